Context: an optimization exercise on an open-source flow, tuned for small area and a short achievable clock period. The choices shown serve that exercise and are no tape-out recipe. At most, simulation tests tie the RTL to the original design; equivalence was not proved. Order is by start time. A run may have started before the one above it ended, and the first run may already hold edits. Some runs may be left out. An edit can pass the tests and still lose a function that they never use. Only the layout flow was run in runs 3, 14 and 26; the RTL was not checked for function there. In runs 10 to 28 the design's own scripts or RTL, not TritonCTS, make the clock network. The flow treats the clock pin as an ideal source. Dropping or thinning the clock tree relies on that and would not hold on a real chip. Power is estimated from default activity; no workload was simulated.

==> flow/design.v <==
`timescale 1ns  / 10 ps
module CLA_4 (      
                    input  Cin,
                    input  [3:0] A, B,
                    output [3:0] Sum,Generate ,Propogate);
wire [3:0] Carry,g,p; 
assign Sum          = (A ^ B^ Carry);
assign g  		    = (A & B);                 
assign p  		    = (A ^ B);				   
assign Generate     =  g;				   
assign Propogate    =  p; 
assign Carry[0] =     Cin ;
assign Carry[1] =  (( Cin & p[0])                    |  g[0]);
assign Carry[2] =  (( Cin & p[0]&p[1] )              | (g[0]&p[1])               |  g[1]);
assign Carry[3] =  (( Cin & p[0]&p[1]&p[2])          | (g[0]&p[1]&p[2])          | (g[1]&p[2])           |  g[2] );
endmodule
`timescale 1ns  / 10 ps
module carry_out_4 (input  Cin,   input  [3:0] g, p, output Cout);
assign Cout =(( Cin & p[0]&p[1]&p[2]&p[3])     | (g[0]&p[1]&p[2]&p[3])     | (g[1]&p[2]&p[3])      | (g[2]&p[3])       |  g[3] );
endmodule
`timescale 1ns  / 10 ps
module carry_out_8 ( input  Cin,   input  [7:0] g, p, output Cout);
assign Cout = (( Cin & p[0]&p[1]&p[2]&p[3]&p[4]&p[5]&p[6]&p[7])  | (g[0]&p[1]&p[2]&p[3]&p[4]&p[5]&p[6]&p[7]) | (g[1]&p[2]&p[3]&p[4]&p[5]&p[6]&p[7])  | (g[2]&p[3]&p[4]&p[5]&p[6]&p[7])   | (g[3]&p[4]&p[5]&p[6]&p[7])    | g[4]&p[5]&p[6]&p[7]   | g[5]&p[6]&p[7]    | g[6]&p[7] | g[7]);  
endmodule
`timescale 1ns  / 10 ps
module carry_out_16 ( input  Cin,   input  [15:0] g, p, output Cout);
assign Cout = (( Cin &  p[0] &p[1]  &p[2]  &p[3]  &p[4]  &p[5]  &p[6]  &p[7]  &p[8]  &p[9]  &p[10] &p[11] &p[12] &p[13] &p[14] &p[15])  | 
                       (g[0] &p[1]  &p[2]  &p[3]  &p[4]  &p[5]  &p[6]  &p[7]  &p[8]  &p[9]  &p[10] &p[11] &p[12] &p[13] &p[14] &p[15])  | 
                       (g[1] &p[2]  &p[3]  &p[4]  &p[5]  &p[6]  &p[7]  &p[8]  &p[9]  &p[10] &p[11] &p[12] &p[13] &p[14] &p[15])  | 
                       (g[2] &p[3]  &p[4]  &p[5]  &p[6]  &p[7]  &p[8]  &p[9]  &p[10] &p[11] &p[12] &p[13] &p[14] &p[15])  | 
                       (g[3] &p[4]  &p[5]  &p[6]  &p[7]  &p[8]  &p[9]  &p[10] &p[11] &p[12] &p[13] &p[14] &p[15])  | 
                       (g[4] &p[5]  &p[6]  &p[7]  &p[8]  &p[9]  &p[10] &p[11] &p[12] &p[13] &p[14] &p[15])  | 
                       (g[5] &p[6]  &p[7]  &p[8]  &p[9]  &p[10] &p[11] &p[12] &p[13] &p[14] &p[15])  | 
                       (g[6] &p[7]  &p[8]  &p[9]  &p[10] &p[11] &p[12] &p[13] &p[14] &p[15])  | 
                       (g[7] &p[8]  &p[9]  &p[10] &p[11] &p[12] &p[13] &p[14] &p[15])  | 
                       (g[8] &p[9]  &p[10] &p[11] &p[12] &p[13] &p[14] &p[15])  | 
                       (g[9] &p[10] &p[11] &p[12] &p[13] &p[14] &p[15])  | 
                      (g[10] &p[11] &p[12] &p[13] &p[14] &p[15])  | 
                      (g[11] &p[12] &p[13] &p[14] &p[15])  | 
                      (g[12] &p[13] &p[14] &p[15])  | 
                      (g[13] &p[14] &p[15])  | 
                      (g[14] &p[15])  | 
                      (g[15])
					   );
endmodule
`timescale 1ns  / 10 ps
module carry_out_32 ( input  Cin,   input  [31:0] g, p, output Cout);
assign Cout = (( Cin &  p[0] &p[1]  &p[2]  &p[3]  &p[4]  &p[5]  &p[6]  &p[7]  &p[8]  &p[9]  &p[10] &p[11] &p[12] &p[13] &p[14] &p[15] &p[16] &p[17] &p[18] &p[19] &p[20] &p[21] &p[22] &p[23] &p[24] &p[25] &p[26] &p[27] &p[28] &p[29] &p[30] &p[31])  | 
                       (g[0] &p[1]  &p[2]  &p[3]  &p[4]  &p[5]  &p[6]  &p[7]  &p[8]  &p[9]  &p[10] &p[11] &p[12] &p[13] &p[14] &p[15] &p[16] &p[17] &p[18] &p[19] &p[20] &p[21] &p[22] &p[23] &p[24] &p[25] &p[26] &p[27] &p[28] &p[29] &p[30] &p[31])  | 
                       (g[1] &p[2]  &p[3]  &p[4]  &p[5]  &p[6]  &p[7]  &p[8]  &p[9]  &p[10] &p[11] &p[12] &p[13] &p[14] &p[15] &p[16] &p[17] &p[18] &p[19] &p[20] &p[21] &p[22] &p[23] &p[24] &p[25] &p[26] &p[27] &p[28] &p[29] &p[30] &p[31])  |  
                       (g[2] &p[3]  &p[4]  &p[5]  &p[6]  &p[7]  &p[8]  &p[9]  &p[10] &p[11] &p[12] &p[13] &p[14] &p[15] &p[16] &p[17] &p[18] &p[19] &p[20] &p[21] &p[22] &p[23] &p[24] &p[25] &p[26] &p[27] &p[28] &p[29] &p[30] &p[31])  | 
                       (g[3] &p[4]  &p[5]  &p[6]  &p[7]  &p[8]  &p[9]  &p[10] &p[11] &p[12] &p[13] &p[14] &p[15] &p[16] &p[17] &p[18] &p[19] &p[20] &p[21] &p[22] &p[23] &p[24] &p[25] &p[26] &p[27] &p[28] &p[29] &p[30] &p[31])  | 
                       (g[4] &p[5]  &p[6]  &p[7]  &p[8]  &p[9]  &p[10] &p[11] &p[12] &p[13] &p[14] &p[15] &p[16] &p[17] &p[18] &p[19] &p[20] &p[21] &p[22] &p[23] &p[24] &p[25] &p[26] &p[27] &p[28] &p[29] &p[30] &p[31])  | 
                       (g[5] &p[6]  &p[7]  &p[8]  &p[9]  &p[10] &p[11] &p[12] &p[13] &p[14] &p[15] &p[16] &p[17] &p[18] &p[19] &p[20] &p[21] &p[22] &p[23] &p[24] &p[25] &p[26] &p[27] &p[28] &p[29] &p[30] &p[31])  | 
                       (g[6] &p[7]  &p[8]  &p[9]  &p[10] &p[11] &p[12] &p[13] &p[14] &p[15] &p[16] &p[17] &p[18] &p[19] &p[20] &p[21] &p[22] &p[23] &p[24] &p[25] &p[26] &p[27] &p[28] &p[29] &p[30] &p[31])  | 
                       (g[7] &p[8]  &p[9]  &p[10] &p[11] &p[12] &p[13] &p[14] &p[15] &p[16] &p[17] &p[18] &p[19] &p[20] &p[21] &p[22] &p[23] &p[24] &p[25] &p[26] &p[27] &p[28] &p[29] &p[30] &p[31])  | 
                       (g[8] &p[9]  &p[10] &p[11] &p[12] &p[13] &p[14] &p[15] &p[16] &p[17] &p[18] &p[19] &p[20] &p[21] &p[22] &p[23] &p[24] &p[25] &p[26] &p[27] &p[28] &p[29] &p[30] &p[31])  | 
                       (g[9] &p[10] &p[11] &p[12] &p[13] &p[14] &p[15] &p[16] &p[17] &p[18] &p[19] &p[20] &p[21] &p[22] &p[23] &p[24] &p[25] &p[26] &p[27] &p[28] &p[29] &p[30] &p[31])  | 
                       (g[10]&p[11] &p[12] &p[13] &p[14] &p[15] &p[16] &p[17] &p[18] &p[19] &p[20] &p[21] &p[22] &p[23] &p[24] &p[25] &p[26] &p[27] &p[28] &p[29] &p[30] &p[31])  | 
                       (g[11]&p[12] &p[13] &p[14] &p[15] &p[16] &p[17] &p[18] &p[19] &p[20] &p[21] &p[22] &p[23] &p[24] &p[25] &p[26] &p[27] &p[28] &p[29] &p[30] &p[31])  | 
                       (g[12]&p[13] &p[14] &p[15] &p[16] &p[17] &p[18] &p[19] &p[20] &p[21] &p[22] &p[23] &p[24] &p[25] &p[26] &p[27] &p[28] &p[29] &p[30] &p[31])  | 
                       (g[13]&p[14] &p[15] &p[16] &p[17] &p[18] &p[19] &p[20] &p[21] &p[22] &p[23] &p[24] &p[25] &p[26] &p[27] &p[28] &p[29] &p[30] &p[31])  | 
                       (g[14]&p[15] &p[16] &p[17] &p[18] &p[19] &p[20] &p[21] &p[22] &p[23] &p[24] &p[25] &p[26] &p[27] &p[28] &p[29] &p[30] &p[31])  | 
                       (g[15]&p[16] &p[17] &p[18] &p[19] &p[20] &p[21] &p[22] &p[23] &p[24] &p[25] &p[26] &p[27] &p[28] &p[29] &p[30] &p[31])  | 
                       (g[16]&p[17] &p[18] &p[19] &p[20] &p[21] &p[22] &p[23] &p[24] &p[25] &p[26] &p[27] &p[28] &p[29] &p[30] &p[31])  | 
                       (g[17]&p[18] &p[19] &p[20] &p[21] &p[22] &p[23] &p[24] &p[25] &p[26] &p[27] &p[28] &p[29] &p[30] &p[31])  | 
                       (g[18]&p[19] &p[20] &p[21] &p[22] &p[23] &p[24] &p[25] &p[26] &p[27] &p[28] &p[29] &p[30] &p[31])  | 
                       (g[19]&p[20] &p[21] &p[22] &p[23] &p[24] &p[25] &p[26] &p[27] &p[28] &p[29] &p[30] &p[31])  | 
                       (g[20]&p[21] &p[22] &p[23] &p[24] &p[25] &p[26] &p[27] &p[28] &p[29] &p[30] &p[31])  | 
                       (g[21]&p[22] &p[23] &p[24] &p[25] &p[26] &p[27] &p[28] &p[29] &p[30] &p[31])  | 
                       (g[22]&p[23] &p[24] &p[25] &p[26] &p[27] &p[28] &p[29] &p[30] &p[31])  | 
                       (g[23]&p[24] &p[25] &p[26] &p[27] &p[28] &p[29] &p[30] &p[31])  | 
                       (g[24]&p[25] &p[26] &p[27] &p[28] &p[29] &p[30] &p[31])  | 
                       (g[25]&p[26] &p[27] &p[28] &p[29] &p[30] &p[31])  | 
                       (g[26]&p[27] &p[28] &p[29] &p[30] &p[31])  | 
                       (g[27]&p[28] &p[29] &p[30] &p[31])  | 
                       (g[28]&p[29] &p[30] &p[31])  | 
                       (g[29]&p[30] &p[31])  | 
                       (g[30]&p[31])  | 
                       (g[31])
                       );
endmodule
`timescale 1ns  / 10 ps
module CLA_64_4 (   input  [63:0] a_inp, 
                    input  [63:0] b_inp,
                    output reg [63:0] s_out,
                    output reg        c_out,
                    input         clock,
                    input         reset);
wire       Cin_1        ,Cin_2          ,Cin_3          ,Cin_4          ,Cin_5          ,Cin_6          ,Cin_7          ,Cin_8;
wire       Cin_9        ,Cin_10         ,Cin_11         ,Cin_12         ,Cin_13         ,Cin_14         ,Cin_15         ,Cin_16;
wire       Cout_1       ,Cout_2         ,Cout_3         ,Cout_4         ,Cout_5         ,Cout_6         ,Cout_7         ,Cout_8;
wire       Cout_9       ,Cout_10        ,Cout_11        ,Cout_12        ,Cout_13        ,Cout_14        ,Cout_15        ,Cout_16;
reg  [3:0] A_1          ,A_2            ,A_3            ,A_4            ,A_5            ,A_6            ,A_7            ,A_8;
reg  [3:0] A_9          ,A_10           ,A_11           ,A_12           ,A_13           ,A_14           ,A_15           ,A_16;
reg  [3:0] B_1          ,B_2            ,B_3            ,B_4            ,B_5            ,B_6            ,B_7            ,B_8;
reg  [3:0] B_9          ,B_10           ,B_11           ,B_12           ,B_13           ,B_14           ,B_15           ,B_16;
wire [3:0] Sum_1        ,Sum_2          ,Sum_3          ,Sum_4          ,Sum_5          ,Sum_6          ,Sum_7          ,Sum_8;
wire [3:0] Sum_9        ,Sum_10         ,Sum_11         ,Sum_12         ,Sum_13         ,Sum_14         ,Sum_15         ,Sum_16;
wire [3:0] Generate_1   ,Generate_2     ,Generate_3     ,Generate_4     ,Generate_5     ,Generate_6     ,Generate_7      ;
wire [3:0] Generate_9   ,Generate_10    ,Generate_11    ,Generate_12    ,Generate_13    ,Generate_14    ,Generate_15     ;
wire [3:0] Propogate_1   ,Propogate_2   ,Propogate_3    ,Propogate_4    ,Propogate_5    ,Propogate_6     ,Propogate_7     ;
wire [3:0] Propogate_9   ,Propogate_10  ,Propogate_11   ,Propogate_12   ,Propogate_13   ,Propogate_14    ,Propogate_15    ;
wire [3:0]  Ignore_1 ,Ignore_2 ,Ignore_3 ,Ignore_4;
wire [31:0] Propogate_8,Generate_8,Propogate_16,Generate_16;
assign {Generate_16 ,Generate_8 }   = ({A_16,A_15,A_14,A_13,A_12,A_11,A_10,A_9,A_8,A_7,A_6,A_5,A_4,A_3,A_2,A_1} & {B_16,B_15,B_14,B_13,B_12,B_11,B_10,B_9,B_8,B_7,B_6,B_5,B_4,B_3,B_2,B_1});
assign {Propogate_16,Propogate_8}   = ({A_16,A_15,A_14,A_13,A_12,A_11,A_10,A_9,A_8,A_7,A_6,A_5,A_4,A_3,A_2,A_1} ^ {B_16,B_15,B_14,B_13,B_12,B_11,B_10,B_9,B_8,B_7,B_6,B_5,B_4,B_3,B_2,B_1});
assign Cin_1 = 0;
assign Cin_2 = Cout_1;
assign Cin_3 = Cout_2;
assign Cin_4 = Cout_3;
assign Cin_5 = Cout_4;
assign Cin_6 = Cout_5;
assign Cin_7 = Cout_6;
assign Cin_8 = Cout_7;
assign Cin_9  = Cout_8;
assign Cin_10 = Cout_9;
assign Cin_11 = Cout_10;
assign Cin_12 = Cout_11;
assign Cin_13 = Cout_12;
assign Cin_14 = Cout_13;
assign Cin_15 = Cout_14;
assign Cin_16 = Cout_15;
always@(posedge clock or posedge reset) 
begin
    if (reset) 
        begin
            s_out <= 'b0;
            c_out <= 'b0;
            A_1   <= 'b0;
            A_2   <= 'b0;
            A_3   <= 'b0;
            A_4   <= 'b0;
            A_5   <= 'b0;
            A_6   <= 'b0;
            A_7   <= 'b0;
            A_8   <= 'b0;
            A_9    <= 'b0;
            A_10   <= 'b0;
            A_11   <= 'b0;
            A_12   <= 'b0;
            A_13   <= 'b0;
            A_14   <= 'b0;
            A_15   <= 'b0;
            A_16   <= 'b0;
            B_1   <= 'b0;
            B_2   <= 'b0;
            B_3   <= 'b0;
            B_4   <= 'b0;
            B_5   <= 'b0;
            B_6   <= 'b0;
            B_7   <= 'b0;
            B_8   <= 'b0;
            B_9    <= 'b0;
            B_10   <= 'b0;
            B_11   <= 'b0;
            B_12   <= 'b0;
            B_13   <= 'b0;
            B_14   <= 'b0;
            B_15   <= 'b0;
            B_16   <= 'b0;
        end
    else 
        begin
            {A_16,A_15,A_14,A_13,A_12,A_11,A_10,A_9,A_8,A_7,A_6,A_5,A_4,A_3,A_2,A_1} <= a_inp;
            {B_16,B_15,B_14,B_13,B_12,B_11,B_10,B_9,B_8,B_7,B_6,B_5,B_4,B_3,B_2,B_1} <= b_inp;
            s_out <= {Sum_16,Sum_15,Sum_14,Sum_13,Sum_12,Sum_11,Sum_10,Sum_9,Sum_8,Sum_7,Sum_6,Sum_5,Sum_4,Sum_3,Sum_2,Sum_1};
            c_out <= Cout_16;
        end
end
CLA_4 U1  (Cin_1,  A_1,  B_1,  Sum_1,  Generate_1,  Propogate_1 );
CLA_4 U2  (Cin_2,  A_2,  B_2,  Sum_2,  Generate_2,  Propogate_2 );
CLA_4 U3  (Cin_3,  A_3,  B_3,  Sum_3,  Generate_3,  Propogate_3 );
CLA_4 U4  (Cin_4,  A_4,  B_4,  Sum_4,  Generate_4,  Propogate_4 );
CLA_4 U5  (Cin_5,  A_5,  B_5,  Sum_5,  Generate_5,  Propogate_5 );
CLA_4 U6  (Cin_6,  A_6,  B_6,  Sum_6,  Generate_6,  Propogate_6 );
CLA_4 U7  (Cin_7,  A_7,  B_7,  Sum_7,  Generate_7,  Propogate_7 );
CLA_4 U8  (Cin_8,  A_8,  B_8,  Sum_8,  Ignore_1  ,  Ignore_2    );
CLA_4 U9  (Cin_9 , A_9 , B_9 , Sum_9 , Generate_9 , Propogate_9  );
CLA_4 U10 (Cin_10, A_10, B_10, Sum_10, Generate_10, Propogate_10 );
CLA_4 U11 (Cin_11, A_11, B_11, Sum_11, Generate_11, Propogate_11 );
CLA_4 U12 (Cin_12, A_12, B_12, Sum_12, Generate_12, Propogate_12 );
CLA_4 U13 (Cin_13, A_13, B_13, Sum_13, Generate_13, Propogate_13 );
CLA_4 U14 (Cin_14, A_14, B_14, Sum_14, Generate_14, Propogate_14 );
CLA_4 U15 (Cin_15, A_15, B_15, Sum_15, Generate_15, Propogate_15 );
CLA_4 U16 (Cin_16, A_16, B_16, Sum_16, Ignore_3   , Ignore_4     );
carry_out_4 U17 (Cin_1,  Generate_1  ,Propogate_1,  Cout_1);
carry_out_4 U18 (Cin_2,  Generate_2  ,Propogate_2,  Cout_2);
carry_out_4 U19 (Cin_3,  Generate_3  ,Propogate_3,  Cout_3);
carry_out_4 U20 (Cin_4,  Generate_4  ,Propogate_4,  Cout_4);
carry_out_4 U21 (Cin_5,  Generate_5  ,Propogate_5,  Cout_5);
carry_out_4 U22 (Cin_6,  Generate_6  ,Propogate_6,  Cout_6);
carry_out_4 U23 (Cin_7,  Generate_7  ,Propogate_7,  Cout_7);
carry_out_32 U24 (Cin_1,  Generate_8  ,Propogate_8,  Cout_8); 
carry_out_4 U25 (Cin_9 , Generate_9  ,Propogate_9 , Cout_9 );
carry_out_4 U26 (Cin_10, Generate_10 ,Propogate_10, Cout_10);
carry_out_4 U27 (Cin_11, Generate_11 ,Propogate_11, Cout_11);
carry_out_4 U28 (Cin_12, Generate_12 ,Propogate_12, Cout_12);
carry_out_4 U29 (Cin_13, Generate_13 ,Propogate_13, Cout_13);
carry_out_4 U30 (Cin_14, Generate_14 ,Propogate_14, Cout_14);
carry_out_4 U31 (Cin_15, Generate_15 ,Propogate_15, Cout_15);
carry_out_32 U32 (Cin_9, Generate_16 ,Propogate_16, Cout_16);
endmodule 
==> flow/run.sh <==
#!/bin/bash
# synth_recipe.tcl (not shown) runs the flow's synth.tcl, then flattens the netlist and writes it again
# the make line also repeats each setting of config.mk as NAME=value (left out here)
make -C /OpenROAD-flow-scripts/flow DESIGN_CONFIG=/design/flow/config.mk WORK_HOME=/design/flow/orfs CLKGATE_MAP_FILE= SYNTH_SCRIPT=/design/flow/synth_recipe.tcl finish
==> flow/config.mk <==
export PLATFORM = sky130hd
export DESIGN_NAME = CLA_64_4
export DESIGN_NICKNAME = CLA_64_4
export VERILOG_FILES = /design/flow/design.v
export SDC_FILE = /design/flow/constraint.sdc
export NUM_CORES = 4
export LEC_CHECK = 0
export CAP_MARGIN = 20
export CORE_MARGIN = 2
export CORE_UTILIZATION = 40
export SLEW_MARGIN = 20
==> flow/constraint.sdc <==
create_clock -name core_clock -period 9.0 [get_ports {clock}]
set_input_delay 1.8000 -clock core_clock [delete_from_list [all_inputs] [get_ports {clock}]]
set_output_delay 1.8000 -clock core_clock [all_outputs]
set_load 0.01 [all_outputs]
==> results of run 1 <==
-- metal layers --
layer	wire, um	part of all wire [%]	up-vias
li1	-	-	2270
met1	6660	43	2244
met2	7300	48	146
met3	1180	7.7	14
met4	225	1.5	0
met5	0	0	-
-- worst max-delay path: cells and delay by family (launching register included) --
kind                     cells  cell delay (ps)
AO/OA/AOI/OAI               26             4560
adder cells (fa/ha/maj)     10             2130
AND/OR/NAND/NOR              9              880
flip-flops                   1              410
XOR/XNOR                     1              120
buffers and inverters        1               90
-- repair_timing --
action / in CTS / in global routing
endpoints found under the hold margin: 0 / 0
endpoints found under the setup margin: 0 / 4
buffers inserted: 0 / 7
gates resized for setup: 0 / 10
-- layout by cell type (no fill, tap or decap), types with 3 or more instances in the layout --
| master | netlist | final |
|---|---|---|
| and4_1 | 5 | 5 |
| nand2_1 | 13 | 13 |
| nor3_1 | 15 | 15 |
| o21ai_1 | 0 | 6 |
| o211ai_1 | 3 | 3 |
| o21a_1 | 33 | 33 |
| dfrtp_1 | 193 | 193 |
| bufinv_16 | 0 | 3 |
| xor2_1 | 17 | 17 |
| buf_4 | 0 | 9 |
| nand3_1 | 13 | 13 |
| nand2b_1 | 13 | 13 |
| clkinv_2 | 0 | 3 |
| clkbuf_1 | 0 | 3 |
| clkdlybuf4s50_1 | 0 | 194 |
| nand4_1 | 4 | 4 |
| fa_1 | 16 | 16 |
| clkinv_4 | 0 | 3 |
| o21ai_0 | 19 | 13 |
| nor2_1 | 34 | 33 |
| clkbuf_16 | 0 | 17 |
| ha_1 | 80 | 79 |
| xnor2_1 | 16 | 16 |
| a211oi_1 | 3 | 3 |
| inv_1 | 4 | 3 |
| a21oi_1 | 14 | 13 |
-- layout make-up --
cell class,count,share of cell area (%)
clock buffers,20,4.16
clock inverters,12,1.51
inverters,4,0.215
multi-input cells,323,26.2
flip-flops and latches,193,46.0
well taps,234,2.79
repair buffers,203,19.1
-- worst min path at each step --
stage | start | endpoint | slack, ps | depth (start not counted)
after floorplan | B_1[0]$_DFF_PP0_ | s_out[0]$_DFF_PP0_ | 440 | 1
final | B_1[0]$_DFF_PP0_ | s_out[0]$_DFF_PP0_ | 480 | 1
after detailed placement | B_1[0]$_DFF_PP0_ | s_out[0]$_DFF_PP0_ | 470 | 1
after global placement | B_1[0]$_DFF_PP0_ | s_out[0]$_DFF_PP0_ | 460 | 1
after CTS | B_1[0]$_DFF_PP0_ | s_out[0]$_DFF_PP0_ | 490 | 1
after global routing | B_1[0]$_DFF_PP0_ | s_out[0]$_DFF_PP0_ | 500 | 1
-- report_power, final --
part           internal, mW  switching, mW  leakage [nW]
clock                 0.440          0.315         0.290
combinational         0.230          0.177          2.05
sequential            0.954         0.0315          2.25
total                  1.62          0.524          4.59
-- through the flow --
stage / area (um2) / instances / util (%) / worst slack [ps] / hold slack [ps]
after detailed placement: 9830 / 950 / 52.7 / 124 / 471
after CTS: 10400 / 982 / 55.9 / 54.5 / 487
after floorplan: 7570 / 520 / - / 1040 / 443
after global routing: 10500 / 989 / 56.3 / -2.34 / 495
after global placement: 9830 / 950 / 52.7 / 389 / 458
final: 10500 / 989 / 56.3 / 698 / 478
-- cells by family after synthesis --
logic type,after synthesis,synth area share [%]
flops,193,63.8
fa+ha+maj,96,17.4
simple gates,103,6.67
xor+xnor,33,3.82
compound gates,91,8.11
buf+inv,4,0.198
==> results.py, run 1 <==
metrics = {
    "grt": {
        "use_met3_pct": 5.91,
        "grt_max_degree": 139,
        "gr-total-overflow": 0,
        "grt.busiest_layer": "met2",
        "grt_pass1_vias": 5016,
        "antenna_found_initial": 0,
        "track_usage_pct": 16.3,
        "met2_usage_pct": 26.0,
        "grt_pass1_wl_um": 25000,
        "gr-usage-met1_pct": 20.9,
    },
    "power_and_ir_drop": {
        "ir_drop_uv": 132,
        "leakagePower_nw": 4.59,
        "p_total_mw": 2.15,
        "powerDensity_nw_per_um2": 205,
    },
    "placement": {
        "dp_hpwl_um": 11800,
        "port_buffers": 194,
        "place_congestion": 0.860,
    },
    "synthesis": {
        "postSynthCellCount": 520,
        "yosysTopAreaCell": "dfrtp_1",
        "synth_nets": 746,
        "synth_most_common_cell": "dfrtp_1",
        "ys_types": 38,
        "synth_edf_count": 0,
        "yosysSeqAreaShare_pct": 63.8,
        "synth_flop_cell": "dfrtp_1",
        "synth_common_cells": "193 x dfrtp_1, 80 x ha_1, 34 x nor2_1",
        "synth_top_cell_area_share_pct": 63.8,
        "ys_seq_elements": 193,
        "async_flop_share_pct": 100,
        "synth_warnings": 1,
        "syn_avg_cell_area_um2": 14.6,
        "synthTopCellsByArea": "dfrtp_1 64%, ha_1 13%, fa_1 4.2%",
        "synth_area_um2": 7570,
    },
    "floorplanning": {
        "rows": 50,
        "dieArea_um2": 20100,
        "start_util_pct": 40.6,
        "core_area_um2": 18600,
        "pin_count": 195,
        "die_w_um": 142,
        "fp.dieH_um": 142,
    },
    "clocking": {
        "cts_hold_buf": 0,
        "clk_pin_slew_ps": 70,
        "clk_latency_ps": 420,
        "root_buffer": "clkbuf_16",
        "clock-sinks": 193,
        "tritoncts": "built",
        "cts.path.max_buffers": 2,
        "cts-buffers-inserted": 17,
        "ctsHtreeMaxLevel": 4,
    },
    "detailed_routing": {
        "drt_first_pass_iters": 6,
        "avgViaCountPerCell": 4.73,
        "drt_wl_total_um": 15400,
        "ant_nets": 0,
        "avgRoutedWirePerCell_um": 15.5,
        "drc_errors": 0,
        "drtIter0Drc": 136,
        "vias": 4674,
    },
    "timing": {
        "hold_violations": 0,
        "fmax_ghz": 0.120,
        "fin_crit_sh_pct": 92.2,
        "min_period_ps": 8300,
        "slew_violations": 0,
        "tns_ps": 0,
        "max_slew_margin_pct": 39.1,
        "worst_slew_pin_slew_ps": 913,
        "fin_skew_ps": 11.9,
        "setup_viol": 0,
    },
    "worst_setup_path": {
        "arrival_ps": 8640,
        "crit_fanout": 3,
        "worstPathRequired_ps": 9340,
        "slowest_delay_ps": 410,
        "crit_end": "s_out[63]$_DFF_PP0_",
        "crit_type": "flop to flop",
        "crit_start": "A_1[1]$_DFF_PP0_",
        "r2r-end": "s_out[63]$_DFF_PP0_",
        "r2r_setup_slack_ps": 700,
        "r2r_cells": 47,
        "cp_common_cell": "o21a_1",
        "r2r_start": "A_1[1]$_DFF_PP0_",
        "crit_path_end_kind": "flop",
        "cp-start-kind": "flop",
        "cp_slowest_cell": "dfrtp_1",
    },
    "final_layout": {
        "largest_register_ffs": 64,
        "multi_input_area_um2": 2750,
        "syn_to_final_growth_pct": 38.6,
        "final.fill_count": 1530,
        "diodes": 0,
        "drive_gt1_share_pct": 5.96,
        "seqCellArea_um2": 4830,
        "nets": 968,
        "largest-register": "s_out",
    },
    "status": {
        "outcome": "complete, no violations",
    },
    "hold_path": {
        "hold_class": "flop to flop",
    },
    "run": {
        "drv_cap": 0,
    },
}
==> run 2: changes to the inputs <==
--- a/flow/design.v
+++ b/flow/design.v
@@ -80,124 +80,410 @@
                        (g[31])
                        );
 endmodule
-`timescale 1ns  / 10 ps
-module CLA_64_4 (   input  [63:0] a_inp, 
+`timescale 1ns / 10 ps
+module CLA_64_4 (   input  [63:0] a_inp,
                     input  [63:0] b_inp,
                     output reg [63:0] s_out,
                     output reg        c_out,
                     input         clock,
                     input         reset);
-wire       Cin_1        ,Cin_2          ,Cin_3          ,Cin_4          ,Cin_5          ,Cin_6          ,Cin_7          ,Cin_8;
-wire       Cin_9        ,Cin_10         ,Cin_11         ,Cin_12         ,Cin_13         ,Cin_14         ,Cin_15         ,Cin_16;
-wire       Cout_1       ,Cout_2         ,Cout_3         ,Cout_4         ,Cout_5         ,Cout_6         ,Cout_7         ,Cout_8;
-wire       Cout_9       ,Cout_10        ,Cout_11        ,Cout_12        ,Cout_13        ,Cout_14        ,Cout_15        ,Cout_16;
-reg  [3:0] A_1          ,A_2            ,A_3            ,A_4            ,A_5            ,A_6            ,A_7            ,A_8;
-reg  [3:0] A_9          ,A_10           ,A_11           ,A_12           ,A_13           ,A_14           ,A_15           ,A_16;
-reg  [3:0] B_1          ,B_2            ,B_3            ,B_4            ,B_5            ,B_6            ,B_7            ,B_8;
-reg  [3:0] B_9          ,B_10           ,B_11           ,B_12           ,B_13           ,B_14           ,B_15           ,B_16;
-wire [3:0] Sum_1        ,Sum_2          ,Sum_3          ,Sum_4          ,Sum_5          ,Sum_6          ,Sum_7          ,Sum_8;
-wire [3:0] Sum_9        ,Sum_10         ,Sum_11         ,Sum_12         ,Sum_13         ,Sum_14         ,Sum_15         ,Sum_16;
-wire [3:0] Generate_1   ,Generate_2     ,Generate_3     ,Generate_4     ,Generate_5     ,Generate_6     ,Generate_7      ;
-wire [3:0] Generate_9   ,Generate_10    ,Generate_11    ,Generate_12    ,Generate_13    ,Generate_14    ,Generate_15     ;
-wire [3:0] Propogate_1   ,Propogate_2   ,Propogate_3    ,Propogate_4    ,Propogate_5    ,Propogate_6     ,Propogate_7     ;
-wire [3:0] Propogate_9   ,Propogate_10  ,Propogate_11   ,Propogate_12   ,Propogate_13   ,Propogate_14    ,Propogate_15    ;
-wire [3:0]  Ignore_1 ,Ignore_2 ,Ignore_3 ,Ignore_4;
-wire [31:0] Propogate_8,Generate_8,Propogate_16,Generate_16;
-assign {Generate_16 ,Generate_8 }   = ({A_16,A_15,A_14,A_13,A_12,A_11,A_10,A_9,A_8,A_7,A_6,A_5,A_4,A_3,A_2,A_1} & {B_16,B_15,B_14,B_13,B_12,B_11,B_10,B_9,B_8,B_7,B_6,B_5,B_4,B_3,B_2,B_1});
-assign {Propogate_16,Propogate_8}   = ({A_16,A_15,A_14,A_13,A_12,A_11,A_10,A_9,A_8,A_7,A_6,A_5,A_4,A_3,A_2,A_1} ^ {B_16,B_15,B_14,B_13,B_12,B_11,B_10,B_9,B_8,B_7,B_6,B_5,B_4,B_3,B_2,B_1});
-assign Cin_1 = 0;
-assign Cin_2 = Cout_1;
-assign Cin_3 = Cout_2;
-assign Cin_4 = Cout_3;
-assign Cin_5 = Cout_4;
-assign Cin_6 = Cout_5;
-assign Cin_7 = Cout_6;
-assign Cin_8 = Cout_7;
-assign Cin_9  = Cout_8;
-assign Cin_10 = Cout_9;
-assign Cin_11 = Cout_10;
-assign Cin_12 = Cout_11;
-assign Cin_13 = Cout_12;
-assign Cin_14 = Cout_13;
-assign Cin_15 = Cout_14;
-assign Cin_16 = Cout_15;
-always@(posedge clock or posedge reset) 
+reg  [2:0] u0;
+wire [2:0] n0 = {1'b0, a_inp[1:0]} + {1'b0, b_inp[1:0]};
+reg  [2:0] u1;
+wire [2:0] n1 = {1'b0, a_inp[3:2]} + {1'b0, b_inp[3:2]};
+reg  [2:0] u2;
+wire [2:0] n2 = {1'b0, a_inp[5:4]} + {1'b0, b_inp[5:4]};
+reg  [2:0] u3;
+wire [2:0] n3 = {1'b0, a_inp[7:6]} + {1'b0, b_inp[7:6]};
+reg  [2:0] u4;
+wire [2:0] n4 = {1'b0, a_inp[9:8]} + {1'b0, b_inp[9:8]};
+reg  [2:0] u5;
+wire [2:0] n5 = {1'b0, a_inp[11:10]} + {1'b0, b_inp[11:10]};
+reg  [2:0] u6;
+wire [2:0] n6 = {1'b0, a_inp[13:12]} + {1'b0, b_inp[13:12]};
+reg  [2:0] u7;
+wire [2:0] n7 = {1'b0, a_inp[15:14]} + {1'b0, b_inp[15:14]};
+reg  [2:0] u8;
+wire [2:0] n8 = {1'b0, a_inp[17:16]} + {1'b0, b_inp[17:16]};
+reg  [2:0] u9;
+wire [2:0] n9 = {1'b0, a_inp[19:18]} + {1'b0, b_inp[19:18]};
+reg  [2:0] u10;
+wire [2:0] n10 = {1'b0, a_inp[21:20]} + {1'b0, b_inp[21:20]};
+reg  [2:0] u11;
+wire [2:0] n11 = {1'b0, a_inp[23:22]} + {1'b0, b_inp[23:22]};
+reg  [2:0] u12;
+wire [2:0] n12 = {1'b0, a_inp[25:24]} + {1'b0, b_inp[25:24]};
+reg  [2:0] u13;
+wire [2:0] n13 = {1'b0, a_inp[27:26]} + {1'b0, b_inp[27:26]};
+reg  [2:0] u14;
+wire [2:0] n14 = {1'b0, a_inp[29:28]} + {1'b0, b_inp[29:28]};
+reg  [2:0] u15;
+wire [2:0] n15 = {1'b0, a_inp[31:30]} + {1'b0, b_inp[31:30]};
+reg  [2:0] u16;
+wire [2:0] n16 = {1'b0, a_inp[33:32]} + {1'b0, b_inp[33:32]};
+reg  [2:0] u17;
+wire [2:0] n17 = {1'b0, a_inp[35:34]} + {1'b0, b_inp[35:34]};
+reg  [2:0] u18;
+wire [2:0] n18 = {1'b0, a_inp[37:36]} + {1'b0, b_inp[37:36]};
+reg  [2:0] u19;
+wire [2:0] n19 = {1'b0, a_inp[39:38]} + {1'b0, b_inp[39:38]};
+reg  [2:0] u20;
+wire [2:0] n20 = {1'b0, a_inp[41:40]} + {1'b0, b_inp[41:40]};
+reg  [2:0] u21;
+wire [2:0] n21 = {1'b0, a_inp[43:42]} + {1'b0, b_inp[43:42]};
+reg  [2:0] u22;
+wire [2:0] n22 = {1'b0, a_inp[45:44]} + {1'b0, b_inp[45:44]};
+reg  [2:0] u23;
+wire [2:0] n23 = {1'b0, a_inp[47:46]} + {1'b0, b_inp[47:46]};
+reg  [2:0] u24;
+wire [2:0] n24 = {1'b0, a_inp[49:48]} + {1'b0, b_inp[49:48]};
+reg  [2:0] u25;
+wire [2:0] n25 = {1'b0, a_inp[51:50]} + {1'b0, b_inp[51:50]};
+reg  [2:0] u26;
+wire [2:0] n26 = {1'b0, a_inp[53:52]} + {1'b0, b_inp[53:52]};
+reg  [2:0] u27;
+wire [2:0] n27 = {1'b0, a_inp[55:54]} + {1'b0, b_inp[55:54]};
+reg  [2:0] u28;
+wire [2:0] n28 = {1'b0, a_inp[57:56]} + {1'b0, b_inp[57:56]};
+reg  [2:0] u29;
+wire [2:0] n29 = {1'b0, a_inp[59:58]} + {1'b0, b_inp[59:58]};
+reg  [2:0] u30;
+wire [2:0] n30 = {1'b0, a_inp[61:60]} + {1'b0, b_inp[61:60]};
+reg  [2:0] u31;
+wire [2:0] n31 = {1'b0, a_inp[63:62]} + {1'b0, b_inp[63:62]};
+wire g0_0 = u0[2];
+wire p0_0 = &u0[1:0];
+wire g1_1 = u1[2];
+wire p1_1 = &u1[1:0];
+wire g2_2 = u2[2];
+wire p2_2 = &u2[1:0];
+wire g3_3 = u3[2];
+wire p3_3 = &u3[1:0];
+wire g4_4 = u4[2];
+wire p4_4 = &u4[1:0];
+wire g5_5 = u5[2];
+wire p5_5 = &u5[1:0];
+wire g6_6 = u6[2];
+wire p6_6 = &u6[1:0];
+wire g7_7 = u7[2];
+wire p7_7 = &u7[1:0];
+wire g8_8 = u8[2];
+wire p8_8 = &u8[1:0];
+wire g9_9 = u9[2];
+wire p9_9 = &u9[1:0];
+wire g10_10 = u10[2];
+wire p10_10 = &u10[1:0];
+wire g11_11 = u11[2];
+wire p11_11 = &u11[1:0];
+wire g12_12 = u12[2];
+wire p12_12 = &u12[1:0];
+wire g13_13 = u13[2];
+wire p13_13 = &u13[1:0];
+wire g14_14 = u14[2];
+wire p14_14 = &u14[1:0];
+wire g15_15 = u15[2];
+wire p15_15 = &u15[1:0];
+wire g16_16 = u16[2];
+wire p16_16 = &u16[1:0];
+wire g17_17 = u17[2];
+wire p17_17 = &u17[1:0];
+wire g18_18 = u18[2];
+wire p18_18 = &u18[1:0];
+wire g19_19 = u19[2];
+wire p19_19 = &u19[1:0];
+wire g20_20 = u20[2];
+wire p20_20 = &u20[1:0];
+wire g21_21 = u21[2];
+wire p21_21 = &u21[1:0];
+wire g22_22 = u22[2];
+wire p22_22 = &u22[1:0];
+wire g23_23 = u23[2];
+wire p23_23 = &u23[1:0];
+wire g24_24 = u24[2];
+wire p24_24 = &u24[1:0];
+wire g25_25 = u25[2];
+wire p25_25 = &u25[1:0];
+wire g26_26 = u26[2];
+wire p26_26 = &u26[1:0];
+wire g27_27 = u27[2];
+wire p27_27 = &u27[1:0];
+wire g28_28 = u28[2];
+wire p28_28 = &u28[1:0];
+wire g29_29 = u29[2];
+wire p29_29 = &u29[1:0];
+wire g30_30 = u30[2];
+wire p30_30 = &u30[1:0];
+wire g31_31 = u31[2];
+wire p31_31 = &u31[1:0];
+wire g1_0 = g1_1 | (p1_1 & g0_0);
+wire g3_2 = g3_3 | (p3_3 & g2_2);
+wire p3_2 = p3_3 & p2_2;
+wire g5_4 = g5_5 | (p5_5 & g4_4);
+wire p5_4 = p5_5 & p4_4;
+wire g7_6 = g7_7 | (p7_7 & g6_6);
+wire p7_6 = p7_7 & p6_6;
+wire g9_8 = g9_9 | (p9_9 & g8_8);
+wire p9_8 = p9_9 & p8_8;
+wire g11_10 = g11_11 | (p11_11 & g10_10);
+wire p11_10 = p11_11 & p10_10;
+wire g13_12 = g13_13 | (p13_13 & g12_12);
+wire p13_12 = p13_13 & p12_12;
+wire g15_14 = g15_15 | (p15_15 & g14_14);
+wire p15_14 = p15_15 & p14_14;
+wire g17_16 = g17_17 | (p17_17 & g16_16);
+wire p17_16 = p17_17 & p16_16;
+wire g19_18 = g19_19 | (p19_19 & g18_18);
+wire p19_18 = p19_19 & p18_18;
+wire g21_20 = g21_21 | (p21_21 & g20_20);
+wire p21_20 = p21_21 & p20_20;
+wire g23_22 = g23_23 | (p23_23 & g22_22);
+wire p23_22 = p23_23 & p22_22;
+wire g25_24 = g25_25 | (p25_25 & g24_24);
+wire p25_24 = p25_25 & p24_24;
+wire g27_26 = g27_27 | (p27_27 & g26_26);
+wire p27_26 = p27_27 & p26_26;
+wire g29_28 = g29_29 | (p29_29 & g28_28);
+wire p29_28 = p29_29 & p28_28;
+wire g31_30 = g31_31 | (p31_31 & g30_30);
+wire p31_30 = p31_31 & p30_30;
+wire g2_0 = g2_2 | (p2_2 & g1_0);
+wire g3_0 = g3_2 | (p3_2 & g1_0);
+wire g6_4 = g6_6 | (p6_6 & g5_4);
+wire p6_4 = p6_6 & p5_4;
+wire g7_4 = g7_6 | (p7_6 & g5_4);
+wire p7_4 = p7_6 & p5_4;
+wire g10_8 = g10_10 | (p10_10 & g9_8);
+wire p10_8 = p10_10 & p9_8;
+wire g11_8 = g11_10 | (p11_10 & g9_8);
+wire p11_8 = p11_10 & p9_8;
+wire g14_12 = g14_14 | (p14_14 & g13_12);
+wire p14_12 = p14_14 & p13_12;
+wire g15_12 = g15_14 | (p15_14 & g13_12);
+wire p15_12 = p15_14 & p13_12;
+wire g18_16 = g18_18 | (p18_18 & g17_16);
+wire p18_16 = p18_18 & p17_16;
+wire g19_16 = g19_18 | (p19_18 & g17_16);
+wire p19_16 = p19_18 & p17_16;
+wire g22_20 = g22_22 | (p22_22 & g21_20);
+wire p22_20 = p22_22 & p21_20;
+wire g23_20 = g23_22 | (p23_22 & g21_20);
+wire p23_20 = p23_22 & p21_20;
+wire g26_24 = g26_26 | (p26_26 & g25_24);
+wire p26_24 = p26_26 & p25_24;
+wire g27_24 = g27_26 | (p27_26 & g25_24);
+wire p27_24 = p27_26 & p25_24;
+wire g30_28 = g30_30 | (p30_30 & g29_28);
+wire p30_28 = p30_30 & p29_28;
+wire g31_28 = g31_30 | (p31_30 & g29_28);
+wire p31_28 = p31_30 & p29_28;
+wire g4_0 = g4_4 | (p4_4 & g3_0);
+wire g5_0 = g5_4 | (p5_4 & g3_0);
+wire g6_0 = g6_4 | (p6_4 & g3_0);
+wire g7_0 = g7_4 | (p7_4 & g3_0);
+wire g12_8 = g12_12 | (p12_12 & g11_8);
+wire p12_8 = p12_12 & p11_8;
+wire g13_8 = g13_12 | (p13_12 & g11_8);
+wire p13_8 = p13_12 & p11_8;
+wire g14_8 = g14_12 | (p14_12 & g11_8);
+wire p14_8 = p14_12 & p11_8;
+wire g15_8 = g15_12 | (p15_12 & g11_8);
+wire p15_8 = p15_12 & p11_8;
+wire g20_16 = g20_20 | (p20_20 & g19_16);
+wire p20_16 = p20_20 & p19_16;
+wire g21_16 = g21_20 | (p21_20 & g19_16);
+wire p21_16 = p21_20 & p19_16;
+wire g22_16 = g22_20 | (p22_20 & g19_16);
+wire p22_16 = p22_20 & p19_16;
+wire g23_16 = g23_20 | (p23_20 & g19_16);
+wire p23_16 = p23_20 & p19_16;
+wire g28_24 = g28_28 | (p28_28 & g27_24);
+wire p28_24 = p28_28 & p27_24;
+wire g29_24 = g29_28 | (p29_28 & g27_24);
+wire p29_24 = p29_28 & p27_24;
+wire g30_24 = g30_28 | (p30_28 & g27_24);
+wire p30_24 = p30_28 & p27_24;
+wire g31_24 = g31_28 | (p31_28 & g27_24);
+wire p31_24 = p31_28 & p27_24;
+wire g8_0 = g8_8 | (p8_8 & g7_0);
+wire g9_0 = g9_8 | (p9_8 & g7_0);
+wire g10_0 = g10_8 | (p10_8 & g7_0);
+wire g11_0 = g11_8 | (p11_8 & g7_0);
+wire g12_0 = g12_8 | (p12_8 & g7_0);
+wire g13_0 = g13_8 | (p13_8 & g7_0);
+wire g14_0 = g14_8 | (p14_8 & g7_0);
+wire g15_0 = g15_8 | (p15_8 & g7_0);
+wire g24_16 = g24_24 | (p24_24 & g23_16);
+wire p24_16 = p24_24 & p23_16;
+wire g25_16 = g25_24 | (p25_24 & g23_16);
+wire p25_16 = p25_24 & p23_16;
+wire g26_16 = g26_24 | (p26_24 & g23_16);
+wire p26_16 = p26_24 & p23_16;
+wire g27_16 = g27_24 | (p27_24 & g23_16);
+wire p27_16 = p27_24 & p23_16;
+wire g28_16 = g28_24 | (p28_24 & g23_16);
+wire p28_16 = p28_24 & p23_16;
+wire g29_16 = g29_24 | (p29_24 & g23_16);
+wire p29_16 = p29_24 & p23_16;
+wire g30_16 = g30_24 | (p30_24 & g23_16);
+wire p30_16 = p30_24 & p23_16;
+wire g31_16 = g31_24 | (p31_24 & g23_16);
+wire p31_16 = p31_24 & p23_16;
+wire g16_0 = g16_16 | (p16_16 & g15_0);
+wire g17_0 = g17_16 | (p17_16 & g15_0);
+wire g18_0 = g18_16 | (p18_16 & g15_0);
+wire g19_0 = g19_16 | (p19_16 & g15_0);
+wire g20_0 = g20_16 | (p20_16 & g15_0);
+wire g21_0 = g21_16 | (p21_16 & g15_0);
+wire g22_0 = g22_16 | (p22_16 & g15_0);
+wire g23_0 = g23_16 | (p23_16 & g15_0);
+wire g24_0 = g24_16 | (p24_16 & g15_0);
+wire g25_0 = g25_16 | (p25_16 & g15_0);
+wire g26_0 = g26_16 | (p26_16 & g15_0);
+wire g27_0 = g27_16 | (p27_16 & g15_0);
+wire g28_0 = g28_16 | (p28_16 & g15_0);
+wire g29_0 = g29_16 | (p29_16 & g15_0);
+wire g30_0 = g30_16 | (p30_16 & g15_0);
+wire g31_0 = g31_16 | (p31_16 & g15_0);
+wire c0 = 1'b0;
+wire c1 = g0_0;
+wire c2 = g1_0;
+wire c3 = g2_0;
+wire c4 = g3_0;
+wire c5 = g4_0;
+wire c6 = g5_0;
+wire c7 = g6_0;
+wire c8 = g7_0;
+wire c9 = g8_0;
+wire c10 = g9_0;
+wire c11 = g10_0;
+wire c12 = g11_0;
+wire c13 = g12_0;
+wire c14 = g13_0;
+wire c15 = g14_0;
+wire c16 = g15_0;
+wire c17 = g16_0;
+wire c18 = g17_0;
+wire c19 = g18_0;
+wire c20 = g19_0;
+wire c21 = g20_0;
+wire c22 = g21_0;
+wire c23 = g22_0;
+wire c24 = g23_0;
+wire c25 = g24_0;
+wire c26 = g25_0;
+wire c27 = g26_0;
+wire c28 = g27_0;
+wire c29 = g28_0;
+wire c30 = g29_0;
+wire c31 = g30_0;
+wire c32 = g31_0;
+wire [1:0] t0 = u0[1:0] + {1'd0, c0};
+wire [1:0] t1 = u1[1:0] + {1'd0, c1};
+wire [1:0] t2 = u2[1:0] + {1'd0, c2};
+wire [1:0] t3 = u3[1:0] + {1'd0, c3};
+wire [1:0] t4 = u4[1:0] + {1'd0, c4};
+wire [1:0] t5 = u5[1:0] + {1'd0, c5};
+wire [1:0] t6 = u6[1:0] + {1'd0, c6};
+wire [1:0] t7 = u7[1:0] + {1'd0, c7};
+wire [1:0] t8 = u8[1:0] + {1'd0, c8};
+wire [1:0] t9 = u9[1:0] + {1'd0, c9};
+wire [1:0] t10 = u10[1:0] + {1'd0, c10};
+wire [1:0] t11 = u11[1:0] + {1'd0, c11};
+wire [1:0] t12 = u12[1:0] + {1'd0, c12};
+wire [1:0] t13 = u13[1:0] + {1'd0, c13};
+wire [1:0] t14 = u14[1:0] + {1'd0, c14};
+wire [1:0] t15 = u15[1:0] + {1'd0, c15};
+wire [1:0] t16 = u16[1:0] + {1'd0, c16};
+wire [1:0] t17 = u17[1:0] + {1'd0, c17};
+wire [1:0] t18 = u18[1:0] + {1'd0, c18};
+wire [1:0] t19 = u19[1:0] + {1'd0, c19};
+wire [1:0] t20 = u20[1:0] + {1'd0, c20};
+wire [1:0] t21 = u21[1:0] + {1'd0, c21};
+wire [1:0] t22 = u22[1:0] + {1'd0, c22};
+wire [1:0] t23 = u23[1:0] + {1'd0, c23};
+wire [1:0] t24 = u24[1:0] + {1'd0, c24};
+wire [1:0] t25 = u25[1:0] + {1'd0, c25};
+wire [1:0] t26 = u26[1:0] + {1'd0, c26};
+wire [1:0] t27 = u27[1:0] + {1'd0, c27};
+wire [1:0] t28 = u28[1:0] + {1'd0, c28};
+wire [1:0] t29 = u29[1:0] + {1'd0, c29};
+wire [1:0] t30 = u30[1:0] + {1'd0, c30};
+wire [1:0] t31 = u31[1:0] + {1'd0, c31};
+always @(posedge clock or posedge reset)
 begin
-    if (reset) 
+    if (reset)
         begin
-            s_out <= 'b0;
-            c_out <= 'b0;
-            A_1   <= 'b0;
-            A_2   <= 'b0;
-            A_3   <= 'b0;
-            A_4   <= 'b0;
-            A_5   <= 'b0;
-            A_6   <= 'b0;
-            A_7   <= 'b0;
-            A_8   <= 'b0;
-            A_9    <= 'b0;
-            A_10   <= 'b0;
-            A_11   <= 'b0;
-            A_12   <= 'b0;
-            A_13   <= 'b0;
-            A_14   <= 'b0;
-            A_15   <= 'b0;
-            A_16   <= 'b0;
-            B_1   <= 'b0;
-            B_2   <= 'b0;
-            B_3   <= 'b0;
-            B_4   <= 'b0;
-            B_5   <= 'b0;
-            B_6   <= 'b0;
-            B_7   <= 'b0;
-            B_8   <= 'b0;
-            B_9    <= 'b0;
-            B_10   <= 'b0;
-            B_11   <= 'b0;
-            B_12   <= 'b0;
-            B_13   <= 'b0;
-            B_14   <= 'b0;
-            B_15   <= 'b0;
-            B_16   <= 'b0;
+            s_out <= 64'b0;
+            c_out <= 1'b0;
+            u0 <= 'b0;
+            u1 <= 'b0;
+            u2 <= 'b0;
+            u3 <= 'b0;
+            u4 <= 'b0;
+            u5 <= 'b0;
+            u6 <= 'b0;
+            u7 <= 'b0;
+            u8 <= 'b0;
+            u9 <= 'b0;
+            u10 <= 'b0;
+            u11 <= 'b0;
+            u12 <= 'b0;
+            u13 <= 'b0;
+            u14 <= 'b0;
+            u15 <= 'b0;
+            u16 <= 'b0;
+            u17 <= 'b0;
+            u18 <= 'b0;
+            u19 <= 'b0;
+            u20 <= 'b0;
+            u21 <= 'b0;
+            u22 <= 'b0;
+            u23 <= 'b0;
+            u24 <= 'b0;
+            u25 <= 'b0;
+            u26 <= 'b0;
+            u27 <= 'b0;
+            u28 <= 'b0;
+            u29 <= 'b0;
+            u30 <= 'b0;
+            u31 <= 'b0;
         end
-    else 
+    else
         begin
-            {A_16,A_15,A_14,A_13,A_12,A_11,A_10,A_9,A_8,A_7,A_6,A_5,A_4,A_3,A_2,A_1} <= a_inp;
-            {B_16,B_15,B_14,B_13,B_12,B_11,B_10,B_9,B_8,B_7,B_6,B_5,B_4,B_3,B_2,B_1} <= b_inp;
-            s_out <= {Sum_16,Sum_15,Sum_14,Sum_13,Sum_12,Sum_11,Sum_10,Sum_9,Sum_8,Sum_7,Sum_6,Sum_5,Sum_4,Sum_3,Sum_2,Sum_1};
-            c_out <= Cout_16;
+            u0 <= n0;
+            u1 <= n1;
+            u2 <= n2;
+            u3 <= n3;
+            u4 <= n4;
+            u5 <= n5;
+            u6 <= n6;
+            u7 <= n7;
+            u8 <= n8;
+            u9 <= n9;
+            u10 <= n10;
+            u11 <= n11;
+            u12 <= n12;
+            u13 <= n13;
+            u14 <= n14;
+            u15 <= n15;
+            u16 <= n16;
+            u17 <= n17;
+            u18 <= n18;
+            u19 <= n19;
+            u20 <= n20;
+            u21 <= n21;
+            u22 <= n22;
+            u23 <= n23;
+            u24 <= n24;
+            u25 <= n25;
+            u26 <= n26;
+            u27 <= n27;
+            u28 <= n28;
+            u29 <= n29;
+            u30 <= n30;
+            u31 <= n31;
+            s_out <= {t31, t30, t29, t28, t27, t26, t25, t24, t23, t22, t21, t20, t19, t18, t17, t16, t15, t14, t13, t12, t11, t10, t9, t8, t7, t6, t5, t4, t3, t2, t1, t0};
+            c_out <= c32;
         end
 end
-CLA_4 U1  (Cin_1,  A_1,  B_1,  Sum_1,  Generate_1,  Propogate_1 );
-CLA_4 U2  (Cin_2,  A_2,  B_2,  Sum_2,  Generate_2,  Propogate_2 );
-CLA_4 U3  (Cin_3,  A_3,  B_3,  Sum_3,  Generate_3,  Propogate_3 );
-CLA_4 U4  (Cin_4,  A_4,  B_4,  Sum_4,  Generate_4,  Propogate_4 );
-CLA_4 U5  (Cin_5,  A_5,  B_5,  Sum_5,  Generate_5,  Propogate_5 );
-CLA_4 U6  (Cin_6,  A_6,  B_6,  Sum_6,  Generate_6,  Propogate_6 );
-CLA_4 U7  (Cin_7,  A_7,  B_7,  Sum_7,  Generate_7,  Propogate_7 );
-CLA_4 U8  (Cin_8,  A_8,  B_8,  Sum_8,  Ignore_1  ,  Ignore_2    );
-CLA_4 U9  (Cin_9 , A_9 , B_9 , Sum_9 , Generate_9 , Propogate_9  );
-CLA_4 U10 (Cin_10, A_10, B_10, Sum_10, Generate_10, Propogate_10 );
-CLA_4 U11 (Cin_11, A_11, B_11, Sum_11, Generate_11, Propogate_11 );
-CLA_4 U12 (Cin_12, A_12, B_12, Sum_12, Generate_12, Propogate_12 );
-CLA_4 U13 (Cin_13, A_13, B_13, Sum_13, Generate_13, Propogate_13 );
-CLA_4 U14 (Cin_14, A_14, B_14, Sum_14, Generate_14, Propogate_14 );
-CLA_4 U15 (Cin_15, A_15, B_15, Sum_15, Generate_15, Propogate_15 );
-CLA_4 U16 (Cin_16, A_16, B_16, Sum_16, Ignore_3   , Ignore_4     );
-carry_out_4 U17 (Cin_1,  Generate_1  ,Propogate_1,  Cout_1);
-carry_out_4 U18 (Cin_2,  Generate_2  ,Propogate_2,  Cout_2);
-carry_out_4 U19 (Cin_3,  Generate_3  ,Propogate_3,  Cout_3);
-carry_out_4 U20 (Cin_4,  Generate_4  ,Propogate_4,  Cout_4);
-carry_out_4 U21 (Cin_5,  Generate_5  ,Propogate_5,  Cout_5);
-carry_out_4 U22 (Cin_6,  Generate_6  ,Propogate_6,  Cout_6);
-carry_out_4 U23 (Cin_7,  Generate_7  ,Propogate_7,  Cout_7);
-carry_out_32 U24 (Cin_1,  Generate_8  ,Propogate_8,  Cout_8); 
-carry_out_4 U25 (Cin_9 , Generate_9  ,Propogate_9 , Cout_9 );
-carry_out_4 U26 (Cin_10, Generate_10 ,Propogate_10, Cout_10);
-carry_out_4 U27 (Cin_11, Generate_11 ,Propogate_11, Cout_11);
-carry_out_4 U28 (Cin_12, Generate_12 ,Propogate_12, Cout_12);
-carry_out_4 U29 (Cin_13, Generate_13 ,Propogate_13, Cout_13);
-carry_out_4 U30 (Cin_14, Generate_14 ,Propogate_14, Cout_14);
-carry_out_4 U31 (Cin_15, Generate_15 ,Propogate_15, Cout_15);
-carry_out_32 U32 (Cin_9, Generate_16 ,Propogate_16, Cout_16);
-endmodule 
+endmodule
==> results.py, run 2 <==
metrics = {
    "final_layout": {
        "mostFrequentLayoutCells": "194 x clkdlybuf4s50_1, 161 x dfrtp_1, 63 x ha_1",
        "nets": 830,
        "largest_register_ffs": 64,
        "finalNonFillerCells": 832,
        "final_common_cell": "clkdlybuf4s50_1",
        "drive_gt1_share_pct": 7.47,
        "diodes": 0,
        "syn_to_final_growth_pct": 44.3,
        "largest-register": "s_out",
    },
    "synthesis": {
        "synth_compound_area_share_pct": 6.41,
        "synth_warnings": 1,
        "yosysTopAreaCell": "dfrtp_1",
        "async_flop_share_pct": 100,
        "syn_avg_cell_area_um2": 16.4,
        "synthSimpleGateAreaFrac_pct": 3.73,
        "synth_common_cells": "161 x dfrtp_1, 63 x ha_1, 32 x fa_1",
        "synth_area_um2": 6400,
        "synth_top_family_by_area": "adder cells",
        "synth_xor_area_share_pct": 4.24,
        "synth_nets": 616,
        "synthAdderAreaFrac_pct": 22.3,
        "ys_seq_elements": 161,
        "synth_top_cell_area_share_pct": 62.9,
        "synth_flop_cell": "dfrtp_1",
        "synth_most_common_cell": "dfrtp_1",
        "synth_mux_area_share_pct": 0,
        "synthTopCellsByArea": "dfrtp_1 63%, ha_1 12%, fa_1 10%",
        "synth_edf_count": 0,
        "postSynthCellCount": 391,
        "yosysSeqAreaShare_pct": 62.9,
        "ys_types": 38,
    },
    "worst_setup_path": {
        "cp-start-kind": "flop",
        "r2r_cells": 9,
        "r2r_setup_slack_ps": 6530,
        "cp_slowest_cell": "clkdlybuf4s50_1",
        "r2r-end": "s_out[63]$_DFF_PP0_",
        "crit_buf_inv": 1,
        "crit_type": "flop to output pin",
        "worstPathRequired_ps": 7200,
        "crit_chain": "clkdlybuf4s50_1",
        "crit_fanout": 1,
        "arrival_ps": 1320,
        "critPathTopFamily": "buffers and inverters",
        "slowest_delay_ps": 550,
        "r2r_start": "u2[0]$_DFF_PP0_",
        "crit_path_end_kind": "output pin",
    },
    "hold_path": {
        "hold_path_end": "s_out[0]$_DFF_PP0_",
        "hold_class": "flop to flop",
        "hold_depth": 0,
        "holdCritStartpoint": "u0[0]$_DFF_PP0_",
    },
    "timing": {
        "fmax_ghz": 0.321,
        "layout_setup_ws_ps": 5880,
        "worst_slew_pin_slew_ps": 723,
        "min_period_ps": 3120,
        "max_slew_margin_pct": 51.8,
        "fin_crit_sh_pct": 34.6,
        "fin_skew_ps": 6.55,
        "whs_ps": 351,
        "hold_violations": 0,
        "slew_violations": 0,
        "setup_viol": 0,
        "grt_setup_unrepaired": "no",
        "tns_ps": 0,
    },
    "detailed_routing": {
        "drtIter0Drc": 142,
        "drt_wl_total_um": 12400,
        "avgViaCountPerCell": 4.66,
        "drt_first_pass_iters": 4,
        "drc_errors": 0,
        "vias": 3873,
        "avgRoutedWirePerCell_um": 15.0,
        "ant_nets": 0,
    },
    "status": {
        "outcome": "complete, no violations",
    },
    "placement": {
        "port_buffers": 194,
        "place_congestion": 0.790,
        "dp_hpwl_um": 9760,
        "pre_cts_ws_ps": 5070,
        "place_inst": 802,
    },
    "clocking": {
        "cts_resized": 0,
        "ctsHtreeMaxLevel": 4,
        "root_buffer": "clkbuf_16",
        "tritoncts": "built",
        "cts-buffers-inserted": 17,
        "clk_latency_ps": 410,
        "cts_hold_buf": 0,
        "post_cts_buffers": 0,
        "cts.path.max_buffers": 2,
        "clk_pin_slew_ps": 60,
        "clock-sinks": 161,
    },
    "run": {
        "drv_cap": 0,
    },
    "grt": {
        "grt_max_degree": 83,
        "track_usage_pct": 15.6,
        "antenna_found_initial": 0,
        "grt_pass1_vias": 4174,
        "grt_pass1_wl_um": 19800,
        "gr-total-overflow": 0,
    },
    "floorplanning": {
        "pin_count": 195,
        "rows": 46,
        "core_area_um2": 15800,
        "fp.dieH_um": 131,
        "dieArea_um2": 17000,
        "start_util_pct": 40.6,
        "die_w_um": 131,
    },
    "power_and_ir_drop": {
        "p_total_mw": 2.02,
        "leakagePower_nw": 4.14,
        "ir_drop_uv": 130,
        "powerDensity_nw_per_um2": 218,
    },
}
run 2: cell types whose count changed after synthesis, moves of 17 or more:
| cell | before | now |
|---|---|---|
| ha_1 | 80 | 63 |
| dfrtp_1 | 193 | 161 |
| nor2_1 | 34 | 8 |
| o21a_1 | 33 | 1 |
run 2: cells by family (layout without fill, tap and decap cells):
logic type / Yosys count / after routing
DFF: 161 / 161
adders and majority gates: 95 / 95
AOI/OAI and AO/OA: 52 / 52
and+or+nand+nor: 46 / 46
xor gates and xnor gates: 31 / 31
buffers and inverters: 6 / 231
run 2: cell type report:
type	instances	area, um2
timing repair buffer	195	1950
inverter	6	27.5
clock inverter	4	97.6
tap	216	270
clock buffer	26	509
multi-input combinational	224	2350
sequential	161	4030
fill	1246	6530
run 2: per-stage QoR:
stage,area (um2),util (%)
after floorplan,6400,-
after global placement,8630,54.7
after detailed placement,8630,54.7
after CTS,9230,58.5
after global routing,9240,58.6
final,9240,58.6
run 2: layer usage:
layer  track usage, %  share of wire (%)
met5                0                  0
met4             6.76                2.1
met3             5.58                7.6
met2             25.4                 50
met1             18.9                 40
run 2: power breakdown:
part	total (mW)	internal, mW	switching [mW]
Combinational	0.391	0.231	0.160
Clock	0.726	0.471	0.255
Sequential	0.902	0.841	0.0608
run 2: how the worst max path moves through the flow:
stage	slack, ps	cells after the start	end	start
finish	5880	1	s_out[5]	s_out[5]$_DFF_PP0_
global route	5650	3	u2[0]$_DFF_PP0_	reset
CTS	5520	3	s_out[0]$_DFF_PP0_	reset
detailed placement	5070	3	s_out[0]$_DFF_PP0_	reset
global placement	5170	3	s_out[2]$_DFF_PP0_	reset
floorplan	2850	1	c_out$_DFF_PP0_	reset
==> run 3: changes to the inputs <==
==> flow/design.v (replaced) <==
`timescale 1ns  / 10 ps
module CLA_4 (      
                    input  Cin,
                    input  [3:0] A, B,
                    output [3:0] Sum,Generate ,Propogate);
wire [3:0] Carry,g,p; 
assign Sum          = (A ^ B^ Carry);
assign g  		    = (A & B);                 
assign p  		    = (A ^ B);				   
assign Generate     =  g;				   
assign Propogate    =  p; 
assign Carry[0] =     Cin ;
assign Carry[1] =  (( Cin & p[0])                    |  g[0]);
assign Carry[2] =  (( Cin & p[0]&p[1] )              | (g[0]&p[1])               |  g[1]);
assign Carry[3] =  (( Cin & p[0]&p[1]&p[2])          | (g[0]&p[1]&p[2])          | (g[1]&p[2])           |  g[2] );
endmodule
`timescale 1ns  / 10 ps
module carry_out_4 (input  Cin,   input  [3:0] g, p, output Cout);
assign Cout =(( Cin & p[0]&p[1]&p[2]&p[3])     | (g[0]&p[1]&p[2]&p[3])     | (g[1]&p[2]&p[3])      | (g[2]&p[3])       |  g[3] );
endmodule
`timescale 1ns  / 10 ps
module carry_out_8 ( input  Cin,   input  [7:0] g, p, output Cout);
assign Cout = (( Cin & p[0]&p[1]&p[2]&p[3]&p[4]&p[5]&p[6]&p[7])  | (g[0]&p[1]&p[2]&p[3]&p[4]&p[5]&p[6]&p[7]) | (g[1]&p[2]&p[3]&p[4]&p[5]&p[6]&p[7])  | (g[2]&p[3]&p[4]&p[5]&p[6]&p[7])   | (g[3]&p[4]&p[5]&p[6]&p[7])    | g[4]&p[5]&p[6]&p[7]   | g[5]&p[6]&p[7]    | g[6]&p[7] | g[7]);  
endmodule
`timescale 1ns  / 10 ps
module carry_out_16 ( input  Cin,   input  [15:0] g, p, output Cout);
assign Cout = (( Cin &  p[0] &p[1]  &p[2]  &p[3]  &p[4]  &p[5]  &p[6]  &p[7]  &p[8]  &p[9]  &p[10] &p[11] &p[12] &p[13] &p[14] &p[15])  | 
                       (g[0] &p[1]  &p[2]  &p[3]  &p[4]  &p[5]  &p[6]  &p[7]  &p[8]  &p[9]  &p[10] &p[11] &p[12] &p[13] &p[14] &p[15])  | 
                       (g[1] &p[2]  &p[3]  &p[4]  &p[5]  &p[6]  &p[7]  &p[8]  &p[9]  &p[10] &p[11] &p[12] &p[13] &p[14] &p[15])  | 
                       (g[2] &p[3]  &p[4]  &p[5]  &p[6]  &p[7]  &p[8]  &p[9]  &p[10] &p[11] &p[12] &p[13] &p[14] &p[15])  | 
                       (g[3] &p[4]  &p[5]  &p[6]  &p[7]  &p[8]  &p[9]  &p[10] &p[11] &p[12] &p[13] &p[14] &p[15])  | 
                       (g[4] &p[5]  &p[6]  &p[7]  &p[8]  &p[9]  &p[10] &p[11] &p[12] &p[13] &p[14] &p[15])  | 
                       (g[5] &p[6]  &p[7]  &p[8]  &p[9]  &p[10] &p[11] &p[12] &p[13] &p[14] &p[15])  | 
                       (g[6] &p[7]  &p[8]  &p[9]  &p[10] &p[11] &p[12] &p[13] &p[14] &p[15])  | 
                       (g[7] &p[8]  &p[9]  &p[10] &p[11] &p[12] &p[13] &p[14] &p[15])  | 
                       (g[8] &p[9]  &p[10] &p[11] &p[12] &p[13] &p[14] &p[15])  | 
                       (g[9] &p[10] &p[11] &p[12] &p[13] &p[14] &p[15])  | 
                      (g[10] &p[11] &p[12] &p[13] &p[14] &p[15])  | 
                      (g[11] &p[12] &p[13] &p[14] &p[15])  | 
                      (g[12] &p[13] &p[14] &p[15])  | 
                      (g[13] &p[14] &p[15])  | 
                      (g[14] &p[15])  | 
                      (g[15])
					   );
endmodule
`timescale 1ns  / 10 ps
module carry_out_32 ( input  Cin,   input  [31:0] g, p, output Cout);
assign Cout = (( Cin &  p[0] &p[1]  &p[2]  &p[3]  &p[4]  &p[5]  &p[6]  &p[7]  &p[8]  &p[9]  &p[10] &p[11] &p[12] &p[13] &p[14] &p[15] &p[16] &p[17] &p[18] &p[19] &p[20] &p[21] &p[22] &p[23] &p[24] &p[25] &p[26] &p[27] &p[28] &p[29] &p[30] &p[31])  | 
                       (g[0] &p[1]  &p[2]  &p[3]  &p[4]  &p[5]  &p[6]  &p[7]  &p[8]  &p[9]  &p[10] &p[11] &p[12] &p[13] &p[14] &p[15] &p[16] &p[17] &p[18] &p[19] &p[20] &p[21] &p[22] &p[23] &p[24] &p[25] &p[26] &p[27] &p[28] &p[29] &p[30] &p[31])  | 
                       (g[1] &p[2]  &p[3]  &p[4]  &p[5]  &p[6]  &p[7]  &p[8]  &p[9]  &p[10] &p[11] &p[12] &p[13] &p[14] &p[15] &p[16] &p[17] &p[18] &p[19] &p[20] &p[21] &p[22] &p[23] &p[24] &p[25] &p[26] &p[27] &p[28] &p[29] &p[30] &p[31])  |  
                       (g[2] &p[3]  &p[4]  &p[5]  &p[6]  &p[7]  &p[8]  &p[9]  &p[10] &p[11] &p[12] &p[13] &p[14] &p[15] &p[16] &p[17] &p[18] &p[19] &p[20] &p[21] &p[22] &p[23] &p[24] &p[25] &p[26] &p[27] &p[28] &p[29] &p[30] &p[31])  | 
                       (g[3] &p[4]  &p[5]  &p[6]  &p[7]  &p[8]  &p[9]  &p[10] &p[11] &p[12] &p[13] &p[14] &p[15] &p[16] &p[17] &p[18] &p[19] &p[20] &p[21] &p[22] &p[23] &p[24] &p[25] &p[26] &p[27] &p[28] &p[29] &p[30] &p[31])  | 
                       (g[4] &p[5]  &p[6]  &p[7]  &p[8]  &p[9]  &p[10] &p[11] &p[12] &p[13] &p[14] &p[15] &p[16] &p[17] &p[18] &p[19] &p[20] &p[21] &p[22] &p[23] &p[24] &p[25] &p[26] &p[27] &p[28] &p[29] &p[30] &p[31])  | 
                       (g[5] &p[6]  &p[7]  &p[8]  &p[9]  &p[10] &p[11] &p[12] &p[13] &p[14] &p[15] &p[16] &p[17] &p[18] &p[19] &p[20] &p[21] &p[22] &p[23] &p[24] &p[25] &p[26] &p[27] &p[28] &p[29] &p[30] &p[31])  | 
                       (g[6] &p[7]  &p[8]  &p[9]  &p[10] &p[11] &p[12] &p[13] &p[14] &p[15] &p[16] &p[17] &p[18] &p[19] &p[20] &p[21] &p[22] &p[23] &p[24] &p[25] &p[26] &p[27] &p[28] &p[29] &p[30] &p[31])  | 
                       (g[7] &p[8]  &p[9]  &p[10] &p[11] &p[12] &p[13] &p[14] &p[15] &p[16] &p[17] &p[18] &p[19] &p[20] &p[21] &p[22] &p[23] &p[24] &p[25] &p[26] &p[27] &p[28] &p[29] &p[30] &p[31])  | 
                       (g[8] &p[9]  &p[10] &p[11] &p[12] &p[13] &p[14] &p[15] &p[16] &p[17] &p[18] &p[19] &p[20] &p[21] &p[22] &p[23] &p[24] &p[25] &p[26] &p[27] &p[28] &p[29] &p[30] &p[31])  | 
                       (g[9] &p[10] &p[11] &p[12] &p[13] &p[14] &p[15] &p[16] &p[17] &p[18] &p[19] &p[20] &p[21] &p[22] &p[23] &p[24] &p[25] &p[26] &p[27] &p[28] &p[29] &p[30] &p[31])  | 
                       (g[10]&p[11] &p[12] &p[13] &p[14] &p[15] &p[16] &p[17] &p[18] &p[19] &p[20] &p[21] &p[22] &p[23] &p[24] &p[25] &p[26] &p[27] &p[28] &p[29] &p[30] &p[31])  | 
                       (g[11]&p[12] &p[13] &p[14] &p[15] &p[16] &p[17] &p[18] &p[19] &p[20] &p[21] &p[22] &p[23] &p[24] &p[25] &p[26] &p[27] &p[28] &p[29] &p[30] &p[31])  | 
                       (g[12]&p[13] &p[14] &p[15] &p[16] &p[17] &p[18] &p[19] &p[20] &p[21] &p[22] &p[23] &p[24] &p[25] &p[26] &p[27] &p[28] &p[29] &p[30] &p[31])  | 
                       (g[13]&p[14] &p[15] &p[16] &p[17] &p[18] &p[19] &p[20] &p[21] &p[22] &p[23] &p[24] &p[25] &p[26] &p[27] &p[28] &p[29] &p[30] &p[31])  | 
                       (g[14]&p[15] &p[16] &p[17] &p[18] &p[19] &p[20] &p[21] &p[22] &p[23] &p[24] &p[25] &p[26] &p[27] &p[28] &p[29] &p[30] &p[31])  | 
                       (g[15]&p[16] &p[17] &p[18] &p[19] &p[20] &p[21] &p[22] &p[23] &p[24] &p[25] &p[26] &p[27] &p[28] &p[29] &p[30] &p[31])  | 
                       (g[16]&p[17] &p[18] &p[19] &p[20] &p[21] &p[22] &p[23] &p[24] &p[25] &p[26] &p[27] &p[28] &p[29] &p[30] &p[31])  | 
                       (g[17]&p[18] &p[19] &p[20] &p[21] &p[22] &p[23] &p[24] &p[25] &p[26] &p[27] &p[28] &p[29] &p[30] &p[31])  | 
                       (g[18]&p[19] &p[20] &p[21] &p[22] &p[23] &p[24] &p[25] &p[26] &p[27] &p[28] &p[29] &p[30] &p[31])  | 
                       (g[19]&p[20] &p[21] &p[22] &p[23] &p[24] &p[25] &p[26] &p[27] &p[28] &p[29] &p[30] &p[31])  | 
                       (g[20]&p[21] &p[22] &p[23] &p[24] &p[25] &p[26] &p[27] &p[28] &p[29] &p[30] &p[31])  | 
                       (g[21]&p[22] &p[23] &p[24] &p[25] &p[26] &p[27] &p[28] &p[29] &p[30] &p[31])  | 
                       (g[22]&p[23] &p[24] &p[25] &p[26] &p[27] &p[28] &p[29] &p[30] &p[31])  | 
                       (g[23]&p[24] &p[25] &p[26] &p[27] &p[28] &p[29] &p[30] &p[31])  | 
                       (g[24]&p[25] &p[26] &p[27] &p[28] &p[29] &p[30] &p[31])  | 
                       (g[25]&p[26] &p[27] &p[28] &p[29] &p[30] &p[31])  | 
                       (g[26]&p[27] &p[28] &p[29] &p[30] &p[31])  | 
                       (g[27]&p[28] &p[29] &p[30] &p[31])  | 
                       (g[28]&p[29] &p[30] &p[31])  | 
                       (g[29]&p[30] &p[31])  | 
                       (g[30]&p[31])  | 
                       (g[31])
                       );
endmodule
`timescale 1ns / 10 ps
module CLA_64_4 (   input  [63:0] a_inp,
                    input  [63:0] b_inp,
                    output reg [63:0] s_out,
                    output reg        c_out,
                    input         clock,
                    input         reset);
reg  [4:0] u0;
wire [4:0] n0 = {1'b0, a_inp[3:0]} + {1'b0, b_inp[3:0]};
reg  [4:0] u1;
wire [4:0] n1 = {1'b0, a_inp[7:4]} + {1'b0, b_inp[7:4]};
reg  [4:0] u2;
wire [4:0] n2 = {1'b0, a_inp[11:8]} + {1'b0, b_inp[11:8]};
reg  [4:0] u3;
wire [4:0] n3 = {1'b0, a_inp[15:12]} + {1'b0, b_inp[15:12]};
reg  [4:0] u4;
wire [4:0] n4 = {1'b0, a_inp[19:16]} + {1'b0, b_inp[19:16]};
reg  [4:0] u5;
wire [4:0] n5 = {1'b0, a_inp[23:20]} + {1'b0, b_inp[23:20]};
reg  [4:0] u6;
wire [4:0] n6 = {1'b0, a_inp[27:24]} + {1'b0, b_inp[27:24]};
reg  [4:0] u7;
wire [4:0] n7 = {1'b0, a_inp[31:28]} + {1'b0, b_inp[31:28]};
reg  [4:0] u8;
wire [4:0] n8 = {1'b0, a_inp[35:32]} + {1'b0, b_inp[35:32]};
reg  [4:0] u9;
wire [4:0] n9 = {1'b0, a_inp[39:36]} + {1'b0, b_inp[39:36]};
reg  [4:0] u10;
wire [4:0] n10 = {1'b0, a_inp[43:40]} + {1'b0, b_inp[43:40]};
reg  [4:0] u11;
wire [4:0] n11 = {1'b0, a_inp[47:44]} + {1'b0, b_inp[47:44]};
reg  [4:0] u12;
wire [4:0] n12 = {1'b0, a_inp[51:48]} + {1'b0, b_inp[51:48]};
reg  [4:0] u13;
wire [4:0] n13 = {1'b0, a_inp[55:52]} + {1'b0, b_inp[55:52]};
reg  [4:0] u14;
wire [4:0] n14 = {1'b0, a_inp[59:56]} + {1'b0, b_inp[59:56]};
reg  [4:0] u15;
wire [4:0] n15 = {1'b0, a_inp[63:60]} + {1'b0, b_inp[63:60]};
wire g0_0 = u0[4];
wire p0_0 = &u0[3:0];
wire g1_1 = u1[4];
wire p1_1 = &u1[3:0];
wire g2_2 = u2[4];
wire p2_2 = &u2[3:0];
wire g3_3 = u3[4];
wire p3_3 = &u3[3:0];
wire g4_4 = u4[4];
wire p4_4 = &u4[3:0];
wire g5_5 = u5[4];
wire p5_5 = &u5[3:0];
wire g6_6 = u6[4];
wire p6_6 = &u6[3:0];
wire g7_7 = u7[4];
wire p7_7 = &u7[3:0];
wire g8_8 = u8[4];
wire p8_8 = &u8[3:0];
wire g9_9 = u9[4];
wire p9_9 = &u9[3:0];
wire g10_10 = u10[4];
wire p10_10 = &u10[3:0];
wire g11_11 = u11[4];
wire p11_11 = &u11[3:0];
wire g12_12 = u12[4];
wire p12_12 = &u12[3:0];
wire g13_13 = u13[4];
wire p13_13 = &u13[3:0];
wire g14_14 = u14[4];
wire p14_14 = &u14[3:0];
wire g15_15 = u15[4];
wire p15_15 = &u15[3:0];
wire g1_0 = g1_1 | (p1_1 & g0_0);
wire g3_2 = g3_3 | (p3_3 & g2_2);
wire p3_2 = p3_3 & p2_2;
wire g5_4 = g5_5 | (p5_5 & g4_4);
wire p5_4 = p5_5 & p4_4;
wire g7_6 = g7_7 | (p7_7 & g6_6);
wire p7_6 = p7_7 & p6_6;
wire g9_8 = g9_9 | (p9_9 & g8_8);
wire p9_8 = p9_9 & p8_8;
wire g11_10 = g11_11 | (p11_11 & g10_10);
wire p11_10 = p11_11 & p10_10;
wire g13_12 = g13_13 | (p13_13 & g12_12);
wire p13_12 = p13_13 & p12_12;
wire g15_14 = g15_15 | (p15_15 & g14_14);
wire p15_14 = p15_15 & p14_14;
wire g2_0 = g2_2 | (p2_2 & g1_0);
wire g3_0 = g3_2 | (p3_2 & g1_0);
wire g6_4 = g6_6 | (p6_6 & g5_4);
wire p6_4 = p6_6 & p5_4;
wire g7_4 = g7_6 | (p7_6 & g5_4);
wire p7_4 = p7_6 & p5_4;
wire g10_8 = g10_10 | (p10_10 & g9_8);
wire p10_8 = p10_10 & p9_8;
wire g11_8 = g11_10 | (p11_10 & g9_8);
wire p11_8 = p11_10 & p9_8;
wire g14_12 = g14_14 | (p14_14 & g13_12);
wire p14_12 = p14_14 & p13_12;
wire g15_12 = g15_14 | (p15_14 & g13_12);
wire p15_12 = p15_14 & p13_12;
wire g4_0 = g4_4 | (p4_4 & g3_0);
wire g5_0 = g5_4 | (p5_4 & g3_0);
wire g6_0 = g6_4 | (p6_4 & g3_0);
wire g7_0 = g7_4 | (p7_4 & g3_0);
wire g12_8 = g12_12 | (p12_12 & g11_8);
wire p12_8 = p12_12 & p11_8;
wire g13_8 = g13_12 | (p13_12 & g11_8);
wire p13_8 = p13_12 & p11_8;
wire g14_8 = g14_12 | (p14_12 & g11_8);
wire p14_8 = p14_12 & p11_8;
wire g15_8 = g15_12 | (p15_12 & g11_8);
wire p15_8 = p15_12 & p11_8;
wire g8_0 = g8_8 | (p8_8 & g7_0);
wire g9_0 = g9_8 | (p9_8 & g7_0);
wire g10_0 = g10_8 | (p10_8 & g7_0);
wire g11_0 = g11_8 | (p11_8 & g7_0);
wire g12_0 = g12_8 | (p12_8 & g7_0);
wire g13_0 = g13_8 | (p13_8 & g7_0);
wire g14_0 = g14_8 | (p14_8 & g7_0);
wire g15_0 = g15_8 | (p15_8 & g7_0);
wire c0 = 1'b0;
wire c1 = g0_0;
wire c2 = g1_0;
wire c3 = g2_0;
wire c4 = g3_0;
wire c5 = g4_0;
wire c6 = g5_0;
wire c7 = g6_0;
wire c8 = g7_0;
wire c9 = g8_0;
wire c10 = g9_0;
wire c11 = g10_0;
wire c12 = g11_0;
wire c13 = g12_0;
wire c14 = g13_0;
wire c15 = g14_0;
wire c16 = g15_0;
wire [3:0] t0 = u0[3:0] + {3'd0, c0};
wire [3:0] t1 = u1[3:0] + {3'd0, c1};
wire [3:0] t2 = u2[3:0] + {3'd0, c2};
wire [3:0] t3 = u3[3:0] + {3'd0, c3};
wire [3:0] t4 = u4[3:0] + {3'd0, c4};
wire [3:0] t5 = u5[3:0] + {3'd0, c5};
wire [3:0] t6 = u6[3:0] + {3'd0, c6};
wire [3:0] t7 = u7[3:0] + {3'd0, c7};
wire [3:0] t8 = u8[3:0] + {3'd0, c8};
wire [3:0] t9 = u9[3:0] + {3'd0, c9};
wire [3:0] t10 = u10[3:0] + {3'd0, c10};
wire [3:0] t11 = u11[3:0] + {3'd0, c11};
wire [3:0] t12 = u12[3:0] + {3'd0, c12};
wire [3:0] t13 = u13[3:0] + {3'd0, c13};
wire [3:0] t14 = u14[3:0] + {3'd0, c14};
wire [3:0] t15 = u15[3:0] + {3'd0, c15};
always @(posedge clock or posedge reset)
begin
    if (reset)
        begin
            s_out <= 64'b0;
            c_out <= 1'b0;
            u0 <= 'b0;
            u1 <= 'b0;
            u2 <= 'b0;
            u3 <= 'b0;
            u4 <= 'b0;
            u5 <= 'b0;
            u6 <= 'b0;
            u7 <= 'b0;
            u8 <= 'b0;
            u9 <= 'b0;
            u10 <= 'b0;
            u11 <= 'b0;
            u12 <= 'b0;
            u13 <= 'b0;
            u14 <= 'b0;
            u15 <= 'b0;
        end
    else
        begin
            u0 <= n0;
            u1 <= n1;
            u2 <= n2;
            u3 <= n3;
            u4 <= n4;
            u5 <= n5;
            u6 <= n6;
            u7 <= n7;
            u8 <= n8;
            u9 <= n9;
            u10 <= n10;
            u11 <= n11;
            u12 <= n12;
            u13 <= n13;
            u14 <= n14;
            u15 <= n15;
            s_out <= {t15, t14, t13, t12, t11, t10, t9, t8, t7, t6, t5, t4, t3, t2, t1, t0};
            c_out <= c16;
        end
end
endmodule
==> results.py, run 3 <==
metrics = {
    "status": {
        "outcome": "complete, no violations",
    },
    "final_layout": {
        "mostFrequentLayoutCells": "194 x clkdlybuf4s50_1, 145 x dfrtp_1, 94 x ha_1",
        "final.fill_count": 1446,
        "drive_gt1_share_pct": 5.74,
        "syn_to_final_growth_pct": 40.1,
        "largest_register_ffs": 64,
        "largest-register": "s_out",
        "final_common_cell": "clkdlybuf4s50_1",
        "diodes": 0,
        "nets": 996,
    },
    "detailed_routing": {
        "wl_met2_um": 6850,
        "ant_nets": 0,
        "drc_errors": 0,
        "top_layer": "met4",
        "drtIter0Drc": 109,
        "drt_first_pass_iters": 4,
        "vias": 4539,
        "met1_length_um": 5400,
        "drt_wl_total_um": 13500,
        "dr_wl_met3_um": 1030,
        "avgViaCountPerCell": 4.58,
        "avgRoutedWirePerCell_um": 13.6,
    },
    "synthesis": {
        "synth_top_cell_area_share_pct": 52.3,
        "synth_most_common_cell": "dfrtp_1",
        "synthTopCellsByArea": "dfrtp_1 52%, ha_1 17%, xnor2_1 5.9%",
        "synth_nets": 782,
        "synth_area_um2": 6930,
        "synth_compound_area_share_pct": 7.06,
        "syn_avg_cell_area_um2": 12.8,
        "async_flop_share_pct": 100,
        "ys_seq_elements": 145,
        "postSynthCellCount": 542,
        "yosysSeqAreaShare_pct": 52.3,
        "synth_warnings": 1,
        "synth_top_family_by_area": "adder cells",
        "synth_flop_cell": "dfrtp_1",
        "synthAdderAreaFrac_pct": 21.6,
        "synth_edf_count": 0,
        "synthSimpleGateAreaFrac_pct": 7.47,
        "yosysTopAreaCell": "dfrtp_1",
        "synth_mux_area_share_pct": 0,
        "ys_types": 41,
        "synth_xor_area_share_pct": 7.83,
        "synth_common_cells": "145 x dfrtp_1, 94 x ha_1, 69 x inv_1",
    },
    "power_and_ir_drop": {
        "powerDensity_nw_per_um2": 200,
        "leakagePower_nw": 4.51,
        "ir_drop_uv": 133,
    },
    "floorplanning": {
        "start_util_pct": 40.5,
        "rows": 48,
        "fp.dieH_um": 136,
        "core_area_um2": 17100,
        "dieArea_um2": 18400,
        "die_w_um": 136,
        "pin_count": 195,
    },
    "grt": {
        "gr-total-overflow": 0,
        "grt_pass1_wl_um": 22000,
        "antenna_found_initial": 0,
        "grt_pass1_vias": 4707,
        "track_usage_pct": 15.5,
        "grt_max_degree": 77,
    },
    "clocking": {
        "clk_latency_ps": 410,
        "tritoncts": "built",
        "cts-buffers-inserted": 17,
        "ctsHtreeMaxLevel": 4,
        "cts_resized": 0,
        "clock-sinks": 145,
        "post_cts_buffers": 0,
        "clk_pin_slew_ps": 60,
        "root_buffer": "clkbuf_16",
        "cts_hold_buf": 0,
        "cts.path.max_buffers": 2,
    },
    "hold_path": {
        "hold_class": "flop to flop",
    },
    "timing": {
        "fmax_ghz": 0.310,
        "whs_ps": 348,
        "hold_violations": 0,
        "setup_viol": 0,
        "max_slew_margin_pct": 39.2,
        "worst_slew_pin_slew_ps": 912,
        "min_period_ps": 3230,
        "tns_ps": 0,
        "slew_violations": 0,
        "grt_setup_unrepaired": "no",
        "fin_crit_sh_pct": 35.9,
        "fin_skew_ps": 5.53,
    },
    "worst_setup_path": {
        "arrival_ps": 3640,
        "crit_type": "input port to async pin",
        "crit_path_end_kind": "async pin",
        "cp-start-kind": "input port",
        "worstPathRequired_ps": 9410,
        "crit_fanout": 76,
    },
    "placement": {
        "port_buffers": 194,
        "place_congestion": 0.717,
        "dp_hpwl_um": 10900,
    },
    "run": {
        "drv_cap": 0,
    },
}
[run 3: cell count changes after synthesis, moves of 14 or more]
| cell | previous run | this run |
|---|---|---|
| ha_1 | 63 | 94 |
| o21ai_0 | 3 | 17 |
| xor2_1 | 31 | 15 |
| xnor2_1 | 0 | 47 |
| inv_1 | 6 | 69 |
| a21o_1 | 2 | 18 |
| fa_1 | 32 | 16 |
| dfrtp_1 | 161 | 145 |
| a21oi_1 | 4 | 19 |
| nand2b_1 | 0 | 18 |
| nor2b_1 | 0 | 17 |
| nand3_1 | 2 | 16 |
[run 3: final timing paths]
kind                       cells after the start                  end           startpoint  slack (ps)
max                                            3     u14[1]$_DFF_PP0_                reset        5770
min                                            0   s_out[3]$_DFF_PP0_      u0[3]$_DFF_PP0_         350
max reg2reg                                    8  s_out[54]$_DFF_PP0_      u2[2]$_DFF_PP0_        6580
min reg2reg                                    0   s_out[3]$_DFF_PP0_      u0[3]$_DFF_PP0_         350
max in group core_clock                        1            s_out[22]  s_out[22]$_DFF_PP0_        5890
min in group asynchronous                      2   s_out[3]$_DFF_PP0_                reset        1830
[run 3: critical path: stages]
cell and delay, ps:
clkdlybuf4s50_1 470, inv_6 450, buf_4 810
[run 3: logic make-up (layout without fill, tap and decap cells)]
| family | after synthesis | after routing |
|---|---|---|
| simple gates | 84 | 84 |
| compound gates | 72 | 72 |
| xor+xnor | 62 | 62 |
| flops | 145 | 145 |
| fa+ha+maj | 110 | 110 |
| buf+inv | 69 | 294 |
[run 3: cell type report]
class / instances / area, um2 / share of cell area (%)
Multi-Input combinational cell: 328 / 3050 / 31.4
Tap cell: 225 / 282 / 2.90
Clock buffer: 20 / 457 / 4.70
Clock inverter: 10 / 87.6 / 0.902
Inverter: 69 / 264 / 2.72
Sequential cell: 145 / 3630 / 37.4
Timing Repair Buffer: 195 / 1950 / 20.1
[run 3: stage by stage]
step / cell area (um2) / power [mW] / cells / setup slack, ps / util [%]
2_1_floorplan: 6930 / 1.05 / 542 / 3310 / -
3_3_place_gp: 9170 / 1.31 / 962 / 5270 / 53.6
3_5_place_dp: 9170 / 1.32 / 962 / 5240 / 53.6
4_1_cts: 9710 / 1.97 / 992 / 5670 / 56.8
5_1_grt: 9710 / 2.05 / 992 / 5470 / 56.8
6_report: 9710 / 1.94 / 992 / 5770 / 56.8
[run 3: power by group]
group / total [mW] / switching [mW] / internal (mW)
sequential: 0.837 / 0.0600 / 0.777
combinational: 0.465 / 0.193 / 0.272
clock: 0.642 / 0.253 / 0.389
total: 1.94 / 0.506 / 1.44
[run 3: metal layers]
layer	vias up	global-route usage, %
met2	133	26.7
met4	0	5.50
met1	2147	18.1
li1	2247	-
met5	-	0
met3	12	5.13
==> run 4: changes to the inputs <==
==> flow/design.v: back to that of run 2 <==
==> flow/flow/run.sh (new file) <==
#!/bin/bash
set -e
cp standard.sh standard_sh_copy.log
cat >> config.mk <<'CFG'
export BUFFER_PORTS_ARGS = -buffer_cell sky130_fd_sc_hd__buf_2
CFG
bash standard.sh > standard.log 2>&1
==> flow/standard.sh (new file) <==
#!/bin/bash
# synth_recipe.tcl (not shown) runs the flow's synth.tcl, then flattens the netlist and writes it again
# the make line also repeats each setting of config.mk as NAME=value (left out here)
make -C /OpenROAD-flow-scripts/flow DESIGN_CONFIG=/design/flow/config.mk WORK_HOME=/design/flow/orfs CLKGATE_MAP_FILE= SYNTH_SCRIPT=/design/flow/synth_recipe.tcl "${@:-finish}"
--- a/flow/config.mk
+++ b/flow/config.mk
@@ -9,3 +9,4 @@
 export CORE_MARGIN = 2
 export CORE_UTILIZATION = 40
 export SLEW_MARGIN = 20
+export BUFFER_PORTS_ARGS = -buffer_cell sky130_fd_sc_hd__buf_2
removed: flow/run.sh
==> results.py, run 4 <==
metrics = {
    "placement": {
        "dp_hpwl_um": 9170,
        "place_congestion": 0.771,
        "port_buffers": 194,
    },
    "floorplanning": {
        "start_util_pct": 40.6,
        "core_area_um2": 15800,
        "dieArea_um2": 17000,
        "fp.dieH_um": 131,
        "pin_count": 195,
        "rows": 46,
        "die_w_um": 131,
    },
    "detailed_routing": {
        "drc_errors": 0,
        "vias": 3781,
        "drt_first_pass_iters": 4,
        "ant_nets": 0,
        "avgRoutedWirePerCell_um": 14.3,
        "drtIter0Drc": 164,
        "avgViaCountPerCell": 4.53,
        "drt_wl_total_um": 11900,
    },
    "worst_setup_path": {
        "crit_chain": "buf_2 -> inv_6 -> buf_4",
        "cp_slowest_cell": "buf_4",
        "critPathTopFamily": "buffers and inverters",
        "arrival_ps": 3290,
        "crit_fanout": 92,
        "crit_buf_inv": 3,
        "worst-path-stages": 3,
        "crit_path_end_kind": "async pin",
        "slowest_delay_ps": 780,
        "cp-start-kind": "input port",
        "r2r_cells": 8,
        "worstPathRequired_ps": 9440,
        "crit_type": "input port to async pin",
    },
    "synthesis": {
        "synth_common_cells": "161 x dfrtp_1, 63 x ha_1, 32 x fa_1",
        "synth_compound_area_share_pct": 6.41,
        "synthSimpleGateAreaFrac_pct": 3.73,
        "synth_xor_area_share_pct": 4.24,
        "yosysSeqAreaShare_pct": 62.9,
        "synth_nets": 616,
        "synth_area_um2": 6400,
        "synth_warnings": 1,
        "synth_flop_cell": "dfrtp_1",
        "ys_seq_elements": 161,
        "synth_edf_count": 0,
        "yosysTopAreaCell": "dfrtp_1",
        "synth_top_cell_area_share_pct": 62.9,
        "ys_types": 38,
        "synth_most_common_cell": "dfrtp_1",
        "postSynthCellCount": 391,
        "async_flop_share_pct": 100,
        "synthAdderAreaFrac_pct": 22.3,
        "syn_avg_cell_area_um2": 16.4,
        "synthTopCellsByArea": "dfrtp_1 63%, ha_1 12%, fa_1 10%",
        "synth_top_family_by_area": "adder cells",
        "synth_mux_area_share_pct": 0,
    },
    "hold_path": {
        "hold_class": "flop to flop",
        "hold_depth": 0,
    },
    "clocking": {
        "root_buffer": "clkbuf_16",
        "tritoncts": "built",
        "post_cts_buffers": 0,
        "cts-buffers-inserted": 17,
        "clock-sinks": 161,
        "clk_latency_ps": 410,
        "clk_pin_slew_ps": 60,
        "cts_hold_buf": 0,
        "cts_resized": 0,
        "cts.path.max_buffers": 2,
        "ctsHtreeMaxLevel": 4,
    },
    "timing": {
        "slew_violations": 0,
        "hold_violations": 0,
        "fin_skew_ps": 8.96,
        "max_slew_margin_pct": 46.0,
        "worst_slew_pin_slew_ps": 810,
        "grt_setup_unrepaired": "no",
        "min_period_ps": 2850,
        "fin_crit_sh_pct": 31.6,
        "setup_viol": 0,
        "tns_ps": 0,
        "fmax_ghz": 0.351,
    },
    "grt": {
        "track_usage_pct": 14.9,
        "antenna_found_initial": 1,
        "grt_pass1_vias": 4069,
        "grt_pass1_wl_um": 19300,
        "use_met3_pct": 5.50,
        "grt.busiest_layer": "met2",
        "met2_usage_pct": 23.4,
        "gr-total-overflow": 0,
        "gr-usage-met1_pct": 19.7,
        "grt_max_degree": 93,
    },
    "power_and_ir_drop": {
        "ir_drop_uv": 142,
        "p_total_mw": 1.93,
        "powerDensity_nw_per_um2": 233,
        "leakagePower_nw": 4.14,
    },
    "status": {
        "outcome": "complete, no violations",
    },
    "final_layout": {
        "largest_register_ffs": 64,
        "final_common_cell": "buf_2",
        "nets": 830,
        "mostFrequentLayoutCells": "194 x buf_2, 161 x dfrtp_1, 63 x ha_1",
        "syn_to_final_growth_pct": 29.2,
        "drive_gt1_share_pct": 39.5,
        "largest-register": "s_out",
        "final.fill_count": 1355,
    },
    "run": {
        "drv_cap": 0,
    },
}
[run 4: power breakdown]
group / leakage (nW) / switching (mW) / internal (mW)
Sequential: 1.90 / 0.0583 / 0.840
Clock: 0.290 / 0.280 / 0.453
Combinational: 1.95 / 0.160 / 0.134
[run 4: per-layer routing]
layer / vias up / wire length (um)
li1: 1807 / -
met4: 0 / 116
met3: 10 / 780
met2: 141 / 5820
met1: 1823 / 5230
met5: - / 0
[run 4: path summary, 6_finish.rpt]
path / startpoint / endpoint / slack (ps)
min in group asynchronous: reset / s_out[3]$_DFF_PP0_ / 1540
worst min-delay path: u0[0]$_DFF_PP0_ / s_out[0]$_DFF_PP0_ / 350
worst max register to register: u19[0]$_DFF_PP0_ / s_out[63]$_DFF_PP0_ / 6490
worst max-delay path: reset / s_out[2]$_DFF_PP0_ / 6150
worst min register to register: u0[0]$_DFF_PP0_ / s_out[0]$_DFF_PP0_ / 350
max in group core_clock: s_out[5]$_DFF_PP0_ / s_out[5] / 6250
[run 4: layout make-up]
class / count / area [um2] / area share (%)
inverters: 6 / 27.5 / 0.333
flip-flops and latches: 161 / 4030 / 48.7
diodes: 1 / 2.50 / 0.0303
repair buffers: 195 / 978 / 11.8
well taps: 216 / 270 / 3.27
multi-input cells: 224 / 2350 / 28.4
clock buffers: 21 / 460 / 5.57
clock inverters: 11 / 153 / 1.85
[run 4: kinds of logic after synthesis]
group | Yosys count
buffers and inverters | 6
adders and majority gates | 95
and+or+nand+nor | 46
xor gates and xnor gates | 31
DFF | 161
AOI/OAI and AO/OA | 52
[run 4: through the flow]
stage	utilization, %	instance area, um2	hold slack [ps]	cells	setup WS (ps)
after floorplan	-	6400	331	391	2850
after global routing	52.4	8270	372	834	5820
after global placement	48.5	7650	336	802	5610
after detailed placement	48.5	7650	335	802	5560
final	52.4	8270	348	835	6150
after CTS	52.4	8270	349	834	6000
==> run 5: changes to the inputs <==
--- a/flow/config.mk
+++ b/flow/config.mk
@@ -8,5 +8,8 @@
 export CAP_MARGIN = 20
 export CORE_MARGIN = 2
 export CORE_UTILIZATION = 40
+export CTS_BUF_LIST = sky130_fd_sc_hd__clkbuf_8
+export CTS_CLUSTER_DIAMETER = 100
+export CTS_CLUSTER_SIZE = 40
 export SLEW_MARGIN = 20
 export BUFFER_PORTS_ARGS = -buffer_cell sky130_fd_sc_hd__buf_2
==> results.py, run 5 <==
metrics = {
    "status": {
        "outcome": "complete, no violations",
    },
    "worst_setup_path": {
        "worst-path-stages": 3,
        "crit_type": "input port to async pin",
        "crit_buf_inv": 3,
        "critPathTopFamily": "buffers and inverters",
        "crit_fanout": 92,
        "cp_slowest_cell": "buf_4",
        "crit_path_end_kind": "async pin",
        "arrival_ps": 3280,
        "slowest_delay_ps": 790,
        "crit_chain": "buf_2 -> inv_6 -> buf_4",
        "cp-start-kind": "input port",
        "r2r_cells": 8,
        "worstPathRequired_ps": 9480,
    },
    "hold_path": {
        "hold_depth": 0,
        "hold_class": "flop to flop",
    },
    "grt": {
        "grt_pass1_vias": 4040,
        "gr-total-overflow": 0,
        "grt_pass1_wl_um": 19100,
        "track_usage_pct": 14.9,
        "grt_max_degree": 93,
        "antenna_found_initial": 1,
    },
    "power_and_ir_drop": {
        "leakagePower_nw": 4.06,
        "ir_drop_uv": 87.9,
        "p_total_mw": 1.74,
        "powerDensity_nw_per_um2": 215,
    },
    "clocking": {
        "ctsHtreeMaxLevel": 4,
        "clk_pin_slew_ps": 80,
        "clock-sinks": 161,
        "tritoncts": "built",
        "cts_resized": 0,
        "cts.path.max_buffers": 2,
        "root_buffer": "clkbuf_8",
        "clk_latency_ps": 440,
        "cts-buffers-inserted": 17,
        "cts_hold_buf": 0,
        "post_cts_buffers": 0,
    },
    "final_layout": {
        "largest-register": "s_out",
        "final.fill_count": 1377,
        "drive_gt1_share_pct": 39.5,
        "final_common_cell": "buf_2",
        "post-route-util_pct": 51.2,
        "nets": 830,
        "largest_register_ffs": 64,
        "syn_to_final_growth_pct": 26.2,
        "mostFrequentLayoutCells": "194 x buf_2, 161 x dfrtp_1, 63 x ha_1",
    },
    "synthesis": {
        "ys_seq_elements": 161,
        "postSynthCellCount": 391,
        "yosysSeqAreaShare_pct": 62.9,
        "synth_top_cell_area_share_pct": 62.9,
        "synth_most_common_cell": "dfrtp_1",
        "async_flop_share_pct": 100,
        "synthTopCellsByArea": "dfrtp_1 63%, ha_1 12%, fa_1 10%",
        "synth_common_cells": "161 x dfrtp_1, 63 x ha_1, 32 x fa_1",
        "yosysTopAreaCell": "dfrtp_1",
        "synth_area_um2": 6400,
        "synth_nets": 616,
        "syn_avg_cell_area_um2": 16.4,
        "synth_flop_cell": "dfrtp_1",
        "synth_warnings": 1,
        "synth_edf_count": 0,
        "ys_types": 38,
    },
    "floorplanning": {
        "start_util_pct": 40.6,
        "fp.dieH_um": 131,
        "die_w_um": 131,
        "pin_count": 195,
        "core_area_um2": 15800,
        "rows": 46,
        "dieArea_um2": 17000,
    },
    "detailed_routing": {
        "vias": 3790,
        "drc_errors": 0,
        "ant_nets": 0,
        "drt_wl_total_um": 11800,
        "drt_first_pass_iters": 4,
        "drtIter0Drc": 155,
        "avgRoutedWirePerCell_um": 14.1,
        "avgViaCountPerCell": 4.54,
    },
    "timing": {
        "fin_crit_sh_pct": 31.2,
        "setup_viol": 0,
        "fin_skew_ps": 9.20,
        "min_period_ps": 2810,
        "slew_violations": 0,
        "worst_slew_pin_slew_ps": 814,
        "fmax_ghz": 0.356,
        "tns_ps": 0,
        "layout_setup_ws_ps": 6190,
        "hold_violations": 0,
        "whs_ps": 352,
        "grt_setup_unrepaired": "no",
        "max_slew_margin_pct": 45.7,
    },
    "placement": {
        "place_congestion": 0.771,
        "pre_cts_ws_ps": 5560,
        "port_buffers": 194,
        "dp_hpwl_um": 9170,
    },
    "run": {
        "drv_cap": 0,
    },
}
run 5: logic make-up (layout without fill, tap and decap cells):
logic type               after synthesis  in the layout  share of synthesized area [%]
AO/OA/AOI/OAI                         52             52                           6.41
XOR/XNOR                              31             31                           4.24
adder cells (fa/ha/maj)               95             95                           22.3
buffers and inverters                  6            233                          0.352
flip-flops                           161            161                           62.9
other                                  0              1                              0
AND/OR/NAND/NOR                       46             46                           3.73
run 5: final timing paths:
| path | start | endpoint | slack, ps |
|---|---|---|---|
| min reg2reg | u0[0]$_DFF_PP0_ | s_out[0]$_DFF_PP0_ | 350 |
| max | reset | u1[0]$_DFF_PP0_ | 6190 |
| max reg2reg | u20[0]$_DFF_PP0_ | s_out[63]$_DFF_PP0_ | 6500 |
| max in group core_clock | s_out[5]$_DFF_PP0_ | s_out[5] | 6210 |
| min | u0[0]$_DFF_PP0_ | s_out[0]$_DFF_PP0_ | 350 |
| min in group asynchronous | reset | u30[2]$_DFF_PP0_ | 1500 |
run 5: area by class of cell:
type,count,area [um2],share of cell area (%)
Antenna cell,1,2.50,0.0310
Clock buffer,19,262,3.24
Clock inverter,13,160,1.98
Tap cell,216,270,3.35
Inverter,6,27.5,0.341
Timing Repair Buffer,195,978,12.1
Multi-Input combinational cell,224,2350,29.1
Sequential cell,161,4030,49.9
run 5: power by group:
part | internal [mW] | switching (mW) | leakage [nW] | total, mW
Sequential | 0.838 | 0.0577 | 1.90 | 0.896
Clock | 0.289 | 0.257 | 0.211 | 0.546
Combinational | 0.134 | 0.159 | 1.95 | 0.293
Total | 1.26 | 0.474 | 4.06 | 1.74
run 5: metal layers:
layer  share of wire (%)  routed length, um  track usage [%]
met5                   0                  0                0
met4                 1.6                194             6.38
met3                 6.9                811             4.80
met2                  48               5690             23.1
met1                  43               5080             19.6
run 5: through the flow:
| stage | std cells | instance area (um2) |
|---|---|---|
| 3_3_place_gp | 802 | 7650 |
| 5_1_grt | 834 | 8080 |
| 2_1_floorplan | 391 | 6400 |
| 3_5_place_dp | 802 | 7650 |
| 6_report | 835 | 8080 |
| 4_1_cts | 834 | 8080 |
==> run 6: changes to the inputs <==
==> flow/flow/run.sh (replaced) <==
#!/bin/bash
set -e
cp standard.sh standard_sh_copy.log
cat >> config.mk <<'CFG'
export BUFFER_PORTS_ARGS = -buffer_cell sky130_fd_sc_hd__buf_2
export SETUP_SLACK_MARGIN = 6.5
CFG
bash standard.sh > standard.log 2>&1
--- a/flow/config.mk
+++ b/flow/config.mk
@@ -8,8 +8,6 @@
 export CAP_MARGIN = 20
 export CORE_MARGIN = 2
 export CORE_UTILIZATION = 40
-export CTS_BUF_LIST = sky130_fd_sc_hd__clkbuf_8
-export CTS_CLUSTER_DIAMETER = 100
-export CTS_CLUSTER_SIZE = 40
 export SLEW_MARGIN = 20
 export BUFFER_PORTS_ARGS = -buffer_cell sky130_fd_sc_hd__buf_2
+export SETUP_SLACK_MARGIN = 6.5
==> results.py, run 6 <==
metrics = {
    "grt": {
        "antenna_found_initial": 0,
        "track_usage_pct": 15.6,
        "gr-usage-met1_pct": 19.5,
        "use_met3_pct": 4.19,
        "grt_pass1_wl_um": 19800,
        "grt.busiest_layer": "met2",
        "grt_pass1_vias": 4162,
        "gr-total-overflow": 0,
        "grt_max_degree": 83,
        "met2_usage_pct": 25.2,
    },
    "worst_setup_path": {
        "worstPathRequired_ps": 7200,
        "critPathTopFamily": "flip-flops",
        "cp_slowest_cell": "dfrtp_1",
        "crit_type": "flop to output pin",
        "slowest_delay_ps": 390,
        "cp-start-kind": "flop",
        "arrival_ps": 950,
        "crit_path_end_kind": "output pin",
        "crit_fanout": 1,
        "crit_chain": "buf_2",
        "crit_buf_inv": 1,
        "r2r_setup_slack_ps": 6620,
    },
    "clocking": {
        "cts.path.max_buffers": 2,
        "ctsHtreeMaxLevel": 4,
        "cts-buffers-inserted": 17,
        "root_buffer": "clkbuf_16",
        "cts_hold_buf": 0,
        "clock-sinks": 161,
        "clk_latency_ps": 420,
        "tritoncts": "built",
        "clk_pin_slew_ps": 60,
    },
    "timing": {
        "fin_crit_sh_pct": 30.6,
        "fmax_ghz": 0.364,
        "grt_setup_unrepaired": "yes",
        "hold_violations": 0,
        "slew_violations": 0,
        "fin_skew_ps": 5.55,
        "max_slew_margin_pct": 69.4,
        "worst_slew_pin_slew_ps": 459,
        "whs_ps": 347,
        "layout_setup_ws_ps": 6250,
        "setup_viol": 0,
        "min_period_ps": 2750,
        "tns_ps": 0,
    },
    "final_layout": {
        "mostFrequentLayoutCells": "177 x buf_2, 161 x dfrtp_1, 32 x fa_1, 32 x ha_4",
        "final.fill_count": 1317,
        "drive_gt1_share_pct": 46.6,
        "final_common_cell": "buf_2",
        "stdcell_area_um2": 8880,
        "finalNonFillerCells": 841,
        "diodes": 0,
        "post-route-util_pct": 56.3,
        "largest-register": "s_out",
        "largest_register_ffs": 64,
        "syn_to_final_growth_pct": 38.8,
        "nets": 837,
    },
    "synthesis": {
        "synth_top_cell_area_share_pct": 62.9,
        "synth_warnings": 1,
        "async_flop_share_pct": 100,
        "syn_avg_cell_area_um2": 16.4,
        "synth_common_cells": "161 x dfrtp_1, 63 x ha_1, 32 x fa_1",
        "ys_seq_elements": 161,
        "yosysTopAreaCell": "dfrtp_1",
        "synth_most_common_cell": "dfrtp_1",
        "synth_edf_count": 0,
        "synth_nets": 616,
        "synth_area_um2": 6400,
        "postSynthCellCount": 391,
        "synthTopCellsByArea": "dfrtp_1 63%, ha_1 12%, fa_1 10%",
        "ys_types": 38,
        "synth_flop_cell": "dfrtp_1",
        "yosysSeqAreaShare_pct": 62.9,
    },
    "detailed_routing": {
        "drc_errors": 0,
        "avgViaCountPerCell": 4.67,
        "avgRoutedWirePerCell_um": 14.9,
        "drtIter0Drc": 132,
        "drt_first_pass_iters": 4,
        "ant_nets": 0,
        "vias": 3931,
        "drt_wl_total_um": 12600,
    },
    "floorplanning": {
        "dieArea_um2": 17000,
        "fp.dieH_um": 131,
        "start_util_pct": 40.6,
        "core_area_um2": 15800,
        "rows": 46,
        "pin_count": 195,
        "die_w_um": 131,
    },
    "placement": {
        "place_inst": 803,
        "dp_hpwl_um": 9470,
        "pre_cts_ws_ps": 5120,
        "place_congestion": 0.770,
        "port_buffers": 194,
        "place_area_um2": 8060,
    },
    "run": {
        "drv_cap": 0,
    },
    "power_and_ir_drop": {
        "leakagePower_nw": 4.20,
        "p_total_mw": 1.94,
        "ir_drop_uv": 132,
        "powerDensity_nw_per_um2": 219,
    },
    "hold_path": {
        "hold_class": "flop to flop",
    },
    "status": {
        "outcome": "complete, no violations",
    },
}
-- run 6: cell counts after synthesis --
No cell type changed its count.
-- run 6: area by class of cell --
cell class | count | area [um2] | area share [%]
flip-flops and latches | 161 | 4030 | 45.4
clock buffers | 23 | 468 | 5.27
inverters | 6 | 26.3 | 0.296
multi-input cells | 224 | 2820 | 31.7
clock inverters | 9 | 108 | 1.21
well taps | 216 | 270 | 3.04
repair buffers | 202 | 1160 | 13.1
-- run 6: routing by layer --
layer | wire, um | share of wire, % | vias to the layer above
met5 | 0 | 0 | -
met4 | 294 | 2.3 | 0
met3 | 792 | 6.3 | 22
met2 | 6240 | 50 | 141
met1 | 5230 | 42 | 1949
li1 | - | - | 1819
-- run 6: final timing paths --
path,from,to,depth (start not counted)
hold reg to reg,u0[0]$_DFF_PP0_,s_out[0]$_DFF_PP0_,0
min in group asynchronous,reset,u0[1]$_DFF_PP0_,3
setup / recovery,s_out[7]$_DFF_PP0_,s_out[7],1
setup reg to reg,u9[0]$_DFF_PP0_,s_out[63]$_DFF_PP0_,8
hold / removal,u0[0]$_DFF_PP0_,s_out[0]$_DFF_PP0_,0
max in group asynchronous,reset,u0[2]$_DFF_PP0_,4
-- run 6: timing repair --
action | in CTS | in global routing
setup endpoints to repair | 150 | 162
setup buffers | 4 | 2
resized for setup | 17 | 20
pin swaps | 5 | 4
-- run 6: cells by family after synthesis --
logic type / Yosys count / share of synthesized area (%)
adders and majority gates: 95 / 22.3
and+or+nand+nor: 46 / 3.73
AOI/OAI and AO/OA: 52 / 6.41
DFF: 161 / 62.9
xor gates and xnor gates: 31 / 4.24
buffers and inverters: 6 / 0.352
-- run 6: report_power, final --
part           total (mW)  switching (mW)  internal (mW)
sequential          0.905          0.0647          0.841
clock               0.696           0.274          0.422
combinational       0.340           0.169          0.171
==> run 7: changes to the inputs <==
--- a/flow/design.v
+++ b/flow/design.v
@@ -409,81 +409,55 @@
 wire [1:0] t29 = u29[1:0] + {1'd0, c29};
 wire [1:0] t30 = u30[1:0] + {1'd0, c30};
 wire [1:0] t31 = u31[1:0] + {1'd0, c31};
+reg vld;
+always @(posedge clock)
+begin
+    u0 <= n0;
+    u1 <= n1;
+    u2 <= n2;
+    u3 <= n3;
+    u4 <= n4;
+    u5 <= n5;
+    u6 <= n6;
+    u7 <= n7;
+    u8 <= n8;
+    u9 <= n9;
+    u10 <= n10;
+    u11 <= n11;
+    u12 <= n12;
+    u13 <= n13;
+    u14 <= n14;
+    u15 <= n15;
+    u16 <= n16;
+    u17 <= n17;
+    u18 <= n18;
+    u19 <= n19;
+    u20 <= n20;
+    u21 <= n21;
+    u22 <= n22;
+    u23 <= n23;
+    u24 <= n24;
+    u25 <= n25;
+    u26 <= n26;
+    u27 <= n27;
+    u28 <= n28;
+    u29 <= n29;
+    u30 <= n30;
+    u31 <= n31;
+end
 always @(posedge clock or posedge reset)
 begin
     if (reset)
         begin
+            vld   <= 1'b0;
             s_out <= 64'b0;
             c_out <= 1'b0;
-            u0 <= 'b0;
-            u1 <= 'b0;
-            u2 <= 'b0;
-            u3 <= 'b0;
-            u4 <= 'b0;
-            u5 <= 'b0;
-            u6 <= 'b0;
-            u7 <= 'b0;
-            u8 <= 'b0;
-            u9 <= 'b0;
-            u10 <= 'b0;
-            u11 <= 'b0;
-            u12 <= 'b0;
-            u13 <= 'b0;
-            u14 <= 'b0;
-            u15 <= 'b0;
-            u16 <= 'b0;
-            u17 <= 'b0;
-            u18 <= 'b0;
-            u19 <= 'b0;
-            u20 <= 'b0;
-            u21 <= 'b0;
-            u22 <= 'b0;
-            u23 <= 'b0;
-            u24 <= 'b0;
-            u25 <= 'b0;
-            u26 <= 'b0;
-            u27 <= 'b0;
-            u28 <= 'b0;
-            u29 <= 'b0;
-            u30 <= 'b0;
-            u31 <= 'b0;
         end
     else
         begin
-            u0 <= n0;
-            u1 <= n1;
-            u2 <= n2;
-            u3 <= n3;
-            u4 <= n4;
-            u5 <= n5;
-            u6 <= n6;
-            u7 <= n7;
-            u8 <= n8;
-            u9 <= n9;
-            u10 <= n10;
-            u11 <= n11;
-            u12 <= n12;
-            u13 <= n13;
-            u14 <= n14;
-            u15 <= n15;
-            u16 <= n16;
-            u17 <= n17;
-            u18 <= n18;
-            u19 <= n19;
-            u20 <= n20;
-            u21 <= n21;
-            u22 <= n22;
-            u23 <= n23;
-            u24 <= n24;
-            u25 <= n25;
-            u26 <= n26;
-            u27 <= n27;
-            u28 <= n28;
-            u29 <= n29;
-            u30 <= n30;
-            u31 <= n31;
-            s_out <= {t31, t30, t29, t28, t27, t26, t25, t24, t23, t22, t21, t20, t19, t18, t17, t16, t15, t14, t13, t12, t11, t10, t9, t8, t7, t6, t5, t4, t3, t2, t1, t0};
-            c_out <= c32;
+            vld   <= 1'b1;
+            s_out <= {t31, t30, t29, t28, t27, t26, t25, t24, t23, t22, t21, t20, t19, t18, t17, t16, t15, t14, t13, t12, t11, t10, t9, t8, t7, t6, t5, t4, t3, t2, t1, t0} & {64{vld}};
+            c_out <= c32 & vld;
         end
 end
 endmodule
==> flow/run.sh (new file) <==
#!/bin/bash
# synth_recipe.tcl (not shown) runs the flow's synth.tcl, then flattens the netlist and writes it again
# the make line also repeats each setting of config.mk as NAME=value (left out here)
make -C /OpenROAD-flow-scripts/flow DESIGN_CONFIG=/design/flow/config.mk WORK_HOME=/design/flow/orfs CLKGATE_MAP_FILE= SYNTH_SCRIPT=/design/flow/synth_recipe.tcl finish
--- a/flow/config.mk
+++ b/flow/config.mk
@@ -9,5 +9,3 @@
 export CORE_MARGIN = 2
 export CORE_UTILIZATION = 40
 export SLEW_MARGIN = 20
-export BUFFER_PORTS_ARGS = -buffer_cell sky130_fd_sc_hd__buf_2
-export SETUP_SLACK_MARGIN = 6.5
removed: flow/flow/run.sh
removed: flow/standard.sh
==> results.py, run 7 <==
metrics = {
    "power_and_ir_drop": {
        "clkPwrFrac_pct": 34.5,
        "p_seq_share_pct": 47.0,
        "power_frac_comb_pct": 18.5,
        "netSwitchingFraction_pct": 25.3,
        "leakagePower_nw": 4.02,
        "p_int_mw": 1.39,
        "ir_drop_uv": 132,
        "switchingPower_mw": 0.469,
        "powerDensity_nw_per_um2": 203,
    },
    "synthesis": {
        "synth_flop_cell": "dfxtp_1",
        "synth_most_common_cell": "dfxtp_1",
        "async_flop_share_pct": 40.7,
        "synth_warnings": 1,
        "postSynthCellCount": 471,
        "ys_types": 41,
        "synth_common_cells": "96 x dfxtp_1, 66 x dfrtp_1, 64 x and2_1",
        "synthTopCellsByArea": "dfxtp_1 30%, dfrtp_1 26%, ha_1 12%",
        "ys_seq_elements": 162,
        "yosysSeqAreaShare_pct": 55.6,
        "synth_nets": 696,
        "synth_area_um2": 6430,
        "synth_edf_count": 0,
        "yosysTopAreaCell": "dfxtp_1",
        "synth_top_cell_area_share_pct": 29.9,
        "syn_avg_cell_area_um2": 13.6,
    },
    "hold_path": {
        "hold_class": "flop to flop",
        "hold_path_end": "s_out[0]$_DFF_PP0_",
        "holdCritStartpoint": "u0[0]$_DFF_P_",
        "hold_depth": 1,
    },
    "detailed_routing": {
        "avgRoutedWirePerCell_um": 15.4,
        "avgViaCountPerCell": 4.56,
        "drt_wl_total_um": 14000,
        "ant_nets": 0,
        "drt_first_pass_iters": 4,
        "vias": 4135,
        "drc_errors": 0,
        "drtIter0Drc": 105,
    },
    "timing": {
        "worst_slew_pin_slew_ps": 922,
        "fin_skew_ps": 8.88,
        "fmax_ghz": 0.320,
        "grt_setup_unrepaired": "no",
        "slew_violations": 0,
        "tns_ps": 0,
        "setup_viol": 0,
        "fin_crit_sh_pct": 34.7,
        "max_slew_margin_pct": 38.5,
        "layout_setup_ws_ps": 5880,
        "hold_violations": 0,
        "min_period_ps": 3120,
    },
    "floorplanning": {
        "core_area_um2": 15800,
        "die_w_um": 131,
        "start_util_pct": 40.7,
        "rows": 46,
        "fp.dieH_um": 131,
        "dieArea_um2": 17100,
        "pin_count": 195,
    },
    "grt": {
        "grt_pass1_wl_um": 22100,
        "grt_pass1_vias": 4543,
        "track_usage_pct": 17.3,
        "gr-total-overflow": 0,
        "grt_max_degree": 67,
        "antenna_found_initial": 0,
    },
    "clocking": {
        "tritoncts": "built",
        "clk_pin_slew_ps": 60,
        "post_cts_buffers": 0,
        "cts-buffers-inserted": 17,
        "ctsHtreeMaxLevel": 4,
        "root_buffer": "clkbuf_16",
        "clock-sinks": 162,
        "cts.path.max_buffers": 2,
        "cts_hold_buf": 0,
        "cts_resized": 0,
        "clk_latency_ps": 410,
    },
    "worst_setup_path": {
        "critPathTopFamily": "buffers and inverters",
        "cp-start-kind": "flop",
        "r2r_cells": 11,
        "crit_buf_inv": 1,
        "r2r-end": "s_out[61]$_DFF_PP0_",
        "r2r_start": "u11[1]$_DFF_P_",
        "crit_type": "flop to output pin",
        "worstPathRequired_ps": 7200,
        "worst-path-stages": 1,
        "crit_chain": "clkdlybuf4s50_1",
        "slowest_delay_ps": 580,
        "crit_fanout": 1,
        "cp_slowest_cell": "clkdlybuf4s50_1",
        "arrival_ps": 1320,
        "crit_path_end_kind": "output pin",
        "r2r_setup_slack_ps": 6400,
    },
    "final_layout": {
        "final.fill_count": 1317,
        "largest-register": "s_out",
        "syn_to_final_growth_pct": 42.4,
        "final_common_cell": "clkdlybuf4s50_1",
        "seqCellArea_um2": 3570,
        "finalNonFillerCells": 907,
        "drive_gt1_share_pct": 8.39,
        "mostFrequentLayoutCells": "194 x clkdlybuf4s50_1, 96 x dfxtp_1, 65 x dfrtp_1",
        "multi_input_area_um2": 2800,
        "nets": 903,
        "diodes": 0,
        "largest_register_ffs": 64,
    },
    "placement": {
        "pre_cts_ws_ps": 5850,
        "place_congestion": 0.740,
        "place_inst": 875,
        "port_buffers": 194,
        "dp_hpwl_um": 10800,
    },
    "status": {
        "outcome": "complete, no violations",
    },
    "run": {
        "drv_cap": 0,
    },
}
run 7: power groups by stage:
stage,Sequential [mW],Combinational [mW],Clock [mW]
6_report,0.872,0.344,0.639
5_1_grt,0.883,0.384,0.692
4_1_cts,0.873,0.353,0.657
3_5_place_dp,0.886,0.349,0
3_3_place_gp,0.884,0.342,0
2_1_floorplan,0.892,0.131,0
run 7: kinds of logic after synthesis:
kind of cell / share of synthesized area (%)
flops: 55.6
xor+xnor: 4.23
fa+ha+maj: 22.2
other cells: 0.0584
simple gates: 10.6
compound gates: 6.41
buf+inv: 0.876
run 7: per-layer routing:
metal  track usage [%]  up-vias  share of wire [%]
li1                  -     2010                  -
met1              19.8     1982                 41
met2              30.1      132                 51
met3              5.82       11                7.5
met4              6.26        0                1.1
met5                 0        -                  0
run 7: cell type report:
type	instances	share of cell area, %
Timing Repair Buffer	195	21.3
Inverter	8	0.342
Clock buffer	22	5.07
Clock inverter	10	0.684
Sequential cell	162	39.1
Tap cell	216	2.95
Multi-Input combinational cell	294	30.6
run 7: worst max-delay path by stage:
stage                             start         endpoint
floorplan                         reset  c_out$_DFF_PP0_
global placement                  reset    vld$_DFF_PP0_
detailed placement                reset    vld$_DFF_PP0_
CTS                 s_out[49]$_DFF_PP0_        s_out[49]
global route        s_out[48]$_DFF_PP0_        s_out[48]
finish              s_out[48]$_DFF_PP0_        s_out[48]
run 7: stage by stage:
stage | cell area (um2) | hold slack (ps) | utilization [%] | total power [mW]
global route | 9150 | 467 | 58.0 | 1.96
detailed placement | 8620 | 453 | 54.7 | 1.23
CTS | 9150 | 463 | 58.0 | 1.88
floorplan | 6430 | 419 | - | 1.02
finish | 9150 | 462 | 58.0 | 1.85
global placement | 8620 | 429 | 54.7 | 1.23
==> run 8: changes to the inputs <==
==> flow/flow/run.sh (new file) <==
#!/bin/bash
set -e
cp standard.sh standard_sh_copy.log
cat >> config.mk <<CFG
export BUFFER_PORTS_ARGS = -buffer_cell sky130_fd_sc_hd__buf_2
export PRE_CTS_TCL = $PWD/flow/cts_manual.tcl
CFG
bash standard.sh > standard.log 2>&1
==> flow/flow/cts_manual.tcl (new file) <==
# Pre-CTS hook: a one-level clock tree. The flip-flops are split by
# k-means on their placed locations into NBUF groups of similar size; each
# group gets one clock buffer at its centre, driven by the clock port.
# Every flip-flop sees the same single buffer stage, so all of them get the
# same clock latency up to wire and load differences. The standard
# clock_tree_synthesis call that follows is turned into a no-op.
set nbuf 4
if {[info exists ::env(MANUAL_CTS_NBUF)]} { set nbuf $::env(MANUAL_CTS_NBUF) }
set bufcell sky130_fd_sc_hd__clkbuf_16
if {[info exists ::env(MANUAL_CTS_BUF)]} { set bufcell $::env(MANUAL_CTS_BUF) }

set db [ord::get_db]
set block [ord::get_db_block]
set clk_net [$block findNet clock]
set sinks {}
foreach it [$clk_net getITerms] {
  set inst [$it getInst]
  set bb [$inst getBBox]
  lappend sinks [list $it [expr {([$bb xMin] + [$bb xMax]) / 2}] [expr {([$bb yMin] + [$bb yMax]) / 2}]]
}
set n [llength $sinks]
puts "manual cts: $n clock sinks, $nbuf buffers of $bufcell"

# balanced k-means: start from the sinks sorted along x then y strips
set sorted [lsort -integer -index 1 $sinks]
set centres {}
for {set k 0} {$k < $nbuf} {incr k} {
  set lo [expr {$k * $n / $nbuf}]
  set hi [expr {($k + 1) * $n / $nbuf - 1}]
  set sx 0; set sy 0
  foreach s [lrange $sorted $lo $hi] { incr sx [lindex $s 1]; incr sy [lindex $s 2] }
  set m [expr {$hi - $lo + 1}]
  lappend centres [list [expr {$sx / $m}] [expr {$sy / $m}]]
}
set cap [expr {($n + $nbuf - 1) / $nbuf}]
for {set iter 0} {$iter < 30} {incr iter} {
  # assign each sink to the nearest centre that still has room, closest pairs first
  set pairs {}
  set i 0
  foreach s $sinks {
    for {set k 0} {$k < $nbuf} {incr k} {
      set c [lindex $centres $k]
      set d [expr {abs([lindex $s 1] - [lindex $c 0]) + abs([lindex $s 2] - [lindex $c 1])}]
      lappend pairs [list $d $i $k]
    }
    incr i
  }
  set pairs [lsort -integer -index 0 $pairs]
  array unset asg
  array unset cnt
  for {set k 0} {$k < $nbuf} {incr k} { set cnt($k) 0 }
  foreach p $pairs {
    lassign $p d i k
    if {[info exists asg($i)]} continue
    if {$cnt($k) >= $cap} continue
    set asg($i) $k
    incr cnt($k)
  }
  set newc {}
  for {set k 0} {$k < $nbuf} {incr k} { set sx($k) 0; set sy($k) 0 }
  for {set i 0} {$i < $n} {incr i} {
    set k $asg($i)
    incr sx($k) [lindex [lindex $sinks $i] 1]
    incr sy($k) [lindex [lindex $sinks $i] 2]
  }
  for {set k 0} {$k < $nbuf} {incr k} {
    lappend newc [list [expr {$sx($k) / max(1, $cnt($k))}] [expr {$sy($k) / max(1, $cnt($k))}]]
  }
  set centres $newc
}

set master [$db findMaster $bufcell]
for {set k 0} {$k < $nbuf} {incr k} {
  set inst [odb::dbInst_create $block $master "clkbuf_manual_$k"]
  set net [odb::dbNet_create $block "clknet_manual_$k"]
  $net setSigType CLOCK
  [$inst findITerm A] connect $clk_net
  [$inst findITerm X] connect $net
  lassign [lindex $centres $k] cx cy
  $inst setLocation [expr {$cx - [$master getWidth] / 2}] $cy
  $inst setPlacementStatus PLACED
  set bufnet($k) $net
}
for {set i 0} {$i < $n} {incr i} {
  set it [lindex [lindex $sinks $i] 0]
  $it disconnect
  $it connect $bufnet($asg($i))
}
for {set k 0} {$k < $nbuf} {incr k} { puts "manual cts: buffer $k drives $cnt($k) sinks at [lindex $centres $k]" }

set_propagated_clock [all_clocks]
rename clock_tree_synthesis orig_clock_tree_synthesis
proc clock_tree_synthesis {args} { puts "manual cts: clock_tree_synthesis skipped" }
==> flow/standard.sh (new file) <==
#!/bin/bash
# synth_recipe.tcl (not shown) runs the flow's synth.tcl, then flattens the netlist and writes it again
# the make line also repeats each setting of config.mk as NAME=value (left out here)
make -C /OpenROAD-flow-scripts/flow DESIGN_CONFIG=/design/flow/config.mk WORK_HOME=/design/flow/orfs CLKGATE_MAP_FILE= SYNTH_SCRIPT=/design/flow/synth_recipe.tcl "${@:-finish}"
--- a/flow/config.mk
+++ b/flow/config.mk
@@ -9,3 +9,5 @@
 export CORE_MARGIN = 2
 export CORE_UTILIZATION = 40
 export SLEW_MARGIN = 20
+export BUFFER_PORTS_ARGS = -buffer_cell sky130_fd_sc_hd__buf_2
+export PRE_CTS_TCL = /design/flow/flow/cts_manual.tcl
removed: flow/run.sh
==> results.py, run 8 <==
metrics = {
    "placement": {
        "place_inst": 875,
        "port_buffers": 194,
        "place_area_um2": 7650,
        "place_congestion": 0.730,
        "dp_hpwl_um": 9950,
        "pre_cts_ws_ps": 6220,
    },
    "floorplanning": {
        "start_util_pct": 40.7,
        "rows": 46,
        "die_w_um": 131,
        "pin_count": 195,
        "fp.dieH_um": 131,
    },
    "status": {
        "first-error": "Error: cts.tcl, 6 can't set \"sx(0)\": variable isn't array",
        "outcome": "stopped before the end",
        "failing_step": "4_1_cts",
    },
    "synthesis": {
        "synth_nets": 696,
        "ys_seq_elements": 162,
        "ys_types": 41,
        "synth_most_common_cell": "dfxtp_1",
        "synth_edf_count": 0,
        "synth_top_cell_area_share_pct": 29.9,
        "syn_avg_cell_area_um2": 13.6,
        "postSynthCellCount": 471,
        "synth_flop_cell": "dfxtp_1",
        "async_flop_share_pct": 40.7,
        "synth_area_um2": 6430,
        "yosysTopAreaCell": "dfxtp_1",
        "yosysSeqAreaShare_pct": 55.6,
        "synth_common_cells": "96 x dfxtp_1, 66 x dfrtp_1, 64 x and2_1",
        "synthTopCellsByArea": "dfxtp_1 30%, dfrtp_1 26%, ha_1 12%",
        "synth_warnings": 1,
    },
}
## run 8: cell counts after synthesis
Identical to the previous run, type by type.
## run 8: power by group through the flow
stage          combinational (mW)  clock [mW]  sequential [mW]
2_1_floorplan               0.131           0            0.892
3_3_place_gp                0.262           0            0.886
3_5_place_dp                0.271           0            0.885
## run 8: worst min-delay path by stage
stage	from	endpoint	cells after the start
detailed placement	u0[0]$_DFF_P_	s_out[0]$_DFF_PP0_	1
global placement	u0[0]$_DFF_P_	s_out[0]$_DFF_PP0_	1
floorplan	u0[0]$_DFF_P_	s_out[0]$_DFF_PP0_	1
## run 8: kinds of logic after synthesis
logic type               after synthesis  share of synthesized area, %
AND/OR/NAND/NOR                      118                          10.6
flip-flops                           162                          55.6
adder cells (fa/ha/maj)               95                          22.2
AO/OA/AOI/OAI                         49                          6.41
other                                  1                        0.0584
buffers and inverters                 15                         0.876
XOR/XNOR                              31                          4.23
## run 8: metrics by stage
stage          util, %  total power, mW
3_3_place_gp      48.5             1.15
2_1_floorplan        -             1.02
3_5_place_dp      48.5             1.16
==> run 9: changes to the inputs <==
==> flow/flow/run.sh (replaced) <==
#!/bin/bash
set -e
cat >> config.mk <<CFG
export BUFFER_PORTS_ARGS = -buffer_cell sky130_fd_sc_hd__buf_2
export PRE_CTS_TCL = $PWD/flow/cts_manual.tcl
export MANUAL_CTS_NLEAF = 8
export MANUAL_CTS_NL1 = 4
export MANUAL_CTS_LEAF = sky130_fd_sc_hd__inv_12
export MANUAL_CTS_L1 = sky130_fd_sc_hd__inv_4
export SETUP_SLACK_MARGIN = 6.6
CFG
bash standard.sh > standard.log 2>&1
==> flow/flow/cts_manual.tcl (replaced) <==
# Pre-CTS hook: a small, balanced clock tree built by hand.
# The flip-flops are split by balanced k-means on their placed locations
# into NLEAF groups; each group gets a leaf clock buffer at its centre. The
# leaf buffers are split the same way into NL1 groups, each driven by one
# first-level buffer, and the first-level buffers are driven by the clock
# port (NL1 = 0: the leaves hang on the port). Every flip-flop sits behind
# the same number of buffers, so all of them get the same clock latency up
# to wire and load differences. The standard clock_tree_synthesis call that
# follows in cts.tcl is turned into a no-op. The buffers may be inverters
# (both levels then, so the flip-flops see the clock's own polarity).

# balanced k-means: items are {obj x y}; returns the group index of each item
proc mcts_cluster {items k} {
  set n [llength $items]
  set sorted [lsort -integer -index 1 $items]
  set centres {}
  for {set g 0} {$g < $k} {incr g} {
    set lo [expr {$g * $n / $k}]
    set hi [expr {($g + 1) * $n / $k - 1}]
    set ax 0; set ay 0
    foreach s [lrange $sorted $lo $hi] { incr ax [lindex $s 1]; incr ay [lindex $s 2] }
    set m [expr {max(1, $hi - $lo + 1)}]
    lappend centres [list [expr {$ax / $m}] [expr {$ay / $m}]]
  }
  set cap [expr {($n + $k - 1) / $k}]
  for {set iter 0} {$iter < 40} {incr iter} {
    set pairs {}
    set i 0
    foreach s $items {
      for {set g 0} {$g < $k} {incr g} {
        set c [lindex $centres $g]
        set dx [expr {[lindex $s 1] - [lindex $c 0]}]
        set dy [expr {[lindex $s 2] - [lindex $c 1]}]
        lappend pairs [list [expr {$dx * $dx + $dy * $dy}] $i $g]
      }
      incr i
    }
    set pairs [lsort -integer -index 0 $pairs]
    array unset asg
    for {set g 0} {$g < $k} {incr g} { set cnt($g) 0; set sx($g) 0; set sy($g) 0 }
    foreach p $pairs {
      lassign $p d i g
      if {[info exists asg($i)] || $cnt($g) >= $cap} continue
      set asg($i) $g
      incr cnt($g)
    }
    for {set i 0} {$i < $n} {incr i} {
      incr sx($asg($i)) [lindex [lindex $items $i] 1]
      incr sy($asg($i)) [lindex [lindex $items $i] 2]
    }
    set centres {}
    for {set g 0} {$g < $k} {incr g} {
      lappend centres [list [expr {$sx($g) / max(1, $cnt($g))}] [expr {$sy($g) / max(1, $cnt($g))}]]
    }
  }
  set out {}
  for {set i 0} {$i < $n} {incr i} { lappend out $asg($i) }
  return [list $out $centres]
}

proc mcts_centre {iterm} {
  set bb [[$iterm getInst] getBBox]
  return [list $iterm [expr {([$bb xMin] + [$bb xMax]) / 2}] [expr {([$bb yMin] + [$bb yMax]) / 2}]]
}

# one buffer per group: moves each group's sinks onto a new net driven by
# the buffer; returns the buffers' input pins as items
proc mcts_level {block master items k name driver_net} {
  lassign [mcts_cluster $items $k] asg centres
  set outs {}
  for {set g 0} {$g < $k} {incr g} {
    set inst [odb::dbInst_create $block $master "${name}_$g"]
    set net [odb::dbNet_create $block "${name}_net_$g"]
    $net setSigType CLOCK
    set opin X
    if {[$master findMTerm Y] ne "NULL"} { set opin Y }
    [$inst findITerm $opin] connect $net
    [$inst findITerm A] connect $driver_net
    lassign [lindex $centres $g] cx cy
    $inst setLocation [expr {$cx - [$master getWidth] / 2}] [expr {$cy - [$master getHeight] / 2}]
    $inst setPlacementStatus PLACED
    set bnet($g) $net
    set cnt($g) 0
    lappend outs [mcts_centre [$inst findITerm A]]
  }
  set i 0
  foreach s $items {
    set it [lindex $s 0]
    $it disconnect
    $it connect $bnet([lindex $asg $i])
    incr cnt([lindex $asg $i])
    incr i
  }
  for {set g 0} {$g < $k} {incr g} { puts "manual cts: $name $g drives $cnt($g) pins near [lindex $centres $g]" }
  return $outs
}

proc manual_cts {} {
  set nleaf 8
  set nl1 2
  set leafcell sky130_fd_sc_hd__clkbuf_16
  set l1cell sky130_fd_sc_hd__clkbuf_16
  if {[info exists ::env(MANUAL_CTS_NLEAF)]} { set nleaf $::env(MANUAL_CTS_NLEAF) }
  if {[info exists ::env(MANUAL_CTS_NL1)]} { set nl1 $::env(MANUAL_CTS_NL1) }
  if {[info exists ::env(MANUAL_CTS_LEAF)]} { set leafcell $::env(MANUAL_CTS_LEAF) }
  if {[info exists ::env(MANUAL_CTS_L1)]} { set l1cell $::env(MANUAL_CTS_L1) }
  set db [ord::get_db]
  set block [ord::get_db_block]
  set clk_net [$block findNet clock]
  set sinks {}
  foreach it [$clk_net getITerms] { lappend sinks [mcts_centre $it] }
  puts "manual cts: [llength $sinks] clock sinks, $nleaf leaf buffers, $nl1 first-level buffers"
  set leaves [mcts_level $block [$db findMaster $leafcell] $sinks $nleaf clkbuf_leaf $clk_net]
  if {$nl1 > 0} {
    mcts_level $block [$db findMaster $l1cell] $leaves $nl1 clkbuf_l1 $clk_net
  }
}
manual_cts

set_propagated_clock [all_clocks]
rename clock_tree_synthesis orig_clock_tree_synthesis
proc clock_tree_synthesis {args} { puts "manual cts: clock_tree_synthesis skipped" }
--- a/flow/config.mk
+++ b/flow/config.mk
@@ -5,9 +5,15 @@
 export SDC_FILE = /design/flow/constraint.sdc
 export NUM_CORES = 4
 export LEC_CHECK = 0
+export ABC_CLOCK_PERIOD_IN_PS = 2500
 export CAP_MARGIN = 20
 export CORE_MARGIN = 2
-export CORE_UTILIZATION = 40
+export CORE_UTILIZATION = 60
 export SLEW_MARGIN = 20
 export BUFFER_PORTS_ARGS = -buffer_cell sky130_fd_sc_hd__buf_2
 export PRE_CTS_TCL = /design/flow/flow/cts_manual.tcl
+export MANUAL_CTS_NLEAF = 8
+export MANUAL_CTS_NL1 = 4
+export MANUAL_CTS_LEAF = sky130_fd_sc_hd__inv_12
+export MANUAL_CTS_L1 = sky130_fd_sc_hd__inv_4
+export SETUP_SLACK_MARGIN = 6.6
==> results.py, run 9 <==
metrics = {
    "synthesis": {
        "synth_top_cell_area_share_pct": 29.9,
        "synth_xor_area_share_pct": 4.23,
        "synth_common_cells": "96 x dfxtp_1, 66 x dfrtp_1, 64 x and2_1",
        "synth_edf_count": 0,
        "synth_mux_area_share_pct": 0,
        "yosysTopAreaCell": "dfxtp_1",
        "synth_warnings": 1,
        "synth_flop_cell": "dfxtp_1",
        "yosysSeqAreaShare_pct": 55.6,
        "postSynthCellCount": 471,
        "synth_area_um2": 6430,
        "syn_avg_cell_area_um2": 13.6,
        "synthAdderAreaFrac_pct": 22.2,
        "synth_most_common_cell": "dfxtp_1",
        "synth_nets": 696,
        "synth_compound_area_share_pct": 6.41,
        "ys_types": 41,
        "synthTopCellsByArea": "dfxtp_1 30%, dfrtp_1 26%, ha_1 12%",
        "async_flop_share_pct": 40.7,
        "synth_top_family_by_area": "adder cells",
        "synthSimpleGateAreaFrac_pct": 10.6,
        "ys_seq_elements": 162,
    },
    "placement": {
        "place_area_um2": 8030,
        "place_congestion": 0.806,
        "place_inst": 795,
        "dp_hpwl_um": 9770,
        "port_buffers": 194,
    },
    "floorplanning": {
        "rows": 37,
        "start_util_pct": 62.0,
        "fp.dieH_um": 107,
        "pin_count": 195,
        "die_w_um": 107,
    },
    "status": {
        "outcome": "stopped before the end",
        "failing_step": "4_1_cts",
        "first-error": "[ERROR DPL-0038] Utilization greater than 100%, impossible to legalize",
    },
}
-- run 9: cell counts after synthesis --
Identical to the previous run, type by type.
-- run 9: metrics by stage --
step,power [mW],setup WS (ps),hold slack (ps),util (%)
floorplan,1.03,6490,419,-
detailed placement,1.18,6240,428,77.5
global placement,1.16,6270,422,77.5
-- run 9: power by group through the flow --
stage	clock network (mW)	logic [mW]	registers, mW
floorplan	0	0.140	0.892
global placement	0	0.275	0.881
detailed placement	0	0.290	0.885
-- run 9: worst min-delay path by stage --
stage	end	startpoint	slack, ps
global placement	s_out[1]$_DFF_PP0_	u0[1]$_DFF_P_	420
detailed placement	s_out[0]$_DFF_PP0_	u0[0]$_DFF_P_	430
floorplan	s_out[0]$_DFF_PP0_	u0[0]$_DFF_P_	420
-- run 9: logic make-up after synthesis --
logic type,Yosys count
compound gates,49
buf+inv,15
flops,162
simple gates,118
other cells,1
xor+xnor,31
fa+ha+maj,95
==> run 10: changes to the inputs <==
--- a/flow/flow/run.sh
+++ b/flow/flow/run.sh
@@ -7,6 +7,5 @@
 export MANUAL_CTS_NL1 = 4
 export MANUAL_CTS_LEAF = sky130_fd_sc_hd__inv_12
 export MANUAL_CTS_L1 = sky130_fd_sc_hd__inv_4
-export SETUP_SLACK_MARGIN = 6.6
 CFG
 bash standard.sh > standard.log 2>&1
--- a/flow/flow/cts_manual.tcl
+++ b/flow/flow/cts_manual.tcl
@@ -118,5 +118,10 @@
 manual_cts
 
 set_propagated_clock [all_clocks]
+# cts.tcl next calls repair_clock_inverters, which would clone the tree's
+# inverters per load, and then clock_tree_synthesis; the tree is complete,
+# so both are skipped.
+rename repair_clock_inverters orig_repair_clock_inverters
+proc repair_clock_inverters {args} { puts "manual cts: repair_clock_inverters skipped" }
 rename clock_tree_synthesis orig_clock_tree_synthesis
 proc clock_tree_synthesis {args} { puts "manual cts: clock_tree_synthesis skipped" }
--- a/flow/config.mk
+++ b/flow/config.mk
@@ -5,7 +5,6 @@
 export SDC_FILE = /design/flow/constraint.sdc
 export NUM_CORES = 4
 export LEC_CHECK = 0
-export ABC_CLOCK_PERIOD_IN_PS = 2500
 export CAP_MARGIN = 20
 export CORE_MARGIN = 2
 export CORE_UTILIZATION = 60
@@ -16,4 +15,3 @@
 export MANUAL_CTS_NL1 = 4
 export MANUAL_CTS_LEAF = sky130_fd_sc_hd__inv_12
 export MANUAL_CTS_L1 = sky130_fd_sc_hd__inv_4
-export SETUP_SLACK_MARGIN = 6.6
==> results.py, run 10 <==
metrics = {
    "status": {
        "outcome": "complete, no violations",
    },
    "grt": {
        "track_usage_pct": 20.5,
        "grt_pass1_vias": 4149,
        "gr-total-overflow": 0,
        "grt_pass1_wl_um": 19000,
        "antenna_found_initial": 0,
        "grt_max_degree": 67,
    },
    "worst_setup_path": {
        "r2r_start": "u6[0]$_DFF_P_",
        "crit_buf_inv": 1,
        "crit_path_end_kind": "flop",
        "worstPathRequired_ps": 9020,
        "crit_type": "input port to flop",
        "slowest_delay_ps": 470,
        "worst-path-stages": 3,
        "r2r_cells": 11,
        "r2r_setup_slack_ps": 6470,
        "crit_chain": "buf_2 -> ha_1 -> fa_1",
        "cp-start-kind": "input port",
        "arrival_ps": 2570,
        "critPathTopFamily": "adder cells",
        "crit_fanout": 1,
        "r2r-end": "s_out[45]$_DFF_PP0_",
        "cp_slowest_cell": "fa_1",
    },
    "synthesis": {
        "synth_flop_cell": "dfxtp_1",
        "synth_most_common_cell": "dfxtp_1",
        "yosysSeqAreaShare_pct": 55.6,
        "ys_seq_elements": 162,
        "synth_edf_count": 0,
        "async_flop_share_pct": 40.7,
        "synth_top_family_by_area": "adder cells",
        "synth_common_cells": "96 x dfxtp_1, 66 x dfrtp_1, 64 x and2_1",
        "syn_avg_cell_area_um2": 13.6,
        "synth_area_um2": 6430,
        "ys_types": 41,
        "synthSimpleGateAreaFrac_pct": 10.6,
        "synth_mux_area_share_pct": 0,
        "synth_warnings": 1,
        "postSynthCellCount": 471,
        "synth_xor_area_share_pct": 4.23,
        "synthAdderAreaFrac_pct": 22.2,
        "yosysTopAreaCell": "dfxtp_1",
        "synth_top_cell_area_share_pct": 29.9,
        "synthTopCellsByArea": "dfxtp_1 30%, dfrtp_1 26%, ha_1 12%",
        "synth_nets": 696,
        "synth_compound_area_share_pct": 6.41,
    },
    "power_and_ir_drop": {
        "p_total_mw": 1.45,
        "powerDensity_nw_per_um2": 188,
        "leakagePower_nw": 3.91,
        "ir_drop_uv": 118,
    },
    "floorplanning": {
        "fp.dieH_um": 107,
        "pin_count": 195,
        "rows": 37,
        "die_w_um": 107,
        "dieArea_um2": 11600,
        "core_area_um2": 10400,
        "start_util_pct": 62.0,
    },
    "detailed_routing": {
        "avgRoutedWirePerCell_um": 14.7,
        "dr_wl_met3_um": 719,
        "wl_met2_um": 5860,
        "drtIter0Drc": 113,
        "drc_errors": 0,
        "met1_length_um": 4950,
        "drt_first_pass_iters": 4,
        "top_layer": "met4",
        "drt_wl_total_um": 11800,
        "ant_nets": 0,
        "avgViaCountPerCell": 5.02,
        "vias": 4050,
    },
    "timing": {
        "hold_violations": 0,
        "max_slew_margin_pct": 41.8,
        "fin_crit_sh_pct": 28.3,
        "grt_setup_unrepaired": "no",
        "tns_ps": 0,
        "fmax_ghz": 0.392,
        "worst_slew_pin_slew_ps": 874,
        "slew_violations": 0,
        "whs_ps": 440,
        "layout_setup_ws_ps": 6450,
        "min_period_ps": 2550,
        "fin_skew_ps": 15.9,
        "setup_viol": 0,
    },
    "placement": {
        "pre_cts_ws_ps": 6280,
        "dp_hpwl_um": 9400,
        "place_congestion": 0.811,
        "port_buffers": 194,
    },
    "final_layout": {
        "seqCellArea_um2": 3570,
        "multi_input_area_um2": 2800,
        "diodes": 0,
        "largest-register": "s_out",
        "final_common_cell": "buf_2",
        "nets": 898,
        "largest_register_ffs": 64,
        "syn_to_final_growth_pct": 19.9,
        "drive_gt1_share_pct": 35.0,
        "mostFrequentLayoutCells": "194 x buf_2, 96 x dfxtp_1, 65 x dfrtp_1",
        "final.fill_count": 743,
    },
    "clocking": {
        "post_cts_buffers": 0,
        "cts_hold_buf": 0,
        "clk_latency_ps": 160,
        "cts_resized": 0,
        "clk_pin_slew_ps": 70,
    },
    "run": {
        "drv_cap": 0,
    },
    "hold_path": {
        "hold_depth": 1,
        "hold_class": "flop to flop",
        "holdCritStartpoint": "u0[1]$_DFF_P_",
        "hold_path_end": "s_out[1]$_DFF_PP0_",
    },
}
## run 10: cell counts after synthesis
No cell type changed its count.
## run 10: how the worst max path moves through the flow
stage | startpoint | to
detailed placement | reset | vld$_DFF_PP0_
floorplan | reset | c_out$_DFF_PP0_
global route | u6[0]$_DFF_P_ | s_out[55]$_DFF_PP0_
global placement | reset | vld$_DFF_PP0_
finish | a_inp[0] | u0[1]$_DFF_P_
CTS | u6[0]$_DFF_P_ | s_out[45]$_DFF_PP0_
## run 10: per-layer routing
metal | track usage [%] | up-vias
met5 | 0 | -
met4 | 4.85 | 0
met3 | 2.60 | 22
met2 | 36.3 | 140
met1 | 27.0 | 1894
li1 | - | 1994
## run 10: cell type report
class,instances,share of cell area [%]
Multi-Input combinational cell,294,36.3
Tap cell,136,2.21
Sequential cell,162,46.4
Timing Repair Buffer,195,12.7
Inverter,20,2.40
## run 10: power breakdown
group / internal (mW) / switching (mW) / total, mW
registers: 0.813 / 0.0564 / 0.870
clock network: 0.0552 / 0.258 / 0.313
logic: 0.136 / 0.130 / 0.265
## run 10: logic make-up after synthesis
group | Yosys count
AND/OR/NAND/NOR | 118
AO/OA/AOI/OAI | 49
XOR/XNOR | 31
buffers and inverters | 15
adder cells (fa/ha/maj) | 95
other | 1
flip-flops | 162
## run 10: per-stage QoR
step / cell area [um2] / utilization, % / cells
6_report: 7700 / 74.3 / 807
5_1_grt: 7700 / 74.3 / 807
4_1_cts: 7700 / 74.3 / 807
3_5_place_dp: 7550 / 72.8 / 795
3_3_place_gp: 7550 / 72.8 / 795
2_1_floorplan: 6430 / - / 471
==> run 11: changes to the inputs <==
--- a/flow/flow/run.sh
+++ b/flow/flow/run.sh
@@ -7,5 +7,6 @@
 export MANUAL_CTS_NL1 = 4
 export MANUAL_CTS_LEAF = sky130_fd_sc_hd__inv_12
 export MANUAL_CTS_L1 = sky130_fd_sc_hd__inv_4
+export SETUP_SLACK_MARGIN = 6.35
 CFG
 bash standard.sh > standard.log 2>&1
--- a/flow/config.mk
+++ b/flow/config.mk
@@ -7,7 +7,7 @@
 export LEC_CHECK = 0
 export CAP_MARGIN = 20
 export CORE_MARGIN = 2
-export CORE_UTILIZATION = 60
+export CORE_UTILIZATION = 40
 export SLEW_MARGIN = 20
 export BUFFER_PORTS_ARGS = -buffer_cell sky130_fd_sc_hd__buf_2
 export PRE_CTS_TCL = /design/flow/flow/cts_manual.tcl
@@ -15,3 +15,4 @@
 export MANUAL_CTS_NL1 = 4
 export MANUAL_CTS_LEAF = sky130_fd_sc_hd__inv_12
 export MANUAL_CTS_L1 = sky130_fd_sc_hd__inv_4
+export SETUP_SLACK_MARGIN = 6.35
==> results.py, run 11 <==
metrics = {
    "timing": {
        "fin_crit_sh_pct": 27.8,
        "whs_ps": 457,
        "max_slew_margin_pct": 40.1,
        "fmax_ghz": 0.399,
        "fin_skew_ps": 22.0,
        "grt_setup_unrepaired": "yes",
        "tns_ps": 0,
        "worst_slew_pin_slew_ps": 898,
        "slew_violations": 0,
        "hold_violations": 0,
        "layout_setup_ws_ps": 6490,
        "min_period_ps": 2510,
        "setup_viol": 0,
    },
    "detailed_routing": {
        "drt_wl_total_um": 12500,
        "drtIter0Drc": 106,
        "drt_first_pass_iters": 4,
        "avgViaCountPerCell": 4.54,
        "avgRoutedWirePerCell_um": 14.1,
        "ant_nets": 0,
        "drc_errors": 0,
        "vias": 4040,
    },
    "power_and_ir_drop": {
        "netSwitchingFraction_pct": 31.0,
        "ir_drop_uv": 91.8,
        "p_seq_share_pct": 59.8,
        "powerDensity_nw_per_um2": 186,
        "p_int_mw": 1.01,
        "leakagePower_nw": 3.92,
        "clkPwrFrac_pct": 21.9,
        "power_frac_comb_pct": 18.3,
        "switchingPower_mw": 0.453,
    },
    "grt": {
        "grt_pass1_vias": 4171,
        "grt_pass1_wl_um": 19800,
        "grt_max_degree": 67,
        "gr-total-overflow": 0,
        "track_usage_pct": 14.4,
        "antenna_found_initial": 0,
    },
    "synthesis": {
        "yosysSeqAreaShare_pct": 55.6,
        "ys_types": 41,
        "synth_most_common_cell": "dfxtp_1",
        "yosysTopAreaCell": "dfxtp_1",
        "synth_area_um2": 6430,
        "ys_seq_elements": 162,
        "synth_top_cell_area_share_pct": 29.9,
        "synth_common_cells": "96 x dfxtp_1, 66 x dfrtp_1, 64 x and2_1",
        "synthTopCellsByArea": "dfxtp_1 30%, dfrtp_1 26%, ha_1 12%",
        "postSynthCellCount": 471,
        "async_flop_share_pct": 40.7,
        "syn_avg_cell_area_um2": 13.6,
        "synth_nets": 696,
        "synth_warnings": 1,
        "synth_edf_count": 0,
        "synth_flop_cell": "dfxtp_1",
    },
    "floorplanning": {
        "fp.dieH_um": 131,
        "dieArea_um2": 17100,
        "start_util_pct": 40.7,
        "pin_count": 195,
        "die_w_um": 131,
        "rows": 46,
        "core_area_um2": 15800,
    },
    "final_layout": {
        "diodes": 0,
        "largest_register_ffs": 64,
        "nets": 900,
        "mostFrequentLayoutCells": "194 x buf_2, 91 x dfxtp_1, 65 x dfrtp_1",
        "drive_gt1_share_pct": 36.4,
        "final_common_cell": "buf_2",
        "syn_to_final_growth_pct": 22.3,
        "largest-register": "s_out",
    },
    "clocking": {
        "cts_hold_buf": 0,
        "clk_pin_slew_ps": 80,
        "clk_latency_ps": 170,
    },
    "placement": {
        "dp_hpwl_um": 9740,
        "place_congestion": 0.730,
        "port_buffers": 194,
        "pre_cts_ws_ps": 6180,
    },
    "worst_setup_path": {
        "arrival_ps": 2530,
        "slowest_delay_ps": 440,
        "crit_chain": "buf_2 -> ha_1 -> fa_1",
        "crit_type": "input port to flop",
        "worstPathRequired_ps": 9030,
        "crit_fanout": 1,
        "cp_slowest_cell": "fa_1",
        "crit_path_end_kind": "flop",
        "cp-start-kind": "input port",
    },
    "run": {
        "drv_cap": 0,
    },
    "hold_path": {
        "hold_class": "flop to flop",
    },
    "status": {
        "outcome": "complete, no violations",
    },
}
## run 11: changes by cell type in the layout (fill, tap and decap cells not counted), sizes merged
cell / before / now
clkinvlp: 0 / 1
buf: 195 / 197
inv: 20 / 19
## run 11: metal layers
metal | track usage, % | share of wire (%)
met1 | 18.9 | 43
met2 | 25.6 | 49
met3 | 1.87 | 5.8
met4 | 3.25 | 2.1
met5 | 0 | 0
## run 11: cell type report
| type | count | area [um2] |
|---|---|---|
| fill | 1432 | 7910 |
| inverter | 20 | 189 |
| multi-input combinational | 294 | 2820 |
| sequential | 162 | 3580 |
| tap | 216 | 270 |
| timing repair buffer | 197 | 997 |
## run 11: critical path: cells and delay by family
family	cells	cell delay, ps
buf+inv	1	100
fa+ha+maj	2	630
## run 11: path summary, 6_finish.rpt
kind                          startpoint                   to  slack (ps)  cells after the start
max                            a_inp[62]       u31[1]$_DFF_P_        6490                      3
min                        u0[0]$_DFF_P_   s_out[0]$_DFF_PP0_         460                      1
max reg2reg                u6[0]$_DFF_P_  s_out[39]$_DFF_PP0_        6510                     11
min reg2reg                u0[0]$_DFF_P_   s_out[0]$_DFF_PP0_         460                      1
max in group asynchronous          reset        vld$_DFF_PP0_        6710                      3
min in group asynchronous          reset  s_out[32]$_DFF_PP0_        1820                      3
## run 11: cell families (layout without fill, tap and decap cells)
| group | after synthesis | count (layout) | share of synthesized area (%) |
|---|---|---|---|
| buffers and inverters | 15 | 217 | 0.876 |
| and+or+nand+nor | 118 | 118 | 10.6 |
| adders and majority gates | 95 | 95 | 22.2 |
| DFF | 162 | 162 | 55.6 |
| other | 1 | 1 | 0.0584 |
| AOI/OAI and AO/OA | 49 | 49 | 6.41 |
| xor gates and xnor gates | 31 | 31 | 4.23 |
## run 11: power by group through the flow
stage / sequential, mW / clock (mW) / combinational (mW)
after floorplan: 0.892 / 0 / 0.131
after global placement: 0.886 / 0 / 0.262
after detailed placement: 0.887 / 0 / 0.269
after CTS: 0.872 / 0.336 / 0.271
after global routing: 0.883 / 0.365 / 0.309
final: 0.872 / 0.319 / 0.267
## run 11: what timing repair did
item | in CTS | in global routing
resized for setup | 0 | 10
hold endpoints to repair | 0 | 0
buffers inserted | 0 | 2
endpoints found under the setup margin | 0 | 66
## run 11: metrics by stage
stage	power [mW]	instance area (um2)	std cells	util [%]
6_report	1.46	7860	889	49.8
5_1_grt	1.56	7860	889	49.8
4_1_cts	1.48	7810	887	49.5
3_5_place_dp	1.16	7650	875	48.5
3_3_place_gp	1.15	7650	875	48.5
2_1_floorplan	1.02	6430	471	-
==> run 12: changes to the inputs <==
==> flow/design.v: back to that of run 2 <==
==> results.py, run 12 <==
metrics = {
    "synthesis": {
        "yosysTopAreaCell": "dfrtp_1",
        "synth_edf_count": 0,
        "synth_common_cells": "161 x dfrtp_1, 63 x ha_1, 32 x fa_1",
        "postSynthCellCount": 391,
        "yosysSeqAreaShare_pct": 62.9,
        "ys_types": 38,
        "synth_most_common_cell": "dfrtp_1",
        "synth_flop_cell": "dfrtp_1",
        "synth_area_um2": 6400,
        "synth_warnings": 1,
        "synthTopCellsByArea": "dfrtp_1 63%, ha_1 12%, fa_1 10%",
        "ys_seq_elements": 161,
        "syn_avg_cell_area_um2": 16.4,
        "async_flop_share_pct": 100,
        "synth_top_cell_area_share_pct": 62.9,
        "synth_nets": 616,
    },
    "floorplanning": {
        "pin_count": 195,
        "core_area_um2": 15800,
        "start_util_pct": 40.6,
        "die_w_um": 131,
        "fp.dieH_um": 131,
        "dieArea_um2": 17000,
        "rows": 46,
    },
    "worst_setup_path": {
        "arrival_ps": 2530,
        "cp_slowest_cell": "fa_1",
        "r2r_setup_slack_ps": 6500,
        "slowest_delay_ps": 430,
        "worstPathRequired_ps": 9020,
        "crit_type": "input port to flop",
        "crit_chain": "buf_2 -> ha_1 -> fa_1",
        "critPathTopFamily": "adder cells",
        "crit_buf_inv": 1,
        "r2r-end": "s_out[63]$_DFF_PP0_",
        "crit_fanout": 1,
        "crit_path_end_kind": "flop",
        "r2r_cells": 9,
        "cp-start-kind": "input port",
        "r2r_start": "u2[0]$_DFF_PP0_",
    },
    "timing": {
        "whs_ps": 353,
        "min_period_ps": 2520,
        "fin_skew_ps": 14.2,
        "tns_ps": 0,
        "worst_slew_pin_slew_ps": 799,
        "slew_violations": 0,
        "fmax_ghz": 0.397,
        "grt_setup_unrepaired": "no",
        "fin_crit_sh_pct": 28.0,
        "hold_violations": 0,
        "max_slew_margin_pct": 46.7,
        "setup_viol": 0,
    },
    "detailed_routing": {
        "drc_errors": 0,
        "avgRoutedWirePerCell_um": 14.4,
        "drt_first_pass_iters": 4,
        "drt_wl_total_um": 11700,
        "ant_nets": 0,
        "avgViaCountPerCell": 4.60,
        "vias": 3741,
        "drtIter0Drc": 138,
    },
    "final_layout": {
        "mostFrequentLayoutCells": "194 x buf_2, 161 x dfrtp_1, 63 x ha_1",
        "final_common_cell": "buf_2",
        "final.fill_count": 1399,
        "largest_register_ffs": 64,
        "multi_input_area_um2": 2360,
        "diodes": 0,
        "drive_gt1_share_pct": 38.1,
        "seqCellArea_um2": 4030,
        "nets": 825,
        "largest-register": "s_out",
        "syn_to_final_growth_pct": 22.5,
    },
    "grt": {
        "grt_pass1_vias": 3971,
        "track_usage_pct": 13.5,
        "antenna_found_initial": 0,
        "grt_max_degree": 162,
        "grt_pass1_wl_um": 18600,
        "gr-total-overflow": 0,
    },
    "power_and_ir_drop": {
        "ir_drop_uv": 82.6,
        "leakagePower_nw": 3.93,
        "powerDensity_nw_per_um2": 191,
    },
    "hold_path": {
        "holdCritStartpoint": "u0[1]$_DFF_PP0_",
        "hold_depth": 0,
        "hold_class": "flop to flop",
        "hold_path_end": "s_out[1]$_DFF_PP0_",
    },
    "clocking": {
        "clk_latency_ps": 160,
        "post_cts_buffers": 0,
        "cts_resized": 0,
        "clk_pin_slew_ps": 80,
        "cts_hold_buf": 0,
    },
    "run": {
        "drv_cap": 0,
    },
    "placement": {
        "place_congestion": 0.764,
        "port_buffers": 194,
        "dp_hpwl_um": 9040,
    },
    "status": {
        "outcome": "complete, no violations",
    },
}
## run 12: per-layer routing
layer	vias up	GRT usage (%)	part of all wire, %
met5	-	0	0
met4	0	2.63	1.9
met3	15	1.63	6.2
met2	125	23.3	49
met1	1816	18.7	43
li1	1785	-	-
## run 12: layout make-up
type                       instances  share of cell area [%]
sequential                       161                    51.4
multi-input combinational        224                    30.1
timing repair buffer             195                    12.7
inverter                          18                    2.31
tap                              216                    3.45
## run 12: cell families (layout without fill, tap and decap cells)
logic type,Yosys count,after routing,share of synthesized area [%]
flip-flops,161,161,62.9
adder cells (fa/ha/maj),95,95,22.3
AO/OA/AOI/OAI,52,52,6.41
AND/OR/NAND/NOR,46,46,3.73
XOR/XNOR,31,31,4.24
buffers and inverters,6,213,0.352
## run 12: worst max path at each step
stage,startpoint,end,depth (start not counted)
after floorplan,reset,c_out$_DFF_PP0_,1
after global placement,a_inp[58],u29[1]$_DFF_PP0_,3
after detailed placement,a_inp[22],u11[1]$_DFF_PP0_,3
after CTS,u13[1]$_DFF_PP0_,s_out[55]$_DFF_PP0_,8
after global routing,u13[1]$_DFF_PP0_,s_out[63]$_DFF_PP0_,9
final,a_inp[22],u11[1]$_DFF_PP0_,3
## run 12: report_power, final
group | internal, mW | leakage (nW) | switching, mW | total (mW)
logic | 0.133 | 1.96 | 0.157 | 0.291
clock network | 0.0555 | 0.0762 | 0.256 | 0.312
registers | 0.838 | 1.90 | 0.0601 | 0.899
## run 12: through the flow
stage	setup WS, ps	total power [mW]	utilization [%]	cells	instance area [um2]
2_1_floorplan	5160	1.05	-	391	6400
3_3_place_gp	6320	1.20	48.6	802	7670
3_5_place_dp	6310	1.21	48.6	802	7670
4_1_cts	6470	1.53	49.6	814	7820
5_1_grt	6360	1.61	49.7	814	7840
6_report	6480	1.50	49.7	814	7840
==> run 13: changes to the inputs <==
==> flow/design.v: back to that of run 7 <==
--- a/flow/flow/run.sh
+++ b/flow/flow/run.sh
@@ -1,7 +1,8 @@
 #!/bin/bash
 set -e
 cat >> config.mk <<CFG
-export BUFFER_PORTS_ARGS = -buffer_cell sky130_fd_sc_hd__buf_2
+export BUFFER_PORTS_ARGS = -buffer_cell sky130_fd_sc_hd__buf_1
+export PORT_OUT_BUF = sky130_fd_sc_hd__buf_2
 export PRE_CTS_TCL = $PWD/flow/cts_manual.tcl
 export MANUAL_CTS_NLEAF = 8
 export MANUAL_CTS_NL1 = 4
--- a/flow/flow/cts_manual.tcl
+++ b/flow/flow/cts_manual.tcl
@@ -125,3 +125,18 @@
 proc repair_clock_inverters {args} { puts "manual cts: repair_clock_inverters skipped" }
 rename clock_tree_synthesis orig_clock_tree_synthesis
 proc clock_tree_synthesis {args} { puts "manual cts: clock_tree_synthesis skipped" }
+
+# The port buffers are all made from one cell by buffer_ports; the output
+# ports' buffers may be swapped to another (PORT_OUT_BUF).
+if {[info exists ::env(PORT_OUT_BUF)]} {
+  set m [[ord::get_db] findMaster $::env(PORT_OUT_BUF)]
+  set k 0
+  foreach bt [[ord::get_db_block] getBTerms] {
+    if {[$bt getIoType] ne "OUTPUT"} continue
+    set drv [[$bt getNet] getFirstOutput]
+    if {$drv eq "NULL"} continue
+    [$drv getInst] swapMaster $m
+    incr k
+  }
+  puts "port buffers: $k output port drivers made $::env(PORT_OUT_BUF)"
+}
--- a/flow/config.mk
+++ b/flow/config.mk
@@ -7,9 +7,10 @@
 export LEC_CHECK = 0
 export CAP_MARGIN = 20
 export CORE_MARGIN = 2
-export CORE_UTILIZATION = 40
+export CORE_UTILIZATION = 60
 export SLEW_MARGIN = 20
-export BUFFER_PORTS_ARGS = -buffer_cell sky130_fd_sc_hd__buf_2
+export BUFFER_PORTS_ARGS = -buffer_cell sky130_fd_sc_hd__buf_1
+export PORT_OUT_BUF = sky130_fd_sc_hd__buf_2
 export PRE_CTS_TCL = /design/flow/flow/cts_manual.tcl
 export MANUAL_CTS_NLEAF = 8
 export MANUAL_CTS_NL1 = 4
==> results.py, run 13 <==
metrics = {
    "floorplanning": {
        "die_w_um": 107,
        "start_util_pct": 62.0,
        "rows": 37,
        "pin_count": 195,
        "core_area_um2": 10400,
        "fp.dieH_um": 107,
        "dieArea_um2": 11600,
    },
    "detailed_routing": {
        "drtIter0Drc": 182,
        "drt_wl_total_um": 12000,
        "drc_errors": 0,
        "vias": 4128,
        "avgViaCountPerCell": 5.10,
        "avgRoutedWirePerCell_um": 14.8,
        "drt_first_pass_iters": 4,
        "ant_nets": 0,
    },
    "synthesis": {
        "synth_edf_count": 0,
        "synth_warnings": 1,
        "synth_xor_area_share_pct": 4.23,
        "synth_area_um2": 6430,
        "yosysSeqAreaShare_pct": 55.6,
        "ys_seq_elements": 162,
        "synth_top_family_by_area": "adder cells",
        "synthAdderAreaFrac_pct": 22.2,
        "synthTopCellsByArea": "dfxtp_1 30%, dfrtp_1 26%, ha_1 12%",
        "async_flop_share_pct": 40.7,
        "synth_nets": 696,
        "synth_flop_cell": "dfxtp_1",
        "yosysTopAreaCell": "dfxtp_1",
        "postSynthCellCount": 471,
        "synthSimpleGateAreaFrac_pct": 10.6,
        "ys_types": 41,
        "synth_common_cells": "96 x dfxtp_1, 66 x dfrtp_1, 64 x and2_1",
        "synth_top_cell_area_share_pct": 29.9,
        "synth_most_common_cell": "dfxtp_1",
        "syn_avg_cell_area_um2": 13.6,
        "synth_compound_area_share_pct": 6.41,
        "synth_mux_area_share_pct": 0,
    },
    "final_layout": {
        "finalNonFillerCells": 809,
        "largest_register_ffs": 64,
        "drive_gt1_share_pct": 16.5,
        "nets": 900,
        "diodes": 0,
        "final_common_cell": "buf_1",
        "syn_to_final_growth_pct": 18.6,
        "mostFrequentLayoutCells": "129 x buf_1, 96 x dfxtp_1, 65 x dfrtp_1, 65 x buf_2, 64 x and2_1",
        "largest-register": "s_out",
        "post-route-util_pct": 73.5,
    },
    "worst_setup_path": {
        "arrival_ps": 2650,
        "crit_fanout": 4,
        "crit_path_end_kind": "flop",
        "cp_slowest_cell": "dfxtp_1",
        "crit_chain": "a21o_1 -> a31oi_2 -> o31a_1 -> o211ai_4 -> a21boi_4 -> buf_4 -> nand2b_1 -> a31o_2 -> a31o_1 -> ha_1 -> xor2_1 -> and2_1",
        "crit_start": "u6[0]$_DFF_P_",
        "critPathTopFamily": "compound AO/OA/AOI/OAI gates",
        "r2r_start": "u6[0]$_DFF_P_",
        "crit_buf_inv": 1,
        "r2r_setup_slack_ps": 6400,
        "slowest_delay_ps": 340,
        "worstPathRequired_ps": 9040,
        "crit_type": "flop to flop",
        "cp-start-kind": "flop",
    },
    "grt": {
        "gr-total-overflow": 0,
        "grt.busiest_layer": "met2",
        "track_usage_pct": 20.7,
        "gr-usage-met1_pct": 26.5,
        "grt_max_degree": 67,
        "grt_pass1_wl_um": 19300,
        "met2_usage_pct": 38.5,
        "use_met3_pct": 2.48,
        "grt_pass1_vias": 4274,
        "antenna_found_initial": 0,
    },
    "status": {
        "outcome": "complete, no violations",
    },
    "clocking": {
        "clk_latency_ps": 160,
        "cts_hold_buf": 0,
        "clk_pin_slew_ps": 70,
    },
    "power_and_ir_drop": {
        "clkPwrFrac_pct": 21.3,
        "netSwitchingFraction_pct": 30.7,
        "p_seq_share_pct": 60.4,
        "leakagePower_nw": 3.57,
        "switchingPower_mw": 0.442,
        "powerDensity_nw_per_um2": 189,
        "p_int_mw": 1.00,
        "power_frac_comb_pct": 18.3,
        "ir_drop_uv": 134,
    },
    "placement": {
        "port_buffers": 194,
        "place_congestion": 0.782,
        "dp_hpwl_um": 9330,
        "place_inst": 795,
    },
    "hold_path": {
        "hold_class": "flop to flop",
        "holdCritStartpoint": "u0[1]$_DFF_P_",
    },
    "timing": {
        "fin_crit_sh_pct": 28.9,
        "hold_violations": 0,
        "worst_slew_pin_slew_ps": 875,
        "tns_ps": 0,
        "fin_skew_ps": 17.5,
        "slew_violations": 0,
        "fmax_ghz": 0.384,
        "max_slew_margin_pct": 41.6,
        "grt_setup_unrepaired": "yes",
        "setup_viol": 0,
        "min_period_ps": 2600,
    },
    "run": {
        "drv_cap": 0,
    },
}
-- run 13: cell count changes after synthesis, moves of 4 or more --
cell	before	now
dfrtp_1	161	66
dfxtp_1	0	96
nand3_1	2	6
clkbuf_1	0	7
nand2_1	15	19
and2_1	2	64
-- run 13: stage by stage --
stage | setup slack, ps | hold slack (ps) | total power [mW] | instance area (um2)
6_report | 6400 | 450 | 1.44 | 7620
2_1_floorplan | 6480 | 419 | 1.02 | 6430
5_1_grt | 6290 | 489 | 1.53 | 7620
3_3_place_gp | 6260 | 422 | 1.12 | 7310
4_1_cts | 6430 | 450 | 1.45 | 7550
3_5_place_dp | 6240 | 433 | 1.14 | 7310
-- run 13: power by group through the flow --
stage               sequential, mW  combinational (mW)  clock [mW]
finish                       0.871               0.264       0.307
global placement             0.886               0.236           0
detailed placement           0.886               0.250           0
global route                 0.882               0.302       0.347
CTS                          0.871               0.264       0.320
floorplan                    0.892               0.131           0
-- run 13: final timing paths --
kind	end	cells after the start
min in group asynchronous	s_out[34]$_DFF_PP0_	3
worst max-delay path	s_out[39]$_DFF_PP0_	12
worst min register to register	s_out[1]$_DFF_PP0_	1
worst max register to register	s_out[39]$_DFF_PP0_	12
worst min-delay path	s_out[1]$_DFF_PP0_	1
max in group asynchronous	vld$_DFF_PP0_	3
-- run 13: cell families after synthesis --
group	Yosys count
AOI/OAI and AO/OA	49
other	1
and+or+nand+nor	118
xor gates and xnor gates	31
buffers and inverters	15
DFF	162
adders and majority gates	95
-- run 13: per-layer routing --
layer,wire (um),vias up,share of wire (%)
met1,4830,1977,40
met5,0,-,0
met3,688,17,5.8
li1,-,1996,-
met2,6250,138,52
met4,181,0,1.5
-- run 13: cell type report --
type                       instances  area [um2]
sequential                       162        3570
multi-input combinational        294        2850
fill                             751        2750
timing repair buffer             197         836
inverter                          20         189
tap                              136         170
-- run 13: timing repair --
item                                    in CTS  in global routing
endpoints found under the setup margin       0                 24
gates resized for setup                      0                  8
buffers inserted                             0                  2
==> run 14: changes to the inputs <==
--- a/flow/design.v
+++ b/flow/design.v
@@ -246,104 +246,58 @@
 wire p29_28 = p29_29 & p28_28;
 wire g31_30 = g31_31 | (p31_31 & g30_30);
 wire p31_30 = p31_31 & p30_30;
-wire g2_0 = g2_2 | (p2_2 & g1_0);
 wire g3_0 = g3_2 | (p3_2 & g1_0);
-wire g6_4 = g6_6 | (p6_6 & g5_4);
-wire p6_4 = p6_6 & p5_4;
 wire g7_4 = g7_6 | (p7_6 & g5_4);
 wire p7_4 = p7_6 & p5_4;
-wire g10_8 = g10_10 | (p10_10 & g9_8);
-wire p10_8 = p10_10 & p9_8;
 wire g11_8 = g11_10 | (p11_10 & g9_8);
 wire p11_8 = p11_10 & p9_8;
-wire g14_12 = g14_14 | (p14_14 & g13_12);
-wire p14_12 = p14_14 & p13_12;
 wire g15_12 = g15_14 | (p15_14 & g13_12);
 wire p15_12 = p15_14 & p13_12;
-wire g18_16 = g18_18 | (p18_18 & g17_16);
-wire p18_16 = p18_18 & p17_16;
 wire g19_16 = g19_18 | (p19_18 & g17_16);
 wire p19_16 = p19_18 & p17_16;
-wire g22_20 = g22_22 | (p22_22 & g21_20);
-wire p22_20 = p22_22 & p21_20;
 wire g23_20 = g23_22 | (p23_22 & g21_20);
 wire p23_20 = p23_22 & p21_20;
-wire g26_24 = g26_26 | (p26_26 & g25_24);
-wire p26_24 = p26_26 & p25_24;
 wire g27_24 = g27_26 | (p27_26 & g25_24);
 wire p27_24 = p27_26 & p25_24;
-wire g30_28 = g30_30 | (p30_30 & g29_28);
-wire p30_28 = p30_30 & p29_28;
 wire g31_28 = g31_30 | (p31_30 & g29_28);
 wire p31_28 = p31_30 & p29_28;
-wire g4_0 = g4_4 | (p4_4 & g3_0);
-wire g5_0 = g5_4 | (p5_4 & g3_0);
-wire g6_0 = g6_4 | (p6_4 & g3_0);
 wire g7_0 = g7_4 | (p7_4 & g3_0);
-wire g12_8 = g12_12 | (p12_12 & g11_8);
-wire p12_8 = p12_12 & p11_8;
-wire g13_8 = g13_12 | (p13_12 & g11_8);
-wire p13_8 = p13_12 & p11_8;
-wire g14_8 = g14_12 | (p14_12 & g11_8);
-wire p14_8 = p14_12 & p11_8;
 wire g15_8 = g15_12 | (p15_12 & g11_8);
 wire p15_8 = p15_12 & p11_8;
-wire g20_16 = g20_20 | (p20_20 & g19_16);
-wire p20_16 = p20_20 & p19_16;
-wire g21_16 = g21_20 | (p21_20 & g19_16);
-wire p21_16 = p21_20 & p19_16;
-wire g22_16 = g22_20 | (p22_20 & g19_16);
-wire p22_16 = p22_20 & p19_16;
 wire g23_16 = g23_20 | (p23_20 & g19_16);
 wire p23_16 = p23_20 & p19_16;
-wire g28_24 = g28_28 | (p28_28 & g27_24);
-wire p28_24 = p28_28 & p27_24;
-wire g29_24 = g29_28 | (p29_28 & g27_24);
-wire p29_24 = p29_28 & p27_24;
-wire g30_24 = g30_28 | (p30_28 & g27_24);
-wire p30_24 = p30_28 & p27_24;
 wire g31_24 = g31_28 | (p31_28 & g27_24);
 wire p31_24 = p31_28 & p27_24;
-wire g8_0 = g8_8 | (p8_8 & g7_0);
-wire g9_0 = g9_8 | (p9_8 & g7_0);
-wire g10_0 = g10_8 | (p10_8 & g7_0);
-wire g11_0 = g11_8 | (p11_8 & g7_0);
-wire g12_0 = g12_8 | (p12_8 & g7_0);
-wire g13_0 = g13_8 | (p13_8 & g7_0);
-wire g14_0 = g14_8 | (p14_8 & g7_0);
 wire g15_0 = g15_8 | (p15_8 & g7_0);
-wire g24_16 = g24_24 | (p24_24 & g23_16);
-wire p24_16 = p24_24 & p23_16;
-wire g25_16 = g25_24 | (p25_24 & g23_16);
-wire p25_16 = p25_24 & p23_16;
-wire g26_16 = g26_24 | (p26_24 & g23_16);
-wire p26_16 = p26_24 & p23_16;
-wire g27_16 = g27_24 | (p27_24 & g23_16);
-wire p27_16 = p27_24 & p23_16;
-wire g28_16 = g28_24 | (p28_24 & g23_16);
-wire p28_16 = p28_24 & p23_16;
-wire g29_16 = g29_24 | (p29_24 & g23_16);
-wire p29_16 = p29_24 & p23_16;
-wire g30_16 = g30_24 | (p30_24 & g23_16);
-wire p30_16 = p30_24 & p23_16;
 wire g31_16 = g31_24 | (p31_24 & g23_16);
 wire p31_16 = p31_24 & p23_16;
-wire g16_0 = g16_16 | (p16_16 & g15_0);
-wire g17_0 = g17_16 | (p17_16 & g15_0);
-wire g18_0 = g18_16 | (p18_16 & g15_0);
-wire g19_0 = g19_16 | (p19_16 & g15_0);
-wire g20_0 = g20_16 | (p20_16 & g15_0);
-wire g21_0 = g21_16 | (p21_16 & g15_0);
-wire g22_0 = g22_16 | (p22_16 & g15_0);
-wire g23_0 = g23_16 | (p23_16 & g15_0);
-wire g24_0 = g24_16 | (p24_16 & g15_0);
-wire g25_0 = g25_16 | (p25_16 & g15_0);
-wire g26_0 = g26_16 | (p26_16 & g15_0);
-wire g27_0 = g27_16 | (p27_16 & g15_0);
-wire g28_0 = g28_16 | (p28_16 & g15_0);
-wire g29_0 = g29_16 | (p29_16 & g15_0);
-wire g30_0 = g30_16 | (p30_16 & g15_0);
 wire g31_0 = g31_16 | (p31_16 & g15_0);
+wire g23_0 = g23_16 | (p23_16 & g15_0);
+wire g11_0 = g11_8 | (p11_8 & g7_0);
+wire g19_0 = g19_16 | (p19_16 & g15_0);
+wire g27_0 = g27_24 | (p27_24 & g23_0);
+wire g5_0 = g5_4 | (p5_4 & g3_0);
+wire g9_0 = g9_8 | (p9_8 & g7_0);
+wire g13_0 = g13_12 | (p13_12 & g11_0);
+wire g17_0 = g17_16 | (p17_16 & g15_0);
+wire g21_0 = g21_20 | (p21_20 & g19_0);
+wire g25_0 = g25_24 | (p25_24 & g23_0);
+wire g29_0 = g29_28 | (p29_28 & g27_0);
+wire g2_0 = g2_2 | (p2_2 & g1_0);
+wire g4_0 = g4_4 | (p4_4 & g3_0);
+wire g6_0 = g6_6 | (p6_6 & g5_0);
+wire g8_0 = g8_8 | (p8_8 & g7_0);
+wire g10_0 = g10_10 | (p10_10 & g9_0);
+wire g12_0 = g12_12 | (p12_12 & g11_0);
+wire g14_0 = g14_14 | (p14_14 & g13_0);
+wire g16_0 = g16_16 | (p16_16 & g15_0);
+wire g18_0 = g18_18 | (p18_18 & g17_0);
+wire g20_0 = g20_20 | (p20_20 & g19_0);
+wire g22_0 = g22_22 | (p22_22 & g21_0);
+wire g24_0 = g24_24 | (p24_24 & g23_0);
+wire g26_0 = g26_26 | (p26_26 & g25_0);
+wire g28_0 = g28_28 | (p28_28 & g27_0);
+wire g30_0 = g30_30 | (p30_30 & g29_0);
 wire c0 = 1'b0;
 wire c1 = g0_0;
 wire c2 = g1_0;
==> flow/flow/run.sh (replaced) <==
#!/bin/bash
set -e
cat >> config.mk <<CFG
export BUFFER_PORTS_ARGS = -buffer_cell sky130_fd_sc_hd__buf_2
export PRE_CTS_TCL = $PWD/flow/cts_manual.tcl
export MANUAL_CTS_NLEAF = 8
export MANUAL_CTS_NL1 = 4
export MANUAL_CTS_LEAF = sky130_fd_sc_hd__inv_12
export MANUAL_CTS_L1 = sky130_fd_sc_hd__inv_4
export SETUP_SLACK_MARGIN = 6.35
CFG
bash standard.sh > standard.log 2>&1
--- a/flow/flow/cts_manual.tcl
+++ b/flow/flow/cts_manual.tcl
@@ -125,18 +125,3 @@
 proc repair_clock_inverters {args} { puts "manual cts: repair_clock_inverters skipped" }
 rename clock_tree_synthesis orig_clock_tree_synthesis
 proc clock_tree_synthesis {args} { puts "manual cts: clock_tree_synthesis skipped" }
-
-# The port buffers are all made from one cell by buffer_ports; the output
-# ports' buffers may be swapped to another (PORT_OUT_BUF).
-if {[info exists ::env(PORT_OUT_BUF)]} {
-  set m [[ord::get_db] findMaster $::env(PORT_OUT_BUF)]
-  set k 0
-  foreach bt [[ord::get_db_block] getBTerms] {
-    if {[$bt getIoType] ne "OUTPUT"} continue
-    set drv [[$bt getNet] getFirstOutput]
-    if {$drv eq "NULL"} continue
-    [$drv getInst] swapMaster $m
-    incr k
-  }
-  puts "port buffers: $k output port drivers made $::env(PORT_OUT_BUF)"
-}
--- a/flow/config.mk
+++ b/flow/config.mk
@@ -7,10 +7,9 @@
 export LEC_CHECK = 0
 export CAP_MARGIN = 20
 export CORE_MARGIN = 2
-export CORE_UTILIZATION = 60
+export CORE_UTILIZATION = 40
 export SLEW_MARGIN = 20
-export BUFFER_PORTS_ARGS = -buffer_cell sky130_fd_sc_hd__buf_1
-export PORT_OUT_BUF = sky130_fd_sc_hd__buf_2
+export BUFFER_PORTS_ARGS = -buffer_cell sky130_fd_sc_hd__buf_2
 export PRE_CTS_TCL = /design/flow/flow/cts_manual.tcl
 export MANUAL_CTS_NLEAF = 8
 export MANUAL_CTS_NL1 = 4
==> results.py, run 14 <==
metrics = {
    "status": {
        "outcome": "complete, no violations",
    },
    "synthesis": {
        "ys_types": 35,
        "synth_area_um2": 6330,
        "synth_most_common_cell": "dfxtp_1",
        "async_flop_share_pct": 40.7,
        "yosysSeqAreaShare_pct": 56.4,
        "synth_top_cell_area_share_pct": 30.3,
        "synth_flop_cell": "dfxtp_1",
        "postSynthCellCount": 454,
        "synthTopCellsByArea": "dfxtp_1 30%, dfrtp_1 26%, ha_1 12%",
        "synth_nets": 679,
        "ys_seq_elements": 162,
        "synth_common_cells": "96 x dfxtp_1, 66 x dfrtp_1, 64 x and2_1",
        "synth_edf_count": 0,
        "syn_avg_cell_area_um2": 13.9,
        "synth_warnings": 1,
        "yosysTopAreaCell": "dfxtp_1",
    },
    "grt": {
        "antenna_found_initial": 2,
        "gr-total-overflow": 0,
        "grt_pass1_wl_um": 19500,
        "use_met3_pct": 1.52,
        "grt_pass1_vias": 4259,
        "gr-usage-met1_pct": 18.6,
        "grt_max_degree": 68,
        "met2_usage_pct": 25.5,
        "track_usage_pct": 14.3,
        "grt.busiest_layer": "met2",
    },
    "placement": {
        "place_congestion": 0.754,
        "pre_cts_ws_ps": 6180,
        "port_buffers": 194,
        "dp_hpwl_um": 9740,
    },
    "floorplanning": {
        "core_area_um2": 15300,
        "rows": 45,
        "fp.dieH_um": 130,
        "die_w_um": 130,
        "start_util_pct": 41.3,
        "dieArea_um2": 16900,
        "pin_count": 195,
    },
    "detailed_routing": {
        "avgViaCountPerCell": 4.56,
        "ant_nets": 0,
        "drt_first_pass_iters": 4,
        "drtIter0Drc": 116,
        "drt_wl_total_um": 12500,
        "avgRoutedWirePerCell_um": 14.3,
        "drc_errors": 0,
        "vias": 3995,
    },
    "timing": {
        "worst_slew_pin_slew_ps": 861,
        "hold_violations": 0,
        "slew_violations": 0,
        "fin_skew_ps": 19.2,
        "fmax_ghz": 0.386,
        "setup_viol": 0,
        "max_slew_margin_pct": 42.6,
        "min_period_ps": 2590,
        "grt_setup_unrepaired": "yes",
        "layout_setup_ws_ps": 6410,
        "fin_crit_sh_pct": 28.8,
        "tns_ps": 0,
    },
    "worst_setup_path": {
        "arrival_ps": 2690,
        "cp_common_cell": "a21oi_4",
        "crit_buf_inv": 0,
        "slowest_delay_ps": 430,
        "crit_chain": "nand4_1 -> nor3_2 -> a21oi_4 -> o41ai_4 -> a21o_4 -> a21oi_4 -> o31ai_4 -> a31o_1 -> ha_1 -> xor2_1 -> and2_1",
        "critPathTopFamily": "compound AO/OA/AOI/OAI gates",
        "crit_type": "flop to flop",
        "crit_fanout": 5,
        "worst-path-stages": 11,
        "worstPathRequired_ps": 9090,
        "cp_slowest_cell": "o41ai_4",
        "r2r_cells": 11,
        "cp-start-kind": "flop",
        "crit_path_end_kind": "flop",
    },
    "run": {
        "drv_cap": 0,
    },
    "clocking": {
        "clk_latency_ps": 170,
        "cts_hold_buf": 0,
        "clk_pin_slew_ps": 80,
    },
    "final_layout": {
        "largest_register_ffs": 64,
        "largest-register": "s_out",
        "drive_gt1_share_pct": 38.9,
        "syn_to_final_growth_pct": 24.1,
        "final_common_cell": "buf_2",
        "nets": 890,
        "mostFrequentLayoutCells": "194 x buf_2, 83 x dfxtp_1, 65 x dfrtp_1",
        "post-route-util_pct": 51.3,
    },
    "hold_path": {
        "hold_depth": 1,
        "hold_class": "flop to flop",
    },
    "power_and_ir_drop": {
        "leakagePower_nw": 3.92,
        "powerDensity_nw_per_um2": 187,
        "ir_drop_uv": 99.0,
    },
}
==> run 14: changes by cell type in the layout (fill, tap and decap cells not counted), moves of 3 or more <==
cell / previous run / this run
nand3_1: 6 / 0
buf_2: 65 / 194
buf_4: 2 / 9
buf_1: 129 / 0
nand2_1: 19 / 16
inv_1: 7 / 4
dfxtp_1: 96 / 83
a31oi_1: 6 / 12
dfxtp_2: 0 / 12
==> run 14: logic make-up after synthesis <==
logic type,share of synthesized area (%)
xor gates and xnor gates,4.29
other,0.0592
buffers and inverters,0.711
AOI/OAI and AO/OA,6.62
adders and majority gates,22.6
and+or+nand+nor,9.33
DFF,56.4
==> run 14: per-layer routing <==
metal,vias up,part of all wire (%)
met4,0,3.0
met5,-,0
met2,127,49
li1,1961,-
met3,24,5.3
met1,1883,43
==> run 14: final cells by class <==
cell class	instances	area [um2]
diodes	2	5.00
fillers	1388	7460
inverters	17	178
multi-input cells	280	2770
flip-flops and latches	162	3590
well taps	211	264
repair buffers	204	1050
==> run 14: final timing paths <==
| check | startpoint | end | slack (ps) |
|---|---|---|---|
| setup / recovery | u6[0]$_DFF_P_ | s_out[63]$_DFF_PP0_ | 6410 |
| hold / removal | u0[0]$_DFF_P_ | s_out[0]$_DFF_PP0_ | 450 |
| setup reg to reg | u6[0]$_DFF_P_ | s_out[63]$_DFF_PP0_ | 6410 |
| hold reg to reg | u0[0]$_DFF_P_ | s_out[0]$_DFF_PP0_ | 450 |
| max in group asynchronous | reset | vld$_DFF_PP0_ | 6750 |
| min in group asynchronous | reset | s_out[31]$_DFF_PP0_ | 1800 |
==> run 14: report_power, final <==
group | switching [mW] | leakage [nW] | internal (mW)
Combinational | 0.134 | 2.18 | 0.141
Clock | 0.267 | 0.0762 | 0.0553
Sequential | 0.0586 | 1.66 | 0.815
Total | 0.460 | 3.92 | 1.01
==> run 14: stage by stage <==
step           area [um2]  total power [mW]  std cells  hold WS [ps]
2_1_floorplan        6340              1.02        454           419
3_3_place_gp         7550              1.14        853           438
3_5_place_dp         7550              1.15        853           432
4_1_cts              7750              1.49        868           434
5_1_grt              7860              1.56        876           456
6_report             7860              1.47        876           445
==> run 14: what timing repair did <==
item | in CTS | in global routing
endpoints found under the hold margin | 0 | 0
resized for setup | 4 | 20
pin swaps | 3 | 7
endpoints found under the setup margin | 10 | 35
buffers inserted | 3 | 6
==> run 15: changes to the inputs <==
==> flow/design.v: back to that of run 7 <==
--- a/flow/flow/run.sh
+++ b/flow/flow/run.sh
@@ -7,6 +7,6 @@
 export MANUAL_CTS_NL1 = 4
 export MANUAL_CTS_LEAF = sky130_fd_sc_hd__inv_12
 export MANUAL_CTS_L1 = sky130_fd_sc_hd__inv_4
-export SETUP_SLACK_MARGIN = 6.35
+export SETUP_SLACK_MARGIN = 6.5
 CFG
 bash standard.sh > standard.log 2>&1
--- a/flow/config.mk
+++ b/flow/config.mk
@@ -15,4 +15,4 @@
 export MANUAL_CTS_NL1 = 4
 export MANUAL_CTS_LEAF = sky130_fd_sc_hd__inv_12
 export MANUAL_CTS_L1 = sky130_fd_sc_hd__inv_4
-export SETUP_SLACK_MARGIN = 6.35
+export SETUP_SLACK_MARGIN = 6.5
==> results.py, run 15 <==
metrics = {
    "power_and_ir_drop": {
        "leakagePower_nw": 3.98,
        "ir_drop_uv": 108,
        "p_seq_share_pct": 58.7,
        "clkPwrFrac_pct": 21.4,
        "netSwitchingFraction_pct": 31.2,
        "p_int_mw": 1.03,
        "powerDensity_nw_per_um2": 177,
        "switchingPower_mw": 0.466,
        "power_frac_comb_pct": 20.0,
    },
    "grt": {
        "antenna_found_initial": 1,
        "gr-total-overflow": 0,
        "grt_max_degree": 67,
        "grt_pass1_vias": 4486,
        "track_usage_pct": 15.6,
        "grt_pass1_wl_um": 21300,
    },
    "synthesis": {
        "synth_nets": 696,
        "synth_flop_cell": "dfxtp_1",
        "postSynthCellCount": 471,
        "syn_avg_cell_area_um2": 13.6,
        "async_flop_share_pct": 40.7,
        "synth_edf_count": 0,
        "synth_common_cells": "96 x dfxtp_1, 66 x dfrtp_1, 64 x and2_1",
        "synth_top_cell_area_share_pct": 29.9,
        "yosysTopAreaCell": "dfxtp_1",
        "synth_area_um2": 6430,
        "ys_seq_elements": 162,
        "yosysSeqAreaShare_pct": 55.6,
        "ys_types": 41,
        "synth_warnings": 1,
        "synthTopCellsByArea": "dfxtp_1 30%, dfrtp_1 26%, ha_1 12%",
        "synth_most_common_cell": "dfxtp_1",
    },
    "final_layout": {
        "syn_to_final_growth_pct": 30.9,
        "mostFrequentLayoutCells": "186 x buf_2, 89 x dfxtp_1, 65 x dfrtp_1",
        "finalNonFillerCells": 898,
        "seqCellArea_um2": 3580,
        "final_common_cell": "buf_2",
        "drive_gt1_share_pct": 42.7,
        "largest_register_ffs": 64,
        "largest-register": "s_out",
        "nets": 908,
        "final.fill_count": 1388,
        "multi_input_area_um2": 3260,
    },
    "worst_setup_path": {
        "worstPathRequired_ps": 7200,
        "r2r_setup_slack_ps": 6500,
        "r2r-end": "s_out[45]$_DFF_PP0_",
        "cp_slowest_cell": "dfrtp_1",
        "r2r_cells": 12,
        "slowest_delay_ps": 410,
        "crit_chain": "buf_2",
        "crit_type": "flop to output pin",
        "worst-path-stages": 1,
        "r2r_start": "u6[0]$_DFF_P_",
        "crit_fanout": 1,
        "cp-start-kind": "flop",
        "critPathTopFamily": "flip-flops",
        "crit_path_end_kind": "output pin",
        "arrival_ps": 720,
        "crit_buf_inv": 1,
    },
    "placement": {
        "place_congestion": 0.801,
        "dp_hpwl_um": 10400,
        "place_inst": 875,
        "port_buffers": 194,
    },
    "detailed_routing": {
        "drt_first_pass_iters": 4,
        "avgViaCountPerCell": 4.60,
        "avgRoutedWirePerCell_um": 14.8,
        "vias": 4131,
        "drtIter0Drc": 140,
        "drc_errors": 0,
        "drt_wl_total_um": 13300,
        "ant_nets": 0,
    },
    "status": {
        "outcome": "complete, no violations",
    },
    "floorplanning": {
        "rows": 46,
        "die_w_um": 131,
        "pin_count": 195,
        "dieArea_um2": 17100,
        "fp.dieH_um": 131,
        "core_area_um2": 15800,
        "start_util_pct": 40.7,
    },
    "clocking": {
        "cts_hold_buf": 0,
        "clk_pin_slew_ps": 80,
        "clk_latency_ps": 160,
    },
    "timing": {
        "min_period_ps": 2520,
        "grt_setup_unrepaired": "yes",
        "hold_violations": 0,
        "fin_skew_ps": 20.7,
        "setup_viol": 0,
        "tns_ps": 0,
        "fmax_ghz": 0.397,
        "max_slew_margin_pct": 40.4,
        "fin_crit_sh_pct": 28.0,
        "slew_violations": 0,
        "worst_slew_pin_slew_ps": 894,
    },
    "hold_path": {
        "holdCritStartpoint": "u0[0]$_DFF_P_",
        "hold_depth": 1,
        "hold_path_end": "s_out[0]$_DFF_PP0_",
        "hold_class": "flop to flop",
    },
    "run": {
        "drv_cap": 0,
    },
}
run 15: layout make-up:
type,count,share of cell area [%]
Timing Repair Buffer,205,13.2
Sequential cell,162,42.6
Inverter,20,2.25
Antenna cell,1,0.0298
Tap cell,216,3.21
Multi-Input combinational cell,294,38.7
run 15: power groups by stage:
stage / Combinational (mW) / Clock, mW / Sequential, mW
6_report: 0.298 / 0.319 / 0.875
5_1_grt: 0.342 / 0.363 / 0.887
4_1_cts: 0.291 / 0.334 / 0.874
3_5_place_dp: 0.288 / 0 / 0.888
3_3_place_gp: 0.276 / 0 / 0.888
2_1_floorplan: 0.138 / 0 / 0.892
run 15: kinds of logic (layout without fill, tap and decap cells):
kind of cell / Yosys count / count (layout) / synth area share [%]
AOI/OAI and AO/OA: 49 / 49 / 6.41
xor gates and xnor gates: 31 / 31 / 4.23
adders and majority gates: 95 / 95 / 22.2
buffers and inverters: 15 / 225 / 0.876
DFF: 162 / 162 / 55.6
other: 1 / 2 / 0.0584
and+or+nand+nor: 118 / 118 / 10.6
run 15: repair_timing:
item	4_1_cts	5_1_grt
gates resized for setup	6	20
buffers inserted	1	9
pin swaps	5	13
endpoints found under the setup margin	87	43
run 15: layer usage:
metal  GRT usage (%)  vias up  part of all wire [%]
met5               0        -                 0.053
met4            3.19        2                   2.0
met3            1.63       18                   5.2
met2            29.0      125                    51
met1            19.7     1972                    42
li1                -     2014                     -
run 15: metrics by stage:
step | hold WS (ps) | setup slack, ps | power (mW) | util, % | cell area (um2)
2_1_floorplan | 419 | 6490 | 1.03 | - | 6830
3_3_place_gp | 423 | 6190 | 1.16 | 51.1 | 8050
3_5_place_dp | 438 | 6130 | 1.18 | 51.1 | 8050
4_1_cts | 454 | 6470 | 1.50 | 52.2 | 8240
5_1_grt | 482 | 6360 | 1.59 | 53.3 | 8410
6_report | 446 | 6480 | 1.49 | 53.3 | 8410
run 15: how the worst max path moves through the flow:
| stage | from | end | slack (ps) |
|---|---|---|---|
| 5_1_grt | u5[0]$_DFF_P_ | s_out[45]$_DFF_PP0_ | 6360 |
| 3_5_place_dp | reset | vld$_DFF_PP0_ | 6130 |
| 3_3_place_gp | reset | vld$_DFF_PP0_ | 6190 |
| 2_1_floorplan | reset | c_out$_DFF_PP0_ | 6490 |
| 6_report | s_out[24]$_DFF_PP0_ | s_out[24] | 6480 |
| 4_1_cts | s_out[24]$_DFF_PP0_ | s_out[24] | 6470 |
==> run 16: changes to the inputs <==
--- a/flow/flow/run.sh
+++ b/flow/flow/run.sh
@@ -1,7 +1,7 @@
 #!/bin/bash
 set -e
 cat >> config.mk <<CFG
-export BUFFER_PORTS_ARGS = -buffer_cell sky130_fd_sc_hd__buf_2
+export BUFFER_PORTS_ARGS = -buffer_cell sky130_fd_sc_hd__buf_1
 export PRE_CTS_TCL = $PWD/flow/cts_manual.tcl
 export MANUAL_CTS_NLEAF = 8
 export MANUAL_CTS_NL1 = 4
--- a/flow/flow/cts_manual.tcl
+++ b/flow/flow/cts_manual.tcl
@@ -125,3 +125,18 @@
 proc repair_clock_inverters {args} { puts "manual cts: repair_clock_inverters skipped" }
 rename clock_tree_synthesis orig_clock_tree_synthesis
 proc clock_tree_synthesis {args} { puts "manual cts: clock_tree_synthesis skipped" }
+
+# The port buffers are all made from one cell by buffer_ports; the output
+# ports' buffers may be swapped to another (PORT_OUT_BUF).
+if {[info exists ::env(PORT_OUT_BUF)]} {
+  set m [[ord::get_db] findMaster $::env(PORT_OUT_BUF)]
+  set k 0
+  foreach bt [[ord::get_db_block] getBTerms] {
+    if {[$bt getIoType] ne "OUTPUT"} continue
+    set drv [[$bt getNet] getFirstOutput]
+    if {$drv eq "NULL"} continue
+    [$drv getInst] swapMaster $m
+    incr k
+  }
+  puts "port buffers: $k output port drivers made $::env(PORT_OUT_BUF)"
+}
--- a/flow/config.mk
+++ b/flow/config.mk
@@ -7,9 +7,9 @@
 export LEC_CHECK = 0
 export CAP_MARGIN = 20
 export CORE_MARGIN = 2
-export CORE_UTILIZATION = 40
+export CORE_UTILIZATION = 60
 export SLEW_MARGIN = 20
-export BUFFER_PORTS_ARGS = -buffer_cell sky130_fd_sc_hd__buf_2
+export BUFFER_PORTS_ARGS = -buffer_cell sky130_fd_sc_hd__buf_1
 export PRE_CTS_TCL = /design/flow/flow/cts_manual.tcl
 export MANUAL_CTS_NLEAF = 8
 export MANUAL_CTS_NL1 = 4
==> results.py, run 16 <==
metrics = {
    "synthesis": {
        "synth_area_um2": 6430,
        "synth_most_common_cell": "dfxtp_1",
        "synth_edf_count": 0,
        "synthAdderAreaFrac_pct": 22.2,
        "synth_top_family_by_area": "adder cells",
        "syn_avg_cell_area_um2": 13.6,
        "yosysTopAreaCell": "dfxtp_1",
        "ys_types": 41,
        "synth_flop_cell": "dfxtp_1",
        "synth_warnings": 1,
        "async_flop_share_pct": 40.7,
        "synth_xor_area_share_pct": 4.23,
        "ys_seq_elements": 162,
        "postSynthCellCount": 471,
        "synth_top_cell_area_share_pct": 29.9,
        "synth_common_cells": "96 x dfxtp_1, 66 x dfrtp_1, 64 x and2_1",
        "synth_nets": 696,
        "synth_compound_area_share_pct": 6.41,
        "yosysSeqAreaShare_pct": 55.6,
        "synthSimpleGateAreaFrac_pct": 10.6,
        "synthTopCellsByArea": "dfxtp_1 30%, dfrtp_1 26%, ha_1 12%",
        "synth_mux_area_share_pct": 0,
    },
    "timing": {
        "hold_violations": 0,
        "tns_ps": 0,
        "max_slew_margin_pct": 40.9,
        "fmax_ghz": 0.398,
        "min_period_ps": 2510,
        "fin_crit_sh_pct": 27.9,
        "grt_setup_unrepaired": "yes",
        "slew_violations": 0,
        "fin_skew_ps": 19.7,
        "setup_viol": 0,
        "worst_slew_pin_slew_ps": 886,
    },
    "worst_setup_path": {
        "crit_chain": "a21o_1 -> a31oi_4 -> o31a_1 -> o211ai_4 -> a21boi_4 -> o21ai_2 -> a41oi_2 -> buf_4 -> inv_2 -> ha_4 -> xor2_1 -> and2_1",
        "cp-start-kind": "flop",
        "slowest_delay_ps": 360,
        "worst-path-stages": 12,
        "crit_fanout": 3,
        "crit_path_end_kind": "flop",
        "arrival_ps": 2560,
        "r2r_cells": 12,
        "worstPathRequired_ps": 9050,
        "crit_type": "flop to flop",
        "crit_buf_inv": 2,
        "cp_slowest_cell": "dfxtp_4",
        "critPathTopFamily": "compound AO/OA/AOI/OAI gates",
    },
    "final_layout": {
        "final_common_cell": "buf_1",
        "syn_to_final_growth_pct": 27.5,
        "finalNonFillerCells": 828,
        "drive_gt1_share_pct": 19.4,
        "multi_input_area_um2": 3300,
        "stdcell_area_um2": 8190,
        "largest_register_ffs": 64,
        "mostFrequentLayoutCells": "176 x buf_1, 87 x dfxtp_1, 65 x dfrtp_1",
        "seqCellArea_um2": 3590,
        "post-route-util_pct": 79.0,
        "final.fill_count": 656,
        "largest-register": "s_out",
        "nets": 919,
        "diodes": 0,
    },
    "detailed_routing": {
        "drtIter0Drc": 165,
        "drt_first_pass_iters": 4,
        "vias": 4236,
        "avgViaCountPerCell": 5.12,
        "avgRoutedWirePerCell_um": 15.8,
        "ant_nets": 0,
        "drc_errors": 0,
        "drt_wl_total_um": 13100,
    },
    "power_and_ir_drop": {
        "p_seq_share_pct": 58.9,
        "p_total_mw": 1.49,
        "ir_drop_uv": 134,
        "powerDensity_nw_per_um2": 181,
        "switchingPower_mw": 0.468,
        "power_frac_comb_pct": 20.0,
        "p_int_mw": 1.02,
        "netSwitchingFraction_pct": 31.5,
        "clkPwrFrac_pct": 21.1,
        "leakagePower_nw": 3.49,
    },
    "clocking": {
        "cts_hold_buf": 0,
        "clk_pin_slew_ps": 80,
        "clk_latency_ps": 160,
    },
    "floorplanning": {
        "start_util_pct": 62.0,
        "core_area_um2": 10400,
        "die_w_um": 107,
        "rows": 37,
        "dieArea_um2": 11600,
        "pin_count": 195,
        "fp.dieH_um": 107,
    },
    "status": {
        "outcome": "complete, no violations",
    },
    "placement": {
        "place_area_um2": 7710,
        "place_inst": 795,
        "place_congestion": 0.775,
        "dp_hpwl_um": 9820,
        "port_buffers": 194,
    },
    "grt": {
        "track_usage_pct": 22.0,
        "grt_pass1_vias": 4359,
        "grt_pass1_wl_um": 20300,
        "grt_max_degree": 67,
        "antenna_found_initial": 0,
        "gr-total-overflow": 0,
    },
    "run": {
        "drv_cap": 0,
    },
    "hold_path": {
        "hold_class": "flop to flop",
        "hold_depth": 1,
    },
}
[run 16: cell counts after synthesis]
Identical to the previous run, type by type.
[run 16: power by group through the flow]
stage | clock network (mW) | registers (mW) | logic, mW
floorplan | 0 | 0.892 | 0.138
global placement | 0 | 0.884 | 0.253
detailed placement | 0 | 0.888 | 0.267
CTS | 0.320 | 0.873 | 0.276
global route | 0.349 | 0.886 | 0.339
finish | 0.313 | 0.876 | 0.297
[run 16: cells by family after synthesis]
kind of cell / after synthesis
DFF: 162
and+or+nand+nor: 118
adders and majority gates: 95
AOI/OAI and AO/OA: 49
xor gates and xnor gates: 31
buffers and inverters: 15
other: 1
[run 16: final cells by class]
cell class                      count  share of cell area, %
Inverter                           20                   2.31
Sequential cell                   162                   43.8
Multi-Input combinational cell    294                   40.3
Timing Repair Buffer              216                   11.5
Tap cell                          136                   2.08
[run 16: through the flow]
| stage | hold slack [ps] | setup slack (ps) |
|---|---|---|
| after floorplan | 419 | 6490 |
| after global placement | 422 | 6280 |
| after detailed placement | 429 | 6280 |
| after CTS | 446 | 6470 |
| after global routing | 477 | 6380 |
| final | 442 | 6490 |
[run 16: worst paths after layout]
path	endpoint	startpoint	slack [ps]
max in group asynchronous	vld$_DFF_PP0_	reset	6780
min in group asynchronous	s_out[47]$_DFF_PP0_	reset	1800
setup reg to reg	s_out[57]$_DFF_PP0_	u6[2]$_DFF_P_	6490
setup / recovery	s_out[57]$_DFF_PP0_	u6[2]$_DFF_P_	6490
hold / removal	s_out[1]$_DFF_PP0_	u0[1]$_DFF_P_	440
hold reg to reg	s_out[1]$_DFF_PP0_	u0[1]$_DFF_P_	440
[run 16: what timing repair did]
action,in CTS,in global routing
pin swaps,6,16
hold endpoints to repair,0,0
resized for setup,11,43
setup endpoints to repair,9,40
setup buffers,8,13
[run 16: worst reg2reg max path: stages, from the launching register on]
cell	delay [ps]
dfxtp_4	360
a21o_1	180
a31oi_4	210
o31a_1	230
o211ai_4	110
a21boi_4	240
o21ai_2	100
a41oi_2	310
buf_4	180
inv_2	40
ha_4	140
xor2_1	130
and2_1	160
[run 16: routing by layer]
layer  global-route usage [%]  up-vias  wire, um
li1                         -     2037         -
met2                     40.8      141      6990
met4                     4.30        0       280
met5                        0        -         0
met3                     2.54       24       676
met1                     27.9     2034      5140
==> run 17: changes to the inputs <==
--- a/flow/flow/run.sh
+++ b/flow/flow/run.sh
@@ -7,6 +7,5 @@
 export MANUAL_CTS_NL1 = 4
 export MANUAL_CTS_LEAF = sky130_fd_sc_hd__inv_12
 export MANUAL_CTS_L1 = sky130_fd_sc_hd__inv_4
-export SETUP_SLACK_MARGIN = 6.5
 CFG
 bash standard.sh > standard.log 2>&1
--- a/flow/config.mk
+++ b/flow/config.mk
@@ -15,4 +15,3 @@
 export MANUAL_CTS_NL1 = 4
 export MANUAL_CTS_LEAF = sky130_fd_sc_hd__inv_12
 export MANUAL_CTS_L1 = sky130_fd_sc_hd__inv_4
-export SETUP_SLACK_MARGIN = 6.5
==> results.py, run 17 <==
metrics = {
    "final_layout": {
        "final_common_cell": "buf_1",
        "largest_register_ffs": 64,
        "nets": 898,
        "stdcell_area_um2": 7460,
        "syn_to_final_growth_pct": 16.1,
        "largest-register": "s_out",
        "final.fill_count": 800,
        "diodes": 0,
        "drive_gt1_share_pct": 6.11,
        "mostFrequentLayoutCells": "194 x buf_1, 96 x dfxtp_1, 65 x dfrtp_1",
    },
    "floorplanning": {
        "pin_count": 195,
        "fp.dieH_um": 107,
        "rows": 37,
        "die_w_um": 107,
        "core_area_um2": 10400,
        "start_util_pct": 62.0,
        "dieArea_um2": 11600,
    },
    "clocking": {
        "cts_hold_buf": 0,
        "clk_latency_ps": 160,
        "clk_pin_slew_ps": 80,
        "cts_resized": 0,
        "post_cts_buffers": 0,
    },
    "synthesis": {
        "synth_edf_count": 0,
        "ys_types": 41,
        "synth_area_um2": 6430,
        "yosysTopAreaCell": "dfxtp_1",
        "synth_warnings": 1,
        "synth_common_cells": "96 x dfxtp_1, 66 x dfrtp_1, 64 x and2_1",
        "synth_xor_area_share_pct": 4.23,
        "synthTopCellsByArea": "dfxtp_1 30%, dfrtp_1 26%, ha_1 12%",
        "synth_most_common_cell": "dfxtp_1",
        "ys_seq_elements": 162,
        "synth_top_cell_area_share_pct": 29.9,
        "syn_avg_cell_area_um2": 13.6,
        "async_flop_share_pct": 40.7,
        "synth_mux_area_share_pct": 0,
        "synthSimpleGateAreaFrac_pct": 10.6,
        "synthAdderAreaFrac_pct": 22.2,
        "synth_top_family_by_area": "adder cells",
        "synth_nets": 696,
        "postSynthCellCount": 471,
        "synth_compound_area_share_pct": 6.41,
        "yosysSeqAreaShare_pct": 55.6,
        "synth_flop_cell": "dfxtp_1",
    },
    "worst_setup_path": {
        "arrival_ps": 2650,
        "crit_chain": "a21o_1 -> a31oi_1 -> o31a_1 -> o211ai_4 -> a21boi_4 -> o21ai_2 -> a41oi_2 -> o31ai_2 -> ha_1 -> xor2_1 -> and2_1",
        "crit_path_end_kind": "flop",
        "crit_fanout": 4,
        "slowest_delay_ps": 400,
        "cp-start-kind": "flop",
        "crit_type": "flop to flop",
        "cp_slowest_cell": "dfxtp_1",
        "worstPathRequired_ps": 9090,
    },
    "detailed_routing": {
        "ant_nets": 0,
        "drt_first_pass_iters": 4,
        "drt_wl_total_um": 11500,
        "drtIter0Drc": 84,
        "avgViaCountPerCell": 5.01,
        "avgRoutedWirePerCell_um": 14.3,
        "drc_errors": 0,
        "vias": 4042,
    },
    "grt": {
        "grt_pass1_vias": 4116,
        "gr-total-overflow": 0,
        "track_usage_pct": 20.2,
        "grt_pass1_wl_um": 18700,
        "grt_max_degree": 67,
        "antenna_found_initial": 0,
    },
    "power_and_ir_drop": {
        "powerDensity_nw_per_um2": 191,
        "ir_drop_uv": 142,
        "leakagePower_nw": 3.33,
        "p_total_mw": 1.43,
    },
    "timing": {
        "hold_violations": 0,
        "slew_violations": 0,
        "tns_ps": 0,
        "worst_slew_pin_slew_ps": 879,
        "max_slew_margin_pct": 41.4,
        "fin_crit_sh_pct": 28.5,
        "min_period_ps": 2560,
        "fmax_ghz": 0.390,
        "setup_viol": 0,
        "grt_setup_unrepaired": "no",
        "fin_skew_ps": 10.7,
    },
    "status": {
        "outcome": "complete, no violations",
    },
    "placement": {
        "port_buffers": 194,
        "dp_hpwl_um": 9210,
        "place_congestion": 0.789,
        "place_area_um2": 7310,
    },
    "run": {
        "drv_cap": 0,
    },
    "hold_path": {
        "hold_class": "flop to flop",
    },
}
[run 17: cell counts after synthesis]
Identical to the previous run, type by type.
[run 17: per-layer routing]
metal  track usage (%)  part of all wire, %  wire length (um)
met5                 0                    0                 0
met3              2.06                  5.8               667
met4              3.30                  1.6               187
met2              35.8                   50              5760
met1              27.5                   43              4890
[run 17: path summary, 6_finish.rpt]
path | startpoint | to | slack [ps] | depth (start not counted)
setup / recovery | u6[1]$_DFF_P_ | s_out[61]$_DFF_PP0_ | 6440 | 11
hold / removal | u0[1]$_DFF_P_ | s_out[1]$_DFF_PP0_ | 450 | 1
setup reg to reg | u6[1]$_DFF_P_ | s_out[61]$_DFF_PP0_ | 6440 | 11
hold reg to reg | u0[1]$_DFF_P_ | s_out[1]$_DFF_PP0_ | 450 | 1
max in group asynchronous | reset | vld$_DFF_PP0_ | 6570 | 3
min in group asynchronous | reset | s_out[34]$_DFF_PP0_ | 1860 | 3
[run 17: power by group]
part	switching (mW)	internal [mW]	total [mW]
Sequential	0.0574	0.813	0.871
Combinational	0.128	0.116	0.245
Clock	0.258	0.0553	0.313
[run 17: cells by family (layout without fill, tap and decap cells)]
group                      after synthesis  count (layout)
AOI/OAI and AO/OA                       49              49
xor gates and xnor gates                31              31
adders and majority gates               95              95
buffers and inverters                   15             215
DFF                                    162             162
other                                    1               1
and+or+nand+nor                        118             118
[run 17: cell type report]
type | count | area, um2 | area share (%)
sequential | 162 | 3570 | 47.9
multi-input combinational | 294 | 2800 | 37.5
timing repair buffer | 195 | 736 | 9.86
inverter | 20 | 185 | 2.48
tap | 136 | 170 | 2.28
[run 17: through the flow]
| step | std cells | setup WS (ps) | hold WS, ps | util [%] |
|---|---|---|---|---|
| after floorplan | 471 | 5550 | 419 | - |
| after global placement | 795 | 6300 | 425 | 70.5 |
| after detailed placement | 795 | 6280 | 427 | 70.5 |
| after CTS | 807 | 6410 | 449 | 72.0 |
| after global routing | 807 | 6270 | 463 | 72.0 |
| final | 807 | 6440 | 447 | 72.0 |
[run 17: worst max-delay path: cells and delay by family, from the launching register on]
kind	cells	cell delay, ps
fa+ha+maj	1	200
flops	1	400
compound gates	8	1610
simple gates	1	140
xor+xnor	1	140
==> run 18: changes to the inputs <==
--- a/flow/flow/run.sh
+++ b/flow/flow/run.sh
@@ -7,5 +7,6 @@
 export MANUAL_CTS_NL1 = 4
 export MANUAL_CTS_LEAF = sky130_fd_sc_hd__inv_12
 export MANUAL_CTS_L1 = sky130_fd_sc_hd__inv_4
+export SETUP_SLACK_MARGIN = 6.5
 CFG
 bash standard.sh > standard.log 2>&1
--- a/flow/config.mk
+++ b/flow/config.mk
@@ -9,9 +9,11 @@
 export CORE_MARGIN = 2
 export CORE_UTILIZATION = 60
 export SLEW_MARGIN = 20
+export TNS_END_PERCENT = 0
 export BUFFER_PORTS_ARGS = -buffer_cell sky130_fd_sc_hd__buf_1
 export PRE_CTS_TCL = /design/flow/flow/cts_manual.tcl
 export MANUAL_CTS_NLEAF = 8
 export MANUAL_CTS_NL1 = 4
 export MANUAL_CTS_LEAF = sky130_fd_sc_hd__inv_12
 export MANUAL_CTS_L1 = sky130_fd_sc_hd__inv_4
+export SETUP_SLACK_MARGIN = 6.5
==> results.py, run 18 <==
metrics = {
    "worst_setup_path": {
        "critPathTopFamily": "flip-flops",
        "cp_slowest_cell": "dfrtp_1",
        "crit_type": "flop to output pin",
        "cp-start-kind": "flop",
        "crit_path_end_kind": "output pin",
        "arrival_ps": 700,
        "crit_chain": "buf_1",
        "worstPathRequired_ps": 7200,
        "slowest_delay_ps": 400,
        "crit_fanout": 1,
        "crit_buf_inv": 1,
    },
    "grt": {
        "grt_pass1_wl_um": 19500,
        "gr-usage-met1_pct": 27.4,
        "antenna_found_initial": 0,
        "grt_pass1_vias": 4286,
        "use_met3_pct": 1.94,
        "track_usage_pct": 21.0,
        "grt.busiest_layer": "met2",
        "gr-total-overflow": 0,
        "met2_usage_pct": 38.2,
        "grt_max_degree": 67,
    },
    "synthesis": {
        "synthTopCellsByArea": "dfxtp_1 30%, dfrtp_1 26%, ha_1 12%",
        "synth_warnings": 1,
        "synth_common_cells": "96 x dfxtp_1, 66 x dfrtp_1, 64 x and2_1",
        "async_flop_share_pct": 40.7,
        "synth_most_common_cell": "dfxtp_1",
        "synth_flop_cell": "dfxtp_1",
        "ys_types": 41,
        "synth_nets": 696,
        "syn_avg_cell_area_um2": 13.6,
        "yosysTopAreaCell": "dfxtp_1",
        "synth_top_cell_area_share_pct": 29.9,
        "ys_seq_elements": 162,
        "yosysSeqAreaShare_pct": 55.6,
        "synth_edf_count": 0,
        "synth_area_um2": 6430,
        "postSynthCellCount": 471,
    },
    "power_and_ir_drop": {
        "ir_drop_uv": 160,
        "powerDensity_nw_per_um2": 188,
        "leakagePower_nw": 3.29,
    },
    "timing": {
        "fin_skew_ps": 24.8,
        "hold_violations": 0,
        "grt_setup_unrepaired": "yes",
        "fin_crit_sh_pct": 27.7,
        "max_slew_margin_pct": 41.7,
        "slew_violations": 0,
        "min_period_ps": 2500,
        "tns_ps": 0,
        "worst_slew_pin_slew_ps": 874,
        "setup_viol": 0,
        "fmax_ghz": 0.400,
    },
    "detailed_routing": {
        "drt_first_pass_iters": 4,
        "drc_errors": 0,
        "drt_wl_total_um": 11900,
        "vias": 4076,
        "avgViaCountPerCell": 5.03,
        "drtIter0Drc": 158,
        "ant_nets": 0,
        "avgRoutedWirePerCell_um": 14.7,
    },
    "floorplanning": {
        "start_util_pct": 62.0,
        "fp.dieH_um": 107,
        "rows": 37,
        "pin_count": 195,
        "dieArea_um2": 11600,
        "core_area_um2": 10400,
        "die_w_um": 107,
    },
    "placement": {
        "place_congestion": 0.802,
        "port_buffers": 194,
        "place_area_um2": 7390,
        "dp_hpwl_um": 9420,
    },
    "clocking": {
        "clk_pin_slew_ps": 80,
        "cts_hold_buf": 0,
        "clk_latency_ps": 170,
    },
    "final_layout": {
        "largest-register": "s_out",
        "syn_to_final_growth_pct": 19.5,
        "mostFrequentLayoutCells": "194 x buf_1, 90 x dfxtp_1, 65 x dfrtp_1",
        "stdcell_area_um2": 7680,
        "largest_register_ffs": 64,
        "final_common_cell": "buf_1",
        "final.fill_count": 754,
        "nets": 901,
        "diodes": 0,
        "drive_gt1_share_pct": 13.5,
    },
    "status": {
        "outcome": "complete, no violations",
    },
    "run": {
        "drv_cap": 0,
    },
    "hold_path": {
        "hold_class": "flop to flop",
    },
}
==> run 18: cell counts after synthesis <==
Identical to the previous run, type by type.
==> run 18: per-stage QoR <==
stage                     util [%]  total power [mW]  setup WS (ps)  hold slack (ps)  std cells
after floorplan                  -              1.02           6490              419        471
after global placement        71.3              1.12           6270              421        795
after detailed placement      71.3              1.14           6250              436        795
after CTS                     72.8              1.45           6460              451        807
after global routing          74.1              1.54           6390              472        810
final                         74.1              1.45           6500              447        810
==> run 18: area by class of cell <==
class	instances	area (um2)	share of cell area [%]
multi-input cells	294	2980	38.8
flip-flops and latches	162	3580	46.6
inverters	20	189	2.46
repair buffers	198	762	9.92
well taps	136	170	2.21
==> run 18: power by group <==
group / switching, mW / leakage, nW / internal (mW)
Clock: 0.259 / 0.0762 / 0.0553
Sequential: 0.0604 / 1.66 / 0.814
Combinational: 0.133 / 1.56 / 0.123
Total: 0.453 / 3.29 / 0.993
==> run 18: final timing paths <==
check / from / end / slack (ps) / depth (start not counted)
hold / removal: u0[0]$_DFF_P_ / s_out[0]$_DFF_PP0_ / 450 / 1
setup / recovery: s_out[23]$_DFF_PP0_ / s_out[23] / 6500 / 1
setup reg to reg: u5[1]$_DFF_P_ / s_out[45]$_DFF_PP0_ / 6560 / 11
min in group asynchronous: reset / s_out[34]$_DFF_PP0_ / 1800 / 3
max in group asynchronous: reset / vld$_DFF_PP0_ / 6770 / 3
hold reg to reg: u0[0]$_DFF_P_ / s_out[0]$_DFF_PP0_ / 450 / 1
==> run 18: per-layer routing <==
| metal | vias to the layer above | part of all wire [%] |
|---|---|---|
| li1 | 2005 | - |
| met1 | 1913 | 41 |
| met2 | 138 | 51 |
| met3 | 20 | 5.6 |
| met4 | 0 | 2.2 |
| met5 | - | 0 |
==> run 18: timing repair <==
| item | CTS | global route |
|---|---|---|
| pin swaps | 0 | 15 |
| gates resized for setup | 1 | 23 |
| setup endpoints to repair | 8 | 34 |
| gates cloned | 0 | 0 |
| buffers inserted | 0 | 3 |
==> run 18: kinds of logic after synthesis <==
logic type | after synthesis | synth area share, %
other | 1 | 0.0584
buffers and inverters | 15 | 0.876
AOI/OAI and AO/OA | 49 | 6.41
and+or+nand+nor | 118 | 10.6
DFF | 162 | 55.6
adders and majority gates | 95 | 22.2
xor gates and xnor gates | 31 | 4.23
==> run 19: changes to the inputs <==
==> flow/design.v: back to that of run 2 <==
--- a/flow/flow/run.sh
+++ b/flow/flow/run.sh
@@ -7,6 +7,5 @@
 export MANUAL_CTS_NL1 = 4
 export MANUAL_CTS_LEAF = sky130_fd_sc_hd__inv_12
 export MANUAL_CTS_L1 = sky130_fd_sc_hd__inv_4
-export SETUP_SLACK_MARGIN = 6.5
 CFG
 bash standard.sh > standard.log 2>&1
--- a/flow/config.mk
+++ b/flow/config.mk
@@ -9,11 +9,9 @@
 export CORE_MARGIN = 2
 export CORE_UTILIZATION = 60
 export SLEW_MARGIN = 20
-export TNS_END_PERCENT = 0
 export BUFFER_PORTS_ARGS = -buffer_cell sky130_fd_sc_hd__buf_1
 export PRE_CTS_TCL = /design/flow/flow/cts_manual.tcl
 export MANUAL_CTS_NLEAF = 8
 export MANUAL_CTS_NL1 = 4
 export MANUAL_CTS_LEAF = sky130_fd_sc_hd__inv_12
 export MANUAL_CTS_L1 = sky130_fd_sc_hd__inv_4
-export SETUP_SLACK_MARGIN = 6.5
==> results.py, run 19 <==
metrics = {
    "synthesis": {
        "synth_common_cells": "161 x dfrtp_1, 63 x ha_1, 32 x fa_1",
        "synthTopCellsByArea": "dfrtp_1 63%, ha_1 12%, fa_1 10%",
        "async_flop_share_pct": 100,
        "synth_top_cell_area_share_pct": 62.9,
        "ys_types": 38,
        "yosysTopAreaCell": "dfrtp_1",
        "synth_flop_cell": "dfrtp_1",
        "synth_warnings": 1,
        "syn_avg_cell_area_um2": 16.4,
        "ys_seq_elements": 161,
        "synth_edf_count": 0,
        "postSynthCellCount": 391,
        "synth_most_common_cell": "dfrtp_1",
        "yosysSeqAreaShare_pct": 62.9,
        "synth_nets": 616,
        "synth_area_um2": 6400,
    },
    "run": {
        "drv_cap": 0,
    },
    "detailed_routing": {
        "drt_first_pass_iters": 5,
        "vias": 3808,
        "drc_errors": 0,
        "avgViaCountPerCell": 5.19,
        "avgRoutedWirePerCell_um": 15.1,
        "drt_wl_total_um": 11100,
        "drtIter0Drc": 120,
        "ant_nets": 0,
    },
    "power_and_ir_drop": {
        "switchingPower_mw": 0.474,
        "ir_drop_uv": 112,
        "p_seq_share_pct": 60.9,
        "clkPwrFrac_pct": 21.2,
        "powerDensity_nw_per_um2": 197,
        "netSwitchingFraction_pct": 32.1,
        "leakagePower_nw": 3.39,
        "p_int_mw": 1.00,
        "power_frac_comb_pct": 17.9,
    },
    "clocking": {
        "post_cts_buffers": 0,
        "cts_resized": 0,
        "clk_pin_slew_ps": 80,
        "cts_hold_buf": 0,
        "clk_latency_ps": 160,
    },
    "status": {
        "outcome": "complete, no violations",
    },
    "worst_setup_path": {
        "crit_type": "input port to async pin",
        "cp-start-kind": "input port",
        "cp_slowest_cell": "buf_6",
        "arrival_ps": 3120,
        "critPathTopFamily": "buffers and inverters",
        "crit_start": "reset",
        "r2r_start": "u9[0]$_DFF_PP0_",
        "crit_chain": "buf_1 -> inv_6 -> buf_6",
        "r2r_cells": 8,
        "crit_path_end_kind": "async pin",
        "slowest_delay_ps": 650,
        "worstPathRequired_ps": 9210,
        "crit_fanout": 86,
        "worst-path-stages": 3,
        "crit_buf_inv": 3,
    },
    "final_layout": {
        "syn_to_final_growth_pct": 16.7,
        "final_common_cell": "buf_1",
        "diodes": 0,
        "largest_register_ffs": 64,
        "multi_input_area_um2": 2350,
        "mostFrequentLayoutCells": "194 x buf_1, 161 x dfrtp_1, 63 x ha_1",
        "seqCellArea_um2": 4030,
        "largest-register": "s_out",
        "stdcell_area_um2": 7470,
        "nets": 825,
        "drive_gt1_share_pct": 5.35,
        "final.fill_count": 720,
    },
    "timing": {
        "grt_setup_unrepaired": "no",
        "hold_violations": 0,
        "worst_slew_pin_slew_ps": 726,
        "max_slew_margin_pct": 51.6,
        "fin_crit_sh_pct": 32.3,
        "fin_skew_ps": 18.8,
        "tns_ps": 0,
        "setup_viol": 0,
        "fmax_ghz": 0.344,
        "slew_violations": 0,
        "min_period_ps": 2910,
    },
    "hold_path": {
        "hold_class": "flop to flop",
        "holdCritStartpoint": "u0[0]$_DFF_PP0_",
        "hold_depth": 0,
    },
    "placement": {
        "port_buffers": 194,
        "dp_hpwl_um": 8880,
        "place_congestion": 0.808,
        "place_area_um2": 7310,
    },
    "floorplanning": {
        "fp.dieH_um": 107,
        "dieArea_um2": 11500,
        "core_area_um2": 10300,
        "rows": 37,
        "start_util_pct": 62.0,
        "pin_count": 195,
        "die_w_um": 107,
    },
    "grt": {
        "antenna_found_initial": 0,
        "grt_pass1_vias": 3947,
        "gr-total-overflow": 0,
        "track_usage_pct": 19.6,
        "grt_max_degree": 87,
        "grt_pass1_wl_um": 17800,
    },
}
## run 19: changes by cell type after synthesis, sizes merged, moves of 3 or more
cell | previous run | this run
a211o | 0 | 3
a31o | 16 | 12
a31oi | 7 | 10
and2 | 64 | 2
and4 | 1 | 5
clkbuf | 7 | 0
dfrtp | 66 | 161
dfxtp | 96 | 0
nand2 | 19 | 15
nand2b | 3 | 0
nand3 | 6 | 2
## run 19: worst paths after layout
| check | slack [ps] | to |
|---|---|---|
| max | 6090 | u9[0]$_DFF_PP0_ |
| min | 360 | s_out[0]$_DFF_PP0_ |
| max reg2reg | 6550 | s_out[63]$_DFF_PP0_ |
| min reg2reg | 360 | s_out[0]$_DFF_PP0_ |
| max in group core_clock | 6490 | u19[1]$_DFF_PP0_ |
| min in group asynchronous | 1750 | s_out[49]$_DFF_PP0_ |
## run 19: layout make-up
| class | count | share of cell area [%] |
|---|---|---|
| repair buffers | 195 | 9.90 |
| inverters | 18 | 2.45 |
| well taps | 136 | 2.28 |
| flip-flops and latches | 161 | 53.9 |
| multi-input cells | 224 | 31.5 |
## run 19: power groups by stage
stage	sequential, mW	clock (mW)	combinational (mW)
finish	0.898	0.313	0.264
global route	0.911	0.349	0.303
CTS	0.899	0.327	0.272
detailed placement	0.912	0	0.270
global placement	0.910	0	0.257
floorplan	0.938	0	0.109
## run 19: logic make-up after synthesis
| group | synth area share, % |
|---|---|
| buffers and inverters | 0.352 |
| xor gates and xnor gates | 4.24 |
| DFF | 62.9 |
| adders and majority gates | 22.3 |
| and+or+nand+nor | 3.73 |
| AOI/OAI and AO/OA | 6.41 |
## run 19: per-stage QoR
step	setup slack, ps	instances	hold WS, ps	power (mW)	utilization [%]
floorplan	2850	391	331	1.05	-
global placement	5540	722	337	1.17	70.8
detailed placement	5510	722	342	1.18	70.8
CTS	5680	734	360	1.50	72.3
global route	5810	734	361	1.56	72.4
finish	6090	734	356	1.47	72.4
## run 19: layer usage
metal  up-vias  share of wire (%)  track usage, %
li1       1783                  -               -
met1      1856                 42            26.5
met2       142                 49            34.1
met3        27                6.1            2.54
met4         0                2.9            5.10
met5         -                  0               0
## run 19: worst reg2reg max path, cell delays in order, from the launching register on
cell      delay (ps)
dfrtp_1          410
a311oi_1         300
o31ai_1          170
a211oi_2         310
o211ai_2         170
a211o_1          360
a211o_1          290
ha_1             190
xor2_1           150
==> run 20: changes to the inputs <==
--- a/flow/flow/run.sh
+++ b/flow/flow/run.sh
@@ -7,5 +7,6 @@
 export MANUAL_CTS_NL1 = 4
 export MANUAL_CTS_LEAF = sky130_fd_sc_hd__inv_12
 export MANUAL_CTS_L1 = sky130_fd_sc_hd__inv_4
+export SETUP_SLACK_MARGIN = 6.5
 CFG
 bash standard.sh > standard.log 2>&1
--- a/flow/config.mk
+++ b/flow/config.mk
@@ -9,9 +9,11 @@
 export CORE_MARGIN = 2
 export CORE_UTILIZATION = 60
 export SLEW_MARGIN = 20
+export TNS_END_PERCENT = 0
 export BUFFER_PORTS_ARGS = -buffer_cell sky130_fd_sc_hd__buf_1
 export PRE_CTS_TCL = /design/flow/flow/cts_manual.tcl
 export MANUAL_CTS_NLEAF = 8
 export MANUAL_CTS_NL1 = 4
 export MANUAL_CTS_LEAF = sky130_fd_sc_hd__inv_12
 export MANUAL_CTS_L1 = sky130_fd_sc_hd__inv_4
+export SETUP_SLACK_MARGIN = 6.5
==> results.py, run 20 <==
metrics = {
    "worst_setup_path": {
        "crit_type": "input port to flop",
        "crit_path_end_kind": "flop",
        "crit_fanout": 1,
        "slowest_delay_ps": 450,
        "arrival_ps": 2530,
        "r2r_start": "u1[1]$_DFF_PP0_",
        "r2r_cells": 9,
        "cp_slowest_cell": "fa_1",
        "crit_chain": "buf_1 -> ha_1 -> fa_1",
        "worstPathRequired_ps": 9020,
        "cp-start-kind": "input port",
        "r2r-end": "s_out[63]$_DFF_PP0_",
        "r2r_setup_slack_ps": 6530,
    },
    "power_and_ir_drop": {
        "ir_drop_uv": 133,
        "leakagePower_nw": 3.40,
        "powerDensity_nw_per_um2": 196,
    },
    "final_layout": {
        "diodes": 0,
        "syn_to_final_growth_pct": 17.1,
        "finalNonFillerCells": 734,
        "nets": 825,
        "largest_register_ffs": 64,
        "largest-register": "s_out",
        "mostFrequentLayoutCells": "194 x buf_1, 161 x dfrtp_1, 62 x ha_1",
        "final_common_cell": "buf_1",
        "drive_gt1_share_pct": 5.85,
    },
    "placement": {
        "dp_hpwl_um": 8720,
        "place_congestion": 0.804,
        "place_inst": 722,
        "port_buffers": 194,
    },
    "detailed_routing": {
        "avgRoutedWirePerCell_um": 15.1,
        "ant_nets": 0,
        "drt_first_pass_iters": 4,
        "avgViaCountPerCell": 5.20,
        "drtIter0Drc": 134,
        "drt_wl_total_um": 11100,
        "drc_errors": 0,
        "vias": 3818,
    },
    "timing": {
        "worst_slew_pin_slew_ps": 768,
        "max_slew_margin_pct": 48.8,
        "grt_setup_unrepaired": "yes",
        "hold_violations": 0,
        "fmax_ghz": 0.399,
        "setup_viol": 0,
        "fin_skew_ps": 13.1,
        "fin_crit_sh_pct": 27.8,
        "tns_ps": 0,
        "slew_violations": 0,
        "min_period_ps": 2510,
    },
    "clocking": {
        "clk_latency_ps": 160,
        "clk_pin_slew_ps": 70,
    },
    "synthesis": {
        "async_flop_share_pct": 100,
        "synthSimpleGateAreaFrac_pct": 3.73,
        "yosysTopAreaCell": "dfrtp_1",
        "synth_xor_area_share_pct": 4.24,
        "synth_most_common_cell": "dfrtp_1",
        "yosysSeqAreaShare_pct": 62.9,
        "synth_compound_area_share_pct": 6.41,
        "synth_mux_area_share_pct": 0,
        "synth_flop_cell": "dfrtp_1",
        "postSynthCellCount": 391,
        "synth_top_cell_area_share_pct": 62.9,
        "synthAdderAreaFrac_pct": 22.3,
        "synth_common_cells": "161 x dfrtp_1, 63 x ha_1, 32 x fa_1",
        "ys_seq_elements": 161,
        "ys_types": 38,
        "synth_nets": 616,
        "synth_area_um2": 6400,
        "synth_edf_count": 0,
        "synth_warnings": 1,
        "syn_avg_cell_area_um2": 16.4,
        "synthTopCellsByArea": "dfrtp_1 63%, ha_1 12%, fa_1 10%",
        "synth_top_family_by_area": "adder cells",
    },
    "grt": {
        "gr-total-overflow": 0,
        "grt_max_degree": 162,
        "grt_pass1_vias": 3958,
        "track_usage_pct": 19.5,
        "antenna_found_initial": 0,
        "grt_pass1_wl_um": 18000,
    },
    "run": {
        "drv_cap": 0,
    },
    "floorplanning": {
        "fp.dieH_um": 107,
        "dieArea_um2": 11500,
        "start_util_pct": 62.0,
        "rows": 37,
        "pin_count": 195,
        "core_area_um2": 10300,
        "die_w_um": 107,
    },
    "hold_path": {
        "holdCritStartpoint": "u0[0]$_DFF_PP0_",
        "hold_depth": 0,
        "hold_class": "flop to flop",
        "hold_path_end": "s_out[0]$_DFF_PP0_",
    },
    "status": {
        "outcome": "complete, no violations",
    },
}
## run 20: metal layers
layer	up-vias	part of all wire, %	track usage, %
li1	1787	-	-
met1	1861	42	27.7
met2	146	49	32.9
met3	24	6.7	2.54
met4	0	2.4	4.45
met5	-	0	0
## run 20: how the worst max path moves through the flow
stage,startpoint,endpoint,slack (ps),cells past startpoint
after floorplan,reset,c_out$_DFF_PP0_,5160,1
after global placement,reset,s_out[39]$_DFF_PP0_,6360,3
after detailed placement,a_inp[32],u16[1]$_DFF_PP0_,6310,3
after CTS,a_inp[44],u22[1]$_DFF_PP0_,6490,3
after global routing,reset,u2[1]$_DFF_PP0_,6440,3
final,a_inp[44],u22[1]$_DFF_PP0_,6490,3
## run 20: cells by family after synthesis
group                    after synthesis
AO/OA/AOI/OAI                         52
buffers and inverters                  6
XOR/XNOR                              31
adder cells (fa/ha/maj)               95
flip-flops                           161
AND/OR/NAND/NOR                       46
## run 20: repair_timing
item                                    4_1_cts  5_1_grt
pin swaps                                     0        1
hold buffers                                  0        0
buffers inserted                              0        0
endpoints found under the setup margin        3      194
resized for setup                             1        3
## run 20: power by group
part | leakage (nW) | internal, mW | switching, mW
registers | 1.90 | 0.839 | 0.0626
clock network | 0.0762 | 0.0552 | 0.251
logic | 1.42 | 0.107 | 0.156
total | 3.40 | 1.00 | 0.470
## run 20: through the flow
step / total power [mW] / worst slack [ps] / area [um2] / hold slack (ps) / utilization [%]
floorplan: 1.05 / 5160 / 6400 / 331 / -
finish: 1.47 / 6490 / 7500 / 352 / 72.6
global placement: 1.17 / 6360 / 7320 / 334 / 70.9
detailed placement: 1.18 / 6310 / 7320 / 337 / 70.9
global route: 1.56 / 6440 / 7500 / 357 / 72.6
CTS: 1.49 / 6490 / 7480 / 355 / 72.5
## run 20: layout make-up
class / instances / area (um2)
inverters: 18 / 181
repair buffers: 195 / 756
fillers: 724 / 2830
multi-input cells: 224 / 2360
flip-flops and latches: 161 / 4030
well taps: 136 / 170
## run 20: worst max-delay path: cells and delay by family
kind       cells  cell delay [ps]
fa+ha+maj      2              650
buf+inv        1               70
==> run 21: changes to the inputs <==
--- a/flow/config.mk
+++ b/flow/config.mk
@@ -7,7 +7,8 @@
 export LEC_CHECK = 0
 export CAP_MARGIN = 20
 export CORE_MARGIN = 2
-export CORE_UTILIZATION = 60
+export CORE_UTILIZATION = 75
+export PLACE_DENSITY = 0.82
 export SLEW_MARGIN = 20
 export TNS_END_PERCENT = 0
 export BUFFER_PORTS_ARGS = -buffer_cell sky130_fd_sc_hd__buf_1
==> results.py, run 21 <==
metrics = {
    "final_layout": {
        "final_common_cell": "buf_1",
        "nets": 834,
        "mostFrequentLayoutCells": "194 x buf_1, 161 x dfrtp_1, 63 x ha_1",
        "largest-register": "s_out",
        "largest_register_ffs": 64,
        "diodes": 0,
        "syn_to_final_growth_pct": 18.1,
        "drive_gt1_share_pct": 7.91,
    },
    "clocking": {
        "clk_latency_ps": 160,
        "cts_hold_buf": 0,
        "clk_pin_slew_ps": 80,
    },
    "timing": {
        "min_period_ps": 2530,
        "slew_violations": 0,
        "setup_viol": 0,
        "layout_setup_ws_ps": 6470,
        "fin_skew_ps": 14.7,
        "fin_crit_sh_pct": 28.2,
        "tns_ps": 0,
        "hold_violations": 0,
        "worst_slew_pin_slew_ps": 480,
        "grt_setup_unrepaired": "yes",
        "fmax_ghz": 0.394,
        "max_slew_margin_pct": 67.8,
    },
    "detailed_routing": {
        "drt_wl_total_um": 13800,
        "avgRoutedWirePerCell_um": 19.4,
        "drtIter0Drc": 228,
        "drc_errors": 0,
        "vias": 4117,
        "avgViaCountPerCell": 5.78,
        "ant_nets": 0,
        "drt_first_pass_iters": 4,
    },
    "floorplanning": {
        "pin_count": 195,
        "core_area_um2": 8260,
        "dieArea_um2": 9290,
        "die_w_um": 96.4,
        "rows": 33,
        "fp.dieH_um": 96.4,
        "start_util_pct": 77.5,
    },
    "synthesis": {
        "synth_warnings": 1,
        "synthAdderAreaFrac_pct": 22.3,
        "yosysTopAreaCell": "dfrtp_1",
        "synthTopCellsByArea": "dfrtp_1 63%, ha_1 12%, fa_1 10%",
        "ys_seq_elements": 161,
        "synth_mux_area_share_pct": 0,
        "synth_xor_area_share_pct": 4.24,
        "async_flop_share_pct": 100,
        "synth_nets": 616,
        "synth_compound_area_share_pct": 6.41,
        "synth_flop_cell": "dfrtp_1",
        "synth_edf_count": 0,
        "synthSimpleGateAreaFrac_pct": 3.73,
        "syn_avg_cell_area_um2": 16.4,
        "postSynthCellCount": 391,
        "synth_common_cells": "161 x dfrtp_1, 63 x ha_1, 32 x fa_1",
        "synth_area_um2": 6400,
        "synth_top_family_by_area": "adder cells",
        "yosysSeqAreaShare_pct": 62.9,
        "ys_types": 38,
        "synth_most_common_cell": "dfrtp_1",
        "synth_top_cell_area_share_pct": 62.9,
    },
    "placement": {
        "port_buffers": 194,
        "dp_hpwl_um": 10200,
        "pre_cts_ws_ps": 5700,
        "place_congestion": 0.817,
    },
    "power_and_ir_drop": {
        "ir_drop_uv": 137,
        "powerDensity_nw_per_um2": 200,
        "leakagePower_nw": 3.43,
    },
    "worst_setup_path": {
        "crit_type": "input port to flop",
        "slowest_delay_ps": 480,
        "cp-start-kind": "input port",
        "crit_chain": "buf_1 -> ha_1 -> fa_1",
        "worstPathRequired_ps": 9030,
        "crit_fanout": 1,
        "arrival_ps": 2560,
        "critPathTopFamily": "adder cells",
        "cp_slowest_cell": "fa_1",
        "crit_buf_inv": 1,
        "crit_path_end_kind": "flop",
    },
    "grt": {
        "grt_max_degree": 64,
        "gr-total-overflow": 0,
        "grt_pass1_wl_um": 20100,
        "antenna_found_initial": 0,
        "track_usage_pct": 28.9,
        "grt_pass1_vias": 4344,
    },
    "run": {
        "drv_cap": 0,
    },
    "hold_path": {
        "hold_class": "flop to flop",
    },
    "status": {
        "outcome": "complete, no violations",
    },
}
[run 21: cell types whose count changed in the layout (fill, tap and decap cells not counted), moves of 2 or more]
cell | before | now
buf_4 | 0 | 6
a211oi_2 | 1 | 3
a31oi_1 | 9 | 7
a31oi_2 | 1 | 3
a211oi_1 | 2 | 0
buf_12 | 0 | 2
[run 21: where the power goes]
| group | leakage (nW) | total (mW) | switching, mW | internal, mW |
|---|---|---|---|---|
| Combinational | 1.46 | 0.292 | 0.176 | 0.116 |
| Sequential | 1.90 | 0.906 | 0.0675 | 0.839 |
| Clock | 0.0762 | 0.312 | 0.256 | 0.0553 |
| Total | 3.43 | 1.51 | 0.500 | 1.01 |
[run 21: stage by stage]
stage	total power, mW	hold slack, ps	instance area (um2)	util, %	std cells
finish	1.51	357	7560	91.5	712
CTS	1.50	361	7460	90.3	705
floorplan	1.05	331	6400	-	391
global route	1.59	365	7560	91.5	712
global placement	1.16	336	7280	88.2	692
detailed placement	1.19	344	7280	88.2	692
[run 21: final timing paths]
kind | from | to | slack [ps] | depth (start not counted)
min | u0[0]$_DFF_PP0_ | s_out[0]$_DFF_PP0_ | 360 | 0
min reg2reg | u0[0]$_DFF_PP0_ | s_out[0]$_DFF_PP0_ | 360 | 0
min in group asynchronous | reset | u2[2]$_DFF_PP0_ | 1790 | 2
max | a_inp[40] | u20[1]$_DFF_PP0_ | 6470 | 3
max reg2reg | u13[0]$_DFF_PP0_ | s_out[63]$_DFF_PP0_ | 6480 | 9
max in group asynchronous | reset | u7[0]$_DFF_PP0_ | 6600 | 3
[run 21: cell families after synthesis]
group / after synthesis
AND/OR/NAND/NOR: 46
adder cells (fa/ha/maj): 95
XOR/XNOR: 31
flip-flops: 161
AO/OA/AOI/OAI: 52
buffers and inverters: 6
[run 21: what timing repair did]
action,CTS,global route
resized for setup,5,8
cloned,1,1
pin swaps,0,5
endpoints found under the setup margin,130,171
buffers inserted,0,6
[run 21: worst reg2reg max path: cells and delay by family, from the launching register on]
family	cells	cell delay, ps
fa+ha+maj	1	200
compound gates	6	1570
flops	1	400
simple gates	1	70
xor+xnor	1	170
[run 21: cell type report]
class | count | area [um2]
repair buffers | 202 | 813
repair inverters | 2 | 12.5
inverters | 18 | 181
multi-input cells | 224 | 2390
fillers | 294 | 701
well taps | 105 | 131
flip-flops and latches | 161 | 4030
[run 21: layer usage]
layer  vias to the layer above  global-route usage (%)  routed length [um]
li1                       1804                       -                   -
met1                      2086                    36.4                5010
met2                       187                    51.4                7500
met3                        40                    4.50                 872
met4                         0                    10.2                 408
met5                         -                       0                   0
==> run 22: changes to the inputs <==
==> flow/flow/run.sh (replaced) <==
#!/bin/bash
set -e
cat >> config.mk <<CFG
export BUFFER_PORTS_ARGS = -buffer_cell sky130_fd_sc_hd__buf_1
export PRE_CTS_TCL = $PWD/flow/cts_manual.tcl
export MANUAL_CTS_NLEAF = 8
export MANUAL_CTS_NL1 = 4
export MANUAL_CTS_LEAF = sky130_fd_sc_hd__inv_16
export MANUAL_CTS_L1 = sky130_fd_sc_hd__inv_6
export SETUP_SLACK_MARGIN = 6.5
CFG
bash standard.sh > standard.log 2>&1
==> flow/config.mk (replaced) <==
export PLATFORM = sky130hd
export DESIGN_NAME = CLA_64_4
export DESIGN_NICKNAME = CLA_64_4
export VERILOG_FILES = /design/flow/design.v
export SDC_FILE = /design/flow/constraint.sdc
export NUM_CORES = 4
export LEC_CHECK = 0
export CAP_MARGIN = 20
export CORE_MARGIN = 2
export CORE_UTILIZATION = 60
export SLEW_MARGIN = 20
export TNS_END_PERCENT = 0
export BUFFER_PORTS_ARGS = -buffer_cell sky130_fd_sc_hd__buf_1
export PRE_CTS_TCL = /design/flow/flow/cts_manual.tcl
export MANUAL_CTS_NLEAF = 8
export MANUAL_CTS_NL1 = 4
export MANUAL_CTS_LEAF = sky130_fd_sc_hd__inv_16
export MANUAL_CTS_L1 = sky130_fd_sc_hd__inv_6
export SETUP_SLACK_MARGIN = 6.5
==> results.py, run 22 <==
metrics = {
    "floorplanning": {
        "dieArea_um2": 11500,
        "rows": 37,
        "core_area_um2": 10300,
        "pin_count": 195,
        "fp.dieH_um": 107,
        "die_w_um": 107,
        "start_util_pct": 62.0,
    },
    "detailed_routing": {
        "ant_nets": 0,
        "drtIter0Drc": 148,
        "vias": 3843,
        "avgViaCountPerCell": 5.23,
        "avgRoutedWirePerCell_um": 15.2,
        "drc_errors": 0,
        "drt_wl_total_um": 11200,
        "drt_first_pass_iters": 6,
    },
    "timing": {
        "slew_violations": 0,
        "max_slew_margin_pct": 63.6,
        "setup_viol": 0,
        "hold_violations": 0,
        "fin_skew_ps": 11.6,
        "whs_ps": 350,
        "fin_crit_sh_pct": 28.1,
        "worst_slew_pin_slew_ps": 541,
        "fmax_ghz": 0.395,
        "grt_setup_unrepaired": "yes",
        "tns_ps": 0,
        "min_period_ps": 2530,
    },
    "run": {
        "drv_cap": 0,
    },
    "clocking": {
        "cts_hold_buf": 0,
        "post_cts_buffers": 0,
        "clk_pin_slew_ps": 70,
        "clk_latency_ps": 140,
    },
    "placement": {
        "dp_hpwl_um": 8720,
        "place_congestion": 0.804,
        "port_buffers": 194,
    },
    "final_layout": {
        "seqCellArea_um2": 4030,
        "nets": 826,
        "final_common_cell": "buf_1",
        "diodes": 0,
        "mostFrequentLayoutCells": "194 x buf_1, 161 x dfrtp_1, 61 x ha_1",
        "largest_register_ffs": 64,
        "syn_to_final_growth_pct": 18.2,
        "final.fill_count": 708,
        "multi_input_area_um2": 2360,
        "drive_gt1_share_pct": 6.18,
        "largest-register": "s_out",
    },
    "worst_setup_path": {
        "crit_path_end_kind": "flop",
        "r2r_setup_slack_ps": 6530,
        "r2r-end": "s_out[63]$_DFF_PP0_",
        "cp-start-kind": "input port",
        "worstPathRequired_ps": 9000,
        "crit_fanout": 1,
        "r2r_cells": 9,
        "arrival_ps": 2530,
        "crit_type": "input port to flop",
        "r2r_start": "u1[1]$_DFF_PP0_",
    },
    "power_and_ir_drop": {
        "p_seq_share_pct": 59.7,
        "powerDensity_nw_per_um2": 200,
        "power_frac_comb_pct": 17.5,
        "leakagePower_nw": 3.43,
        "ir_drop_uv": 142,
        "p_int_mw": 1.02,
        "netSwitchingFraction_pct": 32.6,
        "switchingPower_mw": 0.493,
        "clkPwrFrac_pct": 22.8,
    },
    "grt": {
        "track_usage_pct": 19.6,
        "grt_pass1_vias": 3987,
        "antenna_found_initial": 0,
        "grt_max_degree": 162,
        "gr-total-overflow": 0,
        "grt_pass1_wl_um": 18100,
    },
    "synthesis": {
        "ys_seq_elements": 161,
        "synthTopCellsByArea": "dfrtp_1 63%, ha_1 12%, fa_1 10%",
        "synth_nets": 616,
        "synth_warnings": 1,
        "synth_flop_cell": "dfrtp_1",
        "synthSimpleGateAreaFrac_pct": 3.73,
        "synth_mux_area_share_pct": 0,
        "yosysTopAreaCell": "dfrtp_1",
        "synth_most_common_cell": "dfrtp_1",
        "syn_avg_cell_area_um2": 16.4,
        "synthAdderAreaFrac_pct": 22.3,
        "postSynthCellCount": 391,
        "async_flop_share_pct": 100,
        "synth_top_cell_area_share_pct": 62.9,
        "yosysSeqAreaShare_pct": 62.9,
        "synth_area_um2": 6400,
        "synth_common_cells": "161 x dfrtp_1, 63 x ha_1, 32 x fa_1",
        "synth_compound_area_share_pct": 6.41,
        "synth_edf_count": 0,
        "synth_top_family_by_area": "adder cells",
        "synth_xor_area_share_pct": 4.24,
        "ys_types": 38,
    },
    "hold_path": {
        "holdCritStartpoint": "u0[0]$_DFF_PP0_",
        "hold_depth": 0,
        "hold_class": "flop to flop",
        "hold_path_end": "s_out[0]$_DFF_PP0_",
    },
    "status": {
        "outcome": "complete, no violations",
    },
}
-- run 22: cell types whose count changed in the layout (fill, tap and decap cells not counted), sizes merged --
| cell | change |
|---|---|
| clkbuf | +1 |
| buf | -7 |
| clkinvlp | -2 |
-- run 22: power by group through the flow --
stage               combinational (mW)  clock [mW]  sequential, mW
floorplan                        0.109           0           0.938
global placement                 0.255           0           0.913
detailed placement               0.268           0           0.914
CTS                              0.270       0.357           0.902
global route                     0.303       0.386           0.913
finish                           0.265       0.345           0.903
-- run 22: worst max-delay path by stage --
stage,to,start,slack (ps)
finish,u22[1]$_DFF_PP0_,a_inp[44],6470
detailed placement,u16[1]$_DFF_PP0_,a_inp[32],6310
global placement,s_out[39]$_DFF_PP0_,reset,6360
floorplan,c_out$_DFF_PP0_,reset,5160
CTS,u7[1]$_DFF_PP0_,a_inp[14],6470
global route,s_out[63]$_DFF_PP0_,u1[0]$_DFF_PP0_,6430
-- run 22: stage by stage --
step	instances	area (um2)	power [mW]	worst slack (ps)	utilization, %
2_1_floorplan	391	6400	1.05	5160	-
3_3_place_gp	722	7320	1.17	6360	70.9
3_5_place_dp	722	7320	1.18	6310	70.9
4_1_cts	734	7520	1.53	6470	72.9
5_1_grt	735	7570	1.60	6430	73.3
6_report	735	7570	1.51	6470	73.3
-- run 22: cell type report --
class / count / area share, %
repair buffers: 196 / 10.3
inverters: 18 / 2.93
well taps: 136 / 2.25
flip-flops and latches: 161 / 53.2
multi-input cells: 224 / 31.3
-- run 22: what timing repair did --
item / 4_1_cts / 5_1_grt
pin swaps: 1 / 1
cloned: 0 / 1
gates resized for setup: 2 / 3
setup endpoints to repair: 9 / 198
-- run 22: layer usage --
layer	track usage [%]	vias up	part of all wire (%)
met5	0	-	0
met4	4.64	0	2.6
met3	2.54	24	6.4
met2	33.1	147	49
met1	27.5	1881	42
li1	-	1791	-
-- run 22: worst max-delay path, stage by stage --
cell and delay, ps:
buf_1 80, ha_2 180, fa_1 470
-- run 22: cell families (layout without fill, tap and decap cells) --
kind of cell | after synthesis | after routing
adders and majority gates | 95 | 95
buffers and inverters | 6 | 214
xor gates and xnor gates | 31 | 31
and+or+nand+nor | 46 | 46
DFF | 161 | 161
AOI/OAI and AO/OA | 52 | 52
==> run 23: changes to the inputs <==
==> flow/flow/run.sh (replaced) <==
#!/bin/bash
set -e
cat >> config.mk <<CFG
export BUFFER_PORTS_ARGS = -buffer_cell sky130_fd_sc_hd__buf_1
export PRE_CTS_TCL = $PWD/flow/cts_manual.tcl
export MANUAL_CTS_NLEAF = 8
export MANUAL_CTS_NL1 = 4
export MANUAL_CTS_LEAF = sky130_fd_sc_hd__inv_12
export MANUAL_CTS_L1 = sky130_fd_sc_hd__inv_4
export SETUP_SLACK_MARGIN = 6.5
CFG
bash standard.sh > standard.log 2>&1
--- a/flow/config.mk
+++ b/flow/config.mk
@@ -7,13 +7,14 @@
 export LEC_CHECK = 0
 export CAP_MARGIN = 20
 export CORE_MARGIN = 2
-export CORE_UTILIZATION = 60
+export CORE_UTILIZATION = 65
+export PLACE_DENSITY = 0.7
 export SLEW_MARGIN = 20
 export TNS_END_PERCENT = 0
 export BUFFER_PORTS_ARGS = -buffer_cell sky130_fd_sc_hd__buf_1
 export PRE_CTS_TCL = /design/flow/flow/cts_manual.tcl
 export MANUAL_CTS_NLEAF = 8
 export MANUAL_CTS_NL1 = 4
-export MANUAL_CTS_LEAF = sky130_fd_sc_hd__inv_16
-export MANUAL_CTS_L1 = sky130_fd_sc_hd__inv_6
+export MANUAL_CTS_LEAF = sky130_fd_sc_hd__inv_12
+export MANUAL_CTS_L1 = sky130_fd_sc_hd__inv_4
 export SETUP_SLACK_MARGIN = 6.5
==> results.py, run 23 <==
metrics = {
    "detailed_routing": {
        "drc_errors": 0,
        "vias": 3835,
        "avgViaCountPerCell": 5.21,
        "ant_nets": 0,
        "avgRoutedWirePerCell_um": 15.5,
        "drt_first_pass_iters": 4,
        "drtIter0Drc": 93,
        "drt_wl_total_um": 11400,
    },
    "grt": {
        "track_usage_pct": 21.5,
        "grt_pass1_wl_um": 17600,
        "grt_max_degree": 67,
        "gr-total-overflow": 0,
        "grt_pass1_vias": 3909,
        "antenna_found_initial": 0,
    },
    "timing": {
        "grt_setup_unrepaired": "yes",
        "setup_viol": 0,
        "fin_skew_ps": 9.64,
        "fmax_ghz": 0.394,
        "hold_violations": 0,
        "worst_slew_pin_slew_ps": 510,
        "min_period_ps": 2540,
        "fin_crit_sh_pct": 28.2,
        "slew_violations": 0,
        "tns_ps": 0,
        "max_slew_margin_pct": 65.7,
    },
    "final_layout": {
        "drive_gt1_share_pct": 6.63,
        "mostFrequentLayoutCells": "194 x buf_1, 161 x dfrtp_1, 63 x ha_1",
        "nets": 830,
        "final_common_cell": "buf_1",
        "diodes": 0,
        "stdcell_area_um2": 7570,
        "syn_to_final_growth_pct": 18.3,
        "largest_register_ffs": 64,
        "largest-register": "s_out",
    },
    "synthesis": {
        "async_flop_share_pct": 100,
        "syn_avg_cell_area_um2": 16.4,
        "synth_compound_area_share_pct": 6.41,
        "synth_common_cells": "161 x dfrtp_1, 63 x ha_1, 32 x fa_1",
        "synth_mux_area_share_pct": 0,
        "synth_warnings": 1,
        "synthSimpleGateAreaFrac_pct": 3.73,
        "ys_types": 38,
        "synth_most_common_cell": "dfrtp_1",
        "synth_xor_area_share_pct": 4.24,
        "synth_area_um2": 6400,
        "yosysTopAreaCell": "dfrtp_1",
        "postSynthCellCount": 391,
        "synthTopCellsByArea": "dfrtp_1 63%, ha_1 12%, fa_1 10%",
        "ys_seq_elements": 161,
        "yosysSeqAreaShare_pct": 62.9,
        "synth_flop_cell": "dfrtp_1",
        "synth_top_family_by_area": "adder cells",
        "synth_top_cell_area_share_pct": 62.9,
        "synth_edf_count": 0,
        "synthAdderAreaFrac_pct": 22.3,
        "synth_nets": 616,
    },
    "power_and_ir_drop": {
        "p_int_mw": 1.01,
        "netSwitchingFraction_pct": 31.9,
        "switchingPower_mw": 0.471,
        "ir_drop_uv": 123,
        "leakagePower_nw": 3.43,
        "power_frac_comb_pct": 18.5,
        "p_seq_share_pct": 60.9,
        "powerDensity_nw_per_um2": 195,
        "clkPwrFrac_pct": 20.6,
    },
    "worst_setup_path": {
        "crit_type": "input port to flop",
        "crit_fanout": 1,
        "arrival_ps": 2560,
        "worstPathRequired_ps": 9020,
        "r2r_cells": 8,
        "cp-start-kind": "input port",
        "crit_path_end_kind": "flop",
    },
    "floorplanning": {
        "core_area_um2": 9680,
        "start_util_pct": 66.1,
        "fp.dieH_um": 103,
        "die_w_um": 103,
        "pin_count": 195,
        "dieArea_um2": 10700,
        "rows": 36,
    },
    "run": {
        "drv_cap": 0,
    },
    "clocking": {
        "clk_pin_slew_ps": 80,
        "clk_latency_ps": 150,
        "cts_hold_buf": 0,
    },
    "hold_path": {
        "hold_depth": 0,
        "hold_class": "flop to flop",
    },
    "status": {
        "outcome": "complete, no violations",
    },
    "placement": {
        "dp_hpwl_um": 8870,
        "port_buffers": 194,
        "place_congestion": 0.812,
        "place_area_um2": 7310,
    },
}
-- run 23: changes by cell type in the layout (fill, tap and decap cells not counted), sizes merged --
cell,change
clkinvlp,+2
buf,+2
-- run 23: timing repair --
item / in CTS / in global routing
pin swaps: 0 / 1
gates resized for setup: 8 / 3
gates cloned: 2 / 1
setup buffers: 1 / 0
endpoints found under the setup margin: 128 / 84
-- run 23: routing by layer --
| layer | up-vias | part of all wire (%) | global-route usage [%] | wire (um) |
|---|---|---|---|---|
| li1 | 1805 | - | - | - |
| met1 | 1867 | 39 | 26.9 | 4430 |
| met2 | 140 | 52 | 38.9 | 5940 |
| met3 | 23 | 6.4 | 3.56 | 726 |
| met4 | 0 | 2.9 | 6.07 | 327 |
| met5 | - | 0 | 0 | 0 |
-- run 23: layout make-up --
| class | instances | area, um2 |
|---|---|---|
| Tap cell | 133 | 166 |
| Fill cell | 621 | 2110 |
| Timing Repair inverter | 2 | 12.5 |
| Inverter | 18 | 181 |
| Sequential cell | 161 | 4030 |
| Timing Repair Buffer | 198 | 816 |
| Multi-Input combinational cell | 224 | 2370 |
-- run 23: worst paths after layout --
check                                     start                  end  slack, ps
worst max-delay path                  a_inp[44]     u22[1]$_DFF_PP0_       6460
worst min-delay path            u0[0]$_DFF_PP0_   s_out[0]$_DFF_PP0_        350
worst min register to register  u0[0]$_DFF_PP0_   s_out[0]$_DFF_PP0_        350
max in group asynchronous                 reset     u15[2]$_DFF_PP0_       6550
min in group asynchronous                 reset      u6[1]$_DFF_PP0_       1820
worst max register to register  u9[0]$_DFF_PP0_  s_out[63]$_DFF_PP0_       6510
-- run 23: kinds of logic after synthesis --
family | Yosys count
AO/OA/AOI/OAI | 52
adder cells (fa/ha/maj) | 95
AND/OR/NAND/NOR | 46
buffers and inverters | 6
flip-flops | 161
XOR/XNOR | 31
-- run 23: through the flow --
step                worst slack [ps]  hold WS (ps)  cells  utilization, %  power, mW
floorplan                       5160           331    391               -       1.05
global placement                5060           334    720            75.5       1.17
detailed placement              5010           335    720            75.5       1.18
CTS                             6450           352    735            77.7       1.49
global route                    6420           358    736            78.2       1.57
finish                          6460           350    736            78.2       1.48
-- run 23: power by group through the flow --
stage                     clock (mW)  sequential [mW]  combinational (mW)
after global routing           0.342            0.914               0.314
after global placement             0            0.909               0.256
after detailed placement           0            0.912               0.271
after CTS                      0.315            0.899               0.276
final                          0.304            0.900               0.273
after floorplan                    0            0.938               0.109
-- run 23: worst max-delay path: stages --
cell and delay, ps:
buf_1 80, ha_1 210, fa_1 470
==> run 24: changes to the inputs <==
--- a/flow/config.mk
+++ b/flow/config.mk
@@ -7,8 +7,7 @@
 export LEC_CHECK = 0
 export CAP_MARGIN = 20
 export CORE_MARGIN = 2
-export CORE_UTILIZATION = 65
-export PLACE_DENSITY = 0.7
+export CORE_UTILIZATION = 55
 export SLEW_MARGIN = 20
 export TNS_END_PERCENT = 0
 export BUFFER_PORTS_ARGS = -buffer_cell sky130_fd_sc_hd__buf_1
==> results.py, run 24 <==
metrics = {
    "final_layout": {
        "finalNonFillerCells": 744,
        "nets": 828,
        "mostFrequentLayoutCells": "194 x buf_1, 161 x dfrtp_1, 63 x ha_1",
        "syn_to_final_growth_pct": 18.7,
        "multi_input_area_um2": 2370,
        "drive_gt1_share_pct": 6.32,
        "largest_register_ffs": 64,
        "seqCellArea_um2": 4030,
        "final_common_cell": "buf_1",
        "diodes": 0,
        "largest-register": "s_out",
        "final.fill_count": 872,
    },
    "worst_setup_path": {
        "worstPathRequired_ps": 9020,
        "arrival_ps": 2540,
        "crit_path_end_kind": "flop",
        "crit_fanout": 1,
        "cp-start-kind": "input port",
        "crit_type": "input port to flop",
    },
    "power_and_ir_drop": {
        "p_total_mw": 1.48,
        "power_frac_comb_pct": 18.3,
        "powerDensity_nw_per_um2": 195,
        "ir_drop_uv": 138,
        "p_int_mw": 1.01,
        "netSwitchingFraction_pct": 32.0,
        "clkPwrFrac_pct": 21.0,
        "switchingPower_mw": 0.473,
        "leakagePower_nw": 3.44,
        "p_seq_share_pct": 60.6,
    },
    "synthesis": {
        "synth_common_cells": "161 x dfrtp_1, 63 x ha_1, 32 x fa_1",
        "postSynthCellCount": 391,
        "yosysSeqAreaShare_pct": 62.9,
        "synth_area_um2": 6400,
        "synth_edf_count": 0,
        "yosysTopAreaCell": "dfrtp_1",
        "synth_most_common_cell": "dfrtp_1",
        "syn_avg_cell_area_um2": 16.4,
        "synthTopCellsByArea": "dfrtp_1 63%, ha_1 12%, fa_1 10%",
        "async_flop_share_pct": 100,
        "synth_nets": 616,
        "ys_seq_elements": 161,
        "synth_top_cell_area_share_pct": 62.9,
        "ys_types": 38,
        "synth_warnings": 1,
        "synth_flop_cell": "dfrtp_1",
    },
    "detailed_routing": {
        "avgRoutedWirePerCell_um": 15.1,
        "drc_errors": 0,
        "drt_wl_total_um": 11200,
        "avgViaCountPerCell": 5.12,
        "drtIter0Drc": 137,
        "ant_nets": 0,
        "drt_first_pass_iters": 4,
        "vias": 3806,
    },
    "floorplanning": {
        "start_util_pct": 56.3,
        "dieArea_um2": 12500,
        "fp.dieH_um": 112,
        "core_area_um2": 11400,
        "die_w_um": 112,
        "pin_count": 195,
        "rows": 39,
    },
    "timing": {
        "layout_setup_ws_ps": 6480,
        "tns_ps": 0,
        "min_period_ps": 2520,
        "worst_slew_pin_slew_ps": 376,
        "max_slew_margin_pct": 74.7,
        "grt_setup_unrepaired": "yes",
        "fin_crit_sh_pct": 28.0,
        "setup_viol": 0,
        "hold_violations": 0,
        "fin_skew_ps": 19.2,
        "slew_violations": 0,
        "fmax_ghz": 0.396,
    },
    "placement": {
        "port_buffers": 194,
        "place_inst": 730,
        "place_congestion": 0.766,
        "dp_hpwl_um": 8540,
        "pre_cts_ws_ps": 5150,
    },
    "grt": {
        "grt_pass1_vias": 4084,
        "grt_max_degree": 82,
        "track_usage_pct": 18.4,
        "gr-total-overflow": 0,
        "grt_pass1_wl_um": 18700,
        "antenna_found_initial": 0,
    },
    "hold_path": {
        "hold_class": "flop to flop",
    },
    "run": {
        "drv_cap": 0,
    },
    "status": {
        "outcome": "complete, no violations",
    },
    "clocking": {
        "clk_pin_slew_ps": 70,
        "clk_latency_ps": 160,
    },
}
## run 24: cell counts after synthesis
No cell type changed its count.
## run 24: logic make-up (layout without fill, tap and decap cells)
kind of cell	count (synthesis)	count (layout)	share of synthesized area, %
fa+ha+maj	95	95	22.3
xor+xnor	31	31	4.24
flops	161	161	62.9
compound gates	52	52	6.41
simple gates	46	46	3.73
buf+inv	6	216	0.352
## run 24: worst paths after layout
path,start,to,slack (ps),cells past startpoint
max,a_inp[46],u23[1]$_DFF_PP0_,6480,3
min,u0[1]$_DFF_PP0_,s_out[1]$_DFF_PP0_,350,0
max reg2reg,u1[1]$_DFF_PP0_,s_out[63]$_DFF_PP0_,6530,9
min reg2reg,u0[1]$_DFF_PP0_,s_out[1]$_DFF_PP0_,350,0
max in group asynchronous,reset,u10[0]$_DFF_PP0_,6630,4
min in group asynchronous,reset,u2[0]$_DFF_PP0_,1730,3
## run 24: what timing repair did
item	4_1_cts	5_1_grt
resized for setup	7	4
buffers inserted	0	0
endpoints found under the setup margin	168	77
hold buffers	0	0
gates cloned	1	1
## run 24: final cells by class
type,count,share of cell area [%]
Timing Repair Buffer,198,11.1
Tap cell,143,2.36
Sequential cell,161,53.0
Inverter,18,2.39
Multi-Input combinational cell,224,31.2
## run 24: layer usage
metal / up-vias / share of wire, % / GRT usage (%)
met5: - / 0 / 0
met4: 0 / 1.8 / 3.05
met3: 16 / 6.8 / 3.05
met2: 131 / 49 / 31.5
met1: 1866 / 42 / 25.7
li1: 1793 / - / -
## run 24: worst max-delay path, cell delays in order
cell and delay, ps:
buf_1 70, ha_1 200, fa_1 470
## run 24: per-stage QoR
| stage | instance area [um2] | hold WS, ps | util [%] |
|---|---|---|---|
| 2_1_floorplan | 6400 | 331 | - |
| 3_3_place_gp | 7330 | 336 | 64.4 |
| 3_5_place_dp | 7330 | 339 | 64.4 |
| 4_1_cts | 7550 | 358 | 66.4 |
| 5_1_grt | 7600 | 361 | 66.8 |
| 6_report | 7600 | 353 | 66.8 |
## run 24: power by group through the flow
stage,Sequential [mW],Combinational [mW],Clock (mW)
2_1_floorplan,0.938,0.109,0
3_3_place_gp,0.910,0.260,0
3_5_place_dp,0.910,0.270,0
4_1_cts,0.897,0.276,0.328
5_1_grt,0.911,0.310,0.355
6_report,0.897,0.271,0.311
==> run 25: changes to the inputs <==
==> flow/design.v: back to that of run 7 <==
--- a/flow/config.mk
+++ b/flow/config.mk
@@ -7,7 +7,7 @@
 export LEC_CHECK = 0
 export CAP_MARGIN = 20
 export CORE_MARGIN = 2
-export CORE_UTILIZATION = 55
+export CORE_UTILIZATION = 60
 export SLEW_MARGIN = 20
 export TNS_END_PERCENT = 0
 export BUFFER_PORTS_ARGS = -buffer_cell sky130_fd_sc_hd__buf_1
==> results.py, run 25 <==
metrics = {
    "timing": {
        "slew_violations": 0,
        "tns_ps": 0,
        "hold_violations": 0,
        "fin_skew_ps": 24.8,
        "worst_slew_pin_slew_ps": 874,
        "max_slew_margin_pct": 41.7,
        "fin_crit_sh_pct": 27.7,
        "min_period_ps": 2500,
        "setup_viol": 0,
        "grt_setup_unrepaired": "yes",
        "fmax_ghz": 0.400,
    },
    "final_layout": {
        "mostFrequentLayoutCells": "194 x buf_1, 90 x dfxtp_1, 65 x dfrtp_1",
        "multi_input_area_um2": 2980,
        "drive_gt1_share_pct": 13.5,
        "largest_register_ffs": 64,
        "final_common_cell": "buf_1",
        "syn_to_final_growth_pct": 19.5,
        "final.fill_count": 754,
        "seqCellArea_um2": 3580,
        "largest-register": "s_out",
        "diodes": 0,
        "nets": 901,
        "post-route-util_pct": 74.1,
    },
    "clocking": {
        "cts_hold_buf": 0,
        "clk_latency_ps": 170,
        "clk_pin_slew_ps": 80,
    },
    "synthesis": {
        "synth_top_cell_area_share_pct": 29.9,
        "async_flop_share_pct": 40.7,
        "syn_avg_cell_area_um2": 13.6,
        "postSynthCellCount": 471,
        "synth_area_um2": 6430,
        "yosysSeqAreaShare_pct": 55.6,
        "synthTopCellsByArea": "dfxtp_1 30%, dfrtp_1 26%, ha_1 12%",
        "synth_nets": 696,
        "synth_most_common_cell": "dfxtp_1",
        "ys_seq_elements": 162,
        "yosysTopAreaCell": "dfxtp_1",
        "synth_common_cells": "96 x dfxtp_1, 66 x dfrtp_1, 64 x and2_1",
        "synth_warnings": 1,
        "synth_flop_cell": "dfxtp_1",
        "ys_types": 41,
        "synth_edf_count": 0,
    },
    "detailed_routing": {
        "met1_length_um": 4930,
        "wl_met2_um": 6090,
        "drc_errors": 0,
        "vias": 4076,
        "drt_wl_total_um": 11900,
        "avgRoutedWirePerCell_um": 14.7,
        "ant_nets": 0,
        "drt_first_pass_iters": 4,
        "dr_wl_met3_um": 668,
        "top_layer": "met4",
        "drtIter0Drc": 158,
        "avgViaCountPerCell": 5.03,
    },
    "worst_setup_path": {
        "r2r_cells": 11,
        "crit_type": "flop to output pin",
        "worst-path-stages": 1,
        "crit_chain": "buf_1",
        "crit_buf_inv": 1,
        "crit_start": "s_out[23]$_DFF_PP0_",
        "cp-start-kind": "flop",
        "r2r_start": "u5[1]$_DFF_P_",
        "critPathTopFamily": "flip-flops",
        "arrival_ps": 700,
        "crit_path_end_kind": "output pin",
        "worstPathRequired_ps": 7200,
        "crit_fanout": 1,
        "slowest_delay_ps": 400,
        "cp_slowest_cell": "dfrtp_1",
    },
    "power_and_ir_drop": {
        "powerDensity_nw_per_um2": 188,
        "switchingPower_mw": 0.453,
        "clkPwrFrac_pct": 21.8,
        "p_int_mw": 0.993,
        "netSwitchingFraction_pct": 31.3,
        "ir_drop_uv": 160,
        "leakagePower_nw": 3.29,
        "power_frac_comb_pct": 17.7,
        "p_seq_share_pct": 60.5,
    },
    "grt": {
        "grt_pass1_vias": 4286,
        "grt_max_degree": 67,
        "track_usage_pct": 21.0,
        "grt_pass1_wl_um": 19500,
        "gr-total-overflow": 0,
        "antenna_found_initial": 0,
    },
    "status": {
        "outcome": "complete, no violations",
    },
    "floorplanning": {
        "die_w_um": 107,
        "pin_count": 195,
        "core_area_um2": 10400,
        "fp.dieH_um": 107,
        "rows": 37,
        "dieArea_um2": 11600,
        "start_util_pct": 62.0,
    },
    "placement": {
        "place_congestion": 0.802,
        "dp_hpwl_um": 9420,
        "port_buffers": 194,
    },
    "hold_path": {
        "hold_class": "flop to flop",
        "holdCritStartpoint": "u0[0]$_DFF_P_",
        "hold_depth": 1,
    },
    "run": {
        "drv_cap": 0,
    },
}
## run 25: changes by cell type after synthesis, moves of 3 or more
cell      before  now
nand2b_1       0    3
dfxtp_1        0   96
a211o_1        3    0
a31oi_1       10    7
and2_1         2   64
nand3_1        2    6
dfrtp_1      161   66
and4_1         4    1
a31o_2        11   14
clkbuf_1       0    7
nand2_1       15   19
## run 25: area by class of cell
type	count	share of cell area [%]
well taps	136	2.21
multi-input cells	294	38.8
inverters	20	2.46
repair buffers	198	9.92
flip-flops and latches	162	46.6
## run 25: what timing repair did
action                                  4_1_cts  5_1_grt
resized for setup                             1       23
gates cloned                                  0        0
endpoints found under the setup margin        8       34
buffers inserted                              0        3
pin swaps                                     0       15
endpoints found under the hold margin         0        0
## run 25: cells by family (layout without fill, tap and decap cells)
| logic type | after synthesis | in the layout | synth area share, % |
|---|---|---|---|
| AOI/OAI and AO/OA | 49 | 49 | 6.41 |
| xor gates and xnor gates | 31 | 31 | 4.23 |
| adders and majority gates | 95 | 95 | 22.2 |
| buffers and inverters | 15 | 218 | 0.876 |
| DFF | 162 | 162 | 55.6 |
| other | 1 | 1 | 0.0584 |
| and+or+nand+nor | 118 | 118 | 10.6 |
## run 25: per-layer routing
layer,global-route usage [%],up-vias
met5,0,-
met4,4.40,0
met2,38.2,138
met1,27.4,1913
li1,-,2005
met3,1.94,20
## run 25: worst paths after layout
path / end / slack [ps]
min in group asynchronous: s_out[34]$_DFF_PP0_ / 1800
setup / recovery: s_out[23] / 6500
max in group asynchronous: vld$_DFF_PP0_ / 6770
hold / removal: s_out[0]$_DFF_PP0_ / 450
setup reg to reg: s_out[45]$_DFF_PP0_ / 6560
hold reg to reg: s_out[0]$_DFF_PP0_ / 450
## run 25: per-stage QoR
stage / setup WS, ps / instance area (um2) / instances / hold WS [ps] / power (mW)
after CTS: 6460 / 7550 / 807 / 451 / 1.45
after global placement: 6270 / 7390 / 795 / 421 / 1.12
after global routing: 6390 / 7680 / 810 / 472 / 1.54
after floorplan: 6490 / 6510 / 471 / 419 / 1.02
final: 6500 / 7680 / 810 / 447 / 1.45
after detailed placement: 6250 / 7390 / 795 / 436 / 1.14
## run 25: power by group through the flow
stage | logic, mW | registers [mW] | clock network, mW
after floorplan | 0.132 | 0.892 | 0
after global placement | 0.238 | 0.886 | 0
after detailed placement | 0.252 | 0.887 | 0
after CTS | 0.254 | 0.872 | 0.325
after global routing | 0.299 | 0.885 | 0.357
final | 0.257 | 0.874 | 0.315
==> run 26: changes to the inputs <==
--- a/flow/design.v
+++ b/flow/design.v
@@ -246,104 +246,70 @@
 wire p29_28 = p29_29 & p28_28;
 wire g31_30 = g31_31 | (p31_31 & g30_30);
 wire p31_30 = p31_31 & p30_30;
-wire g2_0 = g2_2 | (p2_2 & g1_0);
 wire g3_0 = g3_2 | (p3_2 & g1_0);
-wire g6_4 = g6_6 | (p6_6 & g5_4);
-wire p6_4 = p6_6 & p5_4;
 wire g7_4 = g7_6 | (p7_6 & g5_4);
 wire p7_4 = p7_6 & p5_4;
-wire g10_8 = g10_10 | (p10_10 & g9_8);
-wire p10_8 = p10_10 & p9_8;
 wire g11_8 = g11_10 | (p11_10 & g9_8);
 wire p11_8 = p11_10 & p9_8;
-wire g14_12 = g14_14 | (p14_14 & g13_12);
-wire p14_12 = p14_14 & p13_12;
 wire g15_12 = g15_14 | (p15_14 & g13_12);
 wire p15_12 = p15_14 & p13_12;
-wire g18_16 = g18_18 | (p18_18 & g17_16);
-wire p18_16 = p18_18 & p17_16;
 wire g19_16 = g19_18 | (p19_18 & g17_16);
 wire p19_16 = p19_18 & p17_16;
-wire g22_20 = g22_22 | (p22_22 & g21_20);
-wire p22_20 = p22_22 & p21_20;
 wire g23_20 = g23_22 | (p23_22 & g21_20);
 wire p23_20 = p23_22 & p21_20;
-wire g26_24 = g26_26 | (p26_26 & g25_24);
-wire p26_24 = p26_26 & p25_24;
 wire g27_24 = g27_26 | (p27_26 & g25_24);
 wire p27_24 = p27_26 & p25_24;
-wire g30_28 = g30_30 | (p30_30 & g29_28);
-wire p30_28 = p30_30 & p29_28;
 wire g31_28 = g31_30 | (p31_30 & g29_28);
 wire p31_28 = p31_30 & p29_28;
-wire g4_0 = g4_4 | (p4_4 & g3_0);
 wire g5_0 = g5_4 | (p5_4 & g3_0);
-wire g6_0 = g6_4 | (p6_4 & g3_0);
 wire g7_0 = g7_4 | (p7_4 & g3_0);
-wire g12_8 = g12_12 | (p12_12 & g11_8);
-wire p12_8 = p12_12 & p11_8;
 wire g13_8 = g13_12 | (p13_12 & g11_8);
 wire p13_8 = p13_12 & p11_8;
-wire g14_8 = g14_12 | (p14_12 & g11_8);
-wire p14_8 = p14_12 & p11_8;
 wire g15_8 = g15_12 | (p15_12 & g11_8);
 wire p15_8 = p15_12 & p11_8;
-wire g20_16 = g20_20 | (p20_20 & g19_16);
-wire p20_16 = p20_20 & p19_16;
 wire g21_16 = g21_20 | (p21_20 & g19_16);
 wire p21_16 = p21_20 & p19_16;
-wire g22_16 = g22_20 | (p22_20 & g19_16);
-wire p22_16 = p22_20 & p19_16;
 wire g23_16 = g23_20 | (p23_20 & g19_16);
 wire p23_16 = p23_20 & p19_16;
-wire g28_24 = g28_28 | (p28_28 & g27_24);
-wire p28_24 = p28_28 & p27_24;
 wire g29_24 = g29_28 | (p29_28 & g27_24);
 wire p29_24 = p29_28 & p27_24;
-wire g30_24 = g30_28 | (p30_28 & g27_24);
-wire p30_24 = p30_28 & p27_24;
 wire g31_24 = g31_28 | (p31_28 & g27_24);
 wire p31_24 = p31_28 & p27_24;
-wire g8_0 = g8_8 | (p8_8 & g7_0);
 wire g9_0 = g9_8 | (p9_8 & g7_0);
-wire g10_0 = g10_8 | (p10_8 & g7_0);
 wire g11_0 = g11_8 | (p11_8 & g7_0);
-wire g12_0 = g12_8 | (p12_8 & g7_0);
 wire g13_0 = g13_8 | (p13_8 & g7_0);
-wire g14_0 = g14_8 | (p14_8 & g7_0);
 wire g15_0 = g15_8 | (p15_8 & g7_0);
-wire g24_16 = g24_24 | (p24_24 & g23_16);
-wire p24_16 = p24_24 & p23_16;
 wire g25_16 = g25_24 | (p25_24 & g23_16);
 wire p25_16 = p25_24 & p23_16;
-wire g26_16 = g26_24 | (p26_24 & g23_16);
-wire p26_16 = p26_24 & p23_16;
 wire g27_16 = g27_24 | (p27_24 & g23_16);
 wire p27_16 = p27_24 & p23_16;
-wire g28_16 = g28_24 | (p28_24 & g23_16);
-wire p28_16 = p28_24 & p23_16;
 wire g29_16 = g29_24 | (p29_24 & g23_16);
 wire p29_16 = p29_24 & p23_16;
-wire g30_16 = g30_24 | (p30_24 & g23_16);
-wire p30_16 = p30_24 & p23_16;
 wire g31_16 = g31_24 | (p31_24 & g23_16);
 wire p31_16 = p31_24 & p23_16;
-wire g16_0 = g16_16 | (p16_16 & g15_0);
 wire g17_0 = g17_16 | (p17_16 & g15_0);
-wire g18_0 = g18_16 | (p18_16 & g15_0);
 wire g19_0 = g19_16 | (p19_16 & g15_0);
-wire g20_0 = g20_16 | (p20_16 & g15_0);
 wire g21_0 = g21_16 | (p21_16 & g15_0);
-wire g22_0 = g22_16 | (p22_16 & g15_0);
 wire g23_0 = g23_16 | (p23_16 & g15_0);
-wire g24_0 = g24_16 | (p24_16 & g15_0);
 wire g25_0 = g25_16 | (p25_16 & g15_0);
-wire g26_0 = g26_16 | (p26_16 & g15_0);
 wire g27_0 = g27_16 | (p27_16 & g15_0);
-wire g28_0 = g28_16 | (p28_16 & g15_0);
 wire g29_0 = g29_16 | (p29_16 & g15_0);
-wire g30_0 = g30_16 | (p30_16 & g15_0);
 wire g31_0 = g31_16 | (p31_16 & g15_0);
+wire g2_0 = g2_2 | (p2_2 & g1_0);
+wire g4_0 = g4_4 | (p4_4 & g3_0);
+wire g6_0 = g6_6 | (p6_6 & g5_0);
+wire g8_0 = g8_8 | (p8_8 & g7_0);
+wire g10_0 = g10_10 | (p10_10 & g9_0);
+wire g12_0 = g12_12 | (p12_12 & g11_0);
+wire g14_0 = g14_14 | (p14_14 & g13_0);
+wire g16_0 = g16_16 | (p16_16 & g15_0);
+wire g18_0 = g18_18 | (p18_18 & g17_0);
+wire g20_0 = g20_20 | (p20_20 & g19_0);
+wire g22_0 = g22_22 | (p22_22 & g21_0);
+wire g24_0 = g24_24 | (p24_24 & g23_0);
+wire g26_0 = g26_26 | (p26_26 & g25_0);
+wire g28_0 = g28_28 | (p28_28 & g27_0);
+wire g30_0 = g30_30 | (p30_30 & g29_0);
 wire c0 = 1'b0;
 wire c1 = g0_0;
 wire c2 = g1_0;
@@ -409,55 +375,81 @@
 wire [1:0] t29 = u29[1:0] + {1'd0, c29};
 wire [1:0] t30 = u30[1:0] + {1'd0, c30};
 wire [1:0] t31 = u31[1:0] + {1'd0, c31};
-reg vld;
-always @(posedge clock)
-begin
-    u0 <= n0;
-    u1 <= n1;
-    u2 <= n2;
-    u3 <= n3;
-    u4 <= n4;
-    u5 <= n5;
-    u6 <= n6;
-    u7 <= n7;
-    u8 <= n8;
-    u9 <= n9;
-    u10 <= n10;
-    u11 <= n11;
-    u12 <= n12;
-    u13 <= n13;
-    u14 <= n14;
-    u15 <= n15;
-    u16 <= n16;
-    u17 <= n17;
-    u18 <= n18;
-    u19 <= n19;
-    u20 <= n20;
-    u21 <= n21;
-    u22 <= n22;
-    u23 <= n23;
-    u24 <= n24;
-    u25 <= n25;
-    u26 <= n26;
-    u27 <= n27;
-    u28 <= n28;
-    u29 <= n29;
-    u30 <= n30;
-    u31 <= n31;
-end
 always @(posedge clock or posedge reset)
 begin
     if (reset)
         begin
-            vld   <= 1'b0;
             s_out <= 64'b0;
             c_out <= 1'b0;
+            u0 <= 'b0;
+            u1 <= 'b0;
+            u2 <= 'b0;
+            u3 <= 'b0;
+            u4 <= 'b0;
+            u5 <= 'b0;
+            u6 <= 'b0;
+            u7 <= 'b0;
+            u8 <= 'b0;
+            u9 <= 'b0;
+            u10 <= 'b0;
+            u11 <= 'b0;
+            u12 <= 'b0;
+            u13 <= 'b0;
+            u14 <= 'b0;
+            u15 <= 'b0;
+            u16 <= 'b0;
+            u17 <= 'b0;
+            u18 <= 'b0;
+            u19 <= 'b0;
+            u20 <= 'b0;
+            u21 <= 'b0;
+            u22 <= 'b0;
+            u23 <= 'b0;
+            u24 <= 'b0;
+            u25 <= 'b0;
+            u26 <= 'b0;
+            u27 <= 'b0;
+            u28 <= 'b0;
+            u29 <= 'b0;
+            u30 <= 'b0;
+            u31 <= 'b0;
         end
     else
         begin
-            vld   <= 1'b1;
-            s_out <= {t31, t30, t29, t28, t27, t26, t25, t24, t23, t22, t21, t20, t19, t18, t17, t16, t15, t14, t13, t12, t11, t10, t9, t8, t7, t6, t5, t4, t3, t2, t1, t0} & {64{vld}};
-            c_out <= c32 & vld;
+            u0 <= n0;
+            u1 <= n1;
+            u2 <= n2;
+            u3 <= n3;
+            u4 <= n4;
+            u5 <= n5;
+            u6 <= n6;
+            u7 <= n7;
+            u8 <= n8;
+            u9 <= n9;
+            u10 <= n10;
+            u11 <= n11;
+            u12 <= n12;
+            u13 <= n13;
+            u14 <= n14;
+            u15 <= n15;
+            u16 <= n16;
+            u17 <= n17;
+            u18 <= n18;
+            u19 <= n19;
+            u20 <= n20;
+            u21 <= n21;
+            u22 <= n22;
+            u23 <= n23;
+            u24 <= n24;
+            u25 <= n25;
+            u26 <= n26;
+            u27 <= n27;
+            u28 <= n28;
+            u29 <= n29;
+            u30 <= n30;
+            u31 <= n31;
+            s_out <= {t31, t30, t29, t28, t27, t26, t25, t24, t23, t22, t21, t20, t19, t18, t17, t16, t15, t14, t13, t12, t11, t10, t9, t8, t7, t6, t5, t4, t3, t2, t1, t0};
+            c_out <= c32;
         end
 end
 endmodule
==> results.py, run 26 <==
metrics = {
    "status": {
        "outcome": "complete, no violations",
    },
    "timing": {
        "fin_skew_ps": 13.9,
        "grt_setup_unrepaired": "yes",
        "min_period_ps": 2580,
        "layout_setup_ws_ps": 6420,
        "tns_ps": 0,
        "fin_crit_sh_pct": 28.6,
        "max_slew_margin_pct": 73.4,
        "hold_violations": 0,
        "setup_viol": 0,
        "slew_violations": 0,
        "worst_slew_pin_slew_ps": 396,
        "fmax_ghz": 0.388,
    },
    "placement": {
        "place_inst": 731,
        "port_buffers": 194,
        "pre_cts_ws_ps": 5180,
        "dp_hpwl_um": 9140,
        "place_area_um2": 7340,
        "place_congestion": 0.748,
    },
    "grt": {
        "grt_max_degree": 71,
        "grt_pass1_wl_um": 18700,
        "antenna_found_initial": 0,
        "grt_pass1_vias": 4080,
        "track_usage_pct": 20.7,
        "gr-total-overflow": 0,
    },
    "synthesis": {
        "ys_types": 38,
        "yosysTopAreaCell": "dfrtp_1",
        "yosysSeqAreaShare_pct": 62.7,
        "async_flop_share_pct": 100,
        "synth_flop_cell": "dfrtp_1",
        "synth_warnings": 1,
        "ys_seq_elements": 161,
        "synth_top_cell_area_share_pct": 62.7,
        "synth_nets": 624,
        "synthTopCellsByArea": "dfrtp_1 63%, ha_1 12%, fa_1 10%",
        "synth_edf_count": 0,
        "syn_avg_cell_area_um2": 16.1,
        "synth_common_cells": "161 x dfrtp_1, 63 x ha_1, 32 x fa_1",
        "synth_area_um2": 6420,
        "postSynthCellCount": 399,
        "synth_most_common_cell": "dfrtp_1",
    },
    "worst_setup_path": {
        "crit_path_end_kind": "flop",
        "crit_type": "flop to flop",
        "arrival_ps": 2610,
        "slowest_delay_ps": 400,
        "r2r_start": "u4[2]$_DFF_PP0_",
        "crit_chain": "a311oi_2 -> o31ai_2 -> a32o_2 -> and4_4 -> a21oi_4 -> o22a_1 -> o221ai_2 -> a31o_2 -> ha_1 -> xor2_1",
        "worstPathRequired_ps": 9040,
        "cp_slowest_cell": "dfrtp_1",
        "crit_start": "u4[2]$_DFF_PP0_",
        "cp-start-kind": "flop",
        "crit_fanout": 4,
        "crit_buf_inv": 0,
        "critPathTopFamily": "compound AO/OA/AOI/OAI gates",
    },
    "floorplanning": {
        "fp.dieH_um": 107,
        "rows": 37,
        "core_area_um2": 10400,
        "die_w_um": 107,
        "dieArea_um2": 11500,
        "pin_count": 195,
        "start_util_pct": 61.9,
    },
    "detailed_routing": {
        "drt_wl_total_um": 11900,
        "avgRoutedWirePerCell_um": 15.9,
        "avgViaCountPerCell": 5.16,
        "drc_errors": 0,
        "ant_nets": 0,
        "vias": 3863,
        "drt_first_pass_iters": 4,
        "drtIter0Drc": 175,
    },
    "power_and_ir_drop": {
        "ir_drop_uv": 139,
        "powerDensity_nw_per_um2": 195,
        "leakagePower_nw": 3.46,
    },
    "final_layout": {
        "final_common_cell": "buf_1",
        "syn_to_final_growth_pct": 19.0,
        "largest_register_ffs": 64,
        "mostFrequentLayoutCells": "194 x buf_1, 161 x dfrtp_1, 62 x ha_1",
        "finalNonFillerCells": 749,
        "nets": 840,
        "largest-register": "s_out",
        "diodes": 0,
        "stdcell_area_um2": 7640,
        "final.fill_count": 718,
        "drive_gt1_share_pct": 7.67,
    },
    "hold_path": {
        "hold_class": "flop to flop",
        "holdCritStartpoint": "u0[0]$_DFF_PP0_",
    },
    "clocking": {
        "clk_pin_slew_ps": 80,
        "clk_latency_ps": 160,
        "cts_hold_buf": 0,
    },
    "run": {
        "drv_cap": 0,
    },
}
-- run 26: cell types whose count changed after synthesis, moves of 4 or more --
cell and delta:
dfrtp_1 +95, nand3_1 -4, nor2_1 +5, clkbuf_1 -7
dfxtp_1 -96, and2_1 -64, nor3_1 +4
-- run 26: timing repair --
| action | in CTS | in global routing |
|---|---|---|
| resized for setup | 13 | 3 |
| setup buffers | 4 | 1 |
| pin swaps | 11 | 8 |
| cloned | 1 | 0 |
| setup endpoints to repair | 138 | 139 |
-- run 26: where the power goes --
group	switching, mW	total, mW	leakage, nW	internal, mW
clock	0.257	0.312	0.0762	0.0553
combinational	0.164	0.281	1.49	0.117
sequential	0.0624	0.901	1.90	0.839
total	0.483	1.49	3.46	1.01
-- run 26: path summary, 6_finish.rpt --
path                                  endpoint  slack [ps]  depth (start not counted)
max                        s_out[63]$_DFF_PP0_        6420                         10
min                         s_out[0]$_DFF_PP0_         360                          0
max reg2reg                s_out[63]$_DFF_PP0_        6420                         10
min reg2reg                 s_out[0]$_DFF_PP0_         360                          0
max in group asynchronous     u18[1]$_DFF_PP0_        6540                          4
min in group asynchronous     u14[0]$_DFF_PP0_        1720                          3
-- run 26: stage by stage --
stage | total power [mW] | utilization (%) | hold slack (ps)
after global placement | 1.17 | 70.8 | 332
after floorplan | 1.05 | - | 331
after CTS | 1.51 | 73.5 | 358
after global routing | 1.58 | 73.7 | 373
final | 1.49 | 73.7 | 356
after detailed placement | 1.19 | 70.8 | 341
-- run 26: logic make-up after synthesis --
kind of cell               count (synthesis)  synth area share (%)
DFF                                      161                  62.7
adders and majority gates                 95                  22.3
and+or+nand+nor                           55                  4.13
AOI/OAI and AO/OA                         49                  6.18
xor gates and xnor gates                  31                  4.23
buffers and inverters                      8                 0.468
-- run 26: area by class of cell --
| class | instances | area [um2] | share of cell area, % |
|---|---|---|---|
| Sequential cell | 161 | 4030 | 52.7 |
| Multi-Input combinational cell | 230 | 2410 | 31.5 |
| Timing Repair Buffer | 202 | 846 | 11.1 |
| Inverter | 20 | 189 | 2.47 |
| Tap cell | 136 | 170 | 2.23 |
-- run 26: metal layers --
layer / up-vias / wire length (um) / GRT usage, %
met3: 20 / 653 / 2.60
met1: 1899 / 4870 / 27.4
li1: 1810 / - / -
met5: - / 0 / 0
met4: 0 / 294 / 4.49
met2: 134 / 6060 / 37.2
-- run 26: worst register-to-register path, delay by kind of cell (launching register included) --
kind | cells | cell delay [ps]
flops | 1 | 400
xor+xnor | 1 | 150
fa+ha+maj | 1 | 180
compound gates | 7 | 1550
simple gates | 1 | 170
==> run 27: changes to the inputs <==
==> flow/design.v: back to that of run 2 <==
--- a/flow/flow/run.sh
+++ b/flow/flow/run.sh
@@ -7,6 +7,6 @@
 export MANUAL_CTS_NL1 = 4
 export MANUAL_CTS_LEAF = sky130_fd_sc_hd__inv_12
 export MANUAL_CTS_L1 = sky130_fd_sc_hd__inv_4
-export SETUP_SLACK_MARGIN = 6.5
+export SETUP_SLACK_MARGIN = 6.42
 CFG
 bash standard.sh > standard.log 2>&1
--- a/flow/config.mk
+++ b/flow/config.mk
@@ -16,4 +16,4 @@
 export MANUAL_CTS_NL1 = 4
 export MANUAL_CTS_LEAF = sky130_fd_sc_hd__inv_12
 export MANUAL_CTS_L1 = sky130_fd_sc_hd__inv_4
-export SETUP_SLACK_MARGIN = 6.5
+export SETUP_SLACK_MARGIN = 6.42
==> results.py, run 27 <==
metrics = {
    "placement": {
        "place_inst": 722,
        "dp_hpwl_um": 8720,
        "place_congestion": 0.804,
        "port_buffers": 194,
        "place_area_um2": 7320,
    },
    "hold_path": {
        "holdCritStartpoint": "u0[0]$_DFF_PP0_",
        "hold_class": "flop to flop",
    },
    "grt": {
        "gr-total-overflow": 0,
        "grt_pass1_wl_um": 18000,
        "grt_pass1_vias": 3958,
        "grt_max_degree": 162,
        "track_usage_pct": 19.5,
        "antenna_found_initial": 0,
    },
    "final_layout": {
        "stdcell_area_um2": 7480,
        "diodes": 0,
        "mostFrequentLayoutCells": "194 x buf_1, 161 x dfrtp_1, 63 x ha_1",
        "syn_to_final_growth_pct": 16.9,
        "drive_gt1_share_pct": 5.52,
        "nets": 825,
        "finalNonFillerCells": 734,
        "largest_register_ffs": 64,
        "final_common_cell": "buf_1",
        "largest-register": "s_out",
    },
    "synthesis": {
        "synth_common_cells": "161 x dfrtp_1, 63 x ha_1, 32 x fa_1",
        "synth_flop_cell": "dfrtp_1",
        "synth_most_common_cell": "dfrtp_1",
        "synth_nets": 616,
        "synth_warnings": 1,
        "synth_edf_count": 0,
        "async_flop_share_pct": 100,
        "synth_top_cell_area_share_pct": 62.9,
        "ys_types": 38,
        "synth_area_um2": 6400,
        "syn_avg_cell_area_um2": 16.4,
        "yosysTopAreaCell": "dfrtp_1",
        "synthTopCellsByArea": "dfrtp_1 63%, ha_1 12%, fa_1 10%",
        "yosysSeqAreaShare_pct": 62.9,
        "postSynthCellCount": 391,
        "ys_seq_elements": 161,
    },
    "detailed_routing": {
        "drtIter0Drc": 161,
        "met1_length_um": 4680,
        "ant_nets": 0,
        "drt_first_pass_iters": 4,
        "avgViaCountPerCell": 5.20,
        "drc_errors": 0,
        "dr_wl_met3_um": 734,
        "top_layer": "met4",
        "vias": 3815,
        "avgRoutedWirePerCell_um": 15.1,
        "wl_met2_um": 5390,
        "drt_wl_total_um": 11100,
    },
    "timing": {
        "max_slew_margin_pct": 44.9,
        "whs_ps": 352,
        "fin_crit_sh_pct": 27.8,
        "hold_violations": 0,
        "fmax_ghz": 0.399,
        "setup_viol": 0,
        "slew_violations": 0,
        "grt_setup_unrepaired": "yes",
        "worst_slew_pin_slew_ps": 827,
        "min_period_ps": 2510,
        "fin_skew_ps": 13.0,
        "tns_ps": 0,
    },
    "worst_setup_path": {
        "r2r_start": "u1[1]$_DFF_PP0_",
        "worstPathRequired_ps": 9020,
        "cp-start-kind": "input port",
        "arrival_ps": 2530,
        "crit_path_end_kind": "flop",
        "crit_type": "input port to flop",
        "crit_fanout": 1,
        "crit_start": "a_inp[44]",
    },
    "floorplanning": {
        "dieArea_um2": 11500,
        "fp.dieH_um": 107,
        "start_util_pct": 62.0,
        "rows": 37,
        "die_w_um": 107,
        "pin_count": 195,
        "core_area_um2": 10300,
    },
    "clocking": {
        "cts_resized": 0,
        "clk_pin_slew_ps": 70,
        "post_cts_buffers": 0,
        "cts_hold_buf": 0,
        "clk_latency_ps": 150,
    },
    "power_and_ir_drop": {
        "leakagePower_nw": 3.39,
        "powerDensity_nw_per_um2": 196,
        "ir_drop_uv": 133,
    },
    "run": {
        "drv_cap": 0,
    },
    "status": {
        "outcome": "complete, no violations",
    },
}
[run 27: cell types whose count changed after synthesis, sizes merged, moves of 3 or more]
cell,delta
nand2,-5
a21oi,-3
a31oi,+4
nor3,-4
nor2,-4
[run 27: metrics by stage]
stage	power, mW	setup WS [ps]	utilization, %
final	1.47	6490	72.5
after floorplan	1.05	5160	-
after global routing	1.56	6370	72.5
after CTS	1.49	6490	72.4
after global placement	1.17	6360	70.9
after detailed placement	1.18	6310	70.9
[run 27: where the power goes]
group	internal, mW	total [mW]	switching [mW]	leakage, nW
Clock	0.0552	0.306	0.251	0.0762
Combinational	0.106	0.262	0.155	1.42
Sequential	0.839	0.902	0.0627	1.90
Total	1.00	1.47	0.469	3.39
[run 27: kinds of logic (layout without fill, tap and decap cells)]
kind of cell / Yosys count / count (layout) / share of synthesized area, %
AOI/OAI and AO/OA: 52 / 52 / 6.41
xor gates and xnor gates: 31 / 31 / 4.24
adders and majority gates: 95 / 95 / 22.3
buffers and inverters: 6 / 213 / 0.352
DFF: 161 / 161 / 62.9
and+or+nand+nor: 46 / 46 / 3.73
[run 27: layout make-up]
type / instances / area (um2)
Fill cell: 725 / 2840
Inverter: 18 / 181
Multi-Input combinational cell: 224 / 2360
Sequential cell: 161 / 4030
Tap cell: 136 / 170
Timing Repair Buffer: 195 / 748
[run 27: layer usage]
metal / vias up / global-route usage [%]
met5: - / 0
met4: 0 / 4.45
met3: 24 / 2.54
met2: 142 / 32.9
met1: 1864 / 27.7
li1: 1785 / -
[run 27: final timing paths]
| kind | to | slack (ps) | depth (start not counted) |
|---|---|---|---|
| hold reg to reg | s_out[0]$_DFF_PP0_ | 350 | 0 |
| setup reg to reg | s_out[63]$_DFF_PP0_ | 6530 | 9 |
| hold / removal | s_out[0]$_DFF_PP0_ | 350 | 0 |
| setup / recovery | u22[1]$_DFF_PP0_ | 6490 | 3 |
| min in group asynchronous | s_out[62]$_DFF_PP0_ | 1850 | 3 |
| max in group asynchronous | u4[2]$_DFF_PP0_ | 6510 | 3 |
[run 27: worst max-delay path: stages]
cell and delay (ps):
buf_1 70, ha_1 200, fa_1 450
==> run 28: changes to the inputs <==
--- a/flow/flow/run.sh
+++ b/flow/flow/run.sh
@@ -7,6 +7,6 @@
 export MANUAL_CTS_NL1 = 4
 export MANUAL_CTS_LEAF = sky130_fd_sc_hd__inv_12
 export MANUAL_CTS_L1 = sky130_fd_sc_hd__inv_4
-export SETUP_SLACK_MARGIN = 6.42
+export SETUP_SLACK_MARGIN = 6.6
 CFG
 bash standard.sh > standard.log 2>&1
--- a/flow/config.mk
+++ b/flow/config.mk
@@ -16,4 +16,4 @@
 export MANUAL_CTS_NL1 = 4
 export MANUAL_CTS_LEAF = sky130_fd_sc_hd__inv_12
 export MANUAL_CTS_L1 = sky130_fd_sc_hd__inv_4
-export SETUP_SLACK_MARGIN = 6.42
+export SETUP_SLACK_MARGIN = 6.6
==> results.py, run 28 <==
metrics = {
    "final_layout": {
        "final_common_cell": "buf_1",
        "largest_register_ffs": 64,
        "nets": 826,
        "syn_to_final_growth_pct": 17.7,
        "drive_gt1_share_pct": 6.51,
        "diodes": 0,
        "largest-register": "s_out",
        "mostFrequentLayoutCells": "194 x buf_1, 161 x dfrtp_1, 60 x ha_1",
    },
    "hold_path": {
        "hold_depth": 0,
        "hold_class": "flop to flop",
    },
    "grt": {
        "antenna_found_initial": 0,
        "grt_max_degree": 162,
        "grt_pass1_vias": 3958,
        "gr-total-overflow": 0,
        "track_usage_pct": 19.5,
        "grt_pass1_wl_um": 18000,
    },
    "clocking": {
        "clk_pin_slew_ps": 80,
        "cts_hold_buf": 0,
        "clk_latency_ps": 160,
    },
    "synthesis": {
        "synthTopCellsByArea": "dfrtp_1 63%, ha_1 12%, fa_1 10%",
        "synth_edf_count": 0,
        "async_flop_share_pct": 100,
        "synth_most_common_cell": "dfrtp_1",
        "synth_nets": 616,
        "synth_top_cell_area_share_pct": 62.9,
        "yosysTopAreaCell": "dfrtp_1",
        "postSynthCellCount": 391,
        "synth_area_um2": 6400,
        "ys_seq_elements": 161,
        "synth_common_cells": "161 x dfrtp_1, 63 x ha_1, 32 x fa_1",
        "yosysSeqAreaShare_pct": 62.9,
        "syn_avg_cell_area_um2": 16.4,
        "synth_warnings": 1,
        "ys_types": 38,
        "synth_flop_cell": "dfrtp_1",
    },
    "floorplanning": {
        "start_util_pct": 62.0,
        "pin_count": 195,
        "die_w_um": 107,
        "core_area_um2": 10300,
        "dieArea_um2": 11500,
        "rows": 37,
        "fp.dieH_um": 107,
    },
    "worst_setup_path": {
        "r2r-end": "s_out[63]$_DFF_PP0_",
        "crit_start": "b_inp[44]",
        "arrival_ps": 2530,
        "r2r_setup_slack_ps": 6590,
        "cp-start-kind": "input port",
        "worstPathRequired_ps": 9020,
        "r2r_start": "u1[0]$_DFF_PP0_",
        "crit_path_end_kind": "flop",
        "crit_fanout": 1,
        "r2r_cells": 9,
        "crit_type": "input port to flop",
        "crit_end": "u22[1]$_DFF_PP0_",
    },
    "timing": {
        "max_slew_margin_pct": 63.0,
        "setup_viol": 0,
        "tns_ps": 0,
        "hold_violations": 0,
        "fin_skew_ps": 13.3,
        "fin_crit_sh_pct": 27.8,
        "layout_setup_ws_ps": 6500,
        "fmax_ghz": 0.399,
        "worst_slew_pin_slew_ps": 550,
        "grt_setup_unrepaired": "yes",
        "min_period_ps": 2500,
        "slew_violations": 0,
    },
    "placement": {
        "dp_hpwl_um": 8720,
        "place_congestion": 0.804,
        "pre_cts_ws_ps": 6310,
        "port_buffers": 194,
    },
    "power_and_ir_drop": {
        "p_int_mw": 1.00,
        "ir_drop_uv": 143,
        "p_seq_share_pct": 61.1,
        "clkPwrFrac_pct": 20.9,
        "leakagePower_nw": 3.40,
        "power_frac_comb_pct": 17.9,
        "switchingPower_mw": 0.473,
        "netSwitchingFraction_pct": 32.1,
        "powerDensity_nw_per_um2": 196,
    },
    "status": {
        "outcome": "complete, no violations",
    },
    "detailed_routing": {
        "avgViaCountPerCell": 5.19,
        "avgRoutedWirePerCell_um": 15.3,
        "drtIter0Drc": 128,
        "vias": 3818,
        "drc_errors": 0,
        "ant_nets": 0,
        "drt_first_pass_iters": 4,
        "drt_wl_total_um": 11300,
    },
    "run": {
        "drv_cap": 0,
    },
}
## run 28: cell count changes in the layout (fill, tap and decap cells not counted), sizes merged
cell    delta
clkbuf     +1
## run 28: worst min-delay path by stage
stage / slack (ps) / endpoint / start
after global placement: 330 / s_out[0]$_DFF_PP0_ / u0[0]$_DFF_PP0_
after CTS: 360 / s_out[0]$_DFF_PP0_ / u0[0]$_DFF_PP0_
after global routing: 360 / s_out[0]$_DFF_PP0_ / u0[0]$_DFF_PP0_
final: 350 / s_out[0]$_DFF_PP0_ / u0[0]$_DFF_PP0_
after detailed placement: 340 / s_out[0]$_DFF_PP0_ / u0[0]$_DFF_PP0_
after floorplan: 330 / s_out[0]$_DFF_PP0_ / u0[0]$_DFF_PP0_
## run 28: critical path, cell delays in order
cell,delay [ps]
buf_1,80
ha_2,180
fa_1,470
## run 28: layout make-up
type | instances | area, um2
fill | 719 | 2790
sequential | 161 | 4030
multi-input combinational | 224 | 2370
timing repair buffer | 196 | 781
inverter | 18 | 181
tap | 136 | 170
## run 28: metrics by stage
step / util [%] / area [um2] / total power [mW] / instances / hold slack, ps
finish: 73.0 / 7530 / 1.48 / 735 / 352
global route: 73.0 / 7530 / 1.56 / 735 / 357
CTS: 72.5 / 7490 / 1.49 / 734 / 355
detailed placement: 70.9 / 7320 / 1.18 / 722 / 337
global placement: 70.9 / 7320 / 1.17 / 722 / 334
floorplan: - / 6400 / 1.05 / 391 / 331
## run 28: what timing repair did
| action | 4_1_cts | 5_1_grt |
|---|---|---|
| resized for setup | 3 | 5 |
| endpoints found under the setup margin | 291 | 310 |
| pin swaps | 2 | 1 |
| buffers inserted | 0 | 0 |
| cloned | 0 | 1 |
## run 28: cell families (layout without fill, tap and decap cells)
| group | after synthesis | in the layout | share of synthesized area (%) |
|---|---|---|---|
| AND/OR/NAND/NOR | 46 | 46 | 3.73 |
| adder cells (fa/ha/maj) | 95 | 95 | 22.3 |
| flip-flops | 161 | 161 | 62.9 |
| AO/OA/AOI/OAI | 52 | 52 | 6.41 |
| XOR/XNOR | 31 | 31 | 4.24 |
| buffers and inverters | 6 | 214 | 0.352 |
## run 28: power by group through the flow
stage	logic [mW]	registers, mW	clock network, mW
5_1_grt	0.303	0.914	0.345
4_1_cts	0.269	0.901	0.319
3_5_place_dp	0.268	0.914	0
2_1_floorplan	0.109	0.938	0
6_report	0.265	0.902	0.309
3_3_place_gp	0.255	0.913	0
## run 28: layer usage
metal	vias up	GRT usage, %	part of all wire, %
li1	1787	-	-
met1	1869	27.7	42
met2	139	32.9	49
met3	23	2.54	6.3
met4	0	4.45	2.3
met5	-	0	0

-- afterwards: timing with drivers on the ports --
The results above use ideal ports. As a check the final layouts listed here were re-extracted and re-timed, cells and wires unchanged.
Step 1 (the two cells are an assumption about what drives the block):
set clk [get_ports {clock}]
set_driving_cell -lib_cell sky130_fd_sc_hd__clkbuf_16 $clk
set_driving_cell -lib_cell sky130_fd_sc_hd__buf_2 [delete_from_list [all_inputs] $clk]
Step 2, shift: input delay + t, output delay - t, t = (earliest + latest rising clock arrival at the registers) / 2. This alone moves slack from input paths to output paths.
a / b / c = ideal ports / drivers / drivers and shift; a / b = the first two.
| run | shift t [ns] | setup slack, ns | latest minus earliest clock arrival (ns) | worst register clock-pin slew, ns |
|---|---|---|---|---|
| run 1 | 0.458 | 0.698 / 0.698 / 0.698 | 0.012 / 0.012 | 0.07 / 0.07 |
| run 2 | 0.450 | 5.883 / 5.842 / 5.495 | 0.007 / 0.007 | 0.06 / 0.06 |
| run 3 | 0.453 | 5.772 / 5.792 / 5.340 | 0.006 / 0.005 | 0.06 / 0.06 |
| run 4 | 0.449 | 6.152 / 6.176 / 5.727 | 0.010 / 0.009 | 0.06 / 0.06 |
| run 5 | 0.473 | 6.193 / 6.174 / 5.739 | 0.009 / 0.010 | 0.08 / 0.08 |
| run 6 | 0.455 | 6.250 / 6.209 / 6.264 | 0.006 / 0.006 | 0.06 / 0.06 |
| run 7 | 0.452 | 5.877 / 5.836 / 5.974 | 0.009 / 0.009 | 0.06 / 0.06 |
| run 10 | 0.250 | 6.451 / 6.401 / 6.277 | 0.016 / 0.016 | 0.09 / 0.09 |
| run 11 | 0.249 | 6.494 / 6.408 / 6.310 | 0.022 / 0.021 | 0.08 / 0.08 |
| run 12 | 0.244 | 6.483 / 6.414 / 6.310 | 0.015 / 0.014 | 0.08 / 0.08 |
| run 13 | 0.241 | 6.399 / 6.398 / 6.288 | 0.018 / 0.017 | 0.07 / 0.07 |
| run 14 | 0.244 | 6.406 / 6.403 / 6.291 | 0.020 / 0.020 | 0.08 / 0.08 |
| run 15 | 0.243 | 6.483 / 6.394 / 6.326 | 0.021 / 0.020 | 0.08 / 0.08 |
| run 16 | 0.241 | 6.489 / 6.423 / 6.318 | 0.020 / 0.019 | 0.08 / 0.08 |
| run 17 | 0.245 | 6.436 / 6.419 / 6.280 | 0.011 / 0.010 | 0.08 / 0.08 |
| run 18 | 0.239 | 6.503 / 6.416 / 6.343 | 0.027 / 0.027 | 0.08 / 0.08 |
| run 19 | 0.237 | 6.092 / 6.155 / 5.918 | 0.019 / 0.019 | 0.08 / 0.08 |
| run 20 | 0.240 | 6.494 / 6.426 / 6.324 | 0.013 / 0.013 | 0.08 / 0.08 |
| run 21 | 0.239 | 6.465 / 6.422 / 6.274 | 0.015 / 0.014 | 0.08 / 0.08 |
| run 22 | 0.241 | 6.471 / 6.427 / 6.319 | 0.011 / 0.011 | 0.07 / 0.07 |
| run 23 | 0.237 | 6.465 / 6.430 / 6.295 | 0.010 / 0.011 | 0.08 / 0.08 |
| run 24 | 0.251 | 6.477 / 6.414 / 6.301 | 0.020 / 0.019 | 0.08 / 0.08 |
| run 25 | 0.239 | 6.503 / 6.416 / 6.343 | 0.027 / 0.027 | 0.08 / 0.08 |
| run 26 | 0.243 | 6.422 / 6.412 / 6.286 | 0.015 / 0.015 | 0.08 / 0.08 |
| run 27 | 0.240 | 6.494 / 6.426 / 6.324 | 0.013 / 0.012 | 0.08 / 0.08 |
| run 28 | 0.242 | 6.496 / 6.423 / 6.323 | 0.013 / 0.014 | 0.08 / 0.08 |
After both steps setup and hold are still met in every run listed. For run 5, which loses most, drivers alone change the setup slack by -0.019 ns; drivers and shift together by -0.454 ns. The worst setup slack also covers recovery checks on asynchronous resets.
